From an optimization exercise on the open Yosys and OpenROAD flow, aimed at small area; shortcuts taken in it are not production practice. At most, simulation tests tie the RTL to the original design; equivalence was not proved. Order is by start time. A run may have started before the one above it ended, and the first run may already hold edits. Some runs may be left out. An edit can pass the tests and still lose a function that they never use. No functional check of the RTL was part of runs 3, 5, 7, 8, 11 to 14, 20, 21, 23 to 25, 27 to 30 and 34 to 37. Power figures rest on the tool's default switching activity, not on a simulated workload.

==> design/flow/config.mk <==
export PLATFORM = sky130hd
export DESIGN_NAME = rgb_to_ycbcr_444
export DESIGN_NICKNAME = rgb_to_ycbcr_444
export VERILOG_FILES = /design/flow/design.v
export SDC_FILE = /design/flow/constraint.sdc
export NUM_CORES = 4
export LEC_CHECK = 0
export CAP_MARGIN = 20
export CORE_MARGIN = 2
export CORE_UTILIZATION = 40
export SLEW_MARGIN = 20
==> design/flow/constraint.sdc <==
create_clock -name core_clock -period 6.0 [get_ports {in_clock}]
set_input_delay 1.2000 -clock core_clock [delete_from_list [all_inputs] [get_ports {in_clock}]]
set_output_delay 1.2000 -clock core_clock [all_outputs]
set_load 0.01 [all_outputs]
==> design/flow/design.v <==
module rgb_to_ycbcr_444(
  input wire in_reset,
  input wire in_clock,
  input wire [7:0] in_r,
  input wire [7:0] in_g,
  input wire [7:0] in_b,
  output reg [7:0] out_y,
  output reg [7:0] out_cb,
  output reg [7:0] out_cr
  );
  always @(posedge in_clock)begin
    if(in_reset) begin
      out_y <= 0;
      out_cb <= 0;
      out_cr <= 0;
    end
    else begin
      out_y <= 16+(((in_r<<6)+(in_r<<1)+(in_g<<7)+in_g+(in_b<<4)+(in_b<<3)+in_b)>>8);
      out_cb <= 128 + ((-((in_r<<5)+(in_r<<2)+(in_r<<1))-((in_g<<6)+(in_g<<3)+(in_g<<1))+(in_b<<7)-(in_b<<4))>>8);
      out_cr <= 128 + (((in_r<<7)-(in_r<<4)-((in_g<<6)+(in_g<<5)-(in_g<<1))-((in_b<<4)+(in_b<<1)))>>8);
    end
  end
endmodule
==> design/flow/run.sh <==
#!/bin/bash
# synth_recipe.tcl (not shown) runs the flow's synth.tcl, then flattens the netlist and writes it again
# the make line also repeats each setting of config.mk as NAME=value (left out here)
make -C /OpenROAD-flow-scripts/flow DESIGN_CONFIG=/design/flow/config.mk WORK_HOME=/design/flow/orfs CLKGATE_MAP_FILE= SYNTH_SCRIPT=/design/flow/synth_recipe.tcl finish
==> results of run 1 <==
-- worst max-delay path: cells and delay by family --
family | cells | cell delay (ns)
buffers and inverters | 2 | 0.47
muxes | 1 | 0.29
xor gates and xnor gates | 1 | 0.16
and+or+nand+nor | 5 | 0.89
AOI/OAI and AO/OA | 3 | 0.64
adders and majority gates | 6 | 2.29
-- stage by stage --
| step | area [um^2] | hold slack (ns) | cells | util, % |
|---|---|---|---|---|
| after detailed placement | 6600 | 1.94 | 858 | 49.8 |
| after global routing | 6720 | 1.79 | 864 | 50.8 |
| after CTS | 6700 | 1.73 | 862 | 50.6 |
| final | 6720 | 1.73 | 864 | 50.8 |
| after global placement | 6600 | 1.94 | 858 | 49.8 |
| after floorplan | 5450 | 1.40 | 576 | - |
-- final cells by class --
type,count,area [um^2]
Clock buffer,3,75.1
Clock inverter,1,30.0
Fill cell,1285,6520
Inverter,171,642
Multi-Input combinational cell,378,4320
Sequential cell,24,480
Tap cell,176,220
Timing Repair Buffer,111,956
-- cell families (layout without fill, tap and decap cells) --
family | count (synthesis) | after routing | synth area share [%]
simple gates | 78 | 78 | 7.05
fa+ha+maj | 195 | 195 | 57.6
compound gates | 81 | 81 | 10.4
xor+xnor | 20 | 20 | 3.22
buf+inv | 174 | 286 | 12.0
flops | 24 | 24 | 8.82
mux | 4 | 4 | 0.873
-- state kept, by name (all words and copies together) (netlist names) --
signal	flops
out_y	8
out_cr	8
out_cb	8
-- metal layers --
layer	vias up	routed length (um)	track usage [%]
met3	22	629	1.84
met5	-	0	0
met2	83	6480	34.4
li1	2038	-	-
met4	0	231	4.29
met1	2055	5970	27.3
-- report_power, final --
part | switching (W) | leakage [nW] | internal (W)
Combinational | 0.00121 | 3.23 | 0.00112
Clock | 0.0000685 | 0.0511 | 0.000133
Sequential | 0.0000167 | 0.200 | 0.000237
-- how the worst max path moves through the flow --
stage / start / to / slack [ns]
floorplan: in_b[0] / out_cr[4] / 0.54
global placement: in_b[3] / out_y[6] / -0.02
detailed placement: in_b[3] / out_y[6] / -0.07
CTS: in_b[3] / out_y[6] / 0.20
global route: in_b[0] / out_cr[4] / 0.002
finish: in_b[0] / out_cr[4] / 0.23
-- cells in the final DEF (no fill, tap or decap), types with 3 or more instances in the layout --
cell               n
nand3_1            5
or3_1              4
o211ai_1           3
inv_1            171
a211oi_1           3
nand2_1           11
clkbuf_16          3
xnor2_1            9
nor2_1            31
buf_4             62
clkdlybuf4s50_1   49
nand2b_1           3
xor2_1            10
a21o_1             4
nor3_1             6
o21a_1             9
o21ai_0           12
a21oi_1           20
a31oi_1            4
fa_1              93
o21bai_1           7
and3_1             3
a311o_1            3
dfxtp_1           24
nor2b_1            5
ha_1             102
-- what timing repair did --
item	in CTS	in global routing
resized for setup	0	2
setup buffers	0	2
endpoints found under the setup margin	0	3
hold buffers	0	0
==> summary.md, run 1 <==
| Metric | Value |
|---|---|
| DR vias/cell | just under 5 |
| Count of cell types in the netlist | 49 |
| Final GP Congestion | 0.950 |
| Synthesized instance count | 576 |
| RSZ-0062 raised after global routing | no |
| CP max FO | 2 |
| Final setup fails | 0 |
| Worst-case clock buffer depth | 2 |
| Worst hold endpoint | out_cb[2] |
| Vias | roughly 4200 |
| Tcrit/Tclk final | 96.2% |
| Ant diodes | 0 |
| Number of global-route vias before repair | 4590 |
| GRT Total Usage | 19.9% |
| Worst Setup Slack, final | 0.231 ns |
| Most frequent cell after synthesis | inv_1 |
| Worst hold start | in_reset |
| Crit path top cell by count | fa_1 |
| Synth Register Bits | 24 |
| DRT antenna net count | 0 |
| Setup_tns | 0 ns |
| Pleak | 3.48 nW |
| Slew HR | 63.8% |
| Initial Util | 41.1% |
| Overall die height | 121 um |
| Top post-synthesis cells by area | fa_1 34%, ha_1 23%, inv_1 12% |
| Synth warn | 1 |
| Fin crit period | 5.77 ns |
| Final Hold Fails | 0 |
| Crit path cell chain | clkdlybuf4s50_1 -> ha_1 -> fa_1 -> a21oi_1 -> nor2_1 -> nor2_1 -> xnor2_1 -> fa_1 -> fa_1 -> fa_1 -> inv_1 -> ha_1 -> nor2_1 -> and2_0 -> or3b_4 -> a311oi_4 -> o31ai_2 -> mux2_4 |
| Final WL | approximately 13 mm |
| Worst EP required | a little over 6 ns |
| Pre-antenna DRT Iters | 4 |
| Nets | 910 |
| Inserted Clock Buffers | 3 |
| Initial DRC Count | around 240 |
| Clk sinks | 24 |
| Ys async rst share | 0% |
| Setup crit end kind | flip-flop |
| Arrival @ worst endpoint | 5.93 ns |
| CTS tree | built |
| Most common flop cell mapped by yosys | dfxtp_1 |
| Top Ports | 50 |
| GR Overflow Total | 0 |
| Layout cells sized above 1 | about 11% |
| EDFF count, synth | 0 |
| Port bufs | 49 |
| Max-slew violation count | 0 |
| Worst Hold Depth | 3 |
| Sequential fraction of the synthesis area | 8.82% |
| Core area | 13200 um^2 |
| Area leader, netlist | fa_1 |
| Max-cap viol count | 0 |
| Post-DP HPWL | 12.0 mm |
| Slowest CP cell | fa_1 |
| Crit Path Class | in -> reg |
| Avg Cell Area, Syn | 9.45 um^2 |
| Area added between synthesis and finish | 23.5% |
| Largest net degree at the start of global routing | 33 |
| FMAX | around 0.17 GHz |
| Worst Setup Start Kind | input port |
| Clk root buf | clkbuf_16 |
| Worst stage delay on the critical path | between 0.5 and 0.6 ns |
| H-tree levels | 1 |
| Tightest Hold Check Type | in -> reg |
| Measured slew at the worst slew-check pin | 0.538 ns |
| VDD IR max | roughly 0.0003 V |
| Synth top cells by count | 171 x inv_1, 102 x ha_1, 93 x fa_1 |
| Power, Total | 0.00278 W |
| Routed WL per cell | between 15 and 20 um |
| Row count | between 40 and 50 |
| Clk slew on worst S/H paths | 0.07 ns |
| Die ar. | 14600 um^2 |
| PwrDens | roughly 410 nW/um^2 |
| DP Worst Slack | -0.0711 ns |
| DRC violations left | 0 |
| Initial antenna violation count | 0 |
| First-pass GRT wire length | 22.4 mm |
| Post-Syn Area | roughly 5400 um^2 |
| Outcome | timing/DRC/antenna clean |
| Post-synth top area share | between 30 and 40% |
| Die span in x | between 100 and 150 um |
==> run 2, diff against run 1 <==
--- a/design/flow/config.mk
+++ b/design/flow/config.mk
@@ -8,4 +8,6 @@
 export CAP_MARGIN = 20
 export CORE_MARGIN = 2
-export CORE_UTILIZATION = 40
+export CORE_UTILIZATION = 60
+export CTS_BUF_LIST = sky130_fd_sc_hd__clkbuf_4 sky130_fd_sc_hd__clkbuf_8
+export GPL_TIMING_DRIVEN = 0
 export SLEW_MARGIN = 20
==> run 2 against run 1 <==
Still clean. First-iteration DRC count is 34% lower. Combinational power is 5% lower. Sequential power hardly changed. Synthesized area stayed put. Via count is 2.2% lower. Hold slack worse by 0.13 ns. Count of clock-buffer cells in the layout stayed put. Critical endpoint is now out_cb[6]. Highest routed layer unchanged.
==> summary.md, run 2 <==
| Metric | Value |
|---|---|
| Final GP Congestion | 0.893 (was 0.950) |
| Most common flop cell mapped by yosys | dfxtp_1 (unchanged) |
| Port bufs | 49 (unchanged) |
| DR vias/cell | 5.49 (was 4.86) |
| Slowest CP cell | clkdlybuf4s50_1 (was fa_1) |
| FF+latch area | 480 um^2 (unchanged) |
| Largest registers | out_cb: 8 flops, out_cr: 8 flops, out_y: 8 flops (unchanged) |
| FMAX | 0.171 GHz (was 0.173 GHz) |
| GRT Total Usage | 27.2% (was 19.9%) |
| Post-Syn Area | 5450 um^2 (unchanged) |
| Number of global-route vias before repair | 4293 (was 4590) |
| Clk root buf | clkbuf_8 (was clkbuf_16) |
| Commonest non-fill, non-tap cells in the layout | 162 x inv_1, 102 x ha_1, 93 x fa_1 (was 171 x inv_1, 102 x ha_1, 93 x fa_1) |
| Crit Path Class | in -> reg (unchanged) |
| Compound-Gate Fraction of Synth Area | 10.4% (unchanged) |
| Largest family of logic cells by synthesized area | adder cells (unchanged) |
| XOR/XNOR share of the synthesized area | 3.22% (unchanged) |
| Crit path top cell by count | fa_1 (unchanged) |
| Worst-case clock buffer depth | 2 (unchanged) |
| Top post-synthesis cells by area | fa_1 34%, ha_1 23%, inv_1 12% (unchanged) |
| Tightest Hold Check Type | in -> reg (unchanged) |
| Sequential fraction of the synthesis area | 8.82% (unchanged) |
| DRC violations left | 0 (unchanged) |
| Worst EP required | 6.19 ns (was 6.16 ns) |
| Multiplexer area fraction after synthesis | 0.873% (unchanged) |
| Most common cell after layout, fill and taps aside | inv_1 (unchanged) |
| DRT antenna net count | 0 (unchanged) |
| Outcome | timing/DRC/antenna clean (unchanged) |
| H-tree levels | 1 (unchanged) |
| Crit path cell chain | clkdlybuf4s50_1 -> inv_1 -> fa_1 -> inv_1 -> fa_1 -> fa_1 -> fa_1 -> inv_1 -> ha_1 -> o21a_1 -> o21ai_1 -> a21o_1 -> o211ai_1 -> a31o_2 -> mux2_2 (was clkdlybuf4s50_1 -> ha_1 -> fa_1 -> a21oi_1 -> nor2_1 -> nor2_1 -> xnor2_1 -> fa_1 -> fa_1 -> fa_1 -> inv_1 -> ha_1 -> nor2_1 -> and2_0 -> or3b_4 -> a311oi_4 -> o31ai_2 -> mux2_4) |
| Overall die height | 99.3 um (was 121 um) |
| Area leader, netlist | fa_1 (unchanged) |
| Vias | 4106 (was 4198) |
| Pleak | 3.27 nW (was 3.48 nW) |
| Ant diodes | 0 (unchanged) |
| RSZ-0062 raised after global routing | no (unchanged) |
| Post-Synth Adder-Cell Area | 57.6% (unchanged) |
| Avg Cell Area, Syn | 9.45 um^2 (unchanged) |
| Count of cell types in the netlist | 49 (unchanged) |
| Inserted Clock Buffers | 3 (unchanged) |
| Synth Register Bits | 24 (unchanged) |
| Fin crit period | 5.84 ns (was 5.77 ns) |
| Synthesized instance count | 576 (unchanged) |
| # placed instances | 733 (was 858) |
| Worst stage delay on the critical path | 0.63 ns (was 0.54 ns) |
| Die ar. | 9850 um^2 (was 14600 um^2) |
| Measured slew at the worst slew-check pin | 0.745 ns (was 0.538 ns) |
| Row count | 34 (was 42) |
| Slew HR | 50.3% (was 63.8%) |
| Ys async rst share | 0% (unchanged) |
| VDD IR max | 0.000281 V (was 0.000296 V) |
| Area added between synthesis and finish | 15.5% (was 23.5%) |
| Initial Util | 62.1% (was 41.1%) |
| Post-synthesis simple-gate area fraction | 7.05% (unchanged) |
| Core area | 8760 um^2 (was 13200 um^2) |
| Final setup fails | 0 (unchanged) |
| Largest net degree at the start of global routing | 15 (was 33) |
| Max-slew violation count | 0 (unchanged) |
| Initial DRC Count | 157 (was 237) |
| EDFF count, synth | 0 (unchanged) |
| Fill count | 689 (was 1285) |
| Most used routing layer in global routing | met2 (unchanged) |
| Top Ports | 50 (unchanged) |
| Clk slew on worst S/H paths | 0.10 ns (was 0.07 ns) |
| PwrDens | 417 nW/um^2 (was 413 nW/um^2) |
| Final Hold Fails | 0 (unchanged) |
| Clk sinks | 24 (unchanged) |
| Worst Setup Start Kind | input port (unchanged) |
| Initial antenna violation count | 0 (unchanged) |
| CP max FO | 5 (was 2) |
| Layout cells sized above 1 | 6.25% (was 11.3%) |
| Routed WL per cell | 16.6 um (was 15.4 um) |
| Tcrit/Tclk final | 97.3% (was 96.2%) |
| GR Overflow Total | 0 (unchanged) |
| Arrival @ worst endpoint | 6.03 ns (was 5.93 ns) |
| Final WL | 12.4 mm (was 13.3 mm) |
| Setup crit end kind | flip-flop (unchanged) |
| M2 GR Usage | 47.8% (was 34.4%) |
| Post-DP HPWL | 10.5 mm (was 12.0 mm) |
| Die span in x | 99.3 um (was 121 um) |
| Most frequent cell after synthesis | inv_1 (unchanged) |
| Pre-antenna DRT Iters | 5 (was 4) |
| Post-synth top area share | 34.2% (unchanged) |
| Setup_tns | 0 ns (unchanged) |
| CTS tree | built (unchanged) |
| Synth warn | 1 (unchanged) |
| Max-cap viol count | 0 (unchanged) |
| First-pass GRT wire length | 20.7 mm (was 22.4 mm) |
| Layout Cells excl Fill | 748 (was 864) |
| Multi-input logic area | 4340 um^2 (was 4320 um^2) |
| Met1 usage | 36.9% (was 27.3%) |
| Synth top cells by count | 171 x inv_1, 102 x ha_1, 93 x fa_1 (unchanged) |
| Grt met3 use | 2.18% (was 1.84%) |
| Nets | 862 (was 910) |
-- run 2: changes by cell type in the layout (fill, tap and decap cells not counted), sizes merged --
cell,previous run,this run
buf,62,11
clkdlybuf4s50,49,39
dlymetal6s2s,0,8
clkinvlp,0,4
inv,171,167
clkbuf,3,6
dlygate4sd2,0,2
-- run 2: layer usage --
metal	vias to the layer above	share of wire (%)
met5	-	0
met1	2053	44
li1	1944	-
met2	94	50
met4	0	1.9
met3	15	4.1
-- run 2: kinds of logic (layout without fill, tap and decap cells) --
family,after synthesis,count (layout)
DFF,24,24
xor gates and xnor gates,20,20
buffers and inverters,174,238
and+or+nand+nor,78,78
adders and majority gates,195,195
muxes,4,4
AOI/OAI and AO/OA,81,81
-- run 2: final timing paths --
| check | from | end | slack (ns) | cells past startpoint |
|---|---|---|---|---|
| max | in_r[3] | out_cb[6] | 0.16 | 15 |
| min | in_r[6] | out_cr[7] | 1.60 | 5 |
-- run 2: worst max-delay path: cells and delay by family --
family                   cells  cell delay [ns]
buffers and inverters        4             1.01
multiplexers                 1             0.32
AO/OA/AOI/OAI                5             1.13
adder cells (fa/ha/maj)      5             2.35
-- run 2: power by group --
part / internal, W / total, W / switching, W
Combinational: 0.00100 / 0.00221 / 0.00121
Clock: 0.0000895 / 0.000155 / 0.0000657
Sequential: 0.000237 / 0.000252 / 0.0000154
Total: 0.00133 / 0.00262 / 0.00129
-- run 2: what timing repair did --
item                       in CTS  in global routing
gates resized for setup         6                 21
hold buffers                    0                  0
setup buffers                   1                 10
hold endpoints to repair        0                  0
gates cloned                    0                  0
pin swaps                       1                  1
setup endpoints to repair       6                 11
-- run 2: layout make-up --
cell class	count	share of cell area (%)
Tap cell	108	2.15
Inverter	171	10.4
Buffer	3	0.179
Multi-Input combinational cell	378	69.1
Sequential cell	24	7.64
Clock buffer	3	0.657
Timing Repair Buffer	60	9.39
Clock inverter	1	0.478
-- run 2: stage by stage --
stage	setup slack (ns)	utilization [%]	instance area, um^2	hold slack (ns)	total power (W)
global placement	-0.372	69.3	6070	1.94	0.00230
global route	0.0000555	71.8	6290	1.65	0.00292
floorplan	0.538	-	5450	1.40	0.00184
CTS	0.00256	70.2	6150	1.81	0.00257
finish	0.160	71.8	6290	1.60	0.00262
detailed placement	-0.476	69.3	6070	1.93	0.00237
==> run 3, diff against run 2 <==
==> design/flow/design.v (replaced) <==
module rgb_to_ycbcr_444(
  input wire in_reset,
  input wire in_clock,
  input wire [7:0] in_r,
  input wire [7:0] in_g,
  input wire [7:0] in_b,
  output reg [7:0] out_y,
  output reg [7:0] out_cb,
  output reg [7:0] out_cr
  );
  wire n0 = in_g[0] & in_b[0];
  wire n1, n2;
  fa_cell u_n1 (.a(in_r[0]), .b(in_g[1]), .c(in_b[1]), .s(n1), .co(n2));
  wire n3 = n0 & n1;
  wire n4, n5;
  fa_cell u_n4 (.a(in_r[1]), .b(in_g[2]), .c(in_b[2]), .s(n4), .co(n5));
  wire n6 = (n2 & n4) | (n2 & n3) | (n4 & n3);
  wire n7, n8;
  fa_cell u_n7 (.a(in_r[2]), .b(in_g[3]), .c(in_b[3]), .s(n7), .co(n8));
  wire n9, n10;
  fa_cell u_n9 (.a(in_b[0]), .b(n5), .c(n7), .s(n9), .co(n10));
  wire n11 = n9 & n6;
  wire n12, n13;
  fa_cell u_n12 (.a(in_r[3]), .b(in_g[4]), .c(in_b[4]), .s(n12), .co(n13));
  wire n14, n15;
  fa_cell u_n14 (.a(in_b[1]), .b(in_b[0]), .c(n8), .s(n14), .co(n15));
  wire n16, n17;
  fa_cell u_n16 (.a(n12), .b(n10), .c(n14), .s(n16), .co(n17));
  wire n18 = n11 & n16;
  wire n19, n20;
  fa_cell u_n19 (.a(in_r[4]), .b(in_g[5]), .c(in_b[5]), .s(n19), .co(n20));
  wire n21, n22;
  fa_cell u_n21 (.a(in_b[2]), .b(in_b[1]), .c(n13), .s(n21), .co(n22));
  wire n23, n24;
  fa_cell u_n23 (.a(n19), .b(n15), .c(n21), .s(n23), .co(n24));
  wire n25 = (n17 & n23) | (n17 & n18) | (n23 & n18);
  wire n26, n27;
  fa_cell u_n26 (.a(in_r[5]), .b(in_r[0]), .c(in_g[6]), .s(n26), .co(n27));
  wire n28, n29;
  fa_cell u_n28 (.a(in_b[6]), .b(in_b[3]), .c(in_b[2]), .s(n28), .co(n29));
  wire n30, n31;
  fa_cell u_n30 (.a(n20), .b(n26), .c(n28), .s(n30), .co(n31));
  wire n32, n33;
  fa_cell u_n32 (.a(n22), .b(n30), .c(n24), .s(n32), .co(n33));
  wire n34 = n32 & n25;
  wire n35, n36;
  fa_cell u_n35 (.a(in_r[6]), .b(in_r[1]), .c(in_g[7]), .s(n35), .co(n36));
  wire n37, n38;
  fa_cell u_n37 (.a(in_g[0]), .b(in_b[7]), .c(in_b[4]), .s(n37), .co(n38));
  wire n39, n40;
  fa_cell u_n39 (.a(in_b[3]), .b(n27), .c(n29), .s(n39), .co(n40));
  wire n41, n42;
  fa_cell u_n41 (.a(n35), .b(n37), .c(n31), .s(n41), .co(n42));
  wire n43, n44;
  fa_cell u_n43 (.a(n39), .b(n41), .c(n33), .s(n43), .co(n44));
  wire n45 = n34 & n43;
  wire n46, n47;
  fa_cell u_n46 (.a(in_r[7]), .b(in_r[2]), .c(in_g[1]), .s(n46), .co(n47));
  wire n48, n49;
  fa_cell u_n48 (.a(in_b[5]), .b(in_b[4]), .c(n36), .s(n48), .co(n49));
  wire n50, n51;
  fa_cell u_n50 (.a(n38), .b(n46), .c(n40), .s(n50), .co(n51));
  wire n52, n53;
  fa_cell u_n52 (.a(n48), .b(n42), .c(n50), .s(n52), .co(n53));
  wire n54, n55;
  fa_cell u_n54 (.a(n52), .b(n44), .c(n45), .s(n54), .co(n55));
  wire n56, n57;
  fa_cell u_n56 (.a(in_r[3]), .b(in_g[2]), .c(in_b[6]), .s(n56), .co(n57));
  wire n58, n59;
  fa_cell u_n58 (.a(in_b[5]), .b(n47), .c(n56), .s(n58), .co(n59));
  wire n60, n61;
  fa_cell u_n60 (.a(n49), .b(n58), .c(n51), .s(n60), .co(n61));
  wire n62, n63;
  fa_cell u_n62 (.a(n53), .b(n60), .c(n55), .s(n62), .co(n63));
  wire n64, n65;
  fa_cell u_n64 (.a(in_r[4]), .b(in_g[3]), .c(in_b[7]), .s(n64), .co(n65));
  wire n66, n67;
  fa_cell u_n66 (.a(in_b[6]), .b(n57), .c(n64), .s(n66), .co(n67));
  wire n68, n69;
  fa_cell u_n68 (.a(n59), .b(n66), .c(n61), .s(n68), .co(n69));
  wire n70 = n68 ^ n63;
  wire n71 = n68 & n63;
  wire n72, n73;
  fa_cell u_n72 (.a(in_r[5]), .b(in_g[4]), .c(in_b[7]), .s(n72), .co(n73));
  wire n74, n75;
  fa_cell u_n74 (.a(n65), .b(n72), .c(n67), .s(n74), .co(n75));
  wire n76, n77;
  fa_cell u_n76 (.a(n74), .b(n69), .c(n71), .s(n76), .co(n77));
  wire n78, n79;
  fa_cell u_n78 (.a(in_r[6]), .b(in_g[5]), .c(n73), .s(n78), .co(n79));
  wire n80, n81;
  fa_cell u_n80 (.a(n78), .b(n75), .c(n77), .s(n80), .co(n81));
  wire n82, n83;
  fa_cell u_n82 (.a(in_r[7]), .b(in_g[6]), .c(n79), .s(n82), .co(n83));
  wire n84, n85;
  fa_cell u_n84 (.a(n82), .b(n81), .c(n80), .s(n84), .co(n85));
  wire n86, n87;
  fa_cell u_n86 (.a(in_g[7]), .b(n83), .c(n85), .s(n86), .co(n87));
  wire n88 = in_b[0] ^ in_g[0];
  wire n89 = ~in_b[0] & in_g[0];
  wire n90, n91;
  fa_cell u_n90 (.a(~in_b[1]), .b(in_g[1]), .c(n89), .s(n90), .co(n91));
  wire n92, n93;
  fa_cell u_n92 (.a(~in_b[2]), .b(in_g[2]), .c(n91), .s(n92), .co(n93));
  wire n94, n95;
  fa_cell u_n94 (.a(~in_b[3]), .b(in_g[3]), .c(n93), .s(n94), .co(n95));
  wire n96, n97;
  fa_cell u_n96 (.a(~in_b[4]), .b(in_g[4]), .c(n95), .s(n96), .co(n97));
  wire n98, n99;
  fa_cell u_n98 (.a(~in_b[5]), .b(in_g[5]), .c(n97), .s(n98), .co(n99));
  wire n100, n101;
  fa_cell u_n100 (.a(~in_b[6]), .b(in_g[6]), .c(n99), .s(n100), .co(n101));
  wire n102, n103;
  fa_cell u_n102 (.a(~in_b[7]), .b(in_g[7]), .c(n101), .s(n102), .co(n103));
  wire n104 = in_r[0] ^ in_g[0];
  wire n105 = ~in_r[0] & in_g[0];
  wire n106, n107;
  fa_cell u_n106 (.a(~in_r[1]), .b(in_g[1]), .c(n105), .s(n106), .co(n107));
  wire n108, n109;
  fa_cell u_n108 (.a(~in_r[2]), .b(in_g[2]), .c(n107), .s(n108), .co(n109));
  wire n110, n111;
  fa_cell u_n110 (.a(~in_r[3]), .b(in_g[3]), .c(n109), .s(n110), .co(n111));
  wire n112, n113;
  fa_cell u_n112 (.a(~in_r[4]), .b(in_g[4]), .c(n111), .s(n112), .co(n113));
  wire n114, n115;
  fa_cell u_n114 (.a(~in_r[5]), .b(in_g[5]), .c(n113), .s(n114), .co(n115));
  wire n116, n117;
  fa_cell u_n116 (.a(~in_r[6]), .b(in_g[6]), .c(n115), .s(n116), .co(n117));
  wire n118, n119;
  fa_cell u_n118 (.a(~in_r[7]), .b(in_g[7]), .c(n117), .s(n118), .co(n119));
  wire n120, n121;
  fa_cell u_n120 (.a(n104), .b(n104), .c(~n106), .s(n120), .co(n121));
  wire n122, n123;
  fa_cell u_n122 (.a(n106), .b(n108), .c(~n121), .s(n122), .co(n123));
  wire n124 = ~n120 & n122;
  wire n125, n126;
  fa_cell u_n125 (.a(n108), .b(n110), .c(n123), .s(n125), .co(n126));
  wire n127, n128;
  fa_cell u_n127 (.a(~n88), .b(n124), .c(n125), .s(n127), .co(n128));
  wire n129, n130;
  fa_cell u_n129 (.a(~n104), .b(n90), .c(n110), .s(n129), .co(n130));
  wire n131, n132;
  fa_cell u_n131 (.a(n112), .b(n126), .c(n129), .s(n131), .co(n132));
  wire n133, n134;
  fa_cell u_n133 (.a(n128), .b(n127), .c(n131), .s(n133), .co(n134));
  wire n135, n136;
  fa_cell u_n135 (.a(n106), .b(n92), .c(n112), .s(n135), .co(n136));
  wire n137, n138;
  fa_cell u_n137 (.a(n130), .b(n114), .c(n132), .s(n137), .co(n138));
  wire n139, n140;
  fa_cell u_n139 (.a(n135), .b(n134), .c(n137), .s(n139), .co(n140));
  wire n141 = n133 & n139;
  wire n142, n143;
  fa_cell u_n142 (.a(n88), .b(n108), .c(n94), .s(n142), .co(n143));
  wire n144, n145;
  fa_cell u_n144 (.a(n142), .b(n114), .c(n136), .s(n144), .co(n145));
  wire n146, n147;
  fa_cell u_n146 (.a(n116), .b(n138), .c(n144), .s(n146), .co(n147));
  wire n148 = (n140 & n146) | (n140 & n141) | (n146 & n141);
  wire n149, n150;
  fa_cell u_n149 (.a(n110), .b(n96), .c(n143), .s(n149), .co(n150));
  wire n151, n152;
  fa_cell u_n151 (.a(n149), .b(n116), .c(n145), .s(n151), .co(n152));
  wire n153, n154;
  fa_cell u_n153 (.a(n118), .b(n147), .c(n151), .s(n153), .co(n154));
  wire n155, n156;
  fa_cell u_n155 (.a(~n90), .b(n153), .c(n148), .s(n155), .co(n156));
  wire n157, n158;
  fa_cell u_n157 (.a(n112), .b(n98), .c(n150), .s(n157), .co(n158));
  wire n159, n160;
  fa_cell u_n159 (.a(n157), .b(n119), .c(n118), .s(n159), .co(n160));
  wire n161, n162;
  fa_cell u_n161 (.a(n152), .b(n154), .c(n159), .s(n161), .co(n162));
  wire n163, n164;
  fa_cell u_n163 (.a(~n92), .b(n161), .c(n156), .s(n163), .co(n164));
  wire n165, n166;
  fa_cell u_n165 (.a(n114), .b(n100), .c(n158), .s(n165), .co(n166));
  wire n167, n168;
  fa_cell u_n167 (.a(~n94), .b(n119), .c(n165), .s(n167), .co(n168));
  wire n169, n170;
  fa_cell u_n169 (.a(n160), .b(n167), .c(n162), .s(n169), .co(n170));
  wire n171, n172;
  fa_cell u_n171 (.a(n169), .b(n164), .c(n163), .s(n171), .co(n172));
  wire n173, n174;
  fa_cell u_n173 (.a(n116), .b(n102), .c(n166), .s(n173), .co(n174));
  wire n175, n176;
  fa_cell u_n175 (.a(~n96), .b(n168), .c(n173), .s(n175), .co(n176));
  wire n177, n178;
  fa_cell u_n177 (.a(n175), .b(n170), .c(n172), .s(n177), .co(n178));
  wire n179, n180;
  fa_cell u_n179 (.a(~n98), .b(n103), .c(n118), .s(n179), .co(n180));
  wire n181, n182;
  fa_cell u_n181 (.a(n174), .b(n179), .c(n176), .s(n181), .co(n182));
  wire n183, n184;
  fa_cell u_n183 (.a(n181), .b(n178), .c(n177), .s(n183), .co(n184));
  wire n185, n186;
  fa_cell u_n185 (.a(~n100), .b(n119), .c(n180), .s(n185), .co(n186));
  wire n187, n188;
  fa_cell u_n187 (.a(n185), .b(n182), .c(n184), .s(n187), .co(n188));
  wire n189, n190;
  fa_cell u_n189 (.a(~n102), .b(n186), .c(n188), .s(n189), .co(n190));
  wire n191 = ~n103 ^ n190 ^ n189;
  wire n192 = ~n88 & n90;
  wire n193 = n192 & n92;
  wire n194, n195;
  fa_cell u_n194 (.a(n104), .b(n88), .c(~n193), .s(n194), .co(n195));
  wire n196 = n94 & ~n194;
  wire n197, n198;
  fa_cell u_n197 (.a(n106), .b(n90), .c(n96), .s(n197), .co(n198));
  wire n199, n200;
  fa_cell u_n199 (.a(~n195), .b(n196), .c(n197), .s(n199), .co(n200));
  wire n201, n202;
  fa_cell u_n201 (.a(n108), .b(n92), .c(n98), .s(n201), .co(n202));
  wire n203, n204;
  fa_cell u_n203 (.a(n198), .b(n200), .c(n201), .s(n203), .co(n204));
  wire n205 = n199 & n203;
  wire n206, n207;
  fa_cell u_n206 (.a(n104), .b(n110), .c(n94), .s(n206), .co(n207));
  wire n208, n209;
  fa_cell u_n208 (.a(n206), .b(n100), .c(n202), .s(n208), .co(n209));
  wire n210 = (n204 & n208) | (n204 & n205) | (n208 & n205);
  wire n211, n212;
  fa_cell u_n211 (.a(n112), .b(n96), .c(n207), .s(n211), .co(n212));
  wire n213, n214;
  fa_cell u_n213 (.a(n211), .b(n102), .c(n209), .s(n213), .co(n214));
  wire n215, n216;
  fa_cell u_n215 (.a(~n106), .b(n213), .c(n210), .s(n215), .co(n216));
  wire n217, n218;
  fa_cell u_n217 (.a(n114), .b(n98), .c(n212), .s(n217), .co(n218));
  wire n219, n220;
  fa_cell u_n219 (.a(~n108), .b(n217), .c(n103), .s(n219), .co(n220));
  wire n221, n222;
  fa_cell u_n221 (.a(n214), .b(n219), .c(n216), .s(n221), .co(n222));
  wire n223, n224;
  fa_cell u_n223 (.a(n116), .b(n100), .c(n218), .s(n223), .co(n224));
  wire n225, n226;
  fa_cell u_n225 (.a(~n110), .b(n223), .c(n220), .s(n225), .co(n226));
  wire n227, n228;
  fa_cell u_n227 (.a(n225), .b(n222), .c(n221), .s(n227), .co(n228));
  wire n229, n230;
  fa_cell u_n229 (.a(n118), .b(n102), .c(n224), .s(n229), .co(n230));
  wire n231, n232;
  fa_cell u_n231 (.a(~n112), .b(n229), .c(n226), .s(n231), .co(n232));
  wire n233, n234;
  fa_cell u_n233 (.a(n231), .b(n228), .c(n227), .s(n233), .co(n234));
  wire n235, n236;
  fa_cell u_n235 (.a(~n114), .b(n119), .c(n103), .s(n235), .co(n236));
  wire n237, n238;
  fa_cell u_n237 (.a(n230), .b(n235), .c(n232), .s(n237), .co(n238));
  wire n239, n240;
  fa_cell u_n239 (.a(n237), .b(n234), .c(n233), .s(n239), .co(n240));
  wire n241, n242;
  fa_cell u_n241 (.a(~n116), .b(n236), .c(n238), .s(n241), .co(n242));
  wire n243, n244;
  fa_cell u_n243 (.a(n241), .b(n240), .c(n239), .s(n243), .co(n244));
  wire n245, n246;
  fa_cell u_n245 (.a(~n118), .b(n242), .c(n244), .s(n245), .co(n246));
  wire n247 = ~n119 ^ n246 ^ n245;
  wire [7:0] y_d = {n87, n86, n84, ~n80, n76, n70, n62, n54};
  wire [7:0] cb_d = {~n191, ~n189, n187, n183, ~n177, n171, ~n163, n155};
  wire [7:0] cr_d = {~n247, ~n245, n243, ~n239, ~n233, ~n227, ~n221, n215};
  always @(posedge in_clock) begin
    if (in_reset) begin
      out_y <= 8'd0;
      out_cb <= 8'd0;
      out_cr <= 8'd0;
    end else begin
      out_y <= y_d;
      out_cb <= cb_d;
      out_cr <= cr_d;
    end
  end
endmodule
module fa_cell(input wire a, input wire b, input wire c, output wire s, output wire co);
  assign s = a ^ b ^ c;
  assign co = (a & b) | (a & c) | (b & c);
endmodule
--- a/design/flow/config.mk
+++ b/design/flow/config.mk
@@ -12,2 +12,4 @@
 export GPL_TIMING_DRIVEN = 0
 export SLEW_MARGIN = 20
+export SYNTH_HIERARCHICAL = 1
+export SYNTH_MINIMUM_KEEP_SIZE = 0
==> run 3 against run 2 <==
The layout now fails its checks (negative setup slack). Hold slack lost 0.0052 ns. Setup slack worse by 2.2 ns. Sequential share of layout area increased by 3.8 points. Count of clock-buffer cells in the layout stayed put. Global-route usage fell by 0.72 points. First-iteration DRC count fell by 66%. Final area is 33% lower. Critical endpoint is now out_cr[7]. Highest routed layer unchanged.
==> summary.md, run 3 <==
| Metric | Value |
|---|---|
| Tcrit/Tclk final | 134% (was 97.3%) |
| Final GP Congestion | 0.841 (was 0.893) |
| Area added between synthesis and finish | 33.0% (was 15.5%) |
| DRT antenna net count | 0 (unchanged) |
| Clk sinks | 24 (unchanged) |
| CP max FO | 3 (was 5) |
| Pre-antenna DRT Iters | 4 (was 5) |
| Initial DRC Count | 54 (was 157) |
| GRT Total Usage | 26.4% (was 27.2%) |
| Arrival @ worst endpoint | 8.19 ns (was 6.03 ns) |
| Fin crit period | 8.03 ns (was 5.84 ns) |
| Sequential fraction of the synthesis area | 15.2% (was 8.82%) |
| Tightest Hold Check Type | in -> reg (unchanged) |
| Most common flop cell mapped by yosys | dfxtp_1 (unchanged) |
| Max-cap viol count | 0 (unchanged) |
| EDFF count, synth | 0 (unchanged) |
| Ant diodes | 0 (unchanged) |
| Clk root buf | clkbuf_8 (unchanged) |
| M2 GR Usage | 44.5% (was 47.8%) |
| DRC violations left | 0 (unchanged) |
| Largest registers | out_cb: 8 flops, out_cr: 8 flops, out_y: 8 flops (unchanged) |
| Overall die height | 76.7 um (was 99.3 um) |
| Crit Path Class | in -> reg (unchanged) |
| Max-slew violation count | 0 (unchanged) |
| First-pass GRT wire length | 11.5 mm (was 20.7 mm) |
| Met1 usage | 37.0% (was 36.9%) |
| Clk slew on worst S/H paths | 0.09 ns (was 0.10 ns) |
| Port bufs | 49 (unchanged) |
| Layout cells sized above 1 | 32.8% (was 6.25%) |
| Largest net degree at the start of global routing | 15 (unchanged) |
| Measured slew at the worst slew-check pin | 0.316 ns (was 0.745 ns) |
| Post-Syn Area | 3170 um^2 (was 5450 um^2) |
| Vias | 1896 (was 4106) |
| Setup crit end kind | flip-flop (unchanged) |
| CTS tree | built (unchanged) |
| Worst-case clock buffer depth | 2 (unchanged) |
| Die span in x | 76.7 um (was 99.3 um) |
| Post-DP HPWL | 5.42 mm (was 10.5 mm) |
| Count of cell types in the netlist | 18 (was 49) |
| SO Faults | negative setup slack |
| Synth top cells by count | 112 x fa_1, 34 x inv_1, 24 x dfxtp_1 (was 171 x inv_1, 102 x ha_1, 93 x fa_1) |
| Outcome | finished with violations (was timing/DRC/antenna clean) |
| Ys async rst share | 0% (unchanged) |
| Synth warn | 7 (was 1) |
| Initial antenna violation count | 0 (unchanged) |
| DR vias/cell | 5.14 (was 5.49) |
| GR Overflow Total | 0 (unchanged) |
| Most frequent cell after synthesis | fa_1 (was inv_1) |
| Most common cell after layout, fill and taps aside | fa_1 (was inv_1) |
| CTS Hold Bufs | 0 (unchanged) |
| Post-synth top area share | 70.7% (was 34.2%) |
| Grt met3 use | 4.71% (was 2.18%) |
| Avg Cell Area, Syn | 14.4 um^2 (was 9.45 um^2) |
| Worst Setup Slack, final | -2.03 ns (was 0.160 ns) |
| FMAX | 0.125 GHz (was 0.171 GHz) |
| Routed WL per cell | 17.9 um (was 16.6 um) |
| Final setup fails | 14 (was 0) |
| Initial Util | 62.1% (about the same) |
| Nets | 442 (was 862) |
| Commonest non-fill, non-tap cells in the layout | 71 x fa_1, 41 x fa_2, 32 x inv_1 (was 162 x inv_1, 102 x ha_1, 93 x fa_1) |
| Worst EP required | 6.17 ns (was 6.19 ns) |
| Hold slack final | 1.59 ns (was 1.60 ns) |
| RSZ-0062 raised after global routing | yes (was no) |
| Most used routing layer in global routing | met2 (unchanged) |
| Die ar. | 5880 um^2 (was 9850 um^2) |
| Top Ports | 50 (unchanged) |
| Area leader, netlist | fa_1 (unchanged) |
| Number of global-route vias before repair | 2276 (was 4293) |
| Slew HR | 78.8% (was 50.3%) |
| Final Hold Fails | 0 (unchanged) |
| Synth Register Bits | 24 (unchanged) |
| Worst Setup Start Kind | input port (unchanged) |
| Top post-synthesis cells by area | fa_1 71%, dfxtp_1 15%, inv_1 4.0% (was fa_1 34%, ha_1 23%, inv_1 12%) |
| Final WL | 6.61 mm (was 12.4 mm) |
| Synthesized instance count | 220 (was 576) |
| Core area | 5110 um^2 (was 8760 um^2) |
| Row count | 26 (was 34) |
| H-tree levels | 1 (unchanged) |
| Inserted Clock Buffers | 3 (unchanged) |
==> run 3: cell count changes after synthesis, sizes merged, moves of 13 or more <==
cell	before	now
a21oi	21	2
fa	93	112
inv	171	34
ha	102	4
o21ai	13	0
nor2	31	15
==> run 3: area by class of cell <==
| cell class | instances | area (um^2) |
|---|---|---|
| clock inverter | 1 | 30.0 |
| tap | 70 | 87.6 |
| sequential | 24 | 480 |
| multi-input combinational | 160 | 2720 |
| buffer | 2 | 10.0 |
| clock buffer | 3 | 41.3 |
| inverter | 34 | 148 |
| fill | 299 | 891 |
| timing repair buffer | 75 | 702 |
==> run 3: worst paths after layout <==
| check | depth (start not counted) | slack (ns) | start | endpoint |
|---|---|---|---|---|
| setup / recovery | 20 | -2.03 | in_g[0] | out_cr[7] |
| hold / removal | 2 | 1.59 | in_reset | out_y[0] |
==> run 3: layer usage <==
metal  share of wire [%]  vias up
li1                    -      805
met1                  43     1032
met2                  52       47
met3                 3.5       12
met4                 2.2        0
met5                   0        -
==> run 3: repair_timing <==
item                                    4_1_cts  5_1_grt
pin swaps                                    20       30
endpoints found under the setup margin       18       15
gates resized for setup                      76       29
buffers inserted                             15       12
==> run 3: per-module statistics from Yosys (local to each module, per instance) <==
module,times used,flip-flops and latches
fa_cell,112,0
rgb_to_ycbcr_444,1,24
==> run 3: kinds of logic after synthesis <==
family                     count (synthesis)  share of synthesized area, %
AOI/OAI and AO/OA                          7                          1.66
xor gates and xnor gates                   4                          1.11
adders and majority gates                116                          72.3
buffers and inverters                     36                          4.34
DFF                                       24                          15.2
and+or+nand+nor                           33                          5.41
==> run 3: stage by stage <==
stage,util (%),TNS (ns),setup WS (ns),cell area [um^2],std cells
floorplan,-,-14.51,-2.06,3300,220
CTS,80.5,-14.92,-2.04,4110,358
global route,82.6,-16.84,-2.22,4220,369
detailed placement,76.0,-30.98,-3.09,3880,339
global placement,76.0,-30.49,-3.03,3880,339
finish,82.6,-14.97,-2.03,4220,369
==> run 3: critical path, stage by stage <==
cell and delay, ns:
buf_12 0.11, ha_4 0.15, fa_2 0.33, fa_2 0.35, fa_2 0.35, fa_2 0.37
fa_2 0.40, fa_2 0.40, fa_2 0.61, fa_1 0.44, fa_2 0.35, fa_1 0.53
fa_1 0.46, fa_1 0.54, fa_1 0.46, fa_2 0.37, fa_2 0.36, xor2_2 0.19
xnor2_1 0.15, nor2_1 0.05
Power of run 3 is left out: the tool's default activity adds up to more than one toggle a clock period on the data nets, which glitch-free logic cannot reach.
==> run 4, diff against run 3 <==
==> design/flow/design.v (replaced) <==
module rgb_to_ycbcr_444(
  input wire in_reset,
  input wire in_clock,
  input wire [7:0] in_r,
  input wire [7:0] in_g,
  input wire [7:0] in_b,
  output reg [7:0] out_y,
  output reg [7:0] out_cb,
  output reg [7:0] out_cr
  );
  wire n0 = in_g[0] & in_b[0];
  wire n1, n2;
  fa_cell u_n1 (.a(in_r[0]), .b(in_g[1]), .c(in_b[1]), .s(n1), .co(n2));
  wire n3 = n0 & n1;
  wire n4, n5;
  fa_cell u_n4 (.a(in_r[1]), .b(in_g[2]), .c(in_b[2]), .s(n4), .co(n5));
  wire n6 = (n2 & n4) | (n2 & n3) | (n4 & n3);
  wire n7, n8;
  fa_cell u_n7 (.a(in_r[2]), .b(in_g[3]), .c(in_b[3]), .s(n7), .co(n8));
  wire n9, n10;
  fa_cell u_n9 (.a(in_b[0]), .b(n5), .c(n7), .s(n9), .co(n10));
  wire n11 = n9 & n6;
  wire n12, n13;
  fa_cell u_n12 (.a(in_r[3]), .b(in_g[4]), .c(in_b[4]), .s(n12), .co(n13));
  wire n14, n15;
  fa_cell u_n14 (.a(in_b[1]), .b(in_b[0]), .c(n8), .s(n14), .co(n15));
  wire n16, n17;
  fa_cell u_n16 (.a(n12), .b(n10), .c(n14), .s(n16), .co(n17));
  wire n18 = n11 & n16;
  wire n19, n20;
  fa_cell u_n19 (.a(in_r[4]), .b(in_g[5]), .c(in_b[5]), .s(n19), .co(n20));
  wire n21, n22;
  fa_cell u_n21 (.a(in_b[2]), .b(in_b[1]), .c(n13), .s(n21), .co(n22));
  wire n23, n24;
  fa_cell u_n23 (.a(n19), .b(n15), .c(n21), .s(n23), .co(n24));
  wire n25 = (n17 & n23) | (n17 & n18) | (n23 & n18);
  wire n26, n27;
  fa_cell u_n26 (.a(in_r[5]), .b(in_r[0]), .c(in_g[6]), .s(n26), .co(n27));
  wire n28, n29;
  fa_cell u_n28 (.a(in_b[6]), .b(in_b[3]), .c(in_b[2]), .s(n28), .co(n29));
  wire n30, n31;
  fa_cell u_n30 (.a(n20), .b(n26), .c(n28), .s(n30), .co(n31));
  wire n32, n33;
  fa_cell u_n32 (.a(n22), .b(n30), .c(n24), .s(n32), .co(n33));
  wire n34, n35;
  fa_cell u_n34 (.a(in_r[6]), .b(in_r[1]), .c(in_g[7]), .s(n34), .co(n35));
  wire n36, n37;
  fa_cell u_n36 (.a(in_g[0]), .b(in_b[7]), .c(in_b[4]), .s(n36), .co(n37));
  wire n38, n39;
  fa_cell u_n38 (.a(in_b[3]), .b(n27), .c(n29), .s(n38), .co(n39));
  wire n40, n41;
  fa_cell u_n40 (.a(n34), .b(n36), .c(n31), .s(n40), .co(n41));
  wire n42, n43;
  fa_cell u_n42 (.a(n38), .b(n40), .c(n33), .s(n42), .co(n43));
  wire n44, n45;
  fa_cell u_n44 (.a(in_r[7]), .b(in_r[2]), .c(in_g[1]), .s(n44), .co(n45));
  wire n46, n47;
  fa_cell u_n46 (.a(in_b[5]), .b(in_b[4]), .c(n35), .s(n46), .co(n47));
  wire n48, n49;
  fa_cell u_n48 (.a(n37), .b(n44), .c(n39), .s(n48), .co(n49));
  wire n50, n51;
  fa_cell u_n50 (.a(n46), .b(n41), .c(n48), .s(n50), .co(n51));
  wire n52, n53;
  fa_cell u_n52 (.a(in_r[3]), .b(in_g[2]), .c(in_b[6]), .s(n52), .co(n53));
  wire n54, n55;
  fa_cell u_n54 (.a(in_b[5]), .b(n45), .c(n52), .s(n54), .co(n55));
  wire n56, n57;
  fa_cell u_n56 (.a(n47), .b(n54), .c(n49), .s(n56), .co(n57));
  wire n58, n59;
  fa_cell u_n58 (.a(in_r[4]), .b(in_g[3]), .c(in_b[7]), .s(n58), .co(n59));
  wire n60, n61;
  fa_cell u_n60 (.a(in_b[6]), .b(n53), .c(n58), .s(n60), .co(n61));
  wire n62, n63;
  fa_cell u_n62 (.a(n55), .b(n60), .c(n57), .s(n62), .co(n63));
  wire n64, n65;
  fa_cell u_n64 (.a(in_r[5]), .b(in_g[4]), .c(in_b[7]), .s(n64), .co(n65));
  wire n66, n67;
  fa_cell u_n66 (.a(n59), .b(n64), .c(n61), .s(n66), .co(n67));
  wire n68;
  xor_cell u_n68 (.a(in_r[6]), .b(in_g[5]), .y(n68));
  wire n69 = in_r[6] | in_g[5];
  wire n70, n71;
  fa_cell u_n70 (.a(~n68), .b(n65), .c(n67), .s(n70), .co(n71));
  wire n72, n73;
  fa_cell u_n72 (.a(in_r[7]), .b(in_g[6]), .c(n69), .s(n72), .co(n73));
  wire n74 = n32 & n25;
  wire n75 = n32 | n25;
  wire n76 = n50 & n43;
  wire n77 = n50 | n43;
  wire n78;
  xor_cell u_n78 (.a(n50), .b(n43), .y(n78));
  wire n79 = n51 & n56;
  wire n80 = n51 | n56;
  wire n81;
  xor_cell u_n81 (.a(n51), .b(n56), .y(n81));
  wire n82 = n66 & n63;
  wire n83 = n66 | n63;
  wire n84;
  xor_cell u_n84 (.a(n66), .b(n63), .y(n84));
  wire n85 = n72 & n71;
  wire n86 = n72 | n71;
  wire n87;
  xor_cell u_n87 (.a(n72), .b(n71), .y(n87));
  wire n88 = in_g[7] & n73;
  wire n89 = in_g[7] | n73;
  wire n90;
  xor_cell u_n90 (.a(in_g[7]), .b(n73), .y(n90));
  wire n91 = 1'b0 | (n42 & n74);
  wire n92 = n42 & n75;
  wire n93 = n79 | (n80 & n76);
  wire n94 = n80 & n77;
  wire n95 = n82 | (n83 & 1'b0);
  wire n96 = n83 & n62;
  wire n97 = n85 | (n86 & 1'b0);
  wire n98 = n86 & n70;
  wire n99 = 1'b0 | (1'b0 & n88);
  wire n100 = 1'b0 & n89;
  wire n101 = n76 | (n77 & n91);
  wire n102 = n77 & n92;
  wire n103 = n93 | (n94 & n91);
  wire n104 = n94 & n92;
  wire n105 = 1'b0 | (n70 & n95);
  wire n106 = n70 & n96;
  wire n107 = n97 | (n98 & n95);
  wire n108 = n98 & n96;
  wire n109 = 1'b0 | (n62 & n103);
  wire n110 = n62 & n104;
  wire n111 = n95 | (n96 & n103);
  wire n112 = n96 & n104;
  wire n113 = n105 | (n106 & n103);
  wire n114 = n106 & n104;
  wire n115 = n107 | (n108 & n103);
  wire n116 = n108 & n104;
  wire n117 = n88 | (n89 & n115);
  wire n118 = n89 & n116;
  wire n119 = n99 | (n100 & n115);
  wire n120 = n100 & n116;
  wire n121 = n91;
  wire n122;
  xor_cell u_n122 (.a(n78), .b(n121), .y(n122));
  wire n123 = n101;
  wire n124;
  xor_cell u_n124 (.a(n81), .b(n123), .y(n124));
  wire n125 = n103;
  wire n126;
  xor_cell u_n126 (.a(n62), .b(n125), .y(n126));
  wire n127 = n109;
  wire n128;
  xor_cell u_n128 (.a(n84), .b(n127), .y(n128));
  wire n129 = n111;
  wire n130;
  xor_cell u_n130 (.a(n70), .b(n129), .y(n130));
  wire n131 = n113;
  wire n132;
  xor_cell u_n132 (.a(n87), .b(n131), .y(n132));
  wire n133 = n115;
  wire n134;
  xor_cell u_n134 (.a(n90), .b(n133), .y(n134));
  wire n135 = n117;
  wire n136;
  xor_cell u_n136 (.a(1'b0), .b(n135), .y(n136));
  wire n137 = in_r[0] | in_g[0];
  wire n138, n139;
  fa_cell u_n138 (.a(in_r[1]), .b(in_r[0]), .c(in_g[1]), .s(n138), .co(n139));
  wire n140 = n137 | n138;
  wire n141, n142;
  fa_cell u_n141 (.a(in_r[2]), .b(in_r[1]), .c(in_g[2]), .s(n141), .co(n142));
  wire n143, n144;
  fa_cell u_n143 (.a(in_g[0]), .b(n139), .c(n141), .s(n143), .co(n144));
  wire n145 = n140 | n143;
  wire n146, n147;
  fa_cell u_n146 (.a(in_r[3]), .b(in_r[2]), .c(in_g[3]), .s(n146), .co(n147));
  wire n148, n149;
  fa_cell u_n148 (.a(in_g[1]), .b(in_b[0]), .c(n142), .s(n148), .co(n149));
  wire n150, n151;
  fa_cell u_n150 (.a(n146), .b(n144), .c(n148), .s(n150), .co(n151));
  wire n152 = n145 | n150;
  wire n153, n154;
  fa_cell u_n153 (.a(in_r[4]), .b(in_r[3]), .c(in_r[0]), .s(n153), .co(n154));
  wire n155, n156;
  fa_cell u_n155 (.a(in_g[4]), .b(in_g[2]), .c(in_b[1]), .s(n155), .co(n156));
  wire n157, n158;
  fa_cell u_n157 (.a(n147), .b(n153), .c(n155), .s(n157), .co(n158));
  wire n159, n160;
  fa_cell u_n159 (.a(n149), .b(n157), .c(n151), .s(n159), .co(n160));
  wire n161 = n152 | n159;
  wire n162, n163;
  fa_cell u_n162 (.a(in_r[5]), .b(in_r[4]), .c(in_r[1]), .s(n162), .co(n163));
  wire n164, n165;
  fa_cell u_n164 (.a(in_g[5]), .b(in_g[3]), .c(in_g[0]), .s(n164), .co(n165));
  wire n166, n167;
  fa_cell u_n166 (.a(in_b[2]), .b(n154), .c(n156), .s(n166), .co(n167));
  wire n168, n169;
  fa_cell u_n168 (.a(n162), .b(n164), .c(n158), .s(n168), .co(n169));
  wire n170, n171;
  fa_cell u_n170 (.a(n166), .b(n168), .c(n160), .s(n170), .co(n171));
  wire n172, n173;
  fa_cell u_n172 (.a(in_r[6]), .b(in_r[5]), .c(in_r[2]), .s(n172), .co(n173));
  wire n174, n175;
  fa_cell u_n174 (.a(in_g[6]), .b(in_g[4]), .c(in_g[1]), .s(n174), .co(n175));
  wire n176, n177;
  fa_cell u_n176 (.a(in_b[3]), .b(n163), .c(n165), .s(n176), .co(n177));
  wire n178, n179;
  fa_cell u_n178 (.a(~in_b[0]), .b(n172), .c(n174), .s(n178), .co(n179));
  wire n180, n181;
  fa_cell u_n180 (.a(n167), .b(n176), .c(n178), .s(n180), .co(n181));
  wire n182, n183;
  fa_cell u_n182 (.a(n169), .b(n180), .c(n171), .s(n182), .co(n183));
  wire n184, n185;
  fa_cell u_n184 (.a(in_r[7]), .b(in_r[6]), .c(in_r[3]), .s(n184), .co(n185));
  wire n186, n187;
  fa_cell u_n186 (.a(in_g[7]), .b(in_g[5]), .c(in_g[2]), .s(n186), .co(n187));
  wire n188, n189;
  fa_cell u_n188 (.a(in_b[4]), .b(n173), .c(n175), .s(n188), .co(n189));
  wire n190, n191;
  fa_cell u_n190 (.a(~in_b[1]), .b(n184), .c(n186), .s(n190), .co(n191));
  wire n192, n193;
  fa_cell u_n192 (.a(n177), .b(n179), .c(n188), .s(n192), .co(n193));
  wire n194, n195;
  fa_cell u_n194 (.a(n190), .b(n181), .c(n192), .s(n194), .co(n195));
  wire n196, n197;
  fa_cell u_n196 (.a(in_r[7]), .b(in_r[4]), .c(in_g[6]), .s(n196), .co(n197));
  wire n198, n199;
  fa_cell u_n198 (.a(in_g[3]), .b(in_b[5]), .c(~in_b[2]), .s(n198), .co(n199));
  wire n200, n201;
  fa_cell u_n200 (.a(n185), .b(n187), .c(n196), .s(n200), .co(n201));
  wire n202, n203;
  fa_cell u_n202 (.a(n198), .b(n189), .c(n191), .s(n202), .co(n203));
  wire n204, n205;
  fa_cell u_n204 (.a(n200), .b(n193), .c(n202), .s(n204), .co(n205));
  wire n206, n207;
  fa_cell u_n206 (.a(in_r[5]), .b(in_g[7]), .c(in_g[4]), .s(n206), .co(n207));
  wire n208, n209;
  fa_cell u_n208 (.a(in_b[6]), .b(n197), .c(n199), .s(n208), .co(n209));
  wire n210, n211;
  fa_cell u_n210 (.a(n206), .b(n201), .c(n208), .s(n210), .co(n211));
  wire n212, n213;
  fa_cell u_n212 (.a(~in_b[3]), .b(n203), .c(n210), .s(n212), .co(n213));
  wire n214, n215;
  fa_cell u_n214 (.a(in_r[6]), .b(in_g[5]), .c(in_b[7]), .s(n214), .co(n215));
  wire n216, n217;
  fa_cell u_n216 (.a(~in_b[4]), .b(n207), .c(n214), .s(n216), .co(n217));
  wire n218, n219;
  fa_cell u_n218 (.a(n209), .b(n216), .c(n211), .s(n218), .co(n219));
  wire n220, n221;
  fa_cell u_n220 (.a(in_r[7]), .b(in_g[6]), .c(~in_b[5]), .s(n220), .co(n221));
  wire n222, n223;
  fa_cell u_n222 (.a(n215), .b(n220), .c(n217), .s(n222), .co(n223));
  wire n224, n225;
  fa_cell u_n224 (.a(in_g[7]), .b(~in_b[6]), .c(n221), .s(n224), .co(n225));
  wire n226 = ~n161 & ~n170;
  wire n227 = ~n161 | ~n170;
  wire n228 = ~n194 & ~n183;
  wire n229 = ~n194 | ~n183;
  wire n230;
  xor_cell u_n230 (.a(n194), .b(n183), .y(n230));
  wire n231 = ~n195 & ~n204;
  wire n232 = ~n195 | ~n204;
  wire n233;
  xor_cell u_n233 (.a(n195), .b(n204), .y(n233));
  wire n234 = ~n205 & ~n212;
  wire n235 = ~n205 | ~n212;
  wire n236;
  xor_cell u_n236 (.a(n205), .b(n212), .y(n236));
  wire n237 = ~n213 & ~n218;
  wire n238 = ~n213 | ~n218;
  wire n239;
  xor_cell u_n239 (.a(n213), .b(n218), .y(n239));
  wire n240 = ~n222 & ~n219;
  wire n241 = ~n222 | ~n219;
  wire n242;
  xor_cell u_n242 (.a(n222), .b(n219), .y(n242));
  wire n243 = ~n224 & ~n223;
  wire n244 = ~n224 | ~n223;
  wire n245;
  xor_cell u_n245 (.a(n224), .b(n223), .y(n245));
  wire n246 = in_b[7] & ~n225;
  wire n247 = in_b[7] | ~n225;
  wire n248;
  xor_cell u_n248 (.a(in_b[7]), .b(n225), .y(n248));
  wire n249 = ~n182 | (1'b1 & n226);
  wire n250 = 1'b1 & n227;
  wire n251 = n231 | (n232 & n228);
  wire n252 = n232 & n229;
  wire n253 = n237 | (n238 & n234);
  wire n254 = n238 & n235;
  wire n255 = n243 | (n244 & n240);
  wire n256 = n244 & n241;
  wire n257 = 1'b0 | (1'b0 & n246);
  wire n258 = 1'b0 & n247;
  wire n259 = n228 | (n229 & n249);
  wire n260 = n229 & n250;
  wire n261 = n251 | (n252 & n249);
  wire n262 = n252 & n250;
  wire n263 = n240 | (n241 & n253);
  wire n264 = n241 & n254;
  wire n265 = n255 | (n256 & n253);
  wire n266 = n256 & n254;
  wire n267 = n234 | (n235 & n261);
  wire n268 = n235 & n262;
  wire n269 = n253 | (n254 & n261);
  wire n270 = n254 & n262;
  wire n271 = n263 | (n264 & n261);
  wire n272 = n264 & n262;
  wire n273 = n265 | (n266 & n261);
  wire n274 = n266 & n262;
  wire n275 = n246 | (n247 & n273);
  wire n276 = n247 & n274;
  wire n277 = n257 | (n258 & n273);
  wire n278 = n258 & n274;
  wire n279 = n249;
  wire n280;
  xor_cell u_n280 (.a(n230), .b(n279), .y(n280));
  wire n281 = n259;
  wire n282;
  xor_cell u_n282 (.a(n233), .b(n281), .y(n282));
  wire n283 = n261;
  wire n284;
  xor_cell u_n284 (.a(n236), .b(n283), .y(n284));
  wire n285 = n267;
  wire n286;
  xor_cell u_n286 (.a(n239), .b(n285), .y(n286));
  wire n287 = n269;
  wire n288;
  xor_cell u_n288 (.a(n242), .b(n287), .y(n288));
  wire n289 = n271;
  wire n290;
  xor_cell u_n290 (.a(n245), .b(n289), .y(n290));
  wire n291 = n273;
  wire n292;
  xor_cell u_n292 (.a(n248), .b(n291), .y(n292));
  wire n293 = n275;
  wire n294;
  xor_cell u_n294 (.a(1'b0), .b(n293), .y(n294));
  wire n295 = ~in_g[0] & in_b[0];
  wire n296 = (~in_g[1] & in_b[1]) | (~in_g[1] & n295) | (in_b[1] & n295);
  wire n297 = (~in_g[2] & in_b[2]) | (~in_g[2] & n296) | (in_b[2] & n296);
  wire n298, n299;
  fa_cell u_n298 (.a(in_r[0]), .b(in_b[3]), .c(in_b[0]), .s(n298), .co(n299));
  wire n300 = (~in_g[3] & n298) | (~in_g[3] & n297) | (n298 & n297);
  wire n301, n302;
  fa_cell u_n301 (.a(in_r[1]), .b(in_b[4]), .c(in_b[1]), .s(n301), .co(n302));
  wire n303, n304;
  fa_cell u_n303 (.a(in_g[4]), .b(in_g[0]), .c(~n299), .s(n303), .co(n304));
  wire n305, n306;
  fa_cell u_n305 (.a(n301), .b(~n303), .c(n300), .s(n305), .co(n306));
  wire n307, n308;
  fa_cell u_n307 (.a(in_r[2]), .b(in_b[5]), .c(in_b[2]), .s(n307), .co(n308));
  wire n309, n310;
  fa_cell u_n309 (.a(in_g[5]), .b(in_g[1]), .c(~n302), .s(n309), .co(n310));
  wire n311, n312;
  fa_cell u_n311 (.a(~n307), .b(n304), .c(n309), .s(n311), .co(n312));
  wire n313, n314;
  fa_cell u_n313 (.a(~n311), .b(n306), .c(n305), .s(n313), .co(n314));
  wire n315, n316;
  fa_cell u_n315 (.a(in_r[3]), .b(in_g[0]), .c(in_b[6]), .s(n315), .co(n316));
  wire n317, n318;
  fa_cell u_n317 (.a(in_r[0]), .b(in_g[6]), .c(in_g[2]), .s(n317), .co(n318));
  wire n319, n320;
  fa_cell u_n319 (.a(in_b[3]), .b(n308), .c(n315), .s(n319), .co(n320));
  wire n321, n322;
  fa_cell u_n321 (.a(n317), .b(n310), .c(~n319), .s(n321), .co(n322));
  wire n323, n324;
  fa_cell u_n323 (.a(n312), .b(n321), .c(~n314), .s(n323), .co(n324));
  wire n325, n326;
  fa_cell u_n325 (.a(in_r[4]), .b(in_g[1]), .c(in_b[7]), .s(n325), .co(n326));
  wire n327, n328;
  fa_cell u_n327 (.a(in_r[1]), .b(in_g[7]), .c(in_g[3]), .s(n327), .co(n328));
  wire n329, n330;
  fa_cell u_n329 (.a(in_b[4]), .b(n316), .c(n325), .s(n329), .co(n330));
  wire n331, n332;
  fa_cell u_n331 (.a(n318), .b(n327), .c(~n320), .s(n331), .co(n332));
  wire n333, n334;
  fa_cell u_n333 (.a(~n329), .b(n322), .c(n331), .s(n333), .co(n334));
  wire n335, n336;
  ha_cell u_n335 (.a(in_r[5]), .b(in_g[2]), .s(n335), .co(n336));
  wire n337, n338;
  fa_cell u_n337 (.a(in_r[2]), .b(in_g[4]), .c(~in_b[5]), .s(n337), .co(n338));
  wire n339, n340;
  fa_cell u_n339 (.a(n335), .b(n326), .c(~n328), .s(n339), .co(n340));
  wire n341, n342;
  fa_cell u_n341 (.a(~n337), .b(n330), .c(n339), .s(n341), .co(n342));
  wire n343, n344;
  fa_cell u_n343 (.a(n332), .b(~n341), .c(n334), .s(n343), .co(n344));
  wire n345, n346;
  ha_cell u_n345 (.a(in_r[6]), .b(in_g[3]), .s(n345), .co(n346));
  wire n347, n348;
  fa_cell u_n347 (.a(in_b[6]), .b(n336), .c(n345), .s(n347), .co(n348));
  wire n349, n350;
  fa_cell u_n349 (.a(in_r[3]), .b(in_g[5]), .c(n338), .s(n349), .co(n350));
  wire n351, n352;
  fa_cell u_n351 (.a(n347), .b(n340), .c(~n349), .s(n351), .co(n352));
  wire n353, n354;
  fa_cell u_n353 (.a(n342), .b(n351), .c(~n344), .s(n353), .co(n354));
  wire n355, n356;
  ha_cell u_n355 (.a(in_r[7]), .b(in_g[4]), .s(n355), .co(n356));
  wire n357, n358;
  fa_cell u_n357 (.a(in_b[7]), .b(n346), .c(n355), .s(n357), .co(n358));
  wire n359, n360;
  fa_cell u_n359 (.a(in_r[4]), .b(in_g[6]), .c(n350), .s(n359), .co(n360));
  wire n361, n362;
  fa_cell u_n361 (.a(n348), .b(n357), .c(n352), .s(n361), .co(n362));
  wire n363, n364;
  fa_cell u_n363 (.a(~n359), .b(n361), .c(n354), .s(n363), .co(n364));
  wire n365;
  xor_cell u_n365 (.a(in_r[5]), .b(in_g[7]), .y(n365));
  wire n366 = in_r[5] | in_g[7];
  wire n367, n368;
  fa_cell u_n367 (.a(in_g[5]), .b(n356), .c(n365), .s(n367), .co(n368));
  wire n369, n370;
  fa_cell u_n369 (.a(n358), .b(n367), .c(~n360), .s(n369), .co(n370));
  wire n371, n372;
  fa_cell u_n371 (.a(n362), .b(n369), .c(n364), .s(n371), .co(n372));
  wire n373, n374;
  fa_cell u_n373 (.a(in_r[6]), .b(~in_g[6]), .c(n366), .s(n373), .co(n374));
  wire n375, n376;
  fa_cell u_n375 (.a(n368), .b(~n373), .c(n370), .s(n375), .co(n376));
  wire n377;
  xor_cell u_n377 (.a(in_r[7]), .b(in_g[7]), .y(n377));
  wire n378 = ~in_r[7] & in_g[7];
  wire n379, n380;
  fa_cell u_n379 (.a(n377), .b(n374), .c(~n376), .s(n379), .co(n380));
  wire n381;
  xor_cell u_n381 (.a(n378), .b(n380), .y(n381));
  wire n382 = n333 & n324;
  wire n383 = n333 | n324;
  wire n384;
  xor_cell u_n384 (.a(n333), .b(n324), .y(n384));
  wire n385 = ~n375 & ~n372;
  wire n386 = ~n375 | ~n372;
  wire n387;
  xor_cell u_n387 (.a(n375), .b(n372), .y(n387));
  wire n388 = n323 | (1'b1 & 1'b0);
  wire n389 = 1'b1 & ~n313;
  wire n390 = 1'b0 | (n343 & n382);
  wire n391 = n343 & n383;
  wire n392 = 1'b0 | (~n363 & 1'b0);
  wire n393 = ~n363 & ~n353;
  wire n394 = n385 | (n386 & 1'b0);
  wire n395 = n386 & ~n371;
  wire n396 = 1'b0 | (n381 & 1'b0);
  wire n397 = n381 & n379;
  wire n398 = n382 | (n383 & n388);
  wire n399 = n383 & n389;
  wire n400 = n390 | (n391 & n388);
  wire n401 = n391 & n389;
  wire n402 = 1'b0 | (~n371 & n392);
  wire n403 = ~n371 & n393;
  wire n404 = n394 | (n395 & n392);
  wire n405 = n395 & n393;
  wire n406 = 1'b0 | (~n353 & n400);
  wire n407 = ~n353 & n401;
  wire n408 = n392 | (n393 & n400);
  wire n409 = n393 & n401;
  wire n410 = n402 | (n403 & n400);
  wire n411 = n403 & n401;
  wire n412 = n404 | (n405 & n400);
  wire n413 = n405 & n401;
  wire n414 = 1'b0 | (n379 & n412);
  wire n415 = n379 & n413;
  wire n416 = n396 | (n397 & n412);
  wire n417 = n397 & n413;
  wire n418 = n388;
  wire n419;
  xor_cell u_n419 (.a(n384), .b(n418), .y(n419));
  wire n420 = n398;
  wire n421;
  xor_cell u_n421 (.a(n343), .b(n420), .y(n421));
  wire n422 = n400;
  wire n423;
  xor_cell u_n423 (.a(n353), .b(n422), .y(n423));
  wire n424 = n406;
  wire n425;
  xor_cell u_n425 (.a(n363), .b(n424), .y(n425));
  wire n426 = n408;
  wire n427;
  xor_cell u_n427 (.a(n371), .b(n426), .y(n427));
  wire n428 = n410;
  wire n429;
  xor_cell u_n429 (.a(n387), .b(n428), .y(n429));
  wire n430 = n412;
  wire n431;
  xor_cell u_n431 (.a(n379), .b(n430), .y(n431));
  wire n432 = n414;
  wire n433;
  xor_cell u_n433 (.a(n381), .b(n432), .y(n433));
  wire [7:0] y_d = {n136, n134, n132, n130, n128, n126, n124, n122};
  wire [7:0] cb_d = {n294, ~n292, n290, n288, n286, n284, n282, n280};
  wire [7:0] cr_d = {n433, n431, n429, ~n427, ~n425, ~n423, n421, n419};
  always @(posedge in_clock) begin
    if (in_reset) begin
      out_y <= 8'd0;
      out_cb <= 8'd0;
      out_cr <= 8'd0;
    end else begin
      out_y <= y_d;
      out_cb <= cb_d;
      out_cr <= cr_d;
    end
  end
endmodule
module fa_cell(input wire a, input wire b, input wire c, output wire s, output wire co);
  assign s = a ^ b ^ c;
  assign co = (a & b) | (a & c) | (b & c);
endmodule
module ha_cell(input wire a, input wire b, output wire s, output wire co);
  assign s = a ^ b;
  assign co = a & b;
endmodule
module xor_cell(input wire a, input wire b, output wire y);
  assign y = a ^ b;
endmodule
==> run 4 against run 3 <==
Now clean on timing, DRC and antenna. Final cell count is 20% higher. Fmax rose by 38%. Critical path depth decreased by 5. Synthesized area grew 22%. Count of clock-buffer cells in the layout is 1 higher. Via count rose by 27%. Utilization fell by 10 points. Global-route usage shrank 1.2 points. Die area is 21% higher. Highest routed layer unchanged.
==> summary.md, run 4 <==
| Metric | Value |
|---|---|
| Final setup fails | 0 (was 14) |
| Crit path cell chain | clkdlybuf4s50_1 -> ha_1 -> fa_1 -> fa_1 -> inv_1 -> fa_1 -> inv_1 -> fa_1 -> fa_1 -> fa_1 -> nor3_1 -> maj3_1 -> and2_1 -> xor2_1 -> nor2b_1 (was buf_12 -> ha_4 -> fa_2 -> fa_2 -> fa_2 -> fa_2 -> fa_2 -> fa_2 -> fa_2 -> fa_1 -> fa_2 -> fa_1 -> fa_1 -> fa_1 -> fa_1 -> fa_2 -> fa_2 -> xor2_2 -> xnor2_1 -> nor2_1) |
| FMAX | 0.172 GHz (was 0.125 GHz) |
| Setup crit end kind | flip-flop (unchanged) |
| Worst EP required | 6.15 ns (was 6.17 ns) |
| Row count | 29 (was 26) |
| Pre-antenna DRT Iters | 4 (unchanged) |
| DRC violations left | 0 (unchanged) |
| Worst stage delay on the critical path | 0.87 ns (was 0.61 ns) |
| Final GP Congestion | 0.867 (was 0.841) |
| Initial antenna violation count | 0 (unchanged) |
| Clk slew on worst S/H paths | 0.10 ns (was 0.09 ns) |
| Port bufs | 49 (unchanged) |
| PwrDens | 405 nW/um^2 |
| Post-Syn Area | 3880 um^2 (was 3170 um^2) |
| Clk sinks | 24 (unchanged) |
| Worst Setup Slack, final | 0.191 ns (was -2.03 ns) |
| Fin crit period | 5.81 ns (was 8.03 ns) |
| DRT antenna net count | 0 (unchanged) |
| Ant diodes | 0 (unchanged) |
| Slowest CP cell | clkdlybuf4s50_1 (was fa_2) |
| Largest registers | out_cb: 8 flops, out_cr: 8 flops, out_y: 8 flops (unchanged) |
| Final Hold Fails | 0 (unchanged) |
| Pleak | between 1.5 and 2 nW |
| Count of cell types in the netlist | 37 (was 18) |
| Worst Setup Start Kind | input port (unchanged) |
| CTS Hold Bufs | 0 (unchanged) |
| Post-synth top area share | 57.3% (was 70.7%) |
| Top post-synthesis cells by area | fa_1 57%, dfxtp_1 12%, xor2_1 9.5% (was fa_1 71%, dfxtp_1 15%, inv_1 4.0%) |
| Most common flop cell mapped by yosys | dfxtp_1 (unchanged) |
| CP max FO | 8 (was 3) |
| Most common cell after layout, fill and taps aside | fa_1 (unchanged) |
| Synthesized instance count | 310 (was 220) |
| Nets | 505 (was 442) |
| Inserted Clock Buffers | 3 (unchanged) |
| Max-slew violation count | 0 (unchanged) |
| Synth Register Bits | 24 (unchanged) |
| Crit Path Class | in -> reg (unchanged) |
| Final WL | 7.77 mm (was 6.61 mm) |
| GRT Total Usage | 25.3% (was 26.4%) |
| Largest net degree at the start of global routing | 14 (was 15) |
| EDFF count, synth | 0 (unchanged) |
| VDD IR max | 0.000394 V |
| Dpl cell area | 4470 um^2 (was 3880 um^2) |
| GR Overflow Total | 0 (unchanged) |
| Worst-case clock buffer depth | 2 (unchanged) |
| Clk root buf | clkbuf_8 (unchanged) |
| Top Ports | 50 (unchanged) |
| Crit path top cell by count | fa_1 (was fa_2) |
| Tightest Hold Check Type | in -> reg (unchanged) |
| DP Worst Slack | -0.310 ns (was -3.09 ns) |
| Vias | 2413 (was 1896) |
| Post-DP HPWL | 6.31 mm (was 5.42 mm) |
| Routed WL per cell | 17.6 um (was 17.9 um) |
| Area added between synthesis and finish | 17.5% (was 33.0%) |
| Die span in x | 84.4 um (was 76.7 um) |
| Overall die height | 84.4 um (was 76.7 um) |
| DR vias/cell | 5.47 (was 5.14) |
| Synth top cells by count | 111 x fa_1, 42 x xor2_1, 36 x inv_1 (was 112 x fa_1, 34 x inv_1, 24 x dfxtp_1) |
| Slew HR | 53.4% (was 78.8%) |
| Commonest non-fill, non-tap cells in the layout | 111 x fa_1, 42 x xor2_1, 36 x inv_1 (was 71 x fa_1, 41 x fa_2, 32 x inv_1) |
| First-pass GRT wire length | 13.6 mm (was 11.5 mm) |
| CTS tree | built (unchanged) |
| Layout cells sized above 1 | 3.85% (was 32.8%) |
| Area leader, netlist | fa_1 (unchanged) |
| Core Util, Final | 72.2% (was 82.6%) |
| RSZ-0062 raised after global routing | no (was yes) |
| Initial DRC Count | 104 (was 54) |
| Setup_tns | 0 ns (was -14.97 ns) |
| H-tree levels | 1 (unchanged) |
| Synth warn | 7 (unchanged) |
| Tcrit/Tclk final | 96.8% (was 134%) |
| Post-route cell area | 4560 um^2 (was 4220 um^2) |
| Avg Cell Area, Syn | 12.5 um^2 (was 14.4 um^2) |
| Arrival @ worst endpoint | 5.96 ns (was 8.19 ns) |
| Ys async rst share | 0% (unchanged) |
| Power, Total | 0.00185 W |
| Most frequent cell after synthesis | fa_1 (unchanged) |
| Measured slew at the worst slew-check pin | 0.697 ns (was 0.316 ns) |
| Core area | 6310 um^2 (was 5110 um^2) |
| Initial Util | 61.4% (was 62.1%) |
| Die ar. | 7120 um^2 (was 5880 um^2) |
| Outcome | timing/DRC/antenna clean (was finished with violations) |
| Max-cap viol count | 0 (unchanged) |
| Number of global-route vias before repair | 2824 (was 2276) |
| Sequential fraction of the synthesis area | 12.4% (was 15.2%) |
## run 4: cell count changes after synthesis, sizes merged, moves of 3 or more
| cell | previous run | this run |
|---|---|---|
| o211ai | 0 | 3 |
| nand2 | 1 | 5 |
| nor2b | 14 | 22 |
| maj3 | 0 | 10 |
| and2 | 0 | 4 |
| or2 | 0 | 4 |
| nor2 | 15 | 9 |
| xor2 | 2 | 42 |
## run 4: report_power, final
group | switching (W) | total [W] | internal (W)
clock network | 0.0000635 | 0.000122 | 0.0000589
logic | 0.000727 | 0.00147 | 0.000747
registers | 0.0000158 | 0.000248 | 0.000233
total | 0.000807 | 0.00185 | 0.00104
## run 4: metal layers
metal | wire [um] | part of all wire, % | track usage, % | vias to the layer above
met5 | 0 | 0 | 0 | -
met4 | 87 | 1.1 | 4.76 | 0
met3 | 387 | 5.0 | 3.24 | 9
met2 | 4140 | 53 | 45.8 | 58
met1 | 3160 | 41 | 33.4 | 1274
li1 | - | - | - | 1072
## run 4: repair_timing
item | CTS | global route
buffers inserted | 0 | 0
pin swaps | 0 | 0
setup endpoints to repair | 1 | 4
resized for setup | 1 | 14
endpoints found under the hold margin | 0 | 0
## run 4: logic make-up after synthesis
family                     share of synthesized area, %
buffers and inverters                              3.68
and+or+nand+nor                                    7.55
other                                            0.0967
adders and majority gates                          61.0
AOI/OAI and AO/OA                                  5.84
xor gates and xnor gates                           9.49
DFF                                                12.4
## run 4: critical path, delay by kind of cell
kind	cells	cell delay (ns)
adders and majority gates	8	3.20
buffers and inverters	3	1.00
and+or+nand+nor	3	0.40
xor gates and xnor gates	1	0.15
## run 4: final cells by class
class	instances	area [um^2]
multi-input cells	249	3260
fillers	488	1760
repair buffers	49	524
flip-flops and latches	24	480
inverters	36	135
well taps	77	96.3
clock buffers	4	55.1
plain buffers	2	7.51
## run 4: per-module statistics from Yosys, one instance, submodules excluded
module / cells inside / flops+latches / area, um^2
ha_cell: 1 / 0 / 12.5
xor_cell: 1 / 0 / 8.76
rgb_to_ycbcr_444: 154 / 24 / 1250
fa_cell: 1 / 0 / 20.0
## run 4: metrics by stage
stage	std cells	hold WS [ns]
finish	441	1.64
global route	441	1.67
CTS	441	1.64
detailed placement	437	1.94
global placement	437	1.93
floorplan	311	1.27
## run 4: final timing paths
path                     start         to  slack (ns)  cells past startpoint
worst max-delay path   in_r[5]  out_cr[7]        0.19                     15
worst min-delay path  in_reset  out_cb[0]        1.64                      2
## Run 5: large edit since run 4, in outline
design/flow/design.v: 512 -> 624 lines; modules unchanged: 3
  rgb_to_ycbcr_444: edited, 501 -> 613 lines, not shown
removed: design/flow/run.sh
==> design/flow/flow/run.sh (new file) <==
#!/bin/bash
export BUFFER_PORTS_ARGS="-buffer_cell sky130_fd_sc_hd__buf_1"
bash standard.sh > standard.log 2>&1
==> design/flow/standard.sh (new file) <==
#!/bin/bash
# synth_recipe.tcl (not shown) runs the flow's synth.tcl, then flattens the netlist and writes it again
# the make line also repeats each setting of config.mk as NAME=value (left out here)
make -C /OpenROAD-flow-scripts/flow DESIGN_CONFIG=/design/flow/config.mk WORK_HOME=/design/flow/orfs CLKGATE_MAP_FILE= SYNTH_SCRIPT=/design/flow/synth_recipe.tcl "${@:-finish}"
==> run 5 against run 4 <==
Final area fell by 8.2%. Via count rose by 7.3%. Sequential power rose by 3%. Synthesized area fell by 4.9%. Largest cell class unchanged. Non-clock buffer count rose by 5. Routed wire length fell by 5.8%. Fmax rose by 0.66%.
==> summary.md, run 5 <==
| Metric | Value |
|---|---|
| Outcome | timing/DRC/antenna clean (unchanged) |
| GR Overflow Total | 0 (unchanged) |
| Count of cell types in the netlist | 38 (was 37) |
| CTS tree | built (unchanged) |
| Row count | 28 (was 29) |
| Sequential Power Share | 11.5% (was 13.5%) |
| Arrival @ worst endpoint | 5.92 ns (was 5.96 ns) |
| RSZ-0062 raised after global routing | no (unchanged) |
| Commonest non-fill, non-tap cells in the layout | 71 x xor2_1, 64 x fa_1, 46 x inv_1 (was 111 x fa_1, 42 x xor2_1, 36 x inv_1) |
| Most common flop cell mapped by yosys | dfxtp_1 (unchanged) |
| Tcrit/Tclk final | 96.2% (was 96.8%) |
| Worst EP required | 6.14 ns (was 6.15 ns) |
| VDD IR max | 0.000496 V (was 0.000394 V) |
| First-pass GRT wire length | 12.6 mm (was 13.6 mm) |
| Switching pwr | 0.00106 W (was 0.000807 W) |
| Final setup fails | 0 (unchanged) |
| Worst hold start | in_reset (unchanged) |
| Ant diodes | 0 (unchanged) |
| Worst Setup Start Kind | input port (unchanged) |
| Worst hold endpoint | out_cb[4] (was out_cb[0]) |
| Port bufs | 49 (unchanged) |
| GRT Total Usage | 24.8% (was 25.3%) |
| Final WL | 7.32 mm (was 7.77 mm) |
| Switching part of the total | 47.6% (was 43.7%) |
| Synth Register Bits | 24 (unchanged) |
| Post-synth top area share | 34.7% (was 57.3%) |
| Top Ports | 50 (unchanged) |
| Largest registers | out_cb: 8 flops, out_cr: 8 flops, out_y: 8 flops (unchanged) |
| PwrDens | 530 nW/um^2 (was 405 nW/um^2) |
| Layout cells sized above 1 | 11.1% (was 3.85%) |
| Comb power frac | 84.2% (was 79.9%) |
| DRT antenna net count | 0 (unchanged) |
| Post-DP HPWL | 6.09 mm (was 6.31 mm) |
| Worst-case clock buffer depth | 2 (unchanged) |
| Max-slew violation count | 0 (unchanged) |
| Pre-antenna DRT Iters | 4 (unchanged) |
| Area added between synthesis and finish | 13.5% (was 17.5%) |
| Nets | 529 (was 505) |
| Worst Hold Depth | 2 (unchanged) |
| DRC violations left | 0 (unchanged) |
| Clk root buf | clkbuf_8 (unchanged) |
| CP max FO | 5 (was 8) |
| Initial DRC Count | 91 (was 104) |
| Tightest Hold Check Type | in -> reg (unchanged) |
| Avg Cell Area, Syn | 10.0 um^2 (was 12.5 um^2) |
| DR vias/cell | 5.18 (was 5.47) |
| Final Hold Fails | 0 (unchanged) |
| FMAX | 0.173 GHz (was 0.172 GHz) |
| Core area | 5920 um^2 (was 6310 um^2) |
| Synth warn | 7 (unchanged) |
| Sequential fraction of the synthesis area | 13.0% (was 12.4%) |
| Clk slew on worst S/H paths | 0.08 ns (was 0.10 ns) |
| Pint | 0.00116 W (was 0.00104 W) |
| Ys async rst share | 0% (unchanged) |
| Synth top cells by count | 79 x xor2_1, 64 x fa_1, 46 x inv_1 (was 111 x fa_1, 42 x xor2_1, 36 x inv_1) |
| Vias | 2589 (was 2413) |
| Fin crit period | 5.77 ns (was 5.81 ns) |
| Worst Setup Slack, final | 0.229 ns (was 0.191 ns) |
| Top post-synthesis cells by area | fa_1 35%, xor2_1 19%, dfxtp_1 13% (was fa_1 57%, dfxtp_1 12%, xor2_1 9.5%) |
| Setup crit end kind | flip-flop (unchanged) |
| Core Util, Final | 70.7% (was 72.2%) |
| Most frequent cell after synthesis | xor2_1 (was fa_1) |
| H-tree levels | 1 (unchanged) |
| Clk sinks | 24 (unchanged) |
| Area leader, netlist | fa_1 (unchanged) |
| CTS Hold Bufs | 0 (unchanged) |
| Die span in x | 82.4 um (was 84.4 um) |
| Slew HR | 50.0% (was 53.4%) |
| Clock power frac | 4.3% (was 6.6%) |
| Final GP Congestion | 0.849 (was 0.867) |
| Number of global-route vias before repair | 2719 (was 2824) |
| Measured slew at the worst slew-check pin | 0.748 ns (was 0.697 ns) |
| Overall die height | 82.4 um (was 84.4 um) |
| Max-cap viol count | 0 (unchanged) |
| Initial Util | 62.3% (was 61.4%) |
| Pleak | 1.82 nW (was 1.99 nW) |
| Die ar. | 6790 um^2 (was 7120 um^2) |
| DP Worst Slack | -0.776 ns (was -0.310 ns) |
| Largest net degree at the start of global routing | 13 (was 14) |
| Inserted Clock Buffers | 3 (unchanged) |
| Crit Path Class | in -> reg (unchanged) |
| EDFF count, synth | 0 (unchanged) |
| Post-Syn Area | 3690 um^2 (was 3880 um^2) |
| Synthesized instance count | 368 (was 310) |
| Routed WL per cell | 14.6 um (was 17.6 um) |
| Initial antenna violation count | 0 (unchanged) |
| Most common cell after layout, fill and taps aside | xor2_1 (was fa_1) |
[run 5: repair_timing]
| item | 4_1_cts | 5_1_grt |
|---|---|---|
| endpoints found under the setup margin | 3 | 6 |
| resized for setup | 11 | 20 |
| pin swaps | 1 | 4 |
| setup buffers | 3 | 2 |
[run 5: layout make-up]
type	instances	area, um^2
Buffer	2	7.51
Clock buffer	3	41.3
Fill cell	487	1740
Inverter	46	173
Multi-Input combinational cell	296	3160
Sequential cell	24	480
Tap cell	75	93.8
Timing Repair Buffer	54	229
[run 5: worst max-delay path, stage by stage]
cell      delay (ns)
buf_1           0.23
nand2b_4        0.20
maj3_2          0.22
a21oi_2         0.07
maj3_2          0.36
a21oi_4         0.26
maj3_2          0.30
xor2_4          0.28
fa_1            0.48
fa_1            0.40
fa_1            0.51
or3_1           0.37
a31oi_4         0.22
maj3_2          0.25
maj3_2          0.21
nor2b_4         0.14
xor2_1          0.16
nor2_1          0.06
[run 5: worst max-delay path by stage]
| stage | start | end | slack, ns | cells after the start |
|---|---|---|---|---|
| global placement | in_g[0] | out_cb[7] | -0.73 | 18 |
| finish | in_r[0] | out_cb[7] | 0.23 | 18 |
| CTS | in_r[0] | out_cb[7] | 0.001 | 20 |
| detailed placement | in_g[0] | out_cb[7] | -0.78 | 18 |
| global route | in_g[0] | out_cr[7] | 0.01 | 19 |
| floorplan | in_r[0] | out_cb[7] | 0.06 | 17 |
[run 5: power by group through the flow]
| stage | combinational [W] | clock (W) | sequential [W] |
|---|---|---|---|
| 2_1_floorplan | 0.00146 | 0 | 0.000295 |
| 3_3_place_gp | 0.00179 | 0 | 0.000257 |
| 3_5_place_dp | 0.00183 | 0 | 0.000258 |
| 4_1_cts | 0.00185 | 0.000102 | 0.000255 |
| 5_1_grt | 0.00212 | 0.000104 | 0.000263 |
| 6_report | 0.00187 | 0.0000958 | 0.000255 |
[run 5: logic make-up after synthesis]
| family | count (synthesis) | share of synthesized area (%) |
|---|---|---|
| compound gates | 36 | 7.23 |
| buf+inv | 48 | 4.89 |
| flops | 24 | 13.0 |
| simple gates | 87 | 12.2 |
| xor+xnor | 79 | 18.8 |
| fa+ha+maj | 94 | 43.8 |
[run 5: modules after synthesis, one instance, submodules excluded]
module	times used	cells inside	flops+latches	area [um^2]
fa_cell	64	1	0	20.0
ha_cell	12	1	0	12.5
rgb_to_ycbcr_444	1	213	24	1560
xor_cell	79	1	0	8.76
[run 5: routing by layer]
metal / vias to the layer above / GRT usage, % / part of all wire, %
met5: - / 0 / 0
met4: 0 / 2.17 / 0.26
met3: 2 / 2.83 / 2.3
met2: 36 / 46.5 / 53
met1: 1279 / 31.9 / 44
li1: 1272 / - / -
[run 5: stage by stage]
stage,setup TNS (ns),hold slack [ns],instance area (um^2),power (W),std cells
3_3_place_gp,-1.96,1.49,3970,0.00204,492
6_report,0,1.21,4180,0.00222,500
3_5_place_dp,-2.19,1.49,3970,0.00208,492
4_1_cts,0,1.21,4090,0.00221,498
5_1_grt,0,1.23,4180,0.00249,500
2_1_floorplan,0,1.27,3690,0.00176,368
--- run 6: outline of the changes from run 5 ---
design/flow/design.v: 624 -> 646 lines; modules unchanged: 3
  rgb_to_ycbcr_444: edited, 613 -> 635 lines, not shown
==> run 6 against run 5 <==
Combinational power about the same. Power grew 1.3%. Routed wire length increased by 1.6%. Clock power grew 63%. Utilization down 2.2 points. Synthesized cell count down 10%. Final area down 3.7%. Critical path type unchanged. Critical endpoint is now out_y[6]. Largest cell class unchanged. Largest power group unchanged.
==> summary.md, run 6 <==
| Metric | Value |
|---|---|
| Worst Setup SP | in_b[4] (was in_r[0]) |
| Worst stage delay on the critical path | 0.45 ns (was 0.51 ns) |
| Core area | 5890 um^2 (was 5920 um^2) |
| Initial DRC Count | 93 (was 91) |
| Port bufs | 49 (unchanged) |
| Die ar. | 6660 um^2 (was 6790 um^2) |
| Measured slew at the worst slew-check pin | 0.893 ns (was 0.748 ns) |
| Routed WL per cell | 16.2 um (was 14.6 um) |
| Post-synth top area share | 37.7% (was 34.7%) |
| Post-Syn Area | 3610 um^2 (was 3690 um^2) |
| CTS tree | built (unchanged) |
| Synth Register Bits | 24 (unchanged) |
| Die span in x | 81.6 um (was 82.4 um) |
| Inserted Clock Buffers | 3 (unchanged) |
| Top Ports | 50 (unchanged) |
| Sequential fraction of the synthesis area | 13.3% (was 13.0%) |
| FMAX | 0.172 GHz (was 0.173 GHz) |
| Clk root buf | clkbuf_8 (unchanged) |
| Crit path top cell by count | fa_1 (was maj3_2) |
| Initial Util | 61.4% (was 62.3%) |
| Most common flop cell mapped by yosys | dfxtp_1 (unchanged) |
| Initial antenna violation count | 0 (unchanged) |
| Row count | 28 (unchanged) |
| Fill count | 473 (was 487) |
| CP Depth | 15 (was 18) |
| Synthesized instance count | 330 (was 368) |
| Tightest Hold Check Type | in -> reg (unchanged) |
| Pleak | 1.66 nW (was 1.82 nW) |
| PwrDens | 558 nW/um^2 (was 530 nW/um^2) |
| Grt met3 use | 2.42% (was 2.83%) |
| Nets | 490 (was 529) |
| First-pass GRT wire length | 12.4 mm (was 12.6 mm) |
| M2 GR Usage | 44.9% (was 46.5%) |
| VDD IR max | 0.000458 V (was 0.000496 V) |
| Tcrit/Tclk final | 96.7% (was 96.2%) |
| Top post-synthesis cells by area | fa_1 38%, xor2_1 18%, dfxtp_1 13% (was fa_1 35%, xor2_1 19%, dfxtp_1 13%) |
| Area added between synthesis and finish | 11.4% (was 13.5%) |
| Commonest non-fill, non-tap cells in the layout | 69 x xor2_1, 68 x fa_1, 47 x buf_1 (was 71 x xor2_1, 64 x fa_1, 46 x inv_1) |
| Largest net degree at the start of global routing | 15 (was 13) |
| Vias | 2509 (was 2589) |
| Power, Total | 0.00225 W (was 0.00222 W) |
| Most common cell after layout, fill and taps aside | xor2_1 (unchanged) |
| Synth warn | 7 (unchanged) |
| Final setup fails | 0 (unchanged) |
| Met1 usage | 33.5% (was 31.9%) |
| Worst EP required | 6.16 ns (was 6.14 ns) |
| Avg Cell Area, Syn | 11.0 um^2 (was 10.0 um^2) |
| GR Overflow Total | 0 (unchanged) |
| Final Hold Fails | 0 (unchanged) |
| Final GP Congestion | 0.880 (was 0.849) |
| Ant diodes | 0 (unchanged) |
| Most frequent cell after synthesis | xor2_1 (unchanged) |
| Core Util, Final | 68.4% (was 70.7%) |
| Ys async rst share | 0% (unchanged) |
| Post-DP HPWL | 6.06 mm (was 6.09 mm) |
| Worst Setup Start Kind | input port (unchanged) |
| Count of cell types in the netlist | 39 (was 38) |
| Crit Path Class | in -> reg (unchanged) |
| Setup crit end | out_y[6] (was out_cb[7]) |
| EDFF count, synth | 0 (unchanged) |
| Final WL | 7.44 mm (was 7.32 mm) |
| DR vias/cell | 5.48 (was 5.18) |
| DRT antenna net count | 0 (unchanged) |
| H-tree levels | 1 (unchanged) |
| # Post-CTS Setup Buffers | 0 (was 3) |
| Worst Path Buf+Inv | 1 (unchanged) |
| Synth top cells by count | 75 x xor2_1, 68 x fa_1, 24 x dfxtp_1 (was 79 x xor2_1, 64 x fa_1, 46 x inv_1) |
| Max-cap viol count | 0 (unchanged) |
| RSZ-0062 raised after global routing | no (unchanged) |
| Layout cells sized above 1 | 6.53% (was 11.1%) |
| Hold slack final | 1.22 ns (was 1.21 ns) |
| Number of global-route vias before repair | 2571 (was 2719) |
| Slew HR | 40.2% (was 50.0%) |
| Clk slew on worst S/H paths | 0.12 ns (was 0.08 ns) |
| Fin crit period | 5.80 ns (was 5.77 ns) |
| GRT Total Usage | 25.1% (was 24.8%) |
| Post-route cell area | 4030 um^2 (was 4180 um^2) |
| Largest registers | out_cb: 8 flops, out_cr: 8 flops, out_y: 8 flops (unchanged) |
| Most used routing layer in global routing | met2 (unchanged) |
| Outcome | timing/DRC/antenna clean (unchanged) |
| Dpl cell area | 3890 um^2 (was 3970 um^2) |
| Pre-antenna DRT Iters | 4 (unchanged) |
| Crit path cell chain | buf_1 -> fa_1 -> fa_1 -> fa_1 -> fa_1 -> fa_1 -> and3_1 -> fa_1 -> fa_1 -> and2_4 -> maj3_2 -> maj3_2 -> maj3_2 -> xor2_1 -> nor2b_1 (was buf_1 -> nand2b_4 -> maj3_2 -> a21oi_2 -> maj3_2 -> a21oi_4 -> maj3_2 -> xor2_4 -> fa_1 -> fa_1 -> fa_1 -> or3_1 -> a31oi_4 -> maj3_2 -> maj3_2 -> nor2b_4 -> xor2_1 -> nor2_1) |
| Area leader, netlist | fa_1 (unchanged) |
| Overall die height | 81.6 um (was 82.4 um) |
| CP max FO | 6 (was 5) |
| DRC violations left | 0 (unchanged) |
| Setup crit end kind | flip-flop (unchanged) |
| Max-slew violation count | 0 (unchanged) |
| Slowest CP cell | fa_1 (unchanged) |
| Worst-case clock buffer depth | 2 (unchanged) |
| Arrival @ worst endpoint | 5.96 ns (was 5.92 ns) |
| Clk sinks | 24 (unchanged) |
| Largest delay share family, worst path | adder cells (unchanged) |
-- run 6: stage by stage --
step	std cells	setup WS, ns	setup TNS [ns]
after floorplan	330	0.276	0
after global placement	454	-0.287	-1.70
after detailed placement	454	-0.305	-1.89
after CTS	458	0.0668	0
after global routing	458	0.00702	0
final	458	0.200	0
-- run 6: Yosys stat by module, one instance, submodules excluded --
| module | cells | flip-flops and latches |
|---|---|---|
| rgb_to_ycbcr_444 | 175 | 24 |
| fa_cell | 1 | 0 |
| ha_cell | 1 | 0 |
| xor_cell | 1 | 0 |
-- run 6: how the worst min path moves through the flow --
stage / startpoint / endpoint / slack (ns) / cells after the start
floorplan: in_reset / out_cb[5] / 1.27 / 1
global route: in_reset / out_cb[7] / 1.22 / 2
finish: in_reset / out_cr[0] / 1.22 / 2
global placement: in_reset / out_cr[7] / 1.50 / 2
CTS: in_reset / out_cr[7] / 1.21 / 2
detailed placement: in_reset / out_cr[7] / 1.50 / 2
-- run 6: kinds of logic after synthesis --
kind of cell | share of synthesized area [%]
buf+inv | 2.39
compound gates | 9.90
simple gates | 9.24
fa+ha+maj | 47.0
xor+xnor | 18.2
flops | 13.3
-- run 6: where the power goes --
group / switching, W / internal, W
combinational: 0.000964 / 0.000875
sequential: 0.0000138 / 0.000238
clock: 0.0000665 / 0.0000895
-- run 6: metal layers --
| metal | up-vias | part of all wire (%) |
|---|---|---|
| met5 | - | 0 |
| met4 | 0 | 0.69 |
| met3 | 4 | 2.4 |
| met2 | 44 | 51 |
| met1 | 1259 | 46 |
| li1 | 1202 | - |
-- run 6: area by class of cell --
| class | instances | area, um^2 | area share [%] |
|---|---|---|---|
| multi-input cells | 283 | 3110 | 77.2 |
| clock inverters | 1 | 30.0 | 0.746 |
| well taps | 75 | 93.8 | 2.33 |
| plain buffers | 2 | 7.51 | 0.186 |
| repair buffers | 49 | 186 | 4.63 |
| flip-flops and latches | 24 | 480 | 11.9 |
| clock buffers | 3 | 41.3 | 1.03 |
| inverters | 21 | 78.8 | 1.96 |
-- run 6: repair_timing --
action / in CTS / in global routing
gates cloned: 0 / 0
endpoints found under the setup margin: 2 / 8
hold buffers: 0 / 0
pin swaps: 0 / 0
gates resized for setup: 2 / 8
## Run 7: large edit since run 6, in outline
design/flow/design.v: 646 -> 559 lines; modules unchanged: 3
  rgb_to_ycbcr_444: edited, 635 -> 548 lines, not shown
==> run 7 against run 6 <==
Synthesized area fell by 0.93%. Setup slack worse by 0.14 ns. Routed wire length increased by 4.0%. Largest cell class unchanged. Die area decreased by 0.88%. Sequential share of layout area fell by 0.76 points. First-iteration DRC count increased by 5.4%. Global-route usage rose by 0.22 points. Non-clock buffer count is 14 higher. Synthesized cell count is 5.5% higher. Still clean.
==> summary.md, run 7 <==
| Metric | Value |
|---|---|
| CTS Hold Bufs | 0 (unchanged) |
| Ant diodes | 0 (unchanged) |
| Worst EP required | 6.14 ns (was 6.16 ns) |
| Ys async rst share | 0% (unchanged) |
| Worst Setup SP | in_g[0] (was in_b[4]) |
| Final Hold Fails | 0 (unchanged) |
| Row count | 28 (unchanged) |
| Tightest Hold Check Type | in -> reg (unchanged) |
| Most frequent cell after synthesis | fa_1 (was xor2_1) |
| Area added between synthesis and finish | 20.1% (was 11.4%) |
| Top post-synthesis cells by area | fa_1 40%, xor2_1 17%, dfxtp_1 13% (was fa_1 38%, xor2_1 18%, dfxtp_1 13%) |
| Setup crit end kind | flip-flop (unchanged) |
| Fin crit period | 5.94 ns (was 5.80 ns) |
| Worst stage delay on the critical path | 0.58 ns (was 0.45 ns) |
| Max-cap viol count | 0 (unchanged) |
| Number of global-route vias before repair | 2679 (was 2571) |
| Arrival @ worst endpoint | 6.08 ns (was 5.96 ns) |
| Met2 Wirelength | 4.24 mm (was 3.76 mm) |
| Layout cells sized above 1 | 15.4% (was 6.53%) |
| Inserted Clock Buffers | 3 (unchanged) |
| EDFF count, synth | 0 (unchanged) |
| Crit Path Class | in -> reg (unchanged) |
| Worst-case clock buffer depth | 2 (unchanged) |
| Clk sinks | 24 (unchanged) |
| Count of cell types in the netlist | 38 (was 39) |
| Max-slew violation count | 0 (unchanged) |
| Initial DRC Count | 98 (was 93) |
| Post-DP HPWL | 6.24 mm (was 6.06 mm) |
| DRT antenna net count | 0 (unchanged) |
| Pre-antenna DRT Iters | 4 (unchanged) |
| Initial Util | 61.2% (was 61.4%) |
| Synth warn | 7 (unchanged) |
| Largest registers | out_cb: 8 flops, out_cr: 8 flops, out_y: 8 flops (unchanged) |
| GR Overflow Total | 0 (unchanged) |
| DRC violations left | 0 (unchanged) |
| M1 WL | 3.32 mm (was 3.45 mm) |
| Most common cell after layout, fill and taps aside | fa_1 (was xor2_1) |
| CP max FO | 4 (was 6) |
| Clk slew on worst S/H paths | 0.09 ns (was 0.12 ns) |
| Measured slew at the worst slew-check pin | 0.650 ns (was 0.893 ns) |
| DP Worst Slack | -0.738 ns (was -0.305 ns) |
| Core area | 5850 um^2 (was 5890 um^2) |
| Vias | 2586 (was 2509) |
| Avg Cell Area, Syn | 10.3 um^2 (was 11.0 um^2) |
| Post-Syn Area | 3580 um^2 (was 3610 um^2) |
| Die ar. | 6600 um^2 (was 6660 um^2) |
| Die span in x | 81.3 um (was 81.6 um) |
| Clk root buf | clkbuf_8 (unchanged) |
| DR vias/cell | 5.28 (was 5.48) |
| Fill count | 445 (was 473) |
| Post-synth top area share | 40.3% (was 37.7%) |
| H-tree levels | 1 (unchanged) |
| GRT Total Usage | 25.3% (was 25.1%) |
| Worst Setup Start Kind | input port (unchanged) |
| Worst Path Buf+Inv | 3 (was 1) |
| First-pass GRT wire length | 12.5 mm (was 12.4 mm) |
| Final setup fails | 0 (unchanged) |
| CP Depth | 21 (was 15) |
| Tcrit/Tclk final | 99.0% (was 96.7%) |
| Synth top cells by count | 72 x fa_1, 68 x xor2_1, 41 x inv_1 (was 75 x xor2_1, 68 x fa_1, 24 x dfxtp_1) |
| FMAX | 0.168 GHz (was 0.172 GHz) |
| Nets | 523 (was 490) |
| Sequential fraction of the synthesis area | 13.4% (was 13.3%) |
| Largest delay share family, worst path | adder cells (unchanged) |
| Crit path top cell by count | fa_2 (was fa_1) |
| Area leader, netlist | fa_1 (unchanged) |
| Most common flop cell mapped by yosys | dfxtp_1 (unchanged) |
| Worst Setup Slack, final | 0.0602 ns (was 0.200 ns) |
| Crit path cell chain | buf_12 -> nor2b_4 -> fa_2 -> fa_2 -> nand2b_4 -> a221o_1 -> a31oi_4 -> o21ai_4 -> nand2_2 -> xor2_4 -> inv_2 -> fa_2 -> fa_1 -> fa_2 -> a21oi_2 -> nand3_1 -> o21ai_2 -> buf_4 -> maj3_2 -> xor2_1 -> nor2b_1 (was buf_1 -> fa_1 -> fa_1 -> fa_1 -> fa_1 -> fa_1 -> and3_1 -> fa_1 -> fa_1 -> and2_4 -> maj3_2 -> maj3_2 -> maj3_2 -> xor2_1 -> nor2b_1) |
| Slew HR | 56.5% (was 40.2%) |
| Top Metal Used | met4 (unchanged) |
| RSZ-0062 raised after global routing | yes (was no) |
| Final GP Congestion | 0.866 (was 0.880) |
| Final WL | 7.74 mm (was 7.44 mm) |
| Routed WL per cell | 15.8 um (was 16.2 um) |
| Setup crit end | out_cb[5] (was out_y[6]) |
| Slowest CP cell | fa_2 (was fa_1) |
| Initial antenna violation count | 0 (unchanged) |
| CTS tree | built (unchanged) |
| Outcome | timing/DRC/antenna clean (unchanged) |
| Met3 wire len | 159 um (was 178 um) |
| Port bufs | 49 (unchanged) |
| Synth Register Bits | 24 (unchanged) |
| Overall die height | 81.3 um (was 81.6 um) |
| Largest net degree at the start of global routing | 15 (unchanged) |
| Synthesized instance count | 348 (was 330) |
| Commonest non-fill, non-tap cells in the layout | 66 x fa_1, 59 x xor2_1, 45 x buf_1 (was 69 x xor2_1, 68 x fa_1, 47 x buf_1) |
| Top Ports | 50 (unchanged) |
[run 7: changes by cell type after synthesis, sizes merged, moves of 6 or more]
cell    change
inv        +20
nor2       +20
maj3        -8
xor2        -7
o211ai      -6
[run 7: how the worst min path moves through the flow]
stage | from | end | slack, ns | depth (start not counted)
after CTS | in_reset | out_y[3] | 1.28 | 2
after global routing | in_reset | out_y[2] | 1.32 | 2
after floorplan | in_reset | out_cb[1] | 1.27 | 1
after detailed placement | in_reset | out_y[1] | 1.56 | 2
after global placement | in_reset | out_cb[1] | 1.56 | 2
final | in_reset | out_y[3] | 1.29 | 2
[run 7: logic make-up after synthesis]
kind of cell	count (synthesis)	share of synthesized area (%)
AND/OR/NAND/NOR	82	11.6
XOR/XNOR	68	16.6
flip-flops	24	13.4
buffers and inverters	43	4.51
adder cells (fa/ha/maj)	91	46.3
AO/OA/AOI/OAI	40	7.55
[run 7: cell type report]
class | instances | area [um^2] | area share, %
inverters | 41 | 154 | 3.58
multi-input cells | 281 | 3180 | 73.9
plain buffers | 2 | 7.51 | 0.175
flip-flops and latches | 24 | 480 | 11.2
clock inverters | 1 | 30.0 | 0.698
repair buffers | 63 | 315 | 7.33
well taps | 75 | 93.8 | 2.18
clock buffers | 3 | 41.3 | 0.960
[run 7: modules after synthesis (local to each module, per instance)]
module            times used  cell area (um^2)  flops+latches  cells inside
ha_cell                    9              12.5              0             1
rgb_to_ycbcr_444           1              1430             24           199
xor_cell                  68              8.76              0             1
fa_cell                   72              20.0              0             1
[run 7: what timing repair did]
action / in CTS / in global routing
pin swaps: 7 / 16
buffers inserted: 5 / 9
resized for setup: 14 / 32
setup endpoints to repair: 5 / 5
[run 7: stage by stage]
step	instances	TNS [ns]	util (%)	hold WS [ns]	area [um^2]
global route	490	-0.253	73.5	1.32	4300
floorplan	348	0	-	1.27	3610
CTS	481	-0.00497	69.5	1.28	4070
global placement	472	-3.02	66.5	1.56	3890
detailed placement	472	-3.52	66.5	1.56	3890
finish	490	0	73.5	1.29	4300
[run 7: metal layers]
layer,track usage (%),vias up
li1,-,1231
met1,31.5,1301
met2,49.0,50
met3,2.67,4
met4,2.03,0
met5,0,-
Power of run 7 is not shown: the default activity estimate is doubtful for this run.
## Run 8: large edit since run 7, in outline
design/flow/design.v: 559 -> 607 lines; modules unchanged: 3
  rgb_to_ycbcr_444: edited, 548 -> 596 lines, not shown
==> run 8 against run 7 <==
Routed wire length shrank 7.6%. Global-route usage is 1.3 points lower. First-iteration DRC count decreased by 47%. Count of clock-buffer cells in the layout grew 1. Fmax up 3.2%. Via count down 5.9%. Non-clock buffer count down 8. Final cell count is 4.3% lower. Hold slack got worse by 0.048 ns. Sequential share of layout area increased by 0.57 points. Synthesized cell count fell by 3.7%.
==> summary.md, run 8 <==
| Metric | Value |
|---|---|
| Outcome | timing/DRC/antenna clean (unchanged) |
| Multiplexer area fraction after synthesis | 0% (unchanged) |
| Port bufs | 49 (unchanged) |
| Initial DRC Count | 52 (was 98) |
| Inserted Clock Buffers | 3 (unchanged) |
| Ant diodes | 0 (unchanged) |
| Clk slew on worst S/H paths | 0.08 ns (was 0.09 ns) |
| CTS Hold Bufs | 0 (unchanged) |
| Fin crit period | 5.76 ns (was 5.94 ns) |
| Max-slew violation count | 0 (unchanged) |
| Most common cell after layout, fill and taps aside | fa_1 (unchanged) |
| Final Hold Fails | 0 (unchanged) |
| Top Ports | 50 (unchanged) |
| Overall die height | 81.3 um (about the same) |
| Synthesized instance count | 335 (was 348) |
| Final GP Congestion | 0.859 (was 0.866) |
| Largest net degree at the start of global routing | 14 (was 15) |
| Layout cells sized above 1 | 8.88% (was 15.4%) |
| EDFF count, synth | 0 (unchanged) |
| VDD IR max | approximately 0.00041 V |
| Post-DP HPWL | 6.00 mm (was 6.24 mm) |
| Top post-synthesis cells by area | fa_1 40%, xor2_1 17%, dfxtp_1 13% (unchanged) |
| DRC violations left | 0 (unchanged) |
| Measured slew at the worst slew-check pin | 0.791 ns (was 0.650 ns) |
| DP Worst Slack | -0.487 ns (was -0.738 ns) |
| Setup crit end kind | flip-flop (unchanged) |
| DR vias/cell | 5.19 (was 5.28) |
| Post-Syn Area | 3580 um^2 (about the same) |
| Final WL | 7.15 mm (was 7.74 mm) |
| CP max FO | 6 (was 4) |
| Largest registers | out_cb: 8 flops, out_cr: 8 flops, out_y: 8 flops (unchanged) |
| Clk sinks | 24 (unchanged) |
| Die span in x | 81.3 um (about the same) |
| Synth warn | 7 (unchanged) |
| Arrival @ worst endpoint | 5.96 ns (was 6.08 ns) |
| Tcrit/Tclk final | 95.9% (was 99.0%) |
| Synth Register Bits | 24 (unchanged) |
| DRT antenna net count | 0 (unchanged) |
| Worst-case clock buffer depth | 2 (unchanged) |
| Worst Setup Start Kind | input port (unchanged) |
| Count of cell types in the netlist | 38 (unchanged) |
| CTS tree | built (unchanged) |
| Worst Setup Slack, final | 0.243 ns (was 0.0602 ns) |
| First-pass GRT wire length | 11.9 mm (was 12.5 mm) |
| FMAX | 0.174 GHz (was 0.168 GHz) |
| GRT Total Usage | 24.0% (was 25.3%) |
| Synth top cells by count | 71 x fa_1, 70 x xor2_1, 31 x nor2b_1 (was 72 x fa_1, 68 x xor2_1, 41 x inv_1) |
| Post-route cell area | 4090 um^2 (was 4300 um^2) |
| Clk root buf | clkbuf_8 (unchanged) |
| Max-cap viol count | 0 (unchanged) |
| Die ar. | 6600 um^2 (about the same) |
| Core area | 5850 um^2 (unchanged) |
| Worst EP required | 6.20 ns (was 6.14 ns) |
| Commonest non-fill, non-tap cells in the layout | 70 x fa_1, 61 x xor2_1, 47 x buf_1 (was 66 x fa_1, 59 x xor2_1, 45 x buf_1) |
| XOR/XNOR share of the synthesized area | 17.1% (was 16.6%) |
| Post-synth top area share | 39.7% (was 40.3%) |
| Ys async rst share | 0% (unchanged) |
| Sequential fraction of the synthesis area | 13.4% (about the same) |
| H-tree levels | 1 (unchanged) |
| Setup_tns | 0 ns (unchanged) |
| Area leader, netlist | fa_1 (unchanged) |
| Slew HR | 47.1% (was 56.5%) |
| Crit Path Class | in -> reg (unchanged) |
| Largest family of logic cells by synthesized area | adder cells (unchanged) |
| Most frequent cell after synthesis | fa_1 (unchanged) |
| Post-synthesis simple-gate area fraction | 11.9% (was 11.6%) |
| Initial antenna violation count | 0 (unchanged) |
| Avg Cell Area, Syn | 10.7 um^2 (was 10.3 um^2) |
| Initial Util | 61.2% (about the same) |
| Number of global-route vias before repair | 2551 (was 2679) |
| Pre-antenna DRT Iters | 4 (unchanged) |
| Area added between synthesis and finish | 14.2% (was 20.1%) |
| Compound-Gate Fraction of Synth Area | 7.89% (was 7.55%) |
| Post-Synth Adder-Cell Area | 46.7% (was 46.3%) |
| GR Overflow Total | 0 (unchanged) |
| PwrDens | 540 nW/um^2 |
| Dpl cell area | 3860 um^2 (was 3890 um^2) |
| Nets | 503 (was 523) |
| Vias | 2433 (was 2586) |
| Row count | 28 (unchanged) |
| Hold slack final | 1.24 ns (was 1.29 ns) |
| Final setup fails | 0 (unchanged) |
| Most common flop cell mapped by yosys | dfxtp_1 (unchanged) |
| Pleak | 1.71 nW |
| Routed WL per cell | 15.2 um (was 15.8 um) |
| Tightest Hold Check Type | in -> reg (unchanged) |
[run 8: path summary, 6_finish.rpt]
path	cells past startpoint	end	startpoint	slack [ns]
worst max-delay path	18	out_cb[7]	in_g[0]	0.24
worst min-delay path	2	out_cb[0]	in_reset	1.24
[run 8: power by group]
part | internal (W) | switching, W
Sequential | 0.000240 | 0.0000141
Clock | 0.0000585 | 0.0000501
Combinational | 0.000868 | 0.000977
[run 8: timing repair]
item / 4_1_cts / 5_1_grt
pin swaps: 1 / 3
endpoints found under the setup margin: 5 / 6
setup buffers: 0 / 6
resized for setup: 6 / 15
[run 8: per-layer routing]
metal	up-vias	part of all wire [%]	GRT usage, %
met5	-	0	0
met4	0	0.20	2.03
met3	2	2.4	3.33
met2	39	54	43.4
met1	1205	44	32.1
li1	1187	-	-
[run 8: cell type report]
cell class / instances / area [um^2]
fill: 459 / 1760
multi-input combinational: 283 / 3130
clock buffer: 4 / 55.1
sequential: 24 / 480
inverter: 26 / 97.6
timing repair buffer: 55 / 231
buffer: 2 / 7.51
tap: 75 / 93.8
[run 8: critical path: stages]
cell and delay (ns):
buf_1 0.19, nor2b_1 0.20, fa_1 0.44, nand2b_1 0.20
a221o_1 0.35, a31oi_1 0.22, o22ai_1 0.15, a31oi_2 0.25
maj3_2 0.29, fa_1 0.43, inv_1 0.08, fa_1 0.43
fa_2 0.58, o2111a_1 0.30, o31ai_4 0.11, a311oi_2 0.27
xor2_1 0.16, nor2b_1 0.14
[run 8: logic make-up after synthesis]
| kind of cell | count (synthesis) |
|---|---|
| flops | 24 |
| xor+xnor | 70 |
| fa+ha+maj | 93 |
| buf+inv | 28 |
| simple gates | 80 |
| compound gates | 40 |
[run 8: modules after synthesis (local to each module, per instance)]
| module | area (um^2) | flops+latches |
|---|---|---|
| rgb_to_ycbcr_444 | 1410 | 24 |
| fa_cell | 20.0 | 0 |
| ha_cell | 12.5 | 0 |
| xor_cell | 8.76 | 0 |
[run 8: per-stage QoR]
stage | util [%] | cells | power (W)
after floorplan | - | 335 | 0.00169
after global placement | 66.0 | 459 | 0.00198
after detailed placement | 66.0 | 459 | 0.00202
after CTS | 67.4 | 463 | 0.00215
after global routing | 69.9 | 469 | 0.00247
final | 69.9 | 469 | 0.00221
==> run 9, diff against run 8 <==
==> design/flow/design.v: back to that of run 6 <==
--- a/design/flow/config.mk
+++ b/design/flow/config.mk
@@ -8,6 +8,8 @@
 export CAP_MARGIN = 20
 export CORE_MARGIN = 2
-export CORE_UTILIZATION = 60
+export CORE_UTILIZATION = 70
 export CTS_BUF_LIST = sky130_fd_sc_hd__clkbuf_4 sky130_fd_sc_hd__clkbuf_8
+export CTS_CLUSTER_DIAMETER = 200
+export CTS_CLUSTER_SIZE = 30
 export GPL_TIMING_DRIVEN = 0
 export SLEW_MARGIN = 20
==> run 9 against run 8 <==
Via count increased by 5.6%. Final area decreased by 0.80%. Largest power group unchanged. Critical path type unchanged. Non-clock buffer count decreased by 6. Die area decreased by 13%.
==> summary.md, run 9 <==
| Metric | Value |
|---|---|
| CTS Hold Bufs | 0 (unchanged) |
| Top Ports | 50 (unchanged) |
| FMAX | 0.172 GHz (was 0.174 GHz) |
| Number of global-route vias before repair | 2618 (was 2551) |
| Max-slew violation count | 0 (unchanged) |
| GRT Total Usage | 29.0% (was 24.0%) |
| Most common flop cell mapped by yosys | dfxtp_1 (unchanged) |
| Setup crit end kind | flip-flop (unchanged) |
| Crit Path Class | in -> reg (unchanged) |
| GR Overflow Total | 0 (unchanged) |
| Worst-case clock buffer depth | 2 (unchanged) |
| Post-Syn Area | 3610 um^2 (was 3580 um^2) |
| Final setup fails | 0 (unchanged) |
| Count of cell types in the netlist | 39 (was 38) |
| Largest registers | out_cb: 8 flops, out_cr: 8 flops, out_y: 8 flops (unchanged) |
| Core area | 5040 um^2 (was 5850 um^2) |
| Clk slew on worst S/H paths | 0.09 ns (was 0.08 ns) |
| Power, Total | 0.00225 W (was 0.00221 W) |
| Fin crit period | 5.82 ns (was 5.76 ns) |
| CTS tree | built (unchanged) |
| CP max FO | 5 (was 6) |
| Synth warn | 7 (unchanged) |
| Synthesized instance count | 330 (was 335) |
| Most common cell after layout, fill and taps aside | fa_1 (unchanged) |
| PwrDens | 555 nW/um^2 (was 540 nW/um^2) |
| Synth Register Bits | 24 (unchanged) |
| Row count | 26 (was 28) |
| Final WL | 7.54 mm (was 7.15 mm) |
| Slew HR | 38.0% (was 47.1%) |
| Pre-antenna DRT Iters | 4 (unchanged) |
| Tcrit/Tclk final | 97.0% (was 95.9%) |
| Clk sinks | 24 (unchanged) |
| Arrival @ worst endpoint | 5.96 ns (about the same) |
| Inserted Clock Buffers | 3 (unchanged) |
| Layout cells sized above 1 | 8.36% (was 8.88%) |
| Final Hold Fails | 0 (unchanged) |
| Pleak | 1.68 nW (was 1.71 nW) |
| Ys async rst share | 0% (unchanged) |
| Routed WL per cell | 16.6 um (was 15.2 um) |
| Avg Cell Area, Syn | 11.0 um^2 (was 10.7 um^2) |
| Initial antenna violation count | 0 (unchanged) |
| Commonest non-fill, non-tap cells in the layout | 68 x fa_1, 67 x xor2_1, 43 x buf_1 (was 70 x fa_1, 61 x xor2_1, 47 x buf_1) |
| Tightest Hold Check Type | in -> reg (unchanged) |
| Core Util, Final | 80.5% (was 69.9%) |
| Outcome | timing/DRC/antenna clean (unchanged) |
| VDD IR max | 0.000372 V (was 0.000406 V) |
| Nets | 490 (was 503) |
| Area leader, netlist | fa_1 (unchanged) |
| Vias | 2570 (was 2433) |
| Clk root buf | clkbuf_8 (unchanged) |
| H-tree levels | 1 (unchanged) |
| DR vias/cell | 5.67 (was 5.19) |
| Post-synth top area share | 37.7% (was 39.7%) |
| First-pass GRT wire length | 12.2 mm (was 11.9 mm) |
| Die ar. | 5750 um^2 (was 6600 um^2) |
| Final GP Congestion | 0.852 (was 0.859) |
| Area added between synthesis and finish | 12.3% (was 14.2%) |
| Initial DRC Count | 134 (was 52) |
| Worst EP required | 6.14 ns (was 6.20 ns) |
| DRT antenna net count | 0 (unchanged) |
| Overall die height | 75.9 um (was 81.3 um) |
| Ant diodes | 0 (unchanged) |
| Measured slew at the worst slew-check pin | 0.927 ns (was 0.791 ns) |
| Max-cap viol count | 0 (unchanged) |
| Most frequent cell after synthesis | xor2_1 (was fa_1) |
| Largest net degree at the start of global routing | 15 (was 14) |
| Sequential fraction of the synthesis area | 13.3% (was 13.4%) |
| Port bufs | 49 (unchanged) |
| Worst Setup SP | in_g[3] (was in_g[0]) |
| DRC violations left | 0 (unchanged) |
| Worst hold start | in_reset (unchanged) |
| Initial Util | 71.7% (was 61.2%) |
| Post-DP HPWL | 6.00 mm (about the same) |
| EDFF count, synth | 0 (unchanged) |
| Synth top cells by count | 75 x xor2_1, 68 x fa_1, 24 x dfxtp_1 (was 71 x fa_1, 70 x xor2_1, 31 x nor2b_1) |
| Die span in x | 75.9 um (was 81.3 um) |
| Top post-synthesis cells by area | fa_1 38%, xor2_1 18%, dfxtp_1 13% (was fa_1 40%, xor2_1 17%, dfxtp_1 13%) |
| Worst Setup Start Kind | input port (unchanged) |
| Worst Hold Depth | 2 (unchanged) |
[run 9: critical path, stage by stage]
cell and delay [ns]:
buf_1 0.21, fa_1 0.47, fa_1 0.40, fa_1 0.41
fa_1 0.38, fa_1 0.44, and3_1 0.19, fa_1 0.38
fa_1 0.42, and2_4 0.17, maj3_2 0.33, maj3_2 0.34
maj3_2 0.35, xor2_1 0.16, nor2b_1 0.13
[run 9: cell type report]
type                    instances  area [um^2]
multi-input cells             283         3140
plain buffers                   2         7.51
clock buffers                   3         41.3
inverters                      21         78.8
well taps                      70         87.6
repair buffers                 49          191
clock inverters                 1         30.0
fillers                       334          983
flip-flops and latches         24          480
[run 9: per-module statistics from Yosys, one instance, submodules excluded]
module            area (um^2)  flip-flops and latches
fa_cell                  20.0                       0
ha_cell                  12.5                       0
rgb_to_ycbcr_444         1450                      24
xor_cell                 8.76                       0
[run 9: report_power, final]
group / internal, W / switching, W / leakage [nW]
registers: 0.000238 / 0.0000146 / 0.200
logic: 0.000877 / 0.000975 / 1.44
clock network: 0.0000893 / 0.0000599 / 0.0357
[run 9: worst paths after layout]
kind               endpoint  slack [ns]
setup / recovery   out_y[6]        0.18
hold / removal    out_cb[7]        1.21
[run 9: metrics by stage]
step	TNS (ns)	setup slack, ns	area [um^2]	instances	hold slack [ns]
floorplan	0	0.276	3610	330	1.27
global placement	-1.49	-0.281	3890	449	1.49
detailed placement	-2.51	-0.365	3890	449	1.50
CTS	0	0.0830	3970	453	1.21
global route	-0.0464	-0.0464	4060	453	1.25
finish	0	0.178	4060	453	1.21
[run 9: per-layer routing]
metal  wire length [um]  up-vias  global-route usage, %
li1                   -     1204                      -
met1               3170     1295                   36.8
met2               3960       63                   51.0
met3                308        8                   5.03
met4                106        0                   8.38
met5                  0        -                      0
[run 9: logic make-up after synthesis]
| kind of cell | synth area share [%] |
|---|---|
| buffers and inverters | 2.39 |
| AOI/OAI and AO/OA | 9.90 |
| and+or+nand+nor | 9.24 |
| xor gates and xnor gates | 18.2 |
| adders and majority gates | 47.0 |
| DFF | 13.3 |
[run 9: timing repair]
action                     4_1_cts  5_1_grt
setup endpoints to repair        4        8
buffers inserted                 0        0
resized for setup                2       16
pin swaps                        0        0
==> run 10, diff against run 9 <==
--- a/design/flow/config.mk
+++ b/design/flow/config.mk
@@ -8,9 +8,7 @@
 export CAP_MARGIN = 20
 export CORE_MARGIN = 2
-export CORE_UTILIZATION = 70
+export CORE_UTILIZATION = 60
 export CTS_BUF_LIST = sky130_fd_sc_hd__clkbuf_4 sky130_fd_sc_hd__clkbuf_8
-export CTS_CLUSTER_DIAMETER = 200
-export CTS_CLUSTER_SIZE = 30
-export GPL_TIMING_DRIVEN = 0
+export GPL_TIMING_DRIVEN = 1
 export SLEW_MARGIN = 20
 export SYNTH_HIERARCHICAL = 1
==> run 10 against run 9 <==
Global-route usage down 3.1 points. Fmax rose by 1.9%. Final area increased by 4.5%. Count of clock-buffer cells in the layout stayed put. Power grew 0.87%. Sequential cell count did not move. Utilization down 8.4 points. Combinational power hardly changed. Critical endpoint unchanged. Largest power group unchanged.
==> summary.md, run 10 <==
| Metric | Value |
|---|---|
| Slowest CP cell | fa_1 (unchanged) |
| Ys async rst share | 0% (unchanged) |
| Post-synth top area share | 37.7% (unchanged) |
| DRC violations left | 0 (unchanged) |
| Sequential fraction of the synthesis area | 13.3% (unchanged) |
| FMAX | 0.175 GHz (was 0.172 GHz) |
| Fin crit period | 5.71 ns (was 5.82 ns) |
| EDFF count, synth | 0 (unchanged) |
| Final setup fails | 0 (unchanged) |
| Arrival @ worst endpoint | 5.88 ns (was 5.96 ns) |
| Inserted Clock Buffers | 3 (unchanged) |
| Die ar. | 6660 um^2 (was 5750 um^2) |
| Worst EP required | 6.17 ns (was 6.14 ns) |
| Outcome | timing/DRC/antenna clean (unchanged) |
| CP max FO | 3 (was 5) |
| Area leader, netlist | fa_1 (unchanged) |
| Final Hold Fails | 0 (unchanged) |
| Overall die height | 81.6 um (was 75.9 um) |
| Initial Util | 61.4% (was 71.7%) |
| GRT Total Usage | 25.9% (was 29.0%) |
| Area added between synthesis and finish | 17.4% (was 12.3%) |
| DP Worst Slack | -0.0775 ns (was -0.365 ns) |
| Final WL | 7.54 mm (about the same) |
| DRT antenna net count | 0 (unchanged) |
| Most common cell after layout, fill and taps aside | xor2_1 (was fa_1) |
| Worst stage delay on the critical path | 0.46 ns (was 0.47 ns) |
| H-tree levels | 1 (unchanged) |
| Largest registers | out_cb: 8 flops, out_cr: 8 flops, out_y: 8 flops (unchanged) |
| Worst Setup Start Kind | input port (unchanged) |
| FF+latch area | 480 um^2 (unchanged) |
| Count of cell types in the netlist | 39 (unchanged) |
| Tightest Hold Check Type | in -> reg (unchanged) |
| Routed WL per cell | 15.3 um (was 16.6 um) |
| Core area | 5890 um^2 (was 5040 um^2) |
| Clk sinks | 24 (unchanged) |
| Pleak | 1.83 nW (was 1.68 nW) |
| Largest net degree at the start of global routing | 25 (was 15) |
| PostCTS Resize Cnt | 0 (was 2) |
| Worst Setup Slack, final | 0.287 ns (was 0.178 ns) |
| Max-slew violation count | 0 (unchanged) |
| CTS Hold Bufs | 0 (unchanged) |
| Fill count | 453 (was 334) |
| Ant diodes | 0 (unchanged) |
| Nets | 526 (was 490) |
| CTS tree | built (unchanged) |
| Row count | 28 (was 26) |
| GR Overflow Total | 0 (unchanged) |
| Crit Path Class | in -> reg (unchanged) |
| Number of global-route vias before repair | 2757 (was 2618) |
| Most frequent cell after synthesis | xor2_1 (unchanged) |
| Initial DRC Count | 93 (was 134) |
| Port bufs | 49 (unchanged) |
| Measured slew at the worst slew-check pin | 0.753 ns (was 0.927 ns) |
| Synthesized instance count | 330 (unchanged) |
| Layout cells sized above 1 | 13.1% (was 8.36%) |
| Synth top cells by count | 75 x xor2_1, 68 x fa_1, 24 x dfxtp_1 (unchanged) |
| Multi-input logic area | 3050 um^2 (was 3140 um^2) |
| Synth Register Bits | 24 (unchanged) |
| Tcrit/Tclk final | 95.2% (was 97.0%) |
| Top post-synthesis cells by area | fa_1 38%, xor2_1 18%, dfxtp_1 13% (unchanged) |
| VDD IR max | 0.000457 V (was 0.000372 V) |
| Crit path cell chain | buf_1 -> fa_1 -> fa_1 -> fa_1 -> fa_1 -> fa_1 -> and3_1 -> fa_1 -> fa_1 -> and2_4 -> maj3_2 -> maj3_2 -> maj3_2 -> xor2_1 -> nor2b_1 (unchanged) |
| Largest delay share family, worst path | adder cells (unchanged) |
| PwrDens | 536 nW/um^2 (was 555 nW/um^2) |
| Setup crit end kind | flip-flop (unchanged) |
| Most common flop cell mapped by yosys | dfxtp_1 (unchanged) |
| Post-Syn Area | 3610 um^2 (unchanged) |
| Synth warn | 7 (unchanged) |
| Die span in x | 81.6 um (was 75.9 um) |
| Pre-antenna DRT Iters | 4 (unchanged) |
| Top Ports | 50 (unchanged) |
| DR vias/cell | 5.31 (was 5.67) |
| First-pass GRT wire length | 12.9 mm (was 12.2 mm) |
| Slew HR | 49.6% (was 38.0%) |
| Initial antenna violation count | 1 (was 0) |
| Commonest non-fill, non-tap cells in the layout | 75 x xor2_1, 68 x fa_1, 48 x buf_1 (was 68 x fa_1, 67 x xor2_1, 43 x buf_1) |
| Avg Cell Area, Syn | 11.0 um^2 (unchanged) |
| Clk slew on worst S/H paths | 0.11 ns (was 0.09 ns) |
| Max-cap viol count | 0 (unchanged) |
| RSZ-0062 raised after global routing | no |
| Worst Path Buf+Inv | 1 (unchanged) |
| Crit path top cell by count | fa_1 (unchanged) |
| Final GP Congestion | 0.905 (was 0.852) |
| Post-DP HPWL | 6.53 mm (was 6.00 mm) |
| Clk root buf | clkbuf_8 (unchanged) |
| # Post-CTS Setup Buffers | 0 (unchanged) |
| Vias | 2622 (was 2570) |
| Power, Total | 0.00227 W (was 0.00225 W) |
| Worst-case clock buffer depth | 2 (unchanged) |
==> run 10: cell counts after synthesis <==
No cell type changed its count.
==> run 10: layout make-up <==
type | instances | area share (%)
clock buffers | 3 | 0.973
clock inverters | 1 | 0.708
inverters | 21 | 1.86
multi-input cells | 283 | 71.8
flip-flops and latches | 24 | 11.3
well taps | 75 | 2.21
repair buffers | 87 | 11.1
==> run 10: cells by family (layout without fill, tap and decap cells) <==
| family | after synthesis | in the layout | share of synthesized area, % |
|---|---|---|---|
| AO/OA/AOI/OAI | 48 | 48 | 9.90 |
| XOR/XNOR | 75 | 75 | 18.2 |
| adder cells (fa/ha/maj) | 98 | 98 | 47.0 |
| buffers and inverters | 23 | 112 | 2.39 |
| flip-flops | 24 | 24 | 13.3 |
| AND/OR/NAND/NOR | 62 | 62 | 9.24 |
==> run 10: worst min-delay path, cell delays in order <==
cell and delay [ns]:
buf_1 0.12, buf_4 0.18, nand2_1 0.06, a21oi_1 0.06
==> run 10: metrics by stage <==
step           instances  hold slack (ns)  instance area (um^2)  TNS (ns)  util, %
4_1_cts              494             1.36                  4240         0     72.1
5_1_grt              494             1.41                  4240         0     72.1
2_1_floorplan        330             1.27                  3610         0        -
3_5_place_dp         490             1.58                  4170    -0.111     70.9
3_3_place_gp         490             1.59                  4170         0     70.9
6_report             494             1.38                  4240         0     72.1
==> run 10: routing by layer <==
metal | routed length (um) | GRT usage [%] | part of all wire, % | vias up
li1 | - | - | - | 1281
met1 | 3460 | 34.3 | 46 | 1287
met2 | 3830 | 46.1 | 51 | 42
met3 | 170 | 3.30 | 2.3 | 10
met4 | 68 | 4.83 | 0.90 | 2
met5 | 13 | 0 | 0.17 | -
==> run 10: worst paths after layout <==
check	endpoint	cells past startpoint	slack (ns)	start
max	out_y[6]	15	0.29	in_r[3]
min	out_y[7]	4	1.38	in_g[7]
==> run 10: power by group <==
group | switching (W) | internal, W
logic | 0.000954 | 0.000908
registers | 0.0000139 | 0.000238
clock network | 0.0000696 | 0.0000896
total | 0.00104 | 0.00124
==> run 10: Yosys stat by module (local to each module, per instance) <==
module | area [um^2] | copies in the design | cells | flops+latches
fa_cell | 20.0 | 68 | 1 | 0
ha_cell | 12.5 | 12 | 1 | 0
xor_cell | 8.76 | 75 | 1 | 0
rgb_to_ycbcr_444 | 1450 | 1 | 175 | 24
==> run 11: too many edits to list; what changed since run 10 <==
design/flow/design.v: 646 -> 569 lines; modules unchanged: 3
  rgb_to_ycbcr_444: edited, 635 -> 558 lines, not shown
--- a/design/flow/config.mk
+++ b/design/flow/config.mk
@@ -10,5 +10,5 @@
 export CORE_UTILIZATION = 60
 export CTS_BUF_LIST = sky130_fd_sc_hd__clkbuf_4 sky130_fd_sc_hd__clkbuf_8
-export GPL_TIMING_DRIVEN = 1
+export GPL_TIMING_DRIVEN = 0
 export SLEW_MARGIN = 20
 export SYNTH_HIERARCHICAL = 1
==> run 11 against run 10 <==
Fmax fell by 2.2%. Routed wire length rose by 0.41%. First-iteration DRC count is 16% higher.
==> summary.md, run 11 <==
| Metric | Value |
|---|---|
| Synth warn | 7 (unchanged) |
| Final setup fails | 0 (unchanged) |
| Met2 Wirelength | 4.07 mm (was 3.83 mm) |
| Outcome | timing/DRC/antenna clean (unchanged) |
| Largest family of logic cells by synthesized area | adder cells (unchanged) |
| Post-route cell area | 4180 um^2 (was 4240 um^2) |
| RSZ-0062 raised after global routing | yes (was no) |
| Vias | 2518 (was 2622) |
| Top Ports | 50 (unchanged) |
| Max-slew violation count | 0 (unchanged) |
| Fin crit period | 5.84 ns (was 5.71 ns) |
| Most frequent cell after synthesis | xor2_1 (unchanged) |
| Count of cell types in the netlist | 38 (was 39) |
| CP max FO | 7 (was 3) |
| Worst-case clock buffer depth | 2 (unchanged) |
| Nets | 506 (was 526) |
| Dpl cell area | 3830 um^2 (was 4170 um^2) |
| Avg Cell Area, Syn | 10.5 um^2 (was 11.0 um^2) |
| Slowest CP cell | fa_1 (unchanged) |
| Fill count | 455 (was 453) |
| Worst Setup Slack, final | 0.155 ns (was 0.287 ns) |
| Pre-antenna DRT Iters | 4 (unchanged) |
| Area added between synthesis and finish | 17.7% (was 17.4%) |
| Initial DRC Count | 108 (was 93) |
| Crit path top cell by count | fa_1 (unchanged) |
| Final GP Congestion | 0.843 (was 0.905) |
| Synth top cells by count | 74 x xor2_1, 73 x fa_1, 46 x inv_1 (was 75 x xor2_1, 68 x fa_1, 24 x dfxtp_1) |
| Layout cells sized above 1 | 15.7% (was 13.1%) |
| Clk slew on worst S/H paths | 0.09 ns (was 0.11 ns) |
| Overall die height | 81.0 um (was 81.6 um) |
| Ys async rst share | 0% (unchanged) |
| Die span in x | 81.0 um (was 81.6 um) |
| Met3 wire len | 233 um (was 170 um) |
| CTS tree | built (unchanged) |
| Tightest Hold Check Type | in -> reg (unchanged) |
| Top Metal Used | met4 (was met5) |
| Clk sinks | 24 (unchanged) |
| Crit path cell chain | buf_2 -> nor2b_1 -> fa_1 -> fa_2 -> inv_1 -> maj3_2 -> maj3_2 -> xor2_2 -> fa_1 -> fa_1 -> xor2_2 -> nand2b_1 -> o2111ai_1 -> a2bb2oi_2 -> o21a_1 -> a221oi_2 -> nor3_1 -> xor2_1 -> nor2b_1 (was buf_1 -> fa_1 -> fa_1 -> fa_1 -> fa_1 -> fa_1 -> and3_1 -> fa_1 -> fa_1 -> and2_4 -> maj3_2 -> maj3_2 -> maj3_2 -> xor2_1 -> nor2b_1) |
| DRC violations left | 0 (unchanged) |
| Top post-synthesis cells by area | fa_1 41%, xor2_1 18%, dfxtp_1 14% (was fa_1 38%, xor2_1 18%, dfxtp_1 13%) |
| Synthesized instance count | 340 (was 330) |
| Commonest non-fill, non-tap cells in the layout | 69 x fa_1, 65 x xor2_1, 45 x inv_1 (was 75 x xor2_1, 68 x fa_1, 48 x buf_1) |
| XOR/XNOR share of the synthesized area | 18.2% (about the same) |
| GRT Total Usage | 26.1% (was 25.9%) |
| Core area | 5820 um^2 (was 5890 um^2) |
| Sequential fraction of the synthesis area | 13.5% (was 13.3%) |
| Port bufs | 49 (unchanged) |
| GR Overflow Total | 0 (unchanged) |
| Crit Path Class | in -> reg (unchanged) |
| H-tree levels | 1 (unchanged) |
| Inserted Clock Buffers | 3 (unchanged) |
| Die ar. | 6560 um^2 (was 6660 um^2) |
| Arrival @ worst endpoint | 6.01 ns (was 5.88 ns) |
| Post-Syn Area | 3560 um^2 (was 3610 um^2) |
| Initial Util | 61.1% (was 61.4%) |
| Measured slew at the worst slew-check pin | 0.759 ns (was 0.753 ns) |
| Max-cap viol count | 0 (unchanged) |
| Compound-Gate Fraction of Synth Area | 5.91% (was 9.90%) |
| DR vias/cell | 5.28 (was 5.31) |
| Clk root buf | clkbuf_8 (unchanged) |
| Tcrit/Tclk final | 97.4% (was 95.2%) |
| First-pass GRT wire length | 12.7 mm (was 12.9 mm) |
| EDFF count, synth | 0 (unchanged) |
| Most common cell after layout, fill and taps aside | fa_1 (was xor2_1) |
| Row count | 28 (unchanged) |
| Multiplexer area fraction after synthesis | 0% (unchanged) |
| Post-synth top area share | 41.1% (was 37.7%) |
| Number of global-route vias before repair | 2671 (was 2757) |
| DRT antenna net count | 0 (unchanged) |
| Most common flop cell mapped by yosys | dfxtp_1 (unchanged) |
| Core Util, Final | 71.9% (was 72.1%) |
| Synth Register Bits | 24 (unchanged) |
| M1 WL | 3.20 mm (was 3.46 mm) |
| DP Worst Slack | -0.980 ns (was -0.0775 ns) |
| Worst stage delay on the critical path | 0.55 ns (was 0.46 ns) |
| Routed WL per cell | 15.9 um (was 15.3 um) |
| Slew HR | 49.3% (was 49.6%) |
| Hold slack final | 1.22 ns (was 1.38 ns) |
| Final WL | 7.58 mm (was 7.54 mm) |
| Initial antenna violation count | 0 (was 1) |
| Post-Synth Adder-Cell Area | 46.7% (was 47.0%) |
| Largest net degree at the start of global routing | 15 (was 25) |
| Worst Setup Start Kind | input port (unchanged) |
| Multi-input logic area | 3080 um^2 (was 3050 um^2) |
| Ant diodes | 0 (unchanged) |
| Worst EP required | 6.17 ns (about the same) |
| FF+latch area | 480 um^2 (unchanged) |
| Post-synthesis simple-gate area fraction | 10.6% (was 9.24%) |
| Largest registers | out_cb: 8 flops, out_cr: 8 flops, out_y: 8 flops (unchanged) |
| Area leader, netlist | fa_1 (unchanged) |
| Setup crit end kind | flip-flop (unchanged) |
| CTS Hold Bufs | 0 (unchanged) |
| Post-DP HPWL | 5.92 mm (was 6.53 mm) |
| Final Hold Fails | 0 (unchanged) |
| FMAX | 0.171 GHz (was 0.175 GHz) |
-- run 11: cell count changes after synthesis, sizes merged, moves of 3 or more --
cell	before	now
fa	68	73
nor2	9	22
o211ai	6	1
inv	21	46
or2	2	7
nand2b	7	3
nor2b	23	19
o221ai	5	2
ha	12	4
maj3	18	14
a211o	3	0
a31oi	6	3
-- run 11: through the flow --
step / setup TNS, ns / std cells
after floorplan: 0 / 340
after global routing: -0.0750 / 477
final: 0 / 477
after detailed placement: -5.53 / 464
after CTS: 0 / 470
after global placement: -5.08 / 464
-- run 11: path summary, 6_finish.rpt --
kind / end / slack (ns) / startpoint / cells past startpoint
setup / recovery: out_cb[6] / 0.16 / in_g[0] / 19
hold / removal: out_cb[6] / 1.22 / in_reset / 2
-- run 11: logic make-up after synthesis --
family                     after synthesis
buffers and inverters                   48
DFF                                     24
adders and majority gates               91
xor gates and xnor gates                74
AOI/OAI and AO/OA                       29
and+or+nand+nor                         74
-- run 11: worst max-delay path: cells and delay by family --
kind                       cells  cell delay [ns]
xor gates and xnor gates       3             0.90
adders and majority gates      6             2.33
buffers and inverters          2             0.22
AOI/OAI and AO/OA              4             0.78
and+or+nand+nor                4             0.56
-- run 11: what timing repair did --
item                                    CTS  global route
endpoints found under the setup margin    8             6
gates resized for setup                  21            21
pin swaps                                 5             7
buffers inserted                          2             7
-- run 11: final cells by class --
type | instances | share of cell area (%)
plain buffers | 2 | 0.179
well taps | 75 | 2.24
clock buffers | 3 | 0.987
clock inverters | 1 | 0.718
repair buffers | 58 | 6.67
inverters | 46 | 4.13
flip-flops and latches | 24 | 11.5
multi-input cells | 268 | 73.6
-- run 11: per-module statistics from Yosys (local to each module, per instance) --
module,copies in the design,area [um^2],flops+latches
xor_cell,74,8.76,0
ha_cell,4,12.5,0
rgb_to_ycbcr_444,1,1400,24
fa_cell,73,20.0,0
-- run 11: metal layers --
metal / up-vias / track usage (%)
met2: 36 / 46.0
met1: 1299 / 35.5
met5: - / 0
met4: 0 / 5.08
met3: 8 / 2.78
li1: 1175 / -
Power of run 11 is not shown: the default activity estimate is doubtful for this run.
--- run 12: outline of the changes from run 11 ---
design/flow/design.v: 569 -> 613 lines; modules unchanged: 3
  rgb_to_ycbcr_444: edited, 558 -> 602 lines, not shown
==> run 12 against run 11 <==
First-iteration DRC count shrank 16%. Hold slack better by 0.023 ns. Routed wire length up 2.3%. Via count is 3.1% higher. Synthesized cell count rose by 2.6%. Still clean on timing, DRC and antenna. Final cell count grew 4.0%. Critical path depth increased by 1. Largest cell class unchanged. Critical path type unchanged. Sequential cell count stayed put. Sequential share of layout area decreased by 0.28 points. Global-route usage down 0.90 points. Utilization increased by 1.4 points.
==> summary.md, run 12 <==
| Metric | Value |
|---|---|
| Outcome | timing/DRC/antenna clean (unchanged) |
| Setup crit end kind | flip-flop (unchanged) |
| Port bufs | 49 (unchanged) |
| Clk slew on worst S/H paths | 0.09 ns (about the same) |
| Number of global-route vias before repair | 2736 (was 2671) |
| Clk sinks | 24 (unchanged) |
| FF+latch area | 480 um^2 (unchanged) |
| Avg Cell Area, Syn | 10.3 um^2 (was 10.5 um^2) |
| Max-slew violation count | 0 (unchanged) |
| FMAX | 0.170 GHz (was 0.171 GHz) |
| Ant diodes | 0 (unchanged) |
| Commonest non-fill, non-tap cells in the layout | 66 x xor2_1, 63 x fa_1, 38 x buf_1 (was 69 x fa_1, 65 x xor2_1, 45 x inv_1) |
| Sequential fraction of the synthesis area | 13.4% (was 13.5%) |
| Max-cap viol count | 0 (unchanged) |
| Clk root buf | clkbuf_8 (unchanged) |
| GR Overflow Total | 0 (unchanged) |
| Largest delay share family, worst path | adder cells (unchanged) |
| Nets | 523 (was 506) |
| Worst Setup Slack, final | 0.129 ns (was 0.155 ns) |
| Core area | 5850 um^2 (was 5820 um^2) |
| Measured slew at the worst slew-check pin | 0.725 ns (was 0.759 ns) |
| Synth Register Bits | 24 (unchanged) |
| Vias | 2597 (was 2518) |
| Worst stage delay on the critical path | 0.62 ns (was 0.55 ns) |
| Area leader, netlist | fa_1 (unchanged) |
| Pre-antenna DRT Iters | 4 (unchanged) |
| Largest registers | out_cb: 8 flops, out_cr: 8 flops, out_y: 8 flops (unchanged) |
| Worst Setup Start Kind | input port (unchanged) |
| Post-DP HPWL | 6.21 mm (was 5.92 mm) |
| Count of cell types in the netlist | 33 (was 38) |
| Initial DRC Count | 91 (was 108) |
| Final setup fails | 0 (unchanged) |
| CTS Hold Bufs | 0 (unchanged) |
| Top post-synthesis cells by area | fa_1 37%, xor2_1 19%, dfxtp_1 13% (was fa_1 41%, xor2_1 18%, dfxtp_1 14%) |
| Crit path cell chain | buf_4 -> nor2b_4 -> fa_2 -> nand2b_4 -> a221oi_4 -> o221ai_2 -> nand2_2 -> maj3_2 -> maj3_2 -> fa_1 -> fa_1 -> xor2_2 -> inv_1 -> maj3_2 -> maj3_2 -> a221o_1 -> a31oi_2 -> nor2_1 -> xor2_1 -> nor2b_1 (was buf_2 -> nor2b_1 -> fa_1 -> fa_2 -> inv_1 -> maj3_2 -> maj3_2 -> xor2_2 -> fa_1 -> fa_1 -> xor2_2 -> nand2b_1 -> o2111ai_1 -> a2bb2oi_2 -> o21a_1 -> a221oi_2 -> nor3_1 -> xor2_1 -> nor2b_1) |
| Top Ports | 50 (unchanged) |
| Fin crit period | 5.87 ns (was 5.84 ns) |
| Worst Path Buf+Inv | 2 (unchanged) |
| Multi-input logic area | 3160 um^2 (was 3080 um^2) |
| Layout cells sized above 1 | 19.0% (was 15.7%) |
| EDFF count, synth | 0 (unchanged) |
| Inserted Clock Buffers | 3 (unchanged) |
| Tcrit/Tclk final | 97.9% (was 97.4%) |
| Worst-case clock buffer depth | 2 (unchanged) |
| GRT Total Usage | 25.2% (was 26.1%) |
| DP Worst Slack | -0.915 ns (was -0.980 ns) |
| Overall die height | 81.4 um (was 81.0 um) |
| Die ar. | 6630 um^2 (was 6560 um^2) |
| Largest net degree at the start of global routing | 13 (was 15) |
| Hold slack final | 1.24 ns (was 1.22 ns) |
| Die span in x | 81.4 um (was 81.0 um) |
| Fill count | 456 (was 455) |
| Tightest Hold Check Type | in -> reg (unchanged) |
| CTS tree | built (unchanged) |
| Most frequent cell after synthesis | xor2_1 (unchanged) |
| Worst EP required | 6.14 ns (was 6.17 ns) |
| DRC violations left | 0 (unchanged) |
| Worst Hold Depth | 2 (unchanged) |
| Most common cell after layout, fill and taps aside | xor2_1 (was fa_1) |
| RSZ-0062 raised after global routing | yes (unchanged) |
| Synth top cells by count | 77 x xor2_1, 66 x fa_1, 38 x inv_1 (was 74 x xor2_1, 73 x fa_1, 46 x inv_1) |
| Slew HR | 51.7% (was 49.3%) |
| Final GP Congestion | 0.861 (was 0.843) |
| CP Depth | 20 (was 19) |
| Ys async rst share | 0% (unchanged) |
| Final Hold Fails | 0 (unchanged) |
| Synthesized instance count | 349 (was 340) |
| Initial Util | 61.5% (was 61.1%) |
| DRT antenna net count | 0 (unchanged) |
| Routed WL per cell | 15.6 um (was 15.9 um) |
| Crit Path Class | in -> reg (unchanged) |
| Worst hold start | in_reset (unchanged) |
| Most common flop cell mapped by yosys | dfxtp_1 (unchanged) |
| H-tree levels | 1 (unchanged) |
| Final WL | 7.75 mm (was 7.58 mm) |
| First-pass GRT wire length | 12.5 mm (was 12.7 mm) |
| Arrival @ worst endpoint | 6.01 ns (about the same) |
| Area added between synthesis and finish | 19.2% (was 17.7%) |
| Row count | 28 (unchanged) |
| Synth warn | 7 (unchanged) |
| Worst hold endpoint | out_cb[3] (was out_cb[6]) |
| Crit path top cell by count | maj3_2 (was fa_1) |
| Initial antenna violation count | 0 (unchanged) |
| DR vias/cell | 5.24 (was 5.28) |
| CP max FO | 6 (was 7) |
| Post-synth top area share | 36.7% (was 41.1%) |
| Core Util, Final | 73.3% (was 71.9%) |
| Post-Syn Area | 3600 um^2 (was 3560 um^2) |
| Slowest CP cell | fa_1 (unchanged) |
## run 12: cell families after synthesis
logic type,share of synthesized area [%]
compound gates,6.23
xor+xnor,18.7
flops,13.4
simple gates,12.1
fa+ha+maj,45.1
buf+inv,4.49
## run 12: timing repair
item,CTS,global route
pin swaps,3,16
endpoints found under the hold margin,0,0
setup endpoints to repair,7,9
gates resized for setup,13,35
buffers inserted,0,20
cloned,0,0
## run 12: how the worst max path moves through the flow
| stage | slack (ns) | startpoint | endpoint |
|---|---|---|---|
| after floorplan | 0.13 | in_g[0] | out_cb[6] |
| after global placement | -0.77 | in_r[1] | out_cb[6] |
| after detailed placement | -0.91 | in_r[1] | out_cb[6] |
| after CTS | 0.01 | in_r[1] | out_cb[6] |
| after global routing | -0.07 | in_g[0] | out_cb[6] |
| final | 0.13 | in_g[0] | out_cb[6] |
## run 12: area by class of cell
type                            instances  area share [%]
Tap cell                               75            2.19
Buffer                                  2           0.175
Inverter                               41            3.59
Clock buffer                            3           0.963
Multi-Input combinational cell        282            73.7
Timing Repair Buffer                   69            8.17
Sequential cell                        24            11.2
## run 12: routing by layer
layer	GRT usage (%)	part of all wire (%)	wire length, um
met3	3.63	2.6	201
met1	30.1	41	3200
met5	0	0	0
met4	4.75	1.0	81
met2	48.4	55	4260
## run 12: per-module statistics from Yosys (local to each module, per instance)
| module | cells inside | cell area [um^2] | times used | flops+latches |
|---|---|---|---|---|
| fa_cell | 1 | 20.0 | 66 | 0 |
| rgb_to_ycbcr_444 | 198 | 1500 | 1 | 24 |
| xor_cell | 1 | 8.76 | 77 | 0 |
| ha_cell | 1 | 12.5 | 8 | 0 |
## run 12: through the flow
step / cell area, um^2 / setup TNS (ns) / std cells
after detailed placement: 3870 / -5.46 / 473
after global routing: 4290 / -0.122 / 496
after CTS: 3980 / 0 / 476
after floorplan: 3600 / 0 / 349
after global placement: 3870 / -3.94 / 473
final: 4290 / 0 / 496
Power of run 12 is not shown: the default activity estimate is doubtful for this run.
--- run 13: outline of the changes from run 12 ---
design/flow/design.v: 613 -> 601 lines; modules unchanged: 3
  rgb_to_ycbcr_444: edited, 602 -> 590 lines, not shown
==> run 13 against run 12 <==
Still clean on timing, DRC and antenna. Final area shrank 1.4%. Sequential cell count unchanged. Fmax up 0.44%. Critical path depth rose by 1. Final cell count shrank 2.8%. Setup slack gained 0.026 ns. Non-clock buffer count down 8. Count of clock-buffer cells in the layout did not move. Hold slack lost 0.016 ns. Utilization decreased by 1.0 points. Largest cell class unchanged.
==> summary.md, run 13 <==
| Metric | Value |
|---|---|
| # placed instances | 466 (was 473) |
| H-tree levels | 1 (unchanged) |
| Post-synth top area share | 38.3% (was 36.7%) |
| Vias | 2515 (was 2597) |
| Routed WL per cell | 15.2 um (was 15.6 um) |
| Synth warn | 7 (unchanged) |
| CP max FO | 6 (unchanged) |
| Layout Cells excl Fill | 482 (was 496) |
| Final Hold Fails | 0 (unchanged) |
| CTS tree | built (unchanged) |
| Core area | 5850 um^2 (unchanged) |
| Commonest non-fill, non-tap cells in the layout | 68 x xor2_1, 67 x fa_1, 39 x buf_1 (was 66 x xor2_1, 63 x fa_1, 38 x buf_1) |
| CTS Hold Bufs | 0 (unchanged) |
| Sequential fraction of the synthesis area | 13.3% (was 13.4%) |
| Synth top cells by count | 76 x xor2_1, 69 x fa_1, 28 x inv_1, 28 x nor2b_1, 24 x dfxtp_1 (was 77 x xor2_1, 66 x fa_1, 38 x inv_1) |
| Max-slew violation count | 0 (unchanged) |
| Tcrit/Tclk final | 97.4% (was 97.9%) |
| Outcome | timing/DRC/antenna clean (unchanged) |
| Setup crit end kind | flip-flop (unchanged) |
| Arrival @ worst endpoint | 6.01 ns (about the same) |
| Post-DP HPWL | 6.10 mm (was 6.21 mm) |
| DR vias/cell | 5.22 (was 5.24) |
| DRT antenna net count | 0 (unchanged) |
| Clk slew on worst S/H paths | 0.09 ns (about the same) |
| Top Ports | 50 (unchanged) |
| Pre-antenna DRT Iters | 4 (unchanged) |
| First-pass GRT wire length | 12.3 mm (was 12.5 mm) |
| Area added between synthesis and finish | 17.2% (was 19.2%) |
| Final setup fails | 0 (unchanged) |
| Nets | 510 (was 523) |
| Clk sinks | 24 (unchanged) |
| DRC violations left | 0 (unchanged) |
| Count of cell types in the netlist | 40 (was 33) |
| Crit path cell chain | buf_8 -> nor2b_4 -> fa_2 -> nand2b_4 -> a221o_2 -> a31oi_2 -> o31a_1 -> maj3_2 -> maj3_2 -> fa_1 -> fa_1 -> nor2b_4 -> fa_2 -> o21a_1 -> nand2_1 -> a31oi_1 -> a221o_1 -> buf_4 -> buf_4 -> xor2_1 -> nor2b_1 (was buf_4 -> nor2b_4 -> fa_2 -> nand2b_4 -> a221oi_4 -> o221ai_2 -> nand2_2 -> maj3_2 -> maj3_2 -> fa_1 -> fa_1 -> xor2_2 -> inv_1 -> maj3_2 -> maj3_2 -> a221o_1 -> a31oi_2 -> nor2_1 -> xor2_1 -> nor2b_1) |
| EDFF count, synth | 0 (unchanged) |
| Die ar. | 6650 um^2 (was 6630 um^2) |
| Worst-case clock buffer depth | 2 (unchanged) |
| Inserted Clock Buffers | 3 (unchanged) |
| Largest delay share family, worst path | adder cells (unchanged) |
| Top post-synthesis cells by area | fa_1 38%, xor2_1 18%, dfxtp_1 13% (was fa_1 37%, xor2_1 19%, dfxtp_1 13%) |
| Initial DRC Count | 87 (was 91) |
| Hold slack final | 1.23 ns (was 1.24 ns) |
| Measured slew at the worst slew-check pin | 0.717 ns (was 0.725 ns) |
| Layout cells sized above 1 | 16.2% (was 19.0%) |
| Overall die height | 81.6 um (was 81.4 um) |
| GRT Total Usage | 24.5% (was 25.2%) |
| Post-Syn Area | 3610 um^2 (was 3600 um^2) |
| Port bufs | 49 (unchanged) |
| Worst Setup Start Kind | input port (unchanged) |
| Die span in x | 81.6 um (was 81.4 um) |
| Worst Setup Slack, final | 0.155 ns (was 0.129 ns) |
| Synth Register Bits | 24 (unchanged) |
| Fin crit period | 5.85 ns (was 5.87 ns) |
| Final WL | 7.35 mm (was 7.75 mm) |
| Largest registers | out_cb: 8 flops, out_cr: 8 flops, out_y: 8 flops (unchanged) |
| Crit Path Class | in -> reg (unchanged) |
| Clk root buf | clkbuf_8 (unchanged) |
| DP Worst Slack | -0.767 ns (was -0.915 ns) |
| Worst Path Buf+Inv | 3 (was 2) |
| Most frequent cell after synthesis | xor2_1 (unchanged) |
| Row count | 28 (unchanged) |
| Number of global-route vias before repair | 2648 (was 2736) |
| Synthesized instance count | 342 (was 349) |
| Initial Util | 61.7% (was 61.5%) |
| Ys async rst share | 0% (unchanged) |
| Worst stage delay on the critical path | 0.58 ns (was 0.62 ns) |
| Tightest Hold Check Type | in -> reg (unchanged) |
| Most common flop cell mapped by yosys | dfxtp_1 (unchanged) |
| Most common cell after layout, fill and taps aside | xor2_1 (unchanged) |
| Ant diodes | 0 (unchanged) |
| Slew HR | 52.1% (was 51.7%) |
| Final GP Congestion | 0.869 (was 0.861) |
| Max-cap viol count | 0 (unchanged) |
| Largest net degree at the start of global routing | 15 (was 13) |
| Initial antenna violation count | 0 (unchanged) |
| Worst EP required | 6.16 ns (was 6.14 ns) |
| FMAX | 0.171 GHz (was 0.170 GHz) |
| Avg Cell Area, Syn | 10.6 um^2 (was 10.3 um^2) |
| Area leader, netlist | fa_1 (unchanged) |
| Slowest CP cell | fa_1 (unchanged) |
| GR Overflow Total | 0 (unchanged) |
==> run 13: cell count changes after synthesis, sizes merged, moves of 3 or more <==
cell and delta:
inv -13, nand2 +5, a21oi +4, maj3 -4, nand3 -4, a31oi -3
and3 +3, fa +3
==> run 13: path summary, 6_finish.rpt <==
| check | slack (ns) | startpoint | depth (start not counted) | to |
|---|---|---|---|---|
| worst min-delay path | 1.23 | in_reset | 2 | out_cb[7] |
| worst max-delay path | 0.15 | in_g[0] | 21 | out_cb[4] |
==> run 13: kinds of logic (layout without fill, tap and decap cells) <==
kind of cell | Yosys count | after routing | synth area share [%]
xor gates and xnor gates | 76 | 76 | 18.4
AOI/OAI and AO/OA | 35 | 35 | 6.93
buffers and inverters | 30 | 95 | 3.12
DFF | 24 | 24 | 13.3
adders and majority gates | 91 | 91 | 45.1
and+or+nand+nor | 86 | 86 | 13.1
==> run 13: stage by stage <==
stage	util [%]	instance area (um^2)	setup TNS [ns]
4_1_cts	69.3	4050	0
5_1_grt	72.3	4230	-0.0304
2_1_floorplan	-	3610	0
3_5_place_dp	66.4	3890	-5.11
6_report	72.3	4230	0
3_3_place_gp	66.4	3890	-4.44
==> run 13: repair_timing <==
item / in CTS / in global routing
setup buffers: 5 / 7
pin swaps: 2 / 13
gates resized for setup: 9 / 32
endpoints found under the setup margin: 8 / 7
==> run 13: layout make-up <==
class                           instances  area, um^2
Inverter                               28         105
Tap cell                               75        93.8
Multi-Input combinational cell        288        3170
Buffer                                  2        7.51
Clock buffer                            3        41.3
Timing Repair Buffer                   61         303
Clock inverter                          1        30.0
Sequential cell                        24         480
Fill cell                             450        1620
==> run 13: Yosys stat by module, one instance, submodules excluded <==
module,area [um^2],cells,flip-flops and latches,copies in the design
rgb_to_ycbcr_444,1480,190,24,1
ha_cell,12.5,1,0,7
fa_cell,20.0,1,0,69
xor_cell,8.76,1,0,76
==> run 13: routing by layer <==
layer	share of wire, %	vias to the layer above	wire [um]	GRT usage, %
li1	-	1208	-	-
met1	41	1259	3040	29.7
met2	55	44	4060	47.5
met3	2.7	4	195	2.53
met4	0.65	0	48	3.56
met5	0	-	0	0
Power of run 13 is not shown: the default activity estimate is doubtful for this run.
==> run 14: too many edits to list; what changed since run 13 <==
design/flow/design.v: 601 -> 581 lines; modules unchanged: 3
  rgb_to_ycbcr_444: edited, 590 -> 570 lines, not shown
==> run 14 against run 13 <==
Utilization shrank 2.6 points. Via count rose by 0.36%. Count of clock-buffer cells in the layout unchanged. Routed wire length down 3.1%. Critical path depth is 1 lower. Synthesized area did not move. First-iteration DRC count increased by 45%. Synthesized cell count grew 1.8%. Die area did not move. Sequential cell count unchanged.
==> summary.md, run 14 <==
| Metric | Value |
|---|---|
| Clk slew on worst S/H paths | 0.07 ns (was 0.09 ns) |
| Largest net degree at the start of global routing | 13 (was 15) |
| GR Overflow Total | 0 (unchanged) |
| Grt met3 use | 3.41% (was 2.53%) |
| Port bufs | 49 (unchanged) |
| Routed WL per cell | 14.9 um (was 15.2 um) |
| Core Util, Final | 69.7% (was 72.3%) |
| Avg Cell Area, Syn | 10.4 um^2 (was 10.6 um^2) |
| Ys async rst share | 0% (unchanged) |
| Synth Register Bits | 24 (unchanged) |
| Post-synth top area share | 38.8% (was 38.3%) |
| Synth warn | 7 (unchanged) |
| Overall die height | 81.6 um (unchanged) |
| Worst EP required | 6.20 ns (was 6.16 ns) |
| Vias | 2524 (was 2515) |
| Tcrit/Tclk final | 97.9% (was 97.4%) |
| Die ar. | 6650 um^2 (unchanged) |
| DRT antenna net count | 0 (unchanged) |
| Tightest Hold Check Type | in -> reg (unchanged) |
| Outcome | timing/DRC/antenna clean (unchanged) |
| Slew HR | 47.9% (was 52.1%) |
| Synthesized instance count | 348 (was 342) |
| Final setup fails | 0 (unchanged) |
| Crit Path Class | in -> reg (unchanged) |
| Synth top cells by count | 70 x fa_1, 68 x xor2_1, 27 x inv_1, 27 x nor2b_1, 25 x nor2_1 (was 76 x xor2_1, 69 x fa_1, 28 x inv_1, 28 x nor2b_1, 24 x dfxtp_1) |
| M2 GR Usage | 46.9% (was 47.5%) |
| Setup crit end kind | flip-flop (unchanged) |
| Pre-antenna DRT Iters | 4 (unchanged) |
| Layout cells sized above 1 | 11.2% (was 16.2%) |
| Max-cap viol count | 0 (unchanged) |
| Top post-synthesis cells by area | fa_1 39%, xor2_1 16%, dfxtp_1 13% (was fa_1 38%, xor2_1 18%, dfxtp_1 13%) |
| Area leader, netlist | fa_1 (unchanged) |
| Fill count | 456 (was 450) |
| Post-Syn Area | 3610 um^2 (unchanged) |
| Area added between synthesis and finish | 13.0% (was 17.2%) |
| Count of cell types in the netlist | 40 (unchanged) |
| Final GP Congestion | 0.808 (was 0.869) |
| Most frequent cell after synthesis | fa_1 (was xor2_1) |
| Inserted Clock Buffers | 3 (unchanged) |
| Top Ports | 50 (unchanged) |
| FF+latch area | 480 um^2 (unchanged) |
| CTS tree | built (unchanged) |
| CTS Hold Bufs | 0 (unchanged) |
| Number of global-route vias before repair | 2722 (was 2648) |
| CP max FO | 6 (unchanged) |
| EDFF count, synth | 0 (unchanged) |
| Fin crit period | 5.87 ns (was 5.85 ns) |
| Row count | 28 (unchanged) |
| H-tree levels | 1 (unchanged) |
| Worst-case clock buffer depth | 2 (unchanged) |
| Most common cell after layout, fill and taps aside | fa_1 (was xor2_1) |
| Measured slew at the worst slew-check pin | 0.779 ns (was 0.717 ns) |
| GRT Total Usage | 24.4% (was 24.5%) |
| Clk sinks | 24 (unchanged) |
| Sequential fraction of the synthesis area | 13.3% (unchanged) |
| Multi-input logic area | 3130 um^2 (was 3170 um^2) |
| Core area | 5850 um^2 (unchanged) |
| Most common flop cell mapped by yosys | dfxtp_1 (unchanged) |
| First-pass GRT wire length | 12.3 mm (about the same) |
| Largest registers | out_cb: 8 flops, out_cr: 8 flops, out_y: 8 flops (unchanged) |
| DR vias/cell | 5.29 (was 5.22) |
| Max-slew violation count | 0 (unchanged) |
| Die span in x | 81.6 um (unchanged) |
| Final WL | 7.12 mm (was 7.35 mm) |
| FMAX | 0.170 GHz (was 0.171 GHz) |
| Post-DP HPWL | 6.20 mm (was 6.10 mm) |
| Arrival @ worst endpoint | 6.07 ns (was 6.01 ns) |
| Initial Util | 61.7% (unchanged) |
| Initial antenna violation count | 0 (unchanged) |
| Most used routing layer in global routing | met2 (unchanged) |
| RSZ-0062 raised after global routing | yes |
| Worst Setup Start Kind | input port (unchanged) |
| Final Hold Fails | 0 (unchanged) |
| DRC violations left | 0 (unchanged) |
| Initial DRC Count | 126 (was 87) |
| Clk root buf | clkbuf_8 (unchanged) |
| Met1 usage | 29.9% (was 29.7%) |
| Ant diodes | 0 (unchanged) |
| Nets | 512 (was 510) |
| Commonest non-fill, non-tap cells in the layout | 65 x fa_1, 59 x xor2_1, 42 x buf_1 (was 68 x xor2_1, 67 x fa_1, 39 x buf_1) |
[run 14: metrics by stage]
stage	instances	setup TNS, ns	worst slack [ns]	instance area (um^2)	hold WS (ns)
after floorplan	348	0	0.192	3610	1.27
after global placement	472	-3.51	-0.532	3890	1.50
after detailed placement	472	-4.01	-0.595	3890	1.50
after CTS	475	-0.0704	-0.0704	3950	1.23
after global routing	477	-0.0551	-0.0551	4080	1.24
final	477	0	0.125	4080	1.23
[run 14: modules after synthesis, one instance, submodules excluded]
module	area (um^2)	cells inside	flip-flops and latches	times used
ha_cell	12.5	1	0	12
rgb_to_ycbcr_444	1460	198	24	1
xor_cell	8.76	1	0	68
fa_cell	20.0	1	0	70
[run 14: routing by layer]
| metal | share of wire [%] | up-vias | wire length (um) |
|---|---|---|---|
| met5 | 0 | - | 0 |
| met4 | 1.0 | 0 | 72 |
| met3 | 3.1 | 8 | 218 |
| met2 | 54 | 54 | 3870 |
| met1 | 42 | 1247 | 2960 |
| li1 | - | 1215 | - |
[run 14: cell families after synthesis]
family,count (synthesis),share of synthesized area (%)
adders and majority gates,94,46.4
buffers and inverters,32,3.33
DFF,24,13.3
xor gates and xnor gates,68,16.5
and+or+nand+nor,95,13.6
AOI/OAI and AO/OA,35,6.86
[run 14: layout make-up]
class	count	area share [%]
timing repair buffer	51	5.09
multi-input combinational	292	76.9
buffer	2	0.184
sequential	24	11.8
tap	75	2.30
clock buffer	3	1.01
inverter	30	2.76
[run 14: worst paths after layout]
path / from / to / slack (ns) / cells after the start
setup / recovery: in_g[0] / out_cb[7] / 0.13 / 20
hold / removal: in_reset / out_cb[1] / 1.23 / 2
[run 14: worst max-delay path: stages]
cell and delay [ns]:
buf_2 0.17, nor2b_2 0.18, fa_2 0.24, inv_1 0.05, maj3_2 0.37, o2111ai_2 0.22
nand3_2 0.15, maj3_2 0.37, maj3_2 0.40, fa_1 0.43, fa_1 0.48, inv_1 0.05
fa_1 0.56, nand2_1 0.09, maj3_1 0.37, nand2_2 0.12, o21ai_2 0.09, a311oi_2 0.23
xor2_1 0.16, nor2b_1 0.14
[run 14: what timing repair did]
action                                  in CTS  in global routing
setup buffers                                0                  2
endpoints found under the setup margin       9                 11
gates resized for setup                      5                 31
pin swaps                                    0                  5
gates cloned                                 0                  0
Power of run 14 is not shown: the default activity estimate is doubtful for this run.
==> run 15, diff against run 14 <==
==> design/flow/design.v: back to that of run 6 <==
--- a/design/flow/config.mk
+++ b/design/flow/config.mk
@@ -8,5 +8,5 @@
 export CAP_MARGIN = 20
 export CORE_MARGIN = 2
-export CORE_UTILIZATION = 60
+export CORE_UTILIZATION = 50
 export CTS_BUF_LIST = sky130_fd_sc_hd__clkbuf_4 sky130_fd_sc_hd__clkbuf_8
 export GPL_TIMING_DRIVEN = 0
==> run 15 against run 14 <==
Routed wire length increased by 4.7%. Sequential share of layout area about the same. Synthesized cell count decreased by 5.2%. Count of clock-buffer cells in the layout unchanged. Sequential cell count unchanged. Final cell count increased by 0.42%.
==> summary.md, run 15 <==
| Metric | Value |
|---|---|
| Clk slew on worst S/H paths | 0.11 ns (was 0.07 ns) |
| Most frequent cell after synthesis | xor2_1 (was fa_1) |
| Worst EP required | 6.16 ns (was 6.20 ns) |
| Number of global-route vias before repair | 2499 (was 2722) |
| Vias | 2488 (was 2524) |
| Max-slew violation count | 0 (unchanged) |
| Pre-antenna DRT Iters | 4 (unchanged) |
| Tcrit/Tclk final | 97.2% (was 97.9%) |
| Inserted Clock Buffers | 3 (unchanged) |
| Layout cells sized above 1 | 6.53% (was 11.2%) |
| Post-Syn Area | 3610 um^2 (about the same) |
| Comb power frac | 81.9% |
| Setup_tns | 0 ns (unchanged) |
| Synth top cells by count | 75 x xor2_1, 68 x fa_1, 24 x dfxtp_1 (was 70 x fa_1, 68 x xor2_1, 27 x inv_1, 27 x nor2b_1, 25 x nor2_1) |
| Synth warn | 7 (unchanged) |
| DRT antenna net count | 0 (unchanged) |
| Worst-case clock buffer depth | 2 (unchanged) |
| Worst Setup SP | in_g[4] (was in_g[0]) |
| Area leader, netlist | fa_1 (unchanged) |
| Worst Setup Start Kind | input port (unchanged) |
| Switching part of the total | 46.2% |
| Commonest non-fill, non-tap cells in the layout | 69 x xor2_1, 68 x fa_1, 48 x buf_1 (was 65 x fa_1, 59 x xor2_1, 42 x buf_1) |
| CTS Hold Bufs | 0 (unchanged) |
| Tightest Hold Check Type | in -> reg (unchanged) |
| Initial antenna violation count | 0 (unchanged) |
| Post-DP HPWL | 6.10 mm (was 6.20 mm) |
| Final setup fails | 0 (unchanged) |
| DR vias/cell | 5.19 (was 5.29) |
| GR Overflow Total | 0 (unchanged) |
| Dpl cell area | 3920 um^2 (was 3890 um^2) |
| Clk sinks | 24 (unchanged) |
| Fill count | 634 (was 456) |
| Fin crit period | 5.83 ns (was 5.87 ns) |
| Final Hold Fails | 0 (unchanged) |
| Ys async rst share | 0% (unchanged) |
| Row count | 30 (was 28) |
| Nets | 490 (was 512) |
| Power, Total | 0.00224 W |
| Multi-input logic area | 3130 um^2 (about the same) |
| Synthesized instance count | 330 (was 348) |
| FF+latch area | 480 um^2 (unchanged) |
| Initial Util | 52.3% (was 61.7%) |
| Core area | 6910 um^2 (was 5850 um^2) |
| Ant diodes | 0 (unchanged) |
| FMAX | 0.171 GHz (was 0.170 GHz) |
| Clk root buf | clkbuf_8 (unchanged) |
| Initial DRC Count | 125 (was 126) |
| Avg Cell Area, Syn | 11.0 um^2 (was 10.4 um^2) |
| GRT Total Usage | 21.1% (was 24.4%) |
| Overall die height | 89.0 um (was 81.6 um) |
| Measured slew at the worst slew-check pin | 0.908 ns (was 0.779 ns) |
| Clock power frac | around 7% |
| Routed WL per cell | 15.6 um (was 14.9 um) |
| Setup crit end kind | flip-flop (unchanged) |
| Core Util, Final | 58.9% (was 69.7%) |
| H-tree levels | 1 (unchanged) |
| Largest registers | out_cb: 8 flops, out_cr: 8 flops, out_y: 8 flops (unchanged) |
| Most common flop cell mapped by yosys | dfxtp_1 (unchanged) |
| First-pass GRT wire length | 12.7 mm (was 12.3 mm) |
| Die span in x | 89.0 um (was 81.6 um) |
| Pint | 0.00120 W |
| Top post-synthesis cells by area | fa_1 38%, xor2_1 18%, dfxtp_1 13% (was fa_1 39%, xor2_1 16%, dfxtp_1 13%) |
| Layout Cells excl Fill | 479 (was 477) |
| Area added between synthesis and finish | 12.6% (was 13.0%) |
| RSZ-0062 raised after global routing | no (was yes) |
| Arrival @ worst endpoint | 5.99 ns (was 6.07 ns) |
| PwrDens | 549 nW/um^2 |
| Port bufs | 49 (unchanged) |
| Sequential Power Share | between 10% and 20% |
| Max-cap viol count | 0 (unchanged) |
| CTS tree | built (unchanged) |
| Switching pwr | 0.00103 W |
| Die ar. | 7930 um^2 (was 6650 um^2) |
| Post-synth top area share | 37.7% (was 38.8%) |
| EDFF count, synth | 0 (unchanged) |
| Setup crit end | out_y[6] (was out_cb[7]) |
| Crit Path Class | in -> reg (unchanged) |
| Outcome | timing/DRC/antenna clean (unchanged) |
| CP max FO | 5 (was 6) |
| Slew HR | 39.3% (was 47.9%) |
| Largest net degree at the start of global routing | 15 (was 13) |
| Count of cell types in the netlist | 39 (was 40) |
| Pleak | between 1.5 and 2 nW |
| Final GP Congestion | 0.802 (was 0.808) |
| Sequential fraction of the synthesis area | 13.3% (about the same) |
| DRC violations left | 0 (unchanged) |
| Most common cell after layout, fill and taps aside | xor2_1 (was fa_1) |
| Synth Register Bits | 24 (unchanged) |
| Post-route cell area | 4070 um^2 (was 4080 um^2) |
| Top Ports | 50 (unchanged) |
| # placed instances | 475 (was 472) |
| Final WL | 7.46 mm (was 7.12 mm) |
| VDD IR max | 0.000362 V |
run 15: cell types whose count changed after synthesis, sizes merged, moves of 5 or more:
cell     before  now
a2111oi       5    0
inv          28   21
maj3         12   18
nor2         25    9
xor2         68   75
run 15: layer usage:
layer	wire, um	global-route usage [%]	vias to the layer above
li1	-	-	1203
met1	3590	31.4	1252
met2	3660	34.7	31
met3	167	2.12	2
met4	33	2.71	0
met5	0	0	-
run 15: power by group through the flow:
| stage | Clock [W] | Sequential, W | Combinational, W |
|---|---|---|---|
| floorplan | 0 | 0.000290 | 0.00144 |
| global placement | 0 | 0.000255 | 0.00179 |
| detailed placement | 0 | 0.000256 | 0.00181 |
| CTS | 0.000157 | 0.000252 | 0.00184 |
| global route | 0.000162 | 0.000258 | 0.00208 |
| finish | 0.000153 | 0.000252 | 0.00183 |
run 15: worst min-delay path by stage:
stage	start	endpoint	slack (ns)	depth (start not counted)
after CTS	in_reset	out_cb[7]	1.21	2
final	in_reset	out_cb[7]	1.21	2
after floorplan	in_reset	out_cb[5]	1.27	1
after global placement	in_reset	out_cb[5]	1.50	2
after detailed placement	in_reset	out_cb[5]	1.51	2
after global routing	in_reset	out_cb[7]	1.21	2
run 15: logic make-up after synthesis:
group                      share of synthesized area [%]
xor gates and xnor gates                            18.2
AOI/OAI and AO/OA                                   9.90
buffers and inverters                               2.39
and+or+nand+nor                                     9.24
adders and majority gates                           47.0
DFF                                                 13.3
run 15: stage by stage:
step | worst slack (ns) | hold slack [ns]
floorplan | 0.276 | 1.27
global placement | -0.380 | 1.50
detailed placement | -0.381 | 1.51
CTS | 0.00431 | 1.21
global route | 0.000910 | 1.21
finish | 0.168 | 1.21
run 15: layout make-up:
| cell class | instances | share of cell area, % |
|---|---|---|
| Buffer | 2 | 0.184 |
| Clock buffer | 3 | 1.01 |
| Clock inverter | 1 | 0.738 |
| Inverter | 21 | 1.94 |
| Multi-Input combinational cell | 283 | 76.8 |
| Sequential cell | 24 | 11.8 |
| Tap cell | 96 | 2.95 |
| Timing Repair Buffer | 49 | 4.55 |
run 15: worst max-delay path: stages:
cell	delay (ns)
buf_1	0.22
fa_1	0.47
fa_1	0.45
fa_1	0.38
fa_1	0.38
fa_1	0.43
and3_1	0.19
fa_1	0.39
fa_1	0.41
and2_4	0.16
maj3_2	0.33
maj3_2	0.34
maj3_2	0.34
xor2_1	0.16
nor2b_1	0.13
run 15: Yosys stat by module, one instance, submodules excluded:
| module | cell area, um^2 | cells inside | times used | flops+latches |
|---|---|---|---|---|
| ha_cell | 12.5 | 1 | 12 | 0 |
| rgb_to_ycbcr_444 | 1450 | 175 | 1 | 24 |
| xor_cell | 8.76 | 1 | 75 | 0 |
| fa_cell | 20.0 | 1 | 68 | 0 |
run 15: what timing repair did:
item	in CTS	in global routing
gates resized for setup	2	9
setup buffers	0	0
cloned	0	0
setup endpoints to repair	6	8
pin swaps	0	0
==> run 16, diff against run 15 <==
--- a/design/flow/config.mk
+++ b/design/flow/config.mk
@@ -8,5 +8,5 @@
 export CAP_MARGIN = 20
 export CORE_MARGIN = 2
-export CORE_UTILIZATION = 50
+export CORE_UTILIZATION = 65
 export CTS_BUF_LIST = sky130_fd_sc_hd__clkbuf_4 sky130_fd_sc_hd__clkbuf_8
 export GPL_TIMING_DRIVEN = 0
==> run 16 against run 15 <==
Critical path type unchanged. Global-route usage rose by 6.9 points. Sequential cell count did not move. Routed wire length rose by 1.2%. Fmax rose by 0.20%. Sequential power barely moved. Final cell count fell by 5.0%.
==> summary.md, run 16 <==
| Metric | Value |
|---|---|
| Synth Register Bits | 24 (unchanged) |
| Clk sinks | 24 (unchanged) |
| Avg Cell Area, Syn | 11.0 um^2 (unchanged) |
| Ant diodes | 0 (unchanged) |
| DR vias/cell | 5.60 (was 5.19) |
| EDFF count, synth | 0 (unchanged) |
| Tcrit/Tclk final | 97.0% (was 97.2%) |
| Met1 usage | 35.8% (was 31.4%) |
| Grt met3 use | 5.40% (was 2.12%) |
| DRT antenna net count | 0 (unchanged) |
| Overall die height | 78.6 um (was 89.0 um) |
| Pleak | 1.67 nW (was 1.66 nW) |
| Fin crit period | 5.82 ns (was 5.83 ns) |
| GR Overflow Total | 0 (unchanged) |
| Post-synth top area share | 37.7% (unchanged) |
| Slew HR | 43.7% (was 39.3%) |
| Routed WL per cell | 16.6 um (was 15.6 um) |
| Row count | 27 (was 30) |
| Initial Util | 66.5% (was 52.3%) |
| Final WL | 7.55 mm (was 7.46 mm) |
| First-pass GRT wire length | 13.3 mm (was 12.7 mm) |
| M2 GR Usage | 49.1% (was 34.7%) |
| Final setup fails | 0 (unchanged) |
| Commonest non-fill, non-tap cells in the layout | 68 x fa_1, 68 x xor2_1, 44 x buf_1 (was 69 x xor2_1, 68 x fa_1, 48 x buf_1) |
| Die span in x | 78.6 um (was 89.0 um) |
| Final GP Congestion | 0.854 (was 0.802) |
| Power, Total | 0.00223 W (was 0.00224 W) |
| PwrDens | 552 nW/um^2 (was 549 nW/um^2) |
| Most used routing layer in global routing | met2 (unchanged) |
| CTS Hold Bufs | 0 (unchanged) |
| Vias | 2547 (was 2488) |
| Arrival @ worst endpoint | 5.97 ns (was 5.99 ns) |
| Area added between synthesis and finish | 11.7% (was 12.6%) |
| Nets | 490 (unchanged) |
| Fill count | 413 (was 634) |
| Synth top cells by count | 75 x xor2_1, 68 x fa_1, 24 x dfxtp_1 (unchanged) |
| Inserted Clock Buffers | 3 (unchanged) |
| Max-slew violation count | 0 (unchanged) |
| H-tree levels | 1 (unchanged) |
| Crit Path Class | in -> reg (unchanged) |
| Outcome | timing/DRC/antenna clean (unchanged) |
| Top post-synthesis cells by area | fa_1 38%, xor2_1 18%, dfxtp_1 13% (unchanged) |
| Count of cell types in the netlist | 39 (unchanged) |
| DRC violations left | 0 (unchanged) |
| Largest net degree at the start of global routing | 14 (was 15) |
| Final Hold Fails | 0 (unchanged) |
| Initial DRC Count | 117 (was 125) |
| Top Ports | 50 (unchanged) |
| Ys async rst share | 0% (unchanged) |
| Initial antenna violation count | 0 (unchanged) |
| Clk slew on worst S/H paths | 0.09 ns (was 0.11 ns) |
| Layout cells sized above 1 | 7.83% (was 6.53%) |
| Pre-antenna DRT Iters | 4 (unchanged) |
| Tightest Hold Check Type | in -> reg (unchanged) |
| Clk root buf | clkbuf_8 (unchanged) |
| CTS tree | built (unchanged) |
| Hold slack final | 1.20 ns (was 1.21 ns) |
| Synth warn | 7 (unchanged) |
| Most frequent cell after synthesis | xor2_1 (unchanged) |
| CP max FO | 6 (was 5) |
| GRT Total Usage | 28.0% (was 21.1%) |
| Synthesized instance count | 330 (unchanged) |
| FMAX | 0.172 GHz (was 0.171 GHz) |
| VDD IR max | 0.000373 V (was 0.000362 V) |
| Post-Syn Area | 3610 um^2 (unchanged) |
| Post-DP HPWL | 6.16 mm (was 6.10 mm) |
| Number of global-route vias before repair | 2773 (was 2499) |
| Most common flop cell mapped by yosys | dfxtp_1 (unchanged) |
| Worst Setup Slack, final | 0.180 ns (was 0.168 ns) |
| Max-cap viol count | 0 (unchanged) |
| Measured slew at the worst slew-check pin | 0.840 ns (was 0.908 ns) |
| DP Worst Slack | -0.374 ns (was -0.381 ns) |
| Setup crit end kind | flip-flop (unchanged) |
| # Post-CTS Setup Buffers | 0 (unchanged) |
| Worst EP required | 6.15 ns (was 6.16 ns) |
| Sequential fraction of the synthesis area | 13.3% (unchanged) |
| Port bufs | 49 (unchanged) |
| Area leader, netlist | fa_1 (unchanged) |
| Worst Setup Start Kind | input port (unchanged) |
| Core area | 5440 um^2 (was 6910 um^2) |
| Die ar. | 6170 um^2 (was 7930 um^2) |
| Worst-case clock buffer depth | 2 (unchanged) |
| Largest registers | out_cb: 8 flops, out_cr: 8 flops, out_y: 8 flops (unchanged) |
-- run 16: cell families (layout without fill, tap and decap cells) --
kind of cell | after synthesis | in the layout | share of synthesized area (%)
AO/OA/AOI/OAI | 48 | 48 | 9.90
adder cells (fa/ha/maj) | 98 | 98 | 47.0
AND/OR/NAND/NOR | 62 | 62 | 9.24
XOR/XNOR | 75 | 75 | 18.2
buffers and inverters | 23 | 76 | 2.39
flip-flops | 24 | 24 | 13.3
-- run 16: final cells by class --
class | count | area [um^2] | share of cell area [%]
multi-input combinational | 283 | 3130 | 77.7
sequential | 24 | 480 | 11.9
timing repair buffer | 49 | 190 | 4.71
tap | 72 | 90.1 | 2.23
inverter | 21 | 78.8 | 1.95
clock buffer | 4 | 55.1 | 1.36
buffer | 2 | 7.51 | 0.186
-- run 16: final timing paths --
kind / from / to / slack [ns] / cells after the start
max: in_r[2] / out_y[6] / 0.18 / 15
min: in_reset / out_cb[5] / 1.20 / 2
-- run 16: timing repair --
action	4_1_cts	5_1_grt
resized for setup	2	14
gates cloned	0	0
pin swaps	0	0
endpoints found under the setup margin	3	9
-- run 16: per-layer routing --
layer,vias up,wire [um]
met4,0,137
li1,1207,-
met5,-,0
met2,56,3960
met3,16,352
met1,1268,3100
-- run 16: worst max-delay path, cell delays in order --
cell and delay, ns:
buf_1 0.21, fa_1 0.48, fa_1 0.39, fa_1 0.42, fa_1 0.39, fa_1 0.42, and3_1 0.20, fa_1 0.38
fa_1 0.41, and2_4 0.17, maj3_2 0.32, maj3_2 0.34, maj3_2 0.35, xor2_1 0.17, nor2b_1 0.13
-- run 16: Yosys stat by module, one instance, submodules excluded --
module | cells | flip-flops and latches
xor_cell | 1 | 0
ha_cell | 1 | 0
fa_cell | 1 | 0
rgb_to_ycbcr_444 | 175 | 24
-- run 16: metrics by stage --
stage / util [%] / instances / setup TNS (ns) / area (um^2)
floorplan: - / 330 / 0 / 3610
global placement: 71.5 / 451 / -1.48 / 3890
detailed placement: 71.5 / 451 / -2.27 / 3890
CTS: 72.8 / 455 / 0 / 3960
global route: 74.2 / 455 / -0.00644 / 4040
finish: 74.2 / 455 / 0 / 4040
-- run 16: where the power goes --
part / internal, W / switching (W)
Clock: 0.0000589 / 0.0000589
Sequential: 0.000238 / 0.0000151
Combinational: 0.000879 / 0.000978
Total: 0.00118 / 0.00105
==> run 17, diff against run 16 <==
--- a/design/flow/config.mk
+++ b/design/flow/config.mk
@@ -6,10 +6,10 @@
 export NUM_CORES = 4
 export LEC_CHECK = 0
-export CAP_MARGIN = 20
+export CAP_MARGIN = 0
 export CORE_MARGIN = 2
-export CORE_UTILIZATION = 65
+export CORE_UTILIZATION = 60
 export CTS_BUF_LIST = sky130_fd_sc_hd__clkbuf_4 sky130_fd_sc_hd__clkbuf_8
 export GPL_TIMING_DRIVEN = 0
-export SLEW_MARGIN = 20
+export SLEW_MARGIN = 0
 export SYNTH_HIERARCHICAL = 1
 export SYNTH_MINIMUM_KEEP_SIZE = 0
==> run 17 against run 16 <==
Hold slack improved by 0.017 ns. Largest power group unchanged. Synthesized area unchanged. Routed wire length decreased by 1.5%.
==> summary.md, run 17 <==
| Metric | Value |
|---|---|
| Most common flop cell mapped by yosys | dfxtp_1 (unchanged) |
| Largest net degree at the start of global routing | 15 (was 14) |
| H-tree levels | 1 (unchanged) |
| Worst Setup Start Kind | input port (unchanged) |
| RSZ-0062 raised after global routing | no |
| Nets | 490 (unchanged) |
| DRT antenna net count | 0 (unchanged) |
| Crit Path Class | in -> reg (unchanged) |
| Fill count | 473 (was 413) |
| Pre-antenna DRT Iters | 4 (unchanged) |
| Most common cell after layout, fill and taps aside | xor2_1 |
| FF+latch area | 480 um^2 (unchanged) |
| Ys async rst share | 0% (unchanged) |
| Layout cells sized above 1 | 6.53% (was 7.83%) |
| Setup crit end kind | flip-flop (unchanged) |
| PwrDens | 558 nW/um^2 (was 552 nW/um^2) |
| Fin crit period | 5.80 ns (was 5.82 ns) |
| Worst-case clock buffer depth | 2 (unchanged) |
| Setup_tns | 0 ns (unchanged) |
| Overall die height | 81.6 um (was 78.6 um) |
| Final Hold Fails | 0 (unchanged) |
| Outcome | timing/DRC/antenna clean (unchanged) |
| Post-Syn Area | 3610 um^2 (unchanged) |
| Pint | 0.00120 W (was 0.00118 W) |
| Switching pwr | 0.00104 W (was 0.00105 W) |
| GRT Total Usage | 25.1% (was 28.0%) |
| CP max FO | 6 (unchanged) |
| Comb power frac | 81.9% (was 83.4%) |
| VDD IR max | 0.000458 V (was 0.000373 V) |
| Multiplexer area fraction after synthesis | 0% (unchanged) |
| Port bufs | 49 (unchanged) |
| FMAX | 0.172 GHz (about the same) |
| Worst EP required | 6.16 ns (was 6.15 ns) |
| Met1 usage | 33.5% (was 35.8%) |
| XOR/XNOR share of the synthesized area | 18.2% (unchanged) |
| Post-synthesis simple-gate area fraction | 9.24% (unchanged) |
| Final GP Congestion | 0.880 (was 0.854) |
| DRC violations left | 0 (unchanged) |
| Die span in x | 81.6 um (was 78.6 um) |
| Post-synth top area share | 37.7% (unchanged) |
| Vias | 2509 (was 2547) |
| CTS Hold Bufs | 0 (unchanged) |
| Clk root buf | clkbuf_8 (unchanged) |
| Avg Cell Area, Syn | 11.0 um^2 (unchanged) |
| Grt met3 use | 2.42% (was 5.40%) |
| Switching part of the total | 46.5% (was 47.2%) |
| M2 GR Usage | 44.9% (was 49.1%) |
| Initial DRC Count | 93 (was 117) |
| Initial antenna violation count | 0 (unchanged) |
| Power, Total | 0.00225 W (was 0.00223 W) |
| Multi-input logic area | 3110 um^2 (was 3130 um^2) |
| EDFF count, synth | 0 (unchanged) |
| Top Ports | 50 (unchanged) |
| Routed WL per cell | 16.2 um (was 16.6 um) |
| Tightest Hold Check Type | in -> reg (unchanged) |
| Initial Util | 61.4% (was 66.5%) |
| Area leader, netlist | fa_1 (unchanged) |
| Most used routing layer in global routing | met2 (unchanged) |
| Number of global-route vias before repair | 2571 (was 2773) |
| Top post-synthesis cells by area | fa_1 38%, xor2_1 18%, dfxtp_1 13% (unchanged) |
| Max-slew violation count | 0 (unchanged) |
| Measured slew at the worst slew-check pin | 0.893 ns (was 0.840 ns) |
| DR vias/cell | 5.48 (was 5.60) |
| CTS tree | built (unchanged) |
| Max-cap viol count | 0 (unchanged) |
| Post-DP HPWL | 6.06 mm (was 6.16 mm) |
| Final setup fails | 0 (unchanged) |
| Largest registers | out_cb: 8 flops, out_cr: 8 flops, out_y: 8 flops (unchanged) |
| Worst Setup SP | in_b[4] (was in_r[2]) |
| Sequential Power Share | 11.2% (was 11.4%) |
| Synth Register Bits | 24 (unchanged) |
| Synthesized instance count | 330 (unchanged) |
| Clk slew on worst S/H paths | 0.12 ns (was 0.09 ns) |
| Largest family of logic cells by synthesized area | adder cells (unchanged) |
| Clock power frac | 6.9% (was 5.3%) |
| Inserted Clock Buffers | 3 (unchanged) |
| Commonest non-fill, non-tap cells in the layout | 69 x xor2_1, 68 x fa_1, 47 x buf_1 (was 68 x fa_1, 68 x xor2_1, 44 x buf_1) |
| Synth top cells by count | 75 x xor2_1, 68 x fa_1, 24 x dfxtp_1 (unchanged) |
| Compound-Gate Fraction of Synth Area | 9.90% (unchanged) |
| Ant diodes | 0 (unchanged) |
| GR Overflow Total | 0 (unchanged) |
| Row count | 28 (was 27) |
| Area added between synthesis and finish | 11.4% (was 11.7%) |
| First-pass GRT wire length | 12.4 mm (was 13.3 mm) |
| Clk sinks | 24 (unchanged) |
| Sequential fraction of the synthesis area | 13.3% (unchanged) |
| Arrival @ worst endpoint | 5.96 ns (was 5.97 ns) |
| Post-Synth Adder-Cell Area | 47.0% (unchanged) |
| Most frequent cell after synthesis | xor2_1 (unchanged) |
| Worst hold start | in_reset (unchanged) |
| Synth warn | 7 (unchanged) |
| Pleak | 1.66 nW (was 1.67 nW) |
| Tcrit/Tclk final | 96.7% (was 97.0%) |
| Core area | 5890 um^2 (was 5440 um^2) |
| Die ar. | 6660 um^2 (was 6170 um^2) |
| Slew HR | 40.2% (was 43.7%) |
| Final WL | 7.44 mm (was 7.55 mm) |
| Count of cell types in the netlist | 39 (unchanged) |
[run 17: modules after synthesis, one instance, submodules excluded]
module,times used,flops+latches
fa_cell,68,0
ha_cell,12,0
xor_cell,75,0
rgb_to_ycbcr_444,1,24
[run 17: cell families (layout without fill, tap and decap cells)]
logic type,after synthesis,after routing
AOI/OAI and AO/OA,48,48
xor gates and xnor gates,75,75
adders and majority gates,98,98
buffers and inverters,23,76
DFF,24,24
and+or+nand+nor,62,62
[run 17: final timing paths]
path | endpoint | cells after the start
worst max-delay path | out_y[6] | 15
worst min-delay path | out_cr[0] | 2
[run 17: metal layers]
metal | vias up | routed length, um
met4 | 0 | 51
met5 | - | 0
met2 | 44 | 3760
li1 | 1202 | -
met1 | 1259 | 3450
met3 | 4 | 178
[run 17: area by class of cell]
class | count | area share (%)
Clock buffer | 3 | 1.03
Inverter | 21 | 1.96
Multi-Input combinational cell | 283 | 77.2
Timing Repair Buffer | 49 | 4.63
Clock inverter | 1 | 0.746
Tap cell | 75 | 2.33
Sequential cell | 24 | 11.9
Buffer | 2 | 0.186
[run 17: metrics by stage]
stage	instance area (um^2)	hold slack [ns]	worst slack [ns]	utilization (%)	cells
6_report	4030	1.22	0.200	68.4	458
5_1_grt	4030	1.22	0.00702	68.4	458
4_1_cts	3980	1.21	0.0668	67.6	458
3_5_place_dp	3890	1.50	-0.305	66.1	454
3_3_place_gp	3890	1.50	-0.287	66.1	454
2_1_floorplan	3610	1.27	0.276	-	330
[run 17: repair_timing]
item / CTS / global route
setup buffers: 0 / 0
setup endpoints to repair: 2 / 8
resized for setup: 2 / 8
cloned: 0 / 0
[run 17: critical path: stages]
cell     delay (ns)
buf_1          0.22
fa_1           0.44
fa_1           0.45
fa_1           0.39
fa_1           0.39
fa_1           0.42
and3_1         0.19
fa_1           0.38
fa_1           0.41
and2_4         0.16
maj3_2         0.32
maj3_2         0.34
maj3_2         0.34
xor2_1         0.17
nor2b_1        0.14
[run 17: power groups by stage]
stage	Combinational, W	Clock [W]	Sequential (W)
after floorplan	0.00144	0	0.000290
after global placement	0.00177	0	0.000254
after detailed placement	0.00181	0	0.000256
after CTS	0.00184	0.000158	0.000252
after global routing	0.00206	0.000161	0.000259
final	0.00184	0.000156	0.000251
==> run 18, diff against run 17 <==
==> design/flow/flow/run.sh (replaced) <==
#!/bin/bash
export BUFFER_PORTS_ARGS="-buffer_cell sky130_fd_sc_hd__buf_1"
export CTS_ARGS="-sink_clustering_enable -repair_clock_nets -dont_use_dummy_load -sink_clustering_size 30 -sink_clustering_max_diameter 200 -buf_list {sky130_fd_sc_hd__clkbuf_8}"
bash standard.sh > standard.log 2>&1
--- a/design/flow/config.mk
+++ b/design/flow/config.mk
@@ -6,10 +6,10 @@
 export NUM_CORES = 4
 export LEC_CHECK = 0
-export CAP_MARGIN = 0
+export CAP_MARGIN = 20
 export CORE_MARGIN = 2
 export CORE_UTILIZATION = 60
 export CTS_BUF_LIST = sky130_fd_sc_hd__clkbuf_4 sky130_fd_sc_hd__clkbuf_8
 export GPL_TIMING_DRIVEN = 0
-export SLEW_MARGIN = 0
+export SLEW_MARGIN = 20
 export SYNTH_HIERARCHICAL = 1
 export SYNTH_MINIMUM_KEEP_SIZE = 0
==> run 18 against run 17 <==
Still clean on timing, DRC and antenna. First-iteration DRC count grew 23%. Final area decreased by 0.56%. Synthesized cell count unchanged. Final cell count decreased by 0.22%. Synthesized area unchanged. Global-route usage decreased by 0.071 points. Sequential power about the same. Count of clock-buffer cells in the layout unchanged. Setup slack worse by 0.016 ns. Combinational power hardly changed. Critical endpoint unchanged.
==> summary.md, run 18 <==
| Metric | Value |
|---|---|
| Clk root buf | clkbuf_8 (unchanged) |
| Outcome | timing/DRC/antenna clean (unchanged) |
| Synthesized instance count | 330 (unchanged) |
| Pleak | 1.65 nW (was 1.66 nW) |
| CTS Hold Bufs | 0 (unchanged) |
| Pre-antenna DRT Iters | 4 (unchanged) |
| VDD IR max | 0.000457 V (was 0.000458 V) |
| Worst Hold Depth | 2 (unchanged) |
| Multiplexer area fraction after synthesis | 0% (unchanged) |
| Nets | 490 (unchanged) |
| Power, Total | 0.00220 W (was 0.00225 W) |
| Port bufs | 49 (unchanged) |
| Avg Cell Area, Syn | 11.0 um^2 (unchanged) |
| Top Ports | 50 (unchanged) |
| Overall die height | 81.6 um (unchanged) |
| Clk sinks | 24 (unchanged) |
| Ys async rst share | 0% (unchanged) |
| Tcrit/Tclk final | 96.9% (was 96.7%) |
| Clock power frac | 4.9% (was 6.9%) |
| Final GP Congestion | 0.880 (unchanged) |
| Area leader, netlist | fa_1 (unchanged) |
| GR Overflow Total | 0 (unchanged) |
| Switching part of the total | 47.3% (was 46.5%) |
| Initial DRC Count | 114 (was 93) |
| Die ar. | 6660 um^2 (unchanged) |
| Initial Util | 61.4% (unchanged) |
| Worst Setup Slack, final | 0.184 ns (was 0.200 ns) |
| Pint | 0.00116 W (was 0.00120 W) |
| PwrDens | 549 nW/um^2 (was 558 nW/um^2) |
| CP max FO | 6 (unchanged) |
| Initial antenna violation count | 0 (unchanged) |
| Arrival @ worst endpoint | 5.97 ns (was 5.96 ns) |
| DP Worst Slack | -0.305 ns (unchanged) |
| Worst Path Buf+Inv | 1 (unchanged) |
| Switching pwr | 0.00104 W (about the same) |
| Crit Path Class | in -> reg (unchanged) |
| Worst-case clock buffer depth | 2 (unchanged) |
| Worst Setup Start Kind | input port (unchanged) |
| Largest net degree at the start of global routing | 15 (unchanged) |
| Crit path top cell by count | fa_1 (unchanged) |
| Routed WL per cell | 16.2 um (about the same) |
| Ant diodes | 0 (unchanged) |
| Top post-synthesis cells by area | fa_1 38%, xor2_1 18%, dfxtp_1 13% (unchanged) |
| Post-DP HPWL | 6.06 mm (unchanged) |
| EDFF count, synth | 0 (unchanged) |
| Final setup fails | 0 (unchanged) |
| Fin crit period | 5.82 ns (was 5.80 ns) |
| Most common flop cell mapped by yosys | dfxtp_1 (unchanged) |
| Slowest CP cell | fa_1 (unchanged) |
| First-pass GRT wire length | 12.4 mm (about the same) |
| DR vias/cell | 5.50 (was 5.48) |
| DRT antenna net count | 0 (unchanged) |
| Most frequent cell after synthesis | xor2_1 (unchanged) |
| RSZ-0062 raised after global routing | no (unchanged) |
| FMAX | 0.172 GHz (about the same) |
| Synth top cells by count | 75 x xor2_1, 68 x fa_1, 24 x dfxtp_1 (unchanged) |
| DRC violations left | 0 (unchanged) |
| Row count | 28 (unchanged) |
| Compound-Gate Fraction of Synth Area | 9.90% (unchanged) |
| Layout cells sized above 1 | 6.54% (was 6.53%) |
| Slew HR | 43.0% (was 40.2%) |
| Number of global-route vias before repair | 2557 (was 2571) |
| Largest family of logic cells by synthesized area | adder cells (unchanged) |
| Synth Register Bits | 24 (unchanged) |
| Area added between synthesis and finish | 10.8% (was 11.4%) |
| Max-cap viol count | 0 (unchanged) |
| XOR/XNOR share of the synthesized area | 18.2% (unchanged) |
| Fill count | 481 (was 473) |
| Clk slew on worst S/H paths | 0.10 ns (was 0.12 ns) |
| Synth warn | 7 (unchanged) |
| Commonest non-fill, non-tap cells in the layout | 68 x fa_1, 68 x xor2_1, 47 x buf_1 (was 69 x xor2_1, 68 x fa_1, 47 x buf_1) |
| Post-synthesis simple-gate area fraction | 9.24% (unchanged) |
| CP Depth | 15 (unchanged) |
| CTS tree | built (unchanged) |
| GRT Total Usage | 25.0% (was 25.1%) |
| Count of cell types in the netlist | 39 (unchanged) |
| Measured slew at the worst slew-check pin | 0.853 ns (was 0.893 ns) |
| Final Hold Fails | 0 (unchanged) |
| H-tree levels | 1 (unchanged) |
| Post-Syn Area | 3610 um^2 (unchanged) |
| Setup crit end kind | flip-flop (unchanged) |
| Worst stage delay on the critical path | 0.45 ns (about the same) |
| Worst EP required | 6.15 ns (was 6.16 ns) |
| Final WL | 7.38 mm (was 7.44 mm) |
| Crit path cell chain | buf_1 -> fa_1 -> fa_1 -> fa_1 -> fa_1 -> fa_1 -> and3_1 -> fa_1 -> fa_1 -> and2_4 -> maj3_2 -> maj3_2 -> maj3_2 -> xor2_1 -> nor2b_1 (unchanged) |
| Largest registers | out_cb: 8 flops, out_cr: 8 flops, out_y: 8 flops (unchanged) |
| Largest delay share family, worst path | adder cells (unchanged) |
| # Post-CTS Setup Buffers | 0 (unchanged) |
| Core area | 5890 um^2 (unchanged) |
| Post-synth top area share | 37.7% (unchanged) |
| Sequential Power Share | 11.4% (was 11.2%) |
| Comb power frac | 83.7% (was 81.9%) |
| Inserted Clock Buffers | 3 (unchanged) |
| Post-Synth Adder-Cell Area | 47.0% (unchanged) |
| Sequential fraction of the synthesis area | 13.3% (unchanged) |
| Tightest Hold Check Type | in -> reg (unchanged) |
| Die span in x | 81.6 um (unchanged) |
| Max-slew violation count | 0 (unchanged) |
| Vias | 2514 (was 2509) |
==> run 18: area by class of cell <==
cell class              instances  area, um^2  area share [%]
multi-input cells             283        3120            77.8
flip-flops and latches         24         480            12.0
repair buffers                 49         186            4.65
well taps                      75        93.8            2.34
inverters                      21        78.8            1.97
clock buffers                   3        41.3            1.03
plain buffers                   2        7.51           0.187
==> run 18: per-stage QoR <==
step	util, %	hold WS [ns]	cells	TNS [ns]	cell area [um^2]
floorplan	-	1.27	330	0	3610
global placement	66.1	1.50	454	-1.70	3890
detailed placement	66.1	1.50	454	-1.89	3890
CTS	67.1	1.22	457	0	3950
global route	68.0	1.22	457	0	4010
finish	68.0	1.22	457	0	4010
==> run 18: final timing paths <==
kind	startpoint	to
worst min-delay path	in_reset	out_cr[0]
worst max-delay path	in_b[4]	out_y[6]
==> run 18: routing by layer <==
| layer | vias to the layer above | GRT usage [%] | wire (um) |
|---|---|---|---|
| met1 | 1262 | 33.6 | 3370 |
| met2 | 44 | 44.8 | 3770 |
| met4 | 0 | 4.83 | 51 |
| met3 | 4 | 2.09 | 188 |
| met5 | - | 0 | 0 |
| li1 | 1204 | - | - |
==> run 18: cells by family after synthesis <==
kind of cell,after synthesis
buffers and inverters,23
and+or+nand+nor,62
AOI/OAI and AO/OA,48
DFF,24
adders and majority gates,98
xor gates and xnor gates,75
==> run 18: what timing repair did <==
item | CTS | global route
pin swaps | 0 | 0
resized for setup | 2 | 9
endpoints found under the setup margin | 2 | 8
==> run 18: per-module statistics from Yosys, one instance, submodules excluded <==
module | flip-flops and latches | cells inside | cell area (um^2) | times used
rgb_to_ycbcr_444 | 24 | 175 | 1450 | 1
xor_cell | 0 | 1 | 8.76 | 75
ha_cell | 0 | 1 | 12.5 | 12
fa_cell | 0 | 1 | 20.0 | 68
==> run 18: power by group through the flow <==
| stage | combinational [W] | sequential (W) | clock (W) |
|---|---|---|---|
| 6_report | 0.00184 | 0.000251 | 0.000107 |
| 5_1_grt | 0.00206 | 0.000259 | 0.000112 |
| 4_1_cts | 0.00184 | 0.000253 | 0.000109 |
| 3_5_place_dp | 0.00181 | 0.000256 | 0 |
| 3_3_place_gp | 0.00177 | 0.000254 | 0 |
| 2_1_floorplan | 0.00144 | 0.000290 | 0 |
==> run 19, diff against run 18 <==
==> design/flow/flow/run.sh (replaced) <==
#!/bin/bash
export BUFFER_PORTS_ARGS="-buffer_cell sky130_fd_sc_hd__buf_1"
export CTS_ARGS="-sink_clustering_enable -repair_clock_nets -dont_use_dummy_load -buf_list {sky130_fd_sc_hd__clkbuf_4 sky130_fd_sc_hd__clkbuf_8}"
bash standard.sh > standard.log 2>&1
==> run 19 against run 18 <==
Final area is the same. Critical endpoint unchanged. Critical path depth is the same. Via count is the same. Clock power is essentially flat. Sequential cell count is the same. First-iteration DRC count is the same. Fmax is the same. Routed wire length is the same. Synthesized area is the same. Still clean on timing, DRC and antenna. Power is the same. Combinational power is essentially flat. Sequential share of layout area is the same.
==> summary.md, run 19 <==
| Metric | Value |
|---|---|
| FF+latch area | 480 um^2 (unchanged) |
| Final WL | 7.38 mm (unchanged) |
| Worst Setup Start Kind | input port (unchanged) |
| Post-DP HPWL | 6.06 mm (unchanged) |
| PwrDens | 549 nW/um^2 (unchanged) |
| Initial Util | 61.4% (unchanged) |
| Slew HR | 43.0% (unchanged) |
| Max-slew violation count | 0 (unchanged) |
| Ys async rst share | 0% (unchanged) |
| Most frequent cell after synthesis | xor2_1 (unchanged) |
| Die span in x | 81.6 um (unchanged) |
| Setup crit end kind | flip-flop (unchanged) |
| Top Ports | 50 (unchanged) |
| Count of cell types in the netlist | 39 (unchanged) |
| Clk sinks | 24 (unchanged) |
| Row count | 28 (unchanged) |
| Initial DRC Count | 114 (unchanged) |
| DRT antenna net count | 0 (unchanged) |
| Worst EP required | 6.15 ns (about the same) |
| Inserted Clock Buffers | 3 (unchanged) |
| Core area | 5890 um^2 (unchanged) |
| Die ar. | 6660 um^2 (unchanged) |
| Largest registers | out_cb: 8 flops, out_cr: 8 flops, out_y: 8 flops (unchanged) |
| Layout cells sized above 1 | 6.54% (unchanged) |
| DRC violations left | 0 (unchanged) |
| Pre-antenna DRT Iters | 4 (unchanged) |
| Measured slew at the worst slew-check pin | 0.853 ns (unchanged) |
| Final setup fails | 0 (unchanged) |
| Tcrit/Tclk final | 96.9% (unchanged) |
| EDFF count, synth | 0 (unchanged) |
| Multiplexer area fraction after synthesis | 0% (unchanged) |
| Crit path top cell by count | fa_1 (unchanged) |
| Core Util, Final | 68.0% (unchanged) |
| Ant diodes | 0 (unchanged) |
| Overall die height | 81.6 um (unchanged) |
| Max-cap viol count | 0 (unchanged) |
| Worst stage delay on the critical path | 0.45 ns (about the same) |
| Post-route cell area | 4010 um^2 (unchanged) |
| XOR/XNOR share of the synthesized area | 18.2% (unchanged) |
| Top post-synthesis cells by area | fa_1 38%, xor2_1 18%, dfxtp_1 13% (unchanged) |
| Worst-case clock buffer depth | 2 (unchanged) |
| RSZ-0062 raised after global routing | no (unchanged) |
| Clk root buf | clkbuf_8 (unchanged) |
| Largest family of logic cells by synthesized area | adder cells (unchanged) |
| Fill count | 481 (unchanged) |
| Crit Path Class | in -> reg (unchanged) |
| Post-Synth Adder-Cell Area | 47.0% (unchanged) |
| Synth Register Bits | 24 (unchanged) |
| Final Hold Fails | 0 (unchanged) |
| Avg Cell Area, Syn | 11.0 um^2 (unchanged) |
| Crit path cell chain | buf_1 -> fa_1 -> fa_1 -> fa_1 -> fa_1 -> fa_1 -> and3_1 -> fa_1 -> fa_1 -> and2_4 -> maj3_2 -> maj3_2 -> maj3_2 -> xor2_1 -> nor2b_1 (unchanged) |
| Number of global-route vias before repair | 2557 (unchanged) |
| Nets | 490 (unchanged) |
| Clk slew on worst S/H paths | 0.10 ns (about the same) |
| Synth top cells by count | 75 x xor2_1, 68 x fa_1, 24 x dfxtp_1 (unchanged) |
| Port bufs | 49 (unchanged) |
| Pleak | 1.65 nW (unchanged) |
| CP max FO | 6 (unchanged) |
| Largest net degree at the start of global routing | 15 (unchanged) |
| Layout Cells excl Fill | 457 (unchanged) |
| Initial antenna violation count | 0 (unchanged) |
| Vias | 2514 (unchanged) |
| Post-synthesis simple-gate area fraction | 9.24% (unchanged) |
| VDD IR max | 0.000457 V (unchanged) |
| FMAX | 0.172 GHz (unchanged) |
| Routed WL per cell | 16.2 um (unchanged) |
| Final GP Congestion | 0.880 (unchanged) |
| Outcome | timing/DRC/antenna clean (unchanged) |
| Dpl cell area | 3890 um^2 (unchanged) |
| Synth warn | 7 (unchanged) |
| Area added between synthesis and finish | 10.8% (unchanged) |
| # placed instances | 454 (unchanged) |
| # Post-CTS Setup Buffers | 0 (unchanged) |
| Synthesized instance count | 330 (unchanged) |
| Fin crit period | 5.82 ns (unchanged) |
| GRT Total Usage | 25.0% (unchanged) |
| Compound-Gate Fraction of Synth Area | 9.90% (unchanged) |
| Commonest non-fill, non-tap cells in the layout | 68 x fa_1, 68 x xor2_1, 47 x buf_1 (unchanged) |
| Most common flop cell mapped by yosys | dfxtp_1 (unchanged) |
| DR vias/cell | 5.50 (unchanged) |
| First-pass GRT wire length | 12.4 mm (unchanged) |
| Post-synth top area share | 37.7% (unchanged) |
| H-tree levels | 1 (unchanged) |
| CTS tree | built (unchanged) |
| Slowest CP cell | fa_1 (unchanged) |
| Post-Syn Area | 3610 um^2 (unchanged) |
| GR Overflow Total | 0 (unchanged) |
| Tightest Hold Check Type | in -> reg (unchanged) |
| Sequential fraction of the synthesis area | 13.3% (unchanged) |
| Area leader, netlist | fa_1 (unchanged) |
| Multi-input logic area | 3120 um^2 (unchanged) |
| Power, Total | 0.00220 W (unchanged) |
| Arrival @ worst endpoint | 5.97 ns (about the same) |
[run 19: cell counts after synthesis]
Identical to the previous run, type by type.
[run 19: Yosys stat by module, one instance, submodules excluded]
module            copies in the design  cells  cell area (um^2)  flip-flops and latches
rgb_to_ycbcr_444                     1    175              1450                      24
fa_cell                             68      1              20.0                       0
ha_cell                             12      1              12.5                       0
xor_cell                            75      1              8.76                       0
[run 19: path summary, 6_finish.rpt]
kind  startpoint         to  slack [ns]  depth (start not counted)
max      in_b[4]   out_y[6]        0.18                         15
min     in_reset  out_cr[0]        1.22                          2
[run 19: power breakdown]
part           internal, W  total (W)  switching (W)
combinational     0.000875    0.00184       0.000964
sequential        0.000238   0.000251      0.0000138
clock            0.0000452   0.000107      0.0000621
total              0.00116    0.00220        0.00104
[run 19: final cells by class]
class / count / area share (%)
clock buffer: 3 / 1.03
timing repair buffer: 49 / 4.65
inverter: 21 / 1.97
buffer: 2 / 0.187
tap: 75 / 2.34
sequential: 24 / 12.0
multi-input combinational: 283 / 77.8
[run 19: worst max-delay path, delay by kind of cell]
| family | cells | cell delay, ns |
|---|---|---|
| buffers and inverters | 1 | 0.22 |
| adder cells (fa/ha/maj) | 10 | 3.88 |
| AND/OR/NAND/NOR | 3 | 0.49 |
| XOR/XNOR | 1 | 0.17 |
[run 19: per-layer routing]
layer / GRT usage [%] / routed length, um / vias to the layer above
met5: 0 / 0 / -
met4: 4.83 / 51 / 0
met3: 2.09 / 188 / 4
met1: 33.6 / 3370 / 1262
met2: 44.8 / 3770 / 44
li1: - / - / 1204
[run 19: cell families after synthesis]
logic type / count (synthesis)
fa+ha+maj: 98
buf+inv: 23
compound gates: 48
simple gates: 62
flops: 24
xor+xnor: 75
[run 19: timing repair]
| item | 4_1_cts | 5_1_grt |
|---|---|---|
| setup endpoints to repair | 2 | 8 |
| resized for setup | 2 | 9 |
| hold buffers | 0 | 0 |
| endpoints found under the hold margin | 0 | 0 |
[run 19: through the flow]
stage	TNS [ns]	worst slack (ns)	hold WS (ns)
6_report	0	0.184	1.22
2_1_floorplan	0	0.276	1.27
3_3_place_gp	-1.70	-0.287	1.50
3_5_place_dp	-1.89	-0.305	1.50
5_1_grt	0	0.00633	1.22
4_1_cts	0	0.0624	1.22
==> run 20: too many edits to list; what changed since run 19 <==
design/flow/design.v: 646 -> 600 lines; modules unchanged: 3
  rgb_to_ycbcr_444: edited, 635 -> 589 lines, not shown
==> run 20 against run 19 <==
Still clean on timing, DRC and antenna. Via count increased by 0.68%. Final area increased by 5.9%. Setup slack worse by 0.12 ns. Sequential share of layout area shrank 0.67 points. Synthesized cell count shrank 0.61%. Final cell count up 2.6%. Non-clock buffer count increased by 17. Routed wire length rose by 1.6%. Critical path type unchanged. Critical endpoint is now out_cb[5].
==> summary.md, run 20 <==
| Metric | Value |
|---|---|
| Post-DP HPWL | 6.11 mm (was 6.06 mm) |
| Arrival @ worst endpoint | 6.08 ns (was 5.97 ns) |
| Worst EP required | 6.15 ns (about the same) |
| Inserted Clock Buffers | 3 (unchanged) |
| Setup crit end kind | flip-flop (unchanged) |
| Max-slew violation count | 0 (unchanged) |
| Most common flop cell mapped by yosys | dfxtp_1 (unchanged) |
| Crit path cell chain | buf_4 -> nor2b_2 -> fa_2 -> nand2b_4 -> a221oi_4 -> o221ai_1 -> nand2_1 -> maj3_2 -> maj3_2 -> fa_1 -> fa_1 -> fa_2 -> nor2_1 -> a31oi_2 -> o2111ai_2 -> and2_4 -> maj3_1 -> xor2_1 -> nor2_1 (was buf_1 -> fa_1 -> fa_1 -> fa_1 -> fa_1 -> fa_1 -> and3_1 -> fa_1 -> fa_1 -> and2_4 -> maj3_2 -> maj3_2 -> maj3_2 -> xor2_1 -> nor2b_1) |
| Synth top cells by count | 71 x fa_1, 69 x xor2_1, 28 x inv_1 (was 75 x xor2_1, 68 x fa_1, 24 x dfxtp_1) |
| Commonest non-fill, non-tap cells in the layout | 68 x fa_1, 60 x xor2_1, 43 x buf_1 (was 68 x fa_1, 68 x xor2_1, 47 x buf_1) |
| Clk root buf | clkbuf_8 (unchanged) |
| Die ar. | 6530 um^2 (was 6660 um^2) |
| CP Depth | 19 (was 15) |
| Tightest Hold Check Type | in -> reg (unchanged) |
| Fin crit period | 5.94 ns (was 5.82 ns) |
| Measured slew at the worst slew-check pin | 0.726 ns (was 0.853 ns) |
| Crit Path Class | in -> reg (unchanged) |
| FMAX | 0.168 GHz (was 0.172 GHz) |
| Top Ports | 50 (unchanged) |
| Final Hold Fails | 0 (unchanged) |
| DRC violations left | 0 (unchanged) |
| Worst Setup Slack, final | 0.0636 ns (was 0.184 ns) |
| FF+latch area | 480 um^2 (unchanged) |
| Worst-case clock buffer depth | 2 (unchanged) |
| Largest registers | out_cb: 8 flops, out_cr: 8 flops, out_y: 8 flops (unchanged) |
| CP max FO | 6 (unchanged) |
| CTS Hold Bufs | 0 (unchanged) |
| Worst Setup SP | in_g[0] (was in_b[4]) |
| Nets | 504 (was 490) |
| Most frequent cell after synthesis | fa_1 (was xor2_1) |
| Number of global-route vias before repair | 2681 (was 2557) |
| Worst Path Buf+Inv | 1 (unchanged) |
| Final GP Congestion | 0.862 (was 0.880) |
| GRT Total Usage | 25.3% (was 25.0%) |
| Post-Syn Area | 3540 um^2 (was 3610 um^2) |
| Initial DRC Count | 65 (was 114) |
| Tcrit/Tclk final | 98.9% (was 96.9%) |
| Ys async rst share | 0% (unchanged) |
| Worst stage delay on the critical path | 0.60 ns (was 0.45 ns) |
| Largest net degree at the start of global routing | 14 (was 15) |
| Clk sinks | 24 (unchanged) |
| Multi-input logic area | 3200 um^2 (was 3120 um^2) |
| Worst Setup Start Kind | input port (unchanged) |
| Post-synthesis simple-gate area fraction | 12.3% (was 9.24%) |
| Overall die height | 80.8 um (was 81.6 um) |
| Setup_tns | 0 ns (unchanged) |
| Compound-Gate Fraction of Synth Area | 6.54% (was 9.90%) |
| Multiplexer area fraction after synthesis | 0% (unchanged) |
| DP Worst Slack | -0.843 ns (was -0.305 ns) |
| Layout cells sized above 1 | 16.4% (was 6.54%) |
| Slew HR | 51.4% (was 43.0%) |
| Final WL | 7.50 mm (was 7.38 mm) |
| Final setup fails | 0 (unchanged) |
| H-tree levels | 1 (unchanged) |
| Initial Util | 63.1% (was 61.4%) |
| Core Util, Final | 75.7% (was 68.0%) |
| Post-Synth Adder-Cell Area | 47.4% (was 47.0%) |
| First-pass GRT wire length | 12.5 mm (was 12.4 mm) |
| Count of cell types in the netlist | 41 (was 39) |
| Core area | 5610 um^2 (was 5890 um^2) |
| GR Overflow Total | 0 (unchanged) |
| Die span in x | 80.8 um (was 81.6 um) |
| Initial antenna violation count | 0 (unchanged) |
| Max-cap viol count | 0 (unchanged) |
| Largest family of logic cells by synthesized area | adder cells (unchanged) |
| Most common cell after layout, fill and taps aside | fa_1 |
| Port bufs | 49 (unchanged) |
| Synthesized instance count | 328 (was 330) |
| DRT antenna net count | 0 (unchanged) |
| Synth warn | 7 (unchanged) |
| Routed WL per cell | 16.0 um (was 16.2 um) |
| Pre-antenna DRT Iters | 4 (unchanged) |
| Sequential fraction of the synthesis area | 13.6% (was 13.3%) |
| XOR/XNOR share of the synthesized area | 17.1% (was 18.2%) |
| Synth Register Bits | 24 (unchanged) |
| EDFF count, synth | 0 (unchanged) |
| Ant diodes | 0 (unchanged) |
| Post-synth top area share | 40.2% (was 37.7%) |
| Outcome | timing/DRC/antenna clean (unchanged) |
| Clk slew on worst S/H paths | 0.08 ns (was 0.10 ns) |
| Area leader, netlist | fa_1 (unchanged) |
| CTS tree | built (unchanged) |
| DR vias/cell | 5.40 (was 5.50) |
| Hold slack final | 1.26 ns (was 1.22 ns) |
| Setup crit end | out_cb[5] (was out_y[6]) |
| Slowest CP cell | fa_2 (was fa_1) |
| Largest delay share family, worst path | adder cells (unchanged) |
| Area added between synthesis and finish | 19.9% (was 10.8%) |
| Top post-synthesis cells by area | fa_1 40%, xor2_1 17%, dfxtp_1 14% (was fa_1 38%, xor2_1 18%, dfxtp_1 13%) |
| Avg Cell Area, Syn | 10.8 um^2 (was 11.0 um^2) |
| Fill count | 419 (was 481) |
| Vias | 2531 (was 2514) |
| Row count | 27 (was 28) |
-- run 20: changes by cell type after synthesis, sizes merged, moves of 4 or more --
cell / previous run / this run
ha: 12 / 8
inv: 21 / 28
nand2: 13 / 9
nor2: 9 / 15
nor2b: 23 / 27
o211ai: 6 / 0
or2: 2 / 6
xor2: 75 / 69
-- run 20: stage by stage --
| stage | cells | area (um^2) |
|---|---|---|
| final | 469 | 4240 |
| after floorplan | 328 | 3540 |
| after global placement | 449 | 3810 |
| after CTS | 455 | 4000 |
| after global routing | 469 | 4240 |
| after detailed placement | 449 | 3810 |
-- run 20: kinds of logic after synthesis --
| kind of cell | Yosys count |
|---|---|
| compound gates | 32 |
| flops | 24 |
| xor+xnor | 69 |
| simple gates | 79 |
| fa+ha+maj | 94 |
| buf+inv | 30 |
-- run 20: final cells by class --
| cell class | instances | area share [%] |
|---|---|---|
| tap | 72 | 2.12 |
| timing repair buffer | 66 | 7.58 |
| sequential | 24 | 11.3 |
| multi-input combinational | 274 | 75.3 |
| clock buffer | 3 | 0.973 |
| buffer | 2 | 0.177 |
| inverter | 28 | 2.48 |
-- run 20: worst min-delay path by stage --
stage	startpoint	endpoint	slack [ns]	cells past startpoint
floorplan	in_reset	out_cb[4]	1.27	1
detailed placement	in_reset	out_cb[6]	1.53	2
global route	in_reset	out_cb[6]	1.27	2
CTS	in_reset	out_cb[6]	1.24	2
finish	in_reset	out_cb[6]	1.26	2
global placement	in_reset	out_cr[0]	1.52	2
-- run 20: per-layer routing --
metal	up-vias	share of wire, %	global-route usage (%)
li1	1190	-	-
met1	1294	42	32.8
met2	40	55	46.6
met3	7	2.7	3.33
met4	0	0.57	3.39
met5	-	0	0
-- run 20: repair_timing --
| action | 4_1_cts | 5_1_grt |
|---|---|---|
| resized for setup | 20 | 25 |
| gates cloned | 0 | 0 |
| buffers inserted | 3 | 14 |
| pin swaps | 7 | 18 |
| endpoints found under the setup margin | 8 | 8 |
-- run 20: modules after synthesis, one instance, submodules excluded --
module,times used,flip-flops and latches,cells,area (um^2)
fa_cell,71,0,1,20.0
ha_cell,8,0,1,12.5
rgb_to_ycbcr_444,1,24,180,1410
xor_cell,69,0,1,8.76
Power of run 20 is not shown: the default activity estimate is doubtful for this run.
==> run 21: too many edits to list; what changed since run 20 <==
design/flow/design.v: 600 -> 554 lines; modules unchanged: 3
  rgb_to_ycbcr_444: edited, 589 -> 543 lines, not shown
==> run 21 against run 20 <==
Routed wire length about the same. Synthesized area increased by 0.21%. Fmax increased by 1.8%. Sequential cell count unchanged. Final area decreased by 2.9%. Critical path depth decreased by 3.
==> summary.md, run 21 <==
| Metric | Value |
|---|---|
| Outcome | timing/DRC/antenna clean (unchanged) |
| Worst EP required | 6.14 ns (was 6.15 ns) |
| Switching part of the total | between 40% and 50% |
| Comb power frac | 84.8% |
| Slew HR | 49.1% (was 51.4%) |
| Area leader, netlist | fa_1 (unchanged) |
| Post-synth top area share | 42.9% (was 40.2%) |
| Initial antenna violation count | 0 (unchanged) |
| DR vias/cell | 5.26 (was 5.40) |
| Worst Setup Start Kind | input port (unchanged) |
| Vias | 2456 (was 2531) |
| CTS Hold Bufs | 0 (unchanged) |
| Worst hold endpoint | out_cr[4] (was out_cb[6]) |
| Ant diodes | 0 (unchanged) |
| Post-Syn Area | 3550 um^2 (was 3540 um^2) |
| Fill count | 450 (was 419) |
| Synthesized instance count | 330 (was 328) |
| DRT antenna net count | 0 (unchanged) |
| Clk sinks | 24 (unchanged) |
| Initial Util | 61.0% (was 63.1%) |
| EDFF count, synth | 0 (unchanged) |
| Most common cell after layout, fill and taps aside | fa_1 (unchanged) |
| Die span in x | 80.9 um (was 80.8 um) |
| PwrDens | 559 nW/um^2 |
| H-tree levels | 1 (unchanged) |
| Max-slew violation count | 0 (unchanged) |
| Clk root buf | clkbuf_8 (unchanged) |
| Sequential fraction of the synthesis area | 13.5% (was 13.6%) |
| Slowest CP cell | fa_2 (unchanged) |
| Worst Hold Depth | 2 (unchanged) |
| GR Overflow Total | 0 (unchanged) |
| Synth warn | 7 (unchanged) |
| Crit Path Class | in -> reg (unchanged) |
| Largest delay share family, worst path | adder cells (unchanged) |
| Worst Setup SP | in_b[1] (was in_g[0]) |
| Worst Path Buf+Inv | 3 (was 1) |
| Pint | 0.00122 W |
| Most frequent cell after synthesis | fa_1 (unchanged) |
| Largest net degree at the start of global routing | 14 (unchanged) |
| DRC violations left | 0 (unchanged) |
| Nets | 506 (was 504) |
| Final setup fails | 0 (unchanged) |
| Pre-antenna DRT Iters | 4 (unchanged) |
| Tightest Hold Check Type | in -> reg (unchanged) |
| Routed WL per cell | 16.1 um (was 16.0 um) |
| Post-DP HPWL | 6.17 mm (was 6.11 mm) |
| Worst hold start | in_reset (unchanged) |
| Sequential Power Share | between 10% and 20% |
| Die ar. | 6540 um^2 (was 6530 um^2) |
| Commonest non-fill, non-tap cells in the layout | 69 x fa_1, 53 x xor2_1, 43 x inv_1 (was 68 x fa_1, 60 x xor2_1, 43 x buf_1) |
| Top Ports | 50 (unchanged) |
| Port bufs | 49 (unchanged) |
| Initial DRC Count | 102 (was 65) |
| Number of global-route vias before repair | 2592 (was 2681) |
| Top post-synthesis cells by area | fa_1 43%, xor2_1 15%, dfxtp_1 14% (was fa_1 40%, xor2_1 17%, dfxtp_1 14%) |
| Setup_tns | 0 ns (unchanged) |
| Layout cells sized above 1 | 15.3% (was 16.4%) |
| Switching pwr | 0.00108 W |
| Tcrit/Tclk final | 97.2% (was 98.9%) |
| First-pass GRT wire length | 12.3 mm (was 12.5 mm) |
| VDD IR max | between 0.0004 and 0.0005 V |
| Measured slew at the worst slew-check pin | 0.760 ns (was 0.726 ns) |
| Final Hold Fails | 0 (unchanged) |
| FMAX | 0.172 GHz (was 0.168 GHz) |
| Synth top cells by count | 76 x fa_1, 61 x xor2_1, 43 x inv_1 (was 71 x fa_1, 69 x xor2_1, 28 x inv_1) |
| CTS tree | built (unchanged) |
| Largest registers | out_cb: 8 flops, out_cr: 8 flops, out_y: 8 flops (unchanged) |
| Ys async rst share | 0% (unchanged) |
| Fin crit period | 5.83 ns (was 5.94 ns) |
| Crit path top cell by count | fa_1 |
| GRT Total Usage | 25.3% (about the same) |
| Most common flop cell mapped by yosys | dfxtp_1 (unchanged) |
| Avg Cell Area, Syn | 10.7 um^2 (was 10.8 um^2) |
| Final WL | 7.50 mm (about the same) |
| Core area | 5820 um^2 (was 5610 um^2) |
| Crit path cell chain | buf_2 -> inv_1 -> fa_1 -> fa_2 -> xor2_2 -> inv_1 -> fa_1 -> fa_1 -> fa_1 -> fa_1 -> fa_2 -> a41o_1 -> and2_1 -> maj3_2 -> xor2_1 -> nor2_1 (was buf_4 -> nor2b_2 -> fa_2 -> nand2b_4 -> a221oi_4 -> o221ai_1 -> nand2_1 -> maj3_2 -> maj3_2 -> fa_1 -> fa_1 -> fa_2 -> nor2_1 -> a31oi_2 -> o2111ai_2 -> and2_4 -> maj3_1 -> xor2_1 -> nor2_1) |
| Row count | 28 (was 27) |
| Clock power frac | 4.1% |
| Pleak | around 1.8 nW |
| Worst-case clock buffer depth | 2 (unchanged) |
| Inserted Clock Buffers | 3 (unchanged) |
| Power, Total | approximately 0.0023 W |
| Area added between synthesis and finish | 16.1% (was 19.9%) |
| Count of cell types in the netlist | 35 (was 41) |
| Setup crit end kind | flip-flop (unchanged) |
| Synth Register Bits | 24 (unchanged) |
| Final GP Congestion | 0.893 (was 0.862) |
| CP max FO | 4 (was 6) |
| Max-cap viol count | 0 (unchanged) |
| Overall die height | 80.9 um (was 80.8 um) |
| Arrival @ worst endpoint | 5.97 ns (was 6.08 ns) |
| Worst stage delay on the critical path | 0.47 ns (was 0.60 ns) |
| Clk slew on worst S/H paths | 0.08 ns (about the same) |
-- run 21: cell types whose count changed after synthesis, moves of 4 or more --
cell | previous run | this run
inv_1 | 28 | 43
xor2_1 | 69 | 61
fa_1 | 71 | 76
maj3_1 | 11 | 7
-- run 21: what timing repair did --
item,4_1_cts,5_1_grt
buffers inserted,3,7
resized for setup,20,21
pin swaps,3,11
setup endpoints to repair,8,8
-- run 21: how the worst max path moves through the flow --
stage | end | depth (start not counted) | slack [ns]
2_1_floorplan | out_cr[7] | 16 | 0.06
3_3_place_gp | out_cr[7] | 17 | -0.65
3_5_place_dp | out_cr[7] | 17 | -0.70
4_1_cts | out_cr[7] | 19 | 0.005
5_1_grt | out_cr[7] | 21 | -0.06
6_report | out_cb[5] | 16 | 0.17
-- run 21: layout make-up --
cell class	instances	area [um^2]	share of cell area, %
clock buffers	3	41.3	1.00
plain buffers	2	7.51	0.182
multi-input cells	260	3040	73.8
well taps	75	93.8	2.28
flip-flops and latches	24	480	11.7
inverters	44	165	4.01
repair buffers	59	289	7.02
-- run 21: metal layers --
| metal | global-route usage [%] | vias up | wire [um] |
|---|---|---|---|
| li1 | - | 1146 | - |
| met1 | 34.2 | 1255 | 3040 |
| met2 | 45.0 | 51 | 4100 |
| met3 | 3.89 | 4 | 290 |
| met4 | 2.71 | 0 | 78 |
| met5 | 0 | - | 0 |
-- run 21: power groups by stage --
stage | logic, W | registers (W) | clock network [W]
after floorplan | 0.00141 | 0.000295 | 0
after global placement | 0.00179 | 0.000257 | 0
after detailed placement | 0.00184 | 0.000260 | 0
after CTS | 0.00188 | 0.000257 | 0.0000947
after global routing | 0.00220 | 0.000263 | 0.000101
final | 0.00195 | 0.000256 | 0.0000937
-- run 21: kinds of logic (layout without fill, tap and decap cells) --
kind of cell / after synthesis / count (layout) / synth area share, %
adders and majority gates: 97 / 97 / 49.7
xor gates and xnor gates: 61 / 61 / 15.1
buffers and inverters: 46 / 108 / 4.87
AOI/OAI and AO/OA: 28 / 28 / 5.82
DFF: 24 / 24 / 13.5
and+or+nand+nor: 74 / 74 / 11.0
-- run 21: modules after synthesis, one instance, submodules excluded --
module	flip-flops and latches	times used	cells
fa_cell	0	76	1
ha_cell	0	10	1
rgb_to_ycbcr_444	24	1	183
xor_cell	0	61	1
-- run 21: per-stage QoR --
step | setup WS, ns | util [%] | instances | area, um^2 | hold slack (ns)
2_1_floorplan | 0.0552 | - | 330 | 3550 | 1.27
3_3_place_gp | -0.652 | 65.8 | 454 | 3820 | 1.49
3_5_place_dp | -0.695 | 65.8 | 454 | 3820 | 1.49
4_1_cts | 0.00527 | 68.4 | 460 | 3980 | 1.22
5_1_grt | -0.0580 | 70.8 | 467 | 4120 | 1.25
6_report | 0.171 | 70.8 | 467 | 4120 | 1.21
--- run 22: outline of the changes from run 21 ---
design/flow/design.v: 554 -> 649 lines; modules unchanged: 3
  rgb_to_ycbcr_444: edited, 543 -> 635 lines, not shown
  xnor_cell: new, 3 lines
==> module xnor_cell as of run 22 <==
module xnor_cell(input wire a, input wire b, output wire y);
  assign y = ~(a ^ b);
endmodule
==> run 22 against run 21 <==
Still clean on timing, DRC and antenna. Fmax increased by 0.54%. Non-clock buffer count fell by 10. Die area is 0.87% higher. Sequential share of layout area is 0.41 points higher. Final cell count down 2.1%. Setup slack improved by 0.031 ns. Critical endpoint is now out_y[6]. Highest routed layer unchanged.
==> summary.md, run 22 <==
| Metric | Value |
|---|---|
| Outcome | timing/DRC/antenna clean (unchanged) |
| # Post-CTS Setup Buffers | 0 (was 3) |
| Layout cells sized above 1 | 6.28% (was 15.3%) |
| Count of cell types in the netlist | 40 (was 35) |
| Top post-synthesis cells by area | fa_1 38%, xor2_1 15%, dfxtp_1 13% (was fa_1 43%, xor2_1 15%, dfxtp_1 14%) |
| Synth warn | 7 (unchanged) |
| GRT Total Usage | 24.2% (was 25.3%) |
| Power, Total | 0.00221 W (was 0.00230 W) |
| First-pass GRT wire length | 12.0 mm (was 12.3 mm) |
| Setup crit end | out_y[6] (was out_cb[5]) |
| # placed instances | 454 (unchanged) |
| Met3 wire len | 211 um (was 290 um) |
| Ys async rst share | 0% (unchanged) |
| FMAX | 0.172 GHz (about the same) |
| Final Hold Fails | 0 (unchanged) |
| Row count | 28 (unchanged) |
| VDD IR max | 0.000411 V (was 0.000464 V) |
| Ant diodes | 0 (unchanged) |
| Max-cap viol count | 0 (unchanged) |
| Die ar. | 6600 um^2 (was 6540 um^2) |
| Largest registers | out_cb: 8 flops, out_cr: 8 flops, out_y: 8 flops (unchanged) |
| Post-synth top area share | 38.0% (was 42.9%) |
| Die span in x | 81.2 um (was 80.9 um) |
| Number of global-route vias before repair | 2600 (was 2592) |
| M1 WL | 3.04 mm (about the same) |
| Slew HR | 38.1% (was 49.1%) |
| H-tree levels | 1 (unchanged) |
| CP max FO | 7 (was 4) |
| GR Overflow Total | 0 (unchanged) |
| Measured slew at the worst slew-check pin | 0.925 ns (was 0.760 ns) |
| Area added between synthesis and finish | 11.2% (was 16.1%) |
| Synth Register Bits | 24 (unchanged) |
| Initial antenna violation count | 0 (unchanged) |
| Most frequent cell after synthesis | fa_1 (unchanged) |
| Avg Cell Area, Syn | 10.8 um^2 (was 10.7 um^2) |
| Vias | 2508 (was 2456) |
| Post-Syn Area | 3580 um^2 (was 3550 um^2) |
| Pre-antenna DRT Iters | 4 (unchanged) |
| Core area | 5850 um^2 (was 5820 um^2) |
| Crit Path Class | in -> reg (unchanged) |
| Arrival @ worst endpoint | 5.93 ns (was 5.97 ns) |
| Tcrit/Tclk final | 96.6% (was 97.2%) |
| Port bufs | 49 (unchanged) |
| Clk root buf | clkbuf_8 (unchanged) |
| Post-route cell area | 3980 um^2 (was 4120 um^2) |
| Final setup fails | 0 (unchanged) |
| Top Ports | 50 (unchanged) |
| DRT antenna net count | 0 (unchanged) |
| Dpl cell area | 3860 um^2 (was 3820 um^2) |
| Area leader, netlist | fa_1 (unchanged) |
| Multi-input logic area | 3090 um^2 (was 3040 um^2) |
| Commonest non-fill, non-tap cells in the layout | 68 x fa_1, 55 x xor2_1, 48 x buf_1 (was 69 x fa_1, 53 x xor2_1, 43 x inv_1) |
| Tightest Hold Check Type | in -> reg (unchanged) |
| Top Metal Used | met4 (unchanged) |
| Largest net degree at the start of global routing | 14 (unchanged) |
| Inserted Clock Buffers | 3 (unchanged) |
| Layout Cells excl Fill | 457 (was 467) |
| Post-DP HPWL | 6.04 mm (was 6.17 mm) |
| Met2 Wirelength | 3.91 mm (was 4.10 mm) |
| Synthesized instance count | 330 (unchanged) |
| FF+latch area | 480 um^2 (unchanged) |
| Most common cell after layout, fill and taps aside | fa_1 (unchanged) |
| EDFF count, synth | 0 (unchanged) |
| Worst Setup Start Kind | input port (unchanged) |
| Setup crit end kind | flip-flop (unchanged) |
| Clk slew on worst S/H paths | 0.08 ns (about the same) |
| Hold slack final | 1.24 ns (was 1.21 ns) |
| DRC violations left | 0 (unchanged) |
| CTS tree | built (unchanged) |
| Worst-case clock buffer depth | 2 (unchanged) |
| Nets | 490 (was 506) |
| DR vias/cell | 5.49 (was 5.26) |
| Final GP Congestion | 0.845 (was 0.893) |
| Routed WL per cell | 15.7 um (was 16.1 um) |
| Clk sinks | 24 (unchanged) |
| Initial Util | 61.2% (was 61.0%) |
| Worst EP required | 6.14 ns (about the same) |
| Synth top cells by count | 68 x fa_1, 61 x xor2_1, 24 x dfxtp_1 (was 76 x fa_1, 61 x xor2_1, 43 x inv_1) |
| Fin crit period | 5.80 ns (was 5.83 ns) |
| Worst Setup SP | in_r[3] (was in_b[1]) |
| CTS Hold Bufs | 0 (unchanged) |
| RSZ-0062 raised after global routing | no |
| Initial DRC Count | 89 (was 102) |
| Most common flop cell mapped by yosys | dfxtp_1 (unchanged) |
| Pleak | 1.60 nW (was 1.79 nW) |
| Overall die height | 81.2 um (was 80.9 um) |
| Final WL | 7.18 mm (was 7.50 mm) |
| Max-slew violation count | 0 (unchanged) |
| Sequential fraction of the synthesis area | 13.4% (was 13.5%) |
| PostCTS Resize Cnt | 2 (was 20) |
| Fill count | 483 (was 450) |
| PwrDens | 555 nW/um^2 (was 559 nW/um^2) |
-- run 22: changes by cell type in the layout (fill, tap and decap cells not counted), sizes merged, moves of 3 or more --
| cell | change |
|---|---|
| clkbuf | -3 |
| fa | -8 |
| maj3 | +7 |
| nand3 | -3 |
| nand2 | +4 |
| xnor2 | +14 |
| a31oi | +5 |
| nor2 | +5 |
| inv | -23 |
| nor2b | -15 |
| buf | -7 |
| o211ai | +3 |
| o221ai | +3 |
-- run 22: area by class of cell --
type / count / area share, %
multi-input combinational: 283 / 77.7
inverter: 21 / 1.98
clock buffer: 3 / 1.04
tap: 75 / 2.36
sequential: 24 / 12.1
timing repair buffer: 49 / 4.65
buffer: 2 / 0.189
-- run 22: critical path, cell delays in order --
cell	delay, ns
buf_1	0.20
fa_1	0.48
fa_1	0.46
fa_1	0.39
fa_1	0.38
fa_1	0.43
and3_1	0.19
fa_1	0.37
fa_1	0.41
and2_4	0.17
maj3_2	0.33
maj3_2	0.35
maj3_2	0.35
xnor2_1	0.16
nor2_1	0.06
-- run 22: per-module statistics from Yosys (local to each module, per instance) --
| module | flip-flops and latches | copies in the design |
|---|---|---|
| ha_cell | 0 | 12 |
| xnor_cell | 0 | 14 |
| fa_cell | 0 | 68 |
| xor_cell | 0 | 61 |
| rgb_to_ycbcr_444 | 24 | 1 |
-- run 22: routing by layer --
layer,global-route usage [%],vias to the layer above
met2,47.4,38
li1,-,1201
met3,3.33,4
met1,29.2,1265
met5,0,-
met4,1.86,0
-- run 22: worst min path at each step --
stage,slack (ns),cells after the start,endpoint,from
6_report,1.24,2,out_y[2],in_reset
5_1_grt,1.24,2,out_y[2],in_reset
4_1_cts,1.23,2,out_y[2],in_reset
3_5_place_dp,1.51,2,out_y[0],in_reset
3_3_place_gp,1.49,2,out_y[0],in_reset
2_1_floorplan,1.27,1,out_y[7],in_reset
-- run 22: metrics by stage --
stage / utilization [%] / worst slack [ns] / TNS (ns)
after global placement: 65.9 / -0.340 / -1.70
after floorplan: - / 0.349 / 0
final: 68.0 / 0.202 / 0
after CTS: 66.9 / 0.0819 / 0
after detailed placement: 65.9 / -0.375 / -2.08
after global routing: 68.0 / 0.0114 / 0
-- run 22: where the power goes --
group          internal, W  switching, W
clock network    0.0000448     0.0000494
logic             0.000884      0.000977
registers         0.000238     0.0000137
-- run 22: cells by family (layout without fill, tap and decap cells) --
kind of cell / after synthesis / after routing / share of synthesized area [%]
DFF: 24 / 24 / 13.4
and+or+nand+nor: 62 / 62 / 8.35
adders and majority gates: 98 / 98 / 47.5
xor gates and xnor gates: 75 / 75 / 18.4
buffers and inverters: 23 / 75 / 2.41
AOI/OAI and AO/OA: 48 / 48 / 10.0
--- run 23: outline of the changes from run 22 ---
design/flow/design.v: 649 -> 603 lines; modules unchanged: 4
  rgb_to_ycbcr_444: edited, 635 -> 589 lines, not shown
==> run 23 against run 22 <==
Still clean on timing, DRC and antenna. Final cell count grew 1.1%. Critical path depth grew 6. Count of clock-buffer cells in the layout is the same. Setup slack lost 0.014 ns. Final area grew 3.4%. Non-clock buffer count grew 10. Global-route usage grew 0.82 points. Routed wire length shrank 0.29%. Fmax shrank 0.24%. Hold slack gained 0.048 ns. Sequential cell count is the same. Utilization grew 5.8 points. Critical endpoint is now out_cb[5].
==> summary.md, run 23 <==
| Metric | Value |
|---|---|
| Outcome | timing/DRC/antenna clean (unchanged) |
| Post-DP HPWL | 5.98 mm (was 6.04 mm) |
| Worst Setup Start Kind | input port (unchanged) |
| Final GP Congestion | 0.898 (was 0.845) |
| Worst-case clock buffer depth | 2 (unchanged) |
| Vias | 2471 (was 2508) |
| First-pass GRT wire length | 12.0 mm (about the same) |
| Area added between synthesis and finish | 17.1% (was 11.2%) |
| Top Ports | 50 (unchanged) |
| Max-slew violation count | 0 (unchanged) |
| Tcrit/Tclk final | 96.9% (was 96.6%) |
| Row count | 27 (was 28) |
| Most common flop cell mapped by yosys | dfxtp_1 (unchanged) |
| Slew HR | 53.1% (was 38.1%) |
| Fin crit period | 5.81 ns (was 5.80 ns) |
| Initial Util | 63.0% (was 61.2%) |
| Initial antenna violation count | 0 (unchanged) |
| Worst EP required | 6.17 ns (was 6.14 ns) |
| Core Util, Final | 73.8% (was 68.0%) |
| Clk sinks | 24 (unchanged) |
| DR vias/cell | 5.35 (was 5.49) |
| Slowest CP cell | fa_2 (was fa_1) |
| Synthesized instance count | 328 (was 330) |
| CTS tree | built (unchanged) |
| CTS Hold Bufs | 0 (unchanged) |
| Core area | 5570 um^2 (was 5850 um^2) |
| Number of global-route vias before repair | 2634 (was 2600) |
| Synth top cells by count | 71 x fa_1, 58 x xor2_1, 28 x inv_1 (was 68 x fa_1, 61 x xor2_1, 24 x dfxtp_1) |
| Port bufs | 49 (unchanged) |
| EDFF count, synth | 0 (unchanged) |
| Max-cap viol count | 0 (unchanged) |
| Top post-synthesis cells by area | fa_1 40%, xor2_1 14%, dfxtp_1 14% (was fa_1 38%, xor2_1 15%, dfxtp_1 13%) |
| Largest registers | out_cb: 8 flops, out_cr: 8 flops, out_y: 8 flops (unchanged) |
| Final setup fails | 0 (unchanged) |
| GRT Total Usage | 25.0% (was 24.2%) |
| Crit path cell chain | buf_2 -> nor2b_1 -> fa_1 -> nand2b_1 -> a221oi_2 -> o221ai_2 -> nand2_2 -> maj3_2 -> buf_12 -> xor2_4 -> inv_1 -> fa_1 -> fa_2 -> fa_2 -> nor2_1 -> a31oi_2 -> o2111ai_2 -> and2_1 -> maj3_1 -> xor2_1 -> nor2_1 (was buf_1 -> fa_1 -> fa_1 -> fa_1 -> fa_1 -> fa_1 -> and3_1 -> fa_1 -> fa_1 -> and2_4 -> maj3_2 -> maj3_2 -> maj3_2 -> xnor2_1 -> nor2_1) |
| Clk slew on worst S/H paths | 0.10 ns (was 0.08 ns) |
| Area leader, netlist | fa_1 (unchanged) |
| Routed WL per cell | 15.5 um (was 15.7 um) |
| Crit Path Class | in -> reg (unchanged) |
| Ant diodes | 0 (unchanged) |
| Pre-antenna DRT Iters | 4 (unchanged) |
| Sequential fraction of the synthesis area | 13.7% (was 13.4%) |
| CP max FO | 6 (was 7) |
| Ys async rst share | 0% (unchanged) |
| H-tree levels | 1 (unchanged) |
| Largest net degree at the start of global routing | 15 (was 14) |
| Commonest non-fill, non-tap cells in the layout | 69 x fa_1, 51 x xor2_1, 46 x buf_1 (was 68 x fa_1, 55 x xor2_1, 48 x buf_1) |
| Layout cells sized above 1 | 12.3% (was 6.28%) |
| Setup crit end kind | flip-flop (unchanged) |
| Clk root buf | clkbuf_8 (unchanged) |
| Overall die height | 80.5 um (was 81.2 um) |
| Most common cell after layout, fill and taps aside | fa_1 (unchanged) |
| Tightest Hold Check Type | in -> reg (unchanged) |
| Synth Register Bits | 24 (unchanged) |
| Setup crit end | out_cb[5] (was out_y[6]) |
| Avg Cell Area, Syn | 10.7 um^2 (was 10.8 um^2) |
| Post-synth top area share | 40.5% (was 38.0%) |
| Die ar. | 6480 um^2 (was 6600 um^2) |
| Arrival @ worst endpoint | 5.98 ns (was 5.93 ns) |
| Synth warn | 7 (unchanged) |
| Measured slew at the worst slew-check pin | 0.702 ns (was 0.925 ns) |
| FMAX | 0.172 GHz (about the same) |
| Post-Syn Area | 3510 um^2 (was 3580 um^2) |
| Initial DRC Count | 74 (was 89) |
| DRT antenna net count | 0 (unchanged) |
| Worst stage delay on the critical path | 0.59 ns (was 0.48 ns) |
| Final Hold Fails | 0 (unchanged) |
| Die span in x | 80.5 um (was 81.2 um) |
| Count of cell types in the netlist | 42 (was 40) |
| Worst Setup SP | in_g[0] (was in_r[3]) |
| GR Overflow Total | 0 (unchanged) |
| Most frequent cell after synthesis | fa_1 (unchanged) |
| DRC violations left | 0 (unchanged) |
| Inserted Clock Buffers | 3 (unchanged) |
| Final WL | 7.16 mm (was 7.18 mm) |
| Nets | 497 (was 490) |
[run 23: cell count changes after synthesis, moves of 4 or more]
cell	change
o211ai_1	-6
or2_2	+4
ha_1	-4
inv_1	+7
nor2b_1	+7
nand2_1	-4
[run 23: area by class of cell]
type                       instances  area, um^2
buffer                             2        7.51
clock buffer                       3        41.3
fill                             418        1460
inverter                          28         105
multi-input combinational        274        3100
sequential                        24         480
tap                               72        90.1
timing repair buffer              59         288
[run 23: kinds of logic (layout without fill, tap and decap cells)]
logic type      count (synthesis)  count (layout)  share of synthesized area (%)
simple gates                   79              79                           11.6
compound gates                 32              32                           6.59
buf+inv                        30              92                           3.21
fa+ha+maj                      94              94                           47.7
flops                          24              24                           13.7
xor+xnor                       69              69                           17.2
[run 23: through the flow]
stage | setup TNS [ns] | instances | area [um^2] | setup slack [ns] | hold slack [ns]
final | 0 | 462 | 4110 | 0.188 | 1.28
after detailed placement | -3.79 | 449 | 3790 | -0.677 | 1.59
after global placement | -3.08 | 449 | 3790 | -0.561 | 1.56
after CTS | -0.0436 | 452 | 3900 | -0.0436 | 1.29
after floorplan | 0 | 328 | 3510 | 0.211 | 1.27
after global routing | -0.130 | 462 | 4110 | -0.0716 | 1.30
[run 23: metal layers]
metal | global-route usage [%] | share of wire [%]
met5 | 0 | 0
met4 | 9.32 | 1.7
met3 | 2.47 | 2.2
met2 | 45.3 | 54
met1 | 30.8 | 42
[run 23: what timing repair did]
item | in CTS | in global routing
buffers inserted | 0 | 10
resized for setup | 14 | 16
setup endpoints to repair | 8 | 6
pin swaps | 2 | 10
[run 23: critical path: cells and delay by family]
family | cells | cell delay, ns
fa+ha+maj | 6 | 2.45
compound gates | 4 | 0.82
simple gates | 6 | 0.81
buf+inv | 3 | 0.37
xor+xnor | 2 | 0.31
[run 23: how the worst min path moves through the flow]
| stage | slack (ns) | to | start | depth (start not counted) |
|---|---|---|---|---|
| after floorplan | 1.27 | out_y[0] | in_reset | 1 |
| after global placement | 1.56 | out_y[2] | in_reset | 2 |
| after detailed placement | 1.59 | out_y[2] | in_reset | 2 |
| after CTS | 1.29 | out_y[2] | in_reset | 2 |
| after global routing | 1.30 | out_y[3] | in_reset | 2 |
| final | 1.28 | out_y[3] | in_reset | 2 |
[run 23: modules after synthesis, one instance, submodules excluded]
module	cells inside	flops+latches
fa_cell	1	0
ha_cell	1	0
rgb_to_ycbcr_444	180	24
xnor_cell	1	0
xor_cell	1	0
Power of run 23 is not shown: the default activity estimate is doubtful for this run.
--- run 24: outline of the changes from run 23 ---
design/flow/design.v: 603 -> 610 lines; modules unchanged: 4
  rgb_to_ycbcr_444: edited, 589 -> 596 lines, shown in part
==> module rgb_to_ycbcr_444, changes in run 24, first 28 of 608 lines <==
@@ -249,331 +249,338 @@
   xor_cell u_n206 (.a(n180), .b(n205), .y(n206));
   wire n207 = n194;
-  wire n208;
-  xor_cell u_n208 (.a(n110), .b(n161), .y(n208));
-  wire n209 = n110 & ~n161;
+  wire n208, n209;
+  fa_cell u_n208 (.a(n159), .b(n159), .c(~n161), .s(n208), .co(n209));
   wire n210, n211;
-  fa_cell u_n210 (.a(n159), .b(~n112), .c(n196), .s(n210), .co(n211));
+  fa_cell u_n210 (.a(~n161), .b(n196), .c(n209), .s(n210), .co(n211));
   wire n212, n213;
-  fa_cell u_n212 (.a(n209), .b(n200), .c(n210), .s(n212), .co(n213));
-  wire n214, n215;
-  fa_cell u_n214 (.a(n161), .b(~n147), .c(n198), .s(n214), .co(n215));
-  wire n216, n217;
-  fa_cell u_n216 (.a(n211), .b(n202), .c(~n214), .s(n216), .co(n217));
+  ha_cell u_n212 (.a(n110), .b(n196), .s(n212), .co(n213));
+  wire n214;
+  xor_cell u_n214 (.a(n198), .b(n212), .y(n214));
+  wire n215 = n198 & ~n212;
+  wire n216;
+  xor_cell u_n216 (.a(n159), .b(n112), .y(n216));
+  wire n217 = n159 & ~n112;
   wire n218, n219;
-  fa_cell u_n218 (.a(n110), .b(~n196), .c(n149), .s(n218), .co(n219));
+  fa_cell u_n218 (.a(n216), .b(~n213), .c(n198), .s(n218), .co(n219));
   wire n220, n221;
==> run 24 against run 23 <==
Still clean on timing, DRC and antenna. Setup slack improved by 0.043 ns. Final cell count increased by 0.43%. Die area increased by 1.1%. Synthesized cell count increased by 2.1%. Count of clock-buffer cells in the layout unchanged. Non-clock buffer count decreased by 8. Via count decreased by 1.3%. Critical path type unchanged. Largest cell class unchanged.
==> summary.md, run 24 <==
| Metric | Value |
|---|---|
| Clk root buf | clkbuf_8 (unchanged) |
| CP max FO | 6 (unchanged) |
| Clk slew on worst S/H paths | 0.07 ns (was 0.10 ns) |
| Max-cap viol count | 0 (unchanged) |
| VDD IR max | 0.000418 V |
| Setup crit end kind | flip-flop (unchanged) |
| Core Util, Final | 68.5% (was 73.8%) |
| Multi-input logic area | 3060 um^2 (was 3100 um^2) |
| Post-DP HPWL | 5.67 mm (was 5.98 mm) |
| Largest net degree at the start of global routing | 15 (unchanged) |
| Overall die height | 80.9 um (was 80.5 um) |
| Count of cell types in the netlist | 39 (was 42) |
| Worst Setup SP | in_g[0] (unchanged) |
| Crit Path Class | in -> reg (unchanged) |
| Fill count | 478 (was 418) |
| Measured slew at the worst slew-check pin | 0.852 ns (was 0.702 ns) |
| H-tree levels | 1 (unchanged) |
| PwrDens | 550 nW/um^2 |
| Fin crit period | 5.77 ns (was 5.81 ns) |
| Outcome | timing/DRC/antenna clean (unchanged) |
| Port bufs | 49 (unchanged) |
| Initial Util | 61.1% (was 63.0%) |
| Final Hold Fails | 0 (unchanged) |
| Setup crit end | out_cb[7] (was out_cb[5]) |
| Final WL | 6.77 mm (was 7.16 mm) |
| Initial antenna violation count | 0 (unchanged) |
| Hold slack final | 1.25 ns (was 1.28 ns) |
| Nets | 499 (was 497) |
| Number of global-route vias before repair | 2527 (was 2634) |
| Power, Total | 0.00219 W |
| Synth top cells by count | 71 x fa_1, 58 x xor2_1, 30 x nor2_1 (was 71 x fa_1, 58 x xor2_1, 28 x inv_1) |
| FF+latch area | 480 um^2 (unchanged) |
| Post-Syn Area | 3550 um^2 (was 3510 um^2) |
| Area added between synthesis and finish | 12.2% (was 17.1%) |
| Pre-antenna DRT Iters | 4 (unchanged) |
| Final setup fails | 0 (unchanged) |
| Tcrit/Tclk final | 96.2% (was 96.9%) |
| Die span in x | 80.9 um (was 80.5 um) |
| Worst-case clock buffer depth | 2 (unchanged) |
| Area leader, netlist | fa_1 (unchanged) |
| Worst Hold Depth | 2 (unchanged) |
| Worst EP required | 6.13 ns (was 6.17 ns) |
| Worst Setup Start Kind | input port (unchanged) |
| Most common cell after layout, fill and taps aside | fa_1 (unchanged) |
| Most common flop cell mapped by yosys | dfxtp_1 (unchanged) |
| First-pass GRT wire length | 11.6 mm (was 12.0 mm) |
| CTS tree | built (unchanged) |
| DRT antenna net count | 0 (unchanged) |
| GR Overflow Total | 0 (unchanged) |
| Post-route cell area | 3990 um^2 (was 4110 um^2) |
| Initial DRC Count | 70 (was 74) |
| Dpl cell area | 3830 um^2 (was 3790 um^2) |
| Final GP Congestion | 0.862 (was 0.898) |
| Core area | 5820 um^2 (was 5570 um^2) |
| Die ar. | 6550 um^2 (was 6480 um^2) |
| Most frequent cell after synthesis | fa_1 (unchanged) |
| Tightest Hold Check Type | in -> reg (unchanged) |
| Arrival @ worst endpoint | 5.90 ns (was 5.98 ns) |
| Max-slew violation count | 0 (unchanged) |
| FMAX | 0.173 GHz (was 0.172 GHz) |
| Inserted Clock Buffers | 3 (unchanged) |
| DRC violations left | 0 (unchanged) |
| Pleak | 1.65 nW |
| Clk sinks | 24 (unchanged) |
| DR vias/cell | 5.26 (was 5.35) |
| Largest registers | out_cb: 8 flops, out_cr: 8 flops, out_y: 8 flops (unchanged) |
| Synthesized instance count | 335 (was 328) |
| CTS Hold Bufs | 0 (unchanged) |
| Sequential fraction of the synthesis area | 13.5% (was 13.7%) |
| Ant diodes | 0 (unchanged) |
| Top post-synthesis cells by area | fa_1 40%, xor2_1 14%, dfxtp_1 14% (unchanged) |
| Ys async rst share | 0% (unchanged) |
| Slew HR | 43.0% (was 53.1%) |
| EDFF count, synth | 0 (unchanged) |
| Row count | 28 (was 27) |
| Worst Setup Slack, final | 0.231 ns (was 0.188 ns) |
| Synth warn | 7 (unchanged) |
| Vias | 2439 (was 2471) |
| DP Worst Slack | -0.409 ns (was -0.677 ns) |
| Top Ports | 50 (unchanged) |
| Routed WL per cell | 14.6 um (was 15.5 um) |
| GRT Total Usage | 23.3% (was 25.0%) |
| Synth Register Bits | 24 (unchanged) |
| Layout cells sized above 1 | 6.94% (was 12.3%) |
| Avg Cell Area, Syn | 10.6 um^2 (was 10.7 um^2) |
| Post-synth top area share | 40.0% (was 40.5%) |
| Commonest non-fill, non-tap cells in the layout | 71 x fa_1, 51 x xor2_1, 46 x buf_1 (was 69 x fa_1, 51 x xor2_1, 46 x buf_1) |
## run 24: final cells by class
type                            count  area share [%]
Clock buffer                        3            1.04
Timing Repair Buffer               51            5.09
Multi-Input combinational cell    283            76.8
Inverter                           26            2.45
Sequential cell                    24            12.1
Buffer                              2           0.188
Tap cell                           75            2.35
## run 24: worst min path at each step
stage / from / end / slack, ns
after CTS: in_reset / out_y[1] / 1.26
after global routing: in_reset / out_y[1] / 1.28
final: in_reset / out_y[1] / 1.25
after floorplan: in_reset / out_y[0] / 1.27
after detailed placement: in_reset / out_y[0] / 1.52
after global placement: in_reset / out_y[1] / 1.52
## run 24: metal layers
metal / track usage, % / vias up / share of wire [%]
met5: 0 / - / 0
met3: 4.00 / 5 / 4.8
met2: 39.1 / 48 / 49
met4: 4.41 / 0 / 0.74
met1: 32.4 / 1208 / 46
li1: - / 1178 / -
## run 24: worst max-delay path, stage by stage
cell,delay (ns)
clkbuf_2,0.17
nor2b_1,0.17
fa_1,0.44
nand2b_1,0.19
a221o_1,0.35
a31oi_1,0.22
o22ai_1,0.16
a31oi_2,0.25
maj3_2,0.26
fa_1,0.43
inv_1,0.08
fa_1,0.43
fa_1,0.48
o2111a_1,0.35
o31ai_4,0.29
a311oi_2,0.15
xnor2_1,0.20
nor2_1,0.08
## run 24: power breakdown
| group | leakage, nW | switching, W | total [W] | internal (W) |
|---|---|---|---|---|
| Clock | 0.0216 | 0.0000496 | 0.0000945 | 0.0000449 |
| Sequential | 0.200 | 0.0000159 | 0.000256 | 0.000240 |
| Combinational | 1.43 | 0.000985 | 0.00184 | 0.000856 |
| Total | 1.65 | 0.00105 | 0.00219 | 0.00114 |
## run 24: logic make-up (layout without fill, tap and decap cells)
logic type | count (synthesis) | count (layout) | share of synthesized area, %
xor gates and xnor gates | 70 | 70 | 17.3
adders and majority gates | 93 | 93 | 47.1
DFF | 24 | 24 | 13.5
AOI/OAI and AO/OA | 40 | 40 | 7.96
and+or+nand+nor | 80 | 80 | 11.2
buffers and inverters | 28 | 82 | 2.96
## run 24: repair_timing
action / in CTS / in global routing
pin swaps: 1 / 2
resized for setup: 4 / 14
setup endpoints to repair: 3 / 6
setup buffers: 1 / 1
cloned: 0 / 0
## run 24: stage by stage
step                      instances  setup TNS [ns]
after global routing            464        -0.00167
after floorplan                 335               0
final                           464               0
after global placement          459           -1.40
after detailed placement        459           -1.94
after CTS                       463               0
## run 24: modules after synthesis, one instance, submodules excluded
module | area (um^2) | flip-flops and latches | cells
xor_cell | 8.76 | 0 | 1
xnor_cell | 8.76 | 0 | 1
fa_cell | 20.0 | 0 | 1
ha_cell | 12.5 | 0 | 1
rgb_to_ycbcr_444 | 1380 | 24 | 183
==> run 25, diff against run 24 <==
--- a/design/flow/config.mk
+++ b/design/flow/config.mk
@@ -14,2 +14,3 @@
 export SYNTH_HIERARCHICAL = 1
 export SYNTH_MINIMUM_KEEP_SIZE = 0
+export TNS_END_PERCENT = 0
==> run 25 against run 24 <==
Fmax did not move. Non-clock buffer count did not move. Sequential share of layout area did not move. First-iteration DRC count did not move. Final cell count did not move. Routed wire length did not move. Final area did not move. Synthesized cell count did not move. Power did not move. Critical path depth did not move. Setup slack did not move. Hold slack did not move. Critical path type unchanged. Largest cell class unchanged.
==> summary.md, run 25 <==
| Metric | Value |
|---|---|
| Core area | 5820 um^2 (unchanged) |
| VDD IR max | 0.000418 V (unchanged) |
| GR Overflow Total | 0 (unchanged) |
| Post-synth top area share | 40.0% (unchanged) |
| Commonest non-fill, non-tap cells in the layout | 71 x fa_1, 51 x xor2_1, 46 x buf_1 (unchanged) |
| Pint | 0.00114 W (unchanged) |
| H-tree levels | 1 (unchanged) |
| Worst Setup SP | in_g[0] (unchanged) |
| Post-Syn Area | 3550 um^2 (unchanged) |
| Tcrit/Tclk final | 96.2% (unchanged) |
| Worst EP required | 6.13 ns (about the same) |
| Sequential Power Share | 11.7% (about the same) |
| Worst stage delay on the critical path | 0.48 ns (about the same) |
| Avg Cell Area, Syn | 10.6 um^2 (unchanged) |
| Max-cap viol count | 0 (unchanged) |
| Measured slew at the worst slew-check pin | 0.852 ns (unchanged) |
| Worst Path Buf+Inv | 2 (unchanged) |
| Ant diodes | 0 (unchanged) |
| DRC violations left | 0 (unchanged) |
| Die ar. | 6550 um^2 (unchanged) |
| Worst-case clock buffer depth | 2 (unchanged) |
| DR vias/cell | 5.26 (unchanged) |
| Setup_tns | 0 ns (unchanged) |
| Setup crit end kind | flip-flop (unchanged) |
| CP Depth | 18 (unchanged) |
| Sequential fraction of the synthesis area | 13.5% (unchanged) |
| GRT Total Usage | 23.3% (unchanged) |
| Initial antenna violation count | 0 (unchanged) |
| First-pass GRT wire length | 11.6 mm (unchanged) |
| Comb power frac | 84.0% (about the same) |
| Slew HR | 43.0% (unchanged) |
| Top post-synthesis cells by area | fa_1 40%, xor2_1 14%, dfxtp_1 14% (unchanged) |
| Setup crit end | out_cb[7] (unchanged) |
| Count of cell types in the netlist | 39 (unchanged) |
| Nets | 499 (unchanged) |
| Crit path cell chain | clkbuf_2 -> nor2b_1 -> fa_1 -> nand2b_1 -> a221o_1 -> a31oi_1 -> o22ai_1 -> a31oi_2 -> maj3_2 -> fa_1 -> inv_1 -> fa_1 -> fa_1 -> o2111a_1 -> o31ai_4 -> a311oi_2 -> xnor2_1 -> nor2_1 (unchanged) |
| CP max FO | 6 (unchanged) |
| Switching pwr | 0.00105 W (unchanged) |
| Clk root buf | clkbuf_8 (unchanged) |
| Synth Register Bits | 24 (unchanged) |
| Synthesized instance count | 335 (unchanged) |
| Switching part of the total | 47.9% (unchanged) |
| Slowest CP cell | fa_1 (unchanged) |
| Synth top cells by count | 71 x fa_1, 58 x xor2_1, 30 x nor2_1 (unchanged) |
| Core Util, Final | 68.5% (unchanged) |
| CTS tree | built (unchanged) |
| CTS Hold Bufs | 0 (unchanged) |
| Final GP Congestion | 0.862 (unchanged) |
| Largest net degree at the start of global routing | 15 (unchanged) |
| Outcome | timing/DRC/antenna clean (unchanged) |
| Routed WL per cell | 14.6 um (unchanged) |
| Crit Path Class | in -> reg (unchanged) |
| Max-slew violation count | 0 (unchanged) |
| Row count | 28 (unchanged) |
| Arrival @ worst endpoint | 5.90 ns (about the same) |
| Largest registers | out_cb: 8 flops, out_cr: 8 flops, out_y: 8 flops (unchanged) |
| Initial Util | 61.1% (unchanged) |
| Most common flop cell mapped by yosys | dfxtp_1 (unchanged) |
| FMAX | 0.173 GHz (unchanged) |
| Clock power frac | 4.3% (about the same) |
| Overall die height | 80.9 um (unchanged) |
| Power, Total | 0.00219 W (unchanged) |
| Worst Setup Start Kind | input port (unchanged) |
| Synth warn | 7 (unchanged) |
| Die span in x | 80.9 um (unchanged) |
| Fin crit period | 5.77 ns (unchanged) |
| Post-DP HPWL | 5.67 mm (unchanged) |
| Vias | 2439 (unchanged) |
| Ys async rst share | 0% (unchanged) |
| Inserted Clock Buffers | 3 (unchanged) |
| Final WL | 6.77 mm (unchanged) |
| Initial DRC Count | 70 (unchanged) |
| PwrDens | 550 nW/um^2 (unchanged) |
| Port bufs | 49 (unchanged) |
| Number of global-route vias before repair | 2527 (unchanged) |
| Top Ports | 50 (unchanged) |
| DRT antenna net count | 0 (unchanged) |
| Tightest Hold Check Type | in -> reg (unchanged) |
| Most common cell after layout, fill and taps aside | fa_1 (unchanged) |
| Crit path top cell by count | fa_1 (unchanged) |
| Layout cells sized above 1 | 6.94% (unchanged) |
| Pre-antenna DRT Iters | 4 (unchanged) |
| Clk slew on worst S/H paths | 0.07 ns (about the same) |
| Largest delay share family, worst path | adder cells (unchanged) |
| EDFF count, synth | 0 (unchanged) |
| Area leader, netlist | fa_1 (unchanged) |
| Final Hold Fails | 0 (unchanged) |
| Clk sinks | 24 (unchanged) |
| Most frequent cell after synthesis | fa_1 (unchanged) |
| Final setup fails | 0 (unchanged) |
| Fill count | 478 (unchanged) |
| Pleak | 1.65 nW (unchanged) |
| Area added between synthesis and finish | 12.2% (unchanged) |
==> run 25: layer usage <==
layer	up-vias	global-route usage, %	routed length, um
li1	1178	-	-
met2	48	39.1	3300
met4	0	4.41	50
met1	1208	32.4	3090
met5	-	0	0
met3	5	4.00	327
==> run 25: power groups by stage <==
stage	clock, W	combinational [W]	sequential (W)
floorplan	0	0.00142	0.000294
global placement	0	0.00174	0.000257
detailed placement	0	0.00176	0.000259
CTS	0.000100	0.00178	0.000256
global route	0.000104	0.00208	0.000262
finish	0.0000945	0.00184	0.000256
==> run 25: logic make-up after synthesis <==
family	Yosys count	synth area share, %
DFF	24	13.5
and+or+nand+nor	80	11.2
adders and majority gates	93	47.1
xor gates and xnor gates	70	17.3
buffers and inverters	28	2.96
AOI/OAI and AO/OA	40	7.96
==> run 25: area by class of cell <==
type                    instances  area [um^2]  share of cell area [%]
multi-input cells             283         3060                    76.8
flip-flops and latches         24          480                    12.1
repair buffers                 51          203                    5.09
inverters                      26         97.6                    2.45
well taps                      75         93.8                    2.35
clock buffers                   3         41.3                    1.04
plain buffers                   2         7.51                   0.188
==> run 25: through the flow <==
| step | setup slack, ns | hold WS (ns) | instance area, um^2 | instances |
|---|---|---|---|---|
| finish | 0.231 | 1.25 | 3990 | 464 |
| detailed placement | -0.409 | 1.52 | 3830 | 459 |
| global route | -0.00167 | 1.28 | 3990 | 464 |
| CTS | 0.00527 | 1.26 | 3900 | 463 |
| global placement | -0.356 | 1.52 | 3830 | 459 |
| floorplan | 0.414 | 1.27 | 3550 | 335 |
==> run 25: repair_timing <==
item | in CTS | in global routing
pin swaps | 1 | 2
gates resized for setup | 4 | 14
buffers inserted | 1 | 1
setup endpoints to repair | 3 | 6
==> run 25: worst min-delay path by stage <==
stage	cells past startpoint	end	startpoint	slack, ns
2_1_floorplan	1	out_y[0]	in_reset	1.27
3_3_place_gp	2	out_y[1]	in_reset	1.52
3_5_place_dp	2	out_y[0]	in_reset	1.52
4_1_cts	2	out_y[1]	in_reset	1.26
5_1_grt	2	out_y[1]	in_reset	1.28
6_report	2	out_y[1]	in_reset	1.25
==> run 25: Yosys stat by module (local to each module, per instance) <==
| module | cells inside | times used | cell area, um^2 |
|---|---|---|---|
| rgb_to_ycbcr_444 | 183 | 1 | 1380 |
| ha_cell | 1 | 11 | 12.5 |
| xnor_cell | 1 | 12 | 8.76 |
| fa_cell | 1 | 71 | 20.0 |
| xor_cell | 1 | 58 | 8.76 |
==> run 26, diff against run 25 <==
==> design/flow/design.v: back to that of run 22 <==
==> run 26 against run 25 <==
Critical path depth shrank 3. Combinational power hardly changed. Sequential power shrank 2%. Power grew 0.73%. Critical endpoint is now out_y[6]. Largest power group unchanged.
==> summary.md, run 26 <==
| Metric | Value |
|---|---|
| Pleak | 1.60 nW (was 1.65 nW) |
| Worst stage delay on the critical path | 0.48 ns (about the same) |
| Max-cap viol count | 0 (unchanged) |
| Final GP Congestion | 0.845 (was 0.862) |
| Max-slew violation count | 0 (unchanged) |
| Tightest Hold Check Type | in -> reg (unchanged) |
| # Post-CTS Setup Buffers | 0 (was 1) |
| Crit Path Class | in -> reg (unchanged) |
| Most common flop cell mapped by yosys | dfxtp_1 (unchanged) |
| Initial Util | 61.2% (was 61.1%) |
| Largest registers | out_cb: 8 flops, out_cr: 8 flops, out_y: 8 flops (unchanged) |
| Commonest non-fill, non-tap cells in the layout | 68 x fa_1, 55 x xor2_1, 48 x buf_1 (was 71 x fa_1, 51 x xor2_1, 46 x buf_1) |
| Setup crit end kind | flip-flop (unchanged) |
| Comb power frac | 84.3% (was 84.0%) |
| Outcome | timing/DRC/antenna clean (unchanged) |
| DRT antenna net count | 0 (unchanged) |
| H-tree levels | 1 (unchanged) |
| Synth Register Bits | 24 (unchanged) |
| Slew HR | 38.1% (was 43.0%) |
| Final WL | 7.18 mm (was 6.77 mm) |
| Post-route cell area | 3980 um^2 (was 3990 um^2) |
| Port bufs | 49 (unchanged) |
| Synthesized instance count | 330 (was 335) |
| Clk root buf | clkbuf_8 (unchanged) |
| Clk sinks | 24 (unchanged) |
| First-pass GRT wire length | 12.0 mm (was 11.6 mm) |
| Avg Cell Area, Syn | 10.8 um^2 (was 10.6 um^2) |
| Overall die height | 81.2 um (was 80.9 um) |
| Ant diodes | 0 (unchanged) |
| GR Overflow Total | 0 (unchanged) |
| Post-Syn Area | 3580 um^2 (was 3550 um^2) |
| Clock power frac | 4.3% (about the same) |
| Worst EP required | 6.14 ns (was 6.13 ns) |
| PwrDens | 555 nW/um^2 (was 550 nW/um^2) |
| Power, Total | 0.00221 W (was 0.00219 W) |
| Initial DRC Count | 89 (was 70) |
| RSZ-0062 raised after global routing | no |
| GRT Total Usage | 24.2% (was 23.3%) |
| Fin crit period | 5.80 ns (was 5.77 ns) |
| CTS tree | built (unchanged) |
| DR vias/cell | 5.49 (was 5.26) |
| Synth top cells by count | 68 x fa_1, 61 x xor2_1, 24 x dfxtp_1 (was 71 x fa_1, 58 x xor2_1, 30 x nor2_1) |
| Routed WL per cell | 15.7 um (was 14.6 um) |
| DRC violations left | 0 (unchanged) |
| Sequential Power Share | 11.4% (was 11.7%) |
| Top Ports | 50 (unchanged) |
| Sequential fraction of the synthesis area | 13.4% (was 13.5%) |
| Final Hold Fails | 0 (unchanged) |
| Tcrit/Tclk final | 96.6% (was 96.2%) |
| Fill count | 483 (was 478) |
| Area leader, netlist | fa_1 (unchanged) |
| VDD IR max | 0.000411 V (was 0.000418 V) |
| Core area | 5850 um^2 (was 5820 um^2) |
| Worst-case clock buffer depth | 2 (unchanged) |
| Slowest CP cell | fa_1 (unchanged) |
| Most common cell after layout, fill and taps aside | fa_1 (unchanged) |
| Synth warn | 7 (unchanged) |
| Switching part of the total | 47.1% (was 47.9%) |
| Clk slew on worst S/H paths | 0.08 ns (was 0.07 ns) |
| Pre-antenna DRT Iters | 4 (unchanged) |
| Post-DP HPWL | 6.04 mm (was 5.67 mm) |
| Switching pwr | 0.00104 W (was 0.00105 W) |
| Largest net degree at the start of global routing | 14 (was 15) |
| FMAX | 0.172 GHz (was 0.173 GHz) |
| EDFF count, synth | 0 (unchanged) |
| Post-synth top area share | 38.0% (was 40.0%) |
| Ys async rst share | 0% (unchanged) |
| Crit path top cell by count | fa_1 (unchanged) |
| Dpl cell area | 3860 um^2 (was 3830 um^2) |
| Worst Setup Start Kind | input port (unchanged) |
| Number of global-route vias before repair | 2600 (was 2527) |
| CP max FO | 7 (was 6) |
| Nets | 490 (was 499) |
| Die ar. | 6600 um^2 (was 6550 um^2) |
| PostCTS Resize Cnt | 2 (was 4) |
| Measured slew at the worst slew-check pin | 0.925 ns (was 0.852 ns) |
| Initial antenna violation count | 0 (unchanged) |
| CTS Hold Bufs | 0 (unchanged) |
| Layout cells sized above 1 | 6.28% (was 6.94%) |
| Top post-synthesis cells by area | fa_1 38%, xor2_1 15%, dfxtp_1 13% (was fa_1 40%, xor2_1 14%, dfxtp_1 14%) |
| Arrival @ worst endpoint | 5.93 ns (was 5.90 ns) |
| Die span in x | 81.2 um (was 80.9 um) |
| Count of cell types in the netlist | 40 (was 39) |
| Inserted Clock Buffers | 3 (unchanged) |
| Crit path cell chain | buf_1 -> fa_1 -> fa_1 -> fa_1 -> fa_1 -> fa_1 -> and3_1 -> fa_1 -> fa_1 -> and2_4 -> maj3_2 -> maj3_2 -> maj3_2 -> xnor2_1 -> nor2_1 (was clkbuf_2 -> nor2b_1 -> fa_1 -> nand2b_1 -> a221o_1 -> a31oi_1 -> o22ai_1 -> a31oi_2 -> maj3_2 -> fa_1 -> inv_1 -> fa_1 -> fa_1 -> o2111a_1 -> o31ai_4 -> a311oi_2 -> xnor2_1 -> nor2_1) |
| Most frequent cell after synthesis | fa_1 (unchanged) |
| Pint | 0.00117 W (was 0.00114 W) |
| Row count | 28 (unchanged) |
| Vias | 2508 (was 2439) |
| Area added between synthesis and finish | 11.2% (was 12.2%) |
| Final setup fails | 0 (unchanged) |
[run 26: worst max-delay path: cells and delay by family]
family / cells / cell delay, ns
buffers and inverters: 1 / 0.20
XOR/XNOR: 1 / 0.16
AND/OR/NAND/NOR: 3 / 0.42
adder cells (fa/ha/maj): 10 / 3.95
[run 26: final timing paths]
path,start,to,slack [ns],cells after the start
worst min-delay path,in_reset,out_y[2],1.24,2
worst max-delay path,in_r[3],out_y[6],0.20,15
[run 26: cells by family (layout without fill, tap and decap cells)]
logic type	after synthesis	after routing	synth area share [%]
adders and majority gates	98	98	47.5
xor gates and xnor gates	75	75	18.4
and+or+nand+nor	62	62	8.35
AOI/OAI and AO/OA	48	48	10.0
DFF	24	24	13.4
buffers and inverters	23	75	2.41
[run 26: power groups by stage]
stage	logic, W	clock network [W]	registers [W]
global route	0.00209	0.000101	0.000260
detailed placement	0.00186	0	0.000255
finish	0.00186	0.0000942	0.000251
CTS	0.00187	0.0000979	0.000252
floorplan	0.00147	0	0.000290
global placement	0.00181	0	0.000254
[run 26: modules after synthesis, one instance, submodules excluded]
module | times used | cell area, um^2 | cells inside | flops+latches
fa_cell | 68 | 20.0 | 1 | 0
ha_cell | 12 | 12.5 | 1 | 0
rgb_to_ycbcr_444 | 1 | 1410 | 175 | 24
xnor_cell | 14 | 8.76 | 1 | 0
xor_cell | 61 | 8.76 | 1 | 0
[run 26: stage by stage]
step / setup TNS (ns) / util (%) / hold WS, ns / setup slack [ns] / cells
after floorplan: 0 / - / 1.27 / 0.349 / 330
after global placement: -1.70 / 65.9 / 1.49 / -0.340 / 454
after detailed placement: -2.08 / 65.9 / 1.51 / -0.375 / 454
after CTS: 0 / 66.9 / 1.23 / 0.0819 / 457
after global routing: 0 / 68.0 / 1.24 / 0.0114 / 457
final: 0 / 68.0 / 1.24 / 0.202 / 457
[run 26: final cells by class]
| type | count | area, um^2 | area share, % |
|---|---|---|---|
| repair buffers | 49 | 185 | 4.65 |
| inverters | 21 | 78.8 | 1.98 |
| well taps | 75 | 93.8 | 2.36 |
| flip-flops and latches | 24 | 480 | 12.1 |
| plain buffers | 2 | 7.51 | 0.189 |
| multi-input cells | 283 | 3090 | 77.7 |
| clock buffers | 3 | 41.3 | 1.04 |
[run 26: routing by layer]
layer	part of all wire, %	global-route usage [%]	wire (um)	vias up
met2	54	47.4	3910	38
met3	2.9	3.33	211	4
li1	-	-	-	1201
met4	0.29	1.86	21	0
met1	42	29.2	3040	1265
met5	0	0	0	-
## Run 27: large edit since run 26, in outline
design/flow/design.v: 649 -> 597 lines; modules unchanged: 4
  rgb_to_ycbcr_444: edited, 635 -> 583 lines, not shown
--- a/design/flow/config.mk
+++ b/design/flow/config.mk
@@ -14,3 +14,2 @@
 export SYNTH_HIERARCHICAL = 1
 export SYNTH_MINIMUM_KEEP_SIZE = 0
-export TNS_END_PERCENT = 0
==> run 27 against run 26 <==
Count of clock-buffer cells in the layout unchanged. Setup slack improved by 0.12 ns. Largest power group unchanged. Synthesized cell count is 0.91% higher. Sequential cell count stayed put. Still clean. Clock power increased by 6%. First-iteration DRC count grew 6.7%. Global-route usage increased by 2.0 points. Hold slack got worse by 0.0043 ns. Via count shrank 2.6%.
==> summary.md, run 27 <==
| Metric | Value |
|---|---|
| Outcome | timing/DRC/antenna clean (unchanged) |
| Initial Util | 63.1% (was 61.2%) |
| Slew HR | 49.5% (was 38.1%) |
| Synth warn | 7 (unchanged) |
| Synth top cells by count | 71 x fa_1, 58 x xor2_1, 30 x inv_1 (was 68 x fa_1, 61 x xor2_1, 24 x dfxtp_1) |
| Pleak | 1.69 nW (was 1.60 nW) |
| Core area | 5610 um^2 (was 5850 um^2) |
| Final GP Congestion | 0.878 (was 0.845) |
| Most common cell after layout, fill and taps aside | fa_1 (unchanged) |
| Inserted Clock Buffers | 3 (unchanged) |
| PwrDens | 574 nW/um^2 (was 555 nW/um^2) |
| Area leader, netlist | fa_1 (unchanged) |
| Post-Syn Area | 3540 um^2 (was 3580 um^2) |
| Layout cells sized above 1 | 11.2% (was 6.28%) |
| Port bufs | 49 (unchanged) |
| Clock power frac | 4.3% (about the same) |
| Clk sinks | 24 (unchanged) |
| Sequential fraction of the synthesis area | 13.6% (was 13.4%) |
| DRT antenna net count | 0 (unchanged) |
| CTS Hold Bufs | 0 (unchanged) |
| Area added between synthesis and finish | 13.8% (was 11.2%) |
| XOR/XNOR share of the synthesized area | 17.1% (was 18.4%) |
| Synth Register Bits | 24 (unchanged) |
| Top post-synthesis cells by area | fa_1 40%, xor2_1 14%, dfxtp_1 14% (was fa_1 38%, xor2_1 15%, dfxtp_1 13%) |
| Die span in x | 80.8 um (was 81.2 um) |
| Arrival @ worst endpoint | 5.82 ns (was 5.93 ns) |
| DR vias/cell | 5.26 (was 5.49) |
| CTS tree | built (unchanged) |
| Switching part of the total | 47.3% (was 47.1%) |
| Switching pwr | 0.00109 W (was 0.00104 W) |
| Max-cap viol count | 0 (unchanged) |
| Count of cell types in the netlist | 36 (was 40) |
| Largest net degree at the start of global routing | 13 (was 14) |
| Worst-case clock buffer depth | 2 (unchanged) |
| Final WL | 7.20 mm (was 7.18 mm) |
| Initial DRC Count | 95 (was 89) |
| Tightest Hold Check Type | in -> reg (unchanged) |
| Top Ports | 50 (unchanged) |
| Die ar. | 6530 um^2 (was 6600 um^2) |
| Commonest non-fill, non-tap cells in the layout | 71 x fa_1, 51 x xor2_1, 44 x buf_1 (was 68 x fa_1, 55 x xor2_1, 48 x buf_1) |
| DRC violations left | 0 (unchanged) |
| Nets | 499 (was 490) |
| Crit Path Class | in -> reg (unchanged) |
| Tcrit/Tclk final | 94.7% (was 96.6%) |
| Comb power frac | 84.6% (was 84.3%) |
| Final setup fails | 0 (unchanged) |
| RSZ-0062 raised after global routing | no (unchanged) |
| Pre-antenna DRT Iters | 4 (unchanged) |
| Initial antenna violation count | 0 (unchanged) |
| Routed WL per cell | 15.5 um (was 15.7 um) |
| Post-DP HPWL | 5.99 mm (was 6.04 mm) |
| Overall die height | 80.8 um (was 81.2 um) |
| Post-synth top area share | 40.2% (was 38.0%) |
| EDFF count, synth | 0 (unchanged) |
| Power, Total | 0.00231 W (was 0.00221 W) |
| Clk root buf | clkbuf_8 (unchanged) |
| M2 GR Usage | 46.1% (was 47.4%) |
| Sequential Power Share | 11.1% (was 11.4%) |
| GRT Total Usage | 26.2% (was 24.2%) |
| VDD IR max | 0.000639 V (was 0.000411 V) |
| Most frequent cell after synthesis | fa_1 (unchanged) |
| H-tree levels | 1 (unchanged) |
| Largest registers | out_cb: 8 flops, out_cr: 8 flops, out_y: 8 flops (unchanged) |
| Avg Cell Area, Syn | 10.6 um^2 (was 10.8 um^2) |
| Post-Synth Adder-Cell Area | 47.1% (was 47.5%) |
| Max-slew violation count | 0 (unchanged) |
| FMAX | 0.176 GHz (was 0.172 GHz) |
| Most common flop cell mapped by yosys | dfxtp_1 (unchanged) |
| Multiplexer area fraction after synthesis | 0% (unchanged) |
| DP Worst Slack | -0.522 ns (was -0.375 ns) |
| Ant diodes | 0 (unchanged) |
| Compound-Gate Fraction of Synth Area | 7.39% (was 10.0%) |
| First-pass GRT wire length | 12.8 mm (was 12.0 mm) |
| Pint | 0.00122 W (was 0.00117 W) |
| Post-synthesis simple-gate area fraction | 11.5% (was 8.35%) |
| Worst EP required | 6.14 ns (about the same) |
| Number of global-route vias before repair | 2609 (was 2600) |
| Grt met3 use | 3.56% (was 3.33%) |
| Synthesized instance count | 333 (was 330) |
| Largest family of logic cells by synthesized area | adder cells (unchanged) |
| Worst Setup Start Kind | input port (unchanged) |
| Met1 usage | 35.3% (was 29.2%) |
| Final Hold Fails | 0 (unchanged) |
| Clk slew on worst S/H paths | 0.08 ns (about the same) |
| Worst Hold Depth | 2 (unchanged) |
| Ys async rst share | 0% (unchanged) |
| GR Overflow Total | 0 (unchanged) |
| Most used routing layer in global routing | met2 (unchanged) |
| Fin crit period | 5.68 ns (was 5.80 ns) |
| Measured slew at the worst slew-check pin | 0.756 ns (was 0.925 ns) |
| CP max FO | 8 (was 7) |
| Vias | 2442 (was 2508) |
| Setup crit end kind | flip-flop (unchanged) |
| Worst Setup Slack, final | 0.318 ns (was 0.202 ns) |
| Row count | 27 (was 28) |
-- run 27: worst paths after layout --
kind	start	end
worst max-delay path	in_g[3]	out_y[7]
worst min-delay path	in_reset	out_y[1]
-- run 27: cell families (layout without fill, tap and decap cells) --
logic type | Yosys count | in the layout
adders and majority gates | 93 | 93
and+or+nand+nor | 77 | 77
xor gates and xnor gates | 69 | 69
AOI/OAI and AO/OA | 38 | 38
buffers and inverters | 32 | 91
DFF | 24 | 24
-- run 27: power groups by stage --
stage               Combinational (W)  Clock (W)  Sequential [W]
floorplan                     0.00152          0        0.000296
global placement              0.00185          0        0.000259
detailed placement            0.00189          0        0.000260
CTS                           0.00192   0.000105        0.000257
global route                  0.00222   0.000109        0.000263
finish                        0.00195   0.000100        0.000257
-- run 27: through the flow --
| step | std cells | TNS, ns | hold slack (ns) | util [%] | cell area [um^2] |
|---|---|---|---|---|---|
| global placement | 454 | -2.37 | 1.51 | 68.0 | 3810 |
| finish | 464 | 0 | 1.23 | 71.8 | 4030 |
| detailed placement | 454 | -3.28 | 1.52 | 68.0 | 3810 |
| CTS | 457 | -0.00256 | 1.23 | 69.6 | 3910 |
| global route | 464 | 0 | 1.24 | 71.8 | 4030 |
| floorplan | 333 | 0 | 1.27 | - | 3540 |
-- run 27: worst max-delay path, cell delays in order --
cell and delay (ns):
buf_1 0.24, fa_1 0.48, fa_1 0.39, fa_1 0.42
fa_1 0.40, fa_1 0.43, and3_1 0.19, fa_1 0.38
fa_1 0.38, ha_1 0.21, and2_1 0.15, or2_2 0.29
maj3_1 0.40, o21ai_0 0.16, a21oi_1 0.08
-- run 27: cell type report --
type | count | area (um^2)
well taps | 72 | 90.1
fillers | 440 | 1580
multi-input cells | 277 | 3050
repair buffers | 56 | 243
inverters | 30 | 113
plain buffers | 2 | 7.51
clock buffers | 3 | 41.3
flip-flops and latches | 24 | 480
-- run 27: modules after synthesis (local to each module, per instance) --
module,cell area [um^2],copies in the design,flops+latches,cells
rgb_to_ycbcr_444,1410,1,24,185
xor_cell,8.76,58,0,1
xnor_cell,8.76,11,0,1
ha_cell,12.5,8,0,1
fa_cell,20.0,71,0,1
-- run 27: routing by layer --
metal / share of wire (%) / up-vias
li1: - / 1174
met2: 53 / 37
met1: 44 / 1223
met5: 0 / -
met3: 2.4 / 8
met4: 1.1 / 0
-- run 27: what timing repair did --
action | CTS | global route
buffers inserted | 0 | 7
endpoints found under the setup margin | 7 | 8
resized for setup | 7 | 14
cloned | 0 | 0
pin swaps | 0 | 5
==> run 28, diff against run 27 <==
==> design/flow/design.v (replaced) <==
module rgb_to_ycbcr_444(
  input wire in_reset,
  input wire in_clock,
  input wire [7:0] in_r,
  input wire [7:0] in_g,
  input wire [7:0] in_b,
  output reg [7:0] out_y,
  output reg [7:0] out_cb,
  output reg [7:0] out_cr
  );
  wire n0 = in_g[0] & in_b[0];
  wire n1, n2;
  fa_cell u_n1 (.a(in_r[0]), .b(in_g[1]), .c(in_b[1]), .s(n1), .co(n2));
  wire n3 = n0 & n1;
  wire n4, n5;
  fa_cell u_n4 (.a(in_r[1]), .b(in_g[2]), .c(in_b[2]), .s(n4), .co(n5));
  wire n6 = (n2 & n4) | (n2 & n3) | (n4 & n3);
  wire n7, n8;
  fa_cell u_n7 (.a(in_r[2]), .b(in_g[3]), .c(in_b[3]), .s(n7), .co(n8));
  wire n9, n10;
  fa_cell u_n9 (.a(in_b[0]), .b(n5), .c(n7), .s(n9), .co(n10));
  wire n11 = n9 & n6;
  wire n12, n13;
  fa_cell u_n12 (.a(in_r[3]), .b(in_g[4]), .c(in_b[4]), .s(n12), .co(n13));
  wire n14, n15;
  fa_cell u_n14 (.a(in_b[1]), .b(in_b[0]), .c(n8), .s(n14), .co(n15));
  wire n16, n17;
  fa_cell u_n16 (.a(n12), .b(n10), .c(n14), .s(n16), .co(n17));
  wire n18 = n11 & n16;
  wire n19, n20;
  fa_cell u_n19 (.a(in_r[4]), .b(in_g[5]), .c(in_b[5]), .s(n19), .co(n20));
  wire n21, n22;
  fa_cell u_n21 (.a(in_b[2]), .b(in_b[1]), .c(n13), .s(n21), .co(n22));
  wire n23, n24;
  fa_cell u_n23 (.a(n19), .b(n15), .c(n21), .s(n23), .co(n24));
  wire n25 = (n17 & n23) | (n17 & n18) | (n23 & n18);
  wire n26, n27;
  fa_cell u_n26 (.a(in_r[5]), .b(in_r[0]), .c(in_g[6]), .s(n26), .co(n27));
  wire n28, n29;
  fa_cell u_n28 (.a(in_b[6]), .b(in_b[3]), .c(in_b[2]), .s(n28), .co(n29));
  wire n30, n31;
  fa_cell u_n30 (.a(n20), .b(n26), .c(n28), .s(n30), .co(n31));
  wire n32, n33;
  fa_cell u_n32 (.a(n22), .b(n30), .c(n24), .s(n32), .co(n33));
  wire n34 = n32 & n25;
  wire n35, n36;
  fa_cell u_n35 (.a(in_r[6]), .b(in_r[1]), .c(in_g[7]), .s(n35), .co(n36));
  wire n37, n38;
  fa_cell u_n37 (.a(in_g[0]), .b(in_b[7]), .c(in_b[4]), .s(n37), .co(n38));
  wire n39, n40;
  fa_cell u_n39 (.a(in_b[3]), .b(n27), .c(n29), .s(n39), .co(n40));
  wire n41, n42;
  fa_cell u_n41 (.a(n35), .b(n37), .c(n31), .s(n41), .co(n42));
  wire n43, n44;
  fa_cell u_n43 (.a(n39), .b(n41), .c(n33), .s(n43), .co(n44));
  wire n45 = n34 & n43;
  wire n46, n47;
  fa_cell u_n46 (.a(in_r[7]), .b(in_r[2]), .c(in_g[1]), .s(n46), .co(n47));
  wire n48, n49;
  fa_cell u_n48 (.a(in_b[5]), .b(in_b[4]), .c(n36), .s(n48), .co(n49));
  wire n50, n51;
  fa_cell u_n50 (.a(n38), .b(n46), .c(n40), .s(n50), .co(n51));
  wire n52, n53;
  fa_cell u_n52 (.a(n48), .b(n42), .c(n50), .s(n52), .co(n53));
  wire n54, n55;
  fa_cell u_n54 (.a(n52), .b(n44), .c(n45), .s(n54), .co(n55));
  wire n56, n57;
  fa_cell u_n56 (.a(in_r[3]), .b(in_g[2]), .c(in_b[6]), .s(n56), .co(n57));
  wire n58, n59;
  fa_cell u_n58 (.a(in_b[5]), .b(n47), .c(n56), .s(n58), .co(n59));
  wire n60, n61;
  fa_cell u_n60 (.a(n49), .b(n58), .c(n51), .s(n60), .co(n61));
  wire n62, n63;
  fa_cell u_n62 (.a(n53), .b(n60), .c(n55), .s(n62), .co(n63));
  wire n64, n65;
  fa_cell u_n64 (.a(in_r[4]), .b(in_g[3]), .c(in_b[7]), .s(n64), .co(n65));
  wire n66, n67;
  fa_cell u_n66 (.a(in_b[6]), .b(n57), .c(n64), .s(n66), .co(n67));
  wire n68, n69;
  fa_cell u_n68 (.a(n59), .b(n66), .c(n61), .s(n68), .co(n69));
  wire n70, n71;
  ha_cell u_n70 (.a(n68), .b(n63), .s(n70), .co(n71));
  wire n72, n73;
  fa_cell u_n72 (.a(in_r[5]), .b(in_g[4]), .c(in_b[7]), .s(n72), .co(n73));
  wire n74, n75;
  fa_cell u_n74 (.a(n65), .b(n72), .c(n67), .s(n74), .co(n75));
  wire n76, n77;
  ha_cell u_n76 (.a(n74), .b(n69), .s(n76), .co(n77));
  wire n78, n79;
  fa_cell u_n78 (.a(in_r[6]), .b(in_g[5]), .c(n73), .s(n78), .co(n79));
  wire n80, n81;
  fa_cell u_n80 (.a(n78), .b(n75), .c(n77), .s(n80), .co(n81));
  wire n82, n83;
  fa_cell u_n82 (.a(in_r[7]), .b(in_g[6]), .c(n79), .s(n82), .co(n83));
  wire n84 = n76 & n71;
  wire n85 = n76 | n71;
  wire n86;
  xor_cell u_n86 (.a(n76), .b(n71), .y(n86));
  wire n87 = n82 & n81;
  wire n88 = n82 | n81;
  wire n89;
  xor_cell u_n89 (.a(n82), .b(n81), .y(n89));
  wire n90 = in_g[7] & n83;
  wire n91 = in_g[7] | n83;
  wire n92;
  xor_cell u_n92 (.a(in_g[7]), .b(n83), .y(n92));
  wire n93 = n80 | (1'b1 & n84);
  wire n94 = 1'b1 & n85;
  wire n95 = n90 | (n91 & n87);
  wire n96 = n91 & n88;
  wire n97 = n87 | (n88 & n93);
  wire n98 = n88 & n94;
  wire n99 = n95 | (n96 & n93);
  wire n100 = n96 & n94;
  wire n101 = 1'b0 | (1'b0 & n99);
  wire n102 = 1'b0 & n100;
  wire n103 = n84;
  wire n104;
  xor_cell u_n104 (.a(n80), .b(n103), .y(n104));
  wire n105 = n93;
  wire n106;
  xnor_cell u_n106 (.a(n89), .b(n105), .y(n106));
  wire n107 = n97;
  wire n108;
  xnor_cell u_n108 (.a(n92), .b(n107), .y(n108));
  wire n109 = n99;
  wire n110;
  xor_cell u_n110 (.a(in_b[0]), .b(in_g[0]), .y(n110));
  wire n111 = ~in_b[0] & in_g[0];
  wire n112, n113;
  fa_cell u_n112 (.a(~in_b[1]), .b(in_g[1]), .c(n111), .s(n112), .co(n113));
  wire n114, n115;
  fa_cell u_n114 (.a(~in_b[2]), .b(in_g[2]), .c(n113), .s(n114), .co(n115));
  wire n116, n117;
  fa_cell u_n116 (.a(~in_b[3]), .b(in_g[3]), .c(n115), .s(n116), .co(n117));
  wire n118, n119;
  fa_cell u_n118 (.a(~in_b[4]), .b(in_g[4]), .c(n117), .s(n118), .co(n119));
  wire n120 = in_b[5] & ~in_g[5];
  wire n121 = in_b[5] | ~in_g[5];
  wire n122;
  xor_cell u_n122 (.a(in_b[5]), .b(in_g[5]), .y(n122));
  wire n123 = in_b[6] & ~in_g[6];
  wire n124 = in_b[6] | ~in_g[6];
  wire n125;
  xor_cell u_n125 (.a(in_b[6]), .b(in_g[6]), .y(n125));
  wire n126 = in_b[7] & ~in_g[7];
  wire n127 = in_b[7] | ~in_g[7];
  wire n128;
  xor_cell u_n128 (.a(in_b[7]), .b(in_g[7]), .y(n128));
  wire n129 = n120 | (n121 & ~n119);
  wire n130 = n123 | (n124 & n129);
  wire n131 = n124 & n121;
  wire n132 = n126 | (n127 & n130);
  wire n133 = n127 & n131;
  wire n134;
  xor_cell u_n134 (.a(n122), .b(n119), .y(n134));
  wire n135 = n129;
  wire n136;
  xor_cell u_n136 (.a(n125), .b(n135), .y(n136));
  wire n137 = n130;
  wire n138;
  xor_cell u_n138 (.a(n128), .b(n137), .y(n138));
  wire n139 = n132;
  wire n140;
  xor_cell u_n140 (.a(in_r[0]), .b(in_g[0]), .y(n140));
  wire n141 = ~in_r[0] & in_g[0];
  wire n142, n143;
  fa_cell u_n142 (.a(~in_r[1]), .b(in_g[1]), .c(n141), .s(n142), .co(n143));
  wire n144, n145;
  fa_cell u_n144 (.a(~in_r[2]), .b(in_g[2]), .c(n143), .s(n144), .co(n145));
  wire n146, n147;
  fa_cell u_n146 (.a(~in_r[3]), .b(in_g[3]), .c(n145), .s(n146), .co(n147));
  wire n148, n149;
  fa_cell u_n148 (.a(~in_r[4]), .b(in_g[4]), .c(n147), .s(n148), .co(n149));
  wire n150 = in_r[5] & ~in_g[5];
  wire n151 = in_r[5] | ~in_g[5];
  wire n152;
  xor_cell u_n152 (.a(in_r[5]), .b(in_g[5]), .y(n152));
  wire n153 = in_r[6] & ~in_g[6];
  wire n154 = in_r[6] | ~in_g[6];
  wire n155;
  xor_cell u_n155 (.a(in_r[6]), .b(in_g[6]), .y(n155));
  wire n156 = in_r[7] & ~in_g[7];
  wire n157 = in_r[7] | ~in_g[7];
  wire n158;
  xor_cell u_n158 (.a(in_r[7]), .b(in_g[7]), .y(n158));
  wire n159 = n150 | (n151 & ~n149);
  wire n160 = n153 | (n154 & n159);
  wire n161 = n154 & n151;
  wire n162 = n156 | (n157 & n160);
  wire n163 = n157 & n161;
  wire n164;
  xor_cell u_n164 (.a(n152), .b(n149), .y(n164));
  wire n165 = n159;
  wire n166;
  xor_cell u_n166 (.a(n155), .b(n165), .y(n166));
  wire n167 = n160;
  wire n168;
  xor_cell u_n168 (.a(n158), .b(n167), .y(n168));
  wire n169 = n162;
  wire n170, n171;
  fa_cell u_n170 (.a(n140), .b(n140), .c(~n142), .s(n170), .co(n171));
  wire n172, n173;
  fa_cell u_n172 (.a(n142), .b(n144), .c(~n171), .s(n172), .co(n173));
  wire n174;
  xor_cell u_n174 (.a(n110), .b(n144), .y(n174));
  wire n175 = n110 & ~n144;
  wire n176, n177;
  fa_cell u_n176 (.a(n174), .b(n146), .c(n173), .s(n176), .co(n177));
  wire n178;
  xor_cell u_n178 (.a(n140), .b(n112), .y(n178));
  wire n179 = n140 & ~n112;
  wire n180, n181;
  fa_cell u_n180 (.a(n178), .b(~n175), .c(n146), .s(n180), .co(n181));
  wire n182, n183;
  fa_cell u_n182 (.a(n148), .b(n177), .c(n180), .s(n182), .co(n183));
  wire n184, n185;
  fa_cell u_n184 (.a(n142), .b(~n179), .c(n114), .s(n184), .co(n185));
  wire n186, n187;
  fa_cell u_n186 (.a(n184), .b(n148), .c(n181), .s(n186), .co(n187));
  wire n188, n189;
  fa_cell u_n188 (.a(~n164), .b(n183), .c(n186), .s(n188), .co(n189));
  wire n190, n191;
  fa_cell u_n190 (.a(n110), .b(n144), .c(n116), .s(n190), .co(n191));
  wire n192, n193;
  fa_cell u_n192 (.a(n185), .b(n190), .c(~n164), .s(n192), .co(n193));
  wire n194, n195;
  fa_cell u_n194 (.a(n166), .b(n187), .c(n192), .s(n194), .co(n195));
  wire n196, n197;
  fa_cell u_n196 (.a(~n112), .b(n146), .c(n118), .s(n196), .co(n197));
  wire n198, n199;
  fa_cell u_n198 (.a(n191), .b(n166), .c(n196), .s(n198), .co(n199));
  wire n200, n201;
  fa_cell u_n200 (.a(n193), .b(n168), .c(n198), .s(n200), .co(n201));
  wire n202, n203;
  ha_cell u_n202 (.a(n114), .b(n134), .s(n202), .co(n203));
  wire n204, n205;
  fa_cell u_n204 (.a(n148), .b(n197), .c(~n202), .s(n204), .co(n205));
  wire n206, n207;
  fa_cell u_n206 (.a(~n169), .b(n168), .c(n199), .s(n206), .co(n207));
  wire n208, n209;
  fa_cell u_n208 (.a(n204), .b(n201), .c(n206), .s(n208), .co(n209));
  wire n210, n211;
  fa_cell u_n210 (.a(n116), .b(n164), .c(n203), .s(n210), .co(n211));
  wire n212, n213;
  fa_cell u_n212 (.a(n136), .b(~n169), .c(n205), .s(n212), .co(n213));
  wire n214, n215;
  fa_cell u_n214 (.a(~n210), .b(n207), .c(n212), .s(n214), .co(n215));
  wire n216;
  xor_cell u_n216 (.a(n118), .b(n166), .y(n216));
  wire n217 = n118 & ~n166;
  wire n218, n219;
  fa_cell u_n218 (.a(n138), .b(n216), .c(~n211), .s(n218), .co(n219));
  wire n220, n221;
  ha_cell u_n220 (.a(n213), .b(n218), .s(n220), .co(n221));
  wire n222, n223;
  fa_cell u_n222 (.a(~n134), .b(n217), .c(n139), .s(n222), .co(n223));
  wire n224, n225;
  fa_cell u_n224 (.a(n168), .b(n219), .c(~n222), .s(n224), .co(n225));
  wire n226, n227;
  fa_cell u_n226 (.a(n136), .b(n169), .c(n223), .s(n226), .co(n227));
  wire n228, n229;
  ha_cell u_n228 (.a(n138), .b(n227), .s(n228), .co(n229));
  wire n230;
  xor_cell u_n230 (.a(n139), .b(n229), .y(n230));
  wire n231 = ~n170 & n172;
  wire n232 = ~n170 | n172;
  wire n233 = n189 & n194;
  wire n234 = n189 | n194;
  wire n235 = n195 & n200;
  wire n236 = n195 | n200;
  wire n237;
  xor_cell u_n237 (.a(n195), .b(n200), .y(n237));
  wire n238 = n209 & n214;
  wire n239 = n209 | n214;
  wire n240;
  xor_cell u_n240 (.a(n209), .b(n214), .y(n240));
  wire n241 = n220 & n215;
  wire n242 = n220 | n215;
  wire n243;
  xor_cell u_n243 (.a(n220), .b(n215), .y(n243));
  wire n244 = n221 & n224;
  wire n245 = n221 | n224;
  wire n246;
  xor_cell u_n246 (.a(n221), .b(n224), .y(n246));
  wire n247 = n225 & ~n226;
  wire n248 = n225 | ~n226;
  wire n249;
  xor_cell u_n249 (.a(n225), .b(n226), .y(n249));
  wire n250 = 1'b0 | (n176 & n231);
  wire n251 = n176 & n232;
  wire n252 = 1'b0 | (n188 & 1'b0);
  wire n253 = n188 & n182;
  wire n254 = n235 | (n236 & n233);
  wire n255 = n236 & n234;
  wire n256 = n238 | (n239 & 1'b0);
  wire n257 = n239 & n208;
  wire n258 = n244 | (n245 & n241);
  wire n259 = n245 & n242;
  wire n260 = 1'b0 | (~n228 & n247);
  wire n261 = ~n228 & n248;
  wire n262 = 1'b0 | (n182 & n250);
  wire n263 = n182 & n251;
  wire n264 = n252 | (n253 & n250);
  wire n265 = n253 & n251;
  wire n266 = 1'b0 | (n208 & n254);
  wire n267 = n208 & n255;
  wire n268 = n256 | (n257 & n254);
  wire n269 = n257 & n255;
  wire n270 = n247 | (n248 & n258);
  wire n271 = n248 & n259;
  wire n272 = n260 | (n261 & n258);
  wire n273 = n261 & n259;
  wire n274 = n233 | (n234 & n264);
  wire n275 = n234 & n265;
  wire n276 = n254 | (n255 & n264);
  wire n277 = n255 & n265;
  wire n278 = n266 | (n267 & n264);
  wire n279 = n267 & n265;
  wire n280 = n268 | (n269 & n264);
  wire n281 = n269 & n265;
  wire n282 = 1'b0 | (n230 & n272);
  wire n283 = n230 & n273;
  wire n284 = n241 | (n242 & n280);
  wire n285 = n242 & n281;
  wire n286 = n258 | (n259 & n280);
  wire n287 = n259 & n281;
  wire n288 = n270 | (n271 & n280);
  wire n289 = n271 & n281;
  wire n290 = n272 | (n273 & n280);
  wire n291 = n273 & n281;
  wire n292 = n282 | (n283 & n280);
  wire n293 = n283 & n281;
  wire n294 = n274;
  wire n295;
  xnor_cell u_n295 (.a(n237), .b(n294), .y(n295));
  wire n296 = n276;
  wire n297;
  xnor_cell u_n297 (.a(n208), .b(n296), .y(n297));
  wire n298 = n278;
  wire n299;
  xnor_cell u_n299 (.a(n240), .b(n298), .y(n299));
  wire n300 = n280;
  wire n301;
  xnor_cell u_n301 (.a(n243), .b(n300), .y(n301));
  wire n302 = n284;
  wire n303;
  xnor_cell u_n303 (.a(n246), .b(n302), .y(n303));
  wire n304 = n286;
  wire n305;
  xor_cell u_n305 (.a(n249), .b(n304), .y(n305));
  wire n306 = n288;
  wire n307;
  xor_cell u_n307 (.a(n228), .b(n306), .y(n307));
  wire n308 = n290;
  wire n309;
  xnor_cell u_n309 (.a(n230), .b(n308), .y(n309));
  wire n310;
  xor_cell u_n310 (.a(n140), .b(n110), .y(n310));
  wire n311 = n140 | n110;
  wire n312;
  xor_cell u_n312 (.a(n311), .b(n142), .y(n312));
  wire n313 = n311 & ~n142;
  wire n314, n315;
  ha_cell u_n314 (.a(n112), .b(n312), .s(n314), .co(n315));
  wire n316, n317;
  fa_cell u_n316 (.a(~n313), .b(n144), .c(n114), .s(n316), .co(n317));
  wire n318, n319;
  ha_cell u_n318 (.a(n315), .b(n316), .s(n318), .co(n319));
  wire n320, n321;
  fa_cell u_n320 (.a(n140), .b(n146), .c(n116), .s(n320), .co(n321));
  wire n322, n323;
  fa_cell u_n322 (.a(n317), .b(n319), .c(n320), .s(n322), .co(n323));
  wire n324, n325;
  fa_cell u_n324 (.a(~n142), .b(n148), .c(n118), .s(n324), .co(n325));
  wire n326, n327;
  fa_cell u_n326 (.a(n321), .b(n323), .c(n324), .s(n326), .co(n327));
  wire n328, n329;
  ha_cell u_n328 (.a(n144), .b(n164), .s(n328), .co(n329));
  wire n330, n331;
  fa_cell u_n330 (.a(n134), .b(~n325), .c(n328), .s(n330), .co(n331));
  wire n332, n333;
  fa_cell u_n332 (.a(n139), .b(~n327), .c(n330), .s(n332), .co(n333));
  wire n334, n335;
  ha_cell u_n334 (.a(n146), .b(n329), .s(n334), .co(n335));
  wire n336, n337;
  fa_cell u_n336 (.a(n166), .b(n136), .c(~n334), .s(n336), .co(n337));
  wire n338, n339;
  fa_cell u_n338 (.a(n331), .b(~n336), .c(n333), .s(n338), .co(n339));
  wire n340, n341;
  ha_cell u_n340 (.a(n148), .b(n335), .s(n340), .co(n341));
  wire n342, n343;
  fa_cell u_n342 (.a(n168), .b(n138), .c(~n340), .s(n342), .co(n343));
  wire n344, n345;
  ha_cell u_n344 (.a(n337), .b(n342), .s(n344), .co(n345));
  wire n346;
  xor_cell u_n346 (.a(n164), .b(n169), .y(n346));
  wire n347 = ~n164 & n169;
  wire n348, n349;
  fa_cell u_n348 (.a(n139), .b(n341), .c(~n346), .s(n348), .co(n349));
  wire n350, n351;
  fa_cell u_n350 (.a(n343), .b(~n348), .c(n345), .s(n350), .co(n351));
  wire n352, n353;
  fa_cell u_n352 (.a(n166), .b(n347), .c(n349), .s(n352), .co(n353));
  wire n354, n355;
  ha_cell u_n354 (.a(n168), .b(n353), .s(n354), .co(n355));
  wire n356;
  xor_cell u_n356 (.a(n169), .b(n355), .y(n356));
  wire n357 = n310 & n116;
  wire n358 = n310 | n116;
  wire n359 = n314 & n118;
  wire n360 = n314 | n118;
  wire n361 = n318 & ~n134;
  wire n362 = n318 | ~n134;
  wire n363 = n136 & n322;
  wire n364 = n136 | n322;
  wire n365 = n138 & n326;
  wire n366 = n138 | n326;
  wire n367;
  xor_cell u_n367 (.a(n138), .b(n326), .y(n367));
  wire n368 = n344 & ~n339;
  wire n369 = n344 | ~n339;
  wire n370;
  xor_cell u_n370 (.a(n344), .b(n339), .y(n370));
  wire n371 = ~n352 & n351;
  wire n372 = ~n352 | n351;
  wire n373;
  xor_cell u_n373 (.a(n352), .b(n351), .y(n373));
  wire n374 = ~n110 | (1'b1 & 1'b0);
  wire n375 = 1'b1 & 1'b0;
  wire n376 = 1'b0 | (n114 & 1'b0);
  wire n377 = n114 & n112;
  wire n378 = n359 | (n360 & n357);
  wire n379 = n360 & n358;
  wire n380 = n363 | (n364 & n361);
  wire n381 = n364 & n362;
  wire n382 = 1'b0 | (~n332 & n365);
  wire n383 = ~n332 & n366;
  wire n384 = n368 | (n369 & 1'b0);
  wire n385 = n369 & ~n338;
  wire n386 = n371 | (n372 & 1'b0);
  wire n387 = n372 & n350;
  wire n388 = 1'b0 | (n356 & 1'b0);
  wire n389 = n356 & ~n354;
  wire n390 = 1'b0 | (n112 & n374);
  wire n391 = n112 & n375;
  wire n392 = n376 | (n377 & n374);
  wire n393 = n377 & n375;
  wire n394 = n361 | (n362 & n378);
  wire n395 = n362 & n379;
  wire n396 = n380 | (n381 & n378);
  wire n397 = n381 & n379;
  wire n398 = 1'b0 | (~n338 & n382);
  wire n399 = ~n338 & n383;
  wire n400 = n384 | (n385 & n382);
  wire n401 = n385 & n383;
  wire n402 = 1'b0 | (~n354 & n386);
  wire n403 = ~n354 & n387;
  wire n404 = n388 | (n389 & n386);
  wire n405 = n389 & n387;
  wire n406 = n357 | (n358 & n392);
  wire n407 = n358 & n393;
  wire n408 = n378 | (n379 & n392);
  wire n409 = n379 & n393;
  wire n410 = n394 | (n395 & n392);
  wire n411 = n395 & n393;
  wire n412 = n396 | (n397 & n392);
  wire n413 = n397 & n393;
  wire n414 = 1'b0 | (n350 & n400);
  wire n415 = n350 & n401;
  wire n416 = n386 | (n387 & n400);
  wire n417 = n387 & n401;
  wire n418 = n402 | (n403 & n400);
  wire n419 = n403 & n401;
  wire n420 = n404 | (n405 & n400);
  wire n421 = n405 & n401;
  wire n422 = n365 | (n366 & n412);
  wire n423 = n366 & n413;
  wire n424 = n382 | (n383 & n412);
  wire n425 = n383 & n413;
  wire n426 = n398 | (n399 & n412);
  wire n427 = n399 & n413;
  wire n428 = n400 | (n401 & n412);
  wire n429 = n401 & n413;
  wire n430 = n414 | (n415 & n412);
  wire n431 = n415 & n413;
  wire n432 = n416 | (n417 & n412);
  wire n433 = n417 & n413;
  wire n434 = n418 | (n419 & n412);
  wire n435 = n419 & n413;
  wire n436 = n420 | (n421 & n412);
  wire n437 = n421 & n413;
  wire n438 = n412;
  wire n439;
  xnor_cell u_n439 (.a(n367), .b(n438), .y(n439));
  wire n440 = n422;
  wire n441;
  xor_cell u_n441 (.a(n332), .b(n440), .y(n441));
  wire n442 = n424;
  wire n443;
  xor_cell u_n443 (.a(n338), .b(n442), .y(n443));
  wire n444 = n426;
  wire n445;
  xor_cell u_n445 (.a(n370), .b(n444), .y(n445));
  wire n446 = n428;
  wire n447;
  xnor_cell u_n447 (.a(n350), .b(n446), .y(n447));
  wire n448 = n430;
  wire n449;
  xor_cell u_n449 (.a(n373), .b(n448), .y(n449));
  wire n450 = n432;
  wire n451;
  xor_cell u_n451 (.a(n354), .b(n450), .y(n451));
  wire n452 = n434;
  wire n453;
  xnor_cell u_n453 (.a(n356), .b(n452), .y(n453));
  wire [7:0] y_d = {n109, ~n108, ~n106, ~n104, n86, n70, n62, n54};
  wire [7:0] cb_d = {~n309, ~n307, ~n305, ~n303, ~n301, ~n299, ~n297, ~n295};
  wire [7:0] cr_d = {~n453, ~n451, ~n449, ~n447, ~n445, ~n443, ~n441, ~n439};
  always @(posedge in_clock) begin
    if (in_reset) begin
      out_y <= 8'd0;
      out_cb <= 8'd0;
      out_cr <= 8'd0;
    end else begin
      out_y <= y_d;
      out_cb <= cb_d;
      out_cr <= cr_d;
    end
  end
endmodule
module fa_cell(input wire a, input wire b, input wire c, output wire s, output wire co);
  assign s = a ^ b ^ c;
  assign co = (a & b) | (a & c) | (b & c);
endmodule
module ha_cell(input wire a, input wire b, output wire s, output wire co);
  assign s = a ^ b;
  assign co = a & b;
endmodule
module xnor_cell(input wire a, input wire b, output wire y);
  assign y = ~(a ^ b);
endmodule
module xor_cell(input wire a, input wire b, output wire y);
  assign y = a ^ b;
endmodule
==> run 28 against run 27 <==
Hold slack improved by 0.015 ns. Final cell count is 3.0% lower. Sequential cell count unchanged. Via count down 5.1%. Global-route usage decreased by 0.87 points. Setup slack got worse by 0.18 ns. Still clean on timing, DRC and antenna. Critical path depth rose by 4. Fmax shrank 3.1%. Die area is 1.8% lower. Non-clock buffer count increased by 7. Synthesized cell count down 6.3%. Routed wire length is 3.4% lower.
==> summary.md, run 28 <==
| Metric | Value |
|---|---|
| Outcome | timing/DRC/antenna clean (unchanged) |
| Post-Synth Adder-Cell Area | 53.8% (was 47.1%) |
| Worst Setup Start Kind | input port (unchanged) |
| GRT Total Usage | 25.3% (was 26.2%) |
| Synth top cells by count | 81 x fa_1, 41 x xor2_1, 34 x inv_1 (was 71 x fa_1, 58 x xor2_1, 30 x inv_1) |
| Synthesized instance count | 312 (was 333) |
| Crit path top cell by count | maj3_2 (was fa_1) |
| Synth warn | 7 (unchanged) |
| Max-slew violation count | 0 (unchanged) |
| Worst EP required | 6.15 ns (was 6.14 ns) |
| Most frequent cell after synthesis | fa_1 (unchanged) |
| Vias | 2317 (was 2442) |
| CTS tree | built (unchanged) |
| Largest delay share family, worst path | adder cells (unchanged) |
| Tcrit/Tclk final | 97.7% (was 94.7%) |
| Tightest Hold Check Type | in -> reg (unchanged) |
| Nets | 499 (unchanged) |
| Slowest CP cell | fa_1 (unchanged) |
| XOR/XNOR share of the synthesized area | 13.1% (was 17.1%) |
| Hold slack final | 1.25 ns (was 1.23 ns) |
| Compound-Gate Fraction of Synth Area | 5.19% (was 7.39%) |
| Measured slew at the worst slew-check pin | 0.815 ns (was 0.756 ns) |
| CP Depth | 19 (was 15) |
| Worst Path Buf+Inv | 4 (was 1) |
| H-tree levels | 1 (unchanged) |
| Largest family of logic cells by synthesized area | adder cells (unchanged) |
| Final Hold Fails | 0 (unchanged) |
| CTS Hold Bufs | 0 (unchanged) |
| Clk root buf | clkbuf_8 (unchanged) |
| GR Overflow Total | 0 (unchanged) |
| Clk slew on worst S/H paths | 0.09 ns (was 0.08 ns) |
| RSZ-0062 raised after global routing | yes (was no) |
| Setup crit end kind | flip-flop (unchanged) |
| Area leader, netlist | fa_1 (unchanged) |
| First-pass GRT wire length | 12.3 mm (was 12.8 mm) |
| Initial DRC Count | 57 (was 95) |
| Routed WL per cell | 15.5 um (about the same) |
| DR vias/cell | 5.15 (was 5.26) |
| Crit Path Class | in -> reg (unchanged) |
| Final setup fails | 0 (unchanged) |
| Die ar. | 6410 um^2 (was 6530 um^2) |
| Area added between synthesis and finish | 17.0% (was 13.8%) |
| Post-synth top area share | 46.7% (was 40.2%) |
| Layout cells sized above 1 | 16.7% (was 11.2%) |
| Max-cap viol count | 0 (unchanged) |
| Most common flop cell mapped by yosys | dfxtp_1 (unchanged) |
| Top post-synthesis cells by area | fa_1 47%, dfxtp_1 14%, xor2_1 10% (was fa_1 40%, xor2_1 14%, dfxtp_1 14%) |
| CP max FO | 6 (was 8) |
| Arrival @ worst endpoint | 6.02 ns (was 5.82 ns) |
| Post-route cell area | 4060 um^2 (was 4030 um^2) |
| Final GP Congestion | 0.936 (was 0.878) |
| Port bufs | 49 (unchanged) |
| Core area | 5540 um^2 (was 5610 um^2) |
| Most common cell after layout, fill and taps aside | fa_1 (unchanged) |
| Fill count | 410 (was 440) |
| Sequential fraction of the synthesis area | 13.8% (was 13.6%) |
| Ant diodes | 0 (unchanged) |
| DRT antenna net count | 0 (unchanged) |
| Post-DP HPWL | 5.67 mm (was 5.99 mm) |
| Die span in x | 80.1 um (was 80.8 um) |
| Synth Register Bits | 24 (unchanged) |
| Final WL | 6.95 mm (was 7.20 mm) |
| Row count | 27 (unchanged) |
| DP Worst Slack | -0.671 ns (was -0.522 ns) |
| Worst Hold Depth | 2 (unchanged) |
| Clk sinks | 24 (unchanged) |
| Inserted Clock Buffers | 3 (unchanged) |
| DRC violations left | 0 (unchanged) |
| Avg Cell Area, Syn | 11.1 um^2 (was 10.6 um^2) |
| Pre-antenna DRT Iters | 4 (unchanged) |
| Largest registers | out_cb: 8 flops, out_cr: 8 flops, out_y: 8 flops (unchanged) |
| Post-Syn Area | 3470 um^2 (was 3540 um^2) |
| Post-synthesis simple-gate area fraction | 10.1% (was 11.5%) |
| Overall die height | 80.1 um (was 80.8 um) |
| Commonest non-fill, non-tap cells in the layout | 70 x fa_1, 44 x buf_1, 35 x xor2_1 (was 71 x fa_1, 51 x xor2_1, 44 x buf_1) |
| FMAX | 0.171 GHz (was 0.176 GHz) |
| Initial Util | 62.7% (was 63.1%) |
| Dpl cell area | 3770 um^2 (was 3810 um^2) |
| Fin crit period | 5.86 ns (was 5.68 ns) |
| Setup_tns | 0 ns (unchanged) |
| Initial antenna violation count | 0 (unchanged) |
| Ys async rst share | 0% (unchanged) |
| Number of global-route vias before repair | 2571 (was 2609) |
| Worst Setup Slack, final | 0.136 ns (was 0.318 ns) |
| Top Ports | 50 (unchanged) |
| EDFF count, synth | 0 (unchanged) |
| Slew HR | 45.5% (was 49.5%) |
| Crit path cell chain | buf_2 -> nor2b_1 -> fa_1 -> fa_2 -> fa_2 -> fa_2 -> inv_1 -> maj3_2 -> o21ai_2 -> maj3_2 -> buf_4 -> fa_1 -> fa_1 -> o211ai_2 -> inv_2 -> maj3_2 -> maj3_2 -> xnor2_2 -> nor2_1 (was buf_1 -> fa_1 -> fa_1 -> fa_1 -> fa_1 -> fa_1 -> and3_1 -> fa_1 -> fa_1 -> ha_1 -> and2_1 -> or2_2 -> maj3_1 -> o21ai_0 -> a21oi_1) |
| Count of cell types in the netlist | 38 (was 36) |
| Largest net degree at the start of global routing | 15 (was 13) |
| Worst stage delay on the critical path | 0.54 ns (was 0.48 ns) |
| Multiplexer area fraction after synthesis | 0% (unchanged) |
| Worst-case clock buffer depth | 2 (unchanged) |
==> run 28: cell types whose count changed in the layout (fill, tap and decap cells not counted), sizes merged, moves of 5 or more <==
cell   previous run  this run
fa               71        81
maj3             14         9
inv              30        35
xor2             58        41
nor2             24        29
nor2b            18         9
buf              52        63
==> run 28: what timing repair did <==
item | in CTS | in global routing
buffers inserted | 5 | 9
endpoints found under the hold margin | 0 | 0
resized for setup | 14 | 25
endpoints found under the setup margin | 7 | 8
pin swaps | 4 | 9
==> run 28: path summary, 6_finish.rpt <==
| check | startpoint | to | slack, ns |
|---|---|---|---|
| setup / recovery | in_g[0] | out_cb[4] | 0.14 |
| hold / removal | in_reset | out_y[1] | 1.25 |
==> run 28: layout make-up <==
class | instances | area (um^2) | share of cell area [%]
plain buffers | 2 | 7.51 | 0.185
inverters | 35 | 131 | 3.23
clock buffers | 3 | 41.3 | 1.02
repair buffers | 63 | 295 | 7.27
multi-input cells | 251 | 3020 | 74.3
flip-flops and latches | 24 | 480 | 11.8
well taps | 72 | 90.1 | 2.22
==> run 28: cells by family after synthesis <==
kind of cell / after synthesis
adders and majority gates: 102
and+or+nand+nor: 70
xor gates and xnor gates: 52
buffers and inverters: 37
AOI/OAI and AO/OA: 27
DFF: 24
==> run 28: metal layers <==
metal  global-route usage [%]  part of all wire, %
met5                        0                    0
met4                     5.08                 0.35
met3                     3.60                  3.2
met2                     42.5                   51
met1                     35.5                   45
==> run 28: stage by stage <==
stage | instances | utilization (%)
2_1_floorplan | 312 | -
3_3_place_gp | 433 | 68.1
3_5_place_dp | 433 | 68.1
4_1_cts | 441 | 70.5
5_1_grt | 450 | 73.3
6_report | 450 | 73.3
==> run 28: modules after synthesis (local to each module, per instance) <==
| module | cells | flip-flops and latches | cell area (um^2) | times used |
|---|---|---|---|---|
| rgb_to_ycbcr_444 | 167 | 24 | 1240 | 1 |
| ha_cell | 1 | 0 | 12.5 | 12 |
| xor_cell | 1 | 0 | 8.76 | 41 |
| xnor_cell | 1 | 0 | 8.76 | 11 |
| fa_cell | 1 | 0 | 20.0 | 81 |
Power of run 28 is not shown: the default activity estimate is doubtful for this run.
==> run 29, diff against run 28 <==
==> design/flow/design.v (replaced) <==
module rgb_to_ycbcr_444(
  input wire in_reset,
  input wire in_clock,
  input wire [7:0] in_r,
  input wire [7:0] in_g,
  input wire [7:0] in_b,
  output reg [7:0] out_y,
  output reg [7:0] out_cb,
  output reg [7:0] out_cr
  );
  wire n0 = in_g[0] & in_b[0];
  wire n1, n2;
  fa_cell u_n1 (.a(in_r[0]), .b(in_g[1]), .c(in_b[1]), .s(n1), .co(n2));
  wire n3 = n0 & n1;
  wire n4, n5;
  fa_cell u_n4 (.a(in_r[1]), .b(in_g[2]), .c(in_b[2]), .s(n4), .co(n5));
  wire n6 = (n2 & n4) | (n2 & n3) | (n4 & n3);
  wire n7, n8;
  fa_cell u_n7 (.a(in_r[2]), .b(in_g[3]), .c(in_b[3]), .s(n7), .co(n8));
  wire n9, n10;
  fa_cell u_n9 (.a(in_b[0]), .b(n5), .c(n7), .s(n9), .co(n10));
  wire n11 = n9 & n6;
  wire n12, n13;
  fa_cell u_n12 (.a(in_r[3]), .b(in_g[4]), .c(in_b[4]), .s(n12), .co(n13));
  wire n14, n15;
  fa_cell u_n14 (.a(in_b[1]), .b(in_b[0]), .c(n8), .s(n14), .co(n15));
  wire n16, n17;
  fa_cell u_n16 (.a(n12), .b(n10), .c(n14), .s(n16), .co(n17));
  wire n18 = n11 & n16;
  wire n19, n20;
  fa_cell u_n19 (.a(in_r[4]), .b(in_g[5]), .c(in_b[5]), .s(n19), .co(n20));
  wire n21, n22;
  fa_cell u_n21 (.a(in_b[2]), .b(in_b[1]), .c(n13), .s(n21), .co(n22));
  wire n23, n24;
  fa_cell u_n23 (.a(n19), .b(n15), .c(n21), .s(n23), .co(n24));
  wire n25 = (n17 & n23) | (n17 & n18) | (n23 & n18);
  wire n26, n27;
  fa_cell u_n26 (.a(in_r[5]), .b(in_r[0]), .c(in_g[6]), .s(n26), .co(n27));
  wire n28, n29;
  fa_cell u_n28 (.a(in_b[6]), .b(in_b[3]), .c(in_b[2]), .s(n28), .co(n29));
  wire n30, n31;
  fa_cell u_n30 (.a(n20), .b(n26), .c(n28), .s(n30), .co(n31));
  wire n32, n33;
  fa_cell u_n32 (.a(n22), .b(n30), .c(n24), .s(n32), .co(n33));
  wire n34 = n32 & n25;
  wire n35, n36;
  fa_cell u_n35 (.a(in_r[6]), .b(in_r[1]), .c(in_g[7]), .s(n35), .co(n36));
  wire n37, n38;
  fa_cell u_n37 (.a(in_g[0]), .b(in_b[7]), .c(in_b[4]), .s(n37), .co(n38));
  wire n39, n40;
  fa_cell u_n39 (.a(in_b[3]), .b(n27), .c(n29), .s(n39), .co(n40));
  wire n41, n42;
  fa_cell u_n41 (.a(n35), .b(n37), .c(n31), .s(n41), .co(n42));
  wire n43, n44;
  fa_cell u_n43 (.a(n39), .b(n41), .c(n33), .s(n43), .co(n44));
  wire n45 = n34 & n43;
  wire n46, n47;
  fa_cell u_n46 (.a(in_r[7]), .b(in_r[2]), .c(in_g[1]), .s(n46), .co(n47));
  wire n48, n49;
  fa_cell u_n48 (.a(in_b[5]), .b(in_b[4]), .c(n36), .s(n48), .co(n49));
  wire n50, n51;
  fa_cell u_n50 (.a(n38), .b(n46), .c(n40), .s(n50), .co(n51));
  wire n52, n53;
  fa_cell u_n52 (.a(n48), .b(n42), .c(n50), .s(n52), .co(n53));
  wire n54, n55;
  fa_cell u_n54 (.a(n52), .b(n44), .c(n45), .s(n54), .co(n55));
  wire n56, n57;
  fa_cell u_n56 (.a(in_r[3]), .b(in_g[2]), .c(in_b[6]), .s(n56), .co(n57));
  wire n58, n59;
  fa_cell u_n58 (.a(in_b[5]), .b(n47), .c(n56), .s(n58), .co(n59));
  wire n60, n61;
  fa_cell u_n60 (.a(n49), .b(n58), .c(n51), .s(n60), .co(n61));
  wire n62, n63;
  fa_cell u_n62 (.a(n53), .b(n60), .c(n55), .s(n62), .co(n63));
  wire n64, n65;
  fa_cell u_n64 (.a(in_r[4]), .b(in_g[3]), .c(in_b[7]), .s(n64), .co(n65));
  wire n66, n67;
  fa_cell u_n66 (.a(in_b[6]), .b(n57), .c(n64), .s(n66), .co(n67));
  wire n68, n69;
  fa_cell u_n68 (.a(n59), .b(n66), .c(n61), .s(n68), .co(n69));
  wire n70, n71;
  ha_cell u_n70 (.a(n68), .b(n63), .s(n70), .co(n71));
  wire n72, n73;
  fa_cell u_n72 (.a(in_r[5]), .b(in_g[4]), .c(in_b[7]), .s(n72), .co(n73));
  wire n74, n75;
  fa_cell u_n74 (.a(n65), .b(n72), .c(n67), .s(n74), .co(n75));
  wire n76, n77;
  fa_cell u_n76 (.a(n74), .b(n69), .c(n71), .s(n76), .co(n77));
  wire n78, n79;
  fa_cell u_n78 (.a(in_r[6]), .b(in_g[5]), .c(n73), .s(n78), .co(n79));
  wire n80, n81;
  fa_cell u_n80 (.a(n78), .b(n75), .c(n77), .s(n80), .co(n81));
  wire n82, n83;
  fa_cell u_n82 (.a(in_r[7]), .b(in_g[6]), .c(n79), .s(n82), .co(n83));
  wire n84 = n82 & n81;
  wire n85 = n82 | n81;
  wire n86;
  xor_cell u_n86 (.a(n82), .b(n81), .y(n86));
  wire n87 = in_g[7] & n83;
  wire n88 = in_g[7] | n83;
  wire n89;
  xor_cell u_n89 (.a(in_g[7]), .b(n83), .y(n89));
  wire n90 = n84 | (n85 & n80);
  wire n91 = n85 & 1'b1;
  wire n92 = 1'b0 | (1'b0 & n87);
  wire n93 = 1'b0 & n88;
  wire n94 = n87 | (n88 & n90);
  wire n95 = n88 & n91;
  wire n96 = n92 | (n93 & n90);
  wire n97 = n93 & n91;
  wire n98 = n80;
  wire n99;
  xnor_cell u_n99 (.a(n86), .b(n98), .y(n99));
  wire n100 = n90;
  wire n101;
  xnor_cell u_n101 (.a(n89), .b(n100), .y(n101));
  wire n102 = n94;
  wire n103;
  xor_cell u_n103 (.a(in_b[0]), .b(in_g[0]), .y(n103));
  wire n104 = ~in_b[0] & in_g[0];
  wire n105, n106;
  fa_cell u_n105 (.a(~in_b[1]), .b(in_g[1]), .c(n104), .s(n105), .co(n106));
  wire n107, n108;
  fa_cell u_n107 (.a(~in_b[2]), .b(in_g[2]), .c(n106), .s(n107), .co(n108));
  wire n109, n110;
  fa_cell u_n109 (.a(~in_b[3]), .b(in_g[3]), .c(n108), .s(n109), .co(n110));
  wire n111, n112;
  fa_cell u_n111 (.a(~in_b[4]), .b(in_g[4]), .c(n110), .s(n111), .co(n112));
  wire n113 = in_b[5] & ~in_g[5];
  wire n114 = in_b[5] | ~in_g[5];
  wire n115;
  xor_cell u_n115 (.a(in_b[5]), .b(in_g[5]), .y(n115));
  wire n116 = in_b[6] & ~in_g[6];
  wire n117 = in_b[6] | ~in_g[6];
  wire n118;
  xor_cell u_n118 (.a(in_b[6]), .b(in_g[6]), .y(n118));
  wire n119 = in_b[7] & ~in_g[7];
  wire n120 = in_b[7] | ~in_g[7];
  wire n121;
  xor_cell u_n121 (.a(in_b[7]), .b(in_g[7]), .y(n121));
  wire n122 = n113 | (n114 & ~n112);
  wire n123 = n116 | (n117 & n122);
  wire n124 = n117 & n114;
  wire n125 = n119 | (n120 & n123);
  wire n126 = n120 & n124;
  wire n127;
  xor_cell u_n127 (.a(n115), .b(n112), .y(n127));
  wire n128 = n122;
  wire n129;
  xor_cell u_n129 (.a(n118), .b(n128), .y(n129));
  wire n130 = n123;
  wire n131;
  xor_cell u_n131 (.a(n121), .b(n130), .y(n131));
  wire n132 = n125;
  wire n133;
  xor_cell u_n133 (.a(in_r[0]), .b(in_g[0]), .y(n133));
  wire n134 = ~in_r[0] & in_g[0];
  wire n135, n136;
  fa_cell u_n135 (.a(~in_r[1]), .b(in_g[1]), .c(n134), .s(n135), .co(n136));
  wire n137, n138;
  fa_cell u_n137 (.a(~in_r[2]), .b(in_g[2]), .c(n136), .s(n137), .co(n138));
  wire n139, n140;
  fa_cell u_n139 (.a(~in_r[3]), .b(in_g[3]), .c(n138), .s(n139), .co(n140));
  wire n141, n142;
  fa_cell u_n141 (.a(~in_r[4]), .b(in_g[4]), .c(n140), .s(n141), .co(n142));
  wire n143 = in_r[5] & ~in_g[5];
  wire n144 = in_r[5] | ~in_g[5];
  wire n145;
  xor_cell u_n145 (.a(in_r[5]), .b(in_g[5]), .y(n145));
  wire n146 = in_r[6] & ~in_g[6];
  wire n147 = in_r[6] | ~in_g[6];
  wire n148;
  xor_cell u_n148 (.a(in_r[6]), .b(in_g[6]), .y(n148));
  wire n149 = in_r[7] & ~in_g[7];
  wire n150 = in_r[7] | ~in_g[7];
  wire n151;
  xor_cell u_n151 (.a(in_r[7]), .b(in_g[7]), .y(n151));
  wire n152 = n143 | (n144 & ~n142);
  wire n153 = n146 | (n147 & n152);
  wire n154 = n147 & n144;
  wire n155 = n149 | (n150 & n153);
  wire n156 = n150 & n154;
  wire n157;
  xor_cell u_n157 (.a(n145), .b(n142), .y(n157));
  wire n158 = n152;
  wire n159;
  xor_cell u_n159 (.a(n148), .b(n158), .y(n159));
  wire n160 = n153;
  wire n161;
  xor_cell u_n161 (.a(n151), .b(n160), .y(n161));
  wire n162 = n155;
  wire n163, n164;
  ha_cell u_n163 (.a(n133), .b(n137), .s(n163), .co(n164));
  wire n165;
  xor_cell u_n165 (.a(n103), .b(n135), .y(n165));
  wire n166 = n103 & ~n135;
  wire n167, n168;
  fa_cell u_n167 (.a(~n165), .b(n164), .c(n139), .s(n167), .co(n168));
  wire n169, n170;
  ha_cell u_n169 (.a(n133), .b(n166), .s(n169), .co(n170));
  wire n171, n172;
  fa_cell u_n171 (.a(n105), .b(n137), .c(~n169), .s(n171), .co(n172));
  wire n173, n174;
  fa_cell u_n173 (.a(~n171), .b(n141), .c(n168), .s(n173), .co(n174));
  wire n175, n176;
  fa_cell u_n175 (.a(n135), .b(~n170), .c(n107), .s(n175), .co(n176));
  wire n177, n178;
  fa_cell u_n177 (.a(n139), .b(n172), .c(n175), .s(n177), .co(n178));
  wire n179, n180;
  fa_cell u_n179 (.a(n157), .b(n177), .c(~n174), .s(n179), .co(n180));
  wire n181, n182;
  fa_cell u_n181 (.a(n103), .b(n137), .c(n109), .s(n181), .co(n182));
  wire n183, n184;
  fa_cell u_n183 (.a(n176), .b(n141), .c(n178), .s(n183), .co(n184));
  wire n185, n186;
  fa_cell u_n185 (.a(n181), .b(~n159), .c(n183), .s(n185), .co(n186));
  wire n187, n188;
  fa_cell u_n187 (.a(~n105), .b(n139), .c(n111), .s(n187), .co(n188));
  wire n189, n190;
  fa_cell u_n189 (.a(n182), .b(~n157), .c(n184), .s(n189), .co(n190));
  wire n191, n192;
  fa_cell u_n191 (.a(n187), .b(~n161), .c(n186), .s(n191), .co(n192));
  wire n193, n194;
  ha_cell u_n193 (.a(n107), .b(n127), .s(n193), .co(n194));
  wire n195, n196;
  fa_cell u_n195 (.a(n141), .b(n159), .c(n188), .s(n195), .co(n196));
  wire n197, n198;
  fa_cell u_n197 (.a(~n193), .b(n162), .c(n190), .s(n197), .co(n198));
  wire n199, n200;
  fa_cell u_n199 (.a(n195), .b(n192), .c(n197), .s(n199), .co(n200));
  wire n201, n202;
  ha_cell u_n201 (.a(n109), .b(n157), .s(n201), .co(n202));
  wire n203, n204;
  fa_cell u_n203 (.a(n194), .b(~n129), .c(n201), .s(n203), .co(n204));
  wire n205, n206;
  fa_cell u_n205 (.a(n161), .b(n196), .c(~n203), .s(n205), .co(n206));
  wire n207, n208;
  ha_cell u_n207 (.a(n198), .b(n205), .s(n207), .co(n208));
  wire n209, n210;
  fa_cell u_n209 (.a(n111), .b(n202), .c(~n159), .s(n209), .co(n210));
  wire n211, n212;
  fa_cell u_n211 (.a(~n131), .b(n162), .c(n204), .s(n211), .co(n212));
  wire n213, n214;
  fa_cell u_n213 (.a(n209), .b(~n206), .c(n211), .s(n213), .co(n214));
  wire n215, n216;
  fa_cell u_n215 (.a(n127), .b(~n132), .c(n161), .s(n215), .co(n216));
  wire n217, n218;
  fa_cell u_n217 (.a(n210), .b(~n215), .c(n212), .s(n217), .co(n218));
  wire n219, n220;
  fa_cell u_n219 (.a(n129), .b(n162), .c(~n216), .s(n219), .co(n220));
  wire n221, n222;
  ha_cell u_n221 (.a(n131), .b(n220), .s(n221), .co(n222));
  wire n223;
  xor_cell u_n223 (.a(n132), .b(n222), .y(n223));
  wire n224 = n180 & n185;
  wire n225 = n180 | n185;
  wire n226 = n189 & n191;
  wire n227 = n189 | n191;
  wire n228;
  xor_cell u_n228 (.a(n189), .b(n191), .y(n228));
  wire n229 = n207 & n200;
  wire n230 = n207 | n200;
  wire n231;
  xor_cell u_n231 (.a(n207), .b(n200), .y(n231));
  wire n232 = n208 & ~n213;
  wire n233 = n208 | ~n213;
  wire n234;
  xor_cell u_n234 (.a(n208), .b(n213), .y(n234));
  wire n235 = ~n214 & ~n217;
  wire n236 = ~n214 | ~n217;
  wire n237;
  xor_cell u_n237 (.a(n214), .b(n217), .y(n237));
  wire n238 = ~n219 & ~n218;
  wire n239 = ~n219 | ~n218;
  wire n240;
  xor_cell u_n240 (.a(n219), .b(n218), .y(n240));
  wire n241 = 1'b0 | (~n163 & 1'b0);
  wire n242 = ~n163 & ~n135;
  wire n243 = 1'b0 | (~n173 & 1'b0);
  wire n244 = ~n173 & ~n167;
  wire n245 = n224 | (n225 & 1'b0);
  wire n246 = n225 & n179;
  wire n247 = 1'b0 | (n199 & n226);
  wire n248 = n199 & n227;
  wire n249 = n232 | (n233 & n229);
  wire n250 = n233 & n230;
  wire n251 = n238 | (n239 & n235);
  wire n252 = n239 & n236;
  wire n253 = 1'b0 | (n223 & 1'b0);
  wire n254 = n223 & ~n221;
  wire n255 = 1'b0 | (~n167 & n241);
  wire n256 = ~n167 & n242;
  wire n257 = n243 | (n244 & n241);
  wire n258 = n244 & n242;
  wire n259 = n226 | (n227 & n245);
  wire n260 = n227 & n246;
  wire n261 = n247 | (n248 & n245);
  wire n262 = n248 & n246;
  wire n263 = n235 | (n236 & n249);
  wire n264 = n236 & n250;
  wire n265 = n251 | (n252 & n249);
  wire n266 = n252 & n250;
  wire n267 = 1'b0 | (n179 & n257);
  wire n268 = n179 & n258;
  wire n269 = n245 | (n246 & n257);
  wire n270 = n246 & n258;
  wire n271 = n259 | (n260 & n257);
  wire n272 = n260 & n258;
  wire n273 = n261 | (n262 & n257);
  wire n274 = n262 & n258;
  wire n275 = 1'b0 | (~n221 & n265);
  wire n276 = ~n221 & n266;
  wire n277 = n253 | (n254 & n265);
  wire n278 = n254 & n266;
  wire n279 = n229 | (n230 & n273);
  wire n280 = n230 & n274;
  wire n281 = n249 | (n250 & n273);
  wire n282 = n250 & n274;
  wire n283 = n263 | (n264 & n273);
  wire n284 = n264 & n274;
  wire n285 = n265 | (n266 & n273);
  wire n286 = n266 & n274;
  wire n287 = n275 | (n276 & n273);
  wire n288 = n276 & n274;
  wire n289 = n277 | (n278 & n273);
  wire n290 = n278 & n274;
  wire n291 = n269;
  wire n292;
  xnor_cell u_n292 (.a(n228), .b(n291), .y(n292));
  wire n293 = n271;
  wire n294;
  xnor_cell u_n294 (.a(n199), .b(n293), .y(n294));
  wire n295 = n273;
  wire n296;
  xnor_cell u_n296 (.a(n231), .b(n295), .y(n296));
  wire n297 = n279;
  wire n298;
  xor_cell u_n298 (.a(n234), .b(n297), .y(n298));
  wire n299 = n281;
  wire n300;
  xnor_cell u_n300 (.a(n237), .b(n299), .y(n300));
  wire n301 = n283;
  wire n302;
  xnor_cell u_n302 (.a(n240), .b(n301), .y(n302));
  wire n303 = n285;
  wire n304;
  xor_cell u_n304 (.a(n221), .b(n303), .y(n304));
  wire n305 = n287;
  wire n306;
  xnor_cell u_n306 (.a(n223), .b(n305), .y(n306));
  wire n307;
  xor_cell u_n307 (.a(n133), .b(n103), .y(n307));
  wire n308 = n133 | n103;
  wire n309;
  xor_cell u_n309 (.a(n308), .b(n135), .y(n309));
  wire n310 = n308 & ~n135;
  wire n311, n312;
  ha_cell u_n311 (.a(n105), .b(n309), .s(n311), .co(n312));
  wire n313, n314;
  fa_cell u_n313 (.a(~n310), .b(n137), .c(n107), .s(n313), .co(n314));
  wire n315, n316;
  ha_cell u_n315 (.a(n312), .b(n313), .s(n315), .co(n316));
  wire n317, n318;
  fa_cell u_n317 (.a(n133), .b(n139), .c(n109), .s(n317), .co(n318));
  wire n319, n320;
  fa_cell u_n319 (.a(n314), .b(n316), .c(n317), .s(n319), .co(n320));
  wire n321, n322;
  fa_cell u_n321 (.a(~n135), .b(n141), .c(n111), .s(n321), .co(n322));
  wire n323, n324;
  fa_cell u_n323 (.a(n318), .b(n320), .c(n321), .s(n323), .co(n324));
  wire n325, n326;
  ha_cell u_n325 (.a(n137), .b(n157), .s(n325), .co(n326));
  wire n327, n328;
  fa_cell u_n327 (.a(n127), .b(~n322), .c(n325), .s(n327), .co(n328));
  wire n329, n330;
  fa_cell u_n329 (.a(n132), .b(~n324), .c(n327), .s(n329), .co(n330));
  wire n331, n332;
  ha_cell u_n331 (.a(n139), .b(n326), .s(n331), .co(n332));
  wire n333, n334;
  fa_cell u_n333 (.a(n159), .b(n129), .c(~n331), .s(n333), .co(n334));
  wire n335, n336;
  fa_cell u_n335 (.a(n328), .b(~n333), .c(n330), .s(n335), .co(n336));
  wire n337, n338;
  ha_cell u_n337 (.a(n141), .b(n332), .s(n337), .co(n338));
  wire n339, n340;
  fa_cell u_n339 (.a(n161), .b(n131), .c(~n337), .s(n339), .co(n340));
  wire n341, n342;
  ha_cell u_n341 (.a(n334), .b(n339), .s(n341), .co(n342));
  wire n343;
  xor_cell u_n343 (.a(n157), .b(n162), .y(n343));
  wire n344 = ~n157 & n162;
  wire n345, n346;
  fa_cell u_n345 (.a(n132), .b(n338), .c(~n343), .s(n345), .co(n346));
  wire n347, n348;
  fa_cell u_n347 (.a(n340), .b(~n345), .c(n342), .s(n347), .co(n348));
  wire n349, n350;
  fa_cell u_n349 (.a(n159), .b(n344), .c(n346), .s(n349), .co(n350));
  wire n351, n352;
  ha_cell u_n351 (.a(n161), .b(n350), .s(n351), .co(n352));
  wire n353;
  xor_cell u_n353 (.a(n162), .b(n352), .y(n353));
  wire n354 = n307 & n109;
  wire n355 = n307 | n109;
  wire n356 = n311 & n111;
  wire n357 = n311 | n111;
  wire n358 = n315 & ~n127;
  wire n359 = n315 | ~n127;
  wire n360 = n129 & n319;
  wire n361 = n129 | n319;
  wire n362 = n131 & n323;
  wire n363 = n131 | n323;
  wire n364;
  xor_cell u_n364 (.a(n131), .b(n323), .y(n364));
  wire n365 = n341 & ~n336;
  wire n366 = n341 | ~n336;
  wire n367;
  xor_cell u_n367 (.a(n341), .b(n336), .y(n367));
  wire n368 = ~n349 & n348;
  wire n369 = ~n349 | n348;
  wire n370;
  xor_cell u_n370 (.a(n349), .b(n348), .y(n370));
  wire n371 = ~n103 | (1'b1 & 1'b0);
  wire n372 = 1'b1 & 1'b0;
  wire n373 = 1'b0 | (n107 & 1'b0);
  wire n374 = n107 & n105;
  wire n375 = n356 | (n357 & n354);
  wire n376 = n357 & n355;
  wire n377 = n360 | (n361 & n358);
  wire n378 = n361 & n359;
  wire n379 = 1'b0 | (~n329 & n362);
  wire n380 = ~n329 & n363;
  wire n381 = n365 | (n366 & 1'b0);
  wire n382 = n366 & ~n335;
  wire n383 = n368 | (n369 & 1'b0);
  wire n384 = n369 & n347;
  wire n385 = 1'b0 | (n353 & 1'b0);
  wire n386 = n353 & ~n351;
  wire n387 = 1'b0 | (n105 & n371);
  wire n388 = n105 & n372;
  wire n389 = n373 | (n374 & n371);
  wire n390 = n374 & n372;
  wire n391 = n358 | (n359 & n375);
  wire n392 = n359 & n376;
  wire n393 = n377 | (n378 & n375);
  wire n394 = n378 & n376;
  wire n395 = 1'b0 | (~n335 & n379);
  wire n396 = ~n335 & n380;
  wire n397 = n381 | (n382 & n379);
  wire n398 = n382 & n380;
  wire n399 = 1'b0 | (~n351 & n383);
  wire n400 = ~n351 & n384;
  wire n401 = n385 | (n386 & n383);
  wire n402 = n386 & n384;
  wire n403 = n354 | (n355 & n389);
  wire n404 = n355 & n390;
  wire n405 = n375 | (n376 & n389);
  wire n406 = n376 & n390;
  wire n407 = n391 | (n392 & n389);
  wire n408 = n392 & n390;
  wire n409 = n393 | (n394 & n389);
  wire n410 = n394 & n390;
  wire n411 = 1'b0 | (n347 & n397);
  wire n412 = n347 & n398;
  wire n413 = n383 | (n384 & n397);
  wire n414 = n384 & n398;
  wire n415 = n399 | (n400 & n397);
  wire n416 = n400 & n398;
  wire n417 = n401 | (n402 & n397);
  wire n418 = n402 & n398;
  wire n419 = n362 | (n363 & n409);
  wire n420 = n363 & n410;
  wire n421 = n379 | (n380 & n409);
  wire n422 = n380 & n410;
  wire n423 = n395 | (n396 & n409);
  wire n424 = n396 & n410;
  wire n425 = n397 | (n398 & n409);
  wire n426 = n398 & n410;
  wire n427 = n411 | (n412 & n409);
  wire n428 = n412 & n410;
  wire n429 = n413 | (n414 & n409);
  wire n430 = n414 & n410;
  wire n431 = n415 | (n416 & n409);
  wire n432 = n416 & n410;
  wire n433 = n417 | (n418 & n409);
  wire n434 = n418 & n410;
  wire n435 = n409;
  wire n436;
  xnor_cell u_n436 (.a(n364), .b(n435), .y(n436));
  wire n437 = n419;
  wire n438;
  xor_cell u_n438 (.a(n329), .b(n437), .y(n438));
  wire n439 = n421;
  wire n440;
  xor_cell u_n440 (.a(n335), .b(n439), .y(n440));
  wire n441 = n423;
  wire n442;
  xor_cell u_n442 (.a(n367), .b(n441), .y(n442));
  wire n443 = n425;
  wire n444;
  xnor_cell u_n444 (.a(n347), .b(n443), .y(n444));
  wire n445 = n427;
  wire n446;
  xor_cell u_n446 (.a(n370), .b(n445), .y(n446));
  wire n447 = n429;
  wire n448;
  xor_cell u_n448 (.a(n351), .b(n447), .y(n448));
  wire n449 = n431;
  wire n450;
  xnor_cell u_n450 (.a(n353), .b(n449), .y(n450));
  wire [7:0] y_d = {n102, ~n101, ~n99, ~n80, n76, n70, n62, n54};
  wire [7:0] cb_d = {~n306, ~n304, ~n302, ~n300, ~n298, ~n296, ~n294, ~n292};
  wire [7:0] cr_d = {~n450, ~n448, ~n446, ~n444, ~n442, ~n440, ~n438, ~n436};
  always @(posedge in_clock) begin
    if (in_reset) begin
      out_y <= 8'd0;
      out_cb <= 8'd0;
      out_cr <= 8'd0;
    end else begin
      out_y <= y_d;
      out_cb <= cb_d;
      out_cr <= cr_d;
    end
  end
endmodule
module fa_cell(input wire a, input wire b, input wire c, output wire s, output wire co);
  assign s = a ^ b ^ c;
  assign co = (a & b) | (a & c) | (b & c);
endmodule
module ha_cell(input wire a, input wire b, output wire s, output wire co);
  assign s = a ^ b;
  assign co = a & b;
endmodule
module xnor_cell(input wire a, input wire b, output wire y);
  assign y = ~(a ^ b);
endmodule
module xor_cell(input wire a, input wire b, output wire y);
  assign y = a ^ b;
endmodule
==> run 29 against run 28 <==
Still clean on timing, DRC and antenna. Die area down 1.2%. First-iteration DRC count up 89%. Global-route usage down 0.39 points. Hold slack better by 0.0071 ns. Utilization up 3.9 points. Non-clock buffer count up 21. Fmax about the same. Synthesized cell count down 1.9%. Critical path depth unchanged. Sequential cell count unchanged. Count of clock-buffer cells in the layout unchanged. Sequential share of layout area down 0.53 points. Critical endpoint is now out_cb[5]. Highest routed layer unchanged.
==> summary.md, run 29 <==
| Metric | Value |
|---|---|
| Outcome | timing/DRC/antenna clean (unchanged) |
| Tightest Hold Check Type | in -> reg (unchanged) |
| Port bufs | 49 (unchanged) |
| Final Hold Fails | 0 (unchanged) |
| Area added between synthesis and finish | 24.1% (was 17.0%) |
| Largest net degree at the start of global routing | 15 (unchanged) |
| DRT antenna net count | 0 (unchanged) |
| DP Worst Slack | -0.682 ns (was -0.671 ns) |
| Worst-case clock buffer depth | 2 (unchanged) |
| RSZ-0062 raised after global routing | yes (unchanged) |
| Worst EP required | 6.15 ns (about the same) |
| Synth warn | 7 (unchanged) |
| Synth top cells by count | 81 x fa_1, 45 x inv_1, 37 x xor2_1 (was 81 x fa_1, 41 x xor2_1, 34 x inv_1) |
| Initial DRC Count | 108 (was 57) |
| # placed instances | 427 (was 433) |
| GR Overflow Total | 0 (unchanged) |
| Clk root buf | clkbuf_8 (unchanged) |
| Layout cells sized above 1 | 23.4% (was 16.7%) |
| Synthesized instance count | 306 (was 312) |
| Post-Syn Area | 3430 um^2 (was 3470 um^2) |
| Largest registers | out_cb: 8 flops, out_cr: 8 flops, out_y: 8 flops (unchanged) |
| Final GP Congestion | 0.876 (was 0.936) |
| Fin crit period | 5.86 ns (about the same) |
| Row count | 27 (unchanged) |
| CTS Hold Bufs | 0 (unchanged) |
| Final WL | 7.31 mm (was 6.95 mm) |
| Sequential fraction of the synthesis area | 14.0% (was 13.8%) |
| CP max FO | 6 (unchanged) |
| Ant diodes | 0 (unchanged) |
| Worst hold start | in_reset (unchanged) |
| Measured slew at the worst slew-check pin | 0.580 ns (was 0.815 ns) |
| Crit Path Class | in -> reg (unchanged) |
| Routed WL per cell | 15.7 um (was 15.5 um) |
| Post-synth top area share | 47.3% (was 46.7%) |
| Max-slew violation count | 0 (unchanged) |
| H-tree levels | 1 (unchanged) |
| Vias | 2385 (was 2317) |
| Initial antenna violation count | 0 (unchanged) |
| Max-cap viol count | 0 (unchanged) |
| Top Ports | 50 (unchanged) |
| EDFF count, synth | 0 (unchanged) |
| Pre-antenna DRT Iters | 4 (unchanged) |
| Overall die height | 79.6 um (was 80.1 um) |
| Avg Cell Area, Syn | 11.2 um^2 (was 11.1 um^2) |
| Worst Setup Slack, final | 0.138 ns (was 0.136 ns) |
| First-pass GRT wire length | 12.0 mm (was 12.3 mm) |
| Core Util, Final | 77.3% (was 73.3%) |
| Worst Setup SP | in_g[0] (unchanged) |
| Synth Register Bits | 24 (unchanged) |
| Core area | 5510 um^2 (was 5540 um^2) |
| Commonest non-fill, non-tap cells in the layout | 66 x fa_1, 42 x inv_1, 39 x buf_1 (was 70 x fa_1, 44 x buf_1, 35 x xor2_1) |
| Count of cell types in the netlist | 32 (was 38) |
| Most common cell after layout, fill and taps aside | fa_1 (unchanged) |
| Layout Cells excl Fill | 465 (was 450) |
| Slew HR | 61.2% (was 45.5%) |
| Tcrit/Tclk final | 97.7% (about the same) |
| Most frequent cell after synthesis | fa_1 (unchanged) |
| Clk sinks | 24 (unchanged) |
| Worst Setup Start Kind | input port (unchanged) |
| Setup crit end kind | flip-flop (unchanged) |
| Ys async rst share | 0% (unchanged) |
| DRC violations left | 0 (unchanged) |
| Top post-synthesis cells by area | fa_1 47%, dfxtp_1 14%, xor2_1 9.5% (was fa_1 47%, dfxtp_1 14%, xor2_1 10%) |
| Die span in x | 79.6 um (was 80.1 um) |
| Inserted Clock Buffers | 3 (unchanged) |
| DR vias/cell | 5.13 (was 5.15) |
| CTS tree | built (unchanged) |
| Clk slew on worst S/H paths | 0.09 ns (about the same) |
| Post-DP HPWL | 5.40 mm (was 5.67 mm) |
| FMAX | 0.171 GHz (about the same) |
| Arrival @ worst endpoint | 6.01 ns (was 6.02 ns) |
| GRT Total Usage | 24.9% (was 25.3%) |
| Die ar. | 6330 um^2 (was 6410 um^2) |
| Final setup fails | 0 (unchanged) |
| Area leader, netlist | fa_1 (unchanged) |
| Nets | 516 (was 499) |
| Initial Util | 62.3% (was 62.7%) |
| Most common flop cell mapped by yosys | dfxtp_1 (unchanged) |
| Number of global-route vias before repair | 2547 (was 2571) |
## run 29: changes by cell type in the layout (fill, tap and decap cells not counted), moves of 3 or more
cell	before	now
nand2b_1	4	1
fa_1	70	66
fa_2	11	15
buf_4	14	36
inv_1	33	42
xor2_1	35	31
buf_1	44	39
o21ai_1	4	1
nor2_1	27	22
## run 29: layout make-up
cell class / instances / area [um^2]
clock buffers: 3 / 41.3
multi-input cells: 235 / 2990
inverters: 45 / 169
repair buffers: 84 / 479
flip-flops and latches: 24 / 480
well taps: 72 / 90.1
plain buffers: 2 / 7.51
fillers: 372 / 1250
## run 29: modules after synthesis, one instance, submodules excluded
| module | copies in the design | cells | cell area, um^2 |
|---|---|---|---|
| fa_cell | 81 | 1 | 20.0 |
| ha_cell | 14 | 1 | 12.5 |
| rgb_to_ycbcr_444 | 1 | 163 | 1210 |
| xnor_cell | 11 | 1 | 8.76 |
| xor_cell | 37 | 1 | 8.76 |
## run 29: through the flow
step                setup TNS [ns]  cell area [um^2]  hold WS, ns
detailed placement           -4.91              3720         1.53
global route                -0.132              4250         1.31
CTS                              0              3920         1.26
finish                           0              4250         1.25
floorplan                        0              3450         1.27
global placement             -4.68              3720         1.52
## run 29: cells by family after synthesis
group | Yosys count | share of synthesized area (%)
simple gates | 56 | 7.99
compound gates | 26 | 5.07
xor+xnor | 48 | 12.3
fa+ha+maj | 105 | 55.5
buf+inv | 47 | 5.15
flops | 24 | 14.0
## run 29: final timing paths
check                        to  slack, ns  depth (start not counted)
worst max-delay path  out_cb[5]       0.14                         19
worst min-delay path   out_y[1]       1.25                          2
## run 29: timing repair
item	CTS	global route
gates resized for setup	27	34
buffers inserted	8	27
pin swaps	8	26
hold endpoints to repair	0	0
endpoints found under the setup margin	9	8
## run 29: worst max-delay path: stages
cell and delay, ns:
buf_12 0.11, nor2b_4 0.12, fa_2 0.39, fa_2 0.40, fa_2 0.40, fa_2 0.45, inv_2 0.07, maj3_2 0.25
maj3_2 0.27, maj3_4 0.24, buf_4 0.12, fa_1 0.43, fa_1 0.53, inv_1 0.07, o21ai_0 0.28, a21oi_4 0.08
or2_2 0.33, xnor2_1 0.19, nor2_1 0.07
## run 29: layer usage
metal | GRT usage, % | vias to the layer above | part of all wire, %
li1 | - | 1112 | -
met5 | 0 | - | 0
met1 | 35.4 | 1229 | 44
met4 | 3.79 | 0 | 0.63
met2 | 42.4 | 38 | 52
met3 | 2.94 | 6 | 3.1
Power of run 29 is not shown: the default activity estimate is doubtful for this run.
==> run 30, diff against run 29 <==
--- a/design/flow/design.v
+++ b/design/flow/design.v
@@ -191,96 +191,98 @@
   wire n162 = n155;
   wire n163, n164;
-  ha_cell u_n163 (.a(n133), .b(n137), .s(n163), .co(n164));
-  wire n165;
-  xor_cell u_n165 (.a(n103), .b(n135), .y(n165));
-  wire n166 = n103 & ~n135;
-  wire n167, n168;
-  fa_cell u_n167 (.a(~n165), .b(n164), .c(n139), .s(n167), .co(n168));
+  fa_cell u_n163 (.a(n133), .b(n133), .c(~n135), .s(n163), .co(n164));
+  wire n165, n166;
+  fa_cell u_n165 (.a(n135), .b(n137), .c(~n164), .s(n165), .co(n166));
+  wire n167;
+  xor_cell u_n167 (.a(n103), .b(n137), .y(n167));
+  wire n168 = n103 & ~n137;
   wire n169, n170;
-  ha_cell u_n169 (.a(n133), .b(n166), .s(n169), .co(n170));
-  wire n171, n172;
-  fa_cell u_n171 (.a(n105), .b(n137), .c(~n169), .s(n171), .co(n172));
+  fa_cell u_n169 (.a(n167), .b(n139), .c(n166), .s(n169), .co(n170));
+  wire n171;
+  xor_cell u_n171 (.a(n133), .b(n105), .y(n171));
+  wire n172 = n133 & ~n105;
   wire n173, n174;
-  fa_cell u_n173 (.a(~n171), .b(n141), .c(n168), .s(n173), .co(n174));
+  fa_cell u_n173 (.a(n171), .b(~n168), .c(n139), .s(n173), .co(n174));
   wire n175, n176;
-  fa_cell u_n175 (.a(n135), .b(~n170), .c(n107), .s(n175), .co(n176));
+  fa_cell u_n175 (.a(n141), .b(n170), .c(n173), .s(n175), .co(n176));
   wire n177, n178;
-  fa_cell u_n177 (.a(n139), .b(n172), .c(n175), .s(n177), .co(n178));
+  fa_cell u_n177 (.a(n135), .b(~n172), .c(n107), .s(n177), .co(n178));
   wire n179, n180;
-  fa_cell u_n179 (.a(n157), .b(n177), .c(~n174), .s(n179), .co(n180));
+  fa_cell u_n179 (.a(n177), .b(n141), .c(n174), .s(n179), .co(n180));
   wire n181, n182;
-  fa_cell u_n181 (.a(n103), .b(n137), .c(n109), .s(n181), .co(n182));
+  fa_cell u_n181 (.a(~n157), .b(n176), .c(n179), .s(n181), .co(n182));
   wire n183, n184;
-  fa_cell u_n183 (.a(n176), .b(n141), .c(n178), .s(n183), .co(n184));
+  fa_cell u_n183 (.a(n103), .b(n137), .c(n109), .s(n183), .co(n184));
   wire n185, n186;
-  fa_cell u_n185 (.a(n181), .b(~n159), .c(n183), .s(n185), .co(n186));
+  fa_cell u_n185 (.a(n178), .b(n183), .c(~n157), .s(n185), .co(n186));
   wire n187, n188;
-  fa_cell u_n187 (.a(~n105), .b(n139), .c(n111), .s(n187), .co(n188));
+  fa_cell u_n187 (.a(n159), .b(n180), .c(n185), .s(n187), .co(n188));
   wire n189, n190;
-  fa_cell u_n189 (.a(n182), .b(~n157), .c(n184), .s(n189), .co(n190));
+  fa_cell u_n189 (.a(~n105), .b(n139), .c(n111), .s(n189), .co(n190));
   wire n191, n192;
-  fa_cell u_n191 (.a(n187), .b(~n161), .c(n186), .s(n191), .co(n192));
+  fa_cell u_n191 (.a(n184), .b(n159), .c(n189), .s(n191), .co(n192));
   wire n193, n194;
-  ha_cell u_n193 (.a(n107), .b(n127), .s(n193), .co(n194));
+  fa_cell u_n193 (.a(n186), .b(n161), .c(n191), .s(n193), .co(n194));
   wire n195, n196;
-  fa_cell u_n195 (.a(n141), .b(n159), .c(n188), .s(n195), .co(n196));
+  ha_cell u_n195 (.a(n107), .b(n127), .s(n195), .co(n196));
   wire n197, n198;
-  fa_cell u_n197 (.a(~n193), .b(n162), .c(n190), .s(n197), .co(n198));
+  fa_cell u_n197 (.a(n141), .b(n190), .c(~n195), .s(n197), .co(n198));
   wire n199, n200;
-  fa_cell u_n199 (.a(n195), .b(n192), .c(n197), .s(n199), .co(n200));
+  fa_cell u_n199 (.a(~n162), .b(n161), .c(n192), .s(n199), .co(n200));
   wire n201, n202;
-  ha_cell u_n201 (.a(n109), .b(n157), .s(n201), .co(n202));
+  fa_cell u_n201 (.a(n197), .b(n194), .c(n199), .s(n201), .co(n202));
   wire n203, n204;
-  fa_cell u_n203 (.a(n194), .b(~n129), .c(n201), .s(n203), .co(n204));
+  fa_cell u_n203 (.a(n109), .b(n157), .c(n196), .s(n203), .co(n204));
   wire n205, n206;
-  fa_cell u_n205 (.a(n161), .b(n196), .c(~n203), .s(n205), .co(n206));
+  fa_cell u_n205 (.a(n129), .b(~n162), .c(n198), .s(n205), .co(n206));
   wire n207, n208;
-  ha_cell u_n207 (.a(n198), .b(n205), .s(n207), .co(n208));
-  wire n209, n210;
-  fa_cell u_n209 (.a(n111), .b(n202), .c(~n159), .s(n209), .co(n210));
+  fa_cell u_n207 (.a(~n203), .b(n200), .c(n205), .s(n207), .co(n208));
+  wire n209;
+  xor_cell u_n209 (.a(n111), .b(n159), .y(n209));
+  wire n210 = n111 & ~n159;
   wire n211, n212;
-  fa_cell u_n211 (.a(~n131), .b(n162), .c(n204), .s(n211), .co(n212));
+  fa_cell u_n211 (.a(n131), .b(n209), .c(~n204), .s(n211), .co(n212));
   wire n213, n214;
-  fa_cell u_n213 (.a(n209), .b(~n206), .c(n211), .s(n213), .co(n214));
+  ha_cell u_n213 (.a(n206), .b(n211), .s(n213), .co(n214));
   wire n215, n216;
-  fa_cell u_n215 (.a(n127), .b(~n132), .c(n161), .s(n215), .co(n216));
+  fa_cell u_n215 (.a(~n127), .b(n210), .c(n132), .s(n215), .co(n216));
   wire n217, n218;
-  fa_cell u_n217 (.a(n210), .b(~n215), .c(n212), .s(n217), .co(n218));
+  fa_cell u_n217 (.a(n161), .b(n212), .c(~n215), .s(n217), .co(n218));
   wire n219, n220;
-  fa_cell u_n219 (.a(n129), .b(n162), .c(~n216), .s(n219), .co(n220));
+  fa_cell u_n219 (.a(n129), .b(n162), .c(n216), .s(n219), .co(n220));
   wire n221, n222;
   ha_cell u_n221 (.a(n131), .b(n220), .s(n221), .co(n222));
   wire n223;
   xor_cell u_n223 (.a(n132), .b(n222), .y(n223));
-  wire n224 = n180 & n185;
-  wire n225 = n180 | n185;
-  wire n226 = n189 & n191;
-  wire n227 = n189 | n191;
+  wire n224 = n182 & n187;
+  wire n225 = n182 | n187;
+  wire n226 = n188 & n193;
+  wire n227 = n188 | n193;
   wire n228;
-  xor_cell u_n228 (.a(n189), .b(n191), .y(n228));
-  wire n229 = n207 & n200;
-  wire n230 = n207 | n200;
+  xor_cell u_n228 (.a(n188), .b(n193), .y(n228));
+  wire n229 = n202 & n207;
+  wire n230 = n202 | n207;
   wire n231;
-  xor_cell u_n231 (.a(n207), .b(n200), .y(n231));
-  wire n232 = n208 & ~n213;
-  wire n233 = n208 | ~n213;
+  xor_cell u_n231 (.a(n202), .b(n207), .y(n231));
+  wire n232 = n213 & n208;
+  wire n233 = n213 | n208;
   wire n234;
-  xor_cell u_n234 (.a(n208), .b(n213), .y(n234));
-  wire n235 = ~n214 & ~n217;
-  wire n236 = ~n214 | ~n217;
+  xor_cell u_n234 (.a(n213), .b(n208), .y(n234));
+  wire n235 = n214 & n217;
+  wire n236 = n214 | n217;
   wire n237;
   xor_cell u_n237 (.a(n214), .b(n217), .y(n237));
-  wire n238 = ~n219 & ~n218;
-  wire n239 = ~n219 | ~n218;
+  wire n238 = n218 & ~n219;
+  wire n239 = n218 | ~n219;
   wire n240;
-  xor_cell u_n240 (.a(n219), .b(n218), .y(n240));
-  wire n241 = 1'b0 | (~n163 & 1'b0);
-  wire n242 = ~n163 & ~n135;
-  wire n243 = 1'b0 | (~n173 & 1'b0);
-  wire n244 = ~n173 & ~n167;
+  xor_cell u_n240 (.a(n218), .b(n219), .y(n240));
+  wire n241 = 1'b0 | (n165 & ~n163);
+  wire n242 = n165 & 1'b1;
+  wire n243 = 1'b0 | (n175 & 1'b0);
+  wire n244 = n175 & n169;
   wire n245 = n224 | (n225 & 1'b0);
-  wire n246 = n225 & n179;
-  wire n247 = 1'b0 | (n199 & n226);
-  wire n248 = n199 & n227;
+  wire n246 = n225 & n181;
+  wire n247 = 1'b0 | (n201 & n226);
+  wire n248 = n201 & n227;
   wire n249 = n232 | (n233 & n229);
   wire n250 = n233 & n230;
@@ -289,6 +291,6 @@
   wire n253 = 1'b0 | (n223 & 1'b0);
   wire n254 = n223 & ~n221;
-  wire n255 = 1'b0 | (~n167 & n241);
-  wire n256 = ~n167 & n242;
+  wire n255 = 1'b0 | (n169 & n241);
+  wire n256 = n169 & n242;
   wire n257 = n243 | (n244 & n241);
   wire n258 = n244 & n242;
@@ -301,6 +303,6 @@
   wire n265 = n251 | (n252 & n249);
   wire n266 = n252 & n250;
-  wire n267 = 1'b0 | (n179 & n257);
-  wire n268 = n179 & n258;
+  wire n267 = 1'b0 | (n181 & n257);
+  wire n268 = n181 & n258;
   wire n269 = n245 | (n246 & n257);
   wire n270 = n246 & n258;
@@ -330,5 +332,5 @@
   wire n293 = n271;
   wire n294;
-  xnor_cell u_n294 (.a(n199), .b(n293), .y(n294));
+  xnor_cell u_n294 (.a(n201), .b(n293), .y(n294));
   wire n295 = n273;
   wire n296;
@@ -336,5 +338,5 @@
   wire n297 = n279;
   wire n298;
-  xor_cell u_n298 (.a(n234), .b(n297), .y(n298));
+  xnor_cell u_n298 (.a(n234), .b(n297), .y(n298));
   wire n299 = n281;
   wire n300;
@@ -342,5 +344,5 @@
   wire n301 = n283;
   wire n302;
-  xnor_cell u_n302 (.a(n240), .b(n301), .y(n302));
+  xor_cell u_n302 (.a(n240), .b(n301), .y(n302));
   wire n303 = n285;
   wire n304;
==> run 30 against run 29 <==
Hold slack lost 0.012 ns. Setup slack gained 0.022 ns. Global-route usage grew 0.52 points. Fmax grew 0.38%. Critical path depth shrank 4. Utilization shrank 5.5 points. Count of clock-buffer cells in the layout is the same. First-iteration DRC count shrank 30%. Sequential share of layout area grew 0.86 points. Die area shrank 0.35%. Final area shrank 7.1%. Critical path type unchanged. Largest cell class unchanged. Highest routed layer unchanged.
==> summary.md, run 30 <==
| Metric | Value |
|---|---|
| Outcome | timing/DRC/antenna clean (unchanged) |
| Worst Setup Start Kind | input port (unchanged) |
| Area added between synthesis and finish | 15.7% (was 24.1%) |
| Worst EP required | 6.15 ns (about the same) |
| First-pass GRT wire length | 12.1 mm (was 12.0 mm) |
| DRC violations left | 0 (unchanged) |
| Synth Register Bits | 24 (unchanged) |
| Switching part of the total | 46.6% |
| Worst hold start | in_reset (unchanged) |
| Die span in x | 79.5 um (was 79.6 um) |
| DR vias/cell | 5.23 (was 5.13) |
| Worst Setup Slack, final | 0.160 ns (was 0.138 ns) |
| Comb power frac | 84.5% |
| Pre-antenna DRT Iters | 4 (unchanged) |
| Most frequent cell after synthesis | fa_1 (unchanged) |
| EDFF count, synth | 0 (unchanged) |
| Sequential Power Share | roughly 11% |
| Core area | 5510 um^2 (unchanged) |
| Inserted Clock Buffers | 3 (unchanged) |
| Initial antenna violation count | 0 (unchanged) |
| Ys async rst share | 0% (unchanged) |
| Die ar. | 6310 um^2 (was 6330 um^2) |
| Max-cap viol count | 0 (unchanged) |
| Clk root buf | clkbuf_8 (unchanged) |
| Worst-case clock buffer depth | 2 (unchanged) |
| RSZ-0062 raised after global routing | no (was yes) |
| Routed WL per cell | 15.6 um (was 15.7 um) |
| CP max FO | 3 (was 6) |
| PwrDens | about 570 nW/um^2 |
| Crit Path Class | in -> reg (unchanged) |
| Most common cell after layout, fill and taps aside | fa_1 (unchanged) |
| Top post-synthesis cells by area | fa_1 48%, dfxtp_1 14%, xor2_1 10% (was fa_1 47%, dfxtp_1 14%, xor2_1 9.5%) |
| Synth warn | 7 (unchanged) |
| Layout cells sized above 1 | 15.0% (was 23.4%) |
| GR Overflow Total | 0 (unchanged) |
| Ant diodes | 0 (unchanged) |
| Vias | 2253 (was 2385) |
| Switching pwr | 0.00105 W |
| Avg Cell Area, Syn | 11.3 um^2 (was 11.2 um^2) |
| Clk slew on worst S/H paths | 0.09 ns (about the same) |
| Post-Syn Area | 3420 um^2 (was 3430 um^2) |
| Worst Hold Depth | 2 (unchanged) |
| Post-route cell area | 3950 um^2 (was 4250 um^2) |
| Post-DP HPWL | 5.69 mm (was 5.40 mm) |
| Tightest Hold Check Type | in -> reg (unchanged) |
| Measured slew at the worst slew-check pin | 0.778 ns (was 0.580 ns) |
| Number of global-route vias before repair | 2606 (was 2547) |
| Final WL | 6.74 mm (was 7.31 mm) |
| DP Worst Slack | -0.605 ns (was -0.682 ns) |
| Nets | 480 (was 516) |
| Clock power frac | ~4.2% |
| Final setup fails | 0 (unchanged) |
| CTS tree | built (unchanged) |
| Largest registers | out_cb: 8 flops, out_cr: 8 flops, out_y: 8 flops (unchanged) |
| Post-synth top area share | 48.1% (was 47.3%) |
| Row count | 27 (unchanged) |
| Commonest non-fill, non-tap cells in the layout | 71 x fa_1, 41 x buf_1, 37 x inv_1 (was 66 x fa_1, 42 x inv_1, 39 x buf_1) |
| Fill count | 443 (was 372) |
| VDD IR max | ~0.00044 V |
| Setup crit end kind | flip-flop (unchanged) |
| Initial Util | 62.0% (was 62.3%) |
| GRT Total Usage | 25.4% (was 24.9%) |
| Synthesized instance count | 301 (was 306) |
| Clk sinks | 24 (unchanged) |
| Area leader, netlist | fa_1 (unchanged) |
| Count of cell types in the netlist | 35 (was 32) |
| Dpl cell area | 3700 um^2 (was 3720 um^2) |
| Sequential fraction of the synthesis area | 14.1% (was 14.0%) |
| Fin crit period | 5.84 ns (was 5.86 ns) |
| FMAX | 0.171 GHz (about the same) |
| Pleak | 1.65 nW |
| Top Ports | 50 (unchanged) |
| Multi-input logic area | 2950 um^2 (was 2990 um^2) |
| Worst hold endpoint | out_y[1] (unchanged) |
| DRT antenna net count | 0 (unchanged) |
| Max-slew violation count | 0 (unchanged) |
| Most common flop cell mapped by yosys | dfxtp_1 (unchanged) |
| Final GP Congestion | 0.885 (was 0.876) |
| Pint | roughly 0.0012 W |
| Largest net degree at the start of global routing | 15 (unchanged) |
| # placed instances | 422 (was 427) |
| Slew HR | 48.0% (was 61.2%) |
| Initial DRC Count | 76 (was 108) |
| Final Hold Fails | 0 (unchanged) |
| Synth top cells by count | 82 x fa_1, 39 x xor2_1, 38 x inv_1 (was 81 x fa_1, 45 x inv_1, 37 x xor2_1) |
| Arrival @ worst endpoint | 5.99 ns (was 6.01 ns) |
| FF+latch area | 480 um^2 (unchanged) |
| Overall die height | 79.5 um (was 79.6 um) |
| Layout Cells excl Fill | 431 (was 465) |
| H-tree levels | 1 (unchanged) |
| Port bufs | 49 (unchanged) |
| Tcrit/Tclk final | 97.3% (was 97.7%) |
[run 30: cell count changes after synthesis, moves of 3 or more]
cell	delta
and3_1	-3
nand2_1	+4
ha_1	-3
nand2b_1	+3
nor2_1	+3
a21oi_1	-5
inv_1	-7
[run 30: layout make-up]
cell class	count	share of cell area, %
Inverter	38	3.67
Multi-Input combinational cell	237	74.5
Sequential cell	24	12.2
Tap cell	72	2.28
Clock buffer	3	1.04
Timing Repair Buffer	55	6.11
Buffer	2	0.190
[run 30: timing repair]
action,CTS,global route
gates resized for setup,23,23
pin swaps,4,12
endpoints found under the setup margin,11,10
hold buffers,0,0
buffers inserted,3,3
[run 30: power groups by stage]
stage / combinational [W] / clock (W) / sequential [W]
after floorplan: 0.00144 / 0 / 0.000294
after global placement: 0.00176 / 0 / 0.000257
after detailed placement: 0.00180 / 0 / 0.000260
after CTS: 0.00189 / 0.000103 / 0.000257
after global routing: 0.00217 / 0.000107 / 0.000262
final: 0.00191 / 0.0000954 / 0.000256
[run 30: worst max path at each step]
stage	from	endpoint	slack (ns)	depth (start not counted)
floorplan	in_r[3]	out_y[7]	0.04	14
global placement	in_r[1]	out_cb[5]	-0.58	17
detailed placement	in_r[0]	out_cr[7]	-0.61	16
CTS	in_r[1]	out_cr[5]	0.0004	16
global route	in_g[0]	out_cb[7]	0.003	19
finish	in_r[3]	out_y[6]	0.16	15
[run 30: kinds of logic after synthesis]
kind of cell	Yosys count	share of synthesized area, %
flops	24	14.1
buf+inv	40	4.40
fa+ha+maj	103	55.1
xor+xnor	50	12.8
simple gates	58	7.91
compound gates	26	5.68
[run 30: per-stage QoR]
step                util [%]  total power, W  setup TNS, ns  hold WS, ns
floorplan                  -         0.00173              0         1.27
global placement        67.1         0.00202          -5.20         1.52
detailed placement      67.1         0.00206          -5.49         1.53
CTS                     70.0         0.00225              0         1.23
global route            71.8         0.00254              0         1.28
finish                  71.8         0.00226              0         1.24
[run 30: layer usage]
layer	vias to the layer above	track usage, %	routed length, um
met5	-	0	0
li1	1051	-	-
met3	4	3.39	297
met4	0	4.48	57
met2	44	46.3	3640
met1	1154	32.9	2750
[run 30: critical path, cell delays in order]
cell and delay [ns]:
buf_1 0.14, fa_1 0.45, fa_1 0.46, fa_1 0.39, fa_1 0.39, fa_1 0.43
and3_1 0.19, fa_1 0.38, fa_1 0.37, ha_1 0.21, fa_2 0.35, fa_2 0.46
maj3_2 0.37, xnor2_1 0.16, nor2_1 0.06
[run 30: modules after synthesis (local to each module, per instance)]
module            flops+latches  times used  cell area, um^2  cells
rgb_to_ycbcr_444             24           1             1200    158
fa_cell                       0          82             20.0      1
ha_cell                       0          11             12.5      1
xnor_cell                     0          11             8.76      1
xor_cell                      0          39             8.76      1
--- run 31: outline of the changes from run 30 ---
design/flow/design.v: 540 -> 549 lines; modules unchanged: 4
  rgb_to_ycbcr_444: edited, 526 -> 535 lines, not shown
==> run 31 against run 30 <==
Synthesized cell count up 1.3%. Utilization shrank 0.091 points. Sequential cell count stayed put. Sequential share of layout area about the same. Setup slack got worse by 0.0080 ns. Final area shrank 0.13%. Critical path depth grew 3. Synthesized area up 0.66%. Die area up 0.63%. Hold slack worse by 0.026 ns. Via count unchanged.
==> summary.md, run 31 <==
| Metric | Value |
|---|---|
| Outcome | timing/DRC/antenna clean (unchanged) |
| Clk root buf | clkbuf_8 (unchanged) |
| Worst Setup Slack, final | 0.152 ns (was 0.160 ns) |
| Final Hold Fails | 0 (unchanged) |
| Final WL | 6.72 mm (was 6.74 mm) |
| Avg Cell Area, Syn | 11.3 um^2 (about the same) |
| Most frequent cell after synthesis | fa_1 (unchanged) |
| Setup crit end kind | flip-flop (unchanged) |
| Top Ports | 50 (unchanged) |
| Core area | 5510 um^2 (unchanged) |
| CTS tree | built (unchanged) |
| Overall die height | 79.7 um (was 79.5 um) |
| RSZ-0062 raised after global routing | no (unchanged) |
| Number of global-route vias before repair | 2640 (was 2606) |
| GRT Total Usage | 25.9% (was 25.4%) |
| Top post-synthesis cells by area | fa_1 47%, dfxtp_1 14%, xor2_1 10% (was fa_1 48%, dfxtp_1 14%, xor2_1 10%) |
| Worst Path Buf+Inv | 3 (was 1) |
| Tightest Hold Check Type | in -> reg (unchanged) |
| Port bufs | 49 (unchanged) |
| Final GP Congestion | 0.845 (was 0.885) |
| Worst stage delay on the critical path | 0.52 ns (was 0.46 ns) |
| Synthesized instance count | 305 (was 301) |
| Worst Setup SP | in_g[0] (was in_r[3]) |
| Synth Register Bits | 24 (unchanged) |
| Crit Path Class | in -> reg (unchanged) |
| Final setup fails | 0 (unchanged) |
| Ys async rst share | 0% (unchanged) |
| Fin crit period | 5.85 ns (was 5.84 ns) |
| Slew HR | 43.6% (was 48.0%) |
| Layout cells sized above 1 | 12.5% (was 15.0%) |
| EDFF count, synth | 0 (unchanged) |
| Die span in x | 79.7 um (was 79.5 um) |
| CP max FO | 6 (was 3) |
| Worst EP required | 6.14 ns (was 6.15 ns) |
| Vias | 2253 (unchanged) |
| Largest delay share family, worst path | adder cells (unchanged) |
| Crit path top cell by count | fa_2 (was fa_1) |
| Sequential fraction of the synthesis area | 14.0% (was 14.1%) |
| Initial DRC Count | 50 (was 76) |
| Inserted Clock Buffers | 3 (unchanged) |
| Max-slew violation count | 0 (unchanged) |
| Fill count | 420 (was 443) |
| Initial antenna violation count | 0 (unchanged) |
| Routed WL per cell | 15.5 um (was 15.6 um) |
| Synth top cells by count | 81 x fa_1, 41 x xor2_1, 38 x inv_1 (was 82 x fa_1, 39 x xor2_1, 38 x inv_1) |
| Initial Util | 62.4% (was 62.0%) |
| Area added between synthesis and finish | 14.8% (was 15.7%) |
| Clk sinks | 24 (unchanged) |
| DR vias/cell | 5.20 (was 5.23) |
| Largest registers | out_cb: 8 flops, out_cr: 8 flops, out_y: 8 flops (unchanged) |
| Area leader, netlist | fa_1 (unchanged) |
| Post-synth top area share | 47.2% (was 48.1%) |
| Worst-case clock buffer depth | 2 (unchanged) |
| Tcrit/Tclk final | 97.5% (was 97.3%) |
| Slowest CP cell | fa_2 (was fa_1) |
| Arrival @ worst endpoint | 5.99 ns (about the same) |
| First-pass GRT wire length | 12.2 mm (was 12.1 mm) |
| Core Util, Final | 71.7% (was 71.8%) |
| Post-Syn Area | 3440 um^2 (was 3420 um^2) |
| Largest net degree at the start of global routing | 15 (unchanged) |
| Crit path cell chain | buf_2 -> nor2b_1 -> fa_1 -> fa_2 -> fa_2 -> fa_2 -> inv_1 -> maj3_2 -> o21ai_2 -> maj3_2 -> buf_12 -> fa_1 -> fa_2 -> o22a_1 -> a31o_1 -> maj3_2 -> xor2_1 -> nor2_1 (was buf_1 -> fa_1 -> fa_1 -> fa_1 -> fa_1 -> fa_1 -> and3_1 -> fa_1 -> fa_1 -> ha_1 -> fa_2 -> fa_2 -> maj3_2 -> xnor2_1 -> nor2_1) |
| GR Overflow Total | 0 (unchanged) |
| Row count | 27 (unchanged) |
| Worst Setup Start Kind | input port (unchanged) |
| Synth warn | 7 (unchanged) |
| Worst hold start | in_reset (unchanged) |
| DRC violations left | 0 (unchanged) |
| DP Worst Slack | -0.641 ns (was -0.605 ns) |
| Most common cell after layout, fill and taps aside | fa_1 (unchanged) |
| Ant diodes | 0 (unchanged) |
| Count of cell types in the netlist | 35 (unchanged) |
| Nets | 482 (was 480) |
| Commonest non-fill, non-tap cells in the layout | 72 x fa_1, 44 x buf_1, 37 x inv_1 (was 71 x fa_1, 41 x buf_1, 37 x inv_1) |
| FMAX | 0.171 GHz (about the same) |
| Max-cap viol count | 0 (unchanged) |
| Die ar. | 6350 um^2 (was 6310 um^2) |
| DRT antenna net count | 0 (unchanged) |
| Most common flop cell mapped by yosys | dfxtp_1 (unchanged) |
| Post-DP HPWL | 5.71 mm (was 5.69 mm) |
| Pre-antenna DRT Iters | 4 (unchanged) |
| Clk slew on worst S/H paths | 0.09 ns (about the same) |
| Measured slew at the worst slew-check pin | 0.843 ns (was 0.778 ns) |
| H-tree levels | 1 (unchanged) |
-- run 31: cell count changes after synthesis --
cell    change
and2_1      +1
fa_1        -1
or2_2       +1
ha_1        +1
xor2_1      +2
-- run 31: modules after synthesis, one instance, submodules excluded --
module / copies in the design / cells / cell area (um^2) / flip-flops and latches
ha_cell: 12 / 1 / 12.5 / 0
fa_cell: 81 / 1 / 20.0 / 0
rgb_to_ycbcr_444: 1 / 160 / 1210 / 24
xor_cell: 41 / 1 / 8.76 / 0
xnor_cell: 11 / 1 / 8.76 / 0
-- run 31: area by class of cell --
| type | count | area (um^2) | area share (%) |
|---|---|---|---|
| timing repair buffer | 53 | 233 | 5.90 |
| tap | 72 | 90.1 | 2.28 |
| multi-input combinational | 241 | 2950 | 74.8 |
| sequential | 24 | 480 | 12.2 |
| clock buffer | 3 | 41.3 | 1.05 |
| buffer | 2 | 7.51 | 0.190 |
| inverter | 38 | 143 | 3.61 |
-- run 31: timing repair --
item | CTS | global route
buffers inserted | 2 | 2
setup endpoints to repair | 9 | 7
gates cloned | 0 | 0
pin swaps | 3 | 9
hold buffers | 0 | 0
resized for setup | 20 | 14
-- run 31: final timing paths --
kind	endpoint	slack, ns	depth (start not counted)
setup / recovery	out_cb[5]	0.15	18
hold / removal	out_y[0]	1.21	2
-- run 31: kinds of logic (layout without fill, tap and decap cells) --
kind of cell,after synthesis,count (layout),share of synthesized area (%)
adders and majority gates,103,103,54.5
and+or+nand+nor,60,60,8.22
buffers and inverters,40,96,4.37
xor gates and xnor gates,52,52,13.2
AOI/OAI and AO/OA,26,26,5.64
DFF,24,24,14.0
-- run 31: per-stage QoR --
stage | cells | area (um^2) | setup TNS (ns) | hold slack, ns
2_1_floorplan | 305 | 3450 | 0 | 1.27
3_3_place_gp | 426 | 3720 | -4.40 | 1.51
3_5_place_dp | 426 | 3720 | -5.03 | 1.52
4_1_cts | 431 | 3860 | 0 | 1.23
5_1_grt | 433 | 3950 | 0 | 1.22
6_report | 433 | 3950 | 0 | 1.21
-- run 31: per-layer routing --
layer	wire, um	global-route usage (%)
met2	3660	47.1
met4	109	8.10
met1	2760	32.2
met3	193	3.17
met5	0	0
Power of run 31 is not shown: the default activity estimate is doubtful for this run.
==> run 32, diff against run 31 <==
==> design/flow/design.v: back to that of run 22 <==
==> design/flow/flow/run.sh (replaced) <==
#!/bin/bash
export BUFFER_PORTS_ARGS="-buffer_cell sky130_fd_sc_hd__buf_1"
export CTS_ARGS="-sink_clustering_enable -repair_clock_nets -dont_use_dummy_load -buf_list {sky130_fd_sc_hd__clkbuf_4 sky130_fd_sc_hd__clkbuf_8}"
export RECOVER_POWER=100
bash standard.sh > standard.log 2>&1
==> run 32 against run 31 <==
Still clean on timing, DRC and antenna. Non-clock buffer count decreased by 4. Critical path depth decreased by 3. Sequential share of layout area decreased by 0.096 points. Synthesized cell count increased by 8.2%. Utilization decreased by 3.7 points. Fmax increased by 0.82%. Setup slack improved by 0.048 ns. Critical path type unchanged. Highest routed layer unchanged.
==> summary.md, run 32 <==
| Metric | Value |
|---|---|
| Max-cap viol count | 0 (unchanged) |
| Measured slew at the worst slew-check pin | 0.925 ns (was 0.843 ns) |
| Initial antenna violation count | 0 (unchanged) |
| Avg Cell Area, Syn | 10.8 um^2 (was 11.3 um^2) |
| Most common cell after layout, fill and taps aside | fa_1 (unchanged) |
| Core Util, Final | 68.0% (was 71.7%) |
| Most frequent cell after synthesis | fa_1 (unchanged) |
| Row count | 28 (was 27) |
| Worst Setup Slack, final | 0.200 ns (was 0.152 ns) |
| DRT antenna net count | 0 (unchanged) |
| Final GP Congestion | 0.845 (about the same) |
| CP max FO | 7 (was 6) |
| Synth warn | 7 (unchanged) |
| Area added between synthesis and finish | 11.2% (was 14.8%) |
| Synth Register Bits | 24 (unchanged) |
| Sequential fraction of the synthesis area | 13.4% (was 14.0%) |
| Area leader, netlist | fa_1 (unchanged) |
| Slew HR | 38.1% (was 43.6%) |
| GRT Total Usage | 24.2% (was 25.9%) |
| Top Ports | 50 (unchanged) |
| Clk root buf | clkbuf_8 (unchanged) |
| Initial DRC Count | 89 (was 50) |
| Crit Path Class | in -> reg (unchanged) |
| Pre-antenna DRT Iters | 4 (unchanged) |
| Initial Util | 61.2% (was 62.4%) |
| Number of global-route vias before repair | 2600 (was 2640) |
| GR Overflow Total | 0 (unchanged) |
| Count of cell types in the netlist | 40 (was 35) |
| Synth top cells by count | 68 x fa_1, 61 x xor2_1, 24 x dfxtp_1 (was 81 x fa_1, 41 x xor2_1, 38 x inv_1) |
| First-pass GRT wire length | 12.0 mm (was 12.2 mm) |
| Multi-input logic area | 3090 um^2 (was 2950 um^2) |
| CTS tree | built (unchanged) |
| Fill count | 483 (was 420) |
| Tightest Hold Check Type | in -> reg (unchanged) |
| Fin crit period | 5.80 ns (was 5.85 ns) |
| Final WL | 7.18 mm (was 6.72 mm) |
| Die span in x | 81.2 um (was 79.7 um) |
| DRC violations left | 0 (unchanged) |
| Port bufs | 49 (unchanged) |
| Worst EP required | 6.14 ns (about the same) |
| Hold slack final | 1.24 ns (was 1.21 ns) |
| Tcrit/Tclk final | 96.7% (was 97.5%) |
| DR vias/cell | 5.48 (was 5.20) |
| Max-slew violation count | 0 (unchanged) |
| Pleak | 1.60 nW |
| Synthesized instance count | 330 (was 305) |
| Final setup fails | 0 (unchanged) |
| Outcome | timing/DRC/antenna clean (unchanged) |
| FF+latch area | 480 um^2 (unchanged) |
| H-tree levels | 1 (unchanged) |
| Clk sinks | 24 (unchanged) |
| Layout cells sized above 1 | 6.28% (was 12.5%) |
| Top post-synthesis cells by area | fa_1 38%, xor2_1 15%, dfxtp_1 13% (was fa_1 47%, dfxtp_1 14%, xor2_1 10%) |
| Arrival @ worst endpoint | 5.94 ns (was 5.99 ns) |
| PwrDens | 555 nW/um^2 |
| VDD IR max | 0.000411 V |
| FMAX | 0.172 GHz (was 0.171 GHz) |
| RSZ-0062 raised after global routing | no (unchanged) |
| Post-DP HPWL | 6.04 mm (was 5.71 mm) |
| Routed WL per cell | 15.7 um (was 15.5 um) |
| Post-Syn Area | 3580 um^2 (was 3440 um^2) |
| Final Hold Fails | 0 (unchanged) |
| Setup crit end kind | flip-flop (unchanged) |
| DP Worst Slack | -0.375 ns (was -0.641 ns) |
| Post-synth top area share | 38.0% (was 47.2%) |
| Worst-case clock buffer depth | 2 (unchanged) |
| Vias | 2506 (was 2253) |
| EDFF count, synth | 0 (unchanged) |
| Setup_tns | 0 ns (unchanged) |
| Worst Setup Start Kind | input port (unchanged) |
| Overall die height | 81.2 um (was 79.7 um) |
| Commonest non-fill, non-tap cells in the layout | 68 x fa_1, 55 x xor2_1, 45 x buf_1 (was 72 x fa_1, 44 x buf_1, 37 x inv_1) |
| Largest net degree at the start of global routing | 14 (was 15) |
| Largest registers | out_cb: 8 flops, out_cr: 8 flops, out_y: 8 flops (unchanged) |
| Clk slew on worst S/H paths | 0.08 ns (was 0.09 ns) |
| Inserted Clock Buffers | 3 (unchanged) |
| Core area | 5850 um^2 (was 5510 um^2) |
| Ys async rst share | 0% (unchanged) |
| Nets | 490 (was 482) |
| Ant diodes | 0 (unchanged) |
| Die ar. | 6600 um^2 (was 6350 um^2) |
| Most common flop cell mapped by yosys | dfxtp_1 (unchanged) |
==> run 32: cell count changes after synthesis, sizes merged, moves of 4 or more <==
cell and change:
o221ai +5, fa -13, xor2 +20, maj3 +8, a21oi +4, a31oi +4
inv -17
==> run 32: area by class of cell <==
cell class | count | area share, %
multi-input combinational | 283 | 77.7
sequential | 24 | 12.1
timing repair buffer | 49 | 4.65
tap | 75 | 2.36
inverter | 21 | 1.98
clock buffer | 3 | 1.04
buffer | 2 | 0.189
==> run 32: report_power, final <==
group / switching (W) / internal (W)
combinational: 0.000978 / 0.000884
clock: 0.0000494 / 0.0000448
sequential: 0.0000137 / 0.000238
==> run 32: per-module statistics from Yosys, one instance, submodules excluded <==
module / copies in the design / cell area [um^2] / cells inside
xor_cell: 61 / 8.76 / 1
rgb_to_ycbcr_444: 1 / 1410 / 175
xnor_cell: 14 / 8.76 / 1
fa_cell: 68 / 20.0 / 1
ha_cell: 12 / 12.5 / 1
==> run 32: what timing repair did <==
action	CTS	global route
setup endpoints to repair	3	7
gates cloned	0	0
gates resized for setup	2	9
setup buffers	0	0
hold buffers	0	0
==> run 32: cell families (layout without fill, tap and decap cells) <==
kind of cell	Yosys count	in the layout	share of synthesized area [%]
AOI/OAI and AO/OA	48	48	10.0
and+or+nand+nor	62	62	8.35
xor gates and xnor gates	75	75	18.4
buffers and inverters	23	75	2.41
DFF	24	24	13.4
adders and majority gates	98	98	47.5
==> run 32: path summary, 6_finish.rpt <==
path,start,to,cells after the start
setup / recovery,in_r[3],out_y[6],15
hold / removal,in_reset,out_y[2],2
==> run 32: routing by layer <==
layer	up-vias	part of all wire, %	GRT usage (%)	wire length [um]
met5	-	0	0	0
met3	4	2.9	3.33	210
met2	38	54	47.4	3910
met4	0	0.29	1.86	21
met1	1264	42	29.2	3040
li1	1200	-	-	-
==> run 32: worst max-delay path, stage by stage <==
cell	delay, ns
clkbuf_1	0.20
fa_1	0.48
fa_1	0.46
fa_1	0.39
fa_1	0.38
fa_1	0.43
and3_1	0.19
fa_1	0.37
fa_1	0.41
and2_4	0.17
maj3_2	0.33
maj3_2	0.35
maj3_2	0.35
xnor2_1	0.16
nor2_1	0.06
==> run 32: stage by stage <==
stage / area [um^2] / cells / power [W]
2_1_floorplan: 3580 / 330 / 0.00176
3_3_place_gp: 3860 / 454 / 0.00207
3_5_place_dp: 3860 / 454 / 0.00211
4_1_cts: 3910 / 457 / 0.00222
5_1_grt: 3980 / 457 / 0.00245
6_report: 3980 / 457 / 0.00221
==> run 33, diff against run 32 <==
==> design/flow/design.v: back to that of run 31 <==
==> run 33 against run 32 <==
Still clean. Sequential share of layout area rose by 0.10 points. Die area is 3.8% lower. Global-route usage rose by 1.8 points. Fmax is 0.81% lower. Utilization is 3.6 points higher. Setup slack worse by 0.048 ns. Via count shrank 10%. Final area decreased by 0.85%. Non-clock buffer count is 4 higher. First-iteration DRC count is 45% lower. Synthesized cell count shrank 7.6%. Critical path type unchanged. Largest cell class unchanged.
==> summary.md, run 33 <==
| Metric | Value |
|---|---|
| Outcome | timing/DRC/antenna clean (unchanged) |
| Port bufs | 49 (unchanged) |
| Pre-antenna DRT Iters | 4 (unchanged) |
| DRT antenna net count | 0 (unchanged) |
| Slowest CP cell | fa_2 (was fa_1) |
| Worst hold endpoint | out_y[0] (was out_y[2]) |
| M2 GR Usage | 47.1% (was 47.4%) |
| Largest net degree at the start of global routing | 15 (was 14) |
| EDFF count, synth | 0 (unchanged) |
| Slew HR | 43.6% (was 38.1%) |
| Setup_tns | 0 ns (unchanged) |
| First-pass GRT wire length | 12.2 mm (was 12.0 mm) |
| CP max FO | 6 (was 7) |
| Fin crit period | 5.85 ns (was 5.80 ns) |
| Overall die height | 79.7 um (was 81.2 um) |
| Sequential fraction of the synthesis area | 14.0% (was 13.4%) |
| Worst Setup SP | in_g[0] (was in_r[3]) |
| Worst Setup Start Kind | input port (unchanged) |
| Number of global-route vias before repair | 2640 (was 2600) |
| Vias | 2253 (was 2506) |
| Arrival @ worst endpoint | 5.99 ns (was 5.94 ns) |
| Largest registers | out_cb: 8 flops, out_cr: 8 flops, out_y: 8 flops (unchanged) |
| Met1 usage | 32.2% (was 29.2%) |
| Post-Syn Area | 3440 um^2 (was 3580 um^2) |
| Synth Register Bits | 24 (unchanged) |
| Routed WL per cell | 15.5 um (was 15.7 um) |
| GRT Total Usage | 25.9% (was 24.2%) |
| Row count | 27 (was 28) |
| Synthesized instance count | 305 (was 330) |
| Final Hold Fails | 0 (unchanged) |
| Layout Cells excl Fill | 433 (was 457) |
| Tightest Hold Check Type | in -> reg (unchanged) |
| Initial antenna violation count | 0 (unchanged) |
| Clk sinks | 24 (unchanged) |
| Hold slack final | 1.21 ns (was 1.24 ns) |
| Initial DRC Count | 49 (was 89) |
| Most used routing layer in global routing | met2 (unchanged) |
| Post-DP HPWL | 5.71 mm (was 6.04 mm) |
| Measured slew at the worst slew-check pin | 0.843 ns (was 0.925 ns) |
| Inserted Clock Buffers | 3 (unchanged) |
| Top post-synthesis cells by area | fa_1 47%, dfxtp_1 14%, xor2_1 10% (was fa_1 38%, xor2_1 15%, dfxtp_1 13%) |
| DRC violations left | 0 (unchanged) |
| Final setup fails | 0 (unchanged) |
| Crit Path Class | in -> reg (unchanged) |
| Setup crit end kind | flip-flop (unchanged) |
| Worst stage delay on the critical path | 0.52 ns (was 0.48 ns) |
| Avg Cell Area, Syn | 11.3 um^2 (was 10.8 um^2) |
| Crit path cell chain | buf_2 -> nor2b_1 -> fa_1 -> fa_2 -> fa_2 -> fa_2 -> inv_1 -> maj3_2 -> o21ai_2 -> maj3_2 -> buf_12 -> fa_1 -> fa_2 -> o22a_1 -> a31o_1 -> maj3_2 -> xor2_1 -> nor2_1 (was clkbuf_1 -> fa_1 -> fa_1 -> fa_1 -> fa_1 -> fa_1 -> and3_1 -> fa_1 -> fa_1 -> and2_4 -> maj3_2 -> maj3_2 -> maj3_2 -> xnor2_1 -> nor2_1) |
| Most frequent cell after synthesis | fa_1 (unchanged) |
| Layout cells sized above 1 | 12.5% (was 6.28%) |
| Clk slew on worst S/H paths | 0.09 ns (was 0.08 ns) |
| Final GP Congestion | 0.845 (about the same) |
| Final WL | 6.72 mm (was 7.18 mm) |
| CTS tree | built (unchanged) |
| Crit path top cell by count | fa_2 (was fa_1) |
| Commonest non-fill, non-tap cells in the layout | 72 x fa_1, 43 x buf_1, 37 x inv_1 (was 68 x fa_1, 55 x xor2_1, 45 x buf_1) |
| Synth warn | 7 (unchanged) |
| FMAX | 0.171 GHz (was 0.172 GHz) |
| Count of cell types in the netlist | 35 (was 40) |
| Worst hold start | in_reset (unchanged) |
| Max-cap viol count | 0 (unchanged) |
| Synth top cells by count | 81 x fa_1, 41 x xor2_1, 38 x inv_1 (was 68 x fa_1, 61 x xor2_1, 24 x dfxtp_1) |
| Max-slew violation count | 0 (unchanged) |
| Core Util, Final | 71.6% (was 68.0%) |
| Worst Hold Depth | 2 (unchanged) |
| Nets | 482 (was 490) |
| GR Overflow Total | 0 (unchanged) |
| Post-synth top area share | 47.2% (was 38.0%) |
| Top Ports | 50 (unchanged) |
| Worst EP required | 6.14 ns (about the same) |
| Most common cell after layout, fill and taps aside | fa_1 (unchanged) |
| Most common flop cell mapped by yosys | dfxtp_1 (unchanged) |
| Grt met3 use | 3.17% (was 3.33%) |
| Ant diodes | 0 (unchanged) |
| RSZ-0062 raised after global routing | no (unchanged) |
| Core area | 5510 um^2 (was 5850 um^2) |
| Tcrit/Tclk final | 97.5% (was 96.7%) |
| Die ar. | 6350 um^2 (was 6600 um^2) |
| H-tree levels | 1 (unchanged) |
| Area added between synthesis and finish | 14.7% (was 11.2%) |
| DR vias/cell | 5.20 (was 5.48) |
| CTS Hold Bufs | 0 (unchanged) |
| Clk root buf | clkbuf_8 (unchanged) |
| Die span in x | 79.7 um (was 81.2 um) |
| Initial Util | 62.4% (was 61.2%) |
| Ys async rst share | 0% (unchanged) |
| Worst-case clock buffer depth | 2 (unchanged) |
| # placed instances | 426 (was 454) |
| Area leader, netlist | fa_1 (unchanged) |
[run 33: cell types whose count changed in the layout (fill, tap and decap cells not counted), moves of 5 or more]
cell	previous run	this run
o221ai_1	5	0
fa_2	0	9
xor2_1	55	35
maj3_1	12	3
buf_2	0	5
inv_1	21	37
[run 33: stage by stage]
| step | instance area [um^2] | worst slack, ns |
|---|---|---|
| floorplan | 3450 | 0.0581 |
| global placement | 3720 | -0.581 |
| detailed placement | 3720 | -0.641 |
| CTS | 3860 | 0.0115 |
| global route | 3950 | 0.000552 |
| finish | 3950 | 0.152 |
[run 33: cells by family after synthesis]
| kind of cell | Yosys count | synth area share, % |
|---|---|---|
| simple gates | 60 | 8.22 |
| fa+ha+maj | 103 | 54.5 |
| xor+xnor | 52 | 13.2 |
| compound gates | 26 | 5.64 |
| flops | 24 | 14.0 |
| buf+inv | 40 | 4.37 |
[run 33: per-module statistics from Yosys, one instance, submodules excluded]
module            flip-flops and latches  times used  cells  cell area, um^2
fa_cell                                0          81      1             20.0
ha_cell                                0          12      1             12.5
rgb_to_ycbcr_444                      24           1    160             1210
xnor_cell                              0          11      1             8.76
xor_cell                               0          41      1             8.76
[run 33: layer usage]
metal | wire length [um] | share of wire [%]
met1 | 2760 | 41
met4 | 109 | 1.6
met5 | 0 | 0
met2 | 3660 | 54
met3 | 193 | 2.9
[run 33: repair_timing]
item                       in CTS  in global routing
setup endpoints to repair       9                  7
resized for setup              20                 14
pin swaps                       3                  9
gates cloned                    0                  0
buffers inserted                2                  2
[run 33: how the worst max path moves through the flow]
stage,end,slack [ns]
6_report,out_cb[5],0.15
2_1_floorplan,out_cb[5],0.06
3_5_place_dp,out_cb[5],-0.64
5_1_grt,out_cr[6],0.0006
3_3_place_gp,out_cb[5],-0.58
4_1_cts,out_cb[5],0.01
[run 33: worst max-delay path, delay by kind of cell]
kind,cells,cell delay (ns)
compound gates,3,0.59
xor+xnor,1,0.15
simple gates,2,0.21
buf+inv,3,0.38
fa+ha+maj,9,3.46
[run 33: final cells by class]
| cell class | count | area [um^2] |
|---|---|---|
| timing repair buffer | 53 | 230 |
| multi-input combinational | 241 | 2950 |
| clock buffer | 3 | 41.3 |
| sequential | 24 | 480 |
| buffer | 2 | 7.51 |
| inverter | 38 | 143 |
| fill | 421 | 1560 |
| tap | 72 | 90.1 |
Power of run 33 is not shown: the default activity estimate is doubtful for this run.
==> run 34, diff against run 33 <==
==> design/flow/design.v (replaced) <==
module rgb_to_ycbcr_444(
  input wire in_reset,
  input wire in_clock,
  input wire [7:0] in_r,
  input wire [7:0] in_g,
  input wire [7:0] in_b,
  output reg [7:0] out_y,
  output reg [7:0] out_cb,
  output reg [7:0] out_cr
  );
  wire n0 = in_g[0] & in_b[0];
  wire n1, n2;
  fa_cell u_n1 (.a(in_r[0]), .b(in_g[1]), .c(in_b[1]), .s(n1), .co(n2));
  wire n3 = n0 & n1;
  wire n4, n5;
  fa_cell u_n4 (.a(in_r[1]), .b(in_g[2]), .c(in_b[2]), .s(n4), .co(n5));
  wire n6 = (n2 & n4) | (n2 & n3) | (n4 & n3);
  wire n7, n8;
  fa_cell u_n7 (.a(in_r[2]), .b(in_g[3]), .c(in_b[3]), .s(n7), .co(n8));
  wire n9, n10;
  fa_cell u_n9 (.a(in_b[0]), .b(n5), .c(n7), .s(n9), .co(n10));
  wire n11 = n9 & n6;
  wire n12, n13;
  fa_cell u_n12 (.a(in_r[3]), .b(in_g[4]), .c(in_b[4]), .s(n12), .co(n13));
  wire n14, n15;
  fa_cell u_n14 (.a(in_b[1]), .b(in_b[0]), .c(n8), .s(n14), .co(n15));
  wire n16, n17;
  fa_cell u_n16 (.a(n12), .b(n10), .c(n14), .s(n16), .co(n17));
  wire n18 = n11 & n16;
  wire n19, n20;
  fa_cell u_n19 (.a(in_r[4]), .b(in_g[5]), .c(in_b[5]), .s(n19), .co(n20));
  wire n21, n22;
  fa_cell u_n21 (.a(in_b[2]), .b(in_b[1]), .c(n13), .s(n21), .co(n22));
  wire n23, n24;
  fa_cell u_n23 (.a(n19), .b(n15), .c(n21), .s(n23), .co(n24));
  wire n25 = (n17 & n23) | (n17 & n18) | (n23 & n18);
  wire n26, n27;
  fa_cell u_n26 (.a(in_r[5]), .b(in_r[0]), .c(in_g[6]), .s(n26), .co(n27));
  wire n28, n29;
  fa_cell u_n28 (.a(in_b[6]), .b(in_b[3]), .c(in_b[2]), .s(n28), .co(n29));
  wire n30, n31;
  fa_cell u_n30 (.a(n20), .b(n26), .c(n28), .s(n30), .co(n31));
  wire n32, n33;
  fa_cell u_n32 (.a(n22), .b(n30), .c(n24), .s(n32), .co(n33));
  wire n34 = n32 & n25;
  wire n35, n36;
  fa_cell u_n35 (.a(in_r[6]), .b(in_r[1]), .c(in_g[7]), .s(n35), .co(n36));
  wire n37, n38;
  fa_cell u_n37 (.a(in_g[0]), .b(in_b[7]), .c(in_b[4]), .s(n37), .co(n38));
  wire n39, n40;
  fa_cell u_n39 (.a(in_b[3]), .b(n27), .c(n29), .s(n39), .co(n40));
  wire n41, n42;
  fa_cell u_n41 (.a(n35), .b(n37), .c(n31), .s(n41), .co(n42));
  wire n43, n44;
  fa_cell u_n43 (.a(n39), .b(n41), .c(n33), .s(n43), .co(n44));
  wire n45 = n34 & n43;
  wire n46, n47;
  fa_cell u_n46 (.a(in_r[7]), .b(in_r[2]), .c(in_g[1]), .s(n46), .co(n47));
  wire n48, n49;
  fa_cell u_n48 (.a(in_b[5]), .b(in_b[4]), .c(n36), .s(n48), .co(n49));
  wire n50, n51;
  fa_cell u_n50 (.a(n38), .b(n46), .c(n40), .s(n50), .co(n51));
  wire n52, n53;
  fa_cell u_n52 (.a(n48), .b(n42), .c(n50), .s(n52), .co(n53));
  wire n54, n55;
  fa_cell u_n54 (.a(n52), .b(n44), .c(n45), .s(n54), .co(n55));
  wire n56, n57;
  fa_cell u_n56 (.a(in_r[3]), .b(in_g[2]), .c(in_b[6]), .s(n56), .co(n57));
  wire n58, n59;
  fa_cell u_n58 (.a(in_b[5]), .b(n47), .c(n56), .s(n58), .co(n59));
  wire n60, n61;
  fa_cell u_n60 (.a(n49), .b(n58), .c(n51), .s(n60), .co(n61));
  wire n62, n63;
  fa_cell u_n62 (.a(n53), .b(n60), .c(n55), .s(n62), .co(n63));
  wire n64, n65;
  fa_cell u_n64 (.a(in_r[4]), .b(in_g[3]), .c(in_b[7]), .s(n64), .co(n65));
  wire n66, n67;
  fa_cell u_n66 (.a(in_b[6]), .b(n57), .c(n64), .s(n66), .co(n67));
  wire n68, n69;
  fa_cell u_n68 (.a(n59), .b(n66), .c(n61), .s(n68), .co(n69));
  wire n70, n71;
  ha_cell u_n70 (.a(n68), .b(n63), .s(n70), .co(n71));
  wire n72, n73;
  fa_cell u_n72 (.a(in_r[5]), .b(in_g[4]), .c(in_b[7]), .s(n72), .co(n73));
  wire n74, n75;
  fa_cell u_n74 (.a(n65), .b(n72), .c(n67), .s(n74), .co(n75));
  wire n76, n77;
  fa_cell u_n76 (.a(n74), .b(n69), .c(n71), .s(n76), .co(n77));
  wire n78, n79;
  fa_cell u_n78 (.a(in_r[6]), .b(in_g[5]), .c(n73), .s(n78), .co(n79));
  wire n80, n81;
  fa_cell u_n80 (.a(n78), .b(n75), .c(n77), .s(n80), .co(n81));
  wire n82, n83;
  fa_cell u_n82 (.a(in_r[7]), .b(in_g[6]), .c(n79), .s(n82), .co(n83));
  wire n84 = n82 & n81;
  wire n85 = n82 | n81;
  wire n86;
  xor_cell u_n86 (.a(n82), .b(n81), .y(n86));
  wire n87 = in_g[7] & n83;
  wire n88 = in_g[7] | n83;
  wire n89;
  xor_cell u_n89 (.a(in_g[7]), .b(n83), .y(n89));
  wire n90 = n84 | (n85 & n80);
  wire n91 = n85 & 1'b1;
  wire n92 = 1'b0 | (1'b0 & n87);
  wire n93 = 1'b0 & n88;
  wire n94 = n87 | (n88 & n90);
  wire n95 = n88 & n91;
  wire n96 = n92 | (n93 & n90);
  wire n97 = n93 & n91;
  wire n98 = n80;
  wire n99;
  xnor_cell u_n99 (.a(n86), .b(n98), .y(n99));
  wire n100 = n90;
  wire n101;
  xnor_cell u_n101 (.a(n89), .b(n100), .y(n101));
  wire n102 = n94;
  wire n103;
  xor_cell u_n103 (.a(in_b[0]), .b(in_g[0]), .y(n103));
  wire n104 = ~in_b[0] & in_g[0];
  wire n105, n106;
  fa_cell u_n105 (.a(~in_b[1]), .b(in_g[1]), .c(n104), .s(n105), .co(n106));
  wire n107, n108;
  fa_cell u_n107 (.a(~in_b[2]), .b(in_g[2]), .c(n106), .s(n107), .co(n108));
  wire n109, n110;
  fa_cell u_n109 (.a(~in_b[3]), .b(in_g[3]), .c(n108), .s(n109), .co(n110));
  wire n111, n112;
  fa_cell u_n111 (.a(~in_b[4]), .b(in_g[4]), .c(n110), .s(n111), .co(n112));
  wire n113 = in_b[5] & ~in_g[5];
  wire n114 = in_b[5] | ~in_g[5];
  wire n115;
  xor_cell u_n115 (.a(in_b[5]), .b(in_g[5]), .y(n115));
  wire n116 = in_b[6] & ~in_g[6];
  wire n117 = in_b[6] | ~in_g[6];
  wire n118;
  xor_cell u_n118 (.a(in_b[6]), .b(in_g[6]), .y(n118));
  wire n119 = in_b[7] & ~in_g[7];
  wire n120 = in_b[7] | ~in_g[7];
  wire n121;
  xor_cell u_n121 (.a(in_b[7]), .b(in_g[7]), .y(n121));
  wire n122 = n113 | (n114 & ~n112);
  wire n123 = n116 | (n117 & n122);
  wire n124 = n117 & n114;
  wire n125 = n119 | (n120 & n123);
  wire n126 = n120 & n124;
  wire n127;
  xor_cell u_n127 (.a(n115), .b(n112), .y(n127));
  wire n128 = n122;
  wire n129;
  xor_cell u_n129 (.a(n118), .b(n128), .y(n129));
  wire n130 = n123;
  wire n131;
  xor_cell u_n131 (.a(n121), .b(n130), .y(n131));
  wire n132 = n125;
  wire n133;
  xor_cell u_n133 (.a(in_r[0]), .b(in_g[0]), .y(n133));
  wire n134 = ~in_r[0] & in_g[0];
  wire n135, n136;
  fa_cell u_n135 (.a(~in_r[1]), .b(in_g[1]), .c(n134), .s(n135), .co(n136));
  wire n137, n138;
  fa_cell u_n137 (.a(~in_r[2]), .b(in_g[2]), .c(n136), .s(n137), .co(n138));
  wire n139, n140;
  fa_cell u_n139 (.a(~in_r[3]), .b(in_g[3]), .c(n138), .s(n139), .co(n140));
  wire n141, n142;
  fa_cell u_n141 (.a(~in_r[4]), .b(in_g[4]), .c(n140), .s(n141), .co(n142));
  wire n143 = in_r[5] & ~in_g[5];
  wire n144 = in_r[5] | ~in_g[5];
  wire n145;
  xor_cell u_n145 (.a(in_r[5]), .b(in_g[5]), .y(n145));
  wire n146 = in_r[6] & ~in_g[6];
  wire n147 = in_r[6] | ~in_g[6];
  wire n148;
  xor_cell u_n148 (.a(in_r[6]), .b(in_g[6]), .y(n148));
  wire n149 = in_r[7] & ~in_g[7];
  wire n150 = in_r[7] | ~in_g[7];
  wire n151;
  xor_cell u_n151 (.a(in_r[7]), .b(in_g[7]), .y(n151));
  wire n152 = n143 | (n144 & ~n142);
  wire n153 = n146 | (n147 & n152);
  wire n154 = n147 & n144;
  wire n155 = n149 | (n150 & n153);
  wire n156 = n150 & n154;
  wire n157;
  xor_cell u_n157 (.a(n145), .b(n142), .y(n157));
  wire n158 = n152;
  wire n159;
  xor_cell u_n159 (.a(n148), .b(n158), .y(n159));
  wire n160 = n153;
  wire n161;
  xor_cell u_n161 (.a(n151), .b(n160), .y(n161));
  wire n162 = n155;
  wire n163, n164;
  fa_cell u_n163 (.a(n133), .b(n133), .c(~n135), .s(n163), .co(n164));
  wire n165, n166;
  fa_cell u_n165 (.a(n135), .b(n137), .c(~n164), .s(n165), .co(n166));
  wire n167;
  xor_cell u_n167 (.a(n103), .b(n137), .y(n167));
  wire n168 = n103 & ~n137;
  wire n169, n170;
  fa_cell u_n169 (.a(n167), .b(n139), .c(n166), .s(n169), .co(n170));
  wire n171;
  xor_cell u_n171 (.a(n133), .b(n105), .y(n171));
  wire n172 = n133 & ~n105;
  wire n173, n174;
  fa_cell u_n173 (.a(n171), .b(~n168), .c(n139), .s(n173), .co(n174));
  wire n175, n176;
  fa_cell u_n175 (.a(n141), .b(n170), .c(n173), .s(n175), .co(n176));
  wire n177, n178;
  fa_cell u_n177 (.a(n135), .b(~n172), .c(n107), .s(n177), .co(n178));
  wire n179, n180;
  fa_cell u_n179 (.a(n177), .b(n141), .c(n174), .s(n179), .co(n180));
  wire n181, n182;
  fa_cell u_n181 (.a(~n157), .b(n176), .c(n179), .s(n181), .co(n182));
  wire n183, n184;
  fa_cell u_n183 (.a(n103), .b(n137), .c(n109), .s(n183), .co(n184));
  wire n185, n186;
  fa_cell u_n185 (.a(n178), .b(n183), .c(~n157), .s(n185), .co(n186));
  wire n187, n188;
  fa_cell u_n187 (.a(n159), .b(n180), .c(n185), .s(n187), .co(n188));
  wire n189, n190;
  fa_cell u_n189 (.a(~n105), .b(n139), .c(n111), .s(n189), .co(n190));
  wire n191, n192;
  fa_cell u_n191 (.a(n184), .b(n159), .c(n189), .s(n191), .co(n192));
  wire n193, n194;
  fa_cell u_n193 (.a(n186), .b(n161), .c(n191), .s(n193), .co(n194));
  wire n195, n196;
  ha_cell u_n195 (.a(n107), .b(n127), .s(n195), .co(n196));
  wire n197, n198;
  fa_cell u_n197 (.a(n141), .b(n190), .c(~n195), .s(n197), .co(n198));
  wire n199, n200;
  fa_cell u_n199 (.a(~n162), .b(n161), .c(n192), .s(n199), .co(n200));
  wire n201, n202;
  fa_cell u_n201 (.a(n197), .b(n194), .c(n199), .s(n201), .co(n202));
  wire n203, n204;
  fa_cell u_n203 (.a(n109), .b(n157), .c(n196), .s(n203), .co(n204));
  wire n205, n206;
  fa_cell u_n205 (.a(n129), .b(~n162), .c(n198), .s(n205), .co(n206));
  wire n207, n208;
  fa_cell u_n207 (.a(~n203), .b(n200), .c(n205), .s(n207), .co(n208));
  wire n209;
  xor_cell u_n209 (.a(n111), .b(n159), .y(n209));
  wire n210 = n111 & ~n159;
  wire n211, n212;
  fa_cell u_n211 (.a(n131), .b(n209), .c(~n204), .s(n211), .co(n212));
  wire n213, n214;
  ha_cell u_n213 (.a(n206), .b(n211), .s(n213), .co(n214));
  wire n215, n216;
  fa_cell u_n215 (.a(~n127), .b(n210), .c(n132), .s(n215), .co(n216));
  wire n217, n218;
  fa_cell u_n217 (.a(n161), .b(n212), .c(~n215), .s(n217), .co(n218));
  wire n219, n220;
  fa_cell u_n219 (.a(n129), .b(n162), .c(n216), .s(n219), .co(n220));
  wire n221, n222;
  ha_cell u_n221 (.a(n131), .b(n220), .s(n221), .co(n222));
  wire n223;
  xor_cell u_n223 (.a(n132), .b(n222), .y(n223));
  wire n224 = n182 & n187;
  wire n225 = n182 | n187;
  wire n226 = n188 & n193;
  wire n227 = n188 | n193;
  wire n228;
  xor_cell u_n228 (.a(n188), .b(n193), .y(n228));
  wire n229 = n202 & n207;
  wire n230 = n202 | n207;
  wire n231;
  xor_cell u_n231 (.a(n202), .b(n207), .y(n231));
  wire n232 = n213 & n208;
  wire n233 = n213 | n208;
  wire n234;
  xor_cell u_n234 (.a(n213), .b(n208), .y(n234));
  wire n235 = n214 & n217;
  wire n236 = n214 | n217;
  wire n237;
  xor_cell u_n237 (.a(n214), .b(n217), .y(n237));
  wire n238 = n218 & ~n219;
  wire n239 = n218 | ~n219;
  wire n240;
  xor_cell u_n240 (.a(n218), .b(n219), .y(n240));
  wire n241 = 1'b0 | (n165 & ~n163);
  wire n242 = n165 & 1'b1;
  wire n243 = 1'b0 | (n175 & 1'b0);
  wire n244 = n175 & n169;
  wire n245 = n224 | (n225 & 1'b0);
  wire n246 = n225 & n181;
  wire n247 = 1'b0 | (n201 & n226);
  wire n248 = n201 & n227;
  wire n249 = n232 | (n233 & n229);
  wire n250 = n233 & n230;
  wire n251 = n238 | (n239 & n235);
  wire n252 = n239 & n236;
  wire n253 = 1'b0 | (n223 & 1'b0);
  wire n254 = n223 & ~n221;
  wire n255 = 1'b0 | (n169 & n241);
  wire n256 = n169 & n242;
  wire n257 = n243 | (n244 & n241);
  wire n258 = n244 & n242;
  wire n259 = n226 | (n227 & n245);
  wire n260 = n227 & n246;
  wire n261 = n247 | (n248 & n245);
  wire n262 = n248 & n246;
  wire n263 = n235 | (n236 & n249);
  wire n264 = n236 & n250;
  wire n265 = n251 | (n252 & n249);
  wire n266 = n252 & n250;
  wire n267 = 1'b0 | (n181 & n257);
  wire n268 = n181 & n258;
  wire n269 = n245 | (n246 & n257);
  wire n270 = n246 & n258;
  wire n271 = n259 | (n260 & n257);
  wire n272 = n260 & n258;
  wire n273 = n261 | (n262 & n257);
  wire n274 = n262 & n258;
  wire n275 = 1'b0 | (~n221 & n265);
  wire n276 = ~n221 & n266;
  wire n277 = n253 | (n254 & n265);
  wire n278 = n254 & n266;
  wire n279 = n229 | (n230 & n273);
  wire n280 = n230 & n274;
  wire n281 = n249 | (n250 & n273);
  wire n282 = n250 & n274;
  wire n283 = n263 | (n264 & n273);
  wire n284 = n264 & n274;
  wire n285 = n265 | (n266 & n273);
  wire n286 = n266 & n274;
  wire n287 = n275 | (n276 & n273);
  wire n288 = n276 & n274;
  wire n289 = n277 | (n278 & n273);
  wire n290 = n278 & n274;
  wire n291 = n269;
  wire n292;
  xnor_cell u_n292 (.a(n228), .b(n291), .y(n292));
  wire n293 = n271;
  wire n294;
  xnor_cell u_n294 (.a(n201), .b(n293), .y(n294));
  wire n295 = n273;
  wire n296;
  xnor_cell u_n296 (.a(n231), .b(n295), .y(n296));
  wire n297 = n279;
  wire n298;
  xnor_cell u_n298 (.a(n234), .b(n297), .y(n298));
  wire n299 = n281;
  wire n300;
  xnor_cell u_n300 (.a(n237), .b(n299), .y(n300));
  wire n301 = n283;
  wire n302;
  xor_cell u_n302 (.a(n240), .b(n301), .y(n302));
  wire n303 = n285;
  wire n304;
  xor_cell u_n304 (.a(n221), .b(n303), .y(n304));
  wire n305 = n287;
  wire n306;
  xnor_cell u_n306 (.a(n223), .b(n305), .y(n306));
  wire n307;
  xor_cell u_n307 (.a(n133), .b(n103), .y(n307));
  wire n308 = n133 | n103;
  wire n309;
  xor_cell u_n309 (.a(n308), .b(n135), .y(n309));
  wire n310 = n308 & ~n135;
  wire n311, n312;
  ha_cell u_n311 (.a(n105), .b(n309), .s(n311), .co(n312));
  wire n313, n314;
  fa_cell u_n313 (.a(~n310), .b(n137), .c(n107), .s(n313), .co(n314));
  wire n315, n316;
  ha_cell u_n315 (.a(n312), .b(n313), .s(n315), .co(n316));
  wire n317, n318;
  fa_cell u_n317 (.a(n133), .b(n139), .c(n109), .s(n317), .co(n318));
  wire n319, n320;
  fa_cell u_n319 (.a(n314), .b(n316), .c(n317), .s(n319), .co(n320));
  wire n321, n322;
  fa_cell u_n321 (.a(~n135), .b(n141), .c(n111), .s(n321), .co(n322));
  wire n323, n324;
  fa_cell u_n323 (.a(n318), .b(n320), .c(n321), .s(n323), .co(n324));
  wire n325, n326;
  ha_cell u_n325 (.a(n137), .b(n157), .s(n325), .co(n326));
  wire n327, n328;
  fa_cell u_n327 (.a(n127), .b(~n322), .c(n325), .s(n327), .co(n328));
  wire n329, n330;
  fa_cell u_n329 (.a(n132), .b(~n324), .c(n327), .s(n329), .co(n330));
  wire n331, n332;
  ha_cell u_n331 (.a(n139), .b(n326), .s(n331), .co(n332));
  wire n333, n334;
  fa_cell u_n333 (.a(n159), .b(n129), .c(~n331), .s(n333), .co(n334));
  wire n335, n336;
  fa_cell u_n335 (.a(n328), .b(~n333), .c(n330), .s(n335), .co(n336));
  wire n337, n338;
  ha_cell u_n337 (.a(n141), .b(n332), .s(n337), .co(n338));
  wire n339, n340;
  fa_cell u_n339 (.a(n161), .b(n131), .c(~n337), .s(n339), .co(n340));
  wire n341, n342;
  ha_cell u_n341 (.a(n334), .b(n339), .s(n341), .co(n342));
  wire n343;
  xor_cell u_n343 (.a(n157), .b(n162), .y(n343));
  wire n344 = ~n157 & n162;
  wire n345, n346;
  fa_cell u_n345 (.a(n132), .b(n338), .c(~n343), .s(n345), .co(n346));
  wire n347, n348;
  fa_cell u_n347 (.a(n340), .b(~n345), .c(n342), .s(n347), .co(n348));
  wire n349, n350;
  fa_cell u_n349 (.a(n159), .b(n344), .c(n346), .s(n349), .co(n350));
  wire n351, n352;
  ha_cell u_n351 (.a(n161), .b(n350), .s(n351), .co(n352));
  wire n353;
  xor_cell u_n353 (.a(n162), .b(n352), .y(n353));
  wire n354 = ~n103 & n105;
  wire n355 = ~n103 | n105;
  wire n356 = n307 & n109;
  wire n357 = n307 | n109;
  wire n358 = n311 & n111;
  wire n359 = n311 | n111;
  wire n360 = n315 & ~n127;
  wire n361 = n315 | ~n127;
  wire n362 = n129 & n319;
  wire n363 = n129 | n319;
  wire n364 = n131 & n323;
  wire n365 = n131 | n323;
  wire n366;
  xor_cell u_n366 (.a(n131), .b(n323), .y(n366));
  wire n367 = n341 & ~n336;
  wire n368 = n341 | ~n336;
  wire n369;
  xor_cell u_n369 (.a(n341), .b(n336), .y(n369));
  wire n370 = ~n349 & n348;
  wire n371 = ~n349 | n348;
  wire n372;
  xor_cell u_n372 (.a(n349), .b(n348), .y(n372));
  wire n373 = 1'b0 | (n107 & n354);
  wire n374 = n107 & n355;
  wire n375 = n358 | (n359 & n356);
  wire n376 = n359 & n357;
  wire n377 = n362 | (n363 & n360);
  wire n378 = n363 & n361;
  wire n379 = 1'b0 | (~n329 & n364);
  wire n380 = ~n329 & n365;
  wire n381 = n367 | (n368 & 1'b0);
  wire n382 = n368 & ~n335;
  wire n383 = n370 | (n371 & 1'b0);
  wire n384 = n371 & n347;
  wire n385 = 1'b0 | (n353 & 1'b0);
  wire n386 = n353 & ~n351;
  wire n387 = n356 | (n357 & n373);
  wire n388 = n357 & n374;
  wire n389 = n375 | (n376 & n373);
  wire n390 = n376 & n374;
  wire n391 = n364 | (n365 & n377);
  wire n392 = n365 & n378;
  wire n393 = n379 | (n380 & n377);
  wire n394 = n380 & n378;
  wire n395 = 1'b0 | (n347 & n381);
  wire n396 = n347 & n382;
  wire n397 = n383 | (n384 & n381);
  wire n398 = n384 & n382;
  wire n399 = n360 | (n361 & n389);
  wire n400 = n361 & n390;
  wire n401 = n377 | (n378 & n389);
  wire n402 = n378 & n390;
  wire n403 = n391 | (n392 & n389);
  wire n404 = n392 & n390;
  wire n405 = n393 | (n394 & n389);
  wire n406 = n394 & n390;
  wire n407 = 1'b0 | (~n351 & n397);
  wire n408 = ~n351 & n398;
  wire n409 = n385 | (n386 & n397);
  wire n410 = n386 & n398;
  wire n411 = 1'b0 | (~n335 & n405);
  wire n412 = ~n335 & n406;
  wire n413 = n381 | (n382 & n405);
  wire n414 = n382 & n406;
  wire n415 = n395 | (n396 & n405);
  wire n416 = n396 & n406;
  wire n417 = n397 | (n398 & n405);
  wire n418 = n398 & n406;
  wire n419 = n407 | (n408 & n405);
  wire n420 = n408 & n406;
  wire n421 = n409 | (n410 & n405);
  wire n422 = n410 & n406;
  wire n423 = n401;
  wire n424;
  xnor_cell u_n424 (.a(n366), .b(n423), .y(n424));
  wire n425 = n403;
  wire n426;
  xor_cell u_n426 (.a(n329), .b(n425), .y(n426));
  wire n427 = n405;
  wire n428;
  xor_cell u_n428 (.a(n335), .b(n427), .y(n428));
  wire n429 = n411;
  wire n430;
  xor_cell u_n430 (.a(n369), .b(n429), .y(n430));
  wire n431 = n413;
  wire n432;
  xnor_cell u_n432 (.a(n347), .b(n431), .y(n432));
  wire n433 = n415;
  wire n434;
  xor_cell u_n434 (.a(n372), .b(n433), .y(n434));
  wire n435 = n417;
  wire n436;
  xor_cell u_n436 (.a(n351), .b(n435), .y(n436));
  wire n437 = n419;
  wire n438;
  xnor_cell u_n438 (.a(n353), .b(n437), .y(n438));
  wire [7:0] y_d = {n102, ~n101, ~n99, ~n80, n76, n70, n62, n54};
  wire [7:0] cb_d = {~n306, ~n304, ~n302, ~n300, ~n298, ~n296, ~n294, ~n292};
  wire [7:0] cr_d = {~n438, ~n436, ~n434, ~n432, ~n430, ~n428, ~n426, ~n424};
  always @(posedge in_clock) begin
    if (in_reset) begin
      out_y <= 8'd0;
      out_cb <= 8'd0;
      out_cr <= 8'd0;
    end else begin
      out_y <= y_d;
      out_cb <= cb_d;
      out_cr <= cr_d;
    end
  end
endmodule
module fa_cell(input wire a, input wire b, input wire c, output wire s, output wire co);
  assign s = a ^ b ^ c;
  assign co = (a & b) | (a & c) | (b & c);
endmodule
module ha_cell(input wire a, input wire b, output wire s, output wire co);
  assign s = a ^ b;
  assign co = a & b;
endmodule
module xnor_cell(input wire a, input wire b, output wire y);
  assign y = ~(a ^ b);
endmodule
module xor_cell(input wire a, input wire b, output wire y);
  assign y = a ^ b;
endmodule
==> design/flow/flow/run.sh (replaced) <==
#!/bin/bash
export BUFFER_PORTS_ARGS="-buffer_cell sky130_fd_sc_hd__buf_1"
export CTS_ARGS="-sink_clustering_enable -repair_clock_nets -dont_use_dummy_load -buf_list {sky130_fd_sc_hd__clkbuf_4 sky130_fd_sc_hd__clkbuf_8}"
bash standard.sh > standard.log 2>&1
==> run 34 against run 33 <==
Die area about the same. First-iteration DRC count up 59%. Sequential cell count unchanged. Synthesized cell count stayed put. Synthesized area about the same. Sequential share of layout area decreased by 0.57 points. Critical endpoint is now out_cr[7]. Setup slack worse by 0.012 ns. Routed wire length grew 0.13%. Final cell count up 3.7%. Still clean on timing, DRC and antenna. Non-clock buffer count increased by 16. Utilization rose by 3.5 points.
==> summary.md, run 34 <==
| Metric | Value |
|---|---|
| Die span in x | 79.7 um (about the same) |
| Layout cells sized above 1 | 21.0% (was 12.5%) |
| Worst hold start | in_reset (unchanged) |
| Clk root buf | clkbuf_8 (unchanged) |
| Avg Cell Area, Syn | 11.3 um^2 (about the same) |
| Crit path cell chain | buf_12 -> nor2b_4 -> fa_2 -> fa_2 -> fa_2 -> fa_2 -> inv_2 -> maj3_2 -> nor2_2 -> o21a_1 -> maj3_2 -> inv_4 -> xor2_1 -> inv_1 -> fa_1 -> inv_2 -> fa_2 -> o211a_1 -> nand4_1 -> a31oi_1 -> xnor2_1 -> nor2_1 (was buf_2 -> nor2b_1 -> fa_1 -> fa_2 -> fa_2 -> fa_2 -> inv_1 -> maj3_2 -> o21ai_2 -> maj3_2 -> buf_12 -> fa_1 -> fa_2 -> o22a_1 -> a31o_1 -> maj3_2 -> xor2_1 -> nor2_1) |
| Ant diodes | 0 (unchanged) |
| Multi-input logic area | 3030 um^2 (was 2950 um^2) |
| Slew HR | 46.8% (was 43.6%) |
| Ys async rst share | 0% (unchanged) |
| Synth warn | 7 (unchanged) |
| Nets | 498 (was 482) |
| Switching pwr | 0.00108 W |
| Setup crit end kind | flip-flop (unchanged) |
| Outcome | timing/DRC/antenna clean (unchanged) |
| Inserted Clock Buffers | 3 (unchanged) |
| Dpl cell area | 3750 um^2 (was 3720 um^2) |
| Final WL | 6.73 mm (was 6.72 mm) |
| VDD IR max | between 0.0004 and 0.0005 V |
| Clock power frac | 4.2% |
| Post-DP HPWL | 5.51 mm (was 5.71 mm) |
| Number of global-route vias before repair | 2492 (was 2640) |
| Post-Syn Area | 3440 um^2 (about the same) |
| Commonest non-fill, non-tap cells in the layout | 67 x fa_1, 38 x buf_1, 33 x xor2_1 (was 72 x fa_1, 43 x buf_1, 37 x inv_1) |
| Slowest CP cell | fa_2 (unchanged) |
| Largest registers | out_cb: 8 flops, out_cr: 8 flops, out_y: 8 flops (unchanged) |
| Worst-case clock buffer depth | 2 (unchanged) |
| Met3 wire len | 222 um (was 193 um) |
| Worst stage delay on the critical path | 0.56 ns (was 0.52 ns) |
| Most common cell after layout, fill and taps aside | fa_1 (unchanged) |
| M1 WL | 2.80 mm (was 2.76 mm) |
| Most common flop cell mapped by yosys | dfxtp_1 (unchanged) |
| Synthesized instance count | 305 (unchanged) |
| Synth Register Bits | 24 (unchanged) |
| Top Ports | 50 (unchanged) |
| Fin crit period | 5.86 ns (was 5.85 ns) |
| Final GP Congestion | 0.874 (was 0.845) |
| Largest delay share family, worst path | adder cells (unchanged) |
| Initial Util | 62.5% (was 62.4%) |
| Post-synth top area share | 47.7% (was 47.2%) |
| Overall die height | 79.7 um (about the same) |
| GR Overflow Total | 0 (unchanged) |
| H-tree levels | 1 (unchanged) |
| Clk sinks | 24 (unchanged) |
| Area added between synthesis and finish | 20.4% (was 14.7%) |
| Switching part of the total | ~46% |
| Pleak | between 1.5 and 2 nW |
| Row count | 27 (unchanged) |
| Core Util, Final | 75.2% (was 71.6%) |
| Top Metal Used | met4 (unchanged) |
| Vias | 2344 (was 2253) |
| Max-slew violation count | 0 (unchanged) |
| Sequential fraction of the synthesis area | 14.0% (about the same) |
| Post-route cell area | 4140 um^2 (was 3950 um^2) |
| First-pass GRT wire length | 11.3 mm (was 12.2 mm) |
| Sequential Power Share | 10.9% |
| Worst EP required | 6.15 ns (was 6.14 ns) |
| Crit path top cell by count | fa_2 (unchanged) |
| Worst Path Buf+Inv | 5 (was 3) |
| EDFF count, synth | 0 (unchanged) |
| Final setup fails | 0 (unchanged) |
| Tcrit/Tclk final | 97.7% (was 97.5%) |
| Largest net degree at the start of global routing | 13 (was 15) |
| Crit Path Class | in -> reg (unchanged) |
| Top post-synthesis cells by area | fa_1 48%, dfxtp_1 14%, xor2_1 9.9% (was fa_1 47%, dfxtp_1 14%, xor2_1 10%) |
| Die ar. | 6350 um^2 (about the same) |
| Synth top cells by count | 82 x fa_1, 39 x xor2_1, 33 x inv_1 (was 81 x fa_1, 41 x xor2_1, 38 x inv_1) |
| Initial DRC Count | 78 (was 49) |
| Initial antenna violation count | 0 (unchanged) |
| RSZ-0062 raised after global routing | yes (was no) |
| Arrival @ worst endpoint | 6.01 ns (was 5.99 ns) |
| Worst Setup SP | in_g[0] (unchanged) |
| FF+latch area | 480 um^2 (unchanged) |
| Most frequent cell after synthesis | fa_1 (unchanged) |
| Hold slack final | 1.24 ns (was 1.21 ns) |
| Final Hold Fails | 0 (unchanged) |
| Worst Setup Start Kind | input port (unchanged) |
| FMAX | 0.171 GHz (about the same) |
| PwrDens | 566 nW/um^2 |
| Power, Total | 0.00234 W |
| Clk slew on worst S/H paths | 0.09 ns (about the same) |
| Max-cap viol count | 0 (unchanged) |
| Area leader, netlist | fa_1 (unchanged) |
| Routed WL per cell | 15.0 um (was 15.5 um) |
| Comb power frac | a little over four fifths |
| CTS Hold Bufs | 0 (unchanged) |
| Tightest Hold Check Type | in -> reg (unchanged) |
| DRT antenna net count | 0 (unchanged) |
| Count of cell types in the netlist | 37 (was 35) |
| CTS tree | built (unchanged) |
| Pint | 0.00127 W |
| Measured slew at the worst slew-check pin | 0.795 ns (was 0.843 ns) |
| Pre-antenna DRT Iters | 6 (was 4) |
| GRT Total Usage | 23.8% (was 25.9%) |
| Met2 Wirelength | 3.64 mm (was 3.66 mm) |
| DRC violations left | 0 (unchanged) |
| Core area | 5510 um^2 (unchanged) |
| Fill count | 401 (was 421) |
| Port bufs | 49 (unchanged) |
| CP max FO | 4 (was 6) |
| DR vias/cell | 5.22 (was 5.20) |
[run 34: through the flow]
stage	setup TNS [ns]	setup WS (ns)	cells
3_3_place_gp	-5.57	-0.753	426
3_5_place_dp	-6.02	-0.760	426
5_1_grt	-0.0758	-0.0362	449
6_report	0	0.140	449
4_1_cts	0	0.0112	434
2_1_floorplan	0	0.00566	305
[run 34: final cells by class]
cell class,instances,share of cell area (%)
plain buffers,2,0.181
flip-flops and latches,24,11.6
repair buffers,69,8.92
clock buffers,3,0.997
multi-input cells,246,73.1
well taps,72,2.18
inverters,33,3.05
[run 34: routing by layer]
layer	up-vias	track usage, %
met5	-	0
met4	0	5.00
met3	8	3.05
met2	55	43.4
met1	1180	30.5
li1	1101	-
[run 34: final timing paths]
check | endpoint | depth (start not counted)
max | out_cr[7] | 22
min | out_y[2] | 2
[run 34: logic make-up (layout without fill, tap and decap cells)]
family	after synthesis	in the layout	share of synthesized area [%]
compound gates	22	22	4.87
xor+xnor	50	50	12.7
simple gates	71	71	9.89
flops	24	24	14.0
buf+inv	35	107	3.82
fa+ha+maj	103	103	54.7
[run 34: per-module statistics from Yosys (local to each module, per instance)]
module,flops+latches,area (um^2),copies in the design
fa_cell,0,20.0,82
ha_cell,0,12.5,11
rgb_to_ycbcr_444,24,1220,1
xnor_cell,0,8.76,11
xor_cell,0,8.76,39
[run 34: repair_timing]
item | CTS | global route
pin swaps | 11 | 26
endpoints found under the setup margin | 10 | 7
setup buffers | 5 | 15
resized for setup | 30 | 31
[run 34: power groups by stage]
stage | Combinational, W | Sequential [W] | Clock (W)
detailed placement | 0.00181 | 0.000258 | 0
finish | 0.00199 | 0.000254 | 0.0000974
global placement | 0.00177 | 0.000257 | 0
CTS | 0.00188 | 0.000255 | 0.000101
floorplan | 0.00145 | 0.000294 | 0
global route | 0.00221 | 0.000261 | 0.000106
--- run 35: outline of the changes from run 34 ---
design/flow/design.v: 528 -> 550 lines; modules unchanged: 4
  rgb_to_ycbcr_444: edited, 514 -> 536 lines, not shown
==> run 35 against run 34 <==
Largest cell class unchanged. Critical path type unchanged. Final cell count is 0.45% higher. Global-route usage is 1.8 points higher. Synthesized cell count is the same. Still clean.
==> summary.md, run 35 <==
| Metric | Value |
|---|---|
| Sequential fraction of the synthesis area | 14.0% (about the same) |
| Ys async rst share | 0% (unchanged) |
| Largest delay share family, worst path | adder cells (unchanged) |
| Crit Path Class | in -> reg (unchanged) |
| Clk sinks | 24 (unchanged) |
| Ant diodes | 0 (unchanged) |
| Measured slew at the worst slew-check pin | 0.584 ns (was 0.795 ns) |
| First-pass GRT wire length | 12.1 mm (was 11.3 mm) |
| Initial antenna violation count | 0 (unchanged) |
| Top Ports | 50 (unchanged) |
| Crit path cell chain | buf_12 -> nor2b_4 -> fa_2 -> fa_2 -> fa_2 -> fa_2 -> fa_2 -> inv_2 -> fa_1 -> fa_2 -> fa_1 -> nor2_2 -> o211ai_1 -> a211oi_2 -> o221ai_2 -> a21oi_2 -> xnor2_1 -> nor2_1 (was buf_12 -> nor2b_4 -> fa_2 -> fa_2 -> fa_2 -> fa_2 -> inv_2 -> maj3_2 -> nor2_2 -> o21a_1 -> maj3_2 -> inv_4 -> xor2_1 -> inv_1 -> fa_1 -> inv_2 -> fa_2 -> o211a_1 -> nand4_1 -> a31oi_1 -> xnor2_1 -> nor2_1) |
| Most frequent cell after synthesis | fa_1 (unchanged) |
| Most common cell after layout, fill and taps aside | fa_1 (unchanged) |
| Worst stage delay on the critical path | 0.56 ns (about the same) |
| Synth top cells by count | 81 x fa_1, 43 x xor2_1, 37 x inv_1 (was 82 x fa_1, 39 x xor2_1, 33 x inv_1) |
| Worst hold start | in_reset (unchanged) |
| Pre-antenna DRT Iters | 4 (was 6) |
| Inserted Clock Buffers | 3 (unchanged) |
| Vias | 2352 (was 2344) |
| Routed WL per cell | 15.3 um (was 15.0 um) |
| Die ar. | 6350 um^2 (about the same) |
| CP max FO | 6 (was 4) |
| FMAX | 0.169 GHz (was 0.171 GHz) |
| Tightest Hold Check Type | in -> reg (unchanged) |
| Fin crit period | 5.90 ns (was 5.86 ns) |
| DR vias/cell | 5.22 (about the same) |
| Post-route cell area | 4160 um^2 (was 4140 um^2) |
| Port bufs | 49 (unchanged) |
| Worst Path Buf+Inv | 2 (was 5) |
| Slowest CP cell | fa_2 (unchanged) |
| GRT Total Usage | 25.6% (was 23.8%) |
| Outcome | timing/DRC/antenna clean (unchanged) |
| GR Overflow Total | 0 (unchanged) |
| Synthesized instance count | 305 (unchanged) |
| Final GP Congestion | 0.834 (was 0.874) |
| Slew HR | 61.1% (was 46.8%) |
| Post-DP HPWL | 5.60 mm (was 5.51 mm) |
| CTS tree | built (unchanged) |
| Multi-input logic area | 3030 um^2 (about the same) |
| Row count | 27 (unchanged) |
| Arrival @ worst endpoint | 6.06 ns (was 6.01 ns) |
| Crit path top cell by count | fa_2 (unchanged) |
| Core Util, Final | 75.6% (was 75.2%) |
| FF+latch area | 480 um^2 (unchanged) |
| Synth Register Bits | 24 (unchanged) |
| Count of cell types in the netlist | 34 (was 37) |
| DRC violations left | 0 (unchanged) |
| Die span in x | 79.7 um (about the same) |
| CTS Hold Bufs | 0 (unchanged) |
| Final WL | 6.88 mm (was 6.73 mm) |
| Worst-case clock buffer depth | 2 (unchanged) |
| Largest net degree at the start of global routing | 14 (was 13) |
| Max-cap viol count | 0 (unchanged) |
| Layout cells sized above 1 | 21.4% (was 21.0%) |
| Post-synth top area share | 47.2% (was 47.7%) |
| Most common flop cell mapped by yosys | dfxtp_1 (unchanged) |
| Initial Util | 62.4% (was 62.5%) |
| Top post-synthesis cells by area | fa_1 47%, dfxtp_1 14%, xor2_1 11% (was fa_1 48%, dfxtp_1 14%, xor2_1 9.9%) |
| Core area | 5510 um^2 (unchanged) |
| Fill count | 402 (was 401) |
| Area leader, netlist | fa_1 (unchanged) |
| Final Hold Fails | 0 (unchanged) |
| H-tree levels | 1 (unchanged) |
| Number of global-route vias before repair | 2625 (was 2492) |
| Commonest non-fill, non-tap cells in the layout | 62 x fa_1, 43 x buf_1, 36 x xor2_1 (was 67 x fa_1, 38 x buf_1, 33 x xor2_1) |
| Post-Syn Area | 3430 um^2 (was 3440 um^2) |
| Area added between synthesis and finish | 21.2% (was 20.4%) |
| Worst Setup Start Kind | input port (unchanged) |
| Final setup fails | 0 (unchanged) |
| Tcrit/Tclk final | 98.3% (was 97.7%) |
| RSZ-0062 raised after global routing | yes (unchanged) |
| Clk root buf | clkbuf_8 (unchanged) |
| Setup crit end kind | flip-flop (unchanged) |
| Largest registers | out_cb: 8 flops, out_cr: 8 flops, out_y: 8 flops (unchanged) |
| Nets | 499 (was 498) |
| Worst EP required | 6.16 ns (was 6.15 ns) |
| Clk slew on worst S/H paths | 0.09 ns (about the same) |
| EDFF count, synth | 0 (unchanged) |
| Avg Cell Area, Syn | 11.3 um^2 (about the same) |
| Dpl cell area | 3740 um^2 (was 3750 um^2) |
| Initial DRC Count | 96 (was 78) |
| Worst Hold Depth | 2 (unchanged) |
| Max-slew violation count | 0 (unchanged) |
| Worst hold endpoint | out_y[2] (unchanged) |
| Synth warn | 7 (unchanged) |
| DRT antenna net count | 0 (unchanged) |
| Overall die height | 79.7 um (about the same) |
run 35: worst max path at each step:
stage / startpoint / end / cells past startpoint
after detailed placement: in_r[0] / out_cr[7] / 18
after global routing: in_g[0] / out_cr[7] / 18
after CTS: in_g[0] / out_cr[7] / 18
after floorplan: in_g[0] / out_cb[5] / 17
final: in_g[0] / out_cr[7] / 18
after global placement: in_r[1] / out_cr[7] / 18
run 35: logic make-up (layout without fill, tap and decap cells):
logic type      count (synthesis)  count (layout)  synth area share [%]
buf+inv                        39             113                  4.26
xor+xnor                       53              53                  13.5
flops                          24              24                  14.0
compound gates                 26              26                  5.57
simple gates                   61              61                  8.42
fa+ha+maj                     102             102                  54.2
run 35: final cells by class:
type                    instances  area share (%)
inverters                      37            3.34
plain buffers                   2           0.180
flip-flops and latches         24            11.5
multi-input cells             242            72.7
clock buffers                   3           0.992
well taps                      72            2.16
repair buffers                 71            9.08
run 35: timing repair:
action / CTS / global route
hold endpoints to repair: 0 / 0
pin swaps: 5 / 31
resized for setup: 22 / 35
setup endpoints to repair: 9 / 7
buffers inserted: 10 / 12
run 35: stage by stage:
step	hold slack, ns	setup TNS (ns)	setup WS (ns)	std cells
6_report	1.25	0	0.0990	451
5_1_grt	1.26	-0.574	-0.152	451
4_1_cts	1.26	0	0.0134	439
3_5_place_dp	1.55	-5.40	-0.799	426
3_3_place_gp	1.53	-4.89	-0.703	426
2_1_floorplan	1.27	0	0.000593	305
run 35: routing by layer:
| metal | wire length [um] | track usage (%) | vias to the layer above |
|---|---|---|---|
| met1 | 2750 | 32.4 | 1190 |
| met2 | 3760 | 46.6 | 56 |
| met5 | 0 | 0 | - |
| met3 | 266 | 3.73 | 8 |
| li1 | - | - | 1098 |
| met4 | 98 | 5.69 | 0 |
run 35: Yosys stat by module, one instance, submodules excluded:
module            times used  flops+latches
fa_cell                   81              0
xor_cell                  43              0
xnor_cell                 10              0
rgb_to_ycbcr_444           1             24
ha_cell                   11              0
Power of run 35 is not shown: the default activity estimate is doubtful for this run.
==> run 36, diff against run 35 <==
==> design/flow/design.v (replaced) <==
module rgb_to_ycbcr_444(
  input wire in_reset,
  input wire in_clock,
  input wire [7:0] in_r,
  input wire [7:0] in_g,
  input wire [7:0] in_b,
  output reg [7:0] out_y,
  output reg [7:0] out_cb,
  output reg [7:0] out_cr
  );
  wire n0 = in_g[0] & in_b[0];
  wire n1, n2;
  fa_cell u_n1 (.a(in_r[0]), .b(in_g[1]), .c(in_b[1]), .s(n1), .co(n2));
  wire n3 = n0 & n1;
  wire n4, n5;
  fa_cell u_n4 (.a(in_r[1]), .b(in_g[2]), .c(in_b[2]), .s(n4), .co(n5));
  wire n6 = (n2 & n4) | (n2 & n3) | (n4 & n3);
  wire n7, n8;
  fa_cell u_n7 (.a(in_r[2]), .b(in_g[3]), .c(in_b[3]), .s(n7), .co(n8));
  wire n9, n10;
  fa_cell u_n9 (.a(in_b[0]), .b(n5), .c(n7), .s(n9), .co(n10));
  wire n11 = n9 & n6;
  wire n12, n13;
  fa_cell u_n12 (.a(in_r[3]), .b(in_g[4]), .c(in_b[4]), .s(n12), .co(n13));
  wire n14, n15;
  fa_cell u_n14 (.a(in_b[1]), .b(in_b[0]), .c(n8), .s(n14), .co(n15));
  wire n16, n17;
  fa_cell u_n16 (.a(n12), .b(n10), .c(n14), .s(n16), .co(n17));
  wire n18 = n11 & n16;
  wire n19, n20;
  fa_cell u_n19 (.a(in_r[4]), .b(in_g[5]), .c(in_b[5]), .s(n19), .co(n20));
  wire n21, n22;
  fa_cell u_n21 (.a(in_b[2]), .b(in_b[1]), .c(n13), .s(n21), .co(n22));
  wire n23, n24;
  fa_cell u_n23 (.a(n19), .b(n15), .c(n21), .s(n23), .co(n24));
  wire n25 = (n17 & n23) | (n17 & n18) | (n23 & n18);
  wire n26, n27;
  fa_cell u_n26 (.a(in_r[5]), .b(in_r[0]), .c(in_g[6]), .s(n26), .co(n27));
  wire n28, n29;
  fa_cell u_n28 (.a(in_b[6]), .b(in_b[3]), .c(in_b[2]), .s(n28), .co(n29));
  wire n30, n31;
  fa_cell u_n30 (.a(n20), .b(n26), .c(n28), .s(n30), .co(n31));
  wire n32, n33;
  fa_cell u_n32 (.a(n22), .b(n30), .c(n24), .s(n32), .co(n33));
  wire n34 = n32 & n25;
  wire n35, n36;
  fa_cell u_n35 (.a(in_r[6]), .b(in_r[1]), .c(in_g[7]), .s(n35), .co(n36));
  wire n37, n38;
  fa_cell u_n37 (.a(in_g[0]), .b(in_b[7]), .c(in_b[4]), .s(n37), .co(n38));
  wire n39, n40;
  fa_cell u_n39 (.a(in_b[3]), .b(n27), .c(n29), .s(n39), .co(n40));
  wire n41, n42;
  fa_cell u_n41 (.a(n35), .b(n37), .c(n31), .s(n41), .co(n42));
  wire n43, n44;
  fa_cell u_n43 (.a(n39), .b(n41), .c(n33), .s(n43), .co(n44));
  wire n45 = n34 & n43;
  wire n46, n47;
  fa_cell u_n46 (.a(in_r[7]), .b(in_r[2]), .c(in_g[1]), .s(n46), .co(n47));
  wire n48, n49;
  fa_cell u_n48 (.a(in_b[5]), .b(in_b[4]), .c(n36), .s(n48), .co(n49));
  wire n50, n51;
  fa_cell u_n50 (.a(n38), .b(n46), .c(n40), .s(n50), .co(n51));
  wire n52, n53;
  fa_cell u_n52 (.a(n48), .b(n42), .c(n50), .s(n52), .co(n53));
  wire n54, n55;
  fa_cell u_n54 (.a(n52), .b(n44), .c(n45), .s(n54), .co(n55));
  wire n56, n57;
  fa_cell u_n56 (.a(in_r[3]), .b(in_g[2]), .c(in_b[6]), .s(n56), .co(n57));
  wire n58, n59;
  fa_cell u_n58 (.a(in_b[5]), .b(n47), .c(n56), .s(n58), .co(n59));
  wire n60, n61;
  fa_cell u_n60 (.a(n49), .b(n58), .c(n51), .s(n60), .co(n61));
  wire n62, n63;
  fa_cell u_n62 (.a(n53), .b(n60), .c(n55), .s(n62), .co(n63));
  wire n64, n65;
  fa_cell u_n64 (.a(in_r[4]), .b(in_g[3]), .c(in_b[7]), .s(n64), .co(n65));
  wire n66, n67;
  fa_cell u_n66 (.a(in_b[6]), .b(n57), .c(n64), .s(n66), .co(n67));
  wire n68, n69;
  fa_cell u_n68 (.a(n59), .b(n66), .c(n61), .s(n68), .co(n69));
  wire n70, n71;
  ha_cell u_n70 (.a(n68), .b(n63), .s(n70), .co(n71));
  wire n72, n73;
  fa_cell u_n72 (.a(in_r[5]), .b(in_g[4]), .c(in_b[7]), .s(n72), .co(n73));
  wire n74, n75;
  fa_cell u_n74 (.a(n65), .b(n72), .c(n67), .s(n74), .co(n75));
  wire n76, n77;
  fa_cell u_n76 (.a(n74), .b(n69), .c(n71), .s(n76), .co(n77));
  wire n78, n79;
  fa_cell u_n78 (.a(in_r[6]), .b(in_g[5]), .c(n73), .s(n78), .co(n79));
  wire n80, n81;
  fa_cell u_n80 (.a(n78), .b(n75), .c(n77), .s(n80), .co(n81));
  wire n82, n83;
  fa_cell u_n82 (.a(in_r[7]), .b(in_g[6]), .c(n79), .s(n82), .co(n83));
  wire n84 = n82 & n81;
  wire n85 = n82 | n81;
  wire n86;
  xor_cell u_n86 (.a(n82), .b(n81), .y(n86));
  wire n87 = in_g[7] & n83;
  wire n88 = in_g[7] | n83;
  wire n89;
  xor_cell u_n89 (.a(in_g[7]), .b(n83), .y(n89));
  wire n90 = n80 | (1'b1 & 1'b0);
  wire n91 = 1'b1 & n76;
  wire n92 = n87 | (n88 & n84);
  wire n93 = n88 & n85;
  wire n94 = n84 | (n85 & n90);
  wire n95 = n85 & n91;
  wire n96 = n92 | (n93 & n90);
  wire n97 = n93 & n91;
  wire n98 = 1'b0 | (1'b0 & n96);
  wire n99 = 1'b0 & n97;
  wire n100 = 1'b0;
  wire n101;
  xor_cell u_n101 (.a(n80), .b(n100), .y(n101));
  wire n102 = n90;
  wire n103;
  xnor_cell u_n103 (.a(n86), .b(n102), .y(n103));
  wire n104 = n94;
  wire n105;
  xnor_cell u_n105 (.a(n89), .b(n104), .y(n105));
  wire n106 = n96;
  wire n107;
  xor_cell u_n107 (.a(in_b[0]), .b(in_g[0]), .y(n107));
  wire n108 = ~in_b[0] & in_g[0];
  wire n109, n110;
  fa_cell u_n109 (.a(~in_b[1]), .b(in_g[1]), .c(n108), .s(n109), .co(n110));
  wire n111, n112;
  fa_cell u_n111 (.a(~in_b[2]), .b(in_g[2]), .c(n110), .s(n111), .co(n112));
  wire n113, n114;
  fa_cell u_n113 (.a(~in_b[3]), .b(in_g[3]), .c(n112), .s(n113), .co(n114));
  wire n115, n116;
  fa_cell u_n115 (.a(~in_b[4]), .b(in_g[4]), .c(n114), .s(n115), .co(n116));
  wire n117 = in_b[5] & ~in_g[5];
  wire n118 = in_b[5] | ~in_g[5];
  wire n119;
  xor_cell u_n119 (.a(in_b[5]), .b(in_g[5]), .y(n119));
  wire n120 = in_b[6] & ~in_g[6];
  wire n121 = in_b[6] | ~in_g[6];
  wire n122;
  xor_cell u_n122 (.a(in_b[6]), .b(in_g[6]), .y(n122));
  wire n123 = in_b[7] & ~in_g[7];
  wire n124 = in_b[7] | ~in_g[7];
  wire n125;
  xor_cell u_n125 (.a(in_b[7]), .b(in_g[7]), .y(n125));
  wire n126 = n117 | (n118 & ~n116);
  wire n127 = n120 | (n121 & n126);
  wire n128 = n121 & n118;
  wire n129 = n123 | (n124 & n127);
  wire n130 = n124 & n128;
  wire n131;
  xor_cell u_n131 (.a(n119), .b(n116), .y(n131));
  wire n132 = n126;
  wire n133;
  xor_cell u_n133 (.a(n122), .b(n132), .y(n133));
  wire n134 = n127;
  wire n135;
  xor_cell u_n135 (.a(n125), .b(n134), .y(n135));
  wire n136 = n129;
  wire n137;
  xor_cell u_n137 (.a(in_r[0]), .b(in_g[0]), .y(n137));
  wire n138 = ~in_r[0] & in_g[0];
  wire n139, n140;
  fa_cell u_n139 (.a(~in_r[1]), .b(in_g[1]), .c(n138), .s(n139), .co(n140));
  wire n141, n142;
  fa_cell u_n141 (.a(~in_r[2]), .b(in_g[2]), .c(n140), .s(n141), .co(n142));
  wire n143, n144;
  fa_cell u_n143 (.a(~in_r[3]), .b(in_g[3]), .c(n142), .s(n143), .co(n144));
  wire n145, n146;
  fa_cell u_n145 (.a(~in_r[4]), .b(in_g[4]), .c(n144), .s(n145), .co(n146));
  wire n147 = in_r[5] & ~in_g[5];
  wire n148 = in_r[5] | ~in_g[5];
  wire n149;
  xor_cell u_n149 (.a(in_r[5]), .b(in_g[5]), .y(n149));
  wire n150 = in_r[6] & ~in_g[6];
  wire n151 = in_r[6] | ~in_g[6];
  wire n152;
  xor_cell u_n152 (.a(in_r[6]), .b(in_g[6]), .y(n152));
  wire n153 = in_r[7] & ~in_g[7];
  wire n154 = in_r[7] | ~in_g[7];
  wire n155;
  xor_cell u_n155 (.a(in_r[7]), .b(in_g[7]), .y(n155));
  wire n156 = n147 | (n148 & ~n146);
  wire n157 = n150 | (n151 & n156);
  wire n158 = n151 & n148;
  wire n159 = n153 | (n154 & n157);
  wire n160 = n154 & n158;
  wire n161;
  xor_cell u_n161 (.a(n149), .b(n146), .y(n161));
  wire n162 = n156;
  wire n163;
  xor_cell u_n163 (.a(n152), .b(n162), .y(n163));
  wire n164 = n157;
  wire n165;
  xor_cell u_n165 (.a(n155), .b(n164), .y(n165));
  wire n166 = n159;
  wire n167;
  xor_cell u_n167 (.a(n137), .b(n139), .y(n167));
  wire n168 = n137 & ~n139;
  wire n169, n170;
  fa_cell u_n169 (.a(n139), .b(~n168), .c(n141), .s(n169), .co(n170));
  wire n171;
  xor_cell u_n171 (.a(n107), .b(n141), .y(n171));
  wire n172 = n107 & ~n141;
  wire n173, n174;
  fa_cell u_n173 (.a(n171), .b(n143), .c(n170), .s(n173), .co(n174));
  wire n175;
  xor_cell u_n175 (.a(n137), .b(n109), .y(n175));
  wire n176 = n137 & ~n109;
  wire n177, n178;
  fa_cell u_n177 (.a(n175), .b(~n172), .c(n143), .s(n177), .co(n178));
  wire n179, n180;
  fa_cell u_n179 (.a(n145), .b(n174), .c(n177), .s(n179), .co(n180));
  wire n181, n182;
  fa_cell u_n181 (.a(n139), .b(~n176), .c(n111), .s(n181), .co(n182));
  wire n183, n184;
  fa_cell u_n183 (.a(n181), .b(n145), .c(n178), .s(n183), .co(n184));
  wire n185, n186;
  fa_cell u_n185 (.a(~n161), .b(n180), .c(n183), .s(n185), .co(n186));
  wire n187, n188;
  fa_cell u_n187 (.a(n107), .b(n141), .c(n113), .s(n187), .co(n188));
  wire n189, n190;
  fa_cell u_n189 (.a(n182), .b(n187), .c(~n161), .s(n189), .co(n190));
  wire n191, n192;
  fa_cell u_n191 (.a(n163), .b(n184), .c(n189), .s(n191), .co(n192));
  wire n193, n194;
  fa_cell u_n193 (.a(~n109), .b(n143), .c(n115), .s(n193), .co(n194));
  wire n195, n196;
  fa_cell u_n195 (.a(n188), .b(n163), .c(n193), .s(n195), .co(n196));
  wire n197, n198;
  fa_cell u_n197 (.a(n190), .b(n165), .c(n195), .s(n197), .co(n198));
  wire n199, n200;
  ha_cell u_n199 (.a(n111), .b(n131), .s(n199), .co(n200));
  wire n201, n202;
  fa_cell u_n201 (.a(n145), .b(n194), .c(~n199), .s(n201), .co(n202));
  wire n203, n204;
  fa_cell u_n203 (.a(~n166), .b(n165), .c(n196), .s(n203), .co(n204));
  wire n205, n206;
  fa_cell u_n205 (.a(n201), .b(n198), .c(n203), .s(n205), .co(n206));
  wire n207, n208;
  fa_cell u_n207 (.a(n113), .b(n161), .c(n200), .s(n207), .co(n208));
  wire n209, n210;
  fa_cell u_n209 (.a(n133), .b(~n166), .c(n202), .s(n209), .co(n210));
  wire n211, n212;
  fa_cell u_n211 (.a(~n207), .b(n204), .c(n209), .s(n211), .co(n212));
  wire n213;
  xor_cell u_n213 (.a(n115), .b(n163), .y(n213));
  wire n214 = n115 & ~n163;
  wire n215, n216;
  fa_cell u_n215 (.a(n135), .b(n213), .c(~n208), .s(n215), .co(n216));
  wire n217, n218;
  fa_cell u_n217 (.a(n210), .b(n215), .c(n212), .s(n217), .co(n218));
  wire n219, n220;
  fa_cell u_n219 (.a(~n131), .b(n214), .c(n136), .s(n219), .co(n220));
  wire n221, n222;
  fa_cell u_n221 (.a(n165), .b(n216), .c(~n219), .s(n221), .co(n222));
  wire n223, n224;
  fa_cell u_n223 (.a(n133), .b(n166), .c(n220), .s(n223), .co(n224));
  wire n225, n226;
  ha_cell u_n225 (.a(n135), .b(n224), .s(n225), .co(n226));
  wire n227;
  xor_cell u_n227 (.a(n136), .b(n226), .y(n227));
  wire n228 = n186 & n191;
  wire n229 = n186 | n191;
  wire n230 = n192 & n197;
  wire n231 = n192 | n197;
  wire n232;
  xor_cell u_n232 (.a(n192), .b(n197), .y(n232));
  wire n233 = n206 & n211;
  wire n234 = n206 | n211;
  wire n235;
  xor_cell u_n235 (.a(n206), .b(n211), .y(n235));
  wire n236 = n221 & n218;
  wire n237 = n221 | n218;
  wire n238;
  xor_cell u_n238 (.a(n221), .b(n218), .y(n238));
  wire n239 = n222 & ~n223;
  wire n240 = n222 | ~n223;
  wire n241;
  xor_cell u_n241 (.a(n222), .b(n223), .y(n241));
  wire n242 = 1'b0 | (n167 & ~n137);
  wire n243 = n167 & 1'b1;
  wire n244 = 1'b0 | (n173 & 1'b0);
  wire n245 = n173 & n169;
  wire n246 = 1'b0 | (n185 & 1'b0);
  wire n247 = n185 & n179;
  wire n248 = n230 | (n231 & n228);
  wire n249 = n231 & n229;
  wire n250 = n233 | (n234 & 1'b0);
  wire n251 = n234 & n205;
  wire n252 = n236 | (n237 & 1'b0);
  wire n253 = n237 & n217;
  wire n254 = 1'b0 | (~n225 & n239);
  wire n255 = ~n225 & n240;
  wire n256 = 1'b0 | (n169 & n242);
  wire n257 = n169 & n243;
  wire n258 = n244 | (n245 & n242);
  wire n259 = n245 & n243;
  wire n260 = n228 | (n229 & n246);
  wire n261 = n229 & n247;
  wire n262 = n248 | (n249 & n246);
  wire n263 = n249 & n247;
  wire n264 = 1'b0 | (n217 & n250);
  wire n265 = n217 & n251;
  wire n266 = n252 | (n253 & n250);
  wire n267 = n253 & n251;
  wire n268 = 1'b0 | (n227 & n254);
  wire n269 = n227 & n255;
  wire n270 = 1'b0 | (n179 & n258);
  wire n271 = n179 & n259;
  wire n272 = n246 | (n247 & n258);
  wire n273 = n247 & n259;
  wire n274 = n260 | (n261 & n258);
  wire n275 = n261 & n259;
  wire n276 = n262 | (n263 & n258);
  wire n277 = n263 & n259;
  wire n278 = n239 | (n240 & n266);
  wire n279 = n240 & n267;
  wire n280 = n254 | (n255 & n266);
  wire n281 = n255 & n267;
  wire n282 = n268 | (n269 & n266);
  wire n283 = n269 & n267;
  wire n284 = 1'b0 | (n205 & n276);
  wire n285 = n205 & n277;
  wire n286 = n250 | (n251 & n276);
  wire n287 = n251 & n277;
  wire n288 = n264 | (n265 & n276);
  wire n289 = n265 & n277;
  wire n290 = n266 | (n267 & n276);
  wire n291 = n267 & n277;
  wire n292 = n278 | (n279 & n276);
  wire n293 = n279 & n277;
  wire n294 = n280 | (n281 & n276);
  wire n295 = n281 & n277;
  wire n296 = n282 | (n283 & n276);
  wire n297 = n283 & n277;
  wire n298 = n274;
  wire n299;
  xnor_cell u_n299 (.a(n232), .b(n298), .y(n299));
  wire n300 = n276;
  wire n301;
  xnor_cell u_n301 (.a(n205), .b(n300), .y(n301));
  wire n302 = n284;
  wire n303;
  xnor_cell u_n303 (.a(n235), .b(n302), .y(n303));
  wire n304 = n286;
  wire n305;
  xnor_cell u_n305 (.a(n217), .b(n304), .y(n305));
  wire n306 = n288;
  wire n307;
  xnor_cell u_n307 (.a(n238), .b(n306), .y(n307));
  wire n308 = n290;
  wire n309;
  xor_cell u_n309 (.a(n241), .b(n308), .y(n309));
  wire n310 = n292;
  wire n311;
  xor_cell u_n311 (.a(n225), .b(n310), .y(n311));
  wire n312 = n294;
  wire n313;
  xnor_cell u_n313 (.a(n227), .b(n312), .y(n313));
  wire n314, n315;
  fa_cell u_n314 (.a(n137), .b(n107), .c(~n113), .s(n314), .co(n315));
  wire n316;
  xor_cell u_n316 (.a(n139), .b(n109), .y(n316));
  wire n317 = n139 | n109;
  wire n318, n319;
  fa_cell u_n318 (.a(n316), .b(~n115), .c(n315), .s(n318), .co(n319));
  wire n320, n321;
  fa_cell u_n320 (.a(n317), .b(n141), .c(n111), .s(n320), .co(n321));
  wire n322, n323;
  fa_cell u_n322 (.a(~n320), .b(n131), .c(n319), .s(n322), .co(n323));
  wire n324, n325;
  fa_cell u_n324 (.a(n137), .b(n143), .c(n113), .s(n324), .co(n325));
  wire n326, n327;
  fa_cell u_n326 (.a(n321), .b(n324), .c(n133), .s(n326), .co(n327));
  wire n328, n329;
  fa_cell u_n328 (.a(~n139), .b(n145), .c(n115), .s(n328), .co(n329));
  wire n330, n331;
  fa_cell u_n330 (.a(n325), .b(n328), .c(n135), .s(n330), .co(n331));
  wire n332, n333;
  ha_cell u_n332 (.a(n141), .b(n161), .s(n332), .co(n333));
  wire n334, n335;
  fa_cell u_n334 (.a(n131), .b(~n329), .c(n332), .s(n334), .co(n335));
  wire n336, n337;
  fa_cell u_n336 (.a(n136), .b(n334), .c(~n331), .s(n336), .co(n337));
  wire n338, n339;
  ha_cell u_n338 (.a(n143), .b(n333), .s(n338), .co(n339));
  wire n340, n341;
  fa_cell u_n340 (.a(n163), .b(n133), .c(~n338), .s(n340), .co(n341));
  wire n342, n343;
  fa_cell u_n342 (.a(n335), .b(~n340), .c(n337), .s(n342), .co(n343));
  wire n344, n345;
  ha_cell u_n344 (.a(n145), .b(n339), .s(n344), .co(n345));
  wire n346, n347;
  fa_cell u_n346 (.a(n165), .b(n135), .c(~n344), .s(n346), .co(n347));
  wire n348, n349;
  fa_cell u_n348 (.a(n341), .b(n346), .c(~n343), .s(n348), .co(n349));
  wire n350;
  xor_cell u_n350 (.a(n161), .b(n166), .y(n350));
  wire n351 = ~n161 & n166;
  wire n352, n353;
  fa_cell u_n352 (.a(n136), .b(n345), .c(~n350), .s(n352), .co(n353));
  wire n354, n355;
  fa_cell u_n354 (.a(n347), .b(~n352), .c(n349), .s(n354), .co(n355));
  wire n356, n357;
  fa_cell u_n356 (.a(n163), .b(n351), .c(n353), .s(n356), .co(n357));
  wire n358, n359;
  ha_cell u_n358 (.a(n165), .b(n357), .s(n358), .co(n359));
  wire n360;
  xor_cell u_n360 (.a(n166), .b(n359), .y(n360));
  wire n361 = ~n323 & n326;
  wire n362 = ~n323 | n326;
  wire n363 = n327 & n330;
  wire n364 = n327 | n330;
  wire n365;
  xor_cell u_n365 (.a(n327), .b(n330), .y(n365));
  wire n366 = ~n356 & n355;
  wire n367 = ~n356 | n355;
  wire n368;
  xor_cell u_n368 (.a(n356), .b(n355), .y(n368));
  wire n369 = ~n107 | (1'b1 & 1'b0);
  wire n370 = 1'b1 & 1'b0;
  wire n371 = 1'b0 | (n111 & 1'b0);
  wire n372 = n111 & n109;
  wire n373 = 1'b0 | (~n318 & 1'b0);
  wire n374 = ~n318 & ~n314;
  wire n375 = n361 | (n362 & 1'b0);
  wire n376 = n362 & ~n322;
  wire n377 = 1'b0 | (~n336 & n363);
  wire n378 = ~n336 & n364;
  wire n379 = 1'b0 | (n348 & 1'b0);
  wire n380 = n348 & ~n342;
  wire n381 = n366 | (n367 & 1'b0);
  wire n382 = n367 & n354;
  wire n383 = 1'b0 | (n360 & 1'b0);
  wire n384 = n360 & ~n358;
  wire n385 = 1'b0 | (n109 & n369);
  wire n386 = n109 & n370;
  wire n387 = n371 | (n372 & n369);
  wire n388 = n372 & n370;
  wire n389 = 1'b0 | (~n322 & n373);
  wire n390 = ~n322 & n374;
  wire n391 = n375 | (n376 & n373);
  wire n392 = n376 & n374;
  wire n393 = 1'b0 | (~n342 & n377);
  wire n394 = ~n342 & n378;
  wire n395 = n379 | (n380 & n377);
  wire n396 = n380 & n378;
  wire n397 = 1'b0 | (~n358 & n381);
  wire n398 = ~n358 & n382;
  wire n399 = n383 | (n384 & n381);
  wire n400 = n384 & n382;
  wire n401 = 1'b0 | (~n314 & n387);
  wire n402 = ~n314 & n388;
  wire n403 = n373 | (n374 & n387);
  wire n404 = n374 & n388;
  wire n405 = n389 | (n390 & n387);
  wire n406 = n390 & n388;
  wire n407 = n391 | (n392 & n387);
  wire n408 = n392 & n388;
  wire n409 = 1'b0 | (n354 & n395);
  wire n410 = n354 & n396;
  wire n411 = n381 | (n382 & n395);
  wire n412 = n382 & n396;
  wire n413 = n397 | (n398 & n395);
  wire n414 = n398 & n396;
  wire n415 = n399 | (n400 & n395);
  wire n416 = n400 & n396;
  wire n417 = n363 | (n364 & n407);
  wire n418 = n364 & n408;
  wire n419 = n377 | (n378 & n407);
  wire n420 = n378 & n408;
  wire n421 = n393 | (n394 & n407);
  wire n422 = n394 & n408;
  wire n423 = n395 | (n396 & n407);
  wire n424 = n396 & n408;
  wire n425 = n409 | (n410 & n407);
  wire n426 = n410 & n408;
  wire n427 = n411 | (n412 & n407);
  wire n428 = n412 & n408;
  wire n429 = n413 | (n414 & n407);
  wire n430 = n414 & n408;
  wire n431 = n415 | (n416 & n407);
  wire n432 = n416 & n408;
  wire n433 = n407;
  wire n434;
  xnor_cell u_n434 (.a(n365), .b(n433), .y(n434));
  wire n435 = n417;
  wire n436;
  xor_cell u_n436 (.a(n336), .b(n435), .y(n436));
  wire n437 = n419;
  wire n438;
  xor_cell u_n438 (.a(n342), .b(n437), .y(n438));
  wire n439 = n421;
  wire n440;
  xnor_cell u_n440 (.a(n348), .b(n439), .y(n440));
  wire n441 = n423;
  wire n442;
  xnor_cell u_n442 (.a(n354), .b(n441), .y(n442));
  wire n443 = n425;
  wire n444;
  xor_cell u_n444 (.a(n368), .b(n443), .y(n444));
  wire n445 = n427;
  wire n446;
  xor_cell u_n446 (.a(n358), .b(n445), .y(n446));
  wire n447 = n429;
  wire n448;
  xnor_cell u_n448 (.a(n360), .b(n447), .y(n448));
  wire [7:0] y_d = {n106, ~n105, ~n103, ~n101, n76, n70, n62, n54};
  wire [7:0] cb_d = {~n313, ~n311, ~n309, ~n307, ~n305, ~n303, ~n301, ~n299};
  wire [7:0] cr_d = {~n448, ~n446, ~n444, ~n442, ~n440, ~n438, ~n436, ~n434};
  always @(posedge in_clock) begin
    if (in_reset) begin
      out_y <= 8'd0;
      out_cb <= 8'd0;
      out_cr <= 8'd0;
    end else begin
      out_y <= y_d;
      out_cb <= cb_d;
      out_cr <= cr_d;
    end
  end
endmodule
module fa_cell(input wire a, input wire b, input wire c, output wire s, output wire co);
  assign s = a ^ b ^ c;
  assign co = (a & b) | (a & c) | (b & c);
endmodule
module ha_cell(input wire a, input wire b, output wire s, output wire co);
  assign s = a ^ b;
  assign co = a & b;
endmodule
module xnor_cell(input wire a, input wire b, output wire y);
  assign y = ~(a ^ b);
endmodule
module xor_cell(input wire a, input wire b, output wire y);
  assign y = a ^ b;
endmodule
==> run 36 against run 35 <==
The layout now fails its checks (negative setup slack). Synthesized area decreased by 0.69%. Fmax decreased by 3.5%. Sequential cell count unchanged. Global-route usage increased by 0.48 points.
==> summary.md, run 36 <==
| Metric | Value |
|---|---|
| Outcome | finished with violations (was timing/DRC/antenna clean) |
| SO Faults | negative setup slack |
| DRC violations left | 0 (unchanged) |
| Worst Setup Start Kind | input port (unchanged) |
| Initial DRC Count | 72 (was 96) |
| DR vias/cell | 5.15 (was 5.22) |
| Fill count | 400 (was 402) |
| Fin crit period | 6.11 ns (was 5.90 ns) |
| Pre-antenna DRT Iters | 4 (unchanged) |
| Ys async rst share | 0% (unchanged) |
| Most common cell after layout, fill and taps aside | fa_1 (unchanged) |
| Post-DP HPWL | 5.62 mm (was 5.60 mm) |
| Vias | 2269 (was 2352) |
| Worst Setup Slack, final | -0.115 ns (was 0.0990 ns) |
| Worst-case clock buffer depth | 2 (unchanged) |
| Count of cell types in the netlist | 33 (was 34) |
| Avg Cell Area, Syn | 11.6 um^2 (was 11.3 um^2) |
| RSZ-0062 raised after global routing | yes (unchanged) |
| Largest registers | out_cb: 8 flops, out_cr: 8 flops, out_y: 8 flops (unchanged) |
| Commonest non-fill, non-tap cells in the layout | 67 x fa_1, 41 x buf_1, 34 x inv_1 (was 62 x fa_1, 43 x buf_1, 36 x xor2_1) |
| H-tree levels | 1 (unchanged) |
| Crit Path Class | in -> reg (unchanged) |
| CP max FO | 4 (was 6) |
| Inserted Clock Buffers | 3 (unchanged) |
| Number of global-route vias before repair | 2658 (was 2625) |
| Row count | 27 (unchanged) |
| Slew HR | 45.4% (was 61.1%) |
| Nets | 490 (was 499) |
| First-pass GRT wire length | 12.5 mm (was 12.1 mm) |
| Area leader, netlist | fa_1 (unchanged) |
| Arrival @ worst endpoint | 6.28 ns (was 6.06 ns) |
| Die span in x | 79.4 um (was 79.7 um) |
| Post-route cell area | 4170 um^2 (was 4160 um^2) |
| Final WL | 6.98 mm (was 6.88 mm) |
| GR Overflow Total | 0 (unchanged) |
| Dpl cell area | 3760 um^2 (was 3740 um^2) |
| Post-synth top area share | 50.5% (was 47.2%) |
| Slowest CP cell | fa_2 (unchanged) |
| Synth top cells by count | 86 x fa_1, 37 x inv_1, 37 x xor2_1 (was 81 x fa_1, 43 x xor2_1, 37 x inv_1) |
| Core area | 5510 um^2 (unchanged) |
| Port bufs | 49 (unchanged) |
| Final Hold Fails | 0 (unchanged) |
| Final GP Congestion | 0.888 (was 0.834) |
| Sequential fraction of the synthesis area | 14.1% (was 14.0%) |
| Setup crit end kind | flip-flop (unchanged) |
| Tcrit/Tclk final | 102% (was 98.3%) |
| Routed WL per cell | 15.8 um (was 15.3 um) |
| Initial Util | 61.9% (was 62.4%) |
| Ant diodes | 0 (unchanged) |
| Most frequent cell after synthesis | fa_1 (unchanged) |
| Most common flop cell mapped by yosys | dfxtp_1 (unchanged) |
| Worst stage delay on the critical path | 0.59 ns (was 0.56 ns) |
| Post-Syn Area | 3410 um^2 (was 3430 um^2) |
| Max-slew violation count | 0 (unchanged) |
| Area added between synthesis and finish | 22.1% (was 21.2%) |
| Worst hold start | in_reset (unchanged) |
| Measured slew at the worst slew-check pin | 0.817 ns (was 0.584 ns) |
| Synth Register Bits | 24 (unchanged) |
| Crit path top cell by count | fa_2 (unchanged) |
| Final setup fails | 3 (was 0) |
| Worst Hold Depth | 2 (unchanged) |
| Worst hold endpoint | out_y[2] (unchanged) |
| Clk sinks | 24 (unchanged) |
| Largest net degree at the start of global routing | 15 (was 14) |
| CTS Hold Bufs | 0 (unchanged) |
| Initial antenna violation count | 0 (unchanged) |
| Clk root buf | clkbuf_8 (unchanged) |
| Layout cells sized above 1 | 22.5% (was 21.4%) |
| Clk slew on worst S/H paths | 0.10 ns (was 0.09 ns) |
| Worst EP required | 6.16 ns (about the same) |
| Crit path cell chain | buf_12 -> nor2b_4 -> fa_2 -> fa_2 -> fa_2 -> fa_2 -> fa_2 -> fa_2 -> fa_2 -> fa_2 -> fa_2 -> and3_4 -> a32oi_2 -> o31ai_4 -> buf_4 -> maj3_2 -> xor2_1 -> nor2_1 (was buf_12 -> nor2b_4 -> fa_2 -> fa_2 -> fa_2 -> fa_2 -> fa_2 -> inv_2 -> fa_1 -> fa_2 -> fa_1 -> nor2_2 -> o211ai_1 -> a211oi_2 -> o221ai_2 -> a21oi_2 -> xnor2_1 -> nor2_1) |
| GRT Total Usage | 26.1% (was 25.6%) |
| CTS tree | built (unchanged) |
| Die ar. | 6300 um^2 (was 6350 um^2) |
| Tightest Hold Check Type | in -> reg (unchanged) |
| Top Ports | 50 (unchanged) |
| Top post-synthesis cells by area | fa_1 50%, dfxtp_1 14%, xor2_1 9.5% (was fa_1 47%, dfxtp_1 14%, xor2_1 11%) |
| FMAX | 0.164 GHz (was 0.169 GHz) |
| Synthesized instance count | 294 (was 305) |
| Synth warn | 7 (unchanged) |
| Overall die height | 79.4 um (was 79.7 um) |
| Max-cap viol count | 0 (unchanged) |
| EDFF count, synth | 0 (unchanged) |
| DRT antenna net count | 0 (unchanged) |
==> run 36: cell count changes in the layout (fill, tap and decap cells not counted), sizes merged, moves of 3 or more <==
cell	change
a31oi	+3
and2	-3
and3	+4
fa	+5
ha	-4
o21ai	-3
o31ai	+3
xor2	-6
==> run 36: kinds of logic after synthesis <==
kind of cell / count (synthesis) / synth area share [%]
XOR/XNOR: 49 / 12.6
AND/OR/NAND/NOR: 60 / 8.77
flip-flops: 24 / 14.1
AO/OA/AOI/OAI: 19 / 4.37
buffers and inverters: 39 / 4.29
adder cells (fa/ha/maj): 102 / 55.8
other: 1 / 0.110
==> run 36: metal layers <==
metal	vias up	part of all wire (%)	GRT usage, %	routed length, um
met2	33	53	46.8	3730
met1	1175	42	34.2	2930
li1	1051	-	-	-
met5	-	0	0	0
met4	0	1.6	5.69	109
met3	10	3.0	3.28	209
==> run 36: repair_timing <==
action                                  CTS  global route
pin swaps                                23            21
endpoints found under the setup margin   10             8
gates resized for setup                  37            13
setup buffers                            16             7
==> run 36: per-module statistics from Yosys (local to each module, per instance) <==
module | cell area, um^2 | times used | cells
fa_cell | 20.0 | 86 | 1
ha_cell | 12.5 | 7 | 1
rgb_to_ycbcr_444 | 1170 | 1 | 152
xnor_cell | 8.76 | 12 | 1
xor_cell | 8.76 | 37 | 1
==> run 36: worst max-delay path by stage <==
stage                     slack [ns]  depth (start not counted)        end    start
final                          -0.11                         18  out_cb[5]  in_g[0]
after CTS                      -0.13                         18  out_cb[5]  in_g[0]
after global routing           -0.21                         17  out_cb[7]  in_g[0]
after global placement         -0.85                         20  out_cb[7]  in_r[1]
after detailed placement       -0.93                         20  out_cb[7]  in_r[1]
after floorplan                -0.16                         16  out_cb[7]  in_g[0]
==> run 36: area by class of cell <==
| cell class | count | area, um^2 | area share, % |
|---|---|---|---|
| timing repair buffer | 72 | 407 | 9.76 |
| clock buffer | 3 | 41.3 | 0.991 |
| tap | 72 | 90.1 | 2.16 |
| multi-input combinational | 231 | 3000 | 72.0 |
| buffer | 2 | 7.51 | 0.180 |
| inverter | 37 | 139 | 3.33 |
| sequential | 24 | 480 | 11.5 |
==> run 36: metrics by stage <==
stage / utilization (%) / TNS, ns / hold WS, ns / cells / setup WS [ns]
floorplan: - / -0.375 / 1.27 / 294 / -0.164
global placement: 68.2 / -6.08 / 1.53 / 415 / -0.853
detailed placement: 68.2 / -7.00 / 1.55 / 415 / -0.931
CTS: 73.6 / -0.260 / 1.29 / 434 / -0.128
global route: 75.6 / -0.970 / 1.30 / 441 / -0.208
finish: 75.6 / -0.173 / 1.28 / 441 / -0.115
==> run 36: critical path, delay by kind of cell <==
family / cells / cell delay, ns
buffers and inverters: 2 / 0.25
adders and majority gates: 10 / 3.94
and+or+nand+nor: 3 / 0.38
xor gates and xnor gates: 1 / 0.16
AOI/OAI and AO/OA: 2 / 0.33
Power of run 36 is not shown: the default activity estimate is doubtful for this run.
==> run 37: too many edits to list; what changed since run 36 <==
design/flow/design.v: 537 -> 554 lines; modules unchanged: 4
  rgb_to_ycbcr_444: edited, 523 -> 540 lines, not shown
==> run 37 against run 36 <==
The run now finishes clean. Critical path depth is 1 lower. Sequential cell count unchanged. Sequential share of layout area increased by 0.073 points. Count of clock-buffer cells in the layout did not move. Final cell count increased by 1.4%. Die area fell by 0.10%. Setup slack better by 0.19 ns. Final area is 0.63% lower. Synthesized cell count is 3.1% higher.
==> summary.md, run 37 <==
| Metric | Value |
|---|---|
| Largest net degree at the start of global routing | 14 (was 15) |
| RSZ-0062 raised after global routing | yes (unchanged) |
| Max-slew violation count | 0 (unchanged) |
| Most common cell after layout, fill and taps aside | fa_1 (unchanged) |
| Synth warn | 7 (unchanged) |
| Die span in x | 79.4 um (about the same) |
| Setup crit end kind | flip-flop (unchanged) |
| Sequential fraction of the synthesis area | 14.1% (about the same) |
| Layout Cells excl Fill | 447 (was 441) |
| DR vias/cell | 5.09 (was 5.15) |
| GR Overflow Total | 0 (unchanged) |
| Worst Setup Start Kind | input port (unchanged) |
| Post-DP HPWL | 5.41 mm (was 5.62 mm) |
| DRT antenna net count | 0 (unchanged) |
| Initial Util | 61.9% (about the same) |
| Commonest non-fill, non-tap cells in the layout | 66 x fa_1, 43 x buf_1, 38 x xor2_1 (was 67 x fa_1, 41 x buf_1, 34 x inv_1) |
| Outcome | timing/DRC/antenna clean (was finished with violations) |
| Ys async rst share | 0% (unchanged) |
| CP max FO | 6 (was 4) |
| M2 GR Usage | 40.0% (was 46.8%) |
| DRC violations left | 0 (unchanged) |
| Most common flop cell mapped by yosys | dfxtp_1 (unchanged) |
| Core area | 5510 um^2 (unchanged) |
| Worst EP required | 6.16 ns (about the same) |
| Avg Cell Area, Syn | 11.2 um^2 (was 11.6 um^2) |
| Clk slew on worst S/H paths | 0.09 ns (was 0.10 ns) |
| Layout cells sized above 1 | 19.7% (was 22.5%) |
| Initial DRC Count | 62 (was 72) |
| Synthesized instance count | 303 (was 294) |
| Top post-synthesis cells by area | fa_1 46%, dfxtp_1 14%, xor2_1 11% (was fa_1 50%, dfxtp_1 14%, xor2_1 9.5%) |
| EDFF count, synth | 0 (unchanged) |
| Grt met3 use | 3.86% (was 3.28%) |
| # placed instances | 424 (was 415) |
| Multi-input logic area | 3010 um^2 (was 3000 um^2) |
| CTS tree | built (unchanged) |
| Pre-antenna DRT Iters | 4 (unchanged) |
| Dpl cell area | 3730 um^2 (was 3760 um^2) |
| Area added between synthesis and finish | 21.5% (was 22.1%) |
| Ant diodes | 0 (unchanged) |
| Crit Path Class | in -> reg (unchanged) |
| First-pass GRT wire length | 11.5 mm (was 12.5 mm) |
| H-tree levels | 1 (unchanged) |
| Final GP Congestion | 0.898 (was 0.888) |
| Final setup fails | 0 (was 3) |
| Count of cell types in the netlist | 33 (unchanged) |
| Post-Syn Area | 3410 um^2 (about the same) |
| Met1 usage | 34.7% (was 34.2%) |
| GRT Total Usage | 24.3% (was 26.1%) |
| Clk root buf | clkbuf_8 (unchanged) |
| Inserted Clock Buffers | 3 (unchanged) |
| Worst hold endpoint | out_y[0] (was out_y[2]) |
| Measured slew at the worst slew-check pin | 0.617 ns (was 0.817 ns) |
| Area leader, netlist | fa_1 (unchanged) |
| Top Ports | 50 (unchanged) |
| Nets | 495 (was 490) |
| Number of global-route vias before repair | 2435 (was 2658) |
| Routed WL per cell | 15.1 um (was 15.8 um) |
| Max-cap viol count | 0 (unchanged) |
| Clk sinks | 24 (unchanged) |
| Die ar. | 6300 um^2 (about the same) |
| CTS Hold Bufs | 0 (unchanged) |
| Synth top cells by count | 79 x fa_1, 44 x xor2_1, 36 x inv_1 (was 86 x fa_1, 37 x inv_1, 37 x xor2_1) |
| Most frequent cell after synthesis | fa_1 (unchanged) |
| Synth Register Bits | 24 (unchanged) |
| Fin crit period | 5.93 ns (was 6.11 ns) |
| FF+latch area | 480 um^2 (unchanged) |
| Overall die height | 79.4 um (about the same) |
| Row count | 27 (unchanged) |
| Most used routing layer in global routing | met2 (unchanged) |
| Worst hold start | in_reset (unchanged) |
| Final Hold Fails | 0 (unchanged) |
| Slew HR | 58.7% (was 45.4%) |
| Worst-case clock buffer depth | 2 (unchanged) |
| Arrival @ worst endpoint | 6.09 ns (was 6.28 ns) |
| Tightest Hold Check Type | in -> reg (unchanged) |
| FMAX | 0.169 GHz (was 0.164 GHz) |
| Final WL | 6.77 mm (was 6.98 mm) |
| Port bufs | 49 (unchanged) |
| Fill count | 387 (was 400) |
| Post-route cell area | 4140 um^2 (was 4170 um^2) |
| Largest registers | out_cb: 8 flops, out_cr: 8 flops, out_y: 8 flops (unchanged) |
| Worst Hold Depth | 2 (unchanged) |
| Core Util, Final | 75.2% (was 75.6%) |
| Initial antenna violation count | 0 (unchanged) |
| Tcrit/Tclk final | 98.8% (was 102%) |
| Vias | 2275 (was 2269) |
| Post-synth top area share | 46.4% (was 50.5%) |
-- run 37: final cells by class --
class                      count  area share (%)
clock buffer                   3           0.998
tap                           72            2.18
sequential                    24            11.6
inverter                      36            3.33
timing repair buffer          69            8.89
buffer                         2           0.181
multi-input combinational    241            72.8
-- run 37: timing repair --
action                     CTS  global route
setup endpoints to repair    8             7
pin swaps                   10            23
setup buffers               11             9
gates resized for setup     23            37
-- run 37: cell families after synthesis --
group | synth area share (%)
DFF | 14.1
and+or+nand+nor | 7.93
xor gates and xnor gates | 13.9
buffers and inverters | 4.19
adders and majority gates | 54.5
AOI/OAI and AO/OA | 5.36
-- run 37: metrics by stage --
| stage | hold WS (ns) | worst slack [ns] | TNS (ns) |
|---|---|---|---|
| floorplan | 1.27 | 0.0210 | 0 |
| global placement | 1.53 | -0.725 | -4.34 |
| detailed placement | 1.53 | -0.756 | -4.78 |
| CTS | 1.25 | 0.00197 | 0 |
| global route | 1.26 | -0.0927 | -0.351 |
| finish | 1.24 | 0.0735 | 0 |
-- run 37: worst max-delay path, stage by stage --
cell and delay, ns:
buf_12 0.11, nor2b_4 0.12, fa_2 0.34, fa_2 0.40, fa_2 0.40, fa_2 0.44
a21o_1 0.21, o21ai_2 0.12, xor2_4 0.13, fa_1 0.58, fa_1 0.44, fa_1 0.51
and2_4 0.17, maj3_2 0.36, maj3_2 0.33, xor2_1 0.16, nor2_1 0.06
-- run 37: how the worst max path moves through the flow --
stage,from,endpoint,slack (ns)
floorplan,in_g[0],out_cb[4],0.02
global placement,in_b[1],out_cb[7],-0.72
detailed placement,in_b[1],out_cb[7],-0.76
CTS,in_g[0],out_cb[4],0.002
global route,in_g[0],out_cr[7],-0.09
finish,in_g[0],out_cb[4],0.07
-- run 37: per-module statistics from Yosys, one instance, submodules excluded --
module	flops+latches	area, um^2
fa_cell	0	20.0
ha_cell	0	12.5
rgb_to_ycbcr_444	24	1190
xnor_cell	0	8.76
xor_cell	0	8.76
-- run 37: layer usage --
metal	up-vias	wire [um]
li1	1083	-
met1	1146	3140
met2	38	3340
met4	0	91
met3	8	198
met5	-	0
Power of run 37 is not shown: the default activity estimate is doubtful for this run.

## port drivers added, routing unchanged
The results above use ideal ports. As a check the final layouts listed here were re-extracted and re-timed, cells and wires unchanged. Step 1 assumes that a clkbuf_16 drives the clock port and a buf_2 every other input. Step 2 moves the port delays by t, midway between the first and last clock arrival at a register: inputs arrive t later, outputs are due t later. That takes back most of the time a late clock gives input paths. a / b / c = ideal ports / drivers / drivers and shift; a / b = the first two.
run	shift t [ns]	setup slack, ns	hold WS [ns]	clock arrival spread, ns
run 1	0.303	0.231 / 0.242 / -0.061	1.726 / 1.712 / 1.960	0.004 / 0.004
run 2	0.313	0.160 / 0.164 / -0.149	1.596 / 1.586 / 1.899	0.004 / 0.004
run 3	0.296	-2.025 / -2.055 / -2.351	1.590 / 1.581 / 1.878	0.008 / 0.009
run 4	0.310	0.191 / 0.194 / -0.116	1.637 / 1.628 / 1.938	0.010 / 0.010
run 5	0.292	0.229 / 0.236 / -0.056	1.214 / 1.207 / 1.499	0.003 / 0.002
run 6	0.310	0.200 / 0.203 / -0.108	1.219 / 1.212 / 1.522	0.018 / 0.017
run 7	0.288	0.060 / 0.032 / -0.256	1.285 / 1.279 / 1.567	0.004 / 0.004
run 8	0.288	0.243 / 0.248 / -0.040	1.237 / 1.234 / 1.522	0.002 / 0.002
run 9	0.300	0.178 / 0.177 / -0.124	1.209 / 1.203 / 1.504	0.007 / 0.007
run 10	0.314	0.287 / 0.294 / -0.019	1.375 / 1.366 / 1.622	0.009 / 0.009
run 11	0.308	0.155 / 0.166 / -0.143	1.221 / 1.214 / 1.523	0.019 / 0.019
run 12	0.300	0.129 / 0.131 / -0.169	1.244 / 1.235 / 1.535	0.003 / 0.004
run 13	0.303	0.155 / 0.132 / -0.171	1.228 / 1.220 / 1.523	0.008 / 0.008
run 14	0.283	0.125 / 0.129 / -0.154	1.230 / 1.227 / 1.511	0.008 / 0.009
run 15	0.307	0.168 / 0.177 / -0.130	1.214 / 1.206 / 1.513	0.014 / 0.014
run 16	0.306	0.180 / 0.190 / -0.116	1.202 / 1.193 / 1.499	0.006 / 0.006
run 17	0.310	0.200 / 0.203 / -0.108	1.219 / 1.212 / 1.522	0.018 / 0.017
run 18	0.304	0.184 / 0.186 / -0.118	1.220 / 1.213 / 1.517	0.009 / 0.009
run 19	0.304	0.184 / 0.186 / -0.118	1.220 / 1.213 / 1.517	0.009 / 0.009
run 20	0.289	0.064 / 0.066 / -0.223	1.260 / 1.254 / 1.543	0.010 / 0.010
run 21	0.288	0.171 / 0.176 / -0.112	1.209 / 1.205 / 1.493	0.002 / 0.002
run 22	0.284	0.202 / 0.203 / -0.081	1.235 / 1.230 / 1.514	0.006 / 0.006
run 23	0.308	0.188 / 0.201 / -0.108	1.283 / 1.273 / 1.582	0.013 / 0.013
run 24	0.292	0.231 / 0.240 / -0.053	1.249 / 1.240 / 1.532	0.026 / 0.025
run 25	0.292	0.231 / 0.240 / -0.053	1.249 / 1.240 / 1.532	0.026 / 0.025
run 26	0.284	0.202 / 0.203 / -0.081	1.235 / 1.230 / 1.514	0.006 / 0.006
run 27	0.299	0.318 / 0.329 / 0.030	1.231 / 1.219 / 1.519	0.011 / 0.011
run 28	0.287	0.136 / 0.144 / -0.144	1.246 / 1.238 / 1.525	0.019 / 0.019
run 29	0.293	0.138 / 0.112 / -0.181	1.253 / 1.245 / 1.538	0.010 / 0.010
run 30	0.292	0.160 / 0.166 / -0.126	1.241 / 1.230 / 1.522	0.015 / 0.015
run 31	0.304	0.152 / 0.165 / -0.139	1.215 / 1.201 / 1.505	0.017 / 0.016
run 32	0.284	0.200 / 0.200 / -0.084	1.235 / 1.230 / 1.514	0.006 / 0.006
run 33	0.304	0.152 / 0.165 / -0.139	1.215 / 1.201 / 1.505	0.017 / 0.016
run 34	0.299	0.140 / 0.124 / -0.175	1.236 / 1.224 / 1.523	0.004 / 0.004
run 35	0.301	0.099 / 0.071 / -0.230	1.246 / 1.234 / 1.536	0.005 / 0.005
run 36	0.290	-0.115 / -0.138 / -0.428	1.278 / 1.268 / 1.559	0.021 / 0.021
run 37	0.296	0.074 / 0.048 / -0.248	1.244 / 1.233 / 1.529	0.012 / 0.012
Met with ideal ports but missed after step 2: setup timing in 34 of these runs. The setup slack of run 35, which loses most, moves by -0.028 ns with the drivers and by -0.329 ns with both steps.
